This is an optimization exercise on Yosys and OpenROAD, whose aim is small area, not a production implementation. In this exercise RTL edits were held to simulation tests only and were not proved equivalent to the original. The runs stand in the order in which they began. Some may have run side by side, so a run need not build on the results above it, and the first need not be the original design. Some runs may be left out. An edit can pass the tests and still lose a function that they never use.

==> flow/design.v <==
module pacman 
( 
    input logic won, lost,
    input  logic        Reset, 
    input  logic        frame_clk,
    input  logic        frame_en,    
    input logic [3:0] collide,
    input  logic [7:0]  keycode,
    output logic [9:0]  BallX, 
    output logic [9:0]  BallY, 
    output logic [9:0]  BallS ,
    output logic [9:0] Ball_X_Motion_next_out,
    output logic [9:0] Ball_Y_Motion_next_out 
);
    parameter [9:0] Ball_X_Center=321;   
    parameter [9:0] Ball_Y_Center=307;   
    parameter [9:0] Ball_X_Min=208;        
    parameter [9:0] Ball_X_Max=431;      
    parameter [9:0] Ball_Y_Min=96;        
    parameter [9:0] Ball_Y_Max=383;      
    parameter [9:0] Ball_X_Step=1;       
    parameter [9:0] Ball_Y_Step=1;       
    (* fsm_encoding = "none" *) logic [9:0] Ball_X_Motion;
    logic [9:0] Ball_X_Motion_next;
    (* fsm_encoding = "none" *) logic [9:0] Ball_Y_Motion;
    logic [9:0] Ball_Y_Motion_next;
    (* fsm_encoding = "none" *) logic [3:0] last_key;  
    logic [9:0] Ball_X_next;
    logic [9:0] Ball_Y_next;
    logic[3:0] last_key_next;
    always_comb begin
        Ball_Y_Motion_next = Ball_Y_Motion;  
        Ball_X_Motion_next = Ball_X_Motion;
        last_key_next = last_key;
        if (keycode == 8'h1A) begin
            last_key_next = 4'b1000;end
        if (keycode == 8'h16) begin
            last_key_next = 4'b0100; end
        if (keycode == 8'h04) begin
            last_key_next = 4'b0010; end
        if (keycode == 8'h07) begin
            last_key_next = 4'b0001; end
        if(BallY == 8'h83)
           begin
            if((BallX == 8'hdc) || (BallX == 12'h14c))
            begin
                if(last_key == 4'b0100)
                begin
                    Ball_Y_Motion_next = 10'd1;
                    Ball_X_Motion_next = 10'd0; 
                end
                if(last_key == 4'b0001)
                begin
                    Ball_Y_Motion_next = 10'd0;
                    Ball_X_Motion_next = 10'd1;
                end
                if((last_key == 4'b1000) || (last_key == 4'b0010))
                begin
                    Ball_Y_Motion_next = 10'd0;
                    Ball_X_Motion_next = 10'd0;
                end
            end
            if(((BallX > 8'hdc) && (BallX < 12'h104)) || ((BallX > 12'h104) && (BallX < 12'h134)) || ((BallX > 12'h14c) && (BallX < 12'h17c)) || ((BallX > 12'h17c) && (BallX < 12'h1a4)))
            begin
                if(last_key == 4'b0010)
                begin
                    Ball_Y_Motion_next = 10'd0;
                    Ball_X_Motion_next = -10'd1; 
                end
                if(last_key == 4'b0001)
                begin
                    Ball_Y_Motion_next = 10'd0;
                    Ball_X_Motion_next = 10'd1;
                end
            end
            if((BallX == 12'h104) || (BallX == 12'h17c))
            begin
                if(last_key == 4'b0010)
                begin
                    Ball_Y_Motion_next = 10'd0;
                    Ball_X_Motion_next = -10'd1; 
                end
                if(last_key == 4'b0001)
                begin
                    Ball_Y_Motion_next = 10'd0;
                    Ball_X_Motion_next = 10'd1;
                end
                if(last_key == 4'b0100)
                begin
                    Ball_Y_Motion_next = 10'd1;
                    Ball_X_Motion_next = 10'd0; 
                end
                if((last_key == 4'b1000) && (Ball_Y_Motion_next == -10'd1))
                begin
                    Ball_Y_Motion_next = 10'd0;
                    Ball_X_Motion_next = 10'd0;            
                end
            end
           if((BallX == 12'h134) || (BallX == 12'h1a4))
            begin
                if(last_key == 4'b0010)
                    begin
                    Ball_Y_Motion_next = 10'd0;
                    Ball_X_Motion_next = -10'd1;
                    end
                 if(last_key == 4'b0100)
                    begin
                    Ball_Y_Motion_next = 10'd1;
                    Ball_X_Motion_next = 10'd0;                   
                    end
                  if((last_key == 4'b1000) || (last_key == 4'b0001))
                    begin
                    Ball_Y_Motion_next = 10'd0;
                    Ball_X_Motion_next = 10'd0;
                    end
            end    
            end        
            if((BallY > 8'h83) && (BallY < 8'ha3))
                begin
                    if(last_key == 4'b1000)
                    begin
                      Ball_Y_Motion_next = -10'd1;
                      Ball_X_Motion_next = 10'd0;  
                    end
                    if(last_key == 4'b0100)
                    begin
                      Ball_Y_Motion_next = 10'd1;
                      Ball_X_Motion_next = 10'd0;  
                    end
                end
            if(BallY == 8'ha3)
            begin
                if(((BallX > 8'hdc) && (BallX < 12'h104)) || ((BallX > 12'h104) && (BallX < 12'h11c)) || ((BallX > 12'h11c) && (BallX < 12'h134)) || ((BallX > 12'h134) && (BallX < 12'h14c)) || ((BallX > 12'h14c) && (BallX < 12'h164)) || ((BallX > 12'h164) && (BallX < 12'h17c)) || ((BallX > 12'h17c) && (BallX < 12'h1a4)))
                begin
                    if(last_key == 4'b0010)
                    begin
                        Ball_Y_Motion_next = 10'd0;
                        Ball_X_Motion_next = -10'd1; 
                     end
                    if(last_key == 4'b0001)
                    begin
                        Ball_Y_Motion_next = 10'd0;
                        Ball_X_Motion_next = 10'd1;
                    end                                
                  end
                  if(BallX == 8'hdc)
                  begin
                    if(last_key == 4'b1000)
                    begin
                        Ball_Y_Motion_next = -10'd1;
                        Ball_X_Motion_next = 10'd0; 
                     end
                    if(last_key == 4'b0100)
                    begin
                        Ball_Y_Motion_next = 10'd1;
                        Ball_X_Motion_next = 10'd0; 
                     end
                    if(last_key == 4'b0001)
                    begin
                        Ball_Y_Motion_next = 10'd0;
                        Ball_X_Motion_next = 10'd1;
                    end       
                    if((last_key == 4'b0010) && Ball_X_Motion_next == -10'd1)   
                        begin
                        Ball_Y_Motion_next = 10'd0;
                        Ball_X_Motion_next = 10'd0; 
                        end         
                  end
                  if((BallX == 12'h104) || (BallX == 12'h17c))
                    begin
                    if(last_key == 4'b1000)
                    begin
                        Ball_Y_Motion_next = -10'd1;
                        Ball_X_Motion_next = 10'd0; 
                     end
                    if(last_key == 4'b0100)
                    begin
                        Ball_Y_Motion_next = 10'd1;
                        Ball_X_Motion_next = 10'd0; 
                     end
                    if(last_key == 4'b0001)
                    begin
                        Ball_Y_Motion_next = 10'd0;
                        Ball_X_Motion_next = 10'd1;
                    end       
                    if((last_key == 4'b0010))   
                        begin
                        Ball_Y_Motion_next = 10'd0;
                        Ball_X_Motion_next = -10'd1; 
                        end                      
                    end
                if((BallX == 12'h11c) || (BallX == 12'h164))
                begin
                    if(last_key == 4'b0010)
                    begin
                    Ball_Y_Motion_next = 10'd0;
                    Ball_X_Motion_next = -10'd1; 
                    end
                    if(last_key == 4'b0001)
                    begin
                    Ball_Y_Motion_next = 10'd0;
                    Ball_X_Motion_next = 10'd1;
                    end
                    if(last_key == 4'b0100)
                    begin
                    Ball_Y_Motion_next = 10'd1;
                    Ball_X_Motion_next = 10'd0; 
                    end
                    if((last_key == 4'b1000) && (Ball_Y_Motion_next == -10'd1))
                    begin
                    Ball_Y_Motion_next = 10'd0;
                    Ball_X_Motion_next = 10'd0;            
                    end     
                end
                if((BallX == 12'h134) || (BallX == 12'h14c))
                begin
                    if(last_key == 4'b0010)
                    begin
                    Ball_Y_Motion_next = 10'd0;
                    Ball_X_Motion_next = -10'd1; 
                    end
                    if(last_key == 4'b0001)
                    begin
                    Ball_Y_Motion_next = 10'd0;
                    Ball_X_Motion_next = 10'd1;
                    end
                    if(last_key == 4'b1000)
                    begin
                    Ball_Y_Motion_next = -10'd1;
                    Ball_X_Motion_next = 10'd0; 
                    end
                    if((last_key == 4'b0100) && (Ball_Y_Motion_next == 10'd1))
                    begin
                    Ball_Y_Motion_next = 10'd0;
                    Ball_X_Motion_next = 10'd0;            
                    end
                end
                if(BallX == 12'h1a4)
                begin
                    if(last_key == 4'b0010)
                    begin
                    Ball_Y_Motion_next = 10'd0;
                    Ball_X_Motion_next = -10'd1; 
                    end
                    if(last_key == 4'b0100)
                    begin
                    Ball_Y_Motion_next = 10'd1;
                    Ball_X_Motion_next = 10'd0;
                    end
                    if(last_key == 4'b1000)
                    begin
                    Ball_Y_Motion_next = -10'd1;
                    Ball_X_Motion_next = 10'd0; 
                    end
                    if((last_key == 4'b0001) && (Ball_X_Motion_next == 10'd1))
                    begin
                    Ball_Y_Motion_next = 10'd0;
                    Ball_X_Motion_next = 10'd0;            
                    end                      
                 end       
             end
            if((BallY > 8'ha3) && (BallY < 8'hbb))
              begin
                    if(last_key == 4'b1000)
                    begin
                      Ball_Y_Motion_next = -10'd1;
                      Ball_X_Motion_next = 10'd0;  
                    end
                    if(last_key == 4'b0100)
                    begin
                      Ball_Y_Motion_next = 10'd1;
                      Ball_X_Motion_next = 10'd0;  
                    end
              end
              if(BallY == 8'hbb)
              begin
                if(((BallX > 8'hdc) && (BallX < 12'h104)) || ((BallX > 12'h11c) && (BallX < 12'h134)) || ((BallX > 12'h14c) && (BallX < 12'h164)) || ((BallX > 12'h17c) && (BallX < 12'h1a4)))
                  begin
                    if(last_key == 4'b0010)
                    begin
                        Ball_Y_Motion_next = 10'd0;
                        Ball_X_Motion_next = -10'd1; 
                     end
                    if(last_key == 4'b0001)
                    begin
                        Ball_Y_Motion_next = 10'd0;
                        Ball_X_Motion_next = 10'd1;
                    end               
                   end
                 if((BallX == 8'hdc) || (BallX == 12'h11c))
                    begin
                    if(last_key == 4'b1000)
                        begin
                        Ball_Y_Motion_next = -10'd1;
                        Ball_X_Motion_next = 10'd0; 
                        end
                    if(last_key == 4'b0001)
                        begin
                        Ball_Y_Motion_next = 10'd0;
                        Ball_X_Motion_next = 10'd1;
                        end
                    if(((last_key == 4'b0100)) || ((last_key == 4'b0010)))
                    begin
                    Ball_Y_Motion_next = 10'd0;
                    Ball_X_Motion_next = 10'd0;
                    end
                    end
                  if((BallX == 12'h104))
                   begin
                    if(last_key == 4'b0010)
                    begin
                    Ball_Y_Motion_next = 10'd0;
                    Ball_X_Motion_next = -10'd1; 
                    end
                    if(last_key == 4'b0100)
                    begin
                    Ball_Y_Motion_next = 10'd1;
                    Ball_X_Motion_next = 10'd0;
                    end
                    if(last_key == 4'b1000)
                    begin
                    Ball_Y_Motion_next = -10'd1;
                    Ball_X_Motion_next = 10'd0; 
                    end
                    if((last_key == 4'b0001) && (Ball_X_Motion_next == 10'd1))
                    begin
                    Ball_Y_Motion_next = 10'd0;
                    Ball_X_Motion_next = 10'd0;            
                    end 
                   end
                   if(BallX == 12'h134)
                    begin
                        if(last_key == 4'b0010)
                            begin
                            Ball_Y_Motion_next = 10'd0;
                            Ball_X_Motion_next = -10'd1; 
                            end
                        if(last_key == 4'b0100)
                            begin
                            Ball_Y_Motion_next = 10'd1;
                            Ball_X_Motion_next = 10'd0; 
                            end 
                            if(((last_key == 4'b1000)) || ((last_key == 4'b0001)))
                            begin
                            Ball_Y_Motion_next = 10'd0;
                            Ball_X_Motion_next = 10'd0;
                            end
                    end
                   if(BallX == 12'h14c)
                    begin
                        if(last_key == 4'b0001)
                            begin
                            Ball_Y_Motion_next = 10'd0;
                            Ball_X_Motion_next = 10'd1; 
                            end
                        if(last_key == 4'b0100)
                            begin
                            Ball_Y_Motion_next = 10'd1;
                            Ball_X_Motion_next = 10'd0; 
                            end 
                        if(((last_key == 4'b1000)) || ((last_key == 4'b0010)))
                        begin
                        Ball_Y_Motion_next = 10'd0;
                        Ball_X_Motion_next = 10'd0;
                        end                      
                    end
                   if((BallX == 12'h164) || (BallX == 12'h1a4))
                    begin
                        if(last_key == 4'b0010)
                            begin
                            Ball_Y_Motion_next = 10'd0;
                            Ball_X_Motion_next = -10'd1; 
                            end
                        if(last_key == 4'b1000)
                            begin
                            Ball_Y_Motion_next = -10'd1;
                            Ball_X_Motion_next = 10'd0; 
                            end 
                        if(((last_key == 4'b0100)) || ((last_key == 4'b0001)))
                        begin
                        Ball_Y_Motion_next = 10'd0;
                        Ball_X_Motion_next = 10'd0;
                        end                        
                    end
                    if(BallX == 12'h17c)
                    begin
                        if(last_key == 4'b1000)
                        begin
                        Ball_Y_Motion_next = -10'd1;
                        Ball_X_Motion_next = 10'd0; 
                        end
                        if(last_key == 4'b0100)
                        begin
                        Ball_Y_Motion_next = 10'd1;
                        Ball_X_Motion_next = 10'd0; 
                        end
                        if(last_key == 4'b0001)
                        begin
                        Ball_Y_Motion_next = 10'd0;
                        Ball_X_Motion_next = 10'd1;
                        end       
                        if((last_key == 4'b0010) && Ball_X_Motion_next == -10'd1)   
                        begin
                        Ball_Y_Motion_next = 10'd0;
                        Ball_X_Motion_next = 10'd0; 
                        end                       
                      end        
              end
            if((BallY > 8'hbb) && (BallY < 8'hd3))
              begin
                    if(last_key == 4'b1000)
                    begin
                      Ball_Y_Motion_next = -10'd1;
                      Ball_X_Motion_next = 10'd0;  
                    end
                    if(last_key == 4'b0100)
                    begin
                      Ball_Y_Motion_next = 10'd1;
                      Ball_X_Motion_next = 10'd0;  
                    end
              end
            if(BallY == 8'hd3)
            begin
                if(((BallX > 12'h11c) && (BallX < 12'h134)) || ((BallX > 12'h134) && (BallX < 12'h14c)) || ((BallX > 12'h14c) && (BallX < 12'h164)))
                begin
                    if(last_key == 4'b0010)
                    begin
                        Ball_Y_Motion_next = 10'd0;
                        Ball_X_Motion_next = -10'd1; 
                     end
                    if(last_key == 4'b0001)
                    begin
                        Ball_Y_Motion_next = 10'd0;
                        Ball_X_Motion_next = 10'd1;
                    end              
                  end
                if(BallX == 12'h11c)
                    begin
                        if(last_key == 4'b0100)
                            begin
                            Ball_Y_Motion_next = 10'd1;
                            Ball_X_Motion_next = 10'd0;
                            end
                         if(last_key == 4'b0001)
                            begin
                            Ball_Y_Motion_next = 10'd0;
                            Ball_X_Motion_next = 10'd1;
                            end
                          if(((last_key == 4'b1000)) || ((last_key == 4'b0010)))
                            begin
                            Ball_Y_Motion_next = 10'd0;
                            Ball_X_Motion_next = 10'd0;
                            end
                    end
                 if((BallX == 12'h134) || (BallX == 12'h14c))
                    begin
                    if(last_key == 4'b0010)
                    begin
                    Ball_Y_Motion_next = 10'd0;
                    Ball_X_Motion_next = -10'd1; 
                    end
                    if(last_key == 4'b0001)
                    begin
                    Ball_Y_Motion_next = 10'd0;
                    Ball_X_Motion_next = 10'd1;
                    end
                    if(last_key == 4'b1000)
                    begin
                    Ball_Y_Motion_next = -10'd1;
                    Ball_X_Motion_next = 10'd0; 
                    end
                    if((last_key == 4'b0100) && (Ball_Y_Motion_next == 10'd1))
                    begin
                    Ball_Y_Motion_next = 10'd0;
                    Ball_X_Motion_next = 10'd0;            
                    end                    
                    end
                  if(BallX == 12'h164)
                    begin
                        if(last_key == 4'b0100)
                            begin
                            Ball_Y_Motion_next = 10'd1;
                            Ball_X_Motion_next = 10'd0;
                            end
                         if(last_key == 4'b0010)
                            begin
                            Ball_Y_Motion_next = 10'd0;
                            Ball_X_Motion_next = -10'd1;
                            end
                         if(((last_key == 4'b1000)) || ((last_key == 4'b0001)))
                            begin
                            Ball_Y_Motion_next = 10'd0;
                            Ball_X_Motion_next = 10'd0;
                            end                                                     
                    end
            end
           if((BallY > 8'hd3) && (BallY < 8'heb))
              begin
                    if(last_key == 4'b1000)
                    begin
                      Ball_Y_Motion_next = -10'd1;
                      Ball_X_Motion_next = 10'd0;  
                    end
                    if(last_key == 4'b0100)
                    begin
                      Ball_Y_Motion_next = 10'd1;
                      Ball_X_Motion_next = 10'd0;  
                    end
              end
            if(BallY == 8'heb)
              begin
                  if(((BallX > 12'h104) && (BallX < 12'h11c)) || ((BallX > 12'h164) && (BallX < 12'h17c)))  
                  begin
                    if(last_key == 4'b0010)
                    begin
                        Ball_Y_Motion_next = 10'd0;
                        Ball_X_Motion_next = -10'd1; 
                     end
                    if(last_key == 4'b0001)
                    begin
                        Ball_Y_Motion_next = 10'd0;
                        Ball_X_Motion_next = 10'd1;
                    end    
                  end
                  if((BallX == 12'h104) || (BallX == 12'h164))
                    begin
                    if(last_key == 4'b1000)
                    begin
                        Ball_Y_Motion_next = -10'd1;
                        Ball_X_Motion_next = 10'd0; 
                     end
                    if(last_key == 4'b0100)
                    begin
                        Ball_Y_Motion_next = 10'd1;
                        Ball_X_Motion_next = 10'd0; 
                     end
                    if(last_key == 4'b0001)
                    begin
                        Ball_Y_Motion_next = 10'd0;
                        Ball_X_Motion_next = 10'd1;
                    end       
                    if((last_key == 4'b0010) && Ball_X_Motion_next == -10'd1)   
                        begin
                        Ball_Y_Motion_next = 10'd0;
                        Ball_X_Motion_next = 10'd0; 
                        end                   
                    end
                if((BallX == 12'h11c) || (BallX == 12'h17c))
                    begin
                    if(last_key == 4'b0010)
                    begin
                    Ball_Y_Motion_next = 10'd0;
                    Ball_X_Motion_next = -10'd1; 
                    end
                    if(last_key == 4'b0100)
                    begin
                    Ball_Y_Motion_next = 10'd1;
                    Ball_X_Motion_next = 10'd0;
                    end
                    if(last_key == 4'b1000)
                    begin
                    Ball_Y_Motion_next = -10'd1;
                    Ball_X_Motion_next = 10'd0; 
                    end
                    if((last_key == 4'b0001) && (Ball_X_Motion_next == 10'd1))
                    begin
                    Ball_Y_Motion_next = 10'd0;
                    Ball_X_Motion_next = 10'd0;            
                    end  
                    end
              end
            if((BallY > 8'heb) && (BallY < 12'h103))
              begin
                    if(last_key == 4'b1000)
                    begin
                      Ball_Y_Motion_next = -10'd1;
                      Ball_X_Motion_next = 10'd0;  
                    end
                    if(last_key == 4'b0100)
                    begin
                      Ball_Y_Motion_next = 10'd1;
                      Ball_X_Motion_next = 10'd0;  
                    end
              end      
           if(BallY == 12'h103)
            begin
                if((BallX > 12'h11c) && (BallX < 12'h164))
                begin
                    if(last_key == 4'b0010)
                    begin
                        Ball_Y_Motion_next = 10'd0;
                        Ball_X_Motion_next = -10'd1; 
                     end
                    if(last_key == 4'b0001)
                    begin
                        Ball_Y_Motion_next = 10'd0;
                        Ball_X_Motion_next = 10'd1;
                    end               
                end
                if(BallX == 12'h11c)
                    begin
                    if(last_key == 4'b1000)
                    begin
                        Ball_Y_Motion_next = -10'd1;
                        Ball_X_Motion_next = 10'd0; 
                     end
                    if(last_key == 4'b0100)
                    begin
                        Ball_Y_Motion_next = 10'd1;
                        Ball_X_Motion_next = 10'd0; 
                     end
                    if(last_key == 4'b0001)
                    begin
                        Ball_Y_Motion_next = 10'd0;
                        Ball_X_Motion_next = 10'd1;
                    end       
                    if((last_key == 4'b0010) && Ball_X_Motion_next == -10'd1)   
                        begin
                        Ball_Y_Motion_next = 10'd0;
                        Ball_X_Motion_next = 10'd0; 
                        end                      
                    end
                 if(BallX == 12'h164)
                    begin
                    if(last_key == 4'b0010)
                    begin
                    Ball_Y_Motion_next = 10'd0;
                    Ball_X_Motion_next = -10'd1; 
                    end
                    if(last_key == 4'b0100)
                    begin
                    Ball_Y_Motion_next = 10'd1;
                    Ball_X_Motion_next = 10'd0;
                    end
                    if(last_key == 4'b1000)
                    begin
                    Ball_Y_Motion_next = -10'd1;
                    Ball_X_Motion_next = 10'd0; 
                    end
                    if((last_key == 4'b0001) && (Ball_X_Motion_next == 10'd1))
                    begin
                    Ball_Y_Motion_next = 10'd0;
                    Ball_X_Motion_next = 10'd0;            
                    end                   
                    end
            end
           if((BallY > 12'h103) && (BallY < 12'h11b))
              begin
                    if(last_key == 4'b1000)
                    begin
                      Ball_Y_Motion_next = -10'd1;
                      Ball_X_Motion_next = 10'd0;  
                    end
                    if(last_key == 4'b0100)
                    begin
                      Ball_Y_Motion_next = 10'd1;
                      Ball_X_Motion_next = 10'd0;  
                    end
              end 
            if(BallY == 12'h11b)
                begin
                if(((BallX > 8'hdc) && (BallX < 12'h104)) || ((BallX > 12'h104) && (BallX < 12'h11c)) || ((BallX > 12'h11c) && (BallX < 12'h134)) || ((BallX > 12'h14c) && (BallX < 12'h164)) || ((BallX > 12'h164) && (BallX < 12'h17c)) || ((BallX > 12'h17c) && (BallX < 12'h1a4)))
                begin
                    if(last_key == 4'b0010)
                        begin
                        Ball_Y_Motion_next = 10'd0;
                        Ball_X_Motion_next = -10'd1; 
                        end
                    if(last_key == 4'b0001)
                        begin
                        Ball_Y_Motion_next = 10'd0;
                        Ball_X_Motion_next = 10'd1;
                        end                                
                  end
                  if((BallX == 8'hdc) || (BallX == 12'h14c))
                    begin
                        if(last_key == 4'b0100)
                        begin
                        Ball_Y_Motion_next = 10'd1;
                        Ball_X_Motion_next = 10'd0;
                        end
                        if(last_key == 4'b0001)
                        begin
                        Ball_Y_Motion_next = 10'd0;
                        Ball_X_Motion_next = 10'd1;
                        end
                        if(((last_key == 4'b1000)) || ((last_key == 4'b0010)))
                            begin
                            Ball_Y_Motion_next = 10'd0;
                            Ball_X_Motion_next = 10'd0;
                            end  
                    end
                    if((BallX == 12'h104) || (BallX == 12'h17c))
                        begin
                        if(last_key == 4'b0100)
                        begin
                        Ball_Y_Motion_next = 10'd1;
                        Ball_X_Motion_next = 10'd0;
                        end
                        if(last_key == 4'b0001)
                        begin
                        Ball_Y_Motion_next = 10'd0;
                        Ball_X_Motion_next = 10'd1;
                        end
                        if(last_key == 4'b1000)
                        begin
                        Ball_Y_Motion_next = -10'd1;
                        Ball_X_Motion_next = 10'd0;
                        end
                        if(last_key == 4'b0010)
                        begin
                        Ball_Y_Motion_next = 10'd0;
                        Ball_X_Motion_next = -10'd1;
                        end    
                        end
                      if((BallX == 12'h11c) || (BallX == 12'h164))
                        begin
                            if(last_key == 4'b0010)
                            begin
                            Ball_Y_Motion_next = 10'd0;
                            Ball_X_Motion_next = -10'd1; 
                            end
                            if(last_key == 4'b0001)
                            begin
                            Ball_Y_Motion_next = 10'd0;
                            Ball_X_Motion_next = 10'd1;
                            end
                            if(last_key == 4'b1000)
                            begin
                            Ball_Y_Motion_next = -10'd1;
                            Ball_X_Motion_next = 10'd0; 
                            end
                            if((last_key == 4'b0100) && (Ball_Y_Motion_next == 10'd1))
                            begin
                            Ball_Y_Motion_next = 10'd0;
                            Ball_X_Motion_next = 10'd0;            
                            end
                        end
                       if((BallX == 12'h134) || (BallX == 12'h1a4))
                        begin
                        if(last_key == 4'b0100)
                        begin
                        Ball_Y_Motion_next = 10'd1;
                        Ball_X_Motion_next = 10'd0;
                        end
                        if(last_key == 4'b0010)
                        begin
                        Ball_Y_Motion_next = 10'd0;
                        Ball_X_Motion_next = -10'd1;
                        end
                        if(((last_key == 4'b1000)) || ((last_key == 4'b0001)))
                            begin
                            Ball_Y_Motion_next = 10'd0;
                            Ball_X_Motion_next = 10'd0;
                            end                     
                        end
                end
            if((BallY > 12'h11b) && (BallY < 12'h133))
              begin
                    if(last_key == 4'b1000)
                    begin
                      Ball_Y_Motion_next = -10'd1;
                      Ball_X_Motion_next = 10'd0;  
                    end
                    if(last_key == 4'b0100)
                    begin
                      Ball_Y_Motion_next = 10'd1;
                      Ball_X_Motion_next = 10'd0;  
                    end
              end 
            if(BallY == 12'h133)
                begin
                    if(((BallX > 8'hdc) && (BallX < 8'hec)) || ((BallX > 12'h104) && (BallX < 12'h11c)) || ((BallX > 12'h11c) && (BallX < 12'h134)) || ((BallX > 12'h134) && (BallX < 12'h14c)) || ((BallX > 12'h14c) && (BallX < 12'h164)) || ((BallX > 12'h164) && (BallX < 12'h17c)) || ((BallX > 12'h194) && (BallX < 12'h1a4))) 
                        begin
                        if(last_key == 4'b0010)
                        begin
                        Ball_Y_Motion_next = 10'd0;
                        Ball_X_Motion_next = -10'd1; 
                        end
                        if(last_key == 4'b0001)
                        begin
                        Ball_Y_Motion_next = 10'd0;
                        Ball_X_Motion_next = 10'd1;
                        end                         
                        end
                    if(BallX == 8'hdc)
                        begin
                            if(last_key == 4'b1000)  
                            begin
                            Ball_Y_Motion_next = -10'd1;
                            Ball_X_Motion_next = 10'd0;    
                            end
                            if(last_key == 4'b0001)  
                            begin
                            Ball_Y_Motion_next = 10'd0;
                            Ball_X_Motion_next = 10'd1;
                            end
                            if(((last_key == 4'b0100) ) || ((last_key == 4'b0010)))
                            begin
                            Ball_Y_Motion_next = 10'd0;
                            Ball_X_Motion_next = 10'd0;
                            end
                        end
                       if(BallX == 8'hec)
                        begin
                            if(last_key == 4'b0100)  
                            begin
                            Ball_Y_Motion_next = 10'd1;
                            Ball_X_Motion_next = 10'd0;    
                            end
                            if(last_key == 4'b0010)  
                            begin
                            Ball_Y_Motion_next = 10'd0;
                            Ball_X_Motion_next = -10'd1;
                            end
                            if(((last_key == 4'b1000) ) || ((last_key == 4'b0001)))
                            begin
                            Ball_Y_Motion_next = 10'd0;
                            Ball_X_Motion_next = 10'd0;
                            end
                        end
                        if(BallX == 12'h104)
                            begin
                            if(last_key == 4'b1000)
                            begin
                            Ball_Y_Motion_next = -10'd1;
                            Ball_X_Motion_next = 10'd0; 
                            end
                            if(last_key == 4'b0100)
                            begin
                            Ball_Y_Motion_next = 10'd1;
                            Ball_X_Motion_next = 10'd0; 
                            end
                            if(last_key == 4'b0001)
                            begin
                            Ball_Y_Motion_next = 10'd0;
                            Ball_X_Motion_next = 10'd1;
                            end       
                            if((last_key == 4'b0010) && Ball_X_Motion_next == -10'd1)   
                            begin
                            Ball_Y_Motion_next = 10'd0;
                            Ball_X_Motion_next = 10'd0; 
                            end                            
                            end
                         if((BallX == 12'h11c) || (BallX == 12'h164))
                            begin
                            if(last_key == 4'b0010)
                            begin
                            Ball_Y_Motion_next = 10'd0;
                            Ball_X_Motion_next = -10'd1; 
                            end
                            if(last_key == 4'b0001)
                            begin
                            Ball_Y_Motion_next = 10'd0;
                            Ball_X_Motion_next = 10'd1;
                            end
                            if(last_key == 4'b0100)
                            begin
                            Ball_Y_Motion_next = 10'd1;
                            Ball_X_Motion_next = 10'd0; 
                            end
                            if((last_key == 4'b1000) && (Ball_Y_Motion_next == -10'd1))
                            begin
                            Ball_Y_Motion_next = 10'd0;
                            Ball_X_Motion_next = 10'd0;            
                            end                            
                            end
                         if((BallX == 12'h134) || (BallX == 12'h14c))
                            begin
                            if(last_key == 4'b0010)
                            begin
                            Ball_Y_Motion_next = 10'd0;
                            Ball_X_Motion_next = -10'd1; 
                            end
                            if(last_key == 4'b0001)
                            begin
                            Ball_Y_Motion_next = 10'd0;
                            Ball_X_Motion_next = 10'd1;
                            end
                            if(last_key == 4'b1000)
                            begin
                            Ball_Y_Motion_next = -10'd1;
                            Ball_X_Motion_next = 10'd0; 
                            end
                            if((last_key == 4'b0100) && (Ball_Y_Motion_next == 10'd1))
                            begin
                            Ball_Y_Motion_next = 10'd0;
                            Ball_X_Motion_next = 10'd0;            
                            end                            
                            end
                          if(BallX == 12'h17c)
                            begin
                                if(last_key == 4'b0010)
                                begin
                                Ball_Y_Motion_next = 10'd0;
                                Ball_X_Motion_next = -10'd1; 
                                end
                                if(last_key == 4'b0100)
                                begin
                                Ball_Y_Motion_next = 10'd1;
                                Ball_X_Motion_next = 10'd0;
                                end
                                if(last_key == 4'b1000)
                                begin
                                Ball_Y_Motion_next = -10'd1;
                                Ball_X_Motion_next = 10'd0; 
                                end
                                if((last_key == 4'b0001) && (Ball_X_Motion_next == 10'd1))
                                begin
                                Ball_Y_Motion_next = 10'd0;
                                Ball_X_Motion_next = 10'd0;            
                                end                       
                             end
                          if(BallX == 12'h194)
                            begin
                            if(last_key == 4'b0100)  
                            begin
                            Ball_Y_Motion_next = 10'd1;
                            Ball_X_Motion_next = 10'd0;    
                            end
                            if(last_key == 4'b0001)  
                            begin
                            Ball_Y_Motion_next = 10'd0;
                            Ball_X_Motion_next = 10'd1;
                            end
                            if(((last_key == 4'b1000)) || ((last_key == 4'b0010)))
                            begin
                            Ball_Y_Motion_next = 10'd0;
                            Ball_X_Motion_next = 10'd0;
                            end
                            end
                            if(BallX == 12'h1a4)
                            begin
                            if(last_key == 4'b1000)  
                            begin
                            Ball_Y_Motion_next = -10'd1;
                            Ball_X_Motion_next = 10'd0;    
                            end
                            if(last_key == 4'b0010)  
                            begin
                            Ball_Y_Motion_next = 10'd0;
                            Ball_X_Motion_next = -10'd1;
                            end
                            if(((last_key == 4'b0100) ) || ((last_key == 4'b0001) ))
                            begin
                            Ball_Y_Motion_next = 10'd0;
                            Ball_X_Motion_next = 10'd0;
                            end
                            end     
                end
            if((BallY > 12'h133) && (BallY < 12'h14b))
              begin
                    if(last_key == 4'b1000)
                    begin
                      Ball_Y_Motion_next = -10'd1;
                      Ball_X_Motion_next = 10'd0;  
                    end
                    if(last_key == 4'b0100)
                    begin
                      Ball_Y_Motion_next = 10'd1;
                      Ball_X_Motion_next = 10'd0;  
                    end
              end  
              if(BallY == 12'h14b)
                begin
                    if(((BallX > 8'hdc) && (BallX < 8'hec)) || ((BallX > 8'hec) && (BallX < 12'h104)) || ((BallX > 12'h11c) && (BallX < 12'h134)) || ((BallX > 12'h14c) && (BallX < 12'h164)) || ((BallX > 12'h17c) && (BallX < 12'h194)) || ((BallX > 12'h194) && (BallX < 12'h1a4)))
                        begin
                        if(last_key == 4'b0010)
                        begin
                        Ball_Y_Motion_next = 10'd0;
                        Ball_X_Motion_next = -10'd1; 
                        end
                        if(last_key == 4'b0001)
                        begin
                        Ball_Y_Motion_next = 10'd0;
                        Ball_X_Motion_next = 10'd1;
                        end                     
                        end
                      if((BallX == 8'hdc) || (BallX == 12'h14c))
                      begin
                        if(last_key == 4'b0100)
                        begin
                        Ball_Y_Motion_next = 10'd1;
                        Ball_X_Motion_next = 10'd0;
                        end
                        if(last_key == 4'b0001)
                        begin
                        Ball_Y_Motion_next = 10'd0;
                        Ball_X_Motion_next = 10'd1;
                        end
                        if(((last_key == 4'b1000) ) || ((last_key == 4'b0010) ))
                            begin
                            Ball_Y_Motion_next = 10'd0;
                            Ball_X_Motion_next = 10'd0;
                            end                    
                      end
                      if((BallX == 8'hec) || (BallX == 12'h194))
                      begin
                        if(last_key == 4'b0010)
                        begin
                        Ball_Y_Motion_next = 10'd0;
                        Ball_X_Motion_next = -10'd1; 
                        end
                        if(last_key == 4'b0001)
                        begin
                        Ball_Y_Motion_next = 10'd0;
                        Ball_X_Motion_next = 10'd1;
                        end
                        if(last_key == 4'b1000)
                        begin
                        Ball_Y_Motion_next = -10'd1;
                        Ball_X_Motion_next = 10'd0; 
                        end
                        if((last_key == 4'b0100) && (Ball_Y_Motion_next == 10'd1))
                        begin
                        Ball_Y_Motion_next = 10'd0;
                        Ball_X_Motion_next = 10'd0;            
                        end                     
                        end
                      if((BallX == 12'h104) || (BallX == 12'h164))
                      begin
                        if(last_key == 4'b1000)
                        begin
                        Ball_Y_Motion_next = -10'd1;
                        Ball_X_Motion_next = 10'd0;
                        end
                        if(last_key == 4'b0010)
                        begin
                        Ball_Y_Motion_next = 10'd0;
                        Ball_X_Motion_next = -10'd1;
                        end
                        if(((last_key == 4'b0100)) || ((last_key == 4'b0001)))
                            begin
                            Ball_Y_Motion_next = 10'd0;
                            Ball_X_Motion_next = 10'd0;
                            end                    
                      end
                      if((BallX == 12'h11c) || (BallX == 12'h17c))
                      begin
                        if(last_key == 4'b1000)
                        begin
                        Ball_Y_Motion_next = -10'd1;
                        Ball_X_Motion_next = 10'd0;
                        end
                        if(last_key == 4'b0001)
                        begin
                        Ball_Y_Motion_next = 10'd0;
                        Ball_X_Motion_next = 10'd1;
                        end
                        if(((last_key == 4'b0100)) || ((last_key == 4'b0010) ))
                            begin
                            Ball_Y_Motion_next = 10'd0;
                            Ball_X_Motion_next = 10'd0;
                            end
                      end
                      if((BallX == 12'h134) || (BallX == 12'h1a4))
                      begin
                        if(last_key == 4'b0100)
                        begin
                        Ball_Y_Motion_next = 10'd1;
                        Ball_X_Motion_next = 10'd0;
                        end
                        if(last_key == 4'b0010)
                        begin
                        Ball_Y_Motion_next = 10'd0;
                        Ball_X_Motion_next = -10'd1;
                        end
                        if(((last_key == 4'b1000)) || ((last_key == 4'b0001) ))
                            begin
                            Ball_Y_Motion_next = 10'd0;
                            Ball_X_Motion_next = 10'd0;
                            end                     
                      end                  
                end
  if((BallY > 12'h14b) && (BallY < 12'h163))
              begin
                    if(last_key == 4'b1000)
                    begin
                      Ball_Y_Motion_next = -10'd1;
                      Ball_X_Motion_next = 10'd0;  
                    end
                    if(last_key == 4'b0100)
                    begin
                      Ball_Y_Motion_next = 10'd1;
                      Ball_X_Motion_next = 10'd0;  
                    end
              end  
  if(BallY == 12'h163)
    begin
        if(((BallX > 8'hdc) && (BallX < 12'h134)) || ((BallX > 12'h134) && (BallX < 12'h14c)) || ((BallX > 12'h14c) && (BallX < 12'h1a4)))
            begin
                        if(last_key == 4'b0010)
                        begin
                        Ball_Y_Motion_next = 10'd0;
                        Ball_X_Motion_next = -10'd1; 
                        end
                        if(last_key == 4'b0001)
                        begin
                        Ball_Y_Motion_next = 10'd0;
                        Ball_X_Motion_next = 10'd1;
                        end                
            end
        if(BallX == 8'hdc)
        begin
                        if(last_key == 4'b1000)
                        begin
                        Ball_Y_Motion_next = -10'd1;
                        Ball_X_Motion_next = 10'd0;
                        end
                        if(last_key == 4'b0001)
                        begin
                        Ball_Y_Motion_next = 10'd0;
                        Ball_X_Motion_next = 10'd1;
                        end
                        if(((last_key == 4'b0100) ) || ((last_key == 4'b0010) ))
                            begin
                            Ball_Y_Motion_next = 10'd0;
                            Ball_X_Motion_next = 10'd0;
                            end         
        end
        if((BallX == 12'h134) || (BallX == 12'h14c))
            begin
                    if(last_key == 4'b0010)
                    begin
                    Ball_Y_Motion_next = 10'd0;
                    Ball_X_Motion_next = -10'd1; 
                    end
                    if(last_key == 4'b0001)
                    begin
                    Ball_Y_Motion_next = 10'd0;
                    Ball_X_Motion_next = 10'd1;
                    end
                    if(last_key == 4'b1000)
                    begin
                    Ball_Y_Motion_next = -10'd1;
                    Ball_X_Motion_next = 10'd0; 
                    end
                    if((last_key == 4'b0100) && (Ball_Y_Motion_next == 10'd1))
                    begin
                    Ball_Y_Motion_next = 10'd0;
                    Ball_X_Motion_next = 10'd0;            
                    end            
            end
        if(BallX == 12'h1a4)
        begin
                        if(last_key == 4'b1000)
                        begin
                        Ball_Y_Motion_next = -10'd1;
                        Ball_X_Motion_next = 10'd0;
                        end
                        if(last_key == 4'b0010)
                        begin
                        Ball_Y_Motion_next = 10'd0;
                        Ball_X_Motion_next = -10'd1;
                        end
                        if(((last_key == 4'b0100)) || ((last_key == 4'b0001) ))
                            begin
                            Ball_Y_Motion_next = 10'd0;
                            Ball_X_Motion_next = 10'd0;
                            end       
        end
    end
    end
    assign BallS = 8;   
    assign Ball_X_next = (BallX + Ball_X_Motion_next);
    assign Ball_Y_next = (BallY + Ball_Y_Motion_next);
    assign Ball_X_Motion_next_out = Ball_X_Motion_next;
    assign Ball_Y_Motion_next_out = Ball_Y_Motion_next; 
    always_ff @(posedge frame_clk)  
    begin: Move_Ball
        if (Reset)
        begin 
            Ball_Y_Motion <= 10'd0;  
			Ball_X_Motion <= 10'd0;  
            last_key = 4'b0000;
			BallY <= Ball_Y_Center;
			BallX <= Ball_X_Center;
        end
        else if (!frame_en) begin end  
        else if (won == 1'b1 | lost == 1'b1)
        begin
            Ball_Y_Motion <= 10'd0;  
			Ball_X_Motion <= 10'd0;  
            last_key = 4'b0000;
			BallY <= Ball_Y_Center;
			BallX <= Ball_X_Center;
        end
        else if(collide == 4'b0001)
        begin
            Ball_Y_Motion <= 10'd0;  
			Ball_X_Motion <= 10'd0;  
            last_key = 4'b0000;
			BallY <= Ball_Y_Center;
			BallX <= Ball_X_Center;
        end
        else 
        begin 
			Ball_Y_Motion <= Ball_Y_Motion_next; 
			Ball_X_Motion <= Ball_X_Motion_next; 
            last_key = last_key_next;
            BallY <= Ball_Y_next;   
            BallX <= Ball_X_next;
		end  
    end
endmodule
module clyde(
input logic won, lost,
input  logic        Reset,     
input  logic        frame_clk, 
    input  logic        frame_en,    
input logic [3:0] collide,
input  logic [9:0]  pacX,      
input logic [9:0] pacY,       
input logic eat_time, 
output logic [9:0]  BallX,     
output logic [9:0]  BallY,     
output logic [9:0]  BallS      
    );
    parameter [9:0] Ball_X_Center=336;   
    parameter [9:0] Ball_Y_Center=235;   
    parameter [9:0] Ball_X_Min=208;        
    parameter [9:0] Ball_X_Max=431;      
    parameter [9:0] Ball_Y_Min=96;        
    parameter [9:0] Ball_Y_Max=383;      
    parameter [9:0] Ball_X_Step=1;       
    parameter [9:0] Ball_Y_Step=1;       
    (* fsm_encoding = "none" *) logic [9:0] Ball_X_Motion;                                                                                                                     
    logic [9:0] Ball_X_Motion_next;                                                                                                                
    (* fsm_encoding = "none" *) logic [9:0] Ball_Y_Motion;                                                                                                                     
    logic [9:0] Ball_Y_Motion_next;                                                                                                                
    (* fsm_encoding = "none" *) logic [3:0] last_key;  
    logic [9:0] Ball_X_next;                                                                                                                       
    logic [9:0] Ball_Y_next;                                                                                                                       
    logic [7:0] keycode;                                                                                                                           
    logic[3:0] last_key_next;                                                                                                                      
    always_comb begin                                                                                                                              
        Ball_Y_Motion_next = Ball_Y_Motion;  
        Ball_X_Motion_next = Ball_X_Motion;                                                                                                        
        last_key_next = last_key;                                                                                                                  
        if (pacY < BallY && pacX < BallX)                                                                                                                     
        begin                 
            if(BallY - pacY > BallX - pacX)     
            begin  
            last_key_next = 4'b1000;    
            end         
            else
            begin
             last_key_next = 4'b0010;
            end                                                                                                 
        end   
        else if (pacY > BallY && pacX > BallX)                                                                                                                     
        begin                 
            if(pacY - BallY > pacX - BallX)     
            begin   
             last_key_next = 4'b0100;    
            end         
            else
            begin
             last_key_next = 4'b0001;
            end                                                                                                 
        end   
        else if (pacY > BallY && pacX < BallX)                                                                                                                     
        begin                 
            if(pacY - BallY > BallX - pacX)     
            begin
            last_key_next = 4'b0100;    
            end         
            else
            begin
            last_key_next = 4'b0010;
            end                                                                                                 
        end   
        else if (pacY < BallY && pacX > BallX)                                                                                                                     
        begin                 
            if(BallY - pacY > pacX - BallX)     
            begin     
            last_key_next = 4'b1000;    
            end         
            else
            begin
            last_key_next = 4'b0001;
            end                                                                                                 
        end   
        if(BallY == 8'h83)                                                                                                                         
           begin                                                                                                                                   
            if((BallX == 8'hdc) || (BallX == 12'h14c))                                                                                             
            begin                                                                                                                                  
                if(last_key == 4'b0100)                                                                                                            
                begin                                                                                                                              
                    Ball_Y_Motion_next = 10'd1;                                                                                                    
                    Ball_X_Motion_next = 10'd0;                                                                                                    
                end                                                                                                                                
                if(last_key == 4'b0001)                                                                                                            
                begin                                                                                                                              
                    Ball_Y_Motion_next = 10'd0;                                                                                                    
                    Ball_X_Motion_next = 10'd1;                                                                                                    
                end                                                                                                                                
                if((last_key == 4'b1000) || (last_key == 4'b0010))                                                                                 
                begin                                                                                                                              
                    Ball_Y_Motion_next = 10'd0;                                                                                                    
                    Ball_X_Motion_next = 10'd1;                                                                                                    
                end                                                                                                                                
            end                                                                                                                                    
            if((BallX == 12'h104) || (BallX == 12'h17c))                                                                                           
            begin                                                                                                                                  
                if(last_key == 4'b0010)                                                                                                            
                begin                                                                                                                              
                    Ball_Y_Motion_next = 10'd0;                                                                                                    
                    Ball_X_Motion_next = -10'd1;                                                                                                   
                end                                                                                                                                
                if(last_key == 4'b0001)                                                                                                            
                begin                                                                                                                              
                    Ball_Y_Motion_next = 10'd0;                                                                                                    
                    Ball_X_Motion_next = 10'd1;                                                                                                    
                end                                                                                                                                
                if(last_key == 4'b0100)                                                                                                            
                begin                                                                                                                              
                    Ball_Y_Motion_next = 10'd1;                                                                                                    
                    Ball_X_Motion_next = 10'd0;                                                                                                    
                end                                                                                                                                
                if((last_key == 4'b1000) && (Ball_Y_Motion_next == -10'd1))                                                                        
                begin                                                                                                                              
                    Ball_Y_Motion_next = 10'd0;                                                                                                    
                    Ball_X_Motion_next = -10'd1;                                                                                                    
                end                                                                                                                                
            end                                                                                                                                    
           if((BallX == 12'h134) || (BallX == 12'h1a4))                                                                                            
            begin                                                                                                                                  
                if(last_key == 4'b0010)                                                                                                            
                    begin                                                                                                                          
                    Ball_Y_Motion_next = 10'd0;                                                                                                    
                    Ball_X_Motion_next = -10'd1;                                                                                                   
                    end                                                                                                                            
                 if(last_key == 4'b0100)                                                                                                           
                    begin                                                                                                                          
                    Ball_Y_Motion_next = 10'd1;                                                                                                    
                    Ball_X_Motion_next = 10'd0;                                                                                                    
                    end                                                                                                                            
                  if((last_key == 4'b1000) || (last_key == 4'b0001))                                                                               
                    begin                                                                                                                          
                    Ball_Y_Motion_next = 10'd0;                                                                                                    
                    Ball_X_Motion_next = -10'd1;                                                                                                    
                    end                                                                                                                            
            end                                                                                                                                    
            end                                                                                                                                    
            if(BallY == 8'ha3)                                                                                                                     
            begin                                                                                                                                  
                  if(BallX == 8'hdc)                                                                                                               
                  begin                                                                                                                            
                    if(last_key == 4'b1000)                                                                                                        
                    begin                                                                                                                          
                        Ball_Y_Motion_next = -10'd1;                                                                                               
                        Ball_X_Motion_next = 10'd0;                                                                                                
                     end                                                                                                                           
                    if(last_key == 4'b0100)                                                                                                        
                    begin                                                                                                                          
                        Ball_Y_Motion_next = 10'd1;                                                                                                
                        Ball_X_Motion_next = 10'd0;                                                                                                
                     end                                                                                                                           
                    if(last_key == 4'b0001)                                                                                                        
                    begin                                                                                                                          
                        Ball_Y_Motion_next = 10'd0;                                                                                                
                        Ball_X_Motion_next = 10'd1;                                                                                                
                    end                                                                                                                            
                    if((last_key == 4'b0010) && Ball_X_Motion_next == -10'd1)                                                                      
                        begin                                                                                                                      
                        Ball_Y_Motion_next = 10'd0;                                                                                                
                        Ball_X_Motion_next = 10'd1;                                                                                                
                        end                                                                                                                        
                  end                                                                                                                              
                  if((BallX == 12'h104) || (BallX == 12'h17c))                                                                                     
                    begin                                                                                                                          
                    if(last_key == 4'b1000)                                                                                                        
                    begin                                                                                                                          
                        Ball_Y_Motion_next = -10'd1;                                                                                               
                        Ball_X_Motion_next = 10'd0;                                                                                                
                     end                                                                                                                           
                    if(last_key == 4'b0100)                                                                                                        
                    begin                                                                                                                          
                        Ball_Y_Motion_next = 10'd1;                                                                                                
                        Ball_X_Motion_next = 10'd0;                                                                                                
                     end                                                                                                                           
                    if(last_key == 4'b0001)                                                                                                        
                    begin                                                                                                                          
                        Ball_Y_Motion_next = 10'd0;                                                                                                
                        Ball_X_Motion_next = 10'd1;                                                                                                
                    end                                                                                                                            
                    if((last_key == 4'b0010))                                                                                                      
                        begin                                                                                                                      
                        Ball_Y_Motion_next = 10'd0;                                                                                                
                        Ball_X_Motion_next = -10'd1;                                                                                               
                        end                                                                                                                        
                    end                                                                                                                            
                if((BallX == 12'h11c) || (BallX == 12'h164))                                                                                       
                begin                                                                                                                              
                    if(last_key == 4'b0010)                                                                                                        
                    begin                                                                                                                          
                    Ball_Y_Motion_next = 10'd0;                                                                                                    
                    Ball_X_Motion_next = -10'd1;                                                                                                   
                    end                                                                                                                            
                    if(last_key == 4'b0001)                                                                                                        
                    begin                                                                                                                          
                    Ball_Y_Motion_next = 10'd0;                                                                                                    
                    Ball_X_Motion_next = 10'd1;                                                                                                    
                    end                                                                                                                            
                    if(last_key == 4'b0100)                                                                                                        
                    begin                                                                                                                          
                    Ball_Y_Motion_next = 10'd1;                                                                                                    
                    Ball_X_Motion_next = 10'd0;                                                                                                    
                    end                                                                                                                            
                    if((last_key == 4'b1000) && (Ball_Y_Motion_next == -10'd1))                                                                    
                    begin                                                                                                                          
                    Ball_Y_Motion_next = 10'd0;                                                                                                    
                    Ball_X_Motion_next = 10'd1;                                                                                                    
                    end                                                                                                                            
                end                                                                                                                                
                if((BallX == 12'h134) || (BallX == 12'h14c))                                                                                       
                begin                                                                                                                              
                    if(last_key == 4'b0010)                                                                                                        
                    begin                                                                                                                          
                    Ball_Y_Motion_next = 10'd0;                                                                                                    
                    Ball_X_Motion_next = -10'd1;                                                                                                   
                    end                                                                                                                            
                    if(last_key == 4'b0001)                                                                                                        
                    begin                                                                                                                          
                    Ball_Y_Motion_next = 10'd0;                                                                                                    
                    Ball_X_Motion_next = 10'd1;                                                                                                    
                    end                                                                                                                            
                    if(last_key == 4'b1000)                                                                                                        
                    begin                                                                                                                          
                    Ball_Y_Motion_next = -10'd1;                                                                                                   
                    Ball_X_Motion_next = 10'd0;                                                                                                    
                    end                                                                                                                            
                    if((last_key == 4'b0100) && (Ball_Y_Motion_next == 10'd1))                                                                     
                    begin                                                                                                                          
                    Ball_Y_Motion_next = 10'd0;                                                                                                    
                    Ball_X_Motion_next = 10'd1;                                                                                                    
                    end                                                                                                                            
                end                                                                                                                                
                if(BallX == 12'h1a4)                                                                                                               
                begin                                                                                                                              
                    if(last_key == 4'b0010)                                                                                                        
                    begin                                                                                                                          
                    Ball_Y_Motion_next = 10'd0;                                                                                                    
                    Ball_X_Motion_next = -10'd1;                                                                                                   
                    end                                                                                                                            
                    if(last_key == 4'b0100)                                                                                                        
                    begin                                                                                                                          
                    Ball_Y_Motion_next = 10'd1;                                                                                                    
                    Ball_X_Motion_next = 10'd0;                                                                                                    
                    end                                                                                                                            
                    if(last_key == 4'b1000)                                                                                                        
                    begin                                                                                                                          
                    Ball_Y_Motion_next = -10'd1;                                                                                                   
                    Ball_X_Motion_next = 10'd0;                                                                                                    
                    end                                                                                                                            
                    if((last_key == 4'b0001) && (Ball_X_Motion_next == 10'd1))                                                                     
                    begin                                                                                                                          
                    Ball_Y_Motion_next = 10'd0;                                                                                                    
                    Ball_X_Motion_next = -10'd1;                                                                                                    
                    end                                                                                                                            
                 end                                                                                                                               
             end                                                                                                                                   
              if(BallY == 8'hbb)                                                                                                                   
              begin                                                                                                                                
                 if((BallX == 8'hdc) || (BallX == 12'h11c))                                                                                        
                    begin                                                                                                                          
                    if(last_key == 4'b1000)                                                                                                        
                        begin                                                                                                                      
                        Ball_Y_Motion_next = -10'd1;                                                                                               
                        Ball_X_Motion_next = 10'd0;                                                                                                
                        end                                                                                                                        
                    if(last_key == 4'b0001)                                                                                                        
                        begin                                                                                                                      
                        Ball_Y_Motion_next = 10'd0;                                                                                                
                        Ball_X_Motion_next = 10'd1;                                                                                                
                        end                                                                                                                        
                    if(((last_key == 4'b0100)) || ((last_key == 4'b0010)))                                                                         
                    begin                                                                                                                          
                    Ball_Y_Motion_next = 10'd0;                                                                                                   
                    Ball_X_Motion_next = 10'd1;                                                                                                    
                    end                                                                                                                            
                    end                                                                                                                            
                  if((BallX == 12'h104))                                                                                                           
                   begin                                                                                                                           
                    if(last_key == 4'b0010)                                                                                                        
                    begin                                                                                                                          
                    Ball_Y_Motion_next = 10'd0;                                                                                                    
                    Ball_X_Motion_next = -10'd1;                                                                                                   
                    end                                                                                                                            
                    if(last_key == 4'b0100)                                                                                                        
                    begin                                                                                                                          
                    Ball_Y_Motion_next = 10'd1;                                                                                                    
                    Ball_X_Motion_next = 10'd0;                                                                                                    
                    end                                                                                                                            
                    if(last_key == 4'b1000)                                                                                                        
                    begin                                                                                                                          
                    Ball_Y_Motion_next = -10'd1;                                                                                                   
                    Ball_X_Motion_next = 10'd0;                                                                                                    
                    end                                                                                                                            
                    if((last_key == 4'b0001) && (Ball_X_Motion_next == 10'd1))                                                                     
                    begin                                                                                                                          
                    Ball_Y_Motion_next = 10'd1;                                                                                                    
                    Ball_X_Motion_next = 10'd0;                                                                                                    
                    end                                                                                                                            
                   end                                                                                                                             
                   if(BallX == 12'h134)                                                                                                            
                    begin                                                                                                                          
                        if(last_key == 4'b0010)                                                                                                    
                            begin                                                                                                                  
                            Ball_Y_Motion_next = 10'd0;                                                                                            
                            Ball_X_Motion_next = -10'd1;                                                                                           
                            end                                                                                                                    
                        if(last_key == 4'b0100)                                                                                                    
                            begin                                                                                                                  
                            Ball_Y_Motion_next = 10'd1;                                                                                            
                            Ball_X_Motion_next = 10'd0;                                                                                            
                            end                                                                                                                    
                            if(((last_key == 4'b1000)) || ((last_key == 4'b0001)))                                                                 
                            begin                                                                                                                  
                            Ball_Y_Motion_next = 10'd0;                                                                                            
                            Ball_X_Motion_next = -10'd1;                                                                                            
                            end                                                                                                                    
                    end                                                                                                                            
                   if(BallX == 12'h14c)                                                                                                            
                    begin                                                                                                                          
                        if(last_key == 4'b0001)                                                                                                    
                            begin                                                                                                                  
                            Ball_Y_Motion_next = 10'd0;                                                                                            
                            Ball_X_Motion_next = 10'd1;                                                                                            
                            end                                                                                                                    
                        if(last_key == 4'b0100)                                                                                                    
                            begin                                                                                                                  
                            Ball_Y_Motion_next = 10'd1;                                                                                            
                            Ball_X_Motion_next = 10'd0;                                                                                            
                            end                                                                                                                    
                        if(((last_key == 4'b1000)) || ((last_key == 4'b0010)))                                                                     
                        begin                                                                                                                      
                        Ball_Y_Motion_next = 10'd0;                                                                                                
                        Ball_X_Motion_next = 10'd1;                                                                                                
                        end                                                                                                                        
                    end                                                                                                                            
                   if((BallX == 12'h164) || (BallX == 12'h1a4))                                                                                    
                    begin                                                                                                                          
                        if(last_key == 4'b0010)                                                                                                    
                            begin                                                                                                                  
                            Ball_Y_Motion_next = 10'd0;                                                                                            
                            Ball_X_Motion_next = -10'd1;                                                                                           
                            end                                                                                                                    
                        if(last_key == 4'b1000)                                                                                                    
                            begin                                                                                                                  
                            Ball_Y_Motion_next = -10'd1;                                                                                           
                            Ball_X_Motion_next = 10'd0;                                                                                            
                            end                                                                                                                    
                        if(((last_key == 4'b0100)) || ((last_key == 4'b0001)))                                                                     
                        begin                                                                                                                      
                        Ball_Y_Motion_next = 10'd0;                                                                                               
                        Ball_X_Motion_next = -10'd1;                                                                                                
                        end                                                                                                                        
                    end                                                                                                                            
                    if(BallX == 12'h17c)                                                                                                           
                    begin                                                                                                                          
                        if(last_key == 4'b1000)                                                                                                    
                        begin                                                                                                                      
                        Ball_Y_Motion_next = -10'd1;                                                                                               
                        Ball_X_Motion_next = 10'd0;                                                                                                
                        end                                                                                                                        
                        if(last_key == 4'b0100)                                                                                                    
                        begin                                                                                                                      
                        Ball_Y_Motion_next = 10'd1;                                                                                                
                        Ball_X_Motion_next = 10'd0;                                                                                                
                        end                                                                                                                        
                        if(last_key == 4'b0001)                                                                                                    
                        begin                                                                                                                      
                        Ball_Y_Motion_next = 10'd0;                                                                                                
                        Ball_X_Motion_next = 10'd1;                                                                                                
                        end                                                                                                                        
                        if((last_key == 4'b0010) && Ball_X_Motion_next == -10'd1)                                                                  
                        begin                                                                                                                      
                        Ball_Y_Motion_next = 10'd1;                                                                                                
                        Ball_X_Motion_next = 10'd0;                                                                                                
                        end                                                                                                                        
                      end                                                                                                                          
              end                                                                                                                                  
            if(BallY == 8'hd3)                                                                                                                     
            begin                                                                                                                                  
                if(BallX == 12'h140)         
                 begin                                                                                                                             
                    if((last_key == 4'b0010) || (last_key == 4'b1000))                                                                                                        
                    begin                                                                                                                          
                        Ball_Y_Motion_next = 10'd0;                                                                                                
                        Ball_X_Motion_next = 10'd1;                                                                                               
                     end                                                                                                                           
                    if((last_key == 4'b0001) || (last_key == 4'b0100))                                                                                                        
                    begin                                                                                                                          
                        Ball_Y_Motion_next = 10'd0;                                                                                                
                        Ball_X_Motion_next = -10'd1;                                                                                                
                    end                                                                                                                            
                  end                                                                                                                              
                if(BallX == 12'h11c)                                                                                                               
                    begin                                                                                                                          
                        if(last_key == 4'b0100)                                                                                                    
                            begin                                                                                                                  
                            Ball_Y_Motion_next = 10'd1;                                                                                            
                            Ball_X_Motion_next = 10'd0;                                                                                            
                            end                                                                                                                    
                         if(last_key == 4'b0001)                                                                                                   
                            begin                                                                                                                  
                            Ball_Y_Motion_next = 10'd0;                                                                                            
                            Ball_X_Motion_next = 10'd1;                                                                                            
                            end                                                                                                                    
                          if(((last_key == 4'b1000)) || ((last_key == 4'b0010)))                                                                   
                            begin                                                                                                                  
                            Ball_Y_Motion_next = 10'd0;                                                                                            
                            Ball_X_Motion_next = 10'd1;                                                                                            
                            end                                                                                                                    
                    end                                                                                                                            
                 if((BallX == 12'h134) || (BallX == 12'h14c))                                                                                      
                    begin                                                                                                                          
                    if(last_key == 4'b0010)                                                                                                        
                    begin                                                                                                                          
                    Ball_Y_Motion_next = 10'd0;                                                                                                    
                    Ball_X_Motion_next = -10'd1;                                                                                                   
                    end                                                                                                                            
                    if(last_key == 4'b0001)                                                                                                        
                    begin                                                                                                                          
                    Ball_Y_Motion_next = 10'd0;                                                                                                    
                    Ball_X_Motion_next = 10'd1;                                                                                                    
                    end                                                                                                                            
                    if(last_key == 4'b1000)                                                                                                        
                    begin                                                                                                                          
                    Ball_Y_Motion_next = -10'd1;                                                                                                   
                    Ball_X_Motion_next = 10'd0;                                                                                                    
                    end                                                                                                                            
                    if((last_key == 4'b0100) && (Ball_Y_Motion_next == 10'd1))                                                                     
                    begin      
                    if((BallX == 12'h134))   
                    begin
                    Ball_Y_Motion_next = 10'd0;                                                                                                    
                    Ball_X_Motion_next = -10'd1;
                    end
                    if((BallX == 12'h14c))   
                    begin                                                                                                              
                    Ball_Y_Motion_next = 10'd0;                                                                                                    
                    Ball_X_Motion_next = 10'd1;   
                    end                                                                                                 
                    end                                                                                                                            
                    end                                                                                                                            
                  if(BallX == 12'h164)                                                                                                             
                    begin                                                                                                                          
                        if(last_key == 4'b0100)                                                                                                    
                            begin                                                                                                                  
                            Ball_Y_Motion_next = 10'd1;                                                                                            
                            Ball_X_Motion_next = 10'd0;                                                                                            
                            end                                                                                                                    
                         if(last_key == 4'b0010)                                                                                                   
                            begin                                                                                                                  
                            Ball_Y_Motion_next = 10'd0;                                                                                            
                            Ball_X_Motion_next = -10'd1;                                                                                           
                            end                                                                                                                    
                         if(((last_key == 4'b1000)) || ((last_key == 4'b0001)))                                                                    
                            begin                                                                                                                  
                            Ball_Y_Motion_next = 10'd0;                                                                                            
                            Ball_X_Motion_next = -10'd1;                                                                                            
                            end                                                                                                                    
                    end                                                                                                                            
            end                                                                                                                                    
            if(BallY == 8'heb)                                                                                                                     
              begin                                                                                                                                
                  if(BallX == 12'h150)
                  begin
                    if((pacX != 12'h141) || (pacY != 12'h133))
                    begin
                    if(eat_time)
                    begin 
                    Ball_Y_Motion_next = 10'd0;
                    Ball_X_Motion_next = 10'd0;
                    end 
                    else
                    begin
                    Ball_Y_Motion_next = 10'd0;                                                                                               
                    Ball_X_Motion_next = -10'd1; 
                    end
                    end
                  end
                  if(BallX == 12'h140)
                    begin
                    Ball_Y_Motion_next = -10'd1;
                    Ball_X_Motion_next = 10'd0;
                    end
                  if((BallX == 12'h104) || (BallX == 12'h164))                                                                                     
                    begin                                                                                                                          
                    if(last_key == 4'b1000)                                                                                                        
                    begin                                                                                                                          
                        Ball_Y_Motion_next = -10'd1;                                                                                               
                        Ball_X_Motion_next = 10'd0;                                                                                                
                     end                                                                                                                           
                    if(last_key == 4'b0100)                                                                                                        
                    begin                                                                                                                          
                        Ball_Y_Motion_next = 10'd1;                                                                                                
                        Ball_X_Motion_next = 10'd0;                                                                                                
                     end                                                                                                                           
                    if(last_key == 4'b0001)                                                                                                        
                    begin                                                                                                                          
                        Ball_Y_Motion_next = 10'd0;                                                                                                
                        Ball_X_Motion_next = 10'd1;                                                                                                
                    end                                                                                                                            
                    if((last_key == 4'b0010) && Ball_X_Motion_next == -10'd1)                                                                      
                        begin                                                                                                                      
                        Ball_Y_Motion_next = 10'd1;                                                                                                
                        Ball_X_Motion_next = 10'd0;                                                                                                
                        end                                                                                                                        
                    end                                                                                                                            
                if((BallX == 12'h11c) || (BallX == 12'h17c))                                                                                       
                    begin                                                                                                                          
                    if(last_key == 4'b0010)                                                                                                        
                    begin                                                                                                                          
                    Ball_Y_Motion_next = 10'd0;                                                                                                    
                    Ball_X_Motion_next = -10'd1;                                                                                                   
                    end                                                                                                                            
                    if(last_key == 4'b0100)                                                                                                        
                    begin                                                                                                                          
                    Ball_Y_Motion_next = 10'd1;                                                                                                    
                    Ball_X_Motion_next = 10'd0;                                                                                                    
                    end                                                                                                                            
                    if(last_key == 4'b1000)                                                                                                        
                    begin                                                                                                                          
                    Ball_Y_Motion_next = -10'd1;                                                                                                   
                    Ball_X_Motion_next = 10'd0;                                                                                                    
                    end                                                                                                                            
                    if((last_key == 4'b0001) && (Ball_X_Motion_next == 10'd1))                                                                     
                    begin                                                                                                                          
                    Ball_Y_Motion_next = -10'd1;                                                                                                    
                    Ball_X_Motion_next = 10'd0;                                                                                                    
                    end                                                                                                                            
                    end                                                                                                                            
              end                                                                                                                                  
           if(BallY == 12'h103)                                                                                                                    
            begin                                                                                                                                  
                if(BallX == 12'h11c)                                                                                                               
                    begin                                                                                                                          
                    if(last_key == 4'b1000)                                                                                                        
                    begin                                                                                                                          
                        Ball_Y_Motion_next = -10'd1;                                                                                               
                        Ball_X_Motion_next = 10'd0;                                                                                                
                     end                                                                                                                           
                    if(last_key == 4'b0100)                                                                                                        
                    begin                                                                                                                          
                        Ball_Y_Motion_next = 10'd1;                                                                                                
                        Ball_X_Motion_next = 10'd0;                                                                                                
                     end                                                                                                                           
                    if(last_key == 4'b0001)                                                                                                        
                    begin                                                                                                                          
                        Ball_Y_Motion_next = 10'd0;                                                                                                
                        Ball_X_Motion_next = 10'd1;                                                                                                
                    end                                                                                                                            
                    if((last_key == 4'b0010) && Ball_X_Motion_next == -10'd1)                                                                      
                        begin                                                                                                                      
                        Ball_Y_Motion_next = -10'd1;                                                                                                
                        Ball_X_Motion_next = 10'd0;                                                                                                
                        end                                                                                                                        
                    end                                                                                                                            
                 if(BallX == 12'h164)                                                                                                              
                    begin                                                                                                                          
                    if(last_key == 4'b0010)                                                                                                        
                    begin                                                                                                                          
                    Ball_Y_Motion_next = 10'd0;                                                                                                    
                    Ball_X_Motion_next = -10'd1;                                                                                                   
                    end                                                                                                                            
                    if(last_key == 4'b0100)                                                                                                        
                    begin                                                                                                                          
                    Ball_Y_Motion_next = 10'd1;                                                                                                    
                    Ball_X_Motion_next = 10'd0;                                                                                                    
                    end                                                                                                                            
                    if(last_key == 4'b1000)                                                                                                        
                    begin                                                                                                                          
                    Ball_Y_Motion_next = -10'd1;                                                                                                   
                    Ball_X_Motion_next = 10'd0;                                                                                                    
                    end                                                                                                                            
                    if((last_key == 4'b0001) && (Ball_X_Motion_next == 10'd1))                                                                     
                    begin                                                                                                                          
                    Ball_Y_Motion_next = 10'd1;                                                                                                    
                    Ball_X_Motion_next = 10'd0;                                                                                                    
                    end                                                                                                                            
                    end                                                                                                                            
            end                                                                                                                                    
            if(BallY == 12'h11b)                                                                                                                   
                begin                                                                                                                              
                  if((BallX == 8'hdc) || (BallX == 12'h14c))                                                                                       
                    begin                                                                                                                          
                        if(last_key == 4'b0100)                                                                                                    
                        begin                                                                                                                      
                        Ball_Y_Motion_next = 10'd1;                                                                                                
                        Ball_X_Motion_next = 10'd0;                                                                                                
                        end                                                                                                                        
                        if(last_key == 4'b0001)                                                                                                    
                        begin                                                                                                                      
                        Ball_Y_Motion_next = 10'd0;                                                                                                
                        Ball_X_Motion_next = 10'd1;                                                                                                
                        end                                                                                                                        
                        if(((last_key == 4'b1000)) || ((last_key == 4'b0010)))                                                                     
                            begin                                                                                                                  
                            Ball_Y_Motion_next = 10'd0;                                                                                            
                            Ball_X_Motion_next = 10'd1;                                                                                            
                            end                                                                                                                    
                    end                                                                                                                            
                    if((BallX == 12'h104) || (BallX == 12'h17c))                                                                                   
                        begin                                                                                                                      
                        if(last_key == 4'b0100)                                                                                                    
                        begin                                                                                                                      
                        Ball_Y_Motion_next = 10'd1;                                                                                                
                        Ball_X_Motion_next = 10'd0;                                                                                                
                        end                                                                                                                        
                        if(last_key == 4'b0001)                                                                                                    
                        begin                                                                                                                      
                        Ball_Y_Motion_next = 10'd0;                                                                                                
                        Ball_X_Motion_next = 10'd1;                                                                                                
                        end                                                                                                                        
                        if(last_key == 4'b1000)                                                                                                    
                        begin                                                                                                                      
                        Ball_Y_Motion_next = -10'd1;                                                                                               
                        Ball_X_Motion_next = 10'd0;                                                                                                
                        end                                                                                                                        
                        if(last_key == 4'b0010)                                                                                                    
                        begin                                                                                                                      
                        Ball_Y_Motion_next = 10'd0;                                                                                                
                        Ball_X_Motion_next = -10'd1;                                                                                               
                        end                                                                                                                        
                        end                                                                                                                        
                      if((BallX == 12'h11c) || (BallX == 12'h164))                                                                                 
                        begin                                                                                                                      
                            if(last_key == 4'b0010)                                                                                                
                            begin                                                                                                                  
                            Ball_Y_Motion_next = 10'd0;                                                                                            
                            Ball_X_Motion_next = -10'd1;                                                                                           
                            end                                                                                                                    
                            if(last_key == 4'b0001)                                                                                                
                            begin                                                                                                                  
                            Ball_Y_Motion_next = 10'd0;                                                                                            
                            Ball_X_Motion_next = 10'd1;                                                                                            
                            end                                                                                                                    
                            if(last_key == 4'b1000)                                                                                                
                            begin                                                                                                                  
                            Ball_Y_Motion_next = -10'd1;                                                                                           
                            Ball_X_Motion_next = 10'd0;                                                                                            
                            end                                                                                                                    
                            if((last_key == 4'b0100) && (Ball_Y_Motion_next == 10'd1))                                                             
                            begin                                                                                                                  
                            Ball_Y_Motion_next = 10'd0;                                                                                            
                            Ball_X_Motion_next = 10'd1;                                                                                            
                            end                                                                                                                    
                        end                                                                                                                        
                       if((BallX == 12'h134) || (BallX == 12'h1a4))                                                                                
                        begin                                                                                                                      
                        if(last_key == 4'b0100)                                                                                                    
                        begin                                                                                                                      
                        Ball_Y_Motion_next = 10'd1;                                                                                                
                        Ball_X_Motion_next = 10'd0;                                                                                                
                        end                                                                                                                        
                        if(last_key == 4'b0010)                                                                                                    
                        begin                                                                                                                      
                        Ball_Y_Motion_next = 10'd0;                                                                                                
                        Ball_X_Motion_next = -10'd1;                                                                                               
                        end                                                                                                                        
                        if(((last_key == 4'b1000)) || ((last_key == 4'b0001)))                                                                     
                            begin                                                                                                                  
                            Ball_Y_Motion_next = 10'd0;                                                                                            
                            Ball_X_Motion_next = -10'd1;                                                                                            
                            end                                                                                                                    
                        end                                                                                                                        
                end                                                                                                                                
            if(BallY == 12'h133)                                                                                                                   
                begin                                                                                                                              
                    if(BallX == 8'hdc)                                                                                                             
                        begin                                                                                                                      
                            if(last_key == 4'b1000)                                                                                                
                            begin                                                                                                                  
                            Ball_Y_Motion_next = -10'd1;                                                                                           
                            Ball_X_Motion_next = 10'd0;                                                                                            
                            end                                                                                                                    
                            if(last_key == 4'b0001)                                                                                                
                            begin                                                                                                                  
                            Ball_Y_Motion_next = 10'd0;                                                                                            
                            Ball_X_Motion_next = 10'd1;                                                                                            
                            end                                                                                                                    
                            if(((last_key == 4'b0100) ) || ((last_key == 4'b0010)))                                                                
                            begin                                                                                                                  
                            Ball_Y_Motion_next = 10'd0;                                                                                           
                            Ball_X_Motion_next = 10'd1;                                                                                            
                            end                                                                                                                    
                        end                                                                                                                        
                       if(BallX == 8'hec)                                                                                                          
                        begin                                                                                                                      
                            if(last_key == 4'b0100)                                                                                                
                            begin                                                                                                                  
                            Ball_Y_Motion_next = 10'd1;                                                                                            
                            Ball_X_Motion_next = 10'd0;                                                                                            
                            end                                                                                                                    
                            if(last_key == 4'b0010)                                                                                                
                            begin                                                                                                                  
                            Ball_Y_Motion_next = 10'd0;                                                                                            
                            Ball_X_Motion_next = -10'd1;                                                                                           
                            end                                                                                                                    
                            if(((last_key == 4'b1000) ) || ((last_key == 4'b0001)))                                                                
                            begin                                                                                                                  
                            Ball_Y_Motion_next = 10'd0;                                                                                            
                            Ball_X_Motion_next = -10'd1;                                                                                            
                            end                                                                                                                    
                        end                                                                                                                        
                        if(BallX == 12'h104)                                                                                                       
                            begin                                                                                                                  
                            if(last_key == 4'b1000)                                                                                                
                            begin                                                                                                                  
                            Ball_Y_Motion_next = -10'd1;                                                                                           
                            Ball_X_Motion_next = 10'd0;                                                                                            
                            end                                                                                                                    
                            if(last_key == 4'b0100)                                                                                                
                            begin                                                                                                                  
                            Ball_Y_Motion_next = 10'd1;                                                                                            
                            Ball_X_Motion_next = 10'd0;                                                                                            
                            end                                                                                                                    
                            if(last_key == 4'b0001)                                                                                                
                            begin                                                                                                                  
                            Ball_Y_Motion_next = 10'd0;                                                                                            
                            Ball_X_Motion_next = 10'd1;                                                                                            
                            end                                                                                                                    
                            if((last_key == 4'b0010) && Ball_X_Motion_next == -10'd1)                                                              
                            begin                                                                                                                  
                            Ball_Y_Motion_next = -10'd1;                                                                                            
                            Ball_X_Motion_next = 10'd0;                                                                                            
                            end                                                                                                                    
                            end                                                                                                                    
                         if((BallX == 12'h11c) || (BallX == 12'h164))                                                                              
                            begin                                                                                                                  
                            if(last_key == 4'b0010)                                                                                                
                            begin                                                                                                                  
                            Ball_Y_Motion_next = 10'd0;                                                                                            
                            Ball_X_Motion_next = -10'd1;                                                                                           
                            end                                                                                                                    
                            if(last_key == 4'b0001)                                                                                                
                            begin                                                                                                                  
                            Ball_Y_Motion_next = 10'd0;                                                                                            
                            Ball_X_Motion_next = 10'd1;                                                                                            
                            end                                                                                                                    
                            if(last_key == 4'b0100)                                                                                                
                            begin                                                                                                                  
                            Ball_Y_Motion_next = 10'd1;                                                                                            
                            Ball_X_Motion_next = 10'd0;                                                                                            
                            end                                                                                                                    
                            if((last_key == 4'b1000) && (Ball_Y_Motion_next == -10'd1))                                                            
                            begin                                                                                                                  
                            Ball_Y_Motion_next = 10'd0;                                                                                            
                            Ball_X_Motion_next = -10'd1;                                                                                            
                            end                                                                                                                    
                            end                                                                                                                    
                         if((BallX == 12'h134) || (BallX == 12'h14c))                                                                              
                            begin                                                                                                                  
                            if(last_key == 4'b0010)                                                                                                
                            begin                                                                                                                  
                            Ball_Y_Motion_next = 10'd0;                                                                                            
                            Ball_X_Motion_next = -10'd1;                                                                                           
                            end                                                                                                                    
                            if(last_key == 4'b0001)                                                                                                
                            begin                                                                                                                  
                            Ball_Y_Motion_next = 10'd0;                                                                                            
                            Ball_X_Motion_next = 10'd1;                                                                                            
                            end                                                                                                                    
                            if(last_key == 4'b1000)                                                                                                
                            begin                                                                                                                  
                            Ball_Y_Motion_next = -10'd1;                                                                                           
                            Ball_X_Motion_next = 10'd0;                                                                                            
                            end                                                                                                                    
                            if((last_key == 4'b0100) && (Ball_Y_Motion_next == 10'd1))                                                             
                            begin                                                                                                                  
                            Ball_Y_Motion_next = 10'd0;                                                                                            
                            Ball_X_Motion_next = -10'd1;                                                                                            
                            end                                                                                                                    
                            end                                                                                                                    
                          if(BallX == 12'h17c)                                                                                                     
                            begin                                                                                                                  
                                if(last_key == 4'b0010)                                                                                            
                                begin                                                                                                              
                                Ball_Y_Motion_next = 10'd0;                                                                                        
                                Ball_X_Motion_next = -10'd1;                                                                                       
                                end                                                                                                                
                                if(last_key == 4'b0100)                                                                                            
                                begin                                                                                                              
                                Ball_Y_Motion_next = 10'd1;                                                                                        
                                Ball_X_Motion_next = 10'd0;                                                                                        
                                end                                                                                                                
                                if(last_key == 4'b1000)                                                                                            
                                begin                                                                                                              
                                Ball_Y_Motion_next = -10'd1;                                                                                       
                                Ball_X_Motion_next = 10'd0;                                                                                        
                                end                                                                                                                
                                if((last_key == 4'b0001) && (Ball_X_Motion_next == 10'd1))                                                         
                                begin                                                                                                              
                                Ball_Y_Motion_next = -10'd1;                                                                                        
                                Ball_X_Motion_next = 10'd0;                                                                                        
                                end                                                                                                                
                             end                                                                                                                   
                          if(BallX == 12'h194)                                                                                                     
                            begin                                                                                                                  
                            if(last_key == 4'b0100)                                                                                                
                            begin                                                                                                                  
                            Ball_Y_Motion_next = 10'd1;                                                                                            
                            Ball_X_Motion_next = 10'd0;                                                                                            
                            end                                                                                                                    
                            if(last_key == 4'b0001)                                                                                                
                            begin                                                                                                                  
                            Ball_Y_Motion_next = 10'd0;                                                                                            
                            Ball_X_Motion_next = 10'd1;                                                                                            
                            end                                                                                                                    
                            if(((last_key == 4'b1000)) || ((last_key == 4'b0010)))                                                                 
                            begin                                                                                                                  
                            Ball_Y_Motion_next = 10'd0;                                                                                            
                            Ball_X_Motion_next = 10'd1;                                                                                            
                            end                                                                                                                    
                            end                                                                                                                    
                            if(BallX == 12'h1a4)                                                                                                   
                            begin                                                                                                                  
                            if(last_key == 4'b1000)                                                                                                
                            begin                                                                                                                  
                            Ball_Y_Motion_next = -10'd1;                                                                                           
                            Ball_X_Motion_next = 10'd0;                                                                                            
                            end                                                                                                                    
                            if(last_key == 4'b0010)                                                                                                
                            begin                                                                                                                  
                            Ball_Y_Motion_next = 10'd0;                                                                                            
                            Ball_X_Motion_next = -10'd1;                                                                                           
                            end                                                                                                                    
                            if(((last_key == 4'b0100) ) || ((last_key == 4'b0001) ))                                                               
                            begin                                                                                                                  
                            Ball_Y_Motion_next = 10'd0;                                                                                           
                            Ball_X_Motion_next = -10'd1;                                                                                            
                            end                                                                                                                    
                            end                                                                                                                    
                end                                                                                                                                
              if(BallY == 12'h14b)                                                                                                                 
                begin                                                                                                                              
                      if((BallX == 8'hdc) || (BallX == 12'h14c))                                                                                   
                      begin                                                                                                                        
                        if(last_key == 4'b0100)                                                                                                    
                        begin                                                                                                                      
                        Ball_Y_Motion_next = 10'd1;                                                                                                
                        Ball_X_Motion_next = 10'd0;                                                                                                
                        end                                                                                                                        
                        if(last_key == 4'b0001)                                                                                                    
                        begin                                                                                                                      
                        Ball_Y_Motion_next = 10'd0;                                                                                                
                        Ball_X_Motion_next = 10'd1;                                                                                                
                        end                                                                                                                        
                        if(((last_key == 4'b1000) ) || ((last_key == 4'b0010) ))                                                                   
                            begin                                                                                                                  
                            Ball_Y_Motion_next = 10'd0;                                                                                            
                            Ball_X_Motion_next = 10'd1;                                                                                            
                            end                                                                                                                    
                      end                                                                                                                          
                      if((BallX == 8'hec) || (BallX == 12'h194))                                                                                   
                      begin                                                                                                                        
                        if(last_key == 4'b0010)                                                                                                    
                        begin                                                                                                                      
                        Ball_Y_Motion_next = 10'd0;                                                                                                
                        Ball_X_Motion_next = -10'd1;                                                                                               
                        end                                                                                                                        
                        if(last_key == 4'b0001)                                                                                                    
                        begin                                                                                                                      
                        Ball_Y_Motion_next = 10'd0;                                                                                                
                        Ball_X_Motion_next = 10'd1;                                                                                                
                        end                                                                                                                        
                        if(last_key == 4'b1000)                                                                                                    
                        begin                                                                                                                      
                        Ball_Y_Motion_next = -10'd1;                                                                                               
                        Ball_X_Motion_next = 10'd0;                                                                                                
                        end                                                                                                                        
                        if((last_key == 4'b0100) && (Ball_Y_Motion_next == 10'd1))                                                                 
                        begin                                                                                                                      
                        Ball_Y_Motion_next = 10'd0;                                                                                                
                        Ball_X_Motion_next = -10'd1;                                                                                                
                        end                                                                                                                        
                        end                                                                                                                        
                      if((BallX == 12'h104) || (BallX == 12'h164))                                                                                 
                      begin                                                                                                                        
                        if(last_key == 4'b1000)                                                                                                    
                        begin                                                                                                                      
                        Ball_Y_Motion_next = -10'd1;                                                                                               
                        Ball_X_Motion_next = 10'd0;                                                                                                
                        end                                                                                                                        
                        if(last_key == 4'b0010)                                                                                                    
                        begin                                                                                                                      
                        Ball_Y_Motion_next = 10'd0;                                                                                                
                        Ball_X_Motion_next = -10'd1;                                                                                               
                        end                                                                                                                        
                        if(((last_key == 4'b0100)) || ((last_key == 4'b0001)))                                                                     
                            begin                                                                                                                  
                            Ball_Y_Motion_next = 10'd0;                                                                                           
                            Ball_X_Motion_next = -10'd1;                                                                                            
                            end                                                                                                                    
                      end                                                                                                                          
                      if((BallX == 12'h11c) || (BallX == 12'h17c))                                                                                 
                      begin                                                                                                                        
                        if(last_key == 4'b1000)                                                                                                    
                        begin                                                                                                                      
                        Ball_Y_Motion_next = -10'd1;                                                                                               
                        Ball_X_Motion_next = 10'd0;                                                                                                
                        end                                                                                                                        
                        if(last_key == 4'b0001)                                                                                                    
                        begin                                                                                                                      
                        Ball_Y_Motion_next = 10'd0;                                                                                                
                        Ball_X_Motion_next = 10'd1;                                                                                                
                        end                                                                                                                        
                        if(((last_key == 4'b0100)) || ((last_key == 4'b0010) ))                                                                    
                            begin                                                                                                                  
                            Ball_Y_Motion_next = 10'd0;                                                                                           
                            Ball_X_Motion_next = 10'd1;                                                                                            
                            end                                                                                                                    
                      end                                                                                                                          
                      if((BallX == 12'h134) || (BallX == 12'h1a4))                                                                                 
                      begin                                                                                                                        
                        if(last_key == 4'b0100)                                                                                                    
                        begin                                                                                                                      
                        Ball_Y_Motion_next = 10'd1;                                                                                                
                        Ball_X_Motion_next = 10'd0;                                                                                                
                        end                                                                                                                        
                        if(last_key == 4'b0010)                                                                                                    
                        begin                                                                                                                      
                        Ball_Y_Motion_next = 10'd0;                                                                                                
                        Ball_X_Motion_next = -10'd1;                                                                                               
                        end                                                                                                                        
                        if(((last_key == 4'b1000)) || ((last_key == 4'b0001) ))                                                                    
                            begin                                                                                                                  
                            Ball_Y_Motion_next = 10'd0;                                                                                            
                            Ball_X_Motion_next = -10'd1;                                                                                            
                            end                                                                                                                    
                      end                                                                                                                          
                end                                                                                                                                
  if(BallY == 12'h163)                                                                                                                             
    begin                                                                                                                                          
        if(BallX == 8'hdc)                                                                                                                         
        begin                                                                                                                                      
                        if(last_key == 4'b1000)                                                                                                    
                        begin                                                                                                                      
                        Ball_Y_Motion_next = -10'd1;                                                                                               
                        Ball_X_Motion_next = 10'd0;                                                                                                
                        end                                                                                                                        
                        if(last_key == 4'b0001)                                                                                                    
                        begin                                                                                                                      
                        Ball_Y_Motion_next = 10'd0;                                                                                                
                        Ball_X_Motion_next = 10'd1;                                                                                                
                        end                                                                                                                        
                        if(((last_key == 4'b0100) ) || ((last_key == 4'b0010) ))                                                                   
                            begin                                                                                                                  
                            Ball_Y_Motion_next = 10'd0;                                                                                           
                            Ball_X_Motion_next = 10'd1;                                                                                            
                            end                                                                                                                    
        end                                                                                                                                        
        if((BallX == 12'h134) || (BallX == 12'h14c))                                                                                               
            begin                                                                                                                                  
                    if(last_key == 4'b0010)                                                                                                        
                    begin                                                                                                                          
                    Ball_Y_Motion_next = 10'd0;                                                                                                    
                    Ball_X_Motion_next = -10'd1;                                                                                                   
                    end                                                                                                                            
                    if(last_key == 4'b0001)                                                                                                        
                    begin                                                                                                                          
                    Ball_Y_Motion_next = 10'd0;                                                                                                    
                    Ball_X_Motion_next = 10'd1;                                                                                                    
                    end                                                                                                                            
                    if(last_key == 4'b1000)                                                                                                        
                    begin                                                                                                                          
                    Ball_Y_Motion_next = -10'd1;                                                                                                   
                    Ball_X_Motion_next = 10'd0;                                                                                                    
                    end                                                                                                                            
                    if((last_key == 4'b0100) && (Ball_Y_Motion_next == 10'd1))                                                                     
                    begin                                                                                                                          
                    Ball_Y_Motion_next = 10'd0;                                                                                                    
                    Ball_X_Motion_next = -10'd1;                                                                                                    
                    end                                                                                                                            
            end                                                                                                                                    
        if(BallX == 12'h1a4)                                                                                                                       
        begin                                                                                                                                      
                        if(last_key == 4'b1000)                                                                                                    
                        begin                                                                                                                      
                        Ball_Y_Motion_next = -10'd1;                                                                                               
                        Ball_X_Motion_next = 10'd0;                                                                                                
                        end                                                                                                                        
                        if(last_key == 4'b0010)                                                                                                    
                        begin                                                                                                                      
                        Ball_Y_Motion_next = 10'd0;                                                                                                
                        Ball_X_Motion_next = -10'd1;                                                                                               
                        end                                                                                                                        
                        if(((last_key == 4'b0100)) || ((last_key == 4'b0001) ))                                                                    
                            begin                                                                                                                  
                            Ball_Y_Motion_next = 10'd0;                                                                                           
                            Ball_X_Motion_next = -10'd1;                                                                                            
                            end                                                                                                                    
        end                                                                                                                                        
    end                                                                                                                                            
    end                                                                                                                                            
    assign BallS = 8;   
    assign Ball_X_next = (BallX + Ball_X_Motion_next);                                                                                             
    assign Ball_Y_next = (BallY + Ball_Y_Motion_next);                                                                                             
    int slow;                                                                                                                                               
    always_ff @(posedge frame_clk)  
    begin: Move_Ball                                                                                                                               
        if (Reset)                                                                                                                                 
        begin                                                                                                                                      
            Ball_Y_Motion <= 10'd0;  
			Ball_X_Motion <= 10'd0;  
            last_key = 4'b0000;                                                                                                                    
			BallY <= Ball_Y_Center;                                                                                                                         
			BallX <= Ball_X_Center;   
			slow = 0;                                                                                                                      
        end  
        else if (!frame_en) begin end  
        else if (won == 1'b1 || lost == 1'b1)
        begin                                                                                                                                      
            Ball_Y_Motion <= 10'd0;  
			Ball_X_Motion <= 10'd0;  
            last_key = 4'b0000;                                                                                                                    
			BallY <= Ball_Y_Center;                                                                                                                         
			BallX <= Ball_X_Center;   
			slow = 0;                                                                                                                      
        end  
        else if (collide == 4'b1000 || collide == 4'b0001)  
        begin
            BallY <= Ball_Y_Center;           
			BallX <= Ball_X_Center;
			Ball_Y_Motion <= 10'd0;  
			Ball_X_Motion <= 10'd0;  
            last_key = 4'b0000; 
        end                                                                                                                                      
        else                                                                                                                                       
        begin                                                                                                                                      
            if (slow == 1 || slow == 2)
            begin                                                                                                                                       
			Ball_Y_Motion <= Ball_Y_Motion_next;                                                                                                            
			Ball_X_Motion <= Ball_X_Motion_next;                                                                                                            
            last_key = last_key_next;                                                                                                              
            BallY <= Ball_Y_next;   
            BallX <= Ball_X_next;    
            if (slow == 1) slow++;
            else if (slow == 2) slow = 0;
            end
            else slow++;                                                                                                           
		end                                                                                                                                              
    end   
endmodule                                                                                                                                          
module stinky(
input logic won, lost,
input  logic        Reset,     
input  logic        frame_clk, 
    input  logic        frame_en,    
input logic [3:0] collide,
input  logic [9:0]  pacX,      
input logic [9:0] pacY,     
input logic eat_time,   
output logic [9:0]  BallX,     
output logic [9:0]  BallY,     
output logic [9:0]  BallS      
    );
    parameter [9:0] Ball_X_Center=304;   
    parameter [9:0] Ball_Y_Center=235;   
    parameter [9:0] Ball_X_Min=208;        
    parameter [9:0] Ball_X_Max=431;      
    parameter [9:0] Ball_Y_Min=96;        
    parameter [9:0] Ball_Y_Max=383;      
    parameter [9:0] Ball_X_Step=1;       
    parameter [9:0] Ball_Y_Step=1;       
    (* fsm_encoding = "none" *) logic [9:0] Ball_X_Motion;                                                                                                                     
    logic [9:0] Ball_X_Motion_next;                                                                                                                
    (* fsm_encoding = "none" *) logic [9:0] Ball_Y_Motion;                                                                                                                     
    logic [9:0] Ball_Y_Motion_next;                                                                                                                
    (* fsm_encoding = "none" *) logic [3:0] last_key;  
    logic [9:0] Ball_X_next;                                                                                                                       
    logic [9:0] Ball_Y_next;                                                                                                                       
    logic [7:0] keycode;                                                                                                                           
    logic[3:0] last_key_next;                                                                                                                      
    always_comb begin                                                                                                                              
        Ball_Y_Motion_next = Ball_Y_Motion;  
        Ball_X_Motion_next = Ball_X_Motion;                                                                                                        
        last_key_next = last_key;                                                                                                                  
        if (pacY < BallY)                                                                                                                     
        begin   
            if (eat_time) last_key_next = 4'b0100;                                                                                                                                   
            else last_key_next = 4'b1000;                                                                                                               
        end                                                                                                                                        
        else if (pacY > BallY)                                                                                                                     
        begin    
            if (eat_time) last_key_next = 4'b1000;                                                                                                                                  
            else last_key_next = 4'b0100;                                                                                                               
        end                                                                                             
        else if((pacX > BallX))                                                                                                                         
        begin   
            if (eat_time) last_key_next = 4'b0010;                                                                                                                                   
            else last_key_next = 4'b0001;                                                                                                               
        end                                                                                                                                        
        else if ((pacX < BallX))                                                                                                                   
        begin                                                                                                                                      
            if (eat_time) last_key_next = 4'b0001;
            else last_key_next = 4'b0010;                                                                                                               
        end                                                                                                                                                                                                                                                                           
        if(BallY == 8'h83)                                                                                                                         
           begin                                                                                                                                   
            if((BallX == 8'hdc) || (BallX == 12'h14c))                                                                                             
            begin                                                                                                                                  
                if(last_key == 4'b0100)                                                                                                            
                begin                                                                                                                              
                    Ball_Y_Motion_next = 10'd1;                                                                                                    
                    Ball_X_Motion_next = 10'd0;                                                                                                    
                end                                                                                                                                
                if(last_key == 4'b0001)                                                                                                            
                begin                                                                                                                              
                    Ball_Y_Motion_next = 10'd0;                                                                                                    
                    Ball_X_Motion_next = 10'd1;                                                                                                    
                end                                                                                                                                
                if((last_key == 4'b1000) || (last_key == 4'b0010))                                                                                 
                begin                                                                                                                              
                    Ball_Y_Motion_next = 10'd0;                                                                                                    
                    Ball_X_Motion_next = 10'd1;                                                                                                    
                end                                                                                                                                
            end                                                                                                                                    
            if((BallX == 12'h104) || (BallX == 12'h17c))                                                                                           
            begin                                                                                                                                  
                if(last_key == 4'b0010)                                                                                                            
                begin                                                                                                                              
                    Ball_Y_Motion_next = 10'd0;                                                                                                    
                    Ball_X_Motion_next = -10'd1;                                                                                                   
                end                                                                                                                                
                if(last_key == 4'b0001)                                                                                                            
                begin                                                                                                                              
                    Ball_Y_Motion_next = 10'd0;                                                                                                    
                    Ball_X_Motion_next = 10'd1;                                                                                                    
                end                                                                                                                                
                if(last_key == 4'b0100)                                                                                                            
                begin                                                                                                                              
                    Ball_Y_Motion_next = 10'd1;                                                                                                    
                    Ball_X_Motion_next = 10'd0;                                                                                                    
                end                                                                                                                                
                if((last_key == 4'b1000) && (Ball_Y_Motion_next == -10'd1))                                                                        
                begin                                                                                                                              
                    Ball_Y_Motion_next = 10'd0;                                                                                                    
                    Ball_X_Motion_next = 10'd1;                                                                                                    
                end                                                                                                                                
            end                                                                                                                                    
           if((BallX == 12'h134) || (BallX == 12'h1a4))                                                                                            
            begin                                                                                                                                  
                if(last_key == 4'b0010)                                                                                                            
                    begin                                                                                                                          
                    Ball_Y_Motion_next = 10'd0;                                                                                                    
                    Ball_X_Motion_next = -10'd1;                                                                                                   
                    end                                                                                                                            
                 if(last_key == 4'b0100)                                                                                                           
                    begin                                                                                                                          
                    Ball_Y_Motion_next = 10'd1;                                                                                                    
                    Ball_X_Motion_next = 10'd0;                                                                                                    
                    end                                                                                                                            
                  if((last_key == 4'b1000) || (last_key == 4'b0001))                                                                               
                    begin                                                                                                                          
                    Ball_Y_Motion_next = 10'd0;                                                                                                    
                    Ball_X_Motion_next = -10'd1;                                                                                                    
                    end                                                                                                                            
            end                                                                                                                                    
            end                                                                                                                                    
            if(BallY == 8'ha3)                                                                                                                     
            begin                                                                                                                                  
                  if(BallX == 8'hdc)                                                                                                               
                  begin                                                                                                                            
                    if(last_key == 4'b1000)                                                                                                        
                    begin                                                                                                                          
                        Ball_Y_Motion_next = -10'd1;                                                                                               
                        Ball_X_Motion_next = 10'd0;                                                                                                
                     end                                                                                                                           
                    if(last_key == 4'b0100)                                                                                                        
                    begin                                                                                                                          
                        Ball_Y_Motion_next = 10'd1;                                                                                                
                        Ball_X_Motion_next = 10'd0;                                                                                                
                     end                                                                                                                           
                    if(last_key == 4'b0001)                                                                                                        
                    begin                                                                                                                          
                        Ball_Y_Motion_next = 10'd0;                                                                                                
                        Ball_X_Motion_next = 10'd1;                                                                                                
                    end                                                                                                                            
                    if((last_key == 4'b0010) && Ball_X_Motion_next == -10'd1)                                                                      
                        begin                                                                                                                      
                        Ball_Y_Motion_next = 10'd0;                                                                                                
                        Ball_X_Motion_next = 10'd0;                                                                                                
                        end                                                                                                                        
                  end                                                                                                                              
                  if((BallX == 12'h104) || (BallX == 12'h17c))                                                                                     
                    begin                                                                                                                          
                    if(last_key == 4'b1000)                                                                                                        
                    begin                                                                                                                          
                        Ball_Y_Motion_next = -10'd1;                                                                                               
                        Ball_X_Motion_next = 10'd0;                                                                                                
                     end                                                                                                                           
                    if(last_key == 4'b0100)                                                                                                        
                    begin                                                                                                                          
                        Ball_Y_Motion_next = 10'd1;                                                                                                
                        Ball_X_Motion_next = 10'd0;                                                                                                
                     end                                                                                                                           
                    if(last_key == 4'b0001)                                                                                                        
                    begin                                                                                                                          
                        Ball_Y_Motion_next = 10'd0;                                                                                                
                        Ball_X_Motion_next = 10'd1;                                                                                                
                    end                                                                                                                            
                    if((last_key == 4'b0010))                                                                                                      
                        begin                                                                                                                      
                        Ball_Y_Motion_next = 10'd0;                                                                                                
                        Ball_X_Motion_next = -10'd1;                                                                                               
                        end                                                                                                                        
                    end                                                                                                                            
                if((BallX == 12'h11c) || (BallX == 12'h164))                                                                                       
                begin                                                                                                                              
                    if(last_key == 4'b0010)                                                                                                        
                    begin                                                                                                                          
                    Ball_Y_Motion_next = 10'd0;                                                                                                    
                    Ball_X_Motion_next = -10'd1;                                                                                                   
                    end                                                                                                                            
                    if(last_key == 4'b0001)                                                                                                        
                    begin                                                                                                                          
                    Ball_Y_Motion_next = 10'd0;                                                                                                    
                    Ball_X_Motion_next = 10'd1;                                                                                                    
                    end                                                                                                                            
                    if(last_key == 4'b0100)                                                                                                        
                    begin                                                                                                                          
                    Ball_Y_Motion_next = 10'd1;                                                                                                    
                    Ball_X_Motion_next = 10'd0;                                                                                                    
                    end                                                                                                                            
                    if((last_key == 4'b1000) && (Ball_Y_Motion_next == -10'd1))                                                                    
                    begin                                                                                                                          
                    Ball_Y_Motion_next = 10'd0;                                                                                                    
                    Ball_X_Motion_next = 10'd1;                                                                                                    
                    end                                                                                                                            
                end                                                                                                                                
                if((BallX == 12'h134) || (BallX == 12'h14c))                                                                                       
                begin                                                                                                                              
                    if(last_key == 4'b0010)                                                                                                        
                    begin                                                                                                                          
                    Ball_Y_Motion_next = 10'd0;                                                                                                    
                    Ball_X_Motion_next = -10'd1;                                                                                                   
                    end                                                                                                                            
                    if(last_key == 4'b0001)                                                                                                        
                    begin                                                                                                                          
                    Ball_Y_Motion_next = 10'd0;                                                                                                    
                    Ball_X_Motion_next = 10'd1;                                                                                                    
                    end                                                                                                                            
                    if(last_key == 4'b1000)                                                                                                        
                    begin                                                                                                                          
                    Ball_Y_Motion_next = -10'd1;                                                                                                   
                    Ball_X_Motion_next = 10'd0;                                                                                                    
                    end                                                                                                                            
                    if((last_key == 4'b0100) && (Ball_Y_Motion_next == 10'd1))                                                                     
                    begin                                                                                                                          
                    Ball_Y_Motion_next = 10'd0;                                                                                                    
                    Ball_X_Motion_next = 10'd1;                                                                                                    
                    end                                                                                                                            
                end                                                                                                                                
                if(BallX == 12'h1a4)                                                                                                               
                begin                                                                                                                              
                    if(last_key == 4'b0010)                                                                                                        
                    begin                                                                                                                          
                    Ball_Y_Motion_next = 10'd0;                                                                                                    
                    Ball_X_Motion_next = -10'd1;                                                                                                   
                    end                                                                                                                            
                    if(last_key == 4'b0100)                                                                                                        
                    begin                                                                                                                          
                    Ball_Y_Motion_next = 10'd1;                                                                                                    
                    Ball_X_Motion_next = 10'd0;                                                                                                    
                    end                                                                                                                            
                    if(last_key == 4'b1000)                                                                                                        
                    begin                                                                                                                          
                    Ball_Y_Motion_next = -10'd1;                                                                                                   
                    Ball_X_Motion_next = 10'd0;                                                                                                    
                    end                                                                                                                            
                    if((last_key == 4'b0001) && (Ball_X_Motion_next == 10'd1))                                                                     
                    begin                                                                                                                          
                    Ball_Y_Motion_next = 10'd0;                                                                                                    
                    Ball_X_Motion_next = 10'd0;                                                                                                    
                    end                                                                                                                            
                 end                                                                                                                               
             end                                                                                                                                   
              if(BallY == 8'hbb)                                                                                                                   
              begin                                                                                                                                
                 if((BallX == 8'hdc) || (BallX == 12'h11c))                                                                                        
                    begin                                                                                                                          
                    if(last_key == 4'b1000)                                                                                                        
                        begin                                                                                                                      
                        Ball_Y_Motion_next = -10'd1;                                                                                               
                        Ball_X_Motion_next = 10'd0;                                                                                                
                        end                                                                                                                        
                    if(last_key == 4'b0001)                                                                                                        
                        begin                                                                                                                      
                        Ball_Y_Motion_next = 10'd0;                                                                                                
                        Ball_X_Motion_next = 10'd1;                                                                                                
                        end                                                                                                                        
                    if(((last_key == 4'b0100)) || ((last_key == 4'b0010)))                                                                         
                    begin                                                                                                                          
                    Ball_Y_Motion_next = 10'd0;                                                                                                   
                    Ball_X_Motion_next = 10'd1;                                                                                                    
                    end                                                                                                                            
                    end                                                                                                                            
                  if((BallX == 12'h104))                                                                                                           
                   begin                                                                                                                           
                    if(last_key == 4'b0010)                                                                                                        
                    begin                                                                                                                          
                    Ball_Y_Motion_next = 10'd0;                                                                                                    
                    Ball_X_Motion_next = -10'd1;                                                                                                   
                    end                                                                                                                            
                    if(last_key == 4'b0100)                                                                                                        
                    begin                                                                                                                          
                    Ball_Y_Motion_next = 10'd1;                                                                                                    
                    Ball_X_Motion_next = 10'd0;                                                                                                    
                    end                                                                                                                            
                    if(last_key == 4'b1000)                                                                                                        
                    begin                                                                                                                          
                    Ball_Y_Motion_next = -10'd1;                                                                                                   
                    Ball_X_Motion_next = 10'd0;                                                                                                    
                    end                                                                                                                            
                    if((last_key == 4'b0001) && (Ball_X_Motion_next == 10'd1))                                                                     
                    begin                                                                                                                          
                    Ball_Y_Motion_next = 10'd0;                                                                                                    
                    Ball_X_Motion_next = 10'd0;                                                                                                    
                    end                                                                                                                            
                   end                                                                                                                             
                   if(BallX == 12'h134)                                                                                                            
                    begin                                                                                                                          
                        if(last_key == 4'b0010)                                                                                                    
                            begin                                                                                                                  
                            Ball_Y_Motion_next = 10'd0;                                                                                            
                            Ball_X_Motion_next = -10'd1;                                                                                           
                            end                                                                                                                    
                        if(last_key == 4'b0100)                                                                                                    
                            begin                                                                                                                  
                            Ball_Y_Motion_next = 10'd1;                                                                                            
                            Ball_X_Motion_next = 10'd0;                                                                                            
                            end                                                                                                                    
                            if(((last_key == 4'b1000)) || ((last_key == 4'b0001)))                                                                 
                            begin                                                                                                                  
                            Ball_Y_Motion_next = 10'd0;                                                                                            
                            Ball_X_Motion_next = -10'd1;                                                                                            
                            end                                                                                                                    
                    end                                                                                                                            
                   if(BallX == 12'h14c)                                                                                                            
                    begin                                                                                                                          
                        if(last_key == 4'b0001)                                                                                                    
                            begin                                                                                                                  
                            Ball_Y_Motion_next = 10'd0;                                                                                            
                            Ball_X_Motion_next = 10'd1;                                                                                            
                            end                                                                                                                    
                        if(last_key == 4'b0100)                                                                                                    
                            begin                                                                                                                  
                            Ball_Y_Motion_next = 10'd1;                                                                                            
                            Ball_X_Motion_next = 10'd0;                                                                                            
                            end                                                                                                                    
                        if(((last_key == 4'b1000)) || ((last_key == 4'b0010)))                                                                     
                        begin                                                                                                                      
                        Ball_Y_Motion_next = 10'd0;                                                                                                
                        Ball_X_Motion_next = 10'd1;                                                                                                
                        end                                                                                                                        
                    end                                                                                                                            
                   if((BallX == 12'h164) || (BallX == 12'h1a4))                                                                                    
                    begin                                                                                                                          
                        if(last_key == 4'b0010)                                                                                                    
                            begin                                                                                                                  
                            Ball_Y_Motion_next = 10'd0;                                                                                            
                            Ball_X_Motion_next = -10'd1;                                                                                           
                            end                                                                                                                    
                        if(last_key == 4'b1000)                                                                                                    
                            begin                                                                                                                  
                            Ball_Y_Motion_next = -10'd1;                                                                                           
                            Ball_X_Motion_next = 10'd0;                                                                                            
                            end                                                                                                                    
                        if(((last_key == 4'b0100)) || ((last_key == 4'b0001)))                                                                     
                        begin                                                                                                                      
                        Ball_Y_Motion_next = 10'd0;                                                                                               
                        Ball_X_Motion_next = -10'd1;                                                                                                
                        end                                                                                                                        
                    end                                                                                                                            
                    if(BallX == 12'h17c)                                                                                                           
                    begin                                                                                                                          
                        if(last_key == 4'b1000)                                                                                                    
                        begin                                                                                                                      
                        Ball_Y_Motion_next = -10'd1;                                                                                               
                        Ball_X_Motion_next = 10'd0;                                                                                                
                        end                                                                                                                        
                        if(last_key == 4'b0100)                                                                                                    
                        begin                                                                                                                      
                        Ball_Y_Motion_next = 10'd1;                                                                                                
                        Ball_X_Motion_next = 10'd0;                                                                                                
                        end                                                                                                                        
                        if(last_key == 4'b0001)                                                                                                    
                        begin                                                                                                                      
                        Ball_Y_Motion_next = 10'd0;                                                                                                
                        Ball_X_Motion_next = 10'd1;                                                                                                
                        end                                                                                                                        
                        if((last_key == 4'b0010) && Ball_X_Motion_next == -10'd1)                                                                  
                        begin                                                                                                                      
                        Ball_Y_Motion_next = 10'd0;                                                                                                
                        Ball_X_Motion_next = 10'd0;                                                                                                
                        end                                                                                                                        
                      end                                                                                                                          
              end                                                                                                                                  
            if(BallY == 8'hd3)                                                                                                                     
            begin                                                                                                                                  
                if(BallX == 12'h140)                                                                                                               
                 begin                                                                                                                             
                    if((last_key == 4'b0010) || (last_key == 4'b1000))                                                                                                        
                    begin                                                                                                                          
                        Ball_Y_Motion_next = 10'd0;                                                                                                
                        Ball_X_Motion_next = -10'd1;                                                                                               
                     end                                                                                                                           
                    if((last_key == 4'b0001) || (last_key == 4'b0100))                                                                                                        
                    begin                                                                                                                          
                        Ball_Y_Motion_next = 10'd0;                                                                                                
                        Ball_X_Motion_next = 10'd1;                                                                                                
                    end                                                                                                                            
                  end                                                                                                                              
                if(BallX == 12'h11c)                                                                                                               
                    begin                                                                                                                          
                        if(last_key == 4'b0100)                                                                                                    
                            begin                                                                                                                  
                            Ball_Y_Motion_next = 10'd1;                                                                                            
                            Ball_X_Motion_next = 10'd0;                                                                                            
                            end                                                                                                                    
                         if(last_key == 4'b0001)                                                                                                   
                            begin                                                                                                                  
                            Ball_Y_Motion_next = 10'd0;                                                                                            
                            Ball_X_Motion_next = 10'd1;                                                                                            
                            end                                                                                                                    
                          if(((last_key == 4'b1000)) || ((last_key == 4'b0010)))                                                                   
                            begin                                                                                                                  
                            Ball_Y_Motion_next = 10'd0;                                                                                            
                            Ball_X_Motion_next = 10'd1;                                                                                            
                            end                                                                                                                    
                    end                                                                                                                            
                 if((BallX == 12'h134) || (BallX == 12'h14c))                                                                                      
                    begin                                                                                                                          
                    if(last_key == 4'b0010)                                                                                                        
                    begin                                                                                                                          
                    Ball_Y_Motion_next = 10'd0;                                                                                                    
                    Ball_X_Motion_next = -10'd1;                                                                                                   
                    end                                                                                                                            
                    if(last_key == 4'b0001)                                                                                                        
                    begin                                                                                                                          
                    Ball_Y_Motion_next = 10'd0;                                                                                                    
                    Ball_X_Motion_next = 10'd1;                                                                                                    
                    end                                                                                                                            
                    if(last_key == 4'b1000)                                                                                                        
                    begin                                                                                                                          
                    Ball_Y_Motion_next = -10'd1;                                                                                                   
                    Ball_X_Motion_next = 10'd0;                                                                                                    
                    end                                                                                                                            
                    if((last_key == 4'b0100) && (Ball_Y_Motion_next == 10'd1))                                                                     
                    begin      
                    if((BallX == 12'h134))   
                    begin
                    Ball_Y_Motion_next = 10'd0;                                                                                                    
                    Ball_X_Motion_next = -10'd1;
                    end
                    if((BallX == 12'h14c))   
                    begin                                                                                                              
                    Ball_Y_Motion_next = 10'd0;                                                                                                    
                    Ball_X_Motion_next = 10'd1;   
                    end                                                                                                 
                    end                                                                                                                            
                    end                                                                                                                            
                  if(BallX == 12'h164)                                                                                                             
                    begin                                                                                                                          
                        if(last_key == 4'b0100)                                                                                                    
                            begin                                                                                                                  
                            Ball_Y_Motion_next = 10'd1;                                                                                            
                            Ball_X_Motion_next = 10'd0;                                                                                            
                            end                                                                                                                    
                         if(last_key == 4'b0010)                                                                                                   
                            begin                                                                                                                  
                            Ball_Y_Motion_next = 10'd0;                                                                                            
                            Ball_X_Motion_next = -10'd1;                                                                                           
                            end                                                                                                                    
                         if(((last_key == 4'b1000)) || ((last_key == 4'b0001)))                                                                    
                            begin                                                                                                                  
                            Ball_Y_Motion_next = 10'd0;                                                                                            
                            Ball_X_Motion_next = -10'd1;                                                                                            
                            end                                                                                                                    
                    end                                                                                                                            
            end                                                                                                                                    
            if(BallY == 8'heb)                                                                                                                     
              begin                                                                                                                                
                  if(BallX == 12'h130)
                  begin
                    if((pacX != 12'h141) || (pacY != 12'h133))
                    begin
                    if(eat_time)
                    begin 
                    Ball_Y_Motion_next = 10'd0;
                    Ball_X_Motion_next = 10'd0;
                    end 
                    else
                    begin
                    Ball_Y_Motion_next = 10'd0;                                                                                               
                    Ball_X_Motion_next = 10'd1; 
                    end
                    end
                  end
                  if(BallX == 12'h140)
                    begin
                    Ball_Y_Motion_next = -10'd1;
                    Ball_X_Motion_next = 10'd0;
                    end
                  if((BallX == 12'h104) || (BallX == 12'h164))                                                                                     
                    begin                                                                                                                          
                    if(last_key == 4'b1000)                                                                                                        
                    begin                                                                                                                          
                        Ball_Y_Motion_next = -10'd1;                                                                                               
                        Ball_X_Motion_next = 10'd0;                                                                                                
                     end                                                                                                                           
                    if(last_key == 4'b0100)                                                                                                        
                    begin                                                                                                                          
                        Ball_Y_Motion_next = 10'd1;                                                                                                
                        Ball_X_Motion_next = 10'd0;                                                                                                
                     end                                                                                                                           
                    if(last_key == 4'b0001)                                                                                                        
                    begin                                                                                                                          
                        Ball_Y_Motion_next = 10'd0;                                                                                                
                        Ball_X_Motion_next = 10'd1;                                                                                                
                    end                                                                                                                            
                    if((last_key == 4'b0010) && Ball_X_Motion_next == -10'd1)                                                                      
                        begin                                                                                                                      
                        Ball_Y_Motion_next = 10'd0;                                                                                                
                        Ball_X_Motion_next = 10'd0;                                                                                                
                        end                                                                                                                        
                    end                                                                                                                            
                if((BallX == 12'h11c) || (BallX == 12'h17c))                                                                                       
                    begin                                                                                                                          
                    if(last_key == 4'b0010)                                                                                                        
                    begin                                                                                                                          
                    Ball_Y_Motion_next = 10'd0;                                                                                                    
                    Ball_X_Motion_next = -10'd1;                                                                                                   
                    end                                                                                                                            
                    if(last_key == 4'b0100)                                                                                                        
                    begin                                                                                                                          
                    Ball_Y_Motion_next = 10'd1;                                                                                                    
                    Ball_X_Motion_next = 10'd0;                                                                                                    
                    end                                                                                                                            
                    if(last_key == 4'b1000)                                                                                                        
                    begin                                                                                                                          
                    Ball_Y_Motion_next = -10'd1;                                                                                                   
                    Ball_X_Motion_next = 10'd0;                                                                                                    
                    end                                                                                                                            
                    if((last_key == 4'b0001) && (Ball_X_Motion_next == 10'd1))                                                                     
                    begin                                                                                                                          
                    Ball_Y_Motion_next = 10'd0;                                                                                                    
                    Ball_X_Motion_next = 10'd0;                                                                                                    
                    end                                                                                                                            
                    end                                                                                                                            
              end                                                                                                                                  
           if(BallY == 12'h103)                                                                                                                    
            begin                                                                                                                                  
                if(BallX == 12'h11c)                                                                                                               
                    begin                                                                                                                          
                    if(last_key == 4'b1000)                                                                                                        
                    begin                                                                                                                          
                        Ball_Y_Motion_next = -10'd1;                                                                                               
                        Ball_X_Motion_next = 10'd0;                                                                                                
                     end                                                                                                                           
                    if(last_key == 4'b0100)                                                                                                        
                    begin                                                                                                                          
                        Ball_Y_Motion_next = 10'd1;                                                                                                
                        Ball_X_Motion_next = 10'd0;                                                                                                
                     end                                                                                                                           
                    if(last_key == 4'b0001)                                                                                                        
                    begin                                                                                                                          
                        Ball_Y_Motion_next = 10'd0;                                                                                                
                        Ball_X_Motion_next = 10'd1;                                                                                                
                    end                                                                                                                            
                    if((last_key == 4'b0010) && Ball_X_Motion_next == -10'd1)                                                                      
                        begin                                                                                                                      
                        Ball_Y_Motion_next = 10'd0;                                                                                                
                        Ball_X_Motion_next = 10'd0;                                                                                                
                        end                                                                                                                        
                    end                                                                                                                            
                 if(BallX == 12'h164)                                                                                                              
                    begin                                                                                                                          
                    if(last_key == 4'b0010)                                                                                                        
                    begin                                                                                                                          
                    Ball_Y_Motion_next = 10'd0;                                                                                                    
                    Ball_X_Motion_next = -10'd1;                                                                                                   
                    end                                                                                                                            
                    if(last_key == 4'b0100)                                                                                                        
                    begin                                                                                                                          
                    Ball_Y_Motion_next = 10'd1;                                                                                                    
                    Ball_X_Motion_next = 10'd0;                                                                                                    
                    end                                                                                                                            
                    if(last_key == 4'b1000)                                                                                                        
                    begin                                                                                                                          
                    Ball_Y_Motion_next = -10'd1;                                                                                                   
                    Ball_X_Motion_next = 10'd0;                                                                                                    
                    end                                                                                                                            
                    if((last_key == 4'b0001) && (Ball_X_Motion_next == 10'd1))                                                                     
                    begin                                                                                                                          
                    Ball_Y_Motion_next = 10'd0;                                                                                                    
                    Ball_X_Motion_next = 10'd0;                                                                                                    
                    end                                                                                                                            
                    end                                                                                                                            
            end                                                                                                                                    
            if(BallY == 12'h11b)                                                                                                                   
                begin                                                                                                                              
                  if((BallX == 8'hdc) || (BallX == 12'h14c))                                                                                       
                    begin                                                                                                                          
                        if(last_key == 4'b0100)                                                                                                    
                        begin                                                                                                                      
                        Ball_Y_Motion_next = 10'd1;                                                                                                
                        Ball_X_Motion_next = 10'd0;                                                                                                
                        end                                                                                                                        
                        if(last_key == 4'b0001)                                                                                                    
                        begin                                                                                                                      
                        Ball_Y_Motion_next = 10'd0;                                                                                                
                        Ball_X_Motion_next = 10'd1;                                                                                                
                        end                                                                                                                        
                        if(((last_key == 4'b1000)) || ((last_key == 4'b0010)))                                                                     
                            begin                                                                                                                  
                            Ball_Y_Motion_next = 10'd0;                                                                                            
                            Ball_X_Motion_next = 10'd1;                                                                                            
                            end                                                                                                                    
                    end                                                                                                                            
                    if((BallX == 12'h104) || (BallX == 12'h17c))                                                                                   
                        begin                                                                                                                      
                        if(last_key == 4'b0100)                                                                                                    
                        begin                                                                                                                      
                        Ball_Y_Motion_next = 10'd1;                                                                                                
                        Ball_X_Motion_next = 10'd0;                                                                                                
                        end                                                                                                                        
                        if(last_key == 4'b0001)                                                                                                    
                        begin                                                                                                                      
                        Ball_Y_Motion_next = 10'd0;                                                                                                
                        Ball_X_Motion_next = 10'd1;                                                                                                
                        end                                                                                                                        
                        if(last_key == 4'b1000)                                                                                                    
                        begin                                                                                                                      
                        Ball_Y_Motion_next = -10'd1;                                                                                               
                        Ball_X_Motion_next = 10'd0;                                                                                                
                        end                                                                                                                        
                        if(last_key == 4'b0010)                                                                                                    
                        begin                                                                                                                      
                        Ball_Y_Motion_next = 10'd0;                                                                                                
                        Ball_X_Motion_next = -10'd1;                                                                                               
                        end                                                                                                                        
                        end                                                                                                                        
                      if((BallX == 12'h11c) || (BallX == 12'h164))                                                                                 
                        begin                                                                                                                      
                            if(last_key == 4'b0010)                                                                                                
                            begin                                                                                                                  
                            Ball_Y_Motion_next = 10'd0;                                                                                            
                            Ball_X_Motion_next = -10'd1;                                                                                           
                            end                                                                                                                    
                            if(last_key == 4'b0001)                                                                                                
                            begin                                                                                                                  
                            Ball_Y_Motion_next = 10'd0;                                                                                            
                            Ball_X_Motion_next = 10'd1;                                                                                            
                            end                                                                                                                    
                            if(last_key == 4'b1000)                                                                                                
                            begin                                                                                                                  
                            Ball_Y_Motion_next = -10'd1;                                                                                           
                            Ball_X_Motion_next = 10'd0;                                                                                            
                            end                                                                                                                    
                            if((last_key == 4'b0100) && (Ball_Y_Motion_next == 10'd1))                                                             
                            begin                                                                                                                  
                            Ball_Y_Motion_next = 10'd0;                                                                                            
                            Ball_X_Motion_next = 10'd1;                                                                                            
                            end                                                                                                                    
                        end                                                                                                                        
                       if((BallX == 12'h134) || (BallX == 12'h1a4))                                                                                
                        begin                                                                                                                      
                        if(last_key == 4'b0100)                                                                                                    
                        begin                                                                                                                      
                        Ball_Y_Motion_next = 10'd1;                                                                                                
                        Ball_X_Motion_next = 10'd0;                                                                                                
                        end                                                                                                                        
                        if(last_key == 4'b0010)                                                                                                    
                        begin                                                                                                                      
                        Ball_Y_Motion_next = 10'd0;                                                                                                
                        Ball_X_Motion_next = -10'd1;                                                                                               
                        end                                                                                                                        
                        if(((last_key == 4'b1000)) || ((last_key == 4'b0001)))                                                                     
                            begin                                                                                                                  
                            Ball_Y_Motion_next = 10'd0;                                                                                            
                            Ball_X_Motion_next = -10'd1;                                                                                            
                            end                                                                                                                    
                        end                                                                                                                        
                end                                                                                                                                
            if(BallY == 12'h133)                                                                                                                   
                begin                                                                                                                              
                    if(BallX == 8'hdc)                                                                                                             
                        begin                                                                                                                      
                            if(last_key == 4'b1000)                                                                                                
                            begin                                                                                                                  
                            Ball_Y_Motion_next = -10'd1;                                                                                           
                            Ball_X_Motion_next = 10'd0;                                                                                            
                            end                                                                                                                    
                            if(last_key == 4'b0001)                                                                                                
                            begin                                                                                                                  
                            Ball_Y_Motion_next = 10'd0;                                                                                            
                            Ball_X_Motion_next = 10'd1;                                                                                            
                            end                                                                                                                    
                            if(((last_key == 4'b0100) ) || ((last_key == 4'b0010)))                                                                
                            begin                                                                                                                  
                            Ball_Y_Motion_next = 10'd0;                                                                                           
                            Ball_X_Motion_next = 10'd1;                                                                                            
                            end                                                                                                                    
                        end                                                                                                                        
                       if(BallX == 8'hec)                                                                                                          
                        begin                                                                                                                      
                            if(last_key == 4'b0100)                                                                                                
                            begin                                                                                                                  
                            Ball_Y_Motion_next = 10'd1;                                                                                            
                            Ball_X_Motion_next = 10'd0;                                                                                            
                            end                                                                                                                    
                            if(last_key == 4'b0010)                                                                                                
                            begin                                                                                                                  
                            Ball_Y_Motion_next = 10'd0;                                                                                            
                            Ball_X_Motion_next = -10'd1;                                                                                           
                            end                                                                                                                    
                            if(((last_key == 4'b1000) ) || ((last_key == 4'b0001)))                                                                
                            begin                                                                                                                  
                            Ball_Y_Motion_next = 10'd0;                                                                                            
                            Ball_X_Motion_next = -10'd1;                                                                                            
                            end                                                                                                                    
                        end                                                                                                                        
                        if(BallX == 12'h104)                                                                                                       
                            begin                                                                                                                  
                            if(last_key == 4'b1000)                                                                                                
                            begin                                                                                                                  
                            Ball_Y_Motion_next = -10'd1;                                                                                           
                            Ball_X_Motion_next = 10'd0;                                                                                            
                            end                                                                                                                    
                            if(last_key == 4'b0100)                                                                                                
                            begin                                                                                                                  
                            Ball_Y_Motion_next = 10'd1;                                                                                            
                            Ball_X_Motion_next = 10'd0;                                                                                            
                            end                                                                                                                    
                            if(last_key == 4'b0001)                                                                                                
                            begin                                                                                                                  
                            Ball_Y_Motion_next = 10'd0;                                                                                            
                            Ball_X_Motion_next = 10'd1;                                                                                            
                            end                                                                                                                    
                            if((last_key == 4'b0010) && Ball_X_Motion_next == -10'd1)                                                              
                            begin                                                                                                                  
                            Ball_Y_Motion_next = 10'd0;                                                                                            
                            Ball_X_Motion_next = 10'd0;                                                                                            
                            end                                                                                                                    
                            end                                                                                                                    
                         if((BallX == 12'h11c) || (BallX == 12'h164))                                                                              
                            begin                                                                                                                  
                            if(last_key == 4'b0010)                                                                                                
                            begin                                                                                                                  
                            Ball_Y_Motion_next = 10'd0;                                                                                            
                            Ball_X_Motion_next = -10'd1;                                                                                           
                            end                                                                                                                    
                            if(last_key == 4'b0001)                                                                                                
                            begin                                                                                                                  
                            Ball_Y_Motion_next = 10'd0;                                                                                            
                            Ball_X_Motion_next = 10'd1;                                                                                            
                            end                                                                                                                    
                            if(last_key == 4'b0100)                                                                                                
                            begin                                                                                                                  
                            Ball_Y_Motion_next = 10'd1;                                                                                            
                            Ball_X_Motion_next = 10'd0;                                                                                            
                            end                                                                                                                    
                            if((last_key == 4'b1000) && (Ball_Y_Motion_next == -10'd1))                                                            
                            begin                                                                                                                  
                            Ball_Y_Motion_next = 10'd0;                                                                                            
                            Ball_X_Motion_next = -10'd1;                                                                                            
                            end                                                                                                                    
                            end                                                                                                                    
                         if((BallX == 12'h134) || (BallX == 12'h14c))                                                                              
                            begin                                                                                                                  
                            if(last_key == 4'b0010)                                                                                                
                            begin                                                                                                                  
                            Ball_Y_Motion_next = 10'd0;                                                                                            
                            Ball_X_Motion_next = -10'd1;                                                                                           
                            end                                                                                                                    
                            if(last_key == 4'b0001)                                                                                                
                            begin                                                                                                                  
                            Ball_Y_Motion_next = 10'd0;                                                                                            
                            Ball_X_Motion_next = 10'd1;                                                                                            
                            end                                                                                                                    
                            if(last_key == 4'b1000)                                                                                                
                            begin                                                                                                                  
                            Ball_Y_Motion_next = -10'd1;                                                                                           
                            Ball_X_Motion_next = 10'd0;                                                                                            
                            end                                                                                                                    
                            if((last_key == 4'b0100) && (Ball_Y_Motion_next == 10'd1))                                                             
                            begin                                                                                                                  
                            Ball_Y_Motion_next = 10'd0;                                                                                            
                            Ball_X_Motion_next = -10'd1;                                                                                            
                            end                                                                                                                    
                            end                                                                                                                    
                          if(BallX == 12'h17c)                                                                                                     
                            begin                                                                                                                  
                                if(last_key == 4'b0010)                                                                                            
                                begin                                                                                                              
                                Ball_Y_Motion_next = 10'd0;                                                                                        
                                Ball_X_Motion_next = -10'd1;                                                                                       
                                end                                                                                                                
                                if(last_key == 4'b0100)                                                                                            
                                begin                                                                                                              
                                Ball_Y_Motion_next = 10'd1;                                                                                        
                                Ball_X_Motion_next = 10'd0;                                                                                        
                                end                                                                                                                
                                if(last_key == 4'b1000)                                                                                            
                                begin                                                                                                              
                                Ball_Y_Motion_next = -10'd1;                                                                                       
                                Ball_X_Motion_next = 10'd0;                                                                                        
                                end                                                                                                                
                                if((last_key == 4'b0001) && (Ball_X_Motion_next == 10'd1))                                                         
                                begin                                                                                                              
                                Ball_Y_Motion_next = 10'd0;                                                                                        
                                Ball_X_Motion_next = 10'd0;                                                                                        
                                end                                                                                                                
                             end                                                                                                                   
                          if(BallX == 12'h194)                                                                                                     
                            begin                                                                                                                  
                            if(last_key == 4'b0100)                                                                                                
                            begin                                                                                                                  
                            Ball_Y_Motion_next = 10'd1;                                                                                            
                            Ball_X_Motion_next = 10'd0;                                                                                            
                            end                                                                                                                    
                            if(last_key == 4'b0001)                                                                                                
                            begin                                                                                                                  
                            Ball_Y_Motion_next = 10'd0;                                                                                            
                            Ball_X_Motion_next = 10'd1;                                                                                            
                            end                                                                                                                    
                            if(((last_key == 4'b1000)) || ((last_key == 4'b0010)))                                                                 
                            begin                                                                                                                  
                            Ball_Y_Motion_next = 10'd0;                                                                                            
                            Ball_X_Motion_next = 10'd1;                                                                                            
                            end                                                                                                                    
                            end                                                                                                                    
                            if(BallX == 12'h1a4)                                                                                                   
                            begin                                                                                                                  
                            if(last_key == 4'b1000)                                                                                                
                            begin                                                                                                                  
                            Ball_Y_Motion_next = -10'd1;                                                                                           
                            Ball_X_Motion_next = 10'd0;                                                                                            
                            end                                                                                                                    
                            if(last_key == 4'b0010)                                                                                                
                            begin                                                                                                                  
                            Ball_Y_Motion_next = 10'd0;                                                                                            
                            Ball_X_Motion_next = -10'd1;                                                                                           
                            end                                                                                                                    
                            if(((last_key == 4'b0100) ) || ((last_key == 4'b0001) ))                                                               
                            begin                                                                                                                  
                            Ball_Y_Motion_next = 10'd0;                                                                                           
                            Ball_X_Motion_next = -10'd1;                                                                                            
                            end                                                                                                                    
                            end                                                                                                                    
                end                                                                                                                                
              if(BallY == 12'h14b)                                                                                                                 
                begin                                                                                                                              
                      if((BallX == 8'hdc) || (BallX == 12'h14c))                                                                                   
                      begin                                                                                                                        
                        if(last_key == 4'b0100)                                                                                                    
                        begin                                                                                                                      
                        Ball_Y_Motion_next = 10'd1;                                                                                                
                        Ball_X_Motion_next = 10'd0;                                                                                                
                        end                                                                                                                        
                        if(last_key == 4'b0001)                                                                                                    
                        begin                                                                                                                      
                        Ball_Y_Motion_next = 10'd0;                                                                                                
                        Ball_X_Motion_next = 10'd1;                                                                                                
                        end                                                                                                                        
                        if(((last_key == 4'b1000) ) || ((last_key == 4'b0010) ))                                                                   
                            begin                                                                                                                  
                            Ball_Y_Motion_next = 10'd0;                                                                                            
                            Ball_X_Motion_next = 10'd1;                                                                                            
                            end                                                                                                                    
                      end                                                                                                                          
                      if((BallX == 8'hec) || (BallX == 12'h194))                                                                                   
                      begin                                                                                                                        
                        if(last_key == 4'b0010)                                                                                                    
                        begin                                                                                                                      
                        Ball_Y_Motion_next = 10'd0;                                                                                                
                        Ball_X_Motion_next = -10'd1;                                                                                               
                        end                                                                                                                        
                        if(last_key == 4'b0001)                                                                                                    
                        begin                                                                                                                      
                        Ball_Y_Motion_next = 10'd0;                                                                                                
                        Ball_X_Motion_next = 10'd1;                                                                                                
                        end                                                                                                                        
                        if(last_key == 4'b1000)                                                                                                    
                        begin                                                                                                                      
                        Ball_Y_Motion_next = -10'd1;                                                                                               
                        Ball_X_Motion_next = 10'd0;                                                                                                
                        end                                                                                                                        
                        if((last_key == 4'b0100) && (Ball_Y_Motion_next == 10'd1))                                                                 
                        begin                                                                                                                      
                        Ball_Y_Motion_next = 10'd0;                                                                                                
                        Ball_X_Motion_next = -10'd1;                                                                                                
                        end                                                                                                                        
                        end                                                                                                                        
                      if((BallX == 12'h104) || (BallX == 12'h164))                                                                                 
                      begin                                                                                                                        
                        if(last_key == 4'b1000)                                                                                                    
                        begin                                                                                                                      
                        Ball_Y_Motion_next = -10'd1;                                                                                               
                        Ball_X_Motion_next = 10'd0;                                                                                                
                        end                                                                                                                        
                        if(last_key == 4'b0010)                                                                                                    
                        begin                                                                                                                      
                        Ball_Y_Motion_next = 10'd0;                                                                                                
                        Ball_X_Motion_next = -10'd1;                                                                                               
                        end                                                                                                                        
                        if(((last_key == 4'b0100)) || ((last_key == 4'b0001)))                                                                     
                            begin                                                                                                                  
                            Ball_Y_Motion_next = 10'd0;                                                                                           
                            Ball_X_Motion_next = -10'd1;                                                                                            
                            end                                                                                                                    
                      end                                                                                                                          
                      if((BallX == 12'h11c) || (BallX == 12'h17c))                                                                                 
                      begin                                                                                                                        
                        if(last_key == 4'b1000)                                                                                                    
                        begin                                                                                                                      
                        Ball_Y_Motion_next = -10'd1;                                                                                               
                        Ball_X_Motion_next = 10'd0;                                                                                                
                        end                                                                                                                        
                        if(last_key == 4'b0001)                                                                                                    
                        begin                                                                                                                      
                        Ball_Y_Motion_next = 10'd0;                                                                                                
                        Ball_X_Motion_next = 10'd1;                                                                                                
                        end                                                                                                                        
                        if(((last_key == 4'b0100)) || ((last_key == 4'b0010) ))                                                                    
                            begin                                                                                                                  
                            Ball_Y_Motion_next = 10'd0;                                                                                           
                            Ball_X_Motion_next = 10'd1;                                                                                            
                            end                                                                                                                    
                      end                                                                                                                          
                      if((BallX == 12'h134) || (BallX == 12'h1a4))                                                                                 
                      begin                                                                                                                        
                        if(last_key == 4'b0100)                                                                                                    
                        begin                                                                                                                      
                        Ball_Y_Motion_next = 10'd1;                                                                                                
                        Ball_X_Motion_next = 10'd0;                                                                                                
                        end                                                                                                                        
                        if(last_key == 4'b0010)                                                                                                    
                        begin                                                                                                                      
                        Ball_Y_Motion_next = 10'd0;                                                                                                
                        Ball_X_Motion_next = -10'd1;                                                                                               
                        end                                                                                                                        
                        if(((last_key == 4'b1000)) || ((last_key == 4'b0001) ))                                                                    
                            begin                                                                                                                  
                            Ball_Y_Motion_next = 10'd0;                                                                                            
                            Ball_X_Motion_next = -10'd1;                                                                                            
                            end                                                                                                                    
                      end                                                                                                                          
                end                                                                                                                                
  if(BallY == 12'h163)                                                                                                                             
    begin                                                                                                                                          
        if(BallX == 8'hdc)                                                                                                                         
        begin                                                                                                                                      
                        if(last_key == 4'b1000)                                                                                                    
                        begin                                                                                                                      
                        Ball_Y_Motion_next = -10'd1;                                                                                               
                        Ball_X_Motion_next = 10'd0;                                                                                                
                        end                                                                                                                        
                        if(last_key == 4'b0001)                                                                                                    
                        begin                                                                                                                      
                        Ball_Y_Motion_next = 10'd0;                                                                                                
                        Ball_X_Motion_next = 10'd1;                                                                                                
                        end                                                                                                                        
                        if(((last_key == 4'b0100) ) || ((last_key == 4'b0010) ))                                                                   
                            begin                                                                                                                  
                            Ball_Y_Motion_next = 10'd0;                                                                                           
                            Ball_X_Motion_next = 10'd1;                                                                                            
                            end                                                                                                                    
        end                                                                                                                                        
        if((BallX == 12'h134) || (BallX == 12'h14c))                                                                                               
            begin                                                                                                                                  
                    if(last_key == 4'b0010)                                                                                                        
                    begin                                                                                                                          
                    Ball_Y_Motion_next = 10'd0;                                                                                                    
                    Ball_X_Motion_next = -10'd1;                                                                                                   
                    end                                                                                                                            
                    if(last_key == 4'b0001)                                                                                                        
                    begin                                                                                                                          
                    Ball_Y_Motion_next = 10'd0;                                                                                                    
                    Ball_X_Motion_next = 10'd1;                                                                                                    
                    end                                                                                                                            
                    if(last_key == 4'b1000)                                                                                                        
                    begin                                                                                                                          
                    Ball_Y_Motion_next = -10'd1;                                                                                                   
                    Ball_X_Motion_next = 10'd0;                                                                                                    
                    end                                                                                                                            
                    if((last_key == 4'b0100) && (Ball_Y_Motion_next == 10'd1))                                                                     
                    begin                                                                                                                          
                    Ball_Y_Motion_next = 10'd0;                                                                                                    
                    Ball_X_Motion_next = -10'd1;                                                                                                    
                    end                                                                                                                            
            end                                                                                                                                    
        if(BallX == 12'h1a4)                                                                                                                       
        begin                                                                                                                                      
                        if(last_key == 4'b1000)                                                                                                    
                        begin                                                                                                                      
                        Ball_Y_Motion_next = -10'd1;                                                                                               
                        Ball_X_Motion_next = 10'd0;                                                                                                
                        end                                                                                                                        
                        if(last_key == 4'b0010)                                                                                                    
                        begin                                                                                                                      
                        Ball_Y_Motion_next = 10'd0;                                                                                                
                        Ball_X_Motion_next = -10'd1;                                                                                               
                        end                                                                                                                        
                        if(((last_key == 4'b0100)) || ((last_key == 4'b0001) ))                                                                    
                            begin                                                                                                                  
                            Ball_Y_Motion_next = 10'd0;                                                                                           
                            Ball_X_Motion_next = -10'd1;                                                                                            
                            end                                                                                                                    
        end                                                                                                                                        
    end                                                                                                                                            
    end                                                                                                                                            
    assign BallS = 8;   
    assign Ball_X_next = (BallX + Ball_X_Motion_next);                                                                                             
    assign Ball_Y_next = (BallY + Ball_Y_Motion_next);                                                                                             
    int slow;                                                                                                                                               
    always_ff @(posedge frame_clk)  
    begin: Move_Ball                                                                                                                               
        if (Reset)                                                                                                                                 
        begin                                                                                                                                      
            Ball_Y_Motion <= 10'd0;  
			Ball_X_Motion <= 10'd0;  
            last_key = 4'b0000;                                                                                                                    
			BallY <= Ball_Y_Center;                                                                                                                         
			BallX <= Ball_X_Center;   
			slow = 0;                                                                                                                      
        end   
        else if (!frame_en) begin end  
        else if (won == 1'b1 || lost == 1'b1)
        begin                                                                                                                                      
            Ball_Y_Motion <= 10'd0;  
			Ball_X_Motion <= 10'd0;  
            last_key = 4'b0000;                                                                                                                    
			BallY <= Ball_Y_Center;                                                                                                                         
			BallX <= Ball_X_Center;   
			slow = 0;                                                                                                                      
        end   
        else if (collide == 4'b0100 || collide == 4'b0001) 
        begin
            BallY <= Ball_Y_Center;                                                                                                                         
			BallX <= Ball_X_Center;
			Ball_Y_Motion <= 10'd0;  
			Ball_X_Motion <= 10'd0;  
            last_key = 4'b0000; 
        end                                                                                                                                       
        else                                                                                                                                       
        begin                                                                                                                                      
            if (slow == 1 || slow == 2)
            begin                                                                                                                                       
			Ball_Y_Motion <= Ball_Y_Motion_next;                                                                                                            
			Ball_X_Motion <= Ball_X_Motion_next;                                                                                                            
            last_key = last_key_next;                                                                                                              
            BallY <= Ball_Y_next;   
            BallX <= Ball_X_next;    
            if (slow == 1) slow++;
            else if (slow == 2) slow = 0;
            end
            else slow++;                                                                                                           
		end                                                                                                                                              
    end                                                                                                                                            
endmodule                                                                                                                                          
module tinky 
( 
    input logic won, lost,
    input  logic        Reset, 
    input  logic        frame_clk,
    input  logic        frame_en,    
    input logic [3:0] collide,
    input  logic [9:0]  pacX,
    input logic [9:0] pacY,
    input logic eat_time,
    output logic [9:0]  BallX, 
    output logic [9:0]  BallY, 
    output logic [9:0]  BallS 
);
    parameter [9:0] Ball_X_Center=320;   
    parameter [9:0] Ball_Y_Center=235;   
    parameter [9:0] Ball_X_Min=208;        
    parameter [9:0] Ball_X_Max=431;      
    parameter [9:0] Ball_Y_Min=96;        
    parameter [9:0] Ball_Y_Max=383;      
    parameter [9:0] Ball_X_Step=1;       
    parameter [9:0] Ball_Y_Step=1;       
    (* fsm_encoding = "none" *) logic [9:0] Ball_X_Motion;
    logic [9:0] Ball_X_Motion_next;
    (* fsm_encoding = "none" *) logic [9:0] Ball_Y_Motion;
    logic [9:0] Ball_Y_Motion_next;
    (* fsm_encoding = "none" *) logic [3:0] last_key;  
    logic [9:0] Ball_X_next;
    logic [9:0] Ball_Y_next;
    logic [7:0] keycode;
    logic[3:0] last_key_next;
    always_comb begin
        Ball_Y_Motion_next = Ball_Y_Motion;  
        Ball_X_Motion_next = Ball_X_Motion;
        last_key_next = last_key;
        if((pacX > BallX))
        begin
            if (eat_time) last_key_next = 4'b0010;
            else last_key_next = 4'b0001;
        end
        else if ((pacX < BallX))
        begin
            if (eat_time) last_key_next = 4'b0001;
            else last_key_next = 4'b0010;
        end
        else if (pacY < BallY)
        begin
            if (eat_time) last_key_next = 4'b0100;
            else last_key_next = 4'b1000;
        end
        else if (pacY > BallY)
        begin
            if (eat_time) last_key_next = 4'b1000;
            last_key_next = 4'b0100;
        end
        if(BallY == 8'h83)
           begin
            if((BallX == 8'hdc) || (BallX == 12'h14c))
            begin
                if(last_key == 4'b0100)
                begin
                    Ball_Y_Motion_next = 10'd1;
                    Ball_X_Motion_next = 10'd0; 
                end
                if(last_key == 4'b0001)
                begin
                    Ball_Y_Motion_next = 10'd0;
                    Ball_X_Motion_next = 10'd1;
                end
                if((last_key == 4'b1000) || (last_key == 4'b0010))
                begin
                    Ball_Y_Motion_next = 10'd1;
                    Ball_X_Motion_next = 10'd0;
                end
            end
            if((BallX == 12'h104) || (BallX == 12'h17c))
            begin
                if(last_key == 4'b0010)
                begin
                    Ball_Y_Motion_next = 10'd0;
                    Ball_X_Motion_next = -10'd1; 
                end
                if(last_key == 4'b0001)
                begin
                    Ball_Y_Motion_next = 10'd0;
                    Ball_X_Motion_next = 10'd1;
                end
                if(last_key == 4'b0100)
                begin
                    Ball_Y_Motion_next = 10'd1;
                    Ball_X_Motion_next = 10'd0; 
                end
                if((last_key == 4'b1000) && (Ball_Y_Motion_next == -10'd1))
                begin
                    Ball_Y_Motion_next = 10'd0;
                    Ball_X_Motion_next = 10'd0;            
                end
            end
           if((BallX == 12'h134) || (BallX == 12'h1a4))
            begin
                if(last_key == 4'b0010)
                    begin
                    Ball_Y_Motion_next = 10'd0;
                    Ball_X_Motion_next = -10'd1;
                    end
                 if(last_key == 4'b0100)
                    begin
                    Ball_Y_Motion_next = 10'd1;
                    Ball_X_Motion_next = 10'd0;                   
                    end
                  if((last_key == 4'b1000) || (last_key == 4'b0001))
                    begin
                    Ball_Y_Motion_next = 10'd1;
                    Ball_X_Motion_next = 10'd0;
                    end
            end    
            end        
            if((BallY > 8'h83) && (BallY < 8'ha3))
                begin
                    if(last_key == 4'b1000)
                    begin
                      Ball_Y_Motion_next = -10'd1;
                      Ball_X_Motion_next = 10'd0;  
                    end
                    if(last_key == 4'b0100)
                    begin
                      Ball_Y_Motion_next = 10'd1;
                      Ball_X_Motion_next = 10'd0;  
                    end
                end
            if(BallY == 8'ha3)
            begin
                  if(BallX == 8'hdc)
                  begin
                    if(last_key == 4'b1000)
                    begin
                        Ball_Y_Motion_next = -10'd1;
                        Ball_X_Motion_next = 10'd0; 
                     end
                    if(last_key == 4'b0100)
                    begin
                        Ball_Y_Motion_next = 10'd1;
                        Ball_X_Motion_next = 10'd0; 
                     end
                    if(last_key == 4'b0001)
                    begin
                        Ball_Y_Motion_next = 10'd0;
                        Ball_X_Motion_next = 10'd1;
                    end       
                    if((last_key == 4'b0010) && Ball_X_Motion_next == -10'd1)   
                        begin
                        Ball_Y_Motion_next = 10'd1;
                        Ball_X_Motion_next = 10'd0; 
                        end         
                  end
                  if((BallX == 12'h104) || (BallX == 12'h17c))
                    begin
                    if(last_key == 4'b1000)
                    begin
                        Ball_Y_Motion_next = -10'd1;
                        Ball_X_Motion_next = 10'd0; 
                     end
                    if(last_key == 4'b0100)
                    begin
                        Ball_Y_Motion_next = 10'd1;
                        Ball_X_Motion_next = 10'd0; 
                     end
                    if(last_key == 4'b0001)
                    begin
                        Ball_Y_Motion_next = 10'd0;
                        Ball_X_Motion_next = 10'd1;
                    end       
                    if((last_key == 4'b0010))   
                        begin
                        Ball_Y_Motion_next = 10'd0;
                        Ball_X_Motion_next = -10'd1; 
                        end                      
                    end
                if((BallX == 12'h11c) || (BallX == 12'h164))
                begin
                    if(last_key == 4'b0010)
                    begin
                    Ball_Y_Motion_next = 10'd0;
                    Ball_X_Motion_next = -10'd1; 
                    end
                    if(last_key == 4'b0001)
                    begin
                    Ball_Y_Motion_next = 10'd0;
                    Ball_X_Motion_next = 10'd1;
                    end
                    if(last_key == 4'b0100)
                    begin
                    Ball_Y_Motion_next = 10'd1;
                    Ball_X_Motion_next = 10'd0; 
                    end
                    if((last_key == 4'b1000) && (Ball_Y_Motion_next == -10'd1))
                    begin
                    Ball_Y_Motion_next = 10'd0;
                    Ball_X_Motion_next = 10'd0;            
                    end     
                end
                if((BallX == 12'h134) || (BallX == 12'h14c))
                begin
                    if(last_key == 4'b0010)
                    begin
                    Ball_Y_Motion_next = 10'd0;
                    Ball_X_Motion_next = -10'd1; 
                    end
                    if(last_key == 4'b0001)
                    begin
                    Ball_Y_Motion_next = 10'd0;
                    Ball_X_Motion_next = 10'd1;
                    end
                    if(last_key == 4'b1000)
                    begin
                    Ball_Y_Motion_next = -10'd1;
                    Ball_X_Motion_next = 10'd0; 
                    end
                    if((last_key == 4'b0100) && (Ball_Y_Motion_next == 10'd1))
                    begin
                    Ball_Y_Motion_next = 10'd0;
                    Ball_X_Motion_next = 10'd0;            
                    end
                end
                if(BallX == 12'h1a4)
                begin
                    if(last_key == 4'b0010)
                    begin
                    Ball_Y_Motion_next = 10'd0;
                    Ball_X_Motion_next = -10'd1; 
                    end
                    if(last_key == 4'b0100)
                    begin
                    Ball_Y_Motion_next = 10'd1;
                    Ball_X_Motion_next = 10'd0;
                    end
                    if(last_key == 4'b1000)
                    begin
                    Ball_Y_Motion_next = -10'd1;
                    Ball_X_Motion_next = 10'd0; 
                    end
                    if((last_key == 4'b0001) && (Ball_X_Motion_next == 10'd1))
                    begin
                    Ball_Y_Motion_next = 10'd1;
                    Ball_X_Motion_next = 10'd0;            
                    end                      
                 end       
             end
            if((BallY > 8'ha3) && (BallY < 8'hbb))
              begin
                    if(last_key == 4'b1000)
                    begin
                      Ball_Y_Motion_next = -10'd1;
                      Ball_X_Motion_next = 10'd0;  
                    end
                    if(last_key == 4'b0100)
                    begin
                      Ball_Y_Motion_next = 10'd1;
                      Ball_X_Motion_next = 10'd0;  
                    end
              end
              if(BallY == 8'hbb)
              begin
                 if((BallX == 8'hdc) || (BallX == 12'h11c))
                    begin
                    if(last_key == 4'b1000)
                        begin
                        Ball_Y_Motion_next = -10'd1;
                        Ball_X_Motion_next = 10'd0; 
                        end
                    if(last_key == 4'b0001)
                        begin
                        Ball_Y_Motion_next = 10'd0;
                        Ball_X_Motion_next = 10'd1;
                        end
                    if(((last_key == 4'b0100)) || ((last_key == 4'b0010)))
                    begin
                    Ball_Y_Motion_next = -10'd1;
                    Ball_X_Motion_next = 10'd0;
                    end
                    end
                  if((BallX == 12'h104))
                   begin
                    if(last_key == 4'b0010)
                    begin
                    Ball_Y_Motion_next = 10'd0;
                    Ball_X_Motion_next = -10'd1; 
                    end
                    if(last_key == 4'b0100)
                    begin
                    Ball_Y_Motion_next = 10'd1;
                    Ball_X_Motion_next = 10'd0;
                    end
                    if(last_key == 4'b1000)
                    begin
                    Ball_Y_Motion_next = -10'd1;
                    Ball_X_Motion_next = 10'd0; 
                    end
                    if((last_key == 4'b0001) && (Ball_X_Motion_next == 10'd1))
                    begin
                    Ball_Y_Motion_next = -10'd1;
                    Ball_X_Motion_next = 10'd0;            
                    end 
                   end
                   if(BallX == 12'h134)
                    begin
                        if(last_key == 4'b0010)
                            begin
                            Ball_Y_Motion_next = 10'd0;
                            Ball_X_Motion_next = -10'd1; 
                            end
                        if(last_key == 4'b0100)
                            begin
                            Ball_Y_Motion_next = 10'd1;
                            Ball_X_Motion_next = 10'd0; 
                            end 
                            if(((last_key == 4'b1000)) || ((last_key == 4'b0001)))
                            begin
                            Ball_Y_Motion_next = 10'd1;
                            Ball_X_Motion_next = 10'd0;
                            end
                    end
                   if(BallX == 12'h14c)
                    begin
                        if(last_key == 4'b0001)
                            begin
                            Ball_Y_Motion_next = 10'd0;
                            Ball_X_Motion_next = 10'd1; 
                            end
                        if(last_key == 4'b0100)
                            begin
                            Ball_Y_Motion_next = 10'd1;
                            Ball_X_Motion_next = 10'd0; 
                            end 
                        if(((last_key == 4'b1000)) || ((last_key == 4'b0010)))
                        begin
                        Ball_Y_Motion_next = 10'd1;
                        Ball_X_Motion_next = 10'd0;
                        end                      
                    end
                   if((BallX == 12'h164) || (BallX == 12'h1a4))
                    begin
                        if(last_key == 4'b0010)
                            begin
                            Ball_Y_Motion_next = 10'd0;
                            Ball_X_Motion_next = -10'd1; 
                            end
                        if(last_key == 4'b1000)
                            begin
                            Ball_Y_Motion_next = -10'd1;
                            Ball_X_Motion_next = 10'd0; 
                            end 
                        if(((last_key == 4'b0100)) || ((last_key == 4'b0001)))
                        begin
                        Ball_Y_Motion_next = -10'd1;
                        Ball_X_Motion_next = 10'd0;
                        end                        
                    end
                    if(BallX == 12'h17c)
                    begin
                        if(last_key == 4'b1000)
                        begin
                        Ball_Y_Motion_next = -10'd1;
                        Ball_X_Motion_next = 10'd0; 
                        end
                        if(last_key == 4'b0100)
                        begin
                        Ball_Y_Motion_next = 10'd1;
                        Ball_X_Motion_next = 10'd0; 
                        end
                        if(last_key == 4'b0001)
                        begin
                        Ball_Y_Motion_next = 10'd0;
                        Ball_X_Motion_next = 10'd1;
                        end       
                        if((last_key == 4'b0010) && Ball_X_Motion_next == -10'd1)   
                        begin
                        Ball_Y_Motion_next = 10'd1;
                        Ball_X_Motion_next = 10'd0; 
                        end                       
                      end        
              end
            if((BallY > 8'hbb) && (BallY < 8'hd3))
              begin
                    if(last_key == 4'b1000)
                    begin
                      Ball_Y_Motion_next = -10'd1;
                      Ball_X_Motion_next = 10'd0;  
                    end
                    if(last_key == 4'b0100)
                    begin
                      Ball_Y_Motion_next = 10'd1;
                      Ball_X_Motion_next = 10'd0;  
                    end
              end
            if(BallY == 8'hd3)
            begin
                if(BallX == 12'h140)
                 begin
                    if(last_key == 4'b0010)
                    begin
                        Ball_Y_Motion_next = 10'd0;
                        Ball_X_Motion_next = -10'd1; 
                     end
                    if(last_key == 4'b0001)
                    begin
                        Ball_Y_Motion_next = 10'd0;
                        Ball_X_Motion_next = 10'd1;
                    end              
                  end 
                if(BallX == 12'h11c)
                    begin
                        if(last_key == 4'b0100)
                            begin
                            Ball_Y_Motion_next = 10'd1;
                            Ball_X_Motion_next = 10'd0;
                            end
                         if(last_key == 4'b0001)
                            begin
                            Ball_Y_Motion_next = 10'd0;
                            Ball_X_Motion_next = 10'd1;
                            end
                          if(((last_key == 4'b1000)) || ((last_key == 4'b0010)))
                            begin
                            Ball_Y_Motion_next = 10'd1;
                            Ball_X_Motion_next = 10'd0;
                            end
                    end
                 if((BallX == 12'h134) || (BallX == 12'h14c))
                    begin
                    if(last_key == 4'b0010)
                    begin
                    Ball_Y_Motion_next = 10'd0;
                    Ball_X_Motion_next = -10'd1; 
                    end
                    if(last_key == 4'b0001)
                    begin
                    Ball_Y_Motion_next = 10'd0;
                    Ball_X_Motion_next = 10'd1;
                    end
                    if(last_key == 4'b1000)
                    begin
                    Ball_Y_Motion_next = -10'd1;
                    Ball_X_Motion_next = 10'd0; 
                    end
                    if((last_key == 4'b0100) && (Ball_Y_Motion_next == 10'd1))
                    begin
                    Ball_Y_Motion_next = 10'd0;
                    Ball_X_Motion_next = 10'd0;            
                    end                    
                    end
                  if(BallX == 12'h164)
                    begin
                        if(last_key == 4'b0100)
                            begin
                            Ball_Y_Motion_next = 10'd1;
                            Ball_X_Motion_next = 10'd0;
                            end
                         if(last_key == 4'b0010)
                            begin
                            Ball_Y_Motion_next = 10'd0;
                            Ball_X_Motion_next = -10'd1;
                            end
                         if(((last_key == 4'b1000)) || ((last_key == 4'b0001)))
                            begin
                            Ball_Y_Motion_next = 10'd1;
                            Ball_X_Motion_next = 10'd0;
                            end                                                     
                    end
            end
           if((BallY > 8'hd3) && (BallY < 8'heb))
              begin
                    if(last_key == 4'b1000)
                    begin
                      Ball_Y_Motion_next = -10'd1;
                      Ball_X_Motion_next = 10'd0;  
                    end
                    if(last_key == 4'b0100)
                    begin
                      Ball_Y_Motion_next = 10'd1;
                      Ball_X_Motion_next = 10'd0;  
                    end
              end
            if(BallY == 8'heb)
              begin
                    if(BallX == 12'h140)
                    begin
                    if(pacX != 12'h141 || pacY != 12'h133)
                    begin
                    if(eat_time)
                    begin 
                    Ball_Y_Motion_next = 10'd0;
                    Ball_X_Motion_next = 10'd0;
                    end 
                    else
                    begin
                    Ball_Y_Motion_next = -10'd1;
                    Ball_X_Motion_next = 10'd0;
                    end
                    end
                    end
                  if((BallX == 12'h104) || (BallX == 12'h164))
                    begin
                    if(last_key == 4'b1000)
                    begin
                        Ball_Y_Motion_next = -10'd1;
                        Ball_X_Motion_next = 10'd0; 
                     end
                    if(last_key == 4'b0100)
                    begin
                        Ball_Y_Motion_next = 10'd1;
                        Ball_X_Motion_next = 10'd0; 
                     end
                    if(last_key == 4'b0001)
                    begin
                        Ball_Y_Motion_next = 10'd0;
                        Ball_X_Motion_next = 10'd1;
                    end       
                    if((last_key == 4'b0010) && Ball_X_Motion_next == -10'd1)   
                        begin
                        Ball_Y_Motion_next = 10'd1;
                        Ball_X_Motion_next = 10'd0; 
                        end                   
                    end
                if((BallX == 12'h11c) || (BallX == 12'h17c))
                    begin
                    if(last_key == 4'b0010)
                    begin
                    Ball_Y_Motion_next = 10'd0;
                    Ball_X_Motion_next = -10'd1; 
                    end
                    if(last_key == 4'b0100)
                    begin
                    Ball_Y_Motion_next = 10'd1;
                    Ball_X_Motion_next = 10'd0;
                    end
                    if(last_key == 4'b1000)
                    begin
                    Ball_Y_Motion_next = -10'd1;
                    Ball_X_Motion_next = 10'd0; 
                    end
                    if((last_key == 4'b0001) && (Ball_X_Motion_next == 10'd1))
                    begin
                    Ball_Y_Motion_next = 10'd1;
                    Ball_X_Motion_next = 10'd0;            
                    end  
                    end
              end
            if((BallY > 8'heb) && (BallY < 12'h103))
              begin
                    if(last_key == 4'b1000)
                    begin
                      Ball_Y_Motion_next = -10'd1;
                      Ball_X_Motion_next = 10'd0;  
                    end
                    if(last_key == 4'b0100)
                    begin
                      Ball_Y_Motion_next = 10'd1;
                      Ball_X_Motion_next = 10'd0;  
                    end
              end      
           if(BallY == 12'h103)
            begin
                if(BallX == 12'h11c)
                    begin
                    if(last_key == 4'b1000)
                    begin
                        Ball_Y_Motion_next = -10'd1;
                        Ball_X_Motion_next = 10'd0; 
                     end
                    if(last_key == 4'b0100)
                    begin
                        Ball_Y_Motion_next = 10'd1;
                        Ball_X_Motion_next = 10'd0; 
                     end
                    if(last_key == 4'b0001)
                    begin
                        Ball_Y_Motion_next = 10'd0;
                        Ball_X_Motion_next = 10'd1;
                    end       
                    if((last_key == 4'b0010) && Ball_X_Motion_next == -10'd1)   
                        begin
                        Ball_Y_Motion_next = -10'd1;
                        Ball_X_Motion_next = 10'd0; 
                        end                      
                    end
                 if(BallX == 12'h164)
                    begin
                    if(last_key == 4'b0010)
                    begin
                    Ball_Y_Motion_next = 10'd0;
                    Ball_X_Motion_next = -10'd1; 
                    end
                    if(last_key == 4'b0100)
                    begin
                    Ball_Y_Motion_next = 10'd1;
                    Ball_X_Motion_next = 10'd0;
                    end
                    if(last_key == 4'b1000)
                    begin
                    Ball_Y_Motion_next = -10'd1;
                    Ball_X_Motion_next = 10'd0; 
                    end
                    if((last_key == 4'b0001) && (Ball_X_Motion_next == 10'd1))
                    begin
                    Ball_Y_Motion_next = -10'd1;
                    Ball_X_Motion_next = 10'd0;            
                    end                   
                    end
            end
           if((BallY > 12'h103) && (BallY < 12'h11b))
              begin
                    if(last_key == 4'b1000)
                    begin
                      Ball_Y_Motion_next = -10'd1;
                      Ball_X_Motion_next = 10'd0;  
                    end
                    if(last_key == 4'b0100)
                    begin
                      Ball_Y_Motion_next = 10'd1;
                      Ball_X_Motion_next = 10'd0;  
                    end
              end 
            if(BallY == 12'h11b)
                begin
                  if((BallX == 8'hdc) || (BallX == 12'h14c))
                    begin
                        if(last_key == 4'b0100)
                        begin
                        Ball_Y_Motion_next = 10'd1;
                        Ball_X_Motion_next = 10'd0;
                        end
                        if(last_key == 4'b0001)
                        begin
                        Ball_Y_Motion_next = 10'd0;
                        Ball_X_Motion_next = 10'd1;
                        end
                        if(((last_key == 4'b1000)) || ((last_key == 4'b0010)))
                            begin
                            Ball_Y_Motion_next = 10'd1;
                            Ball_X_Motion_next = 10'd0;
                            end  
                    end
                    if((BallX == 12'h104) || (BallX == 12'h17c))
                        begin
                        if(last_key == 4'b0100)
                        begin
                        Ball_Y_Motion_next = 10'd1;
                        Ball_X_Motion_next = 10'd0;
                        end
                        if(last_key == 4'b0001)
                        begin
                        Ball_Y_Motion_next = 10'd0;
                        Ball_X_Motion_next = 10'd1;
                        end
                        if(last_key == 4'b1000)
                        begin
                        Ball_Y_Motion_next = -10'd1;
                        Ball_X_Motion_next = 10'd0;
                        end
                        if(last_key == 4'b0010)
                        begin
                        Ball_Y_Motion_next = 10'd0;
                        Ball_X_Motion_next = -10'd1;
                        end    
                        end
                      if((BallX == 12'h11c) || (BallX == 12'h164))
                        begin
                            if(last_key == 4'b0010)
                            begin
                            Ball_Y_Motion_next = 10'd0;
                            Ball_X_Motion_next = -10'd1; 
                            end
                            if(last_key == 4'b0001)
                            begin
                            Ball_Y_Motion_next = 10'd0;
                            Ball_X_Motion_next = 10'd1;
                            end
                            if(last_key == 4'b1000)
                            begin
                            Ball_Y_Motion_next = -10'd1;
                            Ball_X_Motion_next = 10'd0; 
                            end
                            if((last_key == 4'b0100) && (Ball_Y_Motion_next == 10'd1))
                            begin
                            Ball_Y_Motion_next = 10'd0;
                            Ball_X_Motion_next = 10'd0;            
                            end
                        end
                       if((BallX == 12'h134) || (BallX == 12'h1a4))
                        begin
                        if(last_key == 4'b0100)
                        begin
                        Ball_Y_Motion_next = 10'd1;
                        Ball_X_Motion_next = 10'd0;
                        end
                        if(last_key == 4'b0010)
                        begin
                        Ball_Y_Motion_next = 10'd0;
                        Ball_X_Motion_next = -10'd1;
                        end
                        if(((last_key == 4'b1000)) || ((last_key == 4'b0001)))
                            begin
                            Ball_Y_Motion_next = 10'd1;
                            Ball_X_Motion_next = 10'd0;
                            end                     
                        end
                end
            if((BallY > 12'h11b) && (BallY < 12'h133))
              begin
                    if(last_key == 4'b1000)
                    begin
                      Ball_Y_Motion_next = -10'd1;
                      Ball_X_Motion_next = 10'd0;  
                    end
                    if(last_key == 4'b0100)
                    begin
                      Ball_Y_Motion_next = 10'd1;
                      Ball_X_Motion_next = 10'd0;  
                    end
              end 
            if(BallY == 12'h133)
                begin
                    if(BallX == 8'hdc)
                        begin
                            if(last_key == 4'b1000)  
                            begin
                            Ball_Y_Motion_next = -10'd1;
                            Ball_X_Motion_next = 10'd0;    
                            end
                            if(last_key == 4'b0001)  
                            begin
                            Ball_Y_Motion_next = 10'd0;
                            Ball_X_Motion_next = 10'd1;
                            end
                            if(((last_key == 4'b0100) ) || ((last_key == 4'b0010)))
                            begin
                            Ball_Y_Motion_next = -10'd1;
                            Ball_X_Motion_next = 10'd0;
                            end
                        end
                       if(BallX == 8'hec)
                        begin
                            if(last_key == 4'b0100)  
                            begin
                            Ball_Y_Motion_next = 10'd1;
                            Ball_X_Motion_next = 10'd0;    
                            end
                            if(last_key == 4'b0010)  
                            begin
                            Ball_Y_Motion_next = 10'd0;
                            Ball_X_Motion_next = -10'd1;
                            end
                            if(((last_key == 4'b1000) ) || ((last_key == 4'b0001)))
                            begin
                            Ball_Y_Motion_next = 10'd1;
                            Ball_X_Motion_next = 10'd0;
                            end
                        end
                        if(BallX == 12'h104)
                            begin
                            if(last_key == 4'b1000)
                            begin
                            Ball_Y_Motion_next = -10'd1;
                            Ball_X_Motion_next = 10'd0; 
                            end
                            if(last_key == 4'b0100)
                            begin
                            Ball_Y_Motion_next = 10'd1;
                            Ball_X_Motion_next = 10'd0; 
                            end
                            if(last_key == 4'b0001)
                            begin
                            Ball_Y_Motion_next = 10'd0;
                            Ball_X_Motion_next = 10'd1;
                            end       
                            if((last_key == 4'b0010) && Ball_X_Motion_next == -10'd1)   
                            begin
                            Ball_Y_Motion_next = -10'd1;
                            Ball_X_Motion_next = 10'd0; 
                            end                            
                            end
                         if((BallX == 12'h11c) || (BallX == 12'h164))
                            begin
                            if(last_key == 4'b0010)
                            begin
                            Ball_Y_Motion_next = 10'd0;
                            Ball_X_Motion_next = -10'd1; 
                            end
                            if(last_key == 4'b0001)
                            begin
                            Ball_Y_Motion_next = 10'd0;
                            Ball_X_Motion_next = 10'd1;
                            end
                            if(last_key == 4'b0100)
                            begin
                            Ball_Y_Motion_next = 10'd1;
                            Ball_X_Motion_next = 10'd0; 
                            end
                            if((last_key == 4'b1000) && (Ball_Y_Motion_next == -10'd1))
                            begin
                            Ball_Y_Motion_next = 10'd0;
                            Ball_X_Motion_next = 10'd0;            
                            end                            
                            end
                         if((BallX == 12'h134) || (BallX == 12'h14c))
                            begin
                            if(last_key == 4'b0010)
                            begin
                            Ball_Y_Motion_next = 10'd0;
                            Ball_X_Motion_next = -10'd1; 
                            end
                            if(last_key == 4'b0001)
                            begin
                            Ball_Y_Motion_next = 10'd0;
                            Ball_X_Motion_next = 10'd1;
                            end
                            if(last_key == 4'b1000)
                            begin
                            Ball_Y_Motion_next = -10'd1;
                            Ball_X_Motion_next = 10'd0; 
                            end
                            if((last_key == 4'b0100) && (Ball_Y_Motion_next == 10'd1))
                            begin
                            Ball_Y_Motion_next = 10'd0;
                            Ball_X_Motion_next = 10'd0;            
                            end                            
                            end
                          if(BallX == 12'h17c)
                            begin
                                if(last_key == 4'b0010)
                                begin
                                Ball_Y_Motion_next = 10'd0;
                                Ball_X_Motion_next = -10'd1; 
                                end
                                if(last_key == 4'b0100)
                                begin
                                Ball_Y_Motion_next = 10'd1;
                                Ball_X_Motion_next = 10'd0;
                                end
                                if(last_key == 4'b1000)
                                begin
                                Ball_Y_Motion_next = -10'd1;
                                Ball_X_Motion_next = 10'd0; 
                                end
                                if((last_key == 4'b0001) && (Ball_X_Motion_next == 10'd1))
                                begin
                                Ball_Y_Motion_next = -10'd1;
                                Ball_X_Motion_next = 10'd0;            
                                end                       
                             end
                          if(BallX == 12'h194)
                            begin
                            if(last_key == 4'b0100)  
                            begin
                            Ball_Y_Motion_next = 10'd1;
                            Ball_X_Motion_next = 10'd0;    
                            end
                            if(last_key == 4'b0001)  
                            begin
                            Ball_Y_Motion_next = 10'd0;
                            Ball_X_Motion_next = 10'd1;
                            end
                            if(((last_key == 4'b1000)) || ((last_key == 4'b0010)))
                            begin
                            Ball_Y_Motion_next = 10'd1;
                            Ball_X_Motion_next = 10'd0;
                            end
                            end
                            if(BallX == 12'h1a4)
                            begin
                            if(last_key == 4'b1000)  
                            begin
                            Ball_Y_Motion_next = -10'd1;
                            Ball_X_Motion_next = 10'd0;    
                            end
                            if(last_key == 4'b0010)  
                            begin
                            Ball_Y_Motion_next = 10'd0;
                            Ball_X_Motion_next = -10'd1;
                            end
                            if(((last_key == 4'b0100) ) || ((last_key == 4'b0001) ))
                            begin
                            Ball_Y_Motion_next = -10'd1;
                            Ball_X_Motion_next = 10'd0;
                            end
                            end     
                end
            if((BallY > 12'h133) && (BallY < 12'h14b))
              begin
                    if(last_key == 4'b1000)
                    begin
                      Ball_Y_Motion_next = -10'd1;
                      Ball_X_Motion_next = 10'd0;  
                    end
                    if(last_key == 4'b0100)
                    begin
                      Ball_Y_Motion_next = 10'd1;
                      Ball_X_Motion_next = 10'd0;  
                    end
              end  
              if(BallY == 12'h14b)
                begin
                      if((BallX == 8'hdc) || (BallX == 12'h14c))
                      begin
                        if(last_key == 4'b0100)
                        begin
                        Ball_Y_Motion_next = 10'd1;
                        Ball_X_Motion_next = 10'd0;
                        end
                        if(last_key == 4'b0001)
                        begin
                        Ball_Y_Motion_next = 10'd0;
                        Ball_X_Motion_next = 10'd1;
                        end
                        if(((last_key == 4'b1000) ) || ((last_key == 4'b0010) ))
                            begin
                            Ball_Y_Motion_next = 10'd1;
                            Ball_X_Motion_next = 10'd0;
                            end                    
                      end
                      if((BallX == 8'hec) || (BallX == 12'h194))
                      begin
                        if(last_key == 4'b0010)
                        begin
                        Ball_Y_Motion_next = 10'd0;
                        Ball_X_Motion_next = -10'd1; 
                        end
                        if(last_key == 4'b0001)
                        begin
                        Ball_Y_Motion_next = 10'd0;
                        Ball_X_Motion_next = 10'd1;
                        end
                        if(last_key == 4'b1000)
                        begin
                        Ball_Y_Motion_next = -10'd1;
                        Ball_X_Motion_next = 10'd0; 
                        end
                        if((last_key == 4'b0100) && (Ball_Y_Motion_next == 10'd1))
                        begin
                        Ball_Y_Motion_next = 10'd0;
                        Ball_X_Motion_next = 10'd0;            
                        end                     
                        end
                      if((BallX == 12'h104) || (BallX == 12'h164))
                      begin
                        if(last_key == 4'b1000)
                        begin
                        Ball_Y_Motion_next = -10'd1;
                        Ball_X_Motion_next = 10'd0;
                        end
                        if(last_key == 4'b0010)
                        begin
                        Ball_Y_Motion_next = 10'd0;
                        Ball_X_Motion_next = -10'd1;
                        end
                        if(((last_key == 4'b0100)) || ((last_key == 4'b0001)))
                            begin
                            Ball_Y_Motion_next = -10'd1;
                            Ball_X_Motion_next = 10'd0;
                            end                    
                      end
                      if((BallX == 12'h11c) || (BallX == 12'h17c))
                      begin
                        if(last_key == 4'b1000)
                        begin
                        Ball_Y_Motion_next = -10'd1;
                        Ball_X_Motion_next = 10'd0;
                        end
                        if(last_key == 4'b0001)
                        begin
                        Ball_Y_Motion_next = 10'd0;
                        Ball_X_Motion_next = 10'd1;
                        end
                        if(((last_key == 4'b0100)) || ((last_key == 4'b0010) ))
                            begin
                            Ball_Y_Motion_next = -10'd1;
                            Ball_X_Motion_next = 10'd0;
                            end
                      end
                      if((BallX == 12'h134) || (BallX == 12'h1a4))
                      begin
                        if(last_key == 4'b0100)
                        begin
                        Ball_Y_Motion_next = 10'd1;
                        Ball_X_Motion_next = 10'd0;
                        end
                        if(last_key == 4'b0010)
                        begin
                        Ball_Y_Motion_next = 10'd0;
                        Ball_X_Motion_next = -10'd1;
                        end
                        if(((last_key == 4'b1000)) || ((last_key == 4'b0001) ))
                            begin
                            Ball_Y_Motion_next = 10'd1;
                            Ball_X_Motion_next = 10'd0;
                            end                     
                      end                  
                end
  if((BallY > 12'h14b) && (BallY < 12'h163))
              begin
                    if(last_key == 4'b1000)
                    begin
                      Ball_Y_Motion_next = -10'd1;
                      Ball_X_Motion_next = 10'd0;  
                    end
                    if(last_key == 4'b0100)
                    begin
                      Ball_Y_Motion_next = 10'd1;
                      Ball_X_Motion_next = 10'd0;  
                    end
              end  
  if(BallY == 12'h163)
    begin
        if(BallX == 8'hdc)
        begin
                        if(last_key == 4'b1000)
                        begin
                        Ball_Y_Motion_next = -10'd1;
                        Ball_X_Motion_next = 10'd0;
                        end
                        if(last_key == 4'b0001)
                        begin
                        Ball_Y_Motion_next = 10'd0;
                        Ball_X_Motion_next = 10'd1;
                        end
                        if(((last_key == 4'b0100) ) || ((last_key == 4'b0010) ))
                            begin
                            Ball_Y_Motion_next = -10'd1;
                            Ball_X_Motion_next = 10'd0;
                            end         
        end
        if((BallX == 12'h134) || (BallX == 12'h14c))
            begin
                    if(last_key == 4'b0010)
                    begin
                    Ball_Y_Motion_next = 10'd0;
                    Ball_X_Motion_next = -10'd1; 
                    end
                    if(last_key == 4'b0001)
                    begin
                    Ball_Y_Motion_next = 10'd0;
                    Ball_X_Motion_next = 10'd1;
                    end
                    if(last_key == 4'b1000)
                    begin
                    Ball_Y_Motion_next = -10'd1;
                    Ball_X_Motion_next = 10'd0; 
                    end
                    if((last_key == 4'b0100) && (Ball_Y_Motion_next == 10'd1))
                    begin
                    Ball_Y_Motion_next = 10'd0;
                    Ball_X_Motion_next = 10'd0;            
                    end            
            end
        if(BallX == 12'h1a4)
        begin
                        if(last_key == 4'b1000)
                        begin
                        Ball_Y_Motion_next = -10'd1;
                        Ball_X_Motion_next = 10'd0;
                        end
                        if(last_key == 4'b0010)
                        begin
                        Ball_Y_Motion_next = 10'd0;
                        Ball_X_Motion_next = -10'd1;
                        end
                        if(((last_key == 4'b0100)) || ((last_key == 4'b0001) ))
                            begin
                            Ball_Y_Motion_next = -10'd1;
                            Ball_X_Motion_next = 10'd0;
                            end       
        end
    end
    end
    assign BallS = 8;   
    assign Ball_X_next = (BallX + Ball_X_Motion_next);                                                                                             
    assign Ball_Y_next = (BallY + Ball_Y_Motion_next);                                                                                             
    int slow;                                                                                                                                               
    always_ff @(posedge frame_clk)  
    begin: Move_Ball                                                                                                                               
        if (Reset)                                                                                                                                 
        begin                                                                                                                                      
            Ball_Y_Motion <= 10'd0;  
			Ball_X_Motion <= 10'd0;  
            last_key = 4'b0000;                                                                                                                    
			BallY <= Ball_Y_Center;                                                                                                                         
			BallX <= Ball_X_Center;   
			slow = 0;                                                                                                                      
        end 
        else if (!frame_en) begin end  
        else if (won == 1'b1 || lost == 1'b1)
        begin                                                                                                                                      
            Ball_Y_Motion <= 10'd0;  
			Ball_X_Motion <= 10'd0;  
            last_key = 4'b0000;                                                                                                                    
			BallY <= Ball_Y_Center;                                                                                                                         
			BallX <= Ball_X_Center;   
			slow = 0;                                                                                                                      
        end  
        else if (collide == 4'b0010 || collide == 4'b0001) 
        begin
            BallY <= Ball_Y_Center;                                                                                                                      
			BallX <= Ball_X_Center;
			Ball_Y_Motion <= 10'd0;  
			Ball_X_Motion <= 10'd0;  
            last_key = 4'b0000; 
        end                                                                                                                                         
        else                                                                                                                                       
        begin                                                                                                                                      
            if (slow == 1 || slow == 2)
            begin                                                                                                                                       
			Ball_Y_Motion <= Ball_Y_Motion_next;                                                                                                            
			Ball_X_Motion <= Ball_X_Motion_next;                                                                                                            
            last_key = last_key_next;                                                                                                              
            BallY <= Ball_Y_next;   
            BallX <= Ball_X_next;    
            if (slow == 1) slow++;
            else if (slow == 2) slow = 0;
            end
            else slow++;                                                                                                           
		end                                                                                                                                              
    end   
endmodule
module collision(
    input logic[12:0] pac,
    input logic[12:0] clyde,
    input logic[12:0] stinky,
    input logic[12:0] tinky,
    input logic eat_time,
    output logic[3:0] collide
    );
    always_comb
    begin
    if(eat_time)
    begin
    if(pac == clyde || pac == stinky || pac == tinky)
    begin
        if(pac == clyde)
        begin
            collide =  4'b1000;
        end
        else if (pac == stinky)
        begin
            collide = 4'b0100;
        end
        else if(pac == tinky)
        begin
            collide = 4'b0010;
        end
        else
            collide = 4'b0000;
    end
    else collide = 4'b0000;
    end
    else
    begin
        if(pac == clyde || pac == stinky || pac == tinky)
        begin
        collide = 4'b0001;
        end
        else collide = 4'b0000;
    end
    end
endmodule
module lives(
    input logic clk,
    input logic reset,
    input logic en,      
    input logic [3:0] collide,
    output logic [3:0] livesout,
    output logic lost
    );
    logic [3:0] lives_local; 
    logic stop;
    always_ff @(posedge clk or posedge reset)
    begin
        if (reset) 
            begin
            lives_local <= 4'b0011;
            lost <= 1'b0;
            stop = 1'b0;
            end
        else if (!en)
            begin
            end
        else if (lives_local == 4'b0000)
            lost <= 1'b1;
        else if (collide == 4'b0001 && ~stop)
            begin
            lives_local <= lives_local - 1'b1;
            stop = 1'b1;
            end
        else
            stop = 1'b0;
    end
    assign livesout = lives_local; 
endmodule
module scorereg (
    input logic clk,
    input logic reset,
    input logic scoreUpdate,
    output logic [11:0] scoreout,
    output logic won
);
    logic [11:0] score; 
    always_ff @(posedge clk or posedge reset)
    begin
        if (reset) 
            begin
            score <= 8'h00;
            won <= 0;
            end
        else if (scoreUpdate) 
            begin
            score <= score + 1'b1;
            if (score == 12'h1de || score == 12'h1df) won <= 1'b1;
            end
    end
    assign scoreout = score; 
endmodule
module Scoretodec(
        input logic [11:0] scorein,
        output logic [3:0] cien,
        output logic [3:0] diez,
        output logic [3:0] uno
    );
always_comb
begin
    uno = scorein %10;
    cien = scorein/100;
    diez = (scorein/10)%10;
end
endmodule
module eat_counter(
    input logic clk,
    input logic reset,
    input logic en,
    output logic eat_time,
    output logic white
);
typedef enum logic [1:0] {
    IDLE,
    RUNNING,
    DONE
} timer_state;
logic [31:0] counter;
timer_state state;
always_ff @(posedge clk or posedge reset) begin
    if (reset) 
    begin
        counter <= 0;
        state <= IDLE;
        eat_time <= 0;
        white <= 0;
    end 
    else begin
        case (state)
            IDLE: 
            begin
                if (en) 
                begin
                    state <= RUNNING;
                    counter <= 0;
                end
            end
            RUNNING: 
            begin
                counter <= counter + 1;
                eat_time <= 1;
                if (counter <= 2_000 && counter >= 1_900)
                    white <= 1'b1;
                else if (counter <= 1_800 && counter >= 1_700)
                    white <= 1'b1;
                else if (counter <= 1_600 && counter >= 1_500)
                    white <= 1'b1;
                else if (counter <= 1_400 && counter >= 1_300)
                    white <= 1'b1;
                else
                    white <= 1'b0;
                if (en) counter <= 0;  
                else if (counter == 2_000) 
                begin  
                    state <= DONE;
                end
            end
            DONE: 
            begin
                if (!en) 
                begin
                    state <= IDLE;
                    eat_time <= 0;
                    white <= 0;
                end
            end
        endcase
    end
end
endmodule
module pacman_fsm(
	input logic clk,
	input logic reset,
	input logic [9:0] motion_x,
	input logic [9:0] motion_y,
	input logic won, 
	output logic [3:0] pac_code
	);
typedef enum logic [3:0] {
CIRCLE,
UP_OPEN,
UP_CLOSE,
DOWN_OPEN,
DOWN_CLOSE,
LEFT_OPEN,
LEFT_CLOSE,
RIGHT_OPEN,
RIGHT_CLOSE
} animation_state;
logic [22:0] counter;
animation_state state;
always_ff @(posedge clk or posedge reset) begin	
	if (reset) begin
	counter <= 0;
	state <= CIRCLE;
	pac_code <= 5'b0;
	end else begin
		case (state)
		CIRCLE : begin
		counter <= counter + 1;
		pac_code <= 4'b0000; 
		if (counter == 20) begin
		counter <= 0;
		if (won == 1'b1)
			state <= CIRCLE;
		else if (motion_x == -10'd1)
			state <= LEFT_OPEN;
		else if (motion_x == 10'd1)
			state <= RIGHT_OPEN;
		else if (motion_y == -10'd1)
			state <= UP_OPEN;
		else if (motion_y == 10'd1)
			state <= DOWN_OPEN;
		else
			state <= CIRCLE;
		end
		end
		UP_OPEN : begin
		counter <= counter + 1;
		pac_code <= 4'b0010; 
		if (counter == 20) begin
		counter <= 0;
		if (won == 1'b1)
			state <= CIRCLE;
		else if (motion_x == -10'd1)
			state <= LEFT_CLOSE;
		else if (motion_x == 10'd1)
			state <= RIGHT_CLOSE;
		else if (motion_y == -10'd1)
			state <= UP_CLOSE;
		else if (motion_y == 10'd1)
			state <= DOWN_CLOSE;
		else
			state <= CIRCLE;
		end
		end
		UP_CLOSE : begin
		counter <= counter + 1;
		pac_code <= 4'b0001; 
		if (counter == 20) begin
		counter <= 0;
		if (won == 1'b1)
			state <= CIRCLE;
		else if (motion_x == -10'd1)
			state <= LEFT_CLOSE;
		else if (motion_x == 10'd1)
			state <= RIGHT_OPEN;
		else if (motion_y == -10'd1)
			state <= UP_OPEN;
		else if (motion_y == 10'd1)
			state <= DOWN_OPEN;
		else
			state <= CIRCLE;
		end
		end
		DOWN_OPEN : begin
		counter <= counter + 1;
		pac_code <= 4'b0110; 
		if (counter == 20) begin
		counter <= 0;
		if (won == 1'b1)
			state <= CIRCLE;
		else if (motion_x == -10'd1)
			state <= LEFT_CLOSE;
		else if (motion_x == 10'd1)
			state <= RIGHT_CLOSE;
		else if (motion_y == -10'd1)
			state <= UP_CLOSE;
		else if (motion_y == 10'd1)
			state <= DOWN_CLOSE;
		else
			state <= CIRCLE;
		end
		end
		DOWN_CLOSE : begin
		counter <= counter + 1;
		pac_code <= 4'b0101; 
		if (counter == 20) begin
		counter <= 0;
		if (won == 1'b1)
			state <= CIRCLE;
		else if (motion_x == -10'd1)
			state <= LEFT_OPEN;
		else if (motion_x == 10'd1)
			state <= RIGHT_OPEN;
		else if (motion_y == -10'd1)
			state <= UP_OPEN;
		else if (motion_y == 10'd1)
			state <= DOWN_OPEN;
		else
			state <= CIRCLE;
		end
		end
		LEFT_OPEN : begin
		counter <= counter + 1;
		pac_code <= 4'b1000; 
		if (counter == 20) begin
		counter <= 0;
		if (won == 1'b1)
			state <= CIRCLE;
		else if (motion_x == -10'd1)
			state <= LEFT_CLOSE;
		else if (motion_x == 10'd1)
			state <= RIGHT_CLOSE;
		else if (motion_y == -10'd1)
			state <= UP_CLOSE;
		else if (motion_y == 10'd1)
			state <= DOWN_CLOSE;
		else
			state <= CIRCLE;
		end
		end
		LEFT_CLOSE : begin
		counter <= counter + 1;
		pac_code <= 4'b0111;
		if (counter == 20) begin
		counter <= 0;
		if (won == 1'b1)
			state <= CIRCLE;
		else if (motion_x == -10'd1)
			state <= LEFT_OPEN;
		else if (motion_x == 10'd1)
			state <= RIGHT_OPEN;
		else if (motion_y == -10'd1)
			state <= UP_OPEN;
		else if (motion_y == 10'd1)
			state <= DOWN_OPEN;
		else
			state <= CIRCLE;
		end
		end
		RIGHT_OPEN : begin
		counter <= counter + 1;
		pac_code <= 4'b0100;
		if (counter == 20) begin
		counter <= 0;
		if (won == 1'b1)
			state <= CIRCLE;
		else if (motion_x == -10'd1)
			state <= LEFT_CLOSE;
		else if (motion_x == 10'd1)
			state <= RIGHT_CLOSE;
		else if (motion_y == -10'd1)
			state <= UP_CLOSE;
		else if (motion_y == 10'd1)
			state <= DOWN_CLOSE;
		else
			state <= CIRCLE;
		end
		end
		RIGHT_CLOSE : begin
		counter <= counter + 1;
		pac_code <= 4'b0011;
		if (counter == 20) begin
		counter <= 0;
		if (won == 1'b1)
			state <= CIRCLE;
		else if (motion_x == -10'd1)
			state <= LEFT_OPEN;
		else if (motion_x == 10'd1)
			state <= RIGHT_OPEN;
		else if (motion_y == -10'd1)
			state <= UP_OPEN;
		else if (motion_y == 10'd1)
			state <= DOWN_OPEN;
		else
			state <= CIRCLE;
		end
		end 
		endcase
	end
end
endmodule
module ghost_fsm(
	input logic clk,
	input logic reset,
	output logic [1:0] ghost_code
	);
typedef enum logic [1:0] {
	FIRST,
	SECOND
} animation_state;
logic [22:0] counter;
animation_state state;
always_ff @(posedge clk or posedge reset) begin
	if (reset) begin
	counter <= 0;
	state <= FIRST;
	ghost_code <= 2'b00;
	end else begin
		case (state)
			FIRST : begin
			 counter <= counter + 1;
			 ghost_code <= 2'b00;
             if (counter == 20) begin 
			 counter <= 0;
             state <= SECOND;
			 end
            end
			SECOND : begin
			 counter <= counter + 1;
			 ghost_code <= 2'b01;
             if (counter == 20) begin 
			 counter <= 0;
             state <= FIRST;
			 end
            end
		endcase
	end
    end
endmodule
module pacman_game (
    input  logic        clk,
    input  logic        reset,
    input  logic        frame_tick,
    input  logic [7:0]  keycode,
    input  logic        pellet,
    input  logic        power_pellet,
    output logic [9:0]  pac_x,
    output logic [9:0]  pac_y,
    output logic [9:0]  clyde_x,
    output logic [9:0]  clyde_y,
    output logic [9:0]  stinky_x,
    output logic [9:0]  stinky_y,
    output logic [9:0]  tinky_x,
    output logic [9:0]  tinky_y,
    output logic [3:0]  collide,
    output logic [3:0]  lives,
    output logic        lost,
    output logic        won,
    output logic [11:0] score,
    output logic [3:0]  score_hundreds,
    output logic [3:0]  score_tens,
    output logic [3:0]  score_ones,
    output logic        eat_time,
    output logic        white,
    output logic [3:0]  pac_code,
    output logic [1:0]  ghost_code
);
    logic [9:0] pac_s, clyde_s, stinky_s, tinky_s;
    logic [9:0] pac_dx, pac_dy;
    logic [12:0] pac_tile, clyde_tile, stinky_tile, tinky_tile;
    function automatic logic [12:0] tile_of(input logic [9:0] x, input logic [9:0] y);
        tile_of = y[9:3] * 13'd80 + {6'd0, x[9:3]};
    endfunction
    assign pac_tile    = tile_of(pac_x, pac_y);
    assign clyde_tile  = tile_of(clyde_x, clyde_y);
    assign stinky_tile = tile_of(stinky_x, stinky_y);
    assign tinky_tile  = tile_of(tinky_x, tinky_y);
    pacman u_pacman (
        .won(won), .lost(lost), .Reset(reset), .frame_clk(clk), .frame_en(frame_tick),
        .collide(collide), .keycode(keycode),
        .BallX(pac_x), .BallY(pac_y), .BallS(pac_s),
        .Ball_X_Motion_next_out(pac_dx), .Ball_Y_Motion_next_out(pac_dy)
    );
    clyde u_clyde (
        .won(won), .lost(lost), .Reset(reset), .frame_clk(clk), .frame_en(frame_tick),
        .collide(collide), .pacX(pac_x), .pacY(pac_y), .eat_time(eat_time),
        .BallX(clyde_x), .BallY(clyde_y), .BallS(clyde_s)
    );
    stinky u_stinky (
        .won(won), .lost(lost), .Reset(reset), .frame_clk(clk), .frame_en(frame_tick),
        .collide(collide), .pacX(pac_x), .pacY(pac_y), .eat_time(eat_time),
        .BallX(stinky_x), .BallY(stinky_y), .BallS(stinky_s)
    );
    tinky u_tinky (
        .won(won), .lost(lost), .Reset(reset), .frame_clk(clk), .frame_en(frame_tick),
        .collide(collide), .pacX(pac_x), .pacY(pac_y), .eat_time(eat_time),
        .BallX(tinky_x), .BallY(tinky_y), .BallS(tinky_s)
    );
    collision u_collision (
        .pac(pac_tile), .clyde(clyde_tile), .stinky(stinky_tile), .tinky(tinky_tile),
        .eat_time(eat_time), .collide(collide)
    );
    lives u_lives (
        .clk(clk), .reset(reset), .en(frame_tick), .collide(collide),
        .livesout(lives), .lost(lost)
    );
    scorereg u_score (
        .clk(clk), .reset(reset), .scoreUpdate(pellet),
        .scoreout(score), .won(won)
    );
    Scoretodec u_dec (
        .scorein(score), .cien(score_hundreds), .diez(score_tens), .uno(score_ones)
    );
    eat_counter u_eat (
        .clk(clk), .reset(reset), .en(power_pellet),
        .eat_time(eat_time), .white(white)
    );
    pacman_fsm u_pac_anim (
        .clk(clk), .reset(reset), .motion_x(pac_dx), .motion_y(pac_dy),
        .won(won), .pac_code(pac_code)
    );
    ghost_fsm u_ghost_anim (
        .clk(clk), .reset(reset), .ghost_code(ghost_code)
    );
endmodule
==> flow/run.sh <==
#!/bin/bash
# synth_recipe.tcl (not shown) runs the flow's synth.tcl, then flattens the netlist and writes it again
# the make line also repeats each setting of config.mk as NAME=value (left out here)
make -C /OpenROAD-flow-scripts/flow DESIGN_CONFIG=/design/flow/config.mk WORK_HOME=/design/flow/orfs CLKGATE_MAP_FILE= SYNTH_SCRIPT=/design/flow/synth_recipe.tcl finish
==> flow/config.mk <==
export PLATFORM = sky130hd
export DESIGN_NAME = pacman_game
export DESIGN_NICKNAME = pacman_game
export VERILOG_FILES = /design/flow/design.v
export SDC_FILE = /design/flow/constraint.sdc
export NUM_CORES = 4
export LEC_CHECK = 0
export CAP_MARGIN = 20
export CORE_MARGIN = 2
export CORE_UTILIZATION = 25
export SLEW_MARGIN = 20
==> flow/constraint.sdc <==
create_clock -name core_clock -period 25.0 [get_ports {clk}]
set_input_delay 5.0000 -clock core_clock [delete_from_list [all_inputs] [get_ports {clk}]]
set_output_delay 5.0000 -clock core_clock [all_outputs]
set_load 0.01 [all_outputs]
==> out/summary.txt, run 1 <==
Hold path cells: 0
Layout cell share with drive strength beyond 1: 6.89%
Clock Skews: 0.0300 ns
Relative slew slack: 13.2%
Worst-path clk slew: 0.06 ns
Setup CP Type: flop to flop
Outcome: no timing/DRC/antenna violations
Die area: 294000 sq um
H-tree depth: 2
Initial antenna violation count: 13
Cell taking the most area after synthesis: a21oi_1
Final Hold Fails: 0
Number of flops mapped to enable cells by yosys: 0
All-Layer GR Usage: 27.5%
Layout Cell Area excl Fill: 80800 sq um
Fin crit period: 18.37 ns
Final core utilization: 28.0%
Ys async rst share: 29.0%
MaxCap Viol Count: 0
GPL Wtd Cong: 1.11
Clock latency on the worst-skew pair: 0.66 ns
Post-synth cell types: 147
Critical path startpoint category: flop
Iteration-0 DRC Markers: 15700
Area share of the largest cell type after synthesis: 8.47%
Placed cell area: 79000 sq um
Die H: 542 um
Core footprint: 288000 sq um
Final #Nets: 11800
Post-cts gate resize count: 0
Routed len/inst: 28.0 um
Fin crit share: 73.5%
Worst Path Arrival: 18.88 ns
Final setup TNS: 0 ns
R2r setup slk: 6.63 ns
Buffer levels on the longest clock path: 3
Worst hold slack: 0.394 ns
F_max: 54.4 MHz
CTS tree: built
Crit Path Max Fanout: 16
Yosys warning count: 12
Worst EP required: 25.52 ns
Mean post-synth cell area: 6.26 sq um
Min-Delay Path Class: flop to flop
I/O pin total: 135
Slowest-stage cell, CP: a2111oi_2
Die width: 542 um
Port Buffer Count: 133
Total routed wirelength: 429000 um
RSZ-0062 raised after global routing: no
CP endpoint kind: flop
FILL cells: 32300
Slew Limit Fails: 0
Row count: 197
Initial Util: 25.2%
Syn Inst Count: 11600
Synth area leaders: a21oi_1, nor2_1, nand2_1, dfxtp_1, o21ai_0
First-pass iteration count of the detailed router: 9
Via count: 99300
Primary FF master, synth: dfxtp_1
Antenna viol nets, final: 0
Largest net degree at the start of global routing: 80
Post-DP HPWL: 332000 um
Layout Area Growth over Synthesis: 11.4%
# hold bufs at CTS: 0
Clk root buf: clkbuf_16
Post-CTS Setup Inserts: 0
Post-route DRC violation count: 0
Sequential area share after synthesis: 11.3%
Clock sink total: 383
Synthesized area: 72500 sq um
Setup Viol. Count Final: 0
FF+latch count, synth: 383
Grt ovf: 0
Clock buffer count from CTS: 49
Slowest Stage Delay on Critical Path: 0.84 ns
Worst slew pin tran: 1.30 ns
R2R cell count: 57
Vias per cell: 6.48
Vias in the first global route: 90100
First-pass GRT wire length: 619000 um
[per-stage QoR]
| stage | setup slack (ns) | cells |
|---|---|---|
| 6_report | 6.63 | 15300 |
| 5_1_grt | 5.73 | 15300 |
| 4_1_cts | 7.22 | 15300 |
| 3_5_place_dp | 7.32 | 15200 |
| 3_3_place_gp | 7.48 | 15200 |
| 2_1_floorplan | 11.03 | 11600 |
[cell usage after synthesis (142+ instances only)]
cell type / instances
dfxtp_1: 272
nor2_1: 1551
inv_1: 239
nor3_1: 328
o211ai_1: 187
nand3_1: 451
clkbuf_1: 514
a31oi_1: 237
xor2_1: 142
o21ai_0: 1061
xnor2_1: 211
a211oi_1: 154
a21o_1: 177
ha_1: 267
a21oi_1: 1226
nand2_1: 1525
nand4_1: 192
[routing by layer]
| metal | vias to the layer above | routed length (um) | GRT usage, % |
|---|---|---|---|
| li1 | 43500 | - | - |
| met1 | 46600 | 167000 | 35.2 |
| met2 | 7409 | 173000 | 40.1 |
| met3 | 1809 | 52400 | 6.93 |
| met4 | 14 | 36400 | 18.8 |
| met5 | - | 88 | 0.0164 |
[cells by family (layout without fill, tap and decap cells)]
family	count (synthesis)	count (layout)	synth area share, %
muxes	26	26	0.366
AOI/OAI and AO/OA	4554	4554	40.6
buffers and inverters	833	792	4.41
adders and majority gates	299	299	5.33
other	1	9	0.00517
DFF	383	383	11.3
xor gates and xnor gates	353	353	4.27
and+or+nand+nor	5132	5132	33.7
[sequential cells by signal, indices dropped and copies added (netlist names), 12 cells and up]
signal	cells
u_eat.counter	32
u_score.score	12
u_stinky.slow	32
u_ghost_anim.counter	23
u_tinky.slow	32
u_clyde.slow	32
u_pac_anim.counter	23
[placed cells by master, fill, tap and decap left out, drive strengths merged, types with 55 or more instances in the layout]
cell type / Yosys / final
or3: 115 / 115
a211oi: 162 / 162
nor4: 132 / 132
a21oi: 1235 / 1235
ha: 267 / 267
a21boi: 65 / 65
buf: 76 / 327
and4: 56 / 56
o21bai: 61 / 61
o31ai: 149 / 149
inv: 241 / 248
nand2: 1528 / 1528
clkbuf: 515 / 65
o22ai: 122 / 122
a221oi: 55 / 55
o21ai: 1171 / 1171
a31oi: 241 / 241
nand3: 452 / 452
o211ai: 190 / 190
and3: 135 / 135
xnor2: 211 / 211
nor2: 1557 / 1557
a31o: 57 / 57
a21o: 177 / 177
dfxtp: 272 / 272
clkdlybuf4s50: 0 / 131
and2: 108 / 108
o21a: 126 / 126
nor2b: 89 / 89
or2: 91 / 91
nor3: 335 / 335
nand2b: 106 / 106
xor2: 142 / 142
a211o: 65 / 65
a22oi: 97 / 97
dfrtp: 109 / 109
nand4: 192 / 192
[final cells by class]
class / instances / area, sq um / area share [%]
multi-input combinational: 10400 / 61400 / 76.0
inverter: 242 / 913 / 1.13
tap: 3781 / 4730 / 5.86
antenna: 8 / 20.0 / 0.0248
sequential: 383 / 8230 / 10.2
clock buffer: 65 / 1390 / 1.72
clock inverter: 27 / 298 / 0.369
timing repair buffer: 458 / 3770 / 4.67
[worst max-delay path: cells and delay by family, from the launching register on]
kind / cells / cell delay, ns
flip-flops: 1 / 0.83
AND/OR/NAND/NOR: 21 / 6.25
adder cells (fa/ha/maj): 1 / 0.27
AO/OA/AOI/OAI: 35 / 10.88
[worst paths after layout]
path                                                         from                              endpoint
worst max-delay path                u_clyde.BallX[8]$_SDFFE_PP1P_         u_clyde.BallX[9]$_SDFFE_PP0P_
max in group asynchronous                                   reset     u_ghost_anim.counter[0]$_DFF_PP0_
worst min-delay path            u_ghost_anim.state[0]$_DFFE_PP0P_  u_ghost_anim.ghost_code[0]$_DFF_PP0_
min in group asynchronous                                   reset              u_lives.lost$_DFFE_PP0P_
worst max register to register      u_clyde.BallX[8]$_SDFFE_PP1P_         u_clyde.BallX[9]$_SDFFE_PP0P_
worst min register to register  u_ghost_anim.state[0]$_DFFE_PP0P_  u_ghost_anim.ghost_code[0]$_DFF_PP0_
Power of run 1 is not shown: the default activity estimate is doubtful for this run.
==> inputs of run 2 (changes only) <==
==> flow/design.v (replaced) <==
module pacman (
    input  logic       clk,
    input  logic       reset,
    input  logic       frame_en,
    input  logic       home,         
    input  logic [7:0] keycode,
    output logic [9:0] x,
    output logic [9:0] y,
    output logic [2:0] mn            
);
    logic [8:0] X, Y;
    logic [2:0] m, l, ln;
    pac_maze u_maze (.X(X), .Y({1'b0, Y}), .m(m), .l(l), .ph(1'b0), .eat(1'b0), .mn(mn));
    always_comb begin
        ln = l;
        case (keycode)
            8'h1A: ln = 3'b111;
            8'h16: ln = 3'b110;
            8'h04: ln = 3'b101;
            8'h07: ln = 3'b100;
            default: ;
        endcase
    end
    always_ff @(posedge clk) begin
        if (reset || (frame_en && home)) begin
            X <= 9'd321;
            Y <= 9'd307;
            m <= 3'b000;
            l <= 3'b000;
        end else if (frame_en) begin
            m <= mn;
            l <= ln;
            if (mn[2] && !mn[1]) X <= mn[0] ? X - 9'd1 : X + 9'd1;
            if (mn[2] &&  mn[1]) Y <= mn[0] ? Y - 9'd1 : Y + 9'd1;
        end
    end
    assign x = {1'b0, X};
    assign y = {1'b0, Y};
endmodule
module pac_maze(input logic [8:0] X, input logic [9:0] Y, input logic [2:0] m, input logic [2:0] l, input logic ph, input logic eat, output logic [2:0] mn);
    logic yr, xc, rh, ch;
    logic [3:0] k;
    assign yr = (Y[2:0] == 3'd3);
    assign xc = (X[2:0] == 3'd4);
    assign rh = (Y == 10'd131) | (Y == 10'd163) | (Y == 10'd187) | (Y == 10'd211) | (Y == 10'd235) | (Y == 10'd259) | (Y == 10'd283) | (Y == 10'd307) | (Y == 10'd331) | (Y == 10'd355);
    assign ch = (X == 9'd220) | (X == 9'd236) | (X == 9'd260) | (X == 9'd284) | (X == 9'd308) | (X == 9'd332) | (X == 9'd356) | (X == 9'd380) | (X == 9'd404) | (X == 9'd420);
    assign k[0] = (~ch) |
        (~rh) |
        (~X[8] & Y[5]) |
        (X[4] & ~X[5] & X[8] & ~Y[3] & ~Y[4]) |
        (X[5] & ~Y[5] & ~Y[6] & Y[7]) |
        (X[5] & ~X[6] & ~Y[5] & ~Y[7]) |
        (X[4] & Y[4] & Y[5] & ~Y[8]) |
        (~X[3] & X[6] & ~Y[3] & Y[5]) |
        (~X[5] & ~X[6] & ~X[7] & Y[5] & ~Y[7]) |
        (~X[3] & Y[3] & ~Y[4] & Y[5]) |
        (X[4] & ~X[7] & Y[3] & ~Y[5] & Y[6]) |
        (~X[4] & ~X[8] & Y[4]) |
        (X[7] & X[8] & Y[4] & ~Y[5]) |
        (~X[3] & X[6] & ~Y[3] & Y[7]) |
        (~X[3] & ~Y[5] & ~Y[6] & ~Y[8]) |
        (X[3] & ~X[5] & ~Y[3] & ~Y[5] & ~Y[7]) |
        (X[5] & X[6] & ~Y[4] & Y[5] & Y[8]);
    assign k[1] = (Y[3] & ~Y[4] & Y[7] & rh & ch) |
        (X[5] & ~X[6] & Y[3] & ~Y[5] & rh & ch) |
        (X[4] & ~X[8] & ~Y[5] & rh & ch) |
        (~X[4] & ~X[5] & X[6] & Y[3] & xc & rh) |
        (X[3] & X[5] & ~Y[3] & ~Y[6] & ~Y[7] & rh & ch) |
        (~X[3] & ~X[5] & ~Y[3] & ~Y[6] & ~Y[7] & rh & ch) |
        (X[2] & X[5] & X[6] & Y[4] & ~Y[5] & ~Y[8] & rh) |
        (X[5] & X[7] & X[8] & ~Y[4] & Y[7] & rh & ch) |
        (~X[3] & ~X[5] & ~X[6] & ~X[7] & Y[4] & Y[7] & xc & rh) |
        (X[4] & X[5] & X[8] & Y[4] & Y[5] & Y[7] & xc & rh) |
        (X[4] & ~X[8] & ~Y[3] & ~Y[8] & rh & ch) |
        (X[3] & ~X[6] & Y[6] & Y[7] & rh & ch) |
        (~X[5] & ~X[6] & ~Y[3] & ~Y[5] & Y[8] & rh & ch) |
        (X[5] & X[6] & ~Y[4] & ~Y[6] & ~Y[7] & rh & ch) |
        (~X[5] & X[6] & ~Y[5] & ~Y[6] & Y[7] & rh & ch) |
        (~X[3] & X[4] & ~X[7] & ~Y[5] & ~Y[6] & ~Y[8] & rh & ch);
    assign k[2] = (~ch) |
        (~rh) |
        (X[5] & ~X[8] & ~Y[6]) |
        (~X[5] & X[6] & ~Y[4] & ~Y[5]) |
        (~X[3] & ~X[5] & X[7] & Y[5]) |
        (X[4] & ~X[5] & ~Y[5] & ~Y[8]) |
        (~X[3] & X[6] & ~Y[5] & Y[7]) |
        (X[7] & Y[3] & Y[4] & Y[8]) |
        (X[5] & ~X[6] & ~Y[4] & ~Y[5]) |
        (~X[4] & ~X[5] & Y[4] & ~Y[5] & ~Y[7]) |
        (~X[5] & ~X[6] & ~Y[4] & Y[5] & ~Y[7]) |
        (X[4] & X[5] & X[6] & ~Y[3] & ~Y[4] & Y[5]) |
        (~X[3] & X[4] & ~X[7] & Y[3]) |
        (~X[4] & X[6] & X[7] & Y[5]) |
        (X[3] & ~X[4] & Y[3] & Y[7]) |
        (~X[3] & X[6] & ~Y[4] & Y[5] & Y[8]) |
        (X[4] & X[5] & Y[4] & ~Y[5] & ~Y[7]) |
        (~X[3] & ~X[5] & ~Y[3] & Y[5] & Y[7]);
    assign k[3] = (X[5] & X[7] & X[8] & ~Y[3] & ~Y[7] & xc & rh) |
        (X[3] & X[4] & X[8] & Y[3] & ~Y[4] & ~Y[7] & rh & ch) |
        (~X[4] & ~X[6] & ~X[7] & ~Y[4] & ~Y[5] & Y[8] & rh & ch) |
        (~X[5] & ~X[8] & Y[5] & Y[6] & yr & ch) |
        (X[4] & ~X[8] & Y[3] & Y[5] & rh & ch) |
        (X[3] & ~X[6] & Y[3] & Y[4] & ~Y[8] & rh & ch) |
        (X[3] & X[5] & X[6] & ~Y[5] & Y[6] & ~Y[8] & rh) |
        (X[4] & X[6] & ~Y[3] & ~Y[5] & Y[8] & rh & ch) |
        (~X[4] & ~X[5] & ~X[6] & ~Y[3] & Y[4] & ~Y[8] & rh) |
        (~X[4] & X[5] & ~X[6] & Y[3] & ~Y[8] & rh & ch) |
        (~X[3] & X[6] & Y[3] & ~Y[6] & ~Y[8] & rh & ch) |
        (~X[3] & X[6] & Y[0] & Y[1] & Y[3] & Y[6] & ~Y[7] & ch) |
        (~X[5] & X[6] & X[7] & Y[4] & Y[5] & ~Y[7] & yr & xc);
    assign mn[0] = (~k[0] & ~k[1] & l[0]) |
        (~k[0] & ~k[2] & ~k[3] & l[0]) |
        (~k[1] & ~k[3] & ~m[1] & l[0] & ~l[1]) |
        (k[1] & k[3] & m[0]) |
        (k[0] & m[0] & m[1] & l[0] & ~l[1]) |
        (k[0] & k[1] & ~k[2] & l[0] & l[1]) |
        (k[0] & k[3] & l[0] & l[1]) |
        (k[0] & k[1] & k[2] & l[0] & ~l[1]) |
        (~k[0] & k[1] & ~k[2] & m[0] & ~l[1]) |
        (~k[0] & ~k[2] & m[0] & ~m[1] & l[1]) |
        (~k[1] & k[2] & m[1] & l[0] & l[1]) |
        (~k[2] & m[0] & ~m[1] & l[0] & l[1]) |
        (k[0] & k[2] & m[0] & ~m[1] & l[1]) |
        (k[0] & ~k[1] & k[2] & m[0] & m[1] & ~l[1]);
    assign mn[1] = (k[1] & ~k[2] & l[1]) |
        (~k[0] & ~k[1] & l[0] & l[1]) |
        (k[0] & ~k[1] & k[2] & m[1]) |
        (~k[0] & k[2] & ~l[0] & l[1]) |
        (k[1] & k[3]) |
        (k[0] & ~k[2] & ~k[3] & ~l[0] & l[1]) |
        (k[3] & l[0] & l[1]) |
        (k[1] & ~l[0] & l[1]) |
        (k[0] & k[1] & ~k[2] & m[1] & l[0]) |
        (~k[0] & k[1] & ~k[2] & m[1] & ~l[0]);
    assign mn[2] = (~k[1] & ~k[3] & ~l[1] & l[2]) |
        (~k[0] & ~k[2] & l[0]) |
        (~k[1] & k[2] & m[2]) |
        (k[1] & ~l[0] & l[1]) |
        (k[0] & ~k[2] & ~k[3] & ~l[0]) |
        (~k[0] & m[0] & ~l[0]) |
        (k[1] & ~k[2] & l[1]) |
        (k[3] & l[0] & l[1]) |
        (k[1] & ~m[0] & m[1]) |
        (k[0] & k[3] & ~l[0] & ~l[1]) |
        (k[0] & k[2] & l[0] & ~l[1]) |
        (~k[1] & ~k[3] & ~m[1] & m[2]) |
        (~k[0] & k[2] & ~l[0]) |
        (~k[2] & ~k[3] & m[1] & ~l[1]);
endmodule
module clyde (
    input  logic       clk,
    input  logic       reset,
    input  logic       frame_en,
    input  logic       over,         
    input  logic       hit,          
    input  logic       eat_time,
    input  logic       pac_home,     
    input  logic [8:0] pacX,
    input  logic [8:0] pacY,
    output logic [9:0] x,
    output logic [9:0] y
);
    logic [8:0] X;
    logic [9:0] Y;
    logic [2:0] m, l, ln, mn;
    logic [1:0] slow;
    clyde_maze u_maze (.X(X), .Y(Y), .m(m), .l(l), .ph(pac_home), .eat(eat_time), .mn(mn));
    logic signed [10:0] dy, dx;
    logic vert;
    assign dy = {1'b0, Y} - {2'b00, pacY};
    assign dx = {2'b00, X} - {2'b00, pacX};
    always_comb begin
        if (!dy[10] && !dx[10])     vert = dy > dx;
        else if (dy[10] && dx[10])  vert = dy < dx;
        else if (dy[10])            vert = (dy + dx) < 0;
        else                        vert = (dy + dx) > 0;
        ln = l;
        if (dy != 0 && dx != 0) begin
            if (vert) ln = {2'b11, !dy[10]};
            else      ln = {2'b10, !dx[10]};
        end
    end
    always_ff @(posedge clk) begin
        if (reset || (frame_en && over)) begin
            X <= 9'd336;
            Y <= 10'd235;
            m <= 3'b000;
            l <= 3'b000;
            slow <= 2'd0;
        end else if (frame_en && hit) begin
            X <= 9'd336;
            Y <= 10'd235;
            m <= 3'b000;
            l <= 3'b000;
        end else if (frame_en) begin
            if (slow == 2'd0) slow <= 2'd1;
            else begin
                slow <= (slow == 2'd1) ? 2'd2 : 2'd0;
                m <= mn;
                l <= ln;
                if (mn[2] && !mn[1]) X <= mn[0] ? X - 1'b1 : X + 1'b1;
                if (mn[2] &&  mn[1]) Y <= mn[0] ? Y - 1'b1 : Y + 1'b1;
            end
        end
    end
    assign x = {1'b0, X};
    assign y = Y;
endmodule
module clyde_maze(input logic [8:0] X, input logic [9:0] Y, input logic [2:0] m, input logic [2:0] l, input logic ph, input logic eat, output logic [2:0] mn);
    logic yr, xc, rh, ch;
    logic [3:0] k;
    assign yr = (Y[2:0] == 3'd3);
    assign xc = (X[2:0] == 3'd4);
    assign rh = (Y == 10'd131) | (Y == 10'd163) | (Y == 10'd187) | (Y == 10'd211) | (Y == 10'd235) | (Y == 10'd259) | (Y == 10'd283) | (Y == 10'd307) | (Y == 10'd331) | (Y == 10'd355);
    assign ch = (X == 9'd220) | (X == 9'd236) | (X == 9'd260) | (X == 9'd284) | (X == 9'd308) | (X == 9'd332) | (X == 9'd356) | (X == 9'd380) | (X == 9'd404) | (X == 9'd420);
    assign k[0] = (X[5] & ~X[6] & Y[5] & ~Y[7] & rh & ch) |
        (X[4] & ~X[8] & ~Y[5] & rh & ch) |
        (~X[4] & X[6] & Y[3] & Y[6] & ~Y[7] & rh & ch) |
        (X[4] & Y[5] & Y[6] & ~Y[8] & rh & ch) |
        (~X[5] & X[6] & X[8] & Y[4] & Y[5] & yr & ch) |
        (~X[3] & ~X[6] & ~Y[3] & Y[4] & ~Y[6] & rh & ch) |
        (~X[0] & ~X[1] & ~X[2] & ~X[3] & ~X[4] & ~X[5] & Y[6] & ~Y[8] & rh) |
        (X[5] & ~X[6] & X[7] & Y[3] & Y[7] & xc & rh) |
        (X[3] & ~X[4] & ~X[5] & Y[3] & ~Y[7] & rh & ch) |
        (~X[5] & X[7] & X[8] & Y[3] & ~Y[4] & yr & ch) |
        (~X[4] & X[5] & ~Y[3] & ~Y[5] & ~Y[7] & rh & ch) |
        (~X[4] & ~X[7] & Y[3] & ~Y[5] & Y[6] & rh & ch) |
        (X[3] & ~X[4] & X[8] & ~Y[5] & ~Y[6] & ~Y[8] & rh & ch) |
        (X[3] & X[5] & ~X[7] & ~Y[3] & Y[4] & Y[5] & rh & ch) |
        (X[4] & ~X[5] & ~Y[3] & ~Y[5] & Y[6] & ~Y[8] & yr & ch) |
        (~X[3] & X[4] & X[5] & ~Y[3] & Y[6] & ~Y[8] & xc & rh) |
        (X[3] & ~X[4] & ~X[5] & X[6] & Y[5] & ~Y[7] & xc & rh) |
        (~X[3] & ~X[5] & ~X[7] & Y[3] & Y[5] & ~Y[6] & rh & ch) |
        (X[3] & ~X[5] & ~X[6] & ~Y[4] & ~Y[6] & ~Y[7] & xc & rh) |
        (~X[3] & X[6] & Y[0] & Y[1] & Y[3] & Y[4] & ~Y[6] & Y[7] & ch);
    assign k[1] = (~rh) |
        (~Y[6] & ~ch) |
        (Y[8] & ~ch) |
        (X[1]) |
        (X[0]) |
        (~X[3] & Y[6] & xc) |
        (X[3] & ~ch) |
        (X[5] & Y[4] & ~Y[8]) |
        (~X[6] & ~Y[4] & ~Y[5]) |
        (~X[4] & Y[5] & Y[8]) |
        (X[5] & ~X[8]) |
        (X[4] & X[8] & ~Y[4] & Y[8]) |
        (X[5] & ~X[6] & Y[8]) |
        (X[4] & Y[3] & Y[4] & Y[7]) |
        (~X[3] & X[4] & ~Y[5]) |
        (X[5] & ~Y[5] & Y[7]) |
        (~X[8] & ~Y[3] & ~Y[7]) |
        (~X[5] & ~X[7] & ~Y[3] & Y[8]) |
        (~X[4] & Y[3] & Y[6] & ~Y[8]) |
        (~X[6] & ~xc) |
        (X[5] & ~ch) |
        (~X[5] & ~X[6] & X[7] & Y[7]);
    assign k[2] = (X[4] & ~X[8] & rh & ch) |
        (X[5] & ~X[6] & X[7] & ~Y[5] & rh & ch) |
        (X[4] & X[5] & ~X[6] & Y[3] & xc & rh) |
        (X[3] & ~X[4] & X[8] & ~Y[6] & Y[7] & rh & ch) |
        (X[5] & Y[3] & ~Y[4] & Y[7] & rh & ch) |
        (~X[5] & X[6] & Y[3] & ~Y[5] & rh & ch) |
        (~X[3] & ~X[5] & Y[5] & ~Y[6] & Y[8] & rh & ch) |
        (~X[4] & X[6] & ~Y[5] & Y[6] & Y[7] & rh & ch) |
        (~X[3] & X[4] & ~X[7] & ~Y[4] & ~Y[8] & rh & ch) |
        (X[3] & ~X[6] & Y[4] & Y[7] & rh & ch) |
        (~X[6] & ~Y[4] & Y[6] & ~Y[8] & rh & ch) |
        (X[3] & ~X[6] & ~Y[5] & Y[8] & rh & ch) |
        (X[4] & X[6] & ~Y[3] & Y[4] & Y[8] & rh & ch) |
        (~X[3] & X[5] & X[7] & ~Y[3] & ~Y[8] & rh & ch) |
        (~X[4] & X[5] & X[8] & Y[4] & ~Y[5] & rh & ch) |
        (X[3] & X[5] & X[7] & ~Y[3] & Y[4] & yr & xc) |
        (X[4] & X[5] & X[8] & ~Y[5] & Y[6] & ~Y[7] & xc & rh) |
        (X[4] & X[5] & X[8] & Y[3] & ~Y[6] & ~Y[8] & xc & rh);
    assign k[3] = (X[4] & ~X[8] & rh & ch) |
        (X[5] & X[7] & X[8] & xc & rh) |
        (~X[7] & Y[3] & ~Y[4] & Y[6] & Y[8] & yr & ch) |
        (~X[4] & X[5] & X[8] & Y[5] & ~Y[6] & rh & ch) |
        (~X[6] & ~X[7] & Y[3] & ~Y[6] & Y[7] & rh & ch) |
        (X[3] & ~X[6] & ~Y[3] & Y[4] & rh & ch) |
        (~X[4] & ~X[5] & ~Y[5] & ~Y[6] & Y[7] & rh & ch) |
        (X[4] & X[5] & ~Y[5] & ~Y[6] & Y[7] & rh & ch) |
        (X[5] & ~X[6] & Y[3] & rh & ch) |
        (~X[8] & ~Y[3] & Y[4] & rh & ch) |
        (~X[3] & X[6] & Y[4] & Y[6] & rh & ch) |
        (~X[4] & ~X[5] & X[6] & Y[3] & ~Y[7] & xc & rh) |
        (~X[3] & X[5] & X[6] & ~Y[3] & ~Y[5] & ~Y[7] & xc & rh) |
        (X[4] & ~X[5] & ~Y[3] & Y[4] & Y[5] & Y[8] & yr & ch) |
        (X[4] & ~X[5] & ~X[7] & ~Y[3] & Y[5] & ~Y[8] & rh & ch) |
        (~X[0] & ~X[1] & ~X[2] & ~X[3] & ~X[4] & Y[5] & Y[6] & ~Y[8] & rh) |
        (X[3] & ~X[4] & X[8] & ~Y[2] & Y[3] & Y[5] & ~Y[6] & ~Y[8] & ch);
    assign mn[0] = (k[0] & k[1] & k[3]) |
        (~k[0] & ~k[1] & ~k[3] & m[2] & l[0]) |
        (~k[0] & k[1] & ~k[2] & ~k[3] & m[0]) |
        (~k[2] & k[3] & l[0] & ~l[1]) |
        (k[0] & ~k[1] & ~k[2] & ~k[3] & ~l[0]) |
        (~k[1] & k[2] & ~k[3] & l[0]) |
        (k[0] & k[1] & ~k[2] & l[0]) |
        (k[1] & m[0] & m[1] & l[0]) |
        (k[2] & k[3] & ~m[0] & ~m[1] & ~l[1]) |
        (k[0] & ~k[2] & k[3] & l[0]) |
        (~k[0] & ~k[1] & k[2] & m[1] & l[0]) |
        (~m[2] & ~ph & ~eat) |
        (k[2] & ~m[0] & l[0] & l[1]) |
        (k[0] & k[1] & ~m[1] & l[0]) |
        (~k[0] & m[0] & ~m[1] & l[0] & l[1]) |
        (k[0] & k[1] & ~k[2] & m[1] & l[1]) |
        (k[0] & k[2] & ~m[0] & ~m[1] & ~l[1]) |
        (k[0] & ~k[2] & k[3] & m[0] & ~l[1]) |
        (k[1] & ~k[2] & ~k[3] & m[0] & l[1]) |
        (k[1] & k[2] & k[3] & m[0] & m[1] & ~l[1]) |
        (k[0] & ~k[1] & ~k[3] & m[0] & ~l[0] & ~l[1]) |
        (~k[0] & ~k[1] & k[2] & ~k[3] & m[0] & l[1]);
    assign mn[1] = (~k[1] & k[3] & ~l[0] & l[1]) |
        (k[1] & k[2] & ~k[3] & l[1]) |
        (k[0] & k[1] & k[3] & m[0]) |
        (~m[0] & m[1] & l[0] & l[1]) |
        (~k[0] & k[1] & ~k[2] & ~k[3] & m[1]) |
        (~k[0] & ~k[1] & ~k[2] & ~k[3] & m[2] & l[1]) |
        (k[1] & k[2] & ~k[3] & l[0]) |
        (k[0] & ~k[1] & k[2] & ~k[3] & ~l[0]) |
        (k[2] & ~k[3] & l[0] & l[1]) |
        (k[0] & k[1] & l[0] & l[1]) |
        (k[0] & ~k[1] & ~k[2] & k[3] & ~l[0]) |
        (~k[0] & ~k[1] & k[2] & k[3] & l[1]) |
        (~k[0] & ~k[2] & k[3] & ~l[0] & l[1]) |
        (k[0] & ~k[2] & k[3] & l[0] & l[1]) |
        (m[1] & ~l[2]) |
        (~k[0] & m[0] & m[1] & ~l[0] & l[1]) |
        (k[1] & k[2] & m[0] & ~m[1] & l[0] & l[1]) |
        (~k[0] & k[3] & ~m[0] & ~m[1] & ~l[0] & l[1]);
    assign mn[2] = (m[2]) |
        (~ph & ~eat);
endmodule
module stinky (
    input  logic       clk,
    input  logic       reset,
    input  logic       frame_en,
    input  logic       over,         
    input  logic       hit,          
    input  logic       eat_time,
    input  logic       pac_home,     
    input  logic [8:0] pacX,
    input  logic [8:0] pacY,
    output logic [9:0] x,
    output logic [9:0] y
);
    logic [8:0] X;
    logic [8:0] Y;
    logic [2:0] m, l, ln, mn;
    logic [1:0] slow;
    stinky_maze u_maze (.X(X), .Y({1'b0, Y}), .m(m), .l(l), .ph(pac_home), .eat(eat_time), .mn(mn));
    always_comb begin
        ln = l;
        if (pacY < Y)       ln = {2'b11, !eat_time};
        else if (pacY > Y)  ln = {2'b11, eat_time};
        else if (pacX > X)  ln = {2'b10, eat_time};
        else if (pacX < X)  ln = {2'b10, !eat_time};
    end
    always_ff @(posedge clk) begin
        if (reset || (frame_en && over)) begin
            X <= 9'd304;
            Y <= 9'd235;
            m <= 3'b000;
            l <= 3'b000;
            slow <= 2'd0;
        end else if (frame_en && hit) begin
            X <= 9'd304;
            Y <= 9'd235;
            m <= 3'b000;
            l <= 3'b000;
        end else if (frame_en) begin
            if (slow == 2'd0) slow <= 2'd1;
            else begin
                slow <= (slow == 2'd1) ? 2'd2 : 2'd0;
                m <= mn;
                l <= ln;
                if (mn[2] && !mn[1]) X <= mn[0] ? X - 1'b1 : X + 1'b1;
                if (mn[2] &&  mn[1]) Y <= mn[0] ? Y - 1'b1 : Y + 1'b1;
            end
        end
    end
    assign x = {1'b0, X};
    assign y = {1'b0, Y};
endmodule
module stinky_maze(input logic [8:0] X, input logic [9:0] Y, input logic [2:0] m, input logic [2:0] l, input logic ph, input logic eat, output logic [2:0] mn);
    logic yr, xc, rh, ch;
    logic [3:0] k;
    assign yr = (Y[2:0] == 3'd3);
    assign xc = (X[2:0] == 3'd4);
    assign rh = (Y == 10'd131) | (Y == 10'd163) | (Y == 10'd187) | (Y == 10'd211) | (Y == 10'd235) | (Y == 10'd259) | (Y == 10'd283) | (Y == 10'd307) | (Y == 10'd331) | (Y == 10'd355);
    assign ch = (X == 9'd220) | (X == 9'd236) | (X == 9'd260) | (X == 9'd284) | (X == 9'd308) | (X == 9'd332) | (X == 9'd356) | (X == 9'd380) | (X == 9'd404) | (X == 9'd420);
    assign k[0] = (X[4] & X[8] & ~Y[5] & Y[6] & ~Y[7] & rh & ch) |
        (X[2] & X[5] & X[7] & X[8] & ~Y[5] & rh) |
        (~X[3] & X[5] & ~X[7] & ~Y[3] & Y[4] & rh & ch) |
        (~X[6] & ~X[7] & Y[4] & Y[5] & Y[7] & rh & ch) |
        (X[3] & X[4] & ~X[7] & Y[3] & ~Y[4] & rh & ch) |
        (~X[0] & ~X[1] & ~X[2] & ~X[3] & ~X[4] & ~X[5] & Y[6] & ~Y[8] & rh) |
        (~X[5] & ~X[8] & ~Y[3] & ~Y[7] & xc & rh) |
        (X[5] & ~X[6] & ~Y[5] & Y[7] & rh & ch) |
        (X[3] & ~Y[3] & Y[4] & ~Y[6] & rh & ch) |
        (X[5] & ~X[8] & Y[3] & Y[6] & rh & ch) |
        (X[4] & X[5] & ~X[6] & Y[3] & ~Y[6] & xc & rh) |
        (~X[0] & ~X[1] & ~X[5] & ~X[8] & Y[4] & ~Y[8] & rh) |
        (~X[4] & X[5] & ~Y[4] & ~Y[6] & ~Y[7] & rh & ch) |
        (X[3] & ~X[4] & X[8] & Y[5] & ~Y[7] & rh & ch) |
        (X[5] & X[7] & X[8] & ~Y[4] & ~Y[6] & xc & rh) |
        (~X[0] & ~X[1] & X[2] & ~X[3] & X[4] & X[5] & ~X[6] & Y[5] & Y[8] & rh);
    assign k[1] = (X[3] & ~X[4] & ~X[7] & Y[3] & rh & ch) |
        (~X[0] & ~X[1] & ~X[5] & ~X[8] & ~Y[5] & rh) |
        (X[4] & ~X[5] & ~X[6] & ~Y[3] & Y[4] & rh & ch) |
        (~X[3] & ~X[4] & X[5] & X[6] & X[8] & Y[5] & ~Y[6] & xc & rh) |
        (~X[3] & X[5] & X[7] & Y[4] & Y[5] & rh & ch) |
        (X[4] & X[6] & X[8] & ~Y[4] & ~Y[6] & Y[7] & rh & ch) |
        (~X[3] & ~X[5] & ~X[7] & ~Y[3] & ~Y[6] & ~Y[8] & rh & ch) |
        (~X[3] & ~X[4] & ~X[5] & ~X[7] & Y[3] & ~Y[7] & xc & rh) |
        (~X[0] & ~X[1] & ~X[2] & ~X[3] & ~X[4] & ~X[5] & Y[6] & ~Y[8] & rh) |
        (X[3] & ~X[6] & ~Y[3] & Y[5] & ~Y[8] & rh & ch) |
        (X[4] & X[6] & Y[3] & ~Y[5] & ~Y[6] & rh & ch) |
        (~X[3] & ~X[4] & X[7] & ~Y[3] & Y[8] & rh & ch) |
        (~X[4] & ~X[5] & X[6] & ~Y[4] & ~Y[5] & ~Y[8] & xc & rh) |
        (~X[4] & X[6] & X[8] & Y[3] & ~Y[4] & ~Y[7] & xc & rh) |
        (~X[0] & ~X[1] & ~X[3] & X[5] & ~X[6] & ~Y[4] & Y[6] & ~Y[8] & ~xc);
    assign k[2] = (~xc & ~rh) |
        (~X[3] & X[4] & ~X[7] & ~Y[3] & Y[5] & rh & ch) |
        (X[3] & ~X[4] & ~X[5] & X[6] & ~Y[3] & Y[5] & xc & rh) |
        (X[3] & ~X[6] & ~Y[3] & Y[5] & ~Y[6] & rh & ch) |
        (~X[4] & X[5] & X[6] & X[8] & Y[4] & ~Y[7] & rh & ch) |
        (~X[5] & X[6] & Y[4] & ~Y[5] & ~Y[8] & rh & ch) |
        (~X[3] & X[4] & ~Y[5] & Y[6] & Y[7] & rh & ch) |
        (~X[3] & X[6] & ~Y[3] & Y[5] & Y[7] & rh & ch) |
        (X[4] & X[6] & X[8] & ~Y[5] & ~Y[6] & ~Y[8] & rh & ch) |
        (X[3] & X[4] & ~X[5] & X[8] & Y[4] & ~Y[7] & rh & ch) |
        (X[3] & ~X[4] & X[5] & X[7] & Y[3] & ~Y[4] & yr & xc) |
        (~X[4] & ~X[6] & ~X[7] & ~Y[5] & ~Y[6] & ~Y[8] & rh & ch) |
        (~X[3] & X[4] & ~X[5] & Y[0] & Y[1] & Y[3] & ~Y[4] & ch);
    assign k[3] = (X[2] & ~rh) |
        (~Y[6] & ~ch) |
        (~Y[7] & ~ch) |
        (X[1] & Y[4]) |
        (~X[5] & ~X[6] & ~ch) |
        (X[5] & X[6] & ~xc) |
        (X[0] & ~Y[3]) |
        (X[7] & Y[4]) |
        (X[4] & ~X[5] & ~Y[5] & ~Y[8]) |
        (~X[4] & X[5] & ~Y[3] & Y[6]) |
        (~X[7] & ~Y[5] & Y[6] & ~Y[7]) |
        (X[3] & ~X[4] & ~Y[5] & ~Y[6]) |
        (X[3] & ~Y[3] & ~ch) |
        (X[6] & xc & ~ch) |
        (X[4] & X[6] & ~Y[3] & Y[6]) |
        (X[5] & ~X[6] & ~Y[5] & ~Y[7]) |
        (~X[5] & X[6] & Y[3] & rh) |
        (~X[3] & X[5] & ~Y[4] & ~Y[5] & Y[7]) |
        (X[4] & ~X[5] & ~Y[3] & Y[6]) |
        (~X[4] & ~X[6] & ~Y[4] & ~Y[7]) |
        (X[4] & ~X[6] & Y[3] & ~Y[6] & ~Y[8]) |
        (~X[6] & ~Y[3] & ~ch) |
        (X[5] & ~X[8] & Y[5]) |
        (~X[4] & ~X[6] & ~Y[5] & Y[6]) |
        (X[4] & X[7] & X[8] & ~Y[3]) |
        (X[3] & X[6] & ~Y[3] & ~Y[5] & ~Y[7]) |
        (~X[3] & X[6] & Y[4] & ~Y[8] & ch);
    assign mn[0] = (~k[1] & k[2] & l[0]) |
        (k[1] & ~k[2] & ~k[3] & m[2] & l[0]) |
        (k[1] & k[3] & ~m[0]) |
        (~k[1] & m[0] & m[1] & l[0]) |
        (k[2] & l[0] & ~l[1]) |
        (k[0] & ~k[1] & ~k[3] & l[0]) |
        (~k[0] & ~k[1] & k[3] & m[0]) |
        (k[0] & m[0] & l[0] & l[1]) |
        (~k[1] & k[2] & m[0] & l[1]) |
        (k[0] & ~k[2] & l[0] & l[1]) |
        (k[0] & ~k[1] & m[0] & m[1] & ~l[1]) |
        (k[0] & k[3] & ~m[0] & ~m[1] & ~l[1]) |
        (~k[3] & m[0] & ~m[1] & l[0] & l[1]) |
        (~k[1] & k[2] & m[0] & m[1]) |
        (~k[1] & ~m[2] & l[0] & l[1]) |
        (k[0] & k[2] & ~m[0] & m[1] & l[1]) |
        (~k[3] & ~m[0] & m[1] & l[0] & l[1]);
    assign mn[1] = (~k[0] & ~k[1] & k[3] & m[1]) |
        (~k[0] & ~k[2] & ~k[3] & m[0] & l[1]) |
        (k[0] & ~k[1] & ~k[2] & ~k[3] & l[1]) |
        (~k[1] & k[2] & l[0] & l[1]) |
        (k[1] & k[2] & ~l[0] & l[1]) |
        (k[0] & k[1] & k[3]) |
        (~m[0] & m[1] & l[0] & l[1]) |
        (~k[1] & k[2] & m[0] & m[1]) |
        (~k[0] & k[1] & ~k[2] & ~k[3] & m[2] & l[1]) |
        (~k[1] & ~m[2] & l[1]) |
        (~k[0] & ~k[1] & ~k[2] & m[1] & l[0]) |
        (~k[0] & k[1] & m[0] & ~l[0] & l[1]) |
        (k[0] & ~k[1] & ~k[2] & ~k[3] & m[1] & ~l[0]) |
        (k[1] & k[3] & ~m[0] & l[0] & l[1]) |
        (~k[0] & ~k[1] & ~k[2] & m[1] & l[1]) |
        (~k[1] & m[0] & m[1] & ~l[0] & l[1]) |
        (k[0] & k[3] & m[0] & ~m[1] & l[0] & l[1]) |
        (k[0] & k[3] & ~m[0] & ~m[1] & ~l[0] & l[1]);
    assign mn[2] = (m[1]) |
        (k[1] & m[2]) |
        (~k[1] & l[1]) |
        (k[2]) |
        (k[3]) |
        (~k[0] & ~k[1] & ~l[0]) |
        (k[0] & l[0]) |
        (k[1] & ~ph & ~eat) |
        (~m[0] & m[2] & l[0]);
endmodule
module tinky (
    input  logic       clk,
    input  logic       reset,
    input  logic       frame_en,
    input  logic       over,         
    input  logic       hit,          
    input  logic       eat_time,
    input  logic       pac_home,     
    input  logic [8:0] pacX,
    input  logic [8:0] pacY,
    output logic [9:0] x,
    output logic [9:0] y
);
    logic [8:0] X;
    logic [9:0] Y;
    logic [2:0] m, l, ln, mn;
    logic [1:0] slow;
    tinky_maze u_maze (.X(X), .Y(Y), .m(m), .l(l), .ph(pac_home), .eat(eat_time), .mn(mn));
    always_comb begin
        ln = l;
        if (pacX > X)       ln = {2'b10, eat_time};
        else if (pacX < X)  ln = {2'b10, !eat_time};
        else if (pacY < Y)  ln = {2'b11, !eat_time};
        else if (pacY > Y)  ln = 3'b110;
    end
    always_ff @(posedge clk) begin
        if (reset || (frame_en && over)) begin
            X <= 9'd320;
            Y <= 10'd235;
            m <= 3'b000;
            l <= 3'b000;
            slow <= 2'd0;
        end else if (frame_en && hit) begin
            X <= 9'd320;
            Y <= 10'd235;
            m <= 3'b000;
            l <= 3'b000;
        end else if (frame_en) begin
            if (slow == 2'd0) slow <= 2'd1;
            else begin
                slow <= (slow == 2'd1) ? 2'd2 : 2'd0;
                m <= mn;
                l <= ln;
                if (mn[2] && !mn[1]) X <= mn[0] ? X - 1'b1 : X + 1'b1;
                if (mn[2] &&  mn[1]) Y <= mn[0] ? Y - 1'b1 : Y + 1'b1;
            end
        end
    end
    assign x = {1'b0, X};
    assign y = Y;
endmodule
module tinky_maze(input logic [8:0] X, input logic [9:0] Y, input logic [2:0] m, input logic [2:0] l, input logic ph, input logic eat, output logic [2:0] mn);
    logic yr, xc, rh, ch;
    logic [3:0] k;
    assign yr = (Y[2:0] == 3'd3);
    assign xc = (X[2:0] == 3'd4);
    assign rh = (Y == 10'd131) | (Y == 10'd163) | (Y == 10'd187) | (Y == 10'd211) | (Y == 10'd235) | (Y == 10'd259) | (Y == 10'd283) | (Y == 10'd307) | (Y == 10'd331) | (Y == 10'd355);
    assign ch = (X == 9'd220) | (X == 9'd236) | (X == 9'd260) | (X == 9'd284) | (X == 9'd308) | (X == 9'd332) | (X == 9'd356) | (X == 9'd380) | (X == 9'd404) | (X == 9'd420);
    assign k[0] = (X[4] & ~X[7] & Y[3] & Y[6] & rh & ch) |
        (~X[3] & ~X[6] & ~X[7] & Y[3] & ~Y[6] & rh & ch) |
        (~X[4] & ~X[6] & ~Y[3] & ~Y[4] & ~Y[8] & rh & ch) |
        (X[3] & X[4] & Y[5] & ~Y[6] & ~Y[7] & rh & ch) |
        (X[2] & X[5] & X[7] & X[8] & ~Y[5] & rh) |
        (~X[3] & X[6] & ~Y[3] & Y[4] & rh & ch) |
        (X[4] & X[5] & ~Y[5] & ~Y[6] & Y[7] & rh & ch) |
        (X[5] & X[6] & X[8] & ~Y[3] & Y[5] & Y[7] & rh & ch) |
        (~X[0] & ~X[1] & ~X[2] & ~X[3] & ~X[4] & ~X[5] & Y[6] & ~Y[8] & rh) |
        (~X[5] & ~X[8] & ~Y[3] & ~Y[7] & xc & rh) |
        (X[3] & ~X[6] & Y[4] & Y[5] & rh & ch) |
        (~X[5] & ~X[8] & Y[3] & Y[5] & rh & ch) |
        (X[4] & X[5] & Y[3] & ~Y[7] & rh & ch) |
        (X[5] & ~X[8] & ~Y[3] & Y[4] & yr & ch) |
        (~X[4] & X[5] & ~Y[4] & ~Y[6] & ~Y[7] & rh & ch) |
        (~X[5] & ~X[6] & ~X[7] & ~Y[3] & Y[5] & Y[7] & rh & ch);
    assign k[1] = (~X[7] & Y[3] & ~Y[5] & rh & ch) |
        (~X[5] & ~X[8] & xc & rh) |
        (~X[5] & X[6] & Y[7] & rh & ch) |
        (~X[4] & Y[3] & ~Y[4] & rh & ch) |
        (X[5] & ~X[6] & Y[5] & ~Y[7] & rh & ch) |
        (X[5] & ~X[6] & ~Y[5] & Y[7] & rh & ch) |
        (X[3] & ~X[4] & ~X[7] & Y[5] & rh & ch) |
        (~X[4] & ~X[6] & X[7] & Y[3] & rh & ch) |
        (X[6] & ~X[7] & Y[3] & ~Y[6] & rh & ch) |
        (X[4] & X[5] & ~X[6] & Y[5] & rh & ch) |
        (X[3] & ~X[5] & Y[4] & Y[7] & rh & ch) |
        (~X[0] & ~X[1] & ~X[2] & ~X[3] & ~X[4] & ~X[5] & Y[6] & ~Y[8] & rh) |
        (X[7] & Y[0] & Y[1] & ~Y[2] & ~Y[3] & Y[4] & Y[5] & ~Y[7] & ch) |
        (~X[3] & X[6] & Y[4] & Y[6] & rh & ch) |
        (~X[4] & ~X[5] & ~Y[3] & Y[5] & ~Y[8] & rh & ch) |
        (~X[5] & X[7] & X[8] & Y[3] & ~Y[4] & yr & ch) |
        (X[3] & X[5] & X[8] & ~Y[3] & Y[5] & Y[7] & rh & ch);
    assign k[2] = (Y[2] & Y[7] & ~Y[8] & ~Y[9]) |
        (~Y[5] & ~Y[7] & Y[8] & ~Y[9] & ~rh) |
        (~Y[6] & ~Y[7] & Y[8] & ~Y[9] & ~rh) |
        (Y[4] & Y[7] & ~Y[8] & ~Y[9] & ~rh) |
        (Y[6] & Y[7] & ~Y[8] & ~Y[9] & ~rh) |
        (Y[3] & Y[7] & ~Y[8] & ~Y[9] & ~rh) |
        (~X[4] & ~X[5] & Y[3] & Y[8] & ch) |
        (~X[4] & X[8] & Y[4] & ~Y[6] & ~Y[8] & ch) |
        (X[5] & X[6] & X[8] & ~Y[3] & Y[5] & ~Y[6] & ch) |
        (X[4] & ~X[8] & ~Y[5] & ch) |
        (Y[5] & Y[7] & ~Y[8] & ~Y[9] & ~yr) |
        (~Y[2] & ~Y[3] & ~Y[4] & ~Y[7] & Y[8] & ~Y[9] & ~rh) |
        (~X[3] & X[7] & ~Y[3] & Y[4] & ch) |
        (~X[4] & ~X[5] & ~X[6] & ~Y[6] & ~Y[8] & ch) |
        (X[3] & X[4] & X[8] & ~Y[3] & Y[5] & ~Y[6] & ch) |
        (X[3] & X[6] & X[8] & ~Y[5] & ~Y[6] & Y[7] & ch) |
        (~X[4] & X[5] & X[6] & X[8] & ~Y[4] & ~Y[5] & ~Y[7] & ch) |
        (X[4] & ~X[5] & ~Y[3] & Y[4] & ~Y[5] & ch) |
        (~X[5] & X[6] & Y[3] & Y[5] & Y[6] & rh) |
        (~X[4] & X[7] & X[8] & ~Y[3] & ~Y[7] & ch) |
        (X[4] & X[6] & Y[3] & Y[4] & ~Y[5] & ch);
    assign k[3] = (Y[2] & Y[7] & ~Y[8] & ~Y[9]) |
        (~Y[5] & ~Y[7] & Y[8] & ~Y[9] & ~rh) |
        (~Y[6] & ~Y[7] & Y[8] & ~Y[9] & ~rh) |
        (Y[6] & Y[7] & ~Y[8] & ~Y[9] & ~rh) |
        (Y[3] & Y[7] & ~Y[8] & ~Y[9] & ~rh) |
        (~Y[3] & Y[4] & ~Y[6] & Y[7] & ~Y[8] & ~Y[9]) |
        (X[4] & ~X[8] & ch) |
        (X[5] & ~X[6] & Y[3] & ch) |
        (~X[7] & Y[3] & Y[6] & Y[8] & ch) |
        (X[7] & ~Y[3] & Y[4] & ch) |
        (Y[5] & Y[7] & ~Y[8] & ~Y[9] & ~yr) |
        (~X[4] & X[5] & ~X[7] & Y[5] & ~Y[8] & ch) |
        (X[3] & X[4] & ~X[5] & Y[5] & ~Y[6] & ch) |
        (~Y[2] & ~Y[3] & ~Y[4] & ~Y[7] & Y[8] & ~Y[9] & ~yr) |
        (~X[5] & X[6] & Y[3] & ch) |
        (~X[4] & ~X[6] & ~Y[5] & ~Y[6] & Y[7] & ch) |
        (~X[3] & ~X[4] & Y[4] & Y[5] & ~Y[7] & ch) |
        (X[3] & X[6] & ~X[7] & ~Y[4] & ~Y[5] & ~Y[8] & ch) |
        (~X[0] & ~X[1] & ~X[3] & ~X[4] & Y[3] & Y[6] & Y[7] & rh) |
        (~X[4] & X[7] & X[8] & ~Y[7] & ch) |
        (~X[3] & X[6] & Y[4] & Y[7] & ch) |
        (X[3] & ~X[6] & Y[4] & ~Y[8] & ch) |
        (X[5] & ~X[6] & ~Y[4] & ~Y[5] & ~Y[8] & ch) |
        (X[3] & ~X[6] & ~Y[3] & ~Y[6] & Y[8] & ch) |
        (X[4] & X[5] & Y[3] & Y[4] & Y[5] & ch);
    assign mn[0] = (k[2] & ~k[3] & l[0]) |
        (~k[0] & k[1] & k[2] & ~m[0]) |
        (k[0] & ~k[2] & l[0] & ~l[1]) |
        (~k[0] & k[1] & ~k[3] & l[0]) |
        (~k[0] & ~k[1] & m[0] & l[0]) |
        (~k[0] & ~k[1] & ~k[3] & m[0]) |
        (k[0] & ~k[1] & l[0] & ~l[1]) |
        (~k[0] & ~k[2] & k[3] & l[0] & l[1]) |
        (k[0] & k[1] & k[2] & k[3] & ~ph & ~eat) |
        (k[0] & ~k[2] & m[0] & ~m[1] & l[1]) |
        (k[0] & ~k[1] & ~k[2] & l[0]) |
        (~k[1] & ~k[3] & m[0] & ~l[1]) |
        (k[1] & ~k[2] & ~k[3] & m[0] & l[1]) |
        (k[0] & ~k[2] & k[3] & ~m[0] & m[1] & l[1]) |
        (k[0] & k[1] & k[2] & k[3] & m[0] & ph) |
        (~k[1] & m[0] & ~m[1] & l[0]) |
        (~k[1] & k[2] & ~k[3] & ~m[1] & ~l[1]) |
        (~k[0] & ~k[1] & k[2] & m[0] & ~l[1]) |
        (~k[0] & k[3] & ~m[0] & l[0] & l[1]) |
        (~k[0] & ~k[2] & m[0] & m[1] & l[0]);
    assign mn[1] = (~k[0] & k[3] & l[1]) |
        (k[0] & ~k[3] & m[1] & l[1]) |
        (~k[2] & k[3] & l[1]) |
        (~k[1] & ~k[3] & m[1] & ~l[0]) |
        (~k[0] & ~k[1] & m[1] & l[0]) |
        (k[2] & ~k[3] & l[1]) |
        (~k[0] & k[3] & m[0] & l[0]) |
        (k[0] & ~k[1] & ~l[0] & l[1]) |
        (~k[0] & k[1] & l[0] & l[1]) |
        (k[0] & k[1] & k[2] & k[3] & m[2] & ph) |
        (k[0] & k[1] & k[2] & k[3] & ~ph & ~eat) |
        (~k[0] & k[2] & ~m[0] & ~l[0]) |
        (k[0] & ~k[1] & ~k[3] & ~l[0]) |
        (~k[2] & k[3] & ~m[0] & m[1] & l[0]) |
        (~k[0] & ~k[1] & k[2]) |
        (k[0] & ~k[1] & ~k[2] & l[1]) |
        (k[1] & k[3] & m[0] & ~m[1] & l[0]) |
        (~k[2] & k[3] & ~m[0] & ~m[1] & ~l[0]) |
        (k[0] & ~k[2] & k[3] & m[0] & m[1] & ~l[0]);
    assign mn[2] = (~m[1] & m[2]) |
        (~k[0] & k[3]) |
        (k[0] & ~k[3]) |
        (~k[2] & l[0]) |
        (~k[1] & ~l[0]) |
        (k[0] & k[1] & m[2] & ph) |
        (~k[1] & ~l[1]) |
        (~k[3] & ~l[1]) |
        (k[1] & k[2] & ~ph & ~eat) |
        (k[0] & ~k[2]);
endmodule
module collision (
    input  logic [8:0] pac_x,
    input  logic [8:0] pac_y,
    input  logic [8:0] clyde_x,
    input  logic [9:0] clyde_y,
    input  logic [8:0] stinky_x,
    input  logic [8:0] stinky_y,
    input  logic [8:0] tinky_x,
    input  logic [9:0] tinky_y,
    input  logic       eat_time,
    output logic [3:0] collide
);
    logic hc, hs, ht;
    assign hc = (pac_x[8:3] == clyde_x[8:3])  && ({1'b0, pac_y[8:3]} == clyde_y[9:3]);
    assign hs = (pac_x[8:3] == stinky_x[8:3]) && (pac_y[8:3] == stinky_y[8:3]);
    assign ht = (pac_x[8:3] == tinky_x[8:3])  && ({1'b0, pac_y[8:3]} == tinky_y[9:3]);
    always_comb begin
        if (eat_time) collide = hc ? 4'b1000 : hs ? 4'b0100 : ht ? 4'b0010 : 4'b0000;
        else          collide = {3'b000, hc | hs | ht};
    end
endmodule
module lives (
    input  logic       clk,
    input  logic       reset,
    input  logic       en,
    input  logic       touch,        
    output logic [3:0] livesout,
    output logic       lost
);
    logic [1:0] n;
    logic stop;
    always_ff @(posedge clk) begin
        if (reset) begin
            n <= 2'd3;
            lost <= 1'b0;
            stop <= 1'b0;
        end else if (en) begin
            if (n == 2'd0) lost <= 1'b1;
            else if (touch && !stop) begin
                n <= n - 2'd1;
                stop <= 1'b1;
            end else stop <= 1'b0;
        end
    end
    assign livesout = {2'b00, n};
endmodule
module scorereg (
    input  logic        clk,
    input  logic        reset,
    input  logic        scoreUpdate,
    output logic [11:0] scoreout,
    output logic [3:0]  cien,
    output logic [3:0]  diez,
    output logic [3:0]  uno,
    output logic        won
);
    always_ff @(posedge clk) begin
        if (reset) begin
            scoreout <= 12'd0;
            cien <= 4'd0;
            diez <= 4'd0;
            uno <= 4'd0;
            won <= 1'b0;
        end else if (scoreUpdate) begin
            scoreout <= scoreout + 12'd1;
            if (scoreout == 12'h1de || scoreout == 12'h1df) won <= 1'b1;
            if (scoreout == 12'hfff) begin
                cien <= 4'd0;
                diez <= 4'd0;
                uno <= 4'd0;
            end else if (uno != 4'd9) uno <= uno + 4'd1;
            else begin
                uno <= 4'd0;
                if (diez != 4'd9) diez <= diez + 4'd1;
                else begin
                    diez <= 4'd0;
                    cien <= cien + 4'd1;
                end
            end
        end
    end
endmodule
module eat_counter (
    input  logic clk,
    input  logic reset,
    input  logic en,
    output logic eat_time,
    output logic white
);
    localparam logic [1:0] IDLE = 2'd0, RUNNING = 2'd1, DONE = 2'd2;
    logic [1:0]  state;
    logic [10:0] counter;
    always_ff @(posedge clk) begin
        if (reset) begin
            state <= IDLE;
            counter <= 11'd0;
            eat_time <= 1'b0;
            white <= 1'b0;
        end else begin
            case (state)
                IDLE: if (en) begin
                    state <= RUNNING;
                    counter <= 11'd0;
                end
                RUNNING: begin
                    eat_time <= 1'b1;
                    white <= (counter >= 11'd1300 && counter <= 11'd1400) ||
                             (counter >= 11'd1500 && counter <= 11'd1600) ||
                             (counter >= 11'd1700 && counter <= 11'd1800) ||
                             (counter >= 11'd1900 && counter <= 11'd2000);
                    if (en) counter <= 11'd0;
                    else begin
                        counter <= counter + 11'd1;
                        if (counter == 11'd2000) state <= DONE;
                    end
                end
                default: if (!en) begin
                    state <= IDLE;
                    eat_time <= 1'b0;
                    white <= 1'b0;
                end
            endcase
        end
    end
endmodule
module pacman_fsm (
    input  logic       clk,
    input  logic       reset,
    input  logic [2:0] mn,           
    input  logic       won,
    output logic       tick,
    output logic [3:0] pac_code
);
    localparam logic [3:0] CIRCLE = 4'd0, UP_CLOSE = 4'd1, UP_OPEN = 4'd2,
        RIGHT_CLOSE = 4'd3, RIGHT_OPEN = 4'd4, DOWN_CLOSE = 4'd5, DOWN_OPEN = 4'd6,
        LEFT_CLOSE = 4'd7, LEFT_OPEN = 4'd8;
    logic [4:0] counter;
    logic [3:0] state, nxt;
    logic opened;
    assign tick = (counter == 5'd20);
    assign opened = (state == UP_OPEN) || (state == DOWN_OPEN) ||
                    (state == LEFT_OPEN) || (state == RIGHT_OPEN);
    always_comb begin
        if (won || !mn[2]) nxt = CIRCLE;
        else if (!mn[1] && mn[0])
            nxt = (opened || state == UP_CLOSE) ? LEFT_CLOSE : LEFT_OPEN;
        else if (!mn[1]) nxt = opened ? RIGHT_CLOSE : RIGHT_OPEN;
        else if (mn[0])  nxt = opened ? UP_CLOSE : UP_OPEN;
        else             nxt = opened ? DOWN_CLOSE : DOWN_OPEN;
    end
    always_ff @(posedge clk) begin
        if (reset) begin
            counter <= 5'd0;
            state <= CIRCLE;
            pac_code <= 4'd0;
        end else begin
            counter <= tick ? 5'd0 : counter + 5'd1;
            if (tick) state <= nxt;
            pac_code <= state;
        end
    end
endmodule
module ghost_fsm (
    input  logic       clk,
    input  logic       reset,
    input  logic       tick,
    output logic [1:0] ghost_code
);
    logic second, g0;
    always_ff @(posedge clk) begin
        if (reset) begin
            second <= 1'b0;
            g0 <= 1'b0;
        end else begin
            if (tick) second <= !second;
            g0 <= second;
        end
    end
    assign ghost_code = {1'b0, g0};
endmodule
module pacman_game (
    input  logic        clk,
    input  logic        reset,
    input  logic        frame_tick,
    input  logic [7:0]  keycode,
    input  logic        pellet,
    input  logic        power_pellet,
    output logic [9:0]  pac_x,
    output logic [9:0]  pac_y,
    output logic [9:0]  clyde_x,
    output logic [9:0]  clyde_y,
    output logic [9:0]  stinky_x,
    output logic [9:0]  stinky_y,
    output logic [9:0]  tinky_x,
    output logic [9:0]  tinky_y,
    output logic [3:0]  collide,
    output logic [3:0]  lives,
    output logic        lost,
    output logic        won,
    output logic [11:0] score,
    output logic [3:0]  score_hundreds,
    output logic [3:0]  score_tens,
    output logic [3:0]  score_ones,
    output logic        eat_time,
    output logic        white,
    output logic [3:0]  pac_code,
    output logic [1:0]  ghost_code
);
    logic [2:0] pac_mn;
    logic over, touch, tick, pac_home;
    assign pac_home = (pac_x == 10'd321) && (pac_y == 10'd307);
    assign over  = won | lost;
    assign touch = (collide == 4'b0001);
    pacman u_pacman (
        .clk(clk), .reset(reset), .frame_en(frame_tick), .home(over | touch),
        .keycode(keycode), .x(pac_x), .y(pac_y), .mn(pac_mn)
    );
    clyde u_clyde (
        .clk(clk), .reset(reset), .frame_en(frame_tick), .over(over),
        .hit(touch | collide[3]), .eat_time(eat_time), .pac_home(pac_home),
        .pacX(pac_x[8:0]), .pacY(pac_y[8:0]), .x(clyde_x), .y(clyde_y)
    );
    stinky u_stinky (
        .clk(clk), .reset(reset), .frame_en(frame_tick), .over(over),
        .hit(touch | collide[2]), .eat_time(eat_time), .pac_home(pac_home),
        .pacX(pac_x[8:0]), .pacY(pac_y[8:0]), .x(stinky_x), .y(stinky_y)
    );
    tinky u_tinky (
        .clk(clk), .reset(reset), .frame_en(frame_tick), .over(over),
        .hit(touch | collide[1]), .eat_time(eat_time), .pac_home(pac_home),
        .pacX(pac_x[8:0]), .pacY(pac_y[8:0]), .x(tinky_x), .y(tinky_y)
    );
    collision u_collision (
        .pac_x(pac_x[8:0]), .pac_y(pac_y[8:0]),
        .clyde_x(clyde_x[8:0]), .clyde_y(clyde_y),
        .stinky_x(stinky_x[8:0]), .stinky_y(stinky_y[8:0]),
        .tinky_x(tinky_x[8:0]), .tinky_y(tinky_y),
        .eat_time(eat_time), .collide(collide)
    );
    lives u_lives (
        .clk(clk), .reset(reset), .en(frame_tick), .touch(touch),
        .livesout(lives), .lost(lost)
    );
    scorereg u_score (
        .clk(clk), .reset(reset), .scoreUpdate(pellet), .scoreout(score),
        .cien(score_hundreds), .diez(score_tens), .uno(score_ones), .won(won)
    );
    eat_counter u_eat (
        .clk(clk), .reset(reset), .en(power_pellet),
        .eat_time(eat_time), .white(white)
    );
    pacman_fsm u_pac_anim (
        .clk(clk), .reset(reset), .mn(pac_mn), .won(won),
        .tick(tick), .pac_code(pac_code)
    );
    ghost_fsm u_ghost_anim (
        .clk(clk), .reset(reset), .tick(tick), .ghost_code(ghost_code)
    );
endmodule
==> run 2 against run 1 <==
  * Still clean
  * Sequential share of layout area rose by 5.8 points
  * Global-route usage fell by 11 points
  * Wire length fell by 86%
  * Highest routed layer unchanged
==> out/summary.txt, run 2 <==
Outcome: no timing/DRC/antenna violations (unchanged)
Final Hold Fails: 0 (unchanged)
Clock sink total: 161 (was 383)
H-tree depth: 4 (was 2)
Clk root buf: clkbuf_16 (unchanged)
Vias in the first global route: 16200 (was 90100)
Area share of the largest cell type after synthesis: 18.4% (was 8.47%)
Row count: 97 (was 197)
Clock latency on the worst-skew pair: 0.49 ns (was 0.66 ns)
Initial Util: 25.2% (about the same)
Synthesized area: 17600 sq um (was 72500 sq um)
CP cell instances: inv_1, ha_1, nand4_1, nor4_1, nor2_1, a21oi_1, clkdlybuf4s50_1
FF+latch count, synth: 161 (was 383)
All-Layer GR Usage: 16.1% (was 27.5%)
Largest regs: u_score.scoreout (12), u_eat.counter (11)
Slowest-stage cell, CP: dfxtp_1 (was a2111oi_2)
Fin crit period: 8.80 ns (was 18.37 ns)
Delay-heaviest family, CP: buffers and inverters (was compound AO/OA/AOI/OAI gates)
Slew Limit Fails: 0 (unchanged)
CTS tree: built (unchanged)
Critical path startpoint category: flop (unchanged)
I/O pin total: 135 (unchanged)
Worst EP required: 20.00 ns (was 25.52 ns)
Post-route DRC violation count: 0 (unchanged)
Finished Layout Cells: 3344 (was 15300)
Crit Path Max Fanout: 27 (was 16)
Worst slew pin tran: 1.01 ns (was 1.30 ns)
Relative slew slack: 32.6% (was 13.2%)
Most common cell after layout, fill and taps aside: nor2_1 (unchanged)
Layout cell share with drive strength beyond 1: 5.28% (was 6.89%)
Cell taking the most area after synthesis: dfxtp_1 (was a21oi_1)
Worst-path clk slew: 0.07 ns (was 0.06 ns)
Number of flip-flops in the largest register: 12
Grt ovf: 0 (unchanged)
Core footprint: 69800 sq um (was 288000 sq um)
Setup Viol. Count Final: 0 (unchanged)
Final #Nets: 2562 (was 11800)
Min-Delay Path Class: flop to flop (unchanged)
Top reg by flops: u_score.scoreout
F_max: 114 MHz (was 54.4 MHz)
# hold bufs at CTS: 0 (unchanged)
Number of flops mapped to enable cells by yosys: 0 (unchanged)
Top cells by count, synth: nor2_1, nand2_1, a21oi_1 (unchanged)
MaxCap Viol Count: 0 (unchanged)
Yosys warning count: 10 (was 12)
Post-CTS Setup Inserts: 0 (unchanged)
RSZ-0062 raised after global routing: no (unchanged)
Clock Skews: 0.0124 ns (was 0.0300 ns)
Layout Area Growth over Synthesis: 14.7% (was 11.4%)
Initial antenna violation count: 1 (was 13)
Vias per cell: 5.36 (was 6.48)
Antenna viol nets, final: 0 (unchanged)
Slowest Stage Delay on Critical Path: 0.88 ns (was 0.84 ns)
Most numerous cell in the Yosys netlist: nor2_1 (unchanged)
Commonest non-fill, non-tap cells in the layout: nor2_1, nand2_1, a21oi_1, dfxtp_1, ha_1 (was nor2_1, nand2_1, a21oi_1)
Port Buffer Count: 125 (was 133)
Ys async rst share: 0% (was 29.0%)
Clock buffer count from CTS: 17 (was 49)
Critical path buffers and inverters: 2 (was 0)
CP endpoint kind: output port (was flop)
Die H: 269 um (was 542 um)
Final setup TNS: 0 ns (unchanged)
Post-cts gate resize count: 0 (unchanged)
Post-synth cell types: 104 (was 147)
Setup CP Type: flop to output port (was flop to flop)
Die width: 269 um (was 542 um)
Synth area leaders: dfxtp_1, ha_1, a21oi_1, nor2_1, nand2_1 (was a21oi_1, nor2_1, nand2_1, dfxtp_1, o21ai_0)
Fin crit share: 35.2% (was 73.5%)
Die area: 72400 sq um (was 294000 sq um)
# diodes: 0 (was 8)
Routed len/inst: 17.6 um (was 28.0 um)
GPL Wtd Cong: 0.923 (was 1.11)
Largest net degree at the start of global routing: 51 (was 80)
Total routed wirelength: 58900 um (was 429000 um)
Placed cell count: 3312 (was 15200)
First-pass iteration count of the detailed router: 6 (was 9)
Iteration-0 DRC Markers: 1618 (was 15700)
First-pass GRT wire length: 92900 um (was 619000 um)
Buffer levels on the longest clock path: 2 (was 3)
Primary FF master, synth: dfxtp_1 (unchanged)
FILL cells: 7561 (was 32300)
Sequential area share after synthesis: 18.4% (was 11.3%)
Via count: 17900 (was 99300)
Mean post-synth cell area: 7.44 sq um (was 6.26 sq um)
Syn Inst Count: 2359 (was 11600)
Post-DP HPWL: 42700 um (was 332000 um)
Worst Path Arrival: 3.80 ns (was 18.88 ns)
[run 2: cell count changes in the layout (fill, tap and decap cells not counted), sizes merged, moves of 201 or more]
cell   change
nand2   -1363
nor2    -1358
a21oi   -1072
o21ai   -1050
nand3    -391
buf      -286
nor3     -279
a31oi    -201
[run 2: area by class of cell]
cell class / instances / area [sq um] / share of cell area [%]
flip-flops and latches: 161 / 3220 / 16.0
multi-input cells: 1898 / 13000 / 64.8
clock buffers: 17 / 425 / 2.11
well taps: 940 / 1180 / 5.84
repair buffers: 165 / 1550 / 7.68
inverters: 148 / 556 / 2.76
clock inverters: 15 / 164 / 0.814
[run 2: final timing paths]
| kind | startpoint | cells past startpoint | slack (ns) | end |
|---|---|---|---|---|
| max | u_stinky.X[5]$_SDFFE_PP1P_ | 7 | 16.20 | collide[0] |
| min | u_lives.stop$_SDFFE_PP0P_ | 2 | 0.45 | u_lives.stop$_SDFFE_PP0P_ |
| max reg2reg | u_clyde.X[3]$_SDFFE_PP0P_ | 24 | 18.27 | u_clyde.Y[9]$_SDFFE_PP0P_ |
| min reg2reg | u_lives.stop$_SDFFE_PP0P_ | 2 | 0.45 | u_lives.stop$_SDFFE_PP0P_ |
[run 2: per-stage QoR]
| stage | setup WS (ns) | util (%) | instance area [sq um] | hold WS (ns) |
|---|---|---|---|---|
| after floorplan | 17.55 | - | 17600 | 0.430 |
| after global routing | 15.89 | 28.9 | 20100 | 0.480 |
| after detailed placement | 16.72 | 28.0 | 19500 | 0.451 |
| after CTS | 16.16 | 28.9 | 20100 | 0.460 |
| after global placement | 16.75 | 28.0 | 19500 | 0.447 |
| final | 16.20 | 28.9 | 20100 | 0.453 |
[run 2: worst reg2reg max path: stages (launching register included)]
cell,delay [ns]
dfxtp_1,0.80
inv_1,0.30
and3_1,0.23
o2111ai_1,0.33
and2_1,0.26
o22ai_1,0.16
nor2_1,0.53
nand2_1,0.16
a31o_2,0.27
a2111oi_2,0.49
and2_1,0.34
inv_1,0.37
ha_1,0.41
a21o_1,0.17
a21oi_1,0.21
o21bai_1,0.11
a21oi_1,0.23
nor2b_1,0.07
o21a_1,0.17
o21ai_0,0.20
nand2b_1,0.09
a21o_1,0.23
and3_1,0.20
o21ai_1,0.15
mux2i_1,0.19
[run 2: kinds of logic (layout without fill, tap and decap cells)]
group	count (synthesis)	after routing	synth area share [%]
AOI/OAI and AO/OA	704	704	27.4
xor gates and xnor gates	110	110	5.49
adders and majority gates	158	158	11.7
buffers and inverters	308	345	7.55
DFF	161	161	18.4
muxes	38	38	2.20
other	1	9	0.0214
and+or+nand+nor	879	879	27.3
[run 2: routing by layer]
metal  GRT usage (%)  up-vias  share of wire (%)
li1                -     8751                  -
met1            22.1     8410                 46
met2            24.6      653                 44
met3            4.31       93                8.1
met4            4.52        2                2.0
met5               0        -              0.034
Power of run 2 is not shown: the default activity estimate is doubtful for this run.
==> inputs of run 3 (changes only) <==
--- a/flow/design.v
+++ b/flow/design.v
@@ -1,2 +1,43 @@
+module stepper #(parameter int W = 9) (
+    input  logic [W-1:0] v,
+    input  logic         en,
+    input  logic         dn,
+    output logic [W-1:0] q
+);
+    logic [W:0] c;
+    assign c[0] = en;
+    for (genvar i = 0; i < W; i++) begin : g_bit
+        assign q[i] = v[i] ^ c[i];
+        assign c[i+1] = c[i] & (v[i] ^ dn);
+    end
+endmodule
+module cmp #(parameter int W = 9) (
+    input  logic [W-1:0] a,
+    input  logic [W-1:0] b,
+    output logic         lt,
+    output logic         gt
+);
+    logic [W:0] l, g;
+    assign l[0] = 1'b0;
+    assign g[0] = 1'b0;
+    for (genvar i = 0; i < W; i++) begin : g_bit
+        assign l[i+1] = (a[i] ^ b[i]) ? b[i] : l[i];
+        assign g[i+1] = (a[i] ^ b[i]) ? a[i] : g[i];
+    end
+    assign lt = l[W];
+    assign gt = g[W];
+endmodule
+module sub #(parameter int W = 10) (
+    input  logic [W-1:0] a,
+    input  logic [W-1:0] b,
+    output logic [W-1:0] d
+);
+    logic [W:0] c;
+    assign c[0] = 1'b1;
+    for (genvar i = 0; i < W; i++) begin : g_bit
+        assign d[i] = a[i] ^ ~b[i] ^ c[i];
+        assign c[i+1] = (a[i] & ~b[i]) | (a[i] & c[i]) | (~b[i] & c[i]);
+    end
+endmodule
 module pacman (
     input  logic       clk,
@@ -22,4 +63,7 @@
         endcase
     end
+    logic [8:0] Xs, Ys;
+    stepper #(9) u_sx (.v(X), .en(frame_en & mn[2] & !mn[1]), .dn(mn[0]), .q(Xs));
+    stepper #(9) u_sy (.v(Y), .en(frame_en & mn[2] &  mn[1]), .dn(mn[0]), .q(Ys));
     always_ff @(posedge clk) begin
         if (reset || (frame_en && home)) begin
@@ -28,9 +72,11 @@
             m <= 3'b000;
             l <= 3'b000;
-        end else if (frame_en) begin
-            m <= mn;
-            l <= ln;
-            if (mn[2] && !mn[1]) X <= mn[0] ? X - 9'd1 : X + 9'd1;
-            if (mn[2] &&  mn[1]) Y <= mn[0] ? Y - 9'd1 : Y + 9'd1;
+        end else begin
+            X <= Xs;
+            Y <= Ys;
+            if (frame_en) begin
+                m <= mn;
+                l <= ln;
+            end
         end
     end
@@ -166,19 +212,33 @@
     logic [1:0] slow;
     clyde_maze u_maze (.X(X), .Y(Y), .m(m), .l(l), .ph(pac_home), .eat(eat_time), .mn(mn));
-    logic signed [10:0] dy, dx;
-    logic vert;
-    assign dy = {1'b0, Y} - {2'b00, pacY};
-    assign dx = {2'b00, X} - {2'b00, pacX};
+    logic [10:0] dy;             
+    logic [9:0]  dx, ndx;        
+    logic sy, sx, zy, zx, vert;
+    logic gt1, lt1, gt2, lt2;
+    sub #(11) u_dy (.a({1'b0, Y}), .b({2'b00, pacY}), .d(dy));
+    sub #(10) u_dx (.a({1'b0, X}), .b({1'b0, pacX}), .d(dx));
+    sub #(10) u_nx (.a({1'b0, pacX}), .b({1'b0, X}), .d(ndx));
+    assign sy = dy[10];
+    assign sx = dx[9];
+    assign zy = (dy == 11'd0);
+    assign zx = (dx == 10'd0);
+    cmp #(11) u_c1 (.a({~dy[10], dy[9:0]}), .b({~dx[9], dx[9], dx[8:0]}), .lt(lt1), .gt(gt1));
+    cmp #(11) u_c2 (.a({~dy[10], dy[9:0]}), .b({~ndx[9], ndx[9], ndx[8:0]}), .lt(lt2), .gt(gt2));
     always_comb begin
-        if (!dy[10] && !dx[10])     vert = dy > dx;
-        else if (dy[10] && dx[10])  vert = dy < dx;
-        else if (dy[10])            vert = (dy + dx) < 0;
-        else                        vert = (dy + dx) > 0;
+        case ({sy, sx})
+            2'b00:   vert = gt1;     
+            2'b11:   vert = lt1;     
+            2'b10:   vert = lt2;     
+            default: vert = gt2;     
+        endcase
         ln = l;
-        if (dy != 0 && dx != 0) begin
-            if (vert) ln = {2'b11, !dy[10]};
-            else      ln = {2'b10, !dx[10]};
-        end
+        if (!zy && !zx) ln = vert ? {2'b11, !sy} : {2'b10, !sx};
     end
+    logic step;
+    logic [8:0] Xs;
+    logic [9:0] Ys;
+    assign step = frame_en & (slow != 2'd0) & mn[2];
+    stepper #(9) u_sx (.v(X), .en(step & !mn[1]), .dn(mn[0]), .q(Xs));
+    stepper #(10) u_sy (.v(Y), .en(step &  mn[1]), .dn(mn[0]), .q(Ys));
     always_ff @(posedge clk) begin
         if (reset || (frame_en && over)) begin
@@ -193,12 +253,14 @@
             m <= 3'b000;
             l <= 3'b000;
-        end else if (frame_en) begin
-            if (slow == 2'd0) slow <= 2'd1;
-            else begin
-                slow <= (slow == 2'd1) ? 2'd2 : 2'd0;
-                m <= mn;
-                l <= ln;
-                if (mn[2] && !mn[1]) X <= mn[0] ? X - 1'b1 : X + 1'b1;
-                if (mn[2] &&  mn[1]) Y <= mn[0] ? Y - 1'b1 : Y + 1'b1;
+        end else begin
+            X <= Xs;
+            Y <= Ys;
+            if (frame_en) begin
+                if (slow == 2'd0) slow <= 2'd1;
+                else begin
+                    slow <= (slow == 2'd1) ? 2'd2 : 2'd0;
+                    m <= mn;
+                    l <= ln;
+                end
             end
         end
@@ -352,11 +414,20 @@
     logic [1:0] slow;
     stinky_maze u_maze (.X(X), .Y({1'b0, Y}), .m(m), .l(l), .ph(pac_home), .eat(eat_time), .mn(mn));
+    logic ylt, ygt, xlt, xgt;    
+    cmp #(9) u_cy (.a(pacY), .b(Y), .lt(ylt), .gt(ygt));
+    cmp #(9) u_cx (.a(pacX), .b(X), .lt(xlt), .gt(xgt));
     always_comb begin
         ln = l;
-        if (pacY < Y)       ln = {2'b11, !eat_time};
-        else if (pacY > Y)  ln = {2'b11, eat_time};
-        else if (pacX > X)  ln = {2'b10, eat_time};
-        else if (pacX < X)  ln = {2'b10, !eat_time};
-    end
+        if (ylt)       ln = {2'b11, !eat_time};
+        else if (ygt)  ln = {2'b11, eat_time};
+        else if (xgt)  ln = {2'b10, eat_time};
+        else if (xlt)  ln = {2'b10, !eat_time};
+    end
+    logic step;
+    logic [8:0] Xs;
+    logic [8:0] Ys;
+    assign step = frame_en & (slow != 2'd0) & mn[2];
+    stepper #(9) u_sx (.v(X), .en(step & !mn[1]), .dn(mn[0]), .q(Xs));
+    stepper #(9) u_sy (.v(Y), .en(step &  mn[1]), .dn(mn[0]), .q(Ys));
     always_ff @(posedge clk) begin
         if (reset || (frame_en && over)) begin
@@ -371,12 +442,14 @@
             m <= 3'b000;
             l <= 3'b000;
-        end else if (frame_en) begin
-            if (slow == 2'd0) slow <= 2'd1;
-            else begin
-                slow <= (slow == 2'd1) ? 2'd2 : 2'd0;
-                m <= mn;
-                l <= ln;
-                if (mn[2] && !mn[1]) X <= mn[0] ? X - 1'b1 : X + 1'b1;
-                if (mn[2] &&  mn[1]) Y <= mn[0] ? Y - 1'b1 : Y + 1'b1;
+        end else begin
+            X <= Xs;
+            Y <= Ys;
+            if (frame_en) begin
+                if (slow == 2'd0) slow <= 2'd1;
+                else begin
+                    slow <= (slow == 2'd1) ? 2'd2 : 2'd0;
+                    m <= mn;
+                    l <= ln;
+                end
             end
         end
@@ -526,11 +599,20 @@
     logic [1:0] slow;
     tinky_maze u_maze (.X(X), .Y(Y), .m(m), .l(l), .ph(pac_home), .eat(eat_time), .mn(mn));
+    logic ylt, ygt, xlt, xgt;    
+    cmp #(10) u_cy (.a({1'b0, pacY}), .b(Y), .lt(ylt), .gt(ygt));
+    cmp #(9) u_cx (.a(pacX), .b(X), .lt(xlt), .gt(xgt));
     always_comb begin
         ln = l;
-        if (pacX > X)       ln = {2'b10, eat_time};
-        else if (pacX < X)  ln = {2'b10, !eat_time};
-        else if (pacY < Y)  ln = {2'b11, !eat_time};
-        else if (pacY > Y)  ln = 3'b110;
-    end
+        if (xgt)       ln = {2'b10, eat_time};
+        else if (xlt)  ln = {2'b10, !eat_time};
+        else if (ylt)  ln = {2'b11, !eat_time};
+        else if (ygt)  ln = 3'b110;
+    end
+    logic step;
+    logic [8:0] Xs;
+    logic [9:0] Ys;
+    assign step = frame_en & (slow != 2'd0) & mn[2];
+    stepper #(9) u_sx (.v(X), .en(step & !mn[1]), .dn(mn[0]), .q(Xs));
+    stepper #(10) u_sy (.v(Y), .en(step &  mn[1]), .dn(mn[0]), .q(Ys));
     always_ff @(posedge clk) begin
         if (reset || (frame_en && over)) begin
@@ -545,12 +627,14 @@
             m <= 3'b000;
             l <= 3'b000;
-        end else if (frame_en) begin
-            if (slow == 2'd0) slow <= 2'd1;
-            else begin
-                slow <= (slow == 2'd1) ? 2'd2 : 2'd0;
-                m <= mn;
-                l <= ln;
-                if (mn[2] && !mn[1]) X <= mn[0] ? X - 1'b1 : X + 1'b1;
-                if (mn[2] &&  mn[1]) Y <= mn[0] ? Y - 1'b1 : Y + 1'b1;
+        end else begin
+            X <= Xs;
+            Y <= Ys;
+            if (frame_en) begin
+                if (slow == 2'd0) slow <= 2'd1;
+                else begin
+                    slow <= (slow == 2'd1) ? 2'd2 : 2'd0;
+                    m <= mn;
+                    l <= ln;
+                end
             end
         end
@@ -751,27 +835,23 @@
     output logic        won
 );
+    logic [11:0] nxt;
+    logic wrap, c1, c2;
+    assign {wrap, nxt} = {1'b0, scoreout} + {12'd0, scoreUpdate};
+    assign c1 = scoreUpdate & uno[3] & uno[0];
+    assign c2 = c1 & diez[3] & diez[0];
     always_ff @(posedge clk) begin
+        if (reset || wrap) begin
+            uno <= 4'd0; diez <= 4'd0; cien <= 4'd0;
+        end else begin
+            uno <= c1 ? 4'd0 : uno + {3'd0, scoreUpdate};
+            diez <= c2 ? 4'd0 : diez + {3'd0, c1};
+            cien <= cien + {3'd0, c2};
+        end
         if (reset) begin
             scoreout <= 12'd0;
-            cien <= 4'd0;
-            diez <= 4'd0;
-            uno <= 4'd0;
             won <= 1'b0;
-        end else if (scoreUpdate) begin
-            scoreout <= scoreout + 12'd1;
-            if (scoreout == 12'h1de || scoreout == 12'h1df) won <= 1'b1;
-            if (scoreout == 12'hfff) begin
-                cien <= 4'd0;
-                diez <= 4'd0;
-                uno <= 4'd0;
-            end else if (uno != 4'd9) uno <= uno + 4'd1;
-            else begin
-                uno <= 4'd0;
-                if (diez != 4'd9) diez <= diez + 4'd1;
-                else begin
-                    diez <= 4'd0;
-                    cien <= cien + 4'd1;
-                end
-            end
+        end else begin
+            scoreout <= nxt;
+            if (scoreUpdate && scoreout[11:1] == 11'h0ef) won <= 1'b1;
         end
     end
@@ -787,16 +867,18 @@
     logic [1:0]  state;
     logic [10:0] counter;
+    logic run;
+    assign run = (state == RUNNING);
+    always_ff @(posedge clk) begin
+        if (reset) counter <= 11'd0;
+        else counter <= en ? 11'd0 : counter + {10'd0, run};
+    end
     always_ff @(posedge clk) begin
         if (reset) begin
             state <= IDLE;
-            counter <= 11'd0;
             eat_time <= 1'b0;
             white <= 1'b0;
         end else begin
             case (state)
-                IDLE: if (en) begin
-                    state <= RUNNING;
-                    counter <= 11'd0;
-                end
+                IDLE: if (en) state <= RUNNING;
                 RUNNING: begin
                     eat_time <= 1'b1;
@@ -805,9 +887,5 @@
                              (counter >= 11'd1700 && counter <= 11'd1800) ||
                              (counter >= 11'd1900 && counter <= 11'd2000);
-                    if (en) counter <= 11'd0;
-                    else begin
-                        counter <= counter + 11'd1;
-                        if (counter == 11'd2000) state <= DONE;
-                    end
+                    if (!en && counter == 11'd2000) state <= DONE;
                 end
                 default: if (!en) begin
==> run 3 against run 2 <==
  * Sequential cell count unchanged
  * Setup slack worse by 0.12 ns
  * Design area shrank 6.0%
  * Critical path depth rose by 1
  * Cell count fell by 5.4%
==> out/summary.txt, run 3 <==
Setup CP Type: flop to output port (unchanged)
H-tree depth: 4 (unchanged)
Clock sink total: 161 (unchanged)
Multi-input logic area: 11900 sq um (was 13000 sq um)
CP endpoint kind: output port (unchanged)
Core footprint: 64600 sq um (was 69800 sq um)
Most common cell after layout, fill and taps aside: nor2_1 (unchanged)
CTS tree: built (unchanged)
Slew Limit Fails: 0 (unchanged)
First-pass iteration count of the detailed router: 6 (unchanged)
Register Area: 3220 sq um (unchanged)
Die H: 260 um (was 269 um)
Number of flops mapped to enable cells by yosys: 0 (unchanged)
Final setup TNS: 0 ns (unchanged)
Post-DP HPWL: 40100 um (was 42700 um)
Post-synth cell types: 102 (was 104)
Post-route DRC violation count: 0 (unchanged)
Yosys warning count: 10 (unchanged)
Post-CTS Setup Inserts: 0 (unchanged)
Die width: 260 um (was 269 um)
Most numerous cell in the Yosys netlist: nor2_1 (unchanged)
Top cells by count, synth: nor2_1, nand2_1, dfxtp_1 (was nor2_1, nand2_1, a21oi_1)
Post-cts gate resize count: 0 (unchanged)
Cell taking the most area after synthesis: dfxtp_1 (unchanged)
F_max: 112 MHz (was 114 MHz)
Clock latency on the worst-skew pair: 0.47 ns (was 0.49 ns)
FF+latch count, synth: 161 (unchanged)
Row count: 93 (was 97)
Clk root buf: clkbuf_16 (unchanged)
Vias per cell: 5.54 (was 5.36)
Worst Path Arrival: 3.93 ns (was 3.80 ns)
Initial Util: 25.3% (was 25.2%)
Die area: 67500 sq um (was 72400 sq um)
Ys async rst share: 0% (unchanged)
Dpl ws: 16.60 ns (was 16.72 ns)
First-pass GRT wire length: 89600 um (was 92900 um)
Fin crit period: 8.93 ns (was 8.80 ns)
Area share of the largest cell type after synthesis: 19.7% (was 18.4%)
Largest regs: u_score.scoreout (12), u_eat.counter (11) (unchanged)
RSZ-0062 raised after global routing: no (unchanged)
Synthesized area: 16400 sq um (was 17600 sq um)
Outcome: no timing/DRC/antenna violations (unchanged)
Routed len/inst: 17.8 um (was 17.6 um)
FILL cells: 6955 (was 7561)
Layout Area Growth over Synthesis: 15.6% (was 14.7%)
Top reg by flops: u_score.scoreout (unchanged)
Relative slew slack: 31.3% (was 32.6%)
Syn Inst Count: 2280 (was 2359)
Initial antenna violation count: 0 (was 1)
Port Buffer Count: 125 (unchanged)
Primary FF master, synth: dfxtp_1 (unchanged)
Iteration-0 DRC Markers: 2153 (was 1618)
Worst EP required: 20.00 ns (about the same)
Buffer levels on the longest clock path: 2 (unchanged)
# diodes: 0 (unchanged)
Mean post-synth cell area: 7.18 sq um (was 7.44 sq um)
Crit Path Max Fanout: 19 (was 27)
Largest net degree at the start of global routing: 35 (was 51)
Fin crit share: 35.7% (was 35.2%)
Final WS setup: 16.07 ns (was 16.20 ns)
Worst slew pin tran: 1.03 ns (was 1.01 ns)
GPL Wtd Cong: 0.918 (was 0.923)
Number of flip-flops in the largest register: 12 (unchanged)
Clock buffer count from CTS: 17 (unchanged)
Synth area leaders: dfxtp_1, nor2_1, a21oi_1, o21ai_0, nand2_1 (was dfxtp_1, ha_1, a21oi_1, nor2_1, nand2_1)
Critical path startpoint category: flop (unchanged)
Via count: 17500 (was 17900)
Commonest non-fill, non-tap cells in the layout: nor2_1, nand2_1, dfxtp_1 (was nor2_1, nand2_1, a21oi_1, dfxtp_1, ha_1)
Min-Delay Path Class: flop to flop (unchanged)
Sequential area share after synthesis: 19.7% (was 18.4%)
Antenna viol nets, final: 0 (unchanged)
I/O pin total: 135 (unchanged)
Final #Nets: 2367 (was 2562)
Layout cell share with drive strength beyond 1: 6.49% (was 5.28%)
Vias in the first global route: 15600 (was 16200)
Worst-path clk slew: 0.08 ns (was 0.07 ns)
All-Layer GR Usage: 16.2% (was 16.1%)
Total routed wirelength: 56400 um (was 58900 um)
Grt ovf: 0 (unchanged)
Final Hold Fails: 0 (unchanged)
# hold bufs at CTS: 0 (unchanged)
Clock Skews: 0.0150 ns (was 0.0124 ns)
Setup Viol. Count Final: 0 (unchanged)
MaxCap Viol Count: 0 (unchanged)
-- run 3: path summary, 6_finish.rpt --
kind / from / slack [ns] / depth (start not counted) / end
max: u_pacman.Y[8]$_SDFF_PP1_ / 16.07 / 8 / collide[0]
min: u_pac_anim.counter[0]$_SDFF_PP0_ / 0.47 / 1 / u_pac_anim.counter[0]$_SDFF_PP0_
max reg2reg: u_pacman.Y[1]$_SDFF_PP1_ / 18.42 / 20 / u_clyde.l[0]$_SDFFE_PP0P_
min reg2reg: u_pac_anim.counter[0]$_SDFF_PP0_ / 0.47 / 1 / u_pac_anim.counter[0]$_SDFF_PP0_
-- run 3: kinds of logic after synthesis --
| group | share of synthesized area (%) |
|---|---|
| compound gates | 27.3 |
| xor+xnor | 5.67 |
| fa+ha+maj | 7.78 |
| buf+inv | 7.64 |
| flops | 19.7 |
| mux | 1.57 |
| other cells | 0.0229 |
| simple gates | 30.4 |
-- run 3: layout make-up --
class | count | share of cell area, %
Tap cell | 855 | 5.65
Multi-Input combinational cell | 1832 | 63.0
Clock inverter | 15 | 1.18
Inverter | 107 | 2.12
Clock buffer | 17 | 2.25
Sequential cell | 161 | 17.0
Timing Repair Buffer | 178 | 8.72
-- run 3: worst max-delay path, stage by stage (launching register included) --
cell,delay (ns)
dfxtp_1,0.75
clkinv_1,0.52
ha_1,0.44
nand2_1,0.04
or4_1,0.65
nand3_1,0.16
nand2_1,0.12
inv_1,0.15
clkdlybuf4s50_1,0.64
-- run 3: routing by layer --
layer,up-vias,part of all wire [%],global-route usage [%]
met5,-,0,0
li1,8422,-,-
met1,8298,45,22.2
met4,0,3.3,5.95
met2,716,44,25.1
met3,90,7.7,3.20
-- run 3: through the flow --
| stage | area (sq um) | utilization (%) | instances | hold WS, ns |
|---|---|---|---|---|
| 6_report | 18900 | 29.3 | 3165 | 0.473 |
| 4_1_cts | 18900 | 29.3 | 3165 | 0.479 |
| 3_3_place_gp | 18300 | 28.3 | 3133 | 0.451 |
| 5_1_grt | 18900 | 29.3 | 3165 | 0.505 |
| 2_1_floorplan | 16400 | - | 2288 | 0.430 |
| 3_5_place_dp | 18300 | 28.3 | 3133 | 0.460 |
Power of run 3 is not shown: the default activity estimate is doubtful for this run.
==> inputs of run 4 (changes only) <==
==> flow/flow/run.sh (new file) <==
#!/bin/bash
# Standard ORFS layout, with two changes:
#  1. after the standard synthesis, its combinational cells are re-mapped for area by
#     abc (flip-flops untouched: same instances, names and cell types);
#  2. ports are buffered with the smallest buffer (every port still gets one).
set -euo pipefail
F=$(cd "$(dirname "$0")" && pwd)
R=$PWD/orfs/results/$FLOW_PLATFORM/pacman_game/base
L=$PWD/orfs/logs/$FLOW_PLATFORM/pacman_game/base
LIB=$(ls $FLOW_HOME/platforms/$FLOW_PLATFORM/lib/sky130_fd_sc_hd__tt_025C_1v80.lib)
bash standard.sh synth > std_synth.log 2>&1
cp $R/1_2_yosys.v std_1_2_yosys.v
grep -o -- "-dont_use [A-Za-z0-9_]*" $L/1_2_yosys.log | sort -u > dont_use_args.txt
bash $F/resynth.ys.sh std_1_2_yosys.v resynth.v $F/abc_area.script dont_use_args.txt $LIB > resynth.log 2>&1
cp resynth.v $R/1_2_yosys.v
touch $R/1_2_yosys.v
bash standard.sh "BUFFER_PORTS_ARGS=-buffer_cell sky130_fd_sc_hd__buf_1" finish > std_layout.log 2>&1
==> flow/flow/abc_area.script (new file) <==
strash
&get -n
&deepsyn -T 60
&put
dch -f
amap
topo
==> flow/flow/resynth.ys.sh (new file) <==
#!/bin/bash
# Re-maps the combinational cells of the standard synthesis netlist for area with abc.
# The flip-flop instances (names, cell types, connections) are left exactly as they are;
# the steps after abc are those of ORFS's synth.tcl (splitnets, tie cells, pass-through buffers).
# usage: resynth.ys.sh IN.v OUT.v ABCSCRIPT DONTUSE_ARGS_FILE LIB
IN=$1; OUT=$2; S=$3; DU=$4; LIB=$5
seq=$(grep -oE "sky130_fd_sc_hd__(df|edf|sdf|dl|sedf)[a-z0-9_]*" "$IN" | sort -u | tr '\n' ' ')
du=$(tr '\n' ' ' < "$DU")
yosys -p "read_liberty -ignore_miss_func $LIB; read_verilog $IN; blackbox $seq; hierarchy -top $FLOW_TOP; flatten; rename -hide w:_*_.*; opt_clean -purge; delete $seq; read_liberty -lib $LIB; hierarchy -top $FLOW_TOP; abc -script $S -liberty $LIB $du; setundef -zero; splitnets; opt_clean -purge; hilomap -singleton -hicell sky130_fd_sc_hd__conb_1 HI -locell sky130_fd_sc_hd__conb_1 LO; insbuf -buf sky130_fd_sc_hd__buf_4 A X; hierarchy -top $FLOW_TOP; check -assert -mapped; stat -liberty $LIB; write_verilog -noattr -nohex -nodec $OUT"
==> flow/standard.sh (new file) <==
#!/bin/bash
# synth_recipe.tcl (not shown) runs the flow's synth.tcl, then flattens the netlist and writes it again
# the make line also repeats each setting of config.mk as NAME=value (left out here)
make -C /OpenROAD-flow-scripts/flow DESIGN_CONFIG=/design/flow/config.mk WORK_HOME=/design/flow/orfs CLKGATE_MAP_FILE= SYNTH_SCRIPT=/design/flow/synth_recipe.tcl "${@:-finish}"
removed: flow/run.sh
==> run 4 against run 3 <==
  * Still clean
  * Fmax grew 2.0%
  * Wire length fell by 12%
  * Register-to-register slack worse by 1.4 ns
  * Cell count decreased by 13%
  * First-iteration DRC count up 7.2%
==> out/summary.txt, run 4 <==
Worst-path clk slew: 0.07 ns (was 0.08 ns)
Final #Nets: 2081 (was 2367)
Critical path startpoint category: flop (unchanged)
Relative slew slack: 27.1% (was 31.3%)
Post-CTS Setup Inserts: 0 (unchanged)
Clock buffer count from CTS: 17 (unchanged)
Total routed wirelength: 49700 um (was 56400 um)
Layout cell share with drive strength beyond 1: 2.40% (was 6.49%)
Die area: 52600 sq um (was 67500 sq um)
Die width: 229 um (was 260 um)
Die H: 229 um (was 260 um)
CTS tree: built (unchanged)
Initial antenna violation count: 0 (unchanged)
Row count: 82 (was 93)
Most common cell after layout, fill and taps aside: nor2_1 (unchanged)
Worst setup path startpoint: u_pacman.X[5]$_SDFF_PP0_ (was u_pacman.Y[8]$_SDFF_PP1_)
Worst EP required: 20.00 ns (about the same)
Post-route DRC violation count: 0 (unchanged)
Worst r2r src: u_pacman.X[5]$_SDFF_PP0_ (was u_pacman.Y[1]$_SDFF_PP1_)
Slew Limit Fails: 0 (unchanged)
Synthesized area: 12700 sq um (was 16400 sq um)
Iteration-0 DRC Markers: 2309 (was 2153)
H-tree depth: 4 (unchanged)
Delay-heaviest family, CP: buffers and inverters (unchanged)
Routed len/inst: 18.1 um (was 17.8 um)
Antenna viol nets, final: 0 (unchanged)
I/O pin total: 135 (unchanged)
Fin crit period: 8.75 ns (was 8.93 ns)
Layout Area Growth over Synthesis: 11.8% (was 15.6%)
Post-cts gate resize count: 0 (unchanged)
Setup CP Type: flop to output port (unchanged)
Grt ovf: 0 (unchanged)
Crit Path Max Fanout: 18 (was 19)
Fin crit share: 35.0% (was 35.7%)
Mean post-synth cell area: 6.44 sq um (was 7.18 sq um)
Commonest non-fill, non-tap cells in the layout: nor2_1, clkinv_1, dfxtp_1 (was nor2_1, nand2_1, dfxtp_1)
Clock latency on the worst-skew pair: 0.45 ns (was 0.47 ns)
Final setup TNS: 0 ns (unchanged)
Clock sink total: 161 (unchanged)
Largest regs: u_score.scoreout (12), u_eat.counter (11) (unchanged)
Top reg by flops: u_score.scoreout (unchanged)
Outcome: no timing/DRC/antenna violations (unchanged)
Clock Skews: 0.0160 ns (was 0.0150 ns)
Final Hold Fails: 0 (unchanged)
Core footprint: 50200 sq um (was 64600 sq um)
Syn Inst Count: 1972 (was 2280)
Port Buffer Count: 125 (unchanged)
Worst slew pin tran: 1.08 ns (was 1.03 ns)
First-pass iteration count of the detailed router: 8 (was 6)
Slowest-stage cell, CP: nor4b_1 (was dfxtp_1)
Clk root buf: clkbuf_16 (unchanged)
Hold wc startpoint: u_ghost_anim.second$_SDFFE_PP0P_ (was u_pac_anim.counter[0]$_SDFF_PP0_)
# diodes: 0 (unchanged)
Via count: 15600 (was 17500)
Cell repeated most along the worst path: clkinv_1 (was nand2_1)
# hold bufs at CTS: 0 (unchanged)
RSZ-0062 raised after global routing: no (unchanged)
Final core utilization: 28.3% (was 29.3%)
Setup Viol. Count Final: 0 (unchanged)
GPL Wtd Cong: 0.970 (was 0.918)
Post-DP HPWL: 37200 um (was 40100 um)
Vias in the first global route: 13700 (was 15600)
Yosys warning count: 10 (unchanged)
All-Layer GR Usage: 18.2% (was 16.2%)
Vias per cell: 5.67 (was 5.54)
Slowest Stage Delay on Critical Path: 0.71 ns (was 0.75 ns)
Min-Delay Path Class: flop to flop (unchanged)
F_max: 114 MHz (was 112 MHz)
Critical path buffers and inverters: 3 (unchanged)
Number of flip-flops in the largest register: 12 (unchanged)
First-pass GRT wire length: 77500 um (was 89600 um)
Largest net degree at the start of global routing: 24 (was 35)
CP endpoint kind: output port (unchanged)
MaxCap Viol Count: 0 (unchanged)
Worst Path Arrival: 3.75 ns (was 3.93 ns)
CP cell instances: clkinv_1, o22ai_1, clkinv_1, nand4_1, nor4b_2, nor4b_1, buf_1 (was clkinv_1, ha_1, nand2_1, or4_1, nand3_1, nand2_1, inv_1, clkdlybuf4s50_1)
Initial Util: 25.3% (about the same)
Buffer levels on the longest clock path: 2 (unchanged)
## run 4: area by class of cell
| class | count | area [sq um] |
|---|---|---|
| multi-input combinational | 1474 | 7940 |
| sequential | 161 | 3220 |
| inverter | 271 | 1020 |
| clock inverter | 12 | 121 |
| fill | 5574 | 36000 |
| clock buffer | 19 | 453 |
| timing repair buffer | 143 | 604 |
| tap | 672 | 841 |
## run 4: through the flow
step           worst slack (ns)  hold WS, ns  instance area, sq um  std cells
5_1_grt                   15.93        0.431                 14200       2752
4_1_cts                   16.13        0.428                 14200       2752
6_report                  16.25        0.425                 14200       2752
3_5_place_dp              16.54        0.413                 13600       2721
2_1_floorplan             17.59        0.398                 12700       1980
3_3_place_gp              16.68        0.407                 13600       2721
## run 4: path summary, 6_finish.rpt
| kind | to | slack, ns | cells after the start |
|---|---|---|---|
| setup / recovery | collide[1] | 16.25 | 7 |
| setup reg to reg | u_pacman.Y[8]$_SDFF_PP1_ | 17.02 | 26 |
| hold reg to reg | u_ghost_anim.second$_SDFFE_PP0P_ | 0.42 | 1 |
| hold / removal | u_ghost_anim.second$_SDFFE_PP0P_ | 0.42 | 1 |
## run 4: metal layers
metal,part of all wire (%),vias up,GRT usage (%)
met5,0,-,0
met4,4.1,0,8.34
met3,9.0,171,3.44
met2,43,917,27.4
met1,44,7104,25.0
li1,-,7411,-
Power of run 4 is not shown: the default activity estimate is doubtful for this run.
==> inputs of run 5 (changes only) <==
--- a/flow/design.v
+++ b/flow/design.v
@@ -40,4 +40,17 @@
     end
 endmodule
+module cmpc #(parameter int W = 10) (
+    input  logic [W-1:0] a,
+    input  logic [W-1:0] b,
+    input  logic         cin,
+    output logic         gt
+);
+    logic [W:0] g;
+    assign g[0] = cin;
+    for (genvar i = 0; i < W; i++) begin : g_bit
+        assign g[i+1] = (a[i] ^ b[i]) ? a[i] : g[i];
+    end
+    assign gt = g[W];
+endmodule
 module pacman (
     input  logic       clk,
@@ -94,65 +107,59 @@
         (~rh) |
         (~X[8] & Y[5]) |
-        (X[4] & ~X[5] & X[8] & ~Y[3] & ~Y[4]) |
-        (X[5] & ~Y[5] & ~Y[6] & Y[7]) |
+        (X[4] & ~X[5] & ~X[6] & ~Y[3] & ~Y[4]) |
+        (X[5] & ~Y[4] & ~Y[5] & ~Y[8]) |
         (X[5] & ~X[6] & ~Y[5] & ~Y[7]) |
-        (X[4] & Y[4] & Y[5] & ~Y[8]) |
-        (~X[3] & X[6] & ~Y[3] & Y[5]) |
-        (~X[5] & ~X[6] & ~X[7] & Y[5] & ~Y[7]) |
-        (~X[3] & Y[3] & ~Y[4] & Y[5]) |
-        (X[4] & ~X[7] & Y[3] & ~Y[5] & Y[6]) |
+        (X[4] & Y[3] & Y[4] & ~Y[8]) |
+        (~X[3] & ~X[4] & ~X[7] & Y[5] & ~Y[7]) |
+        (X[3] & X[4] & X[8] & Y[6] & ~Y[7]) |
+        (~X[3] & X[6] & ~Y[4] & Y[7]) |
         (~X[4] & ~X[8] & Y[4]) |
-        (X[7] & X[8] & Y[4] & ~Y[5]) |
-        (~X[3] & X[6] & ~Y[3] & Y[7]) |
-        (~X[3] & ~Y[5] & ~Y[6] & ~Y[8]) |
-        (X[3] & ~X[5] & ~Y[3] & ~Y[5] & ~Y[7]) |
-        (X[5] & X[6] & ~Y[4] & Y[5] & Y[8]);
-    assign k[1] = (Y[3] & ~Y[4] & Y[7] & rh & ch) |
-        (X[5] & ~X[6] & Y[3] & ~Y[5] & rh & ch) |
-        (X[4] & ~X[8] & ~Y[5] & rh & ch) |
-        (~X[4] & ~X[5] & X[6] & Y[3] & xc & rh) |
-        (X[3] & X[5] & ~Y[3] & ~Y[6] & ~Y[7] & rh & ch) |
-        (~X[3] & ~X[5] & ~Y[3] & ~Y[6] & ~Y[7] & rh & ch) |
-        (X[2] & X[5] & X[6] & Y[4] & ~Y[5] & ~Y[8] & rh) |
-        (X[5] & X[7] & X[8] & ~Y[4] & Y[7] & rh & ch) |
-        (~X[3] & ~X[5] & ~X[6] & ~X[7] & Y[4] & Y[7] & xc & rh) |
-        (X[4] & X[5] & X[8] & Y[4] & Y[5] & Y[7] & xc & rh) |
-        (X[4] & ~X[8] & ~Y[3] & ~Y[8] & rh & ch) |
-        (X[3] & ~X[6] & Y[6] & Y[7] & rh & ch) |
+        (X[3] & ~X[6] & ~Y[3] & ~Y[6]) |
+        (~X[6] & ~Y[5] & ~Y[6] & ~Y[8]) |
+        (~X[3] & X[6] & Y[4] & Y[6]) |
+        (~X[3] & Y[3] & ~Y[4] & Y[5]) |
+        (~X[6] & X[7] & Y[4] & ~Y[5]) |
+        (X[3] & ~X[4] & ~Y[4] & ~Y[6] & Y[8]);
+    assign k[1] = (X[5] & ~X[6] & Y[3] & ~Y[5] & rh & ch) |
+        (~X[5] & X[6] & Y[3] & ~Y[7] & rh & ch) |
+        (X[3] & X[5] & ~Y[3] & Y[4] & rh & ch) |
+        (~X[3] & ~X[5] & ~Y[3] & Y[4] & rh & ch) |
+        (~X[5] & ~X[8] & ~Y[4] & Y[7] & rh & ch) |
+        (X[4] & X[5] & Y[3] & Y[5] & rh & ch) |
+        (~X[4] & ~X[5] & Y[3] & ~Y[8] & rh & ch) |
         (~X[5] & ~X[6] & ~Y[3] & ~Y[5] & Y[8] & rh & ch) |
-        (X[5] & X[6] & ~Y[4] & ~Y[6] & ~Y[7] & rh & ch) |
+        (~X[4] & ~X[6] & X[7] & ~Y[3] & Y[7] & rh & ch) |
+        (X[2] & X[5] & X[6] & ~Y[4] & ~Y[6] & ~Y[7] & rh) |
+        (~X[5] & ~X[6] & Y[6] & Y[7] & rh & ch) |
+        (~X[4] & X[5] & Y[6] & ~Y[8] & rh & ch) |
         (~X[5] & X[6] & ~Y[5] & ~Y[6] & Y[7] & rh & ch) |
-        (~X[3] & X[4] & ~X[7] & ~Y[5] & ~Y[6] & ~Y[8] & rh & ch);
+        (X[5] & ~X[6] & ~Y[5] & ~Y[6] & Y[7] & rh & ch);
     assign k[2] = (~ch) |
         (~rh) |
-        (X[5] & ~X[8] & ~Y[6]) |
+        (X[7] & ~Y[5] & ~Y[6]) |
+        (~X[4] & ~X[8] & Y[5]) |
         (~X[5] & X[6] & ~Y[4] & ~Y[5]) |
-        (~X[3] & ~X[5] & X[7] & Y[5]) |
-        (X[4] & ~X[5] & ~Y[5] & ~Y[8]) |
-        (~X[3] & X[6] & ~Y[5] & Y[7]) |
-        (X[7] & Y[3] & Y[4] & Y[8]) |
-        (X[5] & ~X[6] & ~Y[4] & ~Y[5]) |
+        (~X[3] & X[4] & X[7] & Y[5]) |
+        (X[5] & ~X[6] & ~Y[5] & ~Y[7]) |
+        (~X[5] & X[6] & ~X[7] & Y[3]) |
+        (X[3] & ~X[6] & ~Y[3] & Y[6]) |
+        (~X[4] & X[5] & ~Y[5] & Y[7]) |
+        (~X[3] & ~X[5] & ~Y[3] & ~Y[4] & Y[5]) |
+        (X[4] & ~X[6] & ~Y[5] & ~Y[6] & ~Y[8]) |
+        (X[5] & X[6] & ~Y[3] & ~Y[4] & Y[6]) |
+        (~X[3] & X[4] & Y[3] & Y[7]) |
         (~X[4] & ~X[5] & Y[4] & ~Y[5] & ~Y[7]) |
-        (~X[5] & ~X[6] & ~Y[4] & Y[5] & ~Y[7]) |
-        (X[4] & X[5] & X[6] & ~Y[3] & ~Y[4] & Y[5]) |
-        (~X[3] & X[4] & ~X[7] & Y[3]) |
-        (~X[4] & X[6] & X[7] & Y[5]) |
-        (X[3] & ~X[4] & Y[3] & Y[7]) |
-        (~X[3] & X[6] & ~Y[4] & Y[5] & Y[8]) |
-        (X[4] & X[5] & Y[4] & ~Y[5] & ~Y[7]) |
-        (~X[3] & ~X[5] & ~Y[3] & Y[5] & Y[7]);
-    assign k[3] = (X[5] & X[7] & X[8] & ~Y[3] & ~Y[7] & xc & rh) |
-        (X[3] & X[4] & X[8] & Y[3] & ~Y[4] & ~Y[7] & rh & ch) |
-        (~X[4] & ~X[6] & ~X[7] & ~Y[4] & ~Y[5] & Y[8] & rh & ch) |
-        (~X[5] & ~X[8] & Y[5] & Y[6] & yr & ch) |
-        (X[4] & ~X[8] & Y[3] & Y[5] & rh & ch) |
-        (X[3] & ~X[6] & Y[3] & Y[4] & ~Y[8] & rh & ch) |
-        (X[3] & X[5] & X[6] & ~Y[5] & Y[6] & ~Y[8] & rh) |
-        (X[4] & X[6] & ~Y[3] & ~Y[5] & Y[8] & rh & ch) |
-        (~X[4] & ~X[5] & ~X[6] & ~Y[3] & Y[4] & ~Y[8] & rh) |
-        (~X[4] & X[5] & ~X[6] & Y[3] & ~Y[8] & rh & ch) |
-        (~X[3] & X[6] & Y[3] & ~Y[6] & ~Y[8] & rh & ch) |
-        (~X[3] & X[6] & Y[0] & Y[1] & Y[3] & Y[6] & ~Y[7] & ch) |
-        (~X[5] & X[6] & X[7] & Y[4] & Y[5] & ~Y[7] & yr & xc);
+        (X[4] & X[6] & Y[4] & ~Y[5] & ~Y[7]) |
+        (X[3] & X[5] & ~Y[3] & Y[5] & ~Y[8]);
+    assign k[3] = (~X[5] & ~X[8] & Y[5] & Y[8] & xc & rh) |
+        (X[4] & X[6] & ~X[7] & ~Y[5] & Y[6] & rh & ch) |
+        (~X[4] & X[7] & X[8] & ~Y[3] & ~Y[7] & rh & ch) |
+        (~X[5] & ~X[6] & ~X[7] & Y[3] & Y[6] & ~Y[7] & xc & rh) |
+        (X[3] & X[4] & ~X[5] & Y[3] & ~Y[6] & Y[7] & rh & ch) |
+        (~X[4] & X[5] & X[8] & Y[3] & Y[5] & ~Y[6] & rh & ch) |
+        (~X[4] & ~X[6] & Y[4] & Y[6] & rh & ch) |
+        (~X[4] & ~X[5] & ~X[6] & ~Y[3] & ~Y[5] & Y[8] & rh) |
+        (X[4] & X[5] & X[6] & ~Y[4] & ~Y[6] & Y[8] & rh) |
+        (~X[3] & X[6] & Y[3] & Y[6] & ~Y[7] & yr & ch);
     assign mn[0] = (~k[0] & ~k[1] & l[0]) |
         (~k[0] & ~k[2] & ~k[3] & l[0]) |
@@ -161,10 +168,11 @@
         (k[0] & m[0] & m[1] & l[0] & ~l[1]) |
         (k[0] & k[1] & ~k[2] & l[0] & l[1]) |
-        (k[0] & k[3] & l[0] & l[1]) |
+        (~k[1] & k[3] & l[0] & l[1]) |
+        (~k[1] & k[2] & m[0] & l[0]) |
         (k[0] & k[1] & k[2] & l[0] & ~l[1]) |
         (~k[0] & k[1] & ~k[2] & m[0] & ~l[1]) |
         (~k[0] & ~k[2] & m[0] & ~m[1] & l[1]) |
-        (~k[1] & k[2] & m[1] & l[0] & l[1]) |
-        (~k[2] & m[0] & ~m[1] & l[0] & l[1]) |
+        (~k[1] & ~m[0] & m[1] & l[0] & l[1]) |
+        (~k[1] & m[0] & ~m[1] & l[0] & l[1]) |
         (k[0] & k[2] & m[0] & ~m[1] & l[1]) |
         (k[0] & ~k[1] & k[2] & m[0] & m[1] & ~l[1]);
@@ -180,17 +188,15 @@
         (~k[0] & k[1] & ~k[2] & m[1] & ~l[0]);
     assign mn[2] = (~k[1] & ~k[3] & ~l[1] & l[2]) |
-        (~k[0] & ~k[2] & l[0]) |
+        (k[1] & ~k[2] & m[1]) |
         (~k[1] & k[2] & m[2]) |
+        (~k[0] & ~k[2] & l[0]) |
         (k[1] & ~l[0] & l[1]) |
-        (k[0] & ~k[2] & ~k[3] & ~l[0]) |
-        (~k[0] & m[0] & ~l[0]) |
-        (k[1] & ~k[2] & l[1]) |
+        (~k[2] & ~k[3] & ~m[1] & m[2] & l[1]) |
+        (k[0] & ~k[2] & ~l[0] & ~l[1]) |
+        (~k[0] & k[2] & ~l[0]) |
         (k[3] & l[0] & l[1]) |
-        (k[1] & ~m[0] & m[1]) |
-        (k[0] & k[3] & ~l[0] & ~l[1]) |
         (k[0] & k[2] & l[0] & ~l[1]) |
-        (~k[1] & ~k[3] & ~m[1] & m[2]) |
-        (~k[0] & k[2] & ~l[0]) |
-        (~k[2] & ~k[3] & m[1] & ~l[1]);
+        (k[0] & ~k[2] & ~k[3] & ~l[0]) |
+        (k[1] & ~k[2] & l[1]);
 endmodule
 module clyde (
@@ -213,23 +219,18 @@
     clyde_maze u_maze (.X(X), .Y(Y), .m(m), .l(l), .ph(pac_home), .eat(eat_time), .mn(mn));
     logic [10:0] dy;             
-    logic [9:0]  dx, ndx;        
+    logic [8:0]  dx;             
     logic sy, sx, zy, zx, vert;
-    logic gt1, lt1, gt2, lt2;
+    logic [9:0]  ay;             
+    logic [7:0]  ax;             
     sub #(11) u_dy (.a({1'b0, Y}), .b({2'b00, pacY}), .d(dy));
-    sub #(10) u_dx (.a({1'b0, X}), .b({1'b0, pacX}), .d(dx));
-    sub #(10) u_nx (.a({1'b0, pacX}), .b({1'b0, X}), .d(ndx));
+    sub #(9)  u_dx (.a(X), .b(pacX), .d(dx));
     assign sy = dy[10];
-    assign sx = dx[9];
+    assign sx = dx[8];
     assign zy = (dy == 11'd0);
-    assign zx = (dx == 10'd0);
-    cmp #(11) u_c1 (.a({~dy[10], dy[9:0]}), .b({~dx[9], dx[9], dx[8:0]}), .lt(lt1), .gt(gt1));
-    cmp #(11) u_c2 (.a({~dy[10], dy[9:0]}), .b({~ndx[9], ndx[9], ndx[8:0]}), .lt(lt2), .gt(gt2));
+    assign zx = (dx == 9'd0);
+    assign ay = dy[9:0] ^ {10{sy}};
+    stepper #(8) u_ax (.v(dx[7:0] ^ {8{sx}}), .en(sx), .dn(1'b0), .q(ax));
+    cmpc #(10) u_cv (.a(ay), .b({2'b00, ax}), .cin(sy), .gt(vert));
     always_comb begin
-        case ({sy, sx})
-            2'b00:   vert = gt1;     
-            2'b11:   vert = lt1;     
-            2'b10:   vert = lt2;     
-            default: vert = gt2;     
-        endcase
         ln = l;
         if (!zy && !zx) ln = vert ? {2'b11, !sy} : {2'b10, !sx};
@@ -277,120 +278,108 @@
     assign ch = (X == 9'd220) | (X == 9'd236) | (X == 9'd260) | (X == 9'd284) | (X == 9'd308) | (X == 9'd332) | (X == 9'd356) | (X == 9'd380) | (X == 9'd404) | (X == 9'd420);
     assign k[0] = (X[5] & ~X[6] & Y[5] & ~Y[7] & rh & ch) |
+        (~X[4] & X[8] & Y[3] & ~Y[6] & Y[7] & rh & ch) |
         (X[4] & ~X[8] & ~Y[5] & rh & ch) |
+        (X[4] & ~X[6] & Y[6] & ~Y[8] & rh & ch) |
         (~X[4] & X[6] & Y[3] & Y[6] & ~Y[7] & rh & ch) |
-        (X[4] & Y[5] & Y[6] & ~Y[8] & rh & ch) |
-        (~X[5] & X[6] & X[8] & Y[4] & Y[5] & yr & ch) |
-        (~X[3] & ~X[6] & ~Y[3] & Y[4] & ~Y[6] & rh & ch) |
+        (X[3] & ~X[4] & ~X[7] & Y[4] & ~Y[6] & rh & ch) |
+        (~X[3] & ~X[6] & Y[4] & Y[5] & ~Y[7] & rh & ch) |
+        (~X[3] & ~X[5] & Y[3] & Y[6] & ~Y[7] & rh & ch) |
         (~X[0] & ~X[1] & ~X[2] & ~X[3] & ~X[4] & ~X[5] & Y[6] & ~Y[8] & rh) |
-        (X[5] & ~X[6] & X[7] & Y[3] & Y[7] & xc & rh) |
-        (X[3] & ~X[4] & ~X[5] & Y[3] & ~Y[7] & rh & ch) |
-        (~X[5] & X[7] & X[8] & Y[3] & ~Y[4] & yr & ch) |
-        (~X[4] & X[5] & ~Y[3] & ~Y[5] & ~Y[7] & rh & ch) |
-        (~X[4] & ~X[7] & Y[3] & ~Y[5] & Y[6] & rh & ch) |
-        (X[3] & ~X[4] & X[8] & ~Y[5] & ~Y[6] & ~Y[8] & rh & ch) |
-        (X[3] & X[5] & ~X[7] & ~Y[3] & Y[4] & Y[5] & rh & ch) |
-        (X[4] & ~X[5] & ~Y[3] & ~Y[5] & Y[6] & ~Y[8] & yr & ch) |
-        (~X[3] & X[4] & X[5] & ~Y[3] & Y[6] & ~Y[8] & xc & rh) |
-        (X[3] & ~X[4] & ~X[5] & X[6] & Y[5] & ~Y[7] & xc & rh) |
-        (~X[3] & ~X[5] & ~X[7] & Y[3] & Y[5] & ~Y[6] & rh & ch) |
-        (X[3] & ~X[5] & ~X[6] & ~Y[4] & ~Y[6] & ~Y[7] & xc & rh) |
-        (~X[3] & X[6] & Y[0] & Y[1] & Y[3] & Y[4] & ~Y[6] & Y[7] & ch);
+        (X[4] & ~Y[4] & Y[6] & ~Y[8] & rh & ch) |
+        (X[4] & X[5] & Y[5] & ~Y[6] & Y[8] & rh & ch) |
+        (~X[4] & X[5] & ~Y[4] & ~Y[6] & ~Y[7] & rh & ch) |
+        (X[3] & ~X[6] & ~Y[3] & ~Y[5] & Y[8] & rh & ch) |
+        (~X[5] & X[6] & ~Y[5] & ~Y[6] & Y[7] & rh & ch) |
+        (X[3] & ~X[4] & X[8] & Y[6] & ~Y[7] & rh & ch);
     assign k[1] = (~rh) |
         (~Y[6] & ~ch) |
-        (Y[8] & ~ch) |
+        (~Y[7] & ~ch) |
         (X[1]) |
         (X[0]) |
-        (~X[3] & Y[6] & xc) |
+        (X[2] & ~X[3] & Y[6]) |
         (X[3] & ~ch) |
         (X[5] & Y[4] & ~Y[8]) |
         (~X[6] & ~Y[4] & ~Y[5]) |
         (~X[4] & Y[5] & Y[8]) |
-        (X[5] & ~X[8]) |
-        (X[4] & X[8] & ~Y[4] & Y[8]) |
+        (X[3] & ~X[5] & ~Y[3] & Y[8]) |
+        (~X[4] & ~X[8]) |
+        (~X[3] & X[4] & ~X[6] & Y[3]) |
+        (X[4] & X[8] & ~Y[4] & ~Y[7]) |
+        (X[5] & ~Y[5] & ~Y[8]) |
         (X[5] & ~X[6] & Y[8]) |
-        (X[4] & Y[3] & Y[4] & Y[7]) |
-        (~X[3] & X[4] & ~Y[5]) |
-        (X[5] & ~Y[5] & Y[7]) |
-        (~X[8] & ~Y[3] & ~Y[7]) |
-        (~X[5] & ~X[7] & ~Y[3] & Y[8]) |
-        (~X[4] & Y[3] & Y[6] & ~Y[8]) |
-        (~X[6] & ~xc) |
-        (X[5] & ~ch) |
-        (~X[5] & ~X[6] & X[7] & Y[7]);
-    assign k[2] = (X[4] & ~X[8] & rh & ch) |
-        (X[5] & ~X[6] & X[7] & ~Y[5] & rh & ch) |
-        (X[4] & X[5] & ~X[6] & Y[3] & xc & rh) |
-        (X[3] & ~X[4] & X[8] & ~Y[6] & Y[7] & rh & ch) |
+        (~X[4] & Y[5] & Y[6]) |
+        (X[4] & X[6] & Y[4] & Y[7]) |
+        (X[5] & ~xc) |
+        (X[4] & Y[3] & ~Y[6] & Y[7]) |
+        (~X[5] & ~X[6] & X[7] & ~Y[4]);
+    assign k[2] = (~X[5] & ~X[8] & xc & rh) |
+        (X[4] & ~X[6] & ~X[7] & Y[3] & rh & ch) |
+        (X[5] & ~X[6] & ~Y[4] & Y[7] & rh & ch) |
+        (~X[4] & X[6] & X[8] & Y[4] & ~Y[5] & rh & ch) |
+        (~X[5] & X[6] & ~Y[6] & Y[7] & rh & ch) |
         (X[5] & Y[3] & ~Y[4] & Y[7] & rh & ch) |
-        (~X[5] & X[6] & Y[3] & ~Y[5] & rh & ch) |
-        (~X[3] & ~X[5] & Y[5] & ~Y[6] & Y[8] & rh & ch) |
-        (~X[4] & X[6] & ~Y[5] & Y[6] & Y[7] & rh & ch) |
-        (~X[3] & X[4] & ~X[7] & ~Y[4] & ~Y[8] & rh & ch) |
-        (X[3] & ~X[6] & Y[4] & Y[7] & rh & ch) |
-        (~X[6] & ~Y[4] & Y[6] & ~Y[8] & rh & ch) |
-        (X[3] & ~X[6] & ~Y[5] & Y[8] & rh & ch) |
-        (X[4] & X[6] & ~Y[3] & Y[4] & Y[8] & rh & ch) |
-        (~X[3] & X[5] & X[7] & ~Y[3] & ~Y[8] & rh & ch) |
-        (~X[4] & X[5] & X[8] & Y[4] & ~Y[5] & rh & ch) |
-        (X[3] & X[5] & X[7] & ~Y[3] & Y[4] & yr & xc) |
-        (X[4] & X[5] & X[8] & ~Y[5] & Y[6] & ~Y[7] & xc & rh) |
-        (X[4] & X[5] & X[8] & Y[3] & ~Y[6] & ~Y[8] & xc & rh);
-    assign k[3] = (X[4] & ~X[8] & rh & ch) |
+        (X[5] & ~X[6] & Y[3] & ~Y[5] & rh & ch) |
+        (X[4] & X[6] & Y[4] & Y[5] & rh & ch) |
+        (~X[3] & ~X[5] & ~Y[3] & Y[4] & ~Y[6] & rh & ch) |
+        (X[3] & X[8] & ~Y[4] & ~Y[5] & Y[6] & rh & ch) |
+        (~X[8] & ~Y[3] & ~Y[6] & Y[8] & rh & ch) |
+        (X[3] & ~X[6] & Y[4] & ~Y[5] & rh & ch) |
+        (X[3] & ~X[6] & ~Y[5] & ~Y[7] & rh & ch) |
+        (~X[6] & Y[3] & Y[5] & Y[6] & rh & ch);
+    assign k[3] = (~X[5] & ~X[8] & rh & ch) |
         (X[5] & X[7] & X[8] & xc & rh) |
-        (~X[7] & Y[3] & ~Y[4] & Y[6] & Y[8] & yr & ch) |
-        (~X[4] & X[5] & X[8] & Y[5] & ~Y[6] & rh & ch) |
-        (~X[6] & ~X[7] & Y[3] & ~Y[6] & Y[7] & rh & ch) |
-        (X[3] & ~X[6] & ~Y[3] & Y[4] & rh & ch) |
-        (~X[4] & ~X[5] & ~Y[5] & ~Y[6] & Y[7] & rh & ch) |
-        (X[4] & X[5] & ~Y[5] & ~Y[6] & Y[7] & rh & ch) |
+        (~X[7] & ~Y[5] & Y[6] & ~Y[7] & rh & ch) |
+        (~X[3] & X[6] & Y[5] & ~Y[6] & rh & ch) |
+        (X[4] & ~X[5] & ~Y[3] & Y[4] & rh & ch) |
+        (~X[6] & ~X[7] & Y[3] & Y[5] & ~Y[6] & rh & ch) |
+        (~X[4] & X[5] & ~Y[3] & Y[4] & rh & ch) |
+        (~X[5] & X[6] & Y[3] & ~Y[6] & rh & ch) |
+        (~X[4] & ~X[5] & ~Y[5] & ~Y[6] & ~Y[8] & rh & ch) |
+        (X[4] & X[5] & ~Y[4] & ~Y[5] & ~Y[8] & rh & ch) |
         (X[5] & ~X[6] & Y[3] & rh & ch) |
-        (~X[8] & ~Y[3] & Y[4] & rh & ch) |
-        (~X[3] & X[6] & Y[4] & Y[6] & rh & ch) |
-        (~X[4] & ~X[5] & X[6] & Y[3] & ~Y[7] & xc & rh) |
-        (~X[3] & X[5] & X[6] & ~Y[3] & ~Y[5] & ~Y[7] & xc & rh) |
-        (X[4] & ~X[5] & ~Y[3] & Y[4] & Y[5] & Y[8] & yr & ch) |
-        (X[4] & ~X[5] & ~X[7] & ~Y[3] & Y[5] & ~Y[8] & rh & ch) |
-        (~X[0] & ~X[1] & ~X[2] & ~X[3] & ~X[4] & Y[5] & Y[6] & ~Y[8] & rh) |
-        (X[3] & ~X[4] & X[8] & ~Y[2] & Y[3] & Y[5] & ~Y[6] & ~Y[8] & ch);
+        (X[3] & ~X[6] & Y[5] & ~Y[6] & rh & ch) |
+        (~X[3] & X[6] & ~Y[3] & ~Y[6] & Y[8] & rh & ch) |
+        (~X[0] & ~X[1] & ~X[2] & ~X[3] & ~X[4] & Y[5] & Y[6] & ~Y[8] & rh);
     assign mn[0] = (k[0] & k[1] & k[3]) |
+        (~k[0] & k[2] & l[0] & l[1]) |
         (~k[0] & ~k[1] & ~k[3] & m[2] & l[0]) |
-        (~k[0] & k[1] & ~k[2] & ~k[3] & m[0]) |
         (~k[2] & k[3] & l[0] & ~l[1]) |
         (k[0] & ~k[1] & ~k[2] & ~k[3] & ~l[0]) |
         (~k[1] & k[2] & ~k[3] & l[0]) |
-        (k[0] & k[1] & ~k[2] & l[0]) |
-        (k[1] & m[0] & m[1] & l[0]) |
+        (~k[0] & k[1] & ~k[2] & ~k[3] & m[0]) |
+        (k[0] & k[1] & l[0] & l[1]) |
         (k[2] & k[3] & ~m[0] & ~m[1] & ~l[1]) |
+        (k[1] & m[0] & m[1] & l[0]) |
         (k[0] & ~k[2] & k[3] & l[0]) |
+        (k[0] & k[1] & ~k[2] & l[0]) |
         (~k[0] & ~k[1] & k[2] & m[1] & l[0]) |
         (~m[2] & ~ph & ~eat) |
-        (k[2] & ~m[0] & l[0] & l[1]) |
-        (k[0] & k[1] & ~m[1] & l[0]) |
+        (k[0] & k[1] & m[0] & l[0]) |
         (~k[0] & m[0] & ~m[1] & l[0] & l[1]) |
         (k[0] & k[1] & ~k[2] & m[1] & l[1]) |
         (k[0] & k[2] & ~m[0] & ~m[1] & ~l[1]) |
+        (k[0] & k[1] & ~k[2] & m[0] & l[1]) |
         (k[0] & ~k[2] & k[3] & m[0] & ~l[1]) |
-        (k[1] & ~k[2] & ~k[3] & m[0] & l[1]) |
         (k[1] & k[2] & k[3] & m[0] & m[1] & ~l[1]) |
-        (k[0] & ~k[1] & ~k[3] & m[0] & ~l[0] & ~l[1]) |
-        (~k[0] & ~k[1] & k[2] & ~k[3] & m[0] & l[1]);
-    assign mn[1] = (~k[1] & k[3] & ~l[0] & l[1]) |
-        (k[1] & k[2] & ~k[3] & l[1]) |
+        (~k[1] & k[2] & ~k[3] & m[0] & m[1] & ~l[1]) |
+        (~k[1] & k[2] & ~k[3] & m[0] & ~m[1] & l[1]);
+    assign mn[1] = (k[0] & k[2] & ~k[3] & l[1]) |
+        (~k[1] & k[3] & ~l[0] & l[1]) |
         (k[0] & k[1] & k[3] & m[0]) |
         (~m[0] & m[1] & l[0] & l[1]) |
+        (k[1] & k[2] & ~k[3] & l[0]) |
         (~k[0] & k[1] & ~k[2] & ~k[3] & m[1]) |
         (~k[0] & ~k[1] & ~k[2] & ~k[3] & m[2] & l[1]) |
-        (k[1] & k[2] & ~k[3] & l[0]) |
-        (k[0] & ~k[1] & k[2] & ~k[3] & ~l[0]) |
-        (k[2] & ~k[3] & l[0] & l[1]) |
+        (~k[0] & ~k[1] & k[2] & l[0] & l[1]) |
         (k[0] & k[1] & l[0] & l[1]) |
+        (k[1] & k[2] & ~k[3] & l[1]) |
+        (k[0] & ~k[1] & k[2] & ~k[3] & ~l[0]) |
         (k[0] & ~k[1] & ~k[2] & k[3] & ~l[0]) |
-        (~k[0] & ~k[1] & k[2] & k[3] & l[1]) |
         (~k[0] & ~k[2] & k[3] & ~l[0] & l[1]) |
         (k[0] & ~k[2] & k[3] & l[0] & l[1]) |
         (m[1] & ~l[2]) |
-        (~k[0] & m[0] & m[1] & ~l[0] & l[1]) |
-        (k[1] & k[2] & m[0] & ~m[1] & l[0] & l[1]) |
-        (~k[0] & k[3] & ~m[0] & ~m[1] & ~l[0] & l[1]);
+        (k[1] & m[0] & m[1] & ~l[0] & l[1]) |
+        (k[2] & k[3] & ~m[0] & ~m[1] & ~l[0] & l[1]) |
+        (k[1] & k[2] & m[0] & ~m[1] & l[0] & l[1]);
     assign mn[2] = (m[2]) |
         (~ph & ~eat);
@@ -465,75 +454,69 @@
     assign rh = (Y == 10'd131) | (Y == 10'd163) | (Y == 10'd187) | (Y == 10'd211) | (Y == 10'd235) | (Y == 10'd259) | (Y == 10'd283) | (Y == 10'd307) | (Y == 10'd331) | (Y == 10'd355);
     assign ch = (X == 9'd220) | (X == 9'd236) | (X == 9'd260) | (X == 9'd284) | (X == 9'd308) | (X == 9'd332) | (X == 9'd356) | (X == 9'd380) | (X == 9'd404) | (X == 9'd420);
-    assign k[0] = (X[4] & X[8] & ~Y[5] & Y[6] & ~Y[7] & rh & ch) |
-        (X[2] & X[5] & X[7] & X[8] & ~Y[5] & rh) |
-        (~X[3] & X[5] & ~X[7] & ~Y[3] & Y[4] & rh & ch) |
-        (~X[6] & ~X[7] & Y[4] & Y[5] & Y[7] & rh & ch) |
-        (X[3] & X[4] & ~X[7] & Y[3] & ~Y[4] & rh & ch) |
-        (~X[0] & ~X[1] & ~X[2] & ~X[3] & ~X[4] & ~X[5] & Y[6] & ~Y[8] & rh) |
-        (~X[5] & ~X[8] & ~Y[3] & ~Y[7] & xc & rh) |
+    assign k[0] = (X[6] & Y[5] & ~Y[6] & ~Y[7] & rh & ch) |
+        (X[5] & ~X[6] & Y[3] & ~Y[7] & rh & ch) |
+        (X[3] & X[4] & X[8] & Y[3] & ~Y[4] & rh & ch) |
         (X[5] & ~X[6] & ~Y[5] & Y[7] & rh & ch) |
-        (X[3] & ~Y[3] & Y[4] & ~Y[6] & rh & ch) |
+        (~X[6] & ~X[7] & Y[4] & ~Y[6] & Y[7] & rh & ch) |
+        (~X[5] & X[6] & Y[5] & ~Y[7] & rh & ch) |
+        (~X[3] & X[4] & X[5] & Y[5] & Y[8] & rh & ch) |
+        (X[3] & X[4] & ~X[5] & Y[4] & Y[5] & rh & ch) |
+        (~X[0] & ~X[1] & ~X[2] & ~X[3] & ~X[4] & ~X[5] & Y[6] & ~Y[8] & rh) |
         (X[5] & ~X[8] & Y[3] & Y[6] & rh & ch) |
-        (X[4] & X[5] & ~X[6] & Y[3] & ~Y[6] & xc & rh) |
-        (~X[0] & ~X[1] & ~X[5] & ~X[8] & Y[4] & ~Y[8] & rh) |
-        (~X[4] & X[5] & ~Y[4] & ~Y[6] & ~Y[7] & rh & ch) |
-        (X[3] & ~X[4] & X[8] & Y[5] & ~Y[7] & rh & ch) |
-        (X[5] & X[7] & X[8] & ~Y[4] & ~Y[6] & xc & rh) |
-        (~X[0] & ~X[1] & X[2] & ~X[3] & X[4] & X[5] & ~X[6] & Y[5] & Y[8] & rh);
-    assign k[1] = (X[3] & ~X[4] & ~X[7] & Y[3] & rh & ch) |
-        (~X[0] & ~X[1] & ~X[5] & ~X[8] & ~Y[5] & rh) |
+        (~X[3] & X[6] & ~Y[3] & Y[4] & rh & ch) |
+        (~X[3] & X[6] & ~Y[3] & ~Y[5] & Y[8] & rh & ch) |
+        (X[5] & X[7] & X[8] & ~Y[3] & Y[7] & rh & ch) |
+        (X[4] & ~X[6] & Y[3] & ~Y[4] & ~Y[7] & rh & ch);
+    assign k[1] = (~X[4] & ~X[5] & Y[3] & Y[8] & rh & ch) |
+        (~X[4] & X[5] & X[8] & Y[4] & Y[5] & rh & ch) |
+        (X[4] & ~X[8] & ~Y[5] & rh & ch) |
         (X[4] & ~X[5] & ~X[6] & ~Y[3] & Y[4] & rh & ch) |
-        (~X[3] & ~X[4] & X[5] & X[6] & X[8] & Y[5] & ~Y[6] & xc & rh) |
-        (~X[3] & X[5] & X[7] & Y[4] & Y[5] & rh & ch) |
-        (X[4] & X[6] & X[8] & ~Y[4] & ~Y[6] & Y[7] & rh & ch) |
-        (~X[3] & ~X[5] & ~X[7] & ~Y[3] & ~Y[6] & ~Y[8] & rh & ch) |
-        (~X[3] & ~X[4] & ~X[5] & ~X[7] & Y[3] & ~Y[7] & xc & rh) |
+        (~X[4] & ~X[5] & ~Y[4] & ~Y[5] & Y[7] & rh & ch) |
+        (X[4] & X[6] & ~X[7] & ~Y[4] & ~Y[6] & ~Y[8] & rh & ch) |
+        (~X[3] & ~X[4] & ~X[7] & ~Y[3] & Y[5] & ~Y[8] & rh & ch) |
         (~X[0] & ~X[1] & ~X[2] & ~X[3] & ~X[4] & ~X[5] & Y[6] & ~Y[8] & rh) |
-        (X[3] & ~X[6] & ~Y[3] & Y[5] & ~Y[8] & rh & ch) |
-        (X[4] & X[6] & Y[3] & ~Y[5] & ~Y[6] & rh & ch) |
-        (~X[3] & ~X[4] & X[7] & ~Y[3] & Y[8] & rh & ch) |
-        (~X[4] & ~X[5] & X[6] & ~Y[4] & ~Y[5] & ~Y[8] & xc & rh) |
-        (~X[4] & X[6] & X[8] & Y[3] & ~Y[4] & ~Y[7] & xc & rh) |
-        (~X[0] & ~X[1] & ~X[3] & X[5] & ~X[6] & ~Y[4] & Y[6] & ~Y[8] & ~xc);
-    assign k[2] = (~xc & ~rh) |
-        (~X[3] & X[4] & ~X[7] & ~Y[3] & Y[5] & rh & ch) |
-        (X[3] & ~X[4] & ~X[5] & X[6] & ~Y[3] & Y[5] & xc & rh) |
+        (~X[5] & X[6] & X[8] & Y[3] & rh & ch) |
+        (X[4] & X[6] & Y[4] & ~Y[5] & ~Y[6] & rh & ch) |
+        (X[5] & X[7] & X[8] & ~Y[3] & Y[6] & rh & ch) |
+        (~X[4] & ~X[7] & Y[3] & Y[6] & ~Y[7] & rh & ch) |
         (X[3] & ~X[6] & ~Y[3] & Y[5] & ~Y[6] & rh & ch) |
-        (~X[4] & X[5] & X[6] & X[8] & Y[4] & ~Y[7] & rh & ch) |
-        (~X[5] & X[6] & Y[4] & ~Y[5] & ~Y[8] & rh & ch) |
-        (~X[3] & X[4] & ~Y[5] & Y[6] & Y[7] & rh & ch) |
-        (~X[3] & X[6] & ~Y[3] & Y[5] & Y[7] & rh & ch) |
-        (X[4] & X[6] & X[8] & ~Y[5] & ~Y[6] & ~Y[8] & rh & ch) |
-        (X[3] & X[4] & ~X[5] & X[8] & Y[4] & ~Y[7] & rh & ch) |
-        (X[3] & ~X[4] & X[5] & X[7] & Y[3] & ~Y[4] & yr & xc) |
-        (~X[4] & ~X[6] & ~X[7] & ~Y[5] & ~Y[6] & ~Y[8] & rh & ch) |
-        (~X[3] & X[4] & ~X[5] & Y[0] & Y[1] & Y[3] & ~Y[4] & ch);
-    assign k[3] = (X[2] & ~rh) |
+        (~X[0] & ~X[1] & ~X[3] & X[5] & ~X[6] & ~Y[4] & Y[6] & Y[7] & ~ch);
+    assign k[2] = (~xc & ~rh) |
+        (~X[4] & X[6] & ~X[7] & ~Y[3] & Y[5] & ~Y[6] & rh & ch) |
+        (X[4] & ~X[6] & ~X[7] & ~Y[3] & Y[5] & ~Y[6] & rh & ch) |
+        (X[3] & ~X[4] & ~X[5] & ~Y[3] & Y[6] & rh & ch) |
+        (X[4] & X[5] & ~X[6] & ~Y[3] & Y[6] & rh & ch) |
+        (X[3] & ~X[6] & Y[4] & ~Y[7] & rh & ch) |
+        (~X[4] & ~X[8] & Y[3] & Y[6] & rh & ch) |
+        (~X[3] & X[4] & ~X[5] & Y[3] & ~Y[4] & rh & ch) |
+        (~X[4] & X[5] & ~X[7] & Y[4] & Y[8] & rh & ch) |
+        (X[3] & X[5] & X[8] & ~Y[5] & ~Y[6] & ~Y[8] & rh & ch) |
+        (~X[4] & ~X[6] & ~X[7] & ~Y[5] & ~Y[6] & ~Y[8] & rh & ch);
+    assign k[3] = (xc & ~rh) |
         (~Y[6] & ~ch) |
         (~Y[7] & ~ch) |
-        (X[1] & Y[4]) |
+        (X[0] & Y[4]) |
+        (X[5] & X[6] & ~ch) |
         (~X[5] & ~X[6] & ~ch) |
-        (X[5] & X[6] & ~xc) |
-        (X[0] & ~Y[3]) |
+        (X[1] & Y[4]) |
         (X[7] & Y[4]) |
-        (X[4] & ~X[5] & ~Y[5] & ~Y[8]) |
         (~X[4] & X[5] & ~Y[3] & Y[6]) |
-        (~X[7] & ~Y[5] & Y[6] & ~Y[7]) |
+        (X[4] & ~X[5] & ~Y[5] & ~Y[8]) |
+        (X[5] & ~X[6] & ~Y[4] & ~Y[5]) |
         (X[3] & ~X[4] & ~Y[5] & ~Y[6]) |
-        (X[3] & ~Y[3] & ~ch) |
-        (X[6] & xc & ~ch) |
+        (~X[5] & ~X[6] & ~Y[3] & Y[6]) |
+        (~X[7] & Y[3] & ~Y[4] & Y[8]) |
+        (~X[3] & X[4] & Y[3] & Y[4]) |
         (X[4] & X[6] & ~Y[3] & Y[6]) |
-        (X[5] & ~X[6] & ~Y[5] & ~Y[7]) |
         (~X[5] & X[6] & Y[3] & rh) |
-        (~X[3] & X[5] & ~Y[4] & ~Y[5] & Y[7]) |
-        (X[4] & ~X[5] & ~Y[3] & Y[6]) |
+        (~X[3] & X[6] & ~Y[5] & Y[7] & xc) |
+        (X[3] & ~Y[5] & ~xc) |
+        (~X[6] & Y[4] & ~xc) |
+        (X[5] & ~X[8] & ~Y[3]) |
+        (~X[3] & X[4] & ~X[5] & ~Y[8]) |
+        (~X[4] & X[5] & Y[4] & Y[7]) |
+        (X[3] & ~X[6] & Y[4] & Y[7]) |
         (~X[4] & ~X[6] & ~Y[4] & ~Y[7]) |
-        (X[4] & ~X[6] & Y[3] & ~Y[6] & ~Y[8]) |
-        (~X[6] & ~Y[3] & ~ch) |
-        (X[5] & ~X[8] & Y[5]) |
-        (~X[4] & ~X[6] & ~Y[5] & Y[6]) |
-        (X[4] & X[7] & X[8] & ~Y[3]) |
-        (X[3] & X[6] & ~Y[3] & ~Y[5] & ~Y[7]) |
-        (~X[3] & X[6] & Y[4] & ~Y[8] & ch);
+        (X[3] & X[6] & ~Y[3] & ~Y[5] & ~Y[7]);
     assign mn[0] = (~k[1] & k[2] & l[0]) |
         (k[1] & ~k[2] & ~k[3] & m[2] & l[0]) |
@@ -545,5 +528,5 @@
         (k[0] & m[0] & l[0] & l[1]) |
         (~k[1] & k[2] & m[0] & l[1]) |
-        (k[0] & ~k[2] & l[0] & l[1]) |
+        (k[0] & k[3] & l[0] & l[1]) |
         (k[0] & ~k[1] & m[0] & m[1] & ~l[1]) |
         (k[0] & k[3] & ~m[0] & ~m[1] & ~l[1]) |
@@ -564,16 +547,16 @@
         (~k[1] & ~m[2] & l[1]) |
         (~k[0] & ~k[1] & ~k[2] & m[1] & l[0]) |
-        (~k[0] & k[1] & m[0] & ~l[0] & l[1]) |
+        (k[3] & m[0] & m[1] & ~l[0] & l[1]) |
         (k[0] & ~k[1] & ~k[2] & ~k[3] & m[1] & ~l[0]) |
+        (~k[1] & ~k[2] & ~k[3] & m[1] & l[1]) |
         (k[1] & k[3] & ~m[0] & l[0] & l[1]) |
-        (~k[0] & ~k[1] & ~k[2] & m[1] & l[1]) |
-        (~k[1] & m[0] & m[1] & ~l[0] & l[1]) |
+        (~k[0] & k[1] & m[0] & ~l[0] & l[1]) |
         (k[0] & k[3] & m[0] & ~m[1] & l[0] & l[1]) |
         (k[0] & k[3] & ~m[0] & ~m[1] & ~l[0] & l[1]);
     assign mn[2] = (m[1]) |
         (k[1] & m[2]) |
-        (~k[1] & l[1]) |
-        (k[2]) |
         (k[3]) |
+        (k[2]) |
+        (~k[1] & l[1]) |
         (~k[0] & ~k[1] & ~l[0]) |
         (k[0] & l[0]) |
@@ -650,132 +633,116 @@
     assign rh = (Y == 10'd131) | (Y == 10'd163) | (Y == 10'd187) | (Y == 10'd211) | (Y == 10'd235) | (Y == 10'd259) | (Y == 10'd283) | (Y == 10'd307) | (Y == 10'd331) | (Y == 10'd355);
     assign ch = (X == 9'd220) | (X == 9'd236) | (X == 9'd260) | (X == 9'd284) | (X == 9'd308) | (X == 9'd332) | (X == 9'd356) | (X == 9'd380) | (X == 9'd404) | (X == 9'd420);
-    assign k[0] = (X[4] & ~X[7] & Y[3] & Y[6] & rh & ch) |
-        (~X[3] & ~X[6] & ~X[7] & Y[3] & ~Y[6] & rh & ch) |
-        (~X[4] & ~X[6] & ~Y[3] & ~Y[4] & ~Y[8] & rh & ch) |
-        (X[3] & X[4] & Y[5] & ~Y[6] & ~Y[7] & rh & ch) |
-        (X[2] & X[5] & X[7] & X[8] & ~Y[5] & rh) |
-        (~X[3] & X[6] & ~Y[3] & Y[4] & rh & ch) |
-        (X[4] & X[5] & ~Y[5] & ~Y[6] & Y[7] & rh & ch) |
-        (X[5] & X[6] & X[8] & ~Y[3] & Y[5] & Y[7] & rh & ch) |
-        (~X[0] & ~X[1] & ~X[2] & ~X[3] & ~X[4] & ~X[5] & Y[6] & ~Y[8] & rh) |
-        (~X[5] & ~X[8] & ~Y[3] & ~Y[7] & xc & rh) |
-        (X[3] & ~X[6] & Y[4] & Y[5] & rh & ch) |
-        (~X[5] & ~X[8] & Y[3] & Y[5] & rh & ch) |
-        (X[4] & X[5] & Y[3] & ~Y[7] & rh & ch) |
-        (X[5] & ~X[8] & ~Y[3] & Y[4] & yr & ch) |
-        (~X[4] & X[5] & ~Y[4] & ~Y[6] & ~Y[7] & rh & ch) |
-        (~X[5] & ~X[6] & ~X[7] & ~Y[3] & Y[5] & Y[7] & rh & ch);
-    assign k[1] = (~X[7] & Y[3] & ~Y[5] & rh & ch) |
-        (~X[5] & ~X[8] & xc & rh) |
-        (~X[5] & X[6] & Y[7] & rh & ch) |
-        (~X[4] & Y[3] & ~Y[4] & rh & ch) |
-        (X[5] & ~X[6] & Y[5] & ~Y[7] & rh & ch) |
-        (X[5] & ~X[6] & ~Y[5] & Y[7] & rh & ch) |
-        (X[3] & ~X[4] & ~X[7] & Y[5] & rh & ch) |
-        (~X[4] & ~X[6] & X[7] & Y[3] & rh & ch) |
-        (X[6] & ~X[7] & Y[3] & ~Y[6] & rh & ch) |
-        (X[4] & X[5] & ~X[6] & Y[5] & rh & ch) |
-        (X[3] & ~X[5] & Y[4] & Y[7] & rh & ch) |
+    assign k[0] = (~X[4] & X[8] & Y[3] & Y[7] & rh & ch) |
+        (~X[5] & X[6] & Y[3] & ~Y[5] & rh & ch) |
+        (~X[4] & X[5] & ~X[6] & Y[5] & rh & ch) |
+        (X[5] & X[6] & X[8] & Y[4] & Y[5] & rh & ch) |
+        (X[4] & ~X[5] & ~X[6] & ~Y[3] & Y[4] & rh & ch) |
+        (X[3] & X[4] & ~X[5] & ~Y[4] & Y[5] & ~Y[8] & rh & ch) |
+        (~X[4] & ~X[7] & Y[3] & ~Y[4] & rh & ch) |
+        (~X[4] & ~X[5] & ~Y[4] & ~Y[5] & Y[7] & rh & ch) |
+        (X[4] & X[6] & ~Y[5] & ~Y[6] & Y[7] & rh & ch) |
         (~X[0] & ~X[1] & ~X[2] & ~X[3] & ~X[4] & ~X[5] & Y[6] & ~Y[8] & rh) |
-        (X[7] & Y[0] & Y[1] & ~Y[2] & ~Y[3] & Y[4] & Y[5] & ~Y[7] & ch) |
-        (~X[3] & X[6] & Y[4] & Y[6] & rh & ch) |
-        (~X[4] & ~X[5] & ~Y[3] & Y[5] & ~Y[8] & rh & ch) |
-        (~X[5] & X[7] & X[8] & Y[3] & ~Y[4] & yr & ch) |
-        (X[3] & X[5] & X[8] & ~Y[3] & Y[5] & Y[7] & rh & ch);
+        (Y[3] & ~Y[4] & ~Y[8] & rh & ch) |
+        (~X[3] & X[6] & Y[5] & ~Y[6] & rh & ch) |
+        (~X[4] & X[5] & ~Y[3] & ~Y[5] & ~Y[7] & rh & ch);
+    assign k[1] = (Y[3] & Y[5] & Y[6] & rh & ch) |
+        (X[4] & X[6] & X[8] & Y[4] & ~Y[6] & rh & ch) |
+        (~X[3] & ~X[5] & ~X[7] & Y[5] & ~Y[6] & rh & ch) |
+        (X[4] & X[6] & ~Y[3] & Y[5] & ~Y[8] & rh & ch) |
+        (~X[5] & X[6] & Y[5] & Y[6] & ~Y[8] & rh) |
+        (~X[4] & ~X[6] & ~X[7] & Y[4] & Y[8] & rh & ch) |
+        (~X[4] & ~X[6] & ~Y[4] & Y[5] & ~Y[6] & rh & ch) |
+        (~X[3] & X[6] & ~Y[3] & ~Y[5] & ~Y[7] & rh & ch) |
+        (X[3] & ~X[6] & ~Y[3] & ~Y[5] & Y[8] & rh & ch);
     assign k[2] = (Y[2] & Y[7] & ~Y[8] & ~Y[9]) |
-        (~Y[5] & ~Y[7] & Y[8] & ~Y[9] & ~rh) |
         (~Y[6] & ~Y[7] & Y[8] & ~Y[9] & ~rh) |
-        (Y[4] & Y[7] & ~Y[8] & ~Y[9] & ~rh) |
-        (Y[6] & Y[7] & ~Y[8] & ~Y[9] & ~rh) |
-        (Y[3] & Y[7] & ~Y[8] & ~Y[9] & ~rh) |
-        (~X[4] & ~X[5] & Y[3] & Y[8] & ch) |
-        (~X[4] & X[8] & Y[4] & ~Y[6] & ~Y[8] & ch) |
-        (X[5] & X[6] & X[8] & ~Y[3] & Y[5] & ~Y[6] & ch) |
-        (X[4] & ~X[8] & ~Y[5] & ch) |
-        (Y[5] & Y[7] & ~Y[8] & ~Y[9] & ~yr) |
-        (~Y[2] & ~Y[3] & ~Y[4] & ~Y[7] & Y[8] & ~Y[9] & ~rh) |
-        (~X[3] & X[7] & ~Y[3] & Y[4] & ch) |
-        (~X[4] & ~X[5] & ~X[6] & ~Y[6] & ~Y[8] & ch) |
-        (X[3] & X[4] & X[8] & ~Y[3] & Y[5] & ~Y[6] & ch) |
-        (X[3] & X[6] & X[8] & ~Y[5] & ~Y[6] & Y[7] & ch) |
-        (~X[4] & X[5] & X[6] & X[8] & ~Y[4] & ~Y[5] & ~Y[7] & ch) |
-        (X[4] & ~X[5] & ~Y[3] & Y[4] & ~Y[5] & ch) |
-        (~X[5] & X[6] & Y[3] & Y[5] & Y[6] & rh) |
-        (~X[4] & X[7] & X[8] & ~Y[3] & ~Y[7] & ch) |
-        (X[4] & X[6] & Y[3] & Y[4] & ~Y[5] & ch);
-    assign k[3] = (Y[2] & Y[7] & ~Y[8] & ~Y[9]) |
         (~Y[5] & ~Y[7] & Y[8] & ~Y[9] & ~rh) |
-        (~Y[6] & ~Y[7] & Y[8] & ~Y[9] & ~rh) |
         (Y[6] & Y[7] & ~Y[8] & ~Y[9] & ~rh) |
+        (Y[4] & Y[7] & ~Y[8] & ~Y[9] & ~rh) |
+        (X[3] & X[4] & Y[5] & Y[7] & ch) |
         (Y[3] & Y[7] & ~Y[8] & ~Y[9] & ~rh) |
-        (~Y[3] & Y[4] & ~Y[6] & Y[7] & ~Y[8] & ~Y[9]) |
-        (X[4] & ~X[8] & ch) |
-        (X[5] & ~X[6] & Y[3] & ch) |
-        (~X[7] & Y[3] & Y[6] & Y[8] & ch) |
-        (X[7] & ~Y[3] & Y[4] & ch) |
-        (Y[5] & Y[7] & ~Y[8] & ~Y[9] & ~yr) |
-        (~X[4] & X[5] & ~X[7] & Y[5] & ~Y[8] & ch) |
-        (X[3] & X[4] & ~X[5] & Y[5] & ~Y[6] & ch) |
+        (X[4] & X[5] & Y[3] & ch) |
+        (~X[4] & ~X[6] & ~Y[4] & ~Y[8] & ch) |
+        (Y[5] & Y[7] & ~Y[8] & ~Y[9] & ~rh) |
         (~Y[2] & ~Y[3] & ~Y[4] & ~Y[7] & Y[8] & ~Y[9] & ~yr) |
-        (~X[5] & X[6] & Y[3] & ch) |
-        (~X[4] & ~X[6] & ~Y[5] & ~Y[6] & Y[7] & ch) |
-        (~X[3] & ~X[4] & Y[4] & Y[5] & ~Y[7] & ch) |
-        (X[3] & X[6] & ~X[7] & ~Y[4] & ~Y[5] & ~Y[8] & ch) |
-        (~X[0] & ~X[1] & ~X[3] & ~X[4] & Y[3] & Y[6] & Y[7] & rh) |
-        (~X[4] & X[7] & X[8] & ~Y[7] & ch) |
-        (~X[3] & X[6] & Y[4] & Y[7] & ch) |
-        (X[3] & ~X[6] & Y[4] & ~Y[8] & ch) |
-        (X[5] & ~X[6] & ~Y[4] & ~Y[5] & ~Y[8] & ch) |
-        (X[3] & ~X[6] & ~Y[3] & ~Y[6] & Y[8] & ch) |
-        (X[4] & X[5] & Y[3] & Y[4] & Y[5] & ch);
-    assign mn[0] = (k[2] & ~k[3] & l[0]) |
-        (~k[0] & k[1] & k[2] & ~m[0]) |
-        (k[0] & ~k[2] & l[0] & ~l[1]) |
-        (~k[0] & k[1] & ~k[3] & l[0]) |
-        (~k[0] & ~k[1] & m[0] & l[0]) |
-        (~k[0] & ~k[1] & ~k[3] & m[0]) |
-        (k[0] & ~k[1] & l[0] & ~l[1]) |
-        (~k[0] & ~k[2] & k[3] & l[0] & l[1]) |
-        (k[0] & k[1] & k[2] & k[3] & ~ph & ~eat) |
-        (k[0] & ~k[2] & m[0] & ~m[1] & l[1]) |
-        (k[0] & ~k[1] & ~k[2] & l[0]) |
-        (~k[1] & ~k[3] & m[0] & ~l[1]) |
-        (k[1] & ~k[2] & ~k[3] & m[0] & l[1]) |
-        (k[0] & ~k[2] & k[3] & ~m[0] & m[1] & l[1]) |
-        (k[0] & k[1] & k[2] & k[3] & m[0] & ph) |
-        (~k[1] & m[0] & ~m[1] & l[0]) |
-        (~k[1] & k[2] & ~k[3] & ~m[1] & ~l[1]) |
-        (~k[0] & ~k[1] & k[2] & m[0] & ~l[1]) |
-        (~k[0] & k[3] & ~m[0] & l[0] & l[1]) |
-        (~k[0] & ~k[2] & m[0] & m[1] & l[0]);
-    assign mn[1] = (~k[0] & k[3] & l[1]) |
-        (k[0] & ~k[3] & m[1] & l[1]) |
-        (~k[2] & k[3] & l[1]) |
-        (~k[1] & ~k[3] & m[1] & ~l[0]) |
-        (~k[0] & ~k[1] & m[1] & l[0]) |
-        (k[2] & ~k[3] & l[1]) |
-        (~k[0] & k[3] & m[0] & l[0]) |
-        (k[0] & ~k[1] & ~l[0] & l[1]) |
-        (~k[0] & k[1] & l[0] & l[1]) |
-        (k[0] & k[1] & k[2] & k[3] & m[2] & ph) |
-        (k[0] & k[1] & k[2] & k[3] & ~ph & ~eat) |
-        (~k[0] & k[2] & ~m[0] & ~l[0]) |
-        (k[0] & ~k[1] & ~k[3] & ~l[0]) |
-        (~k[2] & k[3] & ~m[0] & m[1] & l[0]) |
-        (~k[0] & ~k[1] & k[2]) |
+        (X[4] & ~X[8] & Y[5] & ch) |
+        (X[5] & ~X[6] & Y[3] & ~Y[5] & ch) |
+        (~X[3] & X[6] & Y[6] & ~Y[8] & ch) |
+        (X[4] & X[5] & ~Y[4] & ~Y[5] & Y[7] & ch) |
+        (~X[4] & X[5] & X[6] & Y[4] & Y[5] & ~Y[7] & ch) |
+        (X[3] & ~X[6] & Y[3] & ~Y[4] & ch) |
+        (X[3] & ~X[6] & Y[4] & Y[5] & ch) |
+        (~X[3] & ~X[4] & ~Y[4] & Y[5] & Y[7] & ch) |
+        (~X[4] & ~X[6] & Y[4] & ~Y[5] & ~Y[6] & ch) |
+        (~X[0] & ~X[1] & ~X[3] & ~X[4] & ~X[5] & Y[4] & Y[6] & ~xc & rh);
+    assign k[3] = (~X[3] & X[5] & Y[4] & ~Y[5] & rh & ch) |
+        (~X[5] & ~X[8] & Y[5] & rh & ch) |
+        (X[4] & X[5] & Y[4] & Y[5] & rh & ch) |
+        (X[4] & X[8] & Y[3] & ~Y[4] & Y[6] & Y[8] & yr & ch) |
+        (X[3] & ~X[4] & X[8] & ~Y[3] & Y[5] & rh & ch) |
+        (~X[4] & Y[5] & Y[6] & Y[7] & rh & ch) |
+        (X[3] & ~X[6] & Y[3] & Y[4] & rh & ch) |
+        (X[2] & X[5] & ~X[6] & X[7] & ~Y[5] & rh) |
+        (~X[3] & X[4] & X[5] & Y[7] & rh & ch) |
+        (~X[3] & ~X[4] & ~X[5] & Y[4] & Y[5] & rh & ch) |
+        (~X[8] & ~Y[3] & Y[4] & rh & ch) |
+        (X[5] & ~X[8] & Y[3] & Y[6] & yr & ch) |
+        (X[3] & ~X[6] & ~Y[5] & ~Y[7] & rh & ch) |
+        (~X[3] & X[4] & X[5] & Y[6] & rh & ch) |
+        (~X[5] & X[6] & ~Y[3] & Y[6] & rh & ch) |
+        (~X[3] & X[6] & ~Y[5] & ~Y[6] & Y[8] & rh & ch) |
+        (~X[0] & ~X[1] & ~X[2] & ~X[3] & ~X[4] & ~X[5] & Y[4] & Y[6] & rh);
+    assign mn[0] = (k[1] & k[2] & ~k[3] & l[0]) |
+        (~k[1] & k[3] & l[0] & ~l[1]) |
+        (~k[2] & k[3] & l[0] & l[1]) |
+        (k[0] & ~k[1] & ~k[2] & ~m[0]) |
+        (~k[0] & ~k[2] & ~k[3] & m[0]) |
+        (~k[1] & k[3] & m[0] & ~m[1] & l[1]) |
+        (k[1] & k[3] & m[0] & m[1] & l[0]) |
+        (k[0] & k[2] & ~k[3] & l[0] & ~l[1]) |
+        (k[1] & ~k[2] & ~k[3] & ~ph & ~eat) |
+        (~k[2] & k[3] & ~m[1] & l[0]) |
+        (k[1] & k[2] & l[0] & l[1]) |
+        (k[0] & ~k[1] & k[3] & m[0] & l[1]) |
+        (k[1] & ~k[2] & ~k[3] & m[0] & ph) |
+        (~k[0] & k[2] & k[3] & ~m[0] & m[1] & l[1]) |
+        (k[0] & ~k[2] & k[3] & l[0]) |
+        (~k[0] & k[2] & ~k[3] & l[0] & l[1]) |
+        (k[1] & k[3] & ~m[0] & ~m[1] & ~l[1]) |
+        (~k[0] & ~k[1] & ~k[3] & m[0] & ~l[1]) |
+        (k[2] & m[0] & ~m[1] & l[0] & l[1]) |
+        (k[0] & ~k[2] & k[3] & m[0] & ~l[1]) |
+        (k[0] & k[1] & k[2] & ~k[3] & m[0] & ~l[1]);
+    assign mn[1] = (k[1] & k[2] & l[1]) |
+        (~k[0] & ~k[1] & ~k[3] & m[1]) |
+        (k[1] & k[3] & l[1]) |
+        (~k[0] & k[2] & l[1]) |
         (k[0] & ~k[1] & ~k[2] & l[1]) |
-        (k[1] & k[3] & m[0] & ~m[1] & l[0]) |
-        (~k[2] & k[3] & ~m[0] & ~m[1] & ~l[0]) |
-        (k[0] & ~k[2] & k[3] & m[0] & m[1] & ~l[0]);
+        (k[2] & k[3] & m[1] & l[1]) |
+        (~k[0] & k[3] & l[0] & l[1]) |
+        (k[2] & ~k[3] & ~l[0] & l[1]) |
+        (k[1] & ~k[2] & ~k[3] & m[1] & ph) |
+        (k[1] & ~k[2] & ~k[3] & ~ph & ~eat) |
+        (k[0] & ~k[2] & k[3] & ~l[0]) |
+        (~k[0] & k[1] & ~k[2] & l[0]) |
+        (k[1] & k[2] & k[3] & l[0]) |
+        (k[0] & k[1] & k[2] & ~k[3] & ~l[0]) |
+        (k[0] & ~k[1] & ~k[2] & m[0] & l[0]) |
+        (k[0] & ~k[1] & ~k[2] & ~m[0] & ~l[0]) |
+        (~k[0] & ~k[1] & m[0] & m[1] & ~l[0]) |
+        (~k[0] & ~k[1] & k[2] & ~m[0] & m[1] & l[0]) |
+        (~k[0] & k[2] & k[3] & ~m[0] & ~m[1] & ~l[0]) |
+        (~k[0] & ~k[1] & k[2] & m[0] & ~m[1] & l[0]);
     assign mn[2] = (~m[1] & m[2]) |
-        (~k[0] & k[3]) |
-        (k[0] & ~k[3]) |
-        (~k[2] & l[0]) |
-        (~k[1] & ~l[0]) |
-        (k[0] & k[1] & m[2] & ph) |
-        (~k[1] & ~l[1]) |
-        (~k[3] & ~l[1]) |
-        (k[1] & k[2] & ~ph & ~eat) |
-        (k[0] & ~k[2]);
+        (k[2] & ~l[1]) |
+        (k[1] & k[3]) |
+        (~k[0] & ~k[3]) |
+        (k[3] & l[0]) |
+        (k[2] & ~l[0]) |
+        (k[0] & ~k[1] & ~k[2]) |
+        (k[1] & m[2] & ph) |
+        (k[1] & ~ph & ~eat) |
+        (k[3] & ~l[1]) |
+        (k[1] & k[2]);
 endmodule
 module collision (
--- a/flow/config.mk
+++ b/flow/config.mk
@@ -8,4 +8,7 @@
 export CAP_MARGIN = 20
 export CORE_MARGIN = 2
-export CORE_UTILIZATION = 25
+export CORE_UTILIZATION = 50
+export CTS_CLUSTER_DIAMETER = 150
+export CTS_CLUSTER_SIZE = 40
+export GPL_TIMING_DRIVEN = 0
 export SLEW_MARGIN = 20
==> run 5 against run 4 <==
  * Die area shrank 51%
  * Synthesized cell count shrank 2.8%
  * Critical endpoint is now collide[2]
  * Clock-buffer cell count shrank 2
==> out/summary.txt, run 5 <==
Outcome: no timing/DRC/antenna violations (unchanged)
Slowest-stage cell, CP: dfxtp_1 (was nor4b_1)
Post-route DRC violation count: 0 (unchanged)
Hold path cells: 1 (unchanged)
Worst setup path startpoint: u_pacman.X[5]$_SDFF_PP0_ (unchanged)
# diodes: 0 (unchanged)
Placed cell area: 13200 sq um (was 13600 sq um)
Largest net degree at the start of global routing: 21 (was 24)
Post-DP HPWL: 31500 um (was 37200 um)
Layout Cell Area excl Fill: 13900 sq um (was 14200 sq um)
Total routed wirelength: 43400 um (was 49700 um)
Number of flip-flops in the largest register: 12 (unchanged)
Final Hold Fails: 0 (unchanged)
Via count: 15000 (was 15600)
Buffer levels on the longest clock path: 2 (unchanged)
H-tree depth: 4 (unchanged)
Mean post-synth cell area: 6.41 sq um (was 6.44 sq um)
Die area: 25800 sq um (was 52600 sq um)
GPL Wtd Cong: 0.982 (was 0.970)
Fin crit period: 8.96 ns (was 8.75 ns)
Initial Util: 50.6% (was 25.3%)
Synthesized area: 12300 sq um (was 12700 sq um)
Clock latency on the worst-skew pair: 0.44 ns (was 0.45 ns)
Port Buffer Count: 125 (unchanged)
Antenna viol nets, final: 0 (unchanged)
Worst Path Arrival: 3.96 ns (was 3.75 ns)
Slew Limit Fails: 0 (unchanged)
Final core utilization: 57.1% (was 28.3%)
Routed len/inst: 18.0 um (was 18.1 um)
I/O pin total: 135 (unchanged)
Clock buffer count from CTS: 17 (unchanged)
Critical path startpoint category: flop (unchanged)
Yosys warning count: 10 (unchanged)
Layout cell share with drive strength beyond 1: 5.28% (was 2.40%)
Fin crit share: 35.8% (was 35.0%)
Post-CTS Setup Inserts: 0 (unchanged)
Layout Area Growth over Synthesis: 12.8% (was 11.8%)
Core footprint: 24200 sq um (was 50200 sq um)
Row count: 57 (was 82)
CP cell instances: clkinv_1, nor2_1, nor3_1, a221oi_1, nor2_1, a221oi_1, o21ai_0, nor4_1, clkinv_1, nor3_1, buf_1 (was clkinv_1, o22ai_1, clkinv_1, nand4_1, nor4b_2, nor4b_1, buf_1)
Clk root buf: clkbuf_16 (unchanged)
First-pass iteration count of the detailed router: 8 (unchanged)
Vias in the first global route: 13500 (was 13700)
RSZ-0062 raised after global routing: no (unchanged)
Syn Inst Count: 1917 (was 1972)
Final setup TNS: 0 ns (unchanged)
Slowest Stage Delay on Critical Path: 0.72 ns (was 0.71 ns)
Worst-path clk slew: 0.08 ns (was 0.07 ns)
# hold bufs at CTS: 0 (unchanged)
Delay-heaviest family, CP: simple AND/OR/NAND/NOR gates (was buffers and inverters)
Largest regs: u_score.scoreout (12), u_eat.counter (11) (unchanged)
Final #Nets: 2084 (was 2081)
Worst slew pin tran: 1.24 ns (was 1.08 ns)
Most common cell after layout, fill and taps aside: nor2_1 (unchanged)
MaxCap Viol Count: 0 (unchanged)
Relative slew slack: 15.2% (was 27.1%)
Post-cts gate resize count: 0 (unchanged)
WP depth: 11 (was 7)
Vias per cell: 6.21 (was 5.67)
Worst EP required: 20.00 ns (about the same)
Hold wc startpoint: u_ghost_anim.second$_SDFFE_PP0P_ (unchanged)
CTS tree: built (unchanged)
Critical path buffers and inverters: 3 (unchanged)
Grt ovf: 0 (unchanged)
Worst hold slack: 0.431 ns (was 0.425 ns)
R2R cell count: 26 (unchanged)
Die width: 161 um (was 229 um)
Iteration-0 DRC Markers: 1807 (was 2309)
Setup Viol. Count Final: 0 (unchanged)
F_max: 112 MHz (was 114 MHz)
Clock Skews: 0.0103 ns (was 0.0160 ns)
CP endpoint kind: output port (unchanged)
Min-Delay Path Class: flop to flop (unchanged)
Crit Path Max Fanout: 13 (was 18)
Initial antenna violation count: 0 (unchanged)
Top reg by flops: u_score.scoreout (unchanged)
Die H: 161 um (was 229 um)
Clock sink total: 161 (unchanged)
First-pass GRT wire length: 69000 um (was 77500 um)
Worst r2r src: u_clyde.Y[7]$_SDFF_PP1_ (was u_pacman.X[5]$_SDFF_PP0_)
Setup CP Type: flop to output port (unchanged)
Commonest non-fill, non-tap cells in the layout: nor2_1, clkinv_1, dfxtp_1 (unchanged)
All-Layer GR Usage: 32.3% (was 18.2%)
-- run 5: path summary, 6_finish.rpt --
check | endpoint | slack (ns)
max | collide[2] | 16.04
min | u_ghost_anim.second$_SDFFE_PP0P_ | 0.43
max reg2reg | u_clyde.Y[9]$_SDFF_PP0_ | 16.94
min reg2reg | u_ghost_anim.second$_SDFFE_PP0P_ | 0.43
-- run 5: final cells by class --
cell class	instances	area, sq um
plain buffers	71	533
clock buffers	17	425
clock inverters	15	206
fillers	2428	10400
inverters	274	1030
multi-input cells	1419	7540
flip-flops and latches	161	3220
well taps	324	405
repair buffers	127	492
-- run 5: through the flow --
stage               cells  setup WS (ns)
finish               2408          16.04
global route         2408          15.80
CTS                  2408          16.12
detailed placement   2376          15.66
global placement     2374          14.64
floorplan            1925          17.41
-- run 5: per-layer routing --
metal	vias to the layer above	global-route usage [%]	share of wire, %
met4	0	11.5	3.0
met3	132	6.53	9.4
li1	7247	-	-
met2	820	53.3	45
met5	-	0	0
met1	6756	42.1	42
Power of run 5 is not shown: the default activity estimate is doubtful for this run.
==> inputs of run 6 (changes only) <==
--- a/flow/config.mk
+++ b/flow/config.mk
@@ -9,6 +9,6 @@
 export CORE_MARGIN = 2
 export CORE_UTILIZATION = 50
-export CTS_CLUSTER_DIAMETER = 150
-export CTS_CLUSTER_SIZE = 40
+export CTS_BUF_LIST = sky130_fd_sc_hd__clkbuf_8 sky130_fd_sc_hd__clkbuf_16
+export CTS_CLUSTER_SIZE = 20
 export GPL_TIMING_DRIVEN = 0
 export SLEW_MARGIN = 20
==> run 6 against run 5 <==
  * Cell count is the same
  * Largest cell class unchanged
  * Highest routed layer unchanged
  * Register-to-register slack is essentially flat
  * Design area stayed put
  * Core utilization unchanged
  * Via count did not move
  * Die area stayed put
  * Non-clock buffer count did not move
  * Setup slack unchanged
  * Area after synthesis unchanged
==> out/summary.txt, run 6 <==
F_max: 112 MHz (unchanged)
Critical path startpoint category: flop (unchanged)
Vias per cell: 6.21 (unchanged)
All-Layer GR Usage: 32.3% (unchanged)
Layout Area Growth over Synthesis: 12.8% (unchanged)
Initial antenna violation count: 0 (unchanged)
Setup Viol. Count Final: 0 (unchanged)
Final setup TNS: 0 ns (unchanged)
Post-cts gate resize count: 0 (unchanged)
Slowest-stage cell, CP: dfxtp_1 (unchanged)
Met3 WL post-DR: 4090 um (unchanged)
H-tree depth: 4 (unchanged)
CP cell instances: clkinv_1, nor2_1, nor3_1, a221oi_1, nor2_1, a221oi_1, o21ai_0, nor4_1, clkinv_1, nor3_1, buf_1 (unchanged)
Clock latency on the worst-skew pair: 0.44 ns (about the same)
Worst-path clk slew: 0.08 ns (about the same)
Core footprint: 24200 sq um (unchanged)
Top reg by flops: u_score.scoreout (unchanged)
Row count: 57 (unchanged)
GPL Wtd Cong: 0.982 (unchanged)
Routed len/inst: 18.0 um (unchanged)
Antenna viol nets, final: 0 (unchanged)
# hold bufs at CTS: 0 (unchanged)
Layout cell share with drive strength beyond 1: 5.28% (unchanged)
Grt ovf: 0 (unchanged)
CTS tree: built (unchanged)
Hold wc startpoint: u_ghost_anim.second$_SDFFE_PP0P_ (unchanged)
CP endpoint kind: output port (unchanged)
Worst slew pin tran: 1.24 ns (unchanged)
Die H: 161 um (unchanged)
Multi-input logic area: 7540 sq um (unchanged)
FILL cells: 2428 (unchanged)
Yosys warning count: 10 (unchanged)
Clk root buf: clkbuf_16 (unchanged)
Fin crit share: 35.8% (unchanged)
Delay-heaviest family, CP: simple AND/OR/NAND/NOR gates (unchanged)
Synthesized area: 12300 sq um (unchanged)
Final #Nets: 2084 (unchanged)
Port Buffer Count: 125 (unchanged)
Detail Route met2 WL: 19600 um (unchanged)
Total routed wirelength: 43400 um (unchanged)
Number of flip-flops in the largest register: 12 (unchanged)
Commonest non-fill, non-tap cells in the layout: nor2_1, clkinv_1, dfxtp_1 (unchanged)
Clock Skews: 0.0103 ns (unchanged)
Worst r2r src: u_clyde.Y[7]$_SDFF_PP1_ (unchanged)
Post-CTS Setup Inserts: 0 (unchanged)
Most common cell after layout, fill and taps aside: nor2_1 (unchanged)
Initial Util: 50.6% (unchanged)
Largest regs: u_score.scoreout (12), u_eat.counter (11) (unchanged)
Die width: 161 um (unchanged)
Syn Inst Count: 1917 (unchanged)
First-pass GRT wire length: 69000 um (unchanged)
R2r setup slk: 16.94 ns (about the same)
Post-DP HPWL: 31500 um (unchanged)
Worst Path Arrival: 3.96 ns (about the same)
# diodes: 0 (unchanged)
Final Hold Fails: 0 (unchanged)
Register Area: 3220 sq um (unchanged)
Largest net degree at the start of global routing: 21 (unchanged)
Post-route DRC violation count: 0 (unchanged)
Via count: 15000 (unchanged)
Clock sink total: 161 (unchanged)
Slowest Stage Delay on Critical Path: 0.72 ns (about the same)
Buffer levels on the longest clock path: 2 (unchanged)
I/O pin total: 135 (unchanged)
Vias in the first global route: 13500 (unchanged)
Min-Delay Path Class: flop to flop (unchanged)
Crit Path Max Fanout: 13 (unchanged)
Worst EP required: 20.00 ns (about the same)
Clock buffer count from CTS: 17 (unchanged)
Iteration-0 DRC Markers: 1807 (unchanged)
Worst setup path startpoint: u_pacman.X[5]$_SDFF_PP0_ (unchanged)
Mean post-synth cell area: 6.41 sq um (unchanged)
Met1 WL: 18400 um (unchanged)
Die area: 25800 sq um (unchanged)
Relative slew slack: 15.2% (unchanged)
Slew Limit Fails: 0 (unchanged)
Outcome: no timing/DRC/antenna violations (unchanged)
Critical path buffers and inverters: 3 (unchanged)
MaxCap Viol Count: 0 (unchanged)
First-pass iteration count of the detailed router: 8 (unchanged)
Setup CP Type: flop to output port (unchanged)
Fin crit period: 8.96 ns (unchanged)
Highest routed layer: met4 (unchanged)
RSZ-0062 raised after global routing: no (unchanged)
-- run 6: cell counts in the layout (fill, tap and decap cells not counted) --
Identical to the previous run, type by type.
-- run 6: worst register-to-register path: stages, from the launching register on --
cell,delay (ns)
dfxtp_1,0.67
clkinv_1,0.37
nor2_1,0.28
o22ai_1,0.13
nor2_1,0.13
a221oi_1,0.06
a2111oi_0,0.98
clkinv_1,0.44
nor2_1,0.35
clkinv_1,0.14
nor2_1,0.19
nand2_1,0.08
a21oi_1,0.15
nor3_1,0.06
o21ai_1,0.70
clkinv_1,0.56
nor4_1,0.37
o21ai_0,0.18
clkinv_1,0.13
o221ai_1,0.19
o32ai_1,0.44
clkinv_1,0.15
a211oi_1,0.36
o21ai_0,0.28
a221oi_1,0.33
nor2_1,0.07
a211oi_1,0.17
-- run 6: worst paths after layout --
| kind | cells past startpoint | endpoint |
|---|---|---|
| worst min-delay path | 1 | u_ghost_anim.second$_SDFFE_PP0P_ |
| worst min register to register | 1 | u_ghost_anim.second$_SDFFE_PP0P_ |
| worst max-delay path | 11 | collide[2] |
| worst max register to register | 26 | u_clyde.Y[9]$_SDFF_PP0_ |
-- run 6: area by class of cell --
class                      instances  share of cell area (%)
buffer                            71                    3.85
clock buffer                      17                    3.07
clock inverter                    15                    1.49
inverter                         274                    7.42
multi-input combinational       1419                    54.4
sequential                       161                    23.3
tap                              324                    2.93
timing repair buffer             127                    3.55
-- run 6: stage by stage --
step | hold WS (ns) | cell area (sq um) | std cells | utilization, % | setup slack [ns]
2_1_floorplan | 0.398 | 12300 | 1925 | - | 17.41
3_3_place_gp | 0.406 | 13200 | 2374 | 54.4 | 14.64
3_5_place_dp | 0.423 | 13200 | 2376 | 54.5 | 15.66
4_1_cts | 0.434 | 13900 | 2408 | 57.1 | 16.12
5_1_grt | 0.459 | 13900 | 2408 | 57.1 | 15.80
6_report | 0.431 | 13900 | 2408 | 57.1 | 16.04
-- run 6: metal layers --
metal  track usage (%)  up-vias
li1                  -     7247
met1              42.1     6756
met2              53.3      820
met3              6.53      132
met4              11.5        0
met5                 0        -
Power of run 6 is not shown: the default activity estimate is doubtful for this run.
==> inputs of run 7 (changes only) <==
--- a/flow/flow/run.sh
+++ b/flow/flow/run.sh
@@ -1,7 +1,8 @@
 #!/bin/bash
-# Standard ORFS layout, with two changes:
+# Standard ORFS layout, with three changes:
 #  1. after the standard synthesis, its combinational cells are re-mapped for area by
 #     abc (flip-flops untouched: same instances, names and cell types);
-#  2. ports are buffered with the smallest buffer (every port still gets one).
+#  2. ports are buffered with the smallest buffer (every port still gets one);
+#  3. buffers left by synthesis are removed at floorplan (REMOVE_ABC_BUFFERS).
 set -euo pipefail
 F=$(cd "$(dirname "$0")" && pwd)
@@ -15,3 +16,3 @@
 cp resynth.v $R/1_2_yosys.v
 touch $R/1_2_yosys.v
-bash standard.sh "BUFFER_PORTS_ARGS=-buffer_cell sky130_fd_sc_hd__buf_1" finish > std_layout.log 2>&1
+bash standard.sh REMOVE_ABC_BUFFERS=1 "BUFFER_PORTS_ARGS=-buffer_cell sky130_fd_sc_hd__buf_1" finish > std_layout.log 2>&1
==> flow/flow/abc_area.script (replaced) <==
strash
&get -n
&deepsyn -T 300
&put
dch -f
amap
topo
--- a/flow/config.mk
+++ b/flow/config.mk
@@ -9,6 +9,4 @@
 export CORE_MARGIN = 2
 export CORE_UTILIZATION = 50
-export CTS_BUF_LIST = sky130_fd_sc_hd__clkbuf_8 sky130_fd_sc_hd__clkbuf_16
-export CTS_CLUSTER_SIZE = 20
 export GPL_TIMING_DRIVEN = 0
 export SLEW_MARGIN = 20
==> run 7 against run 6 <==
  * Via count decreased by 8.2%
  * Area after synthesis decreased by 4.7%
  * Fmax decreased by 4.0%
  * Synthesized cell count decreased by 6.8%
  * Clock skew increased by 0.0052 ns
  * Sequential cell count unchanged
  * Global-route usage decreased by 0.28 points
  * Register-to-register slack improved by 0.39 ns
  * Wire length decreased by 8.0%
  * First-iteration DRC count decreased by 15%
==> out/summary.txt, run 7 <==
Outcome: no timing/DRC/antenna violations (unchanged)
Worst EP required: 20.00 ns (about the same)
Commonest non-fill, non-tap cells in the layout: nor2_1, clkinv_1, dfxtp_1 (unchanged)
Final WS setup: 15.66 ns (was 16.04 ns)
Row count: 55 (was 57)
Via count: 13700 (was 15000)
F_max: 107 MHz (was 112 MHz)
Post-route DRC violation count: 0 (unchanged)
Clock sink total: 161 (unchanged)
Relative slew slack: 36.3% (was 15.2%)
Vias in the first global route: 12300 (was 13500)
Fin crit share: 37.3% (was 35.8%)
Post-CTS Setup Inserts: 0 (unchanged)
Post-DP HPWL: 29300 um (was 31500 um)
Most common cell after layout, fill and taps aside: nor2_1 (unchanged)
Vias per cell: 6.25 (was 6.21)
Hold path cells: 2 (was 1)
Setup CP Type: flop to output port (unchanged)
Clock latency on the worst-skew pair: 0.44 ns (about the same)
# hold bufs at CTS: 0 (unchanged)
Yosys warning count: 10 (unchanged)
Routed len/inst: 18.2 um (was 18.0 um)
H-tree depth: 4 (unchanged)
R2R cell count: 28 (was 26)
Worst hold slack: 0.446 ns (was 0.431 ns)
Largest regs: u_score.scoreout (12), u_eat.counter (11) (unchanged)
Initial antenna violation count: 0 (unchanged)
Antenna viol nets, final: 0 (unchanged)
Worst slew pin tran: 0.953 ns (was 1.24 ns)
Clock Skews: 0.0155 ns (was 0.0103 ns)
Largest net degree at the start of global routing: 26 (was 21)
# diodes: 0 (unchanged)
Min-Delay Path Class: flop to flop (unchanged)
Fin crit period: 9.34 ns (was 8.96 ns)
CP cell instances: clkinv_1, nor2_1, nor3_1, a221oi_1, nor2_1, a221oi_1, o21ai_0, nor4_1, clkinv_1, and3_1, nor2_1, buf_1 (was clkinv_1, nor2_1, nor3_1, a221oi_1, nor2_1, a221oi_1, o21ai_0, nor4_1, clkinv_1, nor3_1, buf_1)
Crit Path Max Fanout: 11 (was 13)
CTS tree: built (unchanged)
Buffer levels on the longest clock path: 2 (unchanged)
Clock buffer count from CTS: 17 (unchanged)
Setup Viol. Count Final: 0 (unchanged)
FF-to-FF End: u_clyde.Y[9]$_SDFF_PP0_ (unchanged)
Critical path buffers and inverters: 3 (unchanged)
Die H: 157 um (was 161 um)
Delay-heaviest family, CP: simple AND/OR/NAND/NOR gates (unchanged)
Initial Util: 51.4% (was 50.6%)
WHS Endpoint: u_ghost_anim.g0$_SDFF_PP0_ (was u_ghost_anim.second$_SDFFE_PP0P_)
Slew Limit Fails: 0 (unchanged)
Layout Area Growth over Synthesis: 8.83% (was 12.8%)
Slowest Stage Delay on Critical Path: 0.71 ns (was 0.72 ns)
Final #Nets: 1882 (was 2084)
Final setup TNS: 0 ns (unchanged)
R2r setup slk: 17.33 ns (was 16.94 ns)
First-pass iteration count of the detailed router: 6 (was 8)
WP depth: 12 (was 11)
Slowest-stage cell, CP: nor4_1 (was dfxtp_1)
Synthesized area: 11700 sq um (was 12300 sq um)
Mean post-synth cell area: 6.55 sq um (was 6.41 sq um)
Hold wc startpoint: u_ghost_anim.second$_SDFFE_PP0P_ (unchanged)
Core footprint: 22800 sq um (was 24200 sq um)
Port Buffer Count: 125 (unchanged)
CP endpoint kind: output port (unchanged)
Critical path startpoint category: flop (unchanged)
First-pass GRT wire length: 63900 um (was 69000 um)
Cell repeated most along the worst path: nor2_1
MaxCap Viol Count: 0 (unchanged)
Die width: 157 um (was 161 um)
Worst setup path startpoint: u_pacman.X[5]$_SDFF_PP0_ (unchanged)
Worst Path Arrival: 4.34 ns (was 3.96 ns)
Worst r2r src: u_clyde.X[4]$_SDFF_PP1_ (was u_clyde.Y[7]$_SDFF_PP1_)
GPL Wtd Cong: 0.939 (was 0.982)
I/O pin total: 135 (unchanged)
Number of flip-flops in the largest register: 12 (unchanged)
Syn Inst Count: 1787 (was 1917)
Dpl ws: 15.70 ns (was 15.66 ns)
RSZ-0062 raised after global routing: no (unchanged)
Final Hold Fails: 0 (unchanged)
All-Layer GR Usage: 32.0% (was 32.3%)
Layout cell share with drive strength beyond 1: 2.07% (was 5.28%)
Top reg by flops: u_score.scoreout (unchanged)
Post-cts gate resize count: 0 (unchanged)
Worst-path clk slew: 0.08 ns (about the same)
Clk root buf: clkbuf_16 (unchanged)
Total routed wirelength: 39900 um (was 43400 um)
Iteration-0 DRC Markers: 1543 (was 1807)
Grt ovf: 0 (unchanged)
Die area: 24600 sq um (was 25800 sq um)
==> run 7: per-stage QoR <==
step / std cells / instance area, sq um / utilization, %
after global placement: 2162 / 12100 / 52.9
after global routing: 2195 / 12700 / 55.9
final: 2195 / 12700 / 55.9
after floorplan: 1724 / 11200 / -
after detailed placement: 2163 / 12100 / 53.1
after CTS: 2195 / 12700 / 55.9
==> run 7: how the worst max path moves through the flow <==
stage | to | slack [ns]
after floorplan | collide[0] | 17.54
after global placement | u_stinky.m[1]$_SDFFE_PP0P_ | 14.49
after detailed placement | u_stinky.m[1]$_SDFFE_PP0P_ | 15.70
after CTS | collide[0] | 15.85
after global routing | collide[0] | 15.28
final | collide[0] | 15.66
==> run 7: metal layers <==
layer	up-vias	track usage (%)	wire [um]	part of all wire, %
met5	-	0	0	0
li1	6656	-	-	-
met1	6300	44.1	17500	44
met4	0	9.04	695	1.7
met3	73	5.75	3850	9.6
met2	696	51.4	17800	45
==> run 7: area by class of cell <==
type                    instances  area [sq um]
fillers                      2286         10000
multi-input cells            1310          7040
flip-flops and latches        161          3220
inverters                     253           950
repair buffers                126           482
clock buffers                  17           425
well taps                     313           392
clock inverters                15           219
==> run 7: tightest hold or removal path, stage by stage, from the launching register on <==
cell      delay [ns]
dfxtp_1         0.31
clkinv_1        0.05
nor2_1          0.04
Power of run 7 is not shown: the default activity estimate is doubtful for this run.
==> inputs of run 8 (changes only) <==
--- a/flow/config.mk
+++ b/flow/config.mk
@@ -9,4 +9,7 @@
 export CORE_MARGIN = 2
 export CORE_UTILIZATION = 50
+export CTS_BUF_LIST = sky130_fd_sc_hd__clkbuf_8
+export CTS_CLUSTER_DIAMETER = 50
+export CTS_CLUSTER_SIZE = 10
 export GPL_TIMING_DRIVEN = 0
 export SLEW_MARGIN = 20
==> run 8 against run 7 <==
  * Register-to-register slack worse by 0.07 ns
  * Via count grew 0.52%
  * Sequential cell count stayed put
  * Cell count stayed put
  * Non-clock buffer count unchanged
  * Global-route usage shrank 0.053 points
  * Area after synthesis unchanged
  * Die area is the same
  * Core utilization decreased by 0.84 points
  * Highest routed layer unchanged
==> out/summary.txt, run 8 <==
Outcome: no timing/DRC/antenna violations (unchanged)
Initial Util: 51.4% (unchanged)
Largest regs: u_score.scoreout (12), u_eat.counter (11) (unchanged)
Final Hold Fails: 0 (unchanged)
GPL Wtd Cong: 0.939 (unchanged)
Crit Path Max Fanout: 11 (unchanged)
Iteration-0 DRC Markers: 1543 (unchanged)
CP endpoint kind: output port (unchanged)
Vias per cell: 6.29 (was 6.25)
Final #Nets: 1882 (unchanged)
Hold path cells: 2 (unchanged)
Dpl ws: 15.70 ns (unchanged)
Top reg by flops: u_score.scoreout (unchanged)
Post-DP HPWL: 29300 um (unchanged)
Fin crit period: 9.27 ns (was 9.34 ns)
FILL cells: 2305 (was 2286)
FF-to-FF End: u_clyde.Y[9]$_SDFF_PP0_ (unchanged)
Via count: 13800 (was 13700)
Largest net degree at the start of global routing: 26 (unchanged)
Clock buffer count from CTS: 17 (unchanged)
Die width: 157 um (unchanged)
Post-cts gate resize count: 0 (unchanged)
First-pass GRT wire length: 63700 um (was 63900 um)
Yosys warning count: 10 (unchanged)
Core footprint: 22800 sq um (unchanged)
MaxCap Viol Count: 0 (unchanged)
CTS tree: built (unchanged)
Multi-input logic area: 7040 sq um (unchanged)
Clock sink total: 161 (unchanged)
I/O pin total: 135 (unchanged)
Buffer levels on the longest clock path: 2 (unchanged)
Synthesized area: 11700 sq um (unchanged)
Critical path startpoint category: flop (unchanged)
Final setup TNS: 0 ns (unchanged)
First-pass iteration count of the detailed router: 6 (unchanged)
Min-Delay Path Class: flop to flop (unchanged)
H-tree depth: 4 (unchanged)
Clock Skews: 0.0259 ns (was 0.0155 ns)
Hold wc startpoint: u_ghost_anim.second$_SDFFE_PP0P_ (unchanged)
All-Layer GR Usage: 32.0% (about the same)
Die area: 24600 sq um (unchanged)
Number of flip-flops in the largest register: 12 (unchanged)
Initial antenna violation count: 0 (unchanged)
Row count: 55 (unchanged)
Worst-path clk slew: 0.11 ns (was 0.08 ns)
F_max: 108 MHz (was 107 MHz)
Clk root buf: clkbuf_8 (was clkbuf_16)
Die H: 157 um (unchanged)
Routed len/inst: 18.1 um (was 18.2 um)
Layout Area Growth over Synthesis: 7.20% (was 8.83%)
Final WS setup: 15.73 ns (was 15.66 ns)
RSZ-0062 raised after global routing: no (unchanged)
Commonest non-fill, non-tap cells in the layout: nor2_1, clkinv_1, dfxtp_1 (unchanged)
Mean post-synth cell area: 6.55 sq um (unchanged)
Worst Path Arrival: 4.27 ns (was 4.34 ns)
Setup CP Type: flop to output port (unchanged)
Layout cell share with drive strength beyond 1: 2.07% (unchanged)
Grt ovf: 0 (unchanged)
R2r setup slk: 17.26 ns (was 17.33 ns)
Worst hold slack: 0.452 ns (was 0.446 ns)
Vias in the first global route: 12300 (about the same)
Setup Viol. Count Final: 0 (unchanged)
WHS Endpoint: u_ghost_anim.g0$_SDFF_PP0_ (unchanged)
Relative slew slack: 33.3% (was 36.3%)
Most common cell after layout, fill and taps aside: nor2_1 (unchanged)
Fin crit share: 37.1% (was 37.3%)
Worst r2r src: u_clyde.X[4]$_SDFF_PP1_ (unchanged)
# diodes: 0 (unchanged)
Port Buffer Count: 125 (unchanged)
Post-CTS Setup Inserts: 0 (unchanged)
R2R cell count: 28 (unchanged)
Syn Inst Count: 1787 (unchanged)
Worst EP required: 20.00 ns (about the same)
Post-route DRC violation count: 0 (unchanged)
Clock latency on the worst-skew pair: 0.50 ns (was 0.44 ns)
Worst slew pin tran: 0.998 ns (was 0.953 ns)
Register Area: 3220 sq um (unchanged)
Total routed wirelength: 39700 um (was 39900 um)
Slew Limit Fails: 0 (unchanged)
Antenna viol nets, final: 0 (unchanged)
# hold bufs at CTS: 0 (unchanged)
[run 8: cell types whose count changed in the layout (fill, tap and decap cells not counted)]
cell | previous run | this run
clkbuf_8 | 0 | 17
clkbuf_16 | 17 | 0
[run 8: area by class of cell]
class                      count  area share, %
sequential                   161           25.7
tap                          313           3.12
clock buffer                  17           1.87
clock inverter                15           1.75
timing repair buffer         126           3.84
inverter                     253           7.57
multi-input combinational   1310           56.2
[run 8: metal layers]
metal  routed length, um  GRT usage, %
met5                   0             0
met4                 884          10.2
met1               17600          43.8
met2               17500          50.8
met3                3680          5.97
[run 8: how the worst max path moves through the flow]
stage | start | endpoint | depth (start not counted)
3_5_place_dp | reset | u_stinky.m[1]$_SDFFE_PP0P_ | 12
5_1_grt | u_pacman.X[5]$_SDFF_PP0_ | collide[0] | 12
4_1_cts | u_pacman.X[5]$_SDFF_PP0_ | collide[0] | 12
2_1_floorplan | u_pacman.X[5]$_SDFF_PP0_ | collide[0] | 11
6_report | u_pacman.X[5]$_SDFF_PP0_ | collide[0] | 12
3_3_place_gp | reset | u_stinky.m[1]$_SDFFE_PP0P_ | 12
[run 8: worst max-delay path, cell delays in order (launching register included)]
cell and delay, ns:
dfxtp_1 0.65, clkinv_1 0.53, nor2_1 0.27, nor3_1 0.06, a221oi_1 0.23, nor2_1 0.07, a221oi_1 0.29, o21ai_0 0.25
nor4_1 0.61, clkinv_1 0.19, and3_1 0.25, nor2_1 0.16, buf_1 0.22
[run 8: metrics by stage]
step                area [sq um]  utilization [%]  std cells
floorplan                  11200                -       1724
global placement           12100             52.9       2162
detailed placement         12100             53.1       2163
CTS                        12500             55.1       2195
global route               12500             55.1       2195
finish                     12500             55.1       2195
Power of run 8 is not shown: the default activity estimate is doubtful for this run.
==> inputs of run 9 (changes only) <==
==> flow/flow/abc_area.script (replaced) <==
strash
&get -n
&deepsyn -T 600
&put
dch -f
amap
mfs2 -a
strash
dch -f
amap
topo
--- a/flow/config.mk
+++ b/flow/config.mk
@@ -8,5 +8,5 @@
 export CAP_MARGIN = 20
 export CORE_MARGIN = 2
-export CORE_UTILIZATION = 50
+export CORE_UTILIZATION = 55
 export CTS_BUF_LIST = sky130_fd_sc_hd__clkbuf_8
 export CTS_CLUSTER_DIAMETER = 50
==> run 9 against run 8 <==
  * Wire length decreased by 2.6%
  * Cell count down 3.5%
  * Critical path type unchanged
  * Global-route usage up 2.2 points
  * Still clean
  * Largest cell class unchanged
==> out/summary.txt, run 9 <==
Die width: 149 um (was 157 um)
Crit Path Max Fanout: 16 (was 11)
Met3 WL post-DR: 3620 um (was 3680 um)
Syn Inst Count: 1748 (was 1787)
Slowest Stage Delay on Critical Path: 0.79 ns (was 0.65 ns)
Clk root buf: clkbuf_8 (unchanged)
Mean post-synth cell area: 6.62 sq um (was 6.55 sq um)
Final Hold Fails: 0 (unchanged)
Synthesized area: 11600 sq um (was 11700 sq um)
Initial Util: 55.6% (was 51.4%)
Core footprint: 20800 sq um (was 22800 sq um)
Clock latency on the worst-skew pair: 0.47 ns (was 0.50 ns)
Worst EP required: 20.00 ns (about the same)
# hold bufs at CTS: 0 (unchanged)
Multi-input logic area: 6970 sq um (was 7040 sq um)
Register Area: 3220 sq um (unchanged)
CTS tree: built (unchanged)
Fin crit share: 36.3% (was 37.1%)
CP cell instances: clkinv_1, a22oi_1, nand4_1, nor4_1, clkinv_1, and3_1, buf_1 (was clkinv_1, nor2_1, nor3_1, a221oi_1, nor2_1, a221oi_1, o21ai_0, nor4_1, clkinv_1, and3_1, nor2_1, buf_1)
RSZ-0062 raised after global routing: no (unchanged)
Met1 WL: 16500 um (was 17600 um)
Layout Area Growth over Synthesis: 6.59% (was 7.20%)
Critical path buffers and inverters: 3 (unchanged)
Yosys warning count: 10 (unchanged)
Most common cell after layout, fill and taps aside: nor2_1 (unchanged)
Top reg by flops: u_score.scoreout (unchanged)
Post-cts gate resize count: 0 (unchanged)
Grt ovf: 0 (unchanged)
Outcome: no timing/DRC/antenna violations (unchanged)
Worst-path clk slew: 0.11 ns (about the same)
Die area: 22200 sq um (was 24600 sq um)
Row count: 53 (was 55)
Clock buffer count from CTS: 17 (unchanged)
H-tree depth: 4 (unchanged)
Worst Path Arrival: 4.06 ns (was 4.27 ns)
Final setup TNS: 0 ns (unchanged)
MaxCap Viol Count: 0 (unchanged)
CP endpoint kind: output port (unchanged)
Setup Viol. Count Final: 0 (unchanged)
Clock sink total: 161 (unchanged)
Post-route DRC violation count: 0 (unchanged)
Post-CTS Setup Inserts: 0 (unchanged)
Buffer levels on the longest clock path: 2 (unchanged)
Worst slew pin tran: 1.06 ns (was 0.998 ns)
Port Buffer Count: 125 (unchanged)
Cell repeated most along the worst path: clkinv_1 (was nor2_1)
Layout cell share with drive strength beyond 1: 1.95% (was 2.07%)
Initial antenna violation count: 0 (unchanged)
Largest net degree at the start of global routing: 27 (was 26)
Commonest non-fill, non-tap cells in the layout: nor2_1, clkinv_1, dfxtp_1 (unchanged)
Fin crit period: 9.06 ns (was 9.27 ns)
Delay-heaviest family, CP: simple AND/OR/NAND/NOR gates (unchanged)
Vias in the first global route: 12100 (was 12300)
Critical path startpoint category: flop (unchanged)
Slowest-stage cell, CP: nor4_1 (was dfxtp_1)
Slew Limit Fails: 0 (unchanged)
Dpl ws: 16.04 ns (was 15.70 ns)
Number of flip-flops in the largest register: 12 (unchanged)
Relative slew slack: 27.7% (was 33.3%)
FILL cells: 2077 (was 2305)
Die H: 149 um (was 157 um)
Antenna viol nets, final: 0 (unchanged)
GPL Wtd Cong: 1.01 (was 0.939)
First-pass iteration count of the detailed router: 8 (was 6)
Final #Nets: 1844 (was 1882)
Iteration-0 DRC Markers: 1402 (was 1543)
F_max: 110 MHz (was 108 MHz)
# diodes: 0 (unchanged)
Total routed wirelength: 38700 um (was 39700 um)
Highest routed layer: met4 (unchanged)
Via count: 13600 (was 13800)
I/O pin total: 135 (unchanged)
Min-Delay Path Class: flop to flop (unchanged)
Final WS setup: 15.94 ns (was 15.73 ns)
All-Layer GR Usage: 34.2% (was 32.0%)
Clock Skews: 0.0210 ns (was 0.0259 ns)
Setup CP Type: flop to output port (unchanged)
Detail Route met2 WL: 17300 um (was 17500 um)
Routed len/inst: 18.3 um (was 18.1 um)
Post-DP HPWL: 28500 um (was 29300 um)
Largest regs: u_score.scoreout (12), u_eat.counter (11) (unchanged)
First-pass GRT wire length: 61900 um (was 63700 um)
Vias per cell: 6.43 (was 6.29)
==> run 9: worst paths after layout <==
| check | from | endpoint | slack, ns | cells past startpoint |
|---|---|---|---|---|
| worst min register to register | u_pac_anim.counter[0]$_SDFF_PP0_ | u_pac_anim.counter[0]$_SDFF_PP0_ | 0.44 | 1 |
| worst max register to register | u_pacman.Y[3]$_SDFF_PP0_ | u_pacman.X[7]$_SDFF_PP0_ | 17.20 | 24 |
| worst min-delay path | u_pac_anim.counter[0]$_SDFF_PP0_ | u_pac_anim.counter[0]$_SDFF_PP0_ | 0.44 | 1 |
| worst max-delay path | u_pacman.Y[3]$_SDFF_PP0_ | collide[2] | 15.94 | 7 |
==> run 9: final cells by class <==
class | count | area share [%]
clock buffer | 17 | 1.90
clock inverter | 15 | 1.55
inverter | 236 | 7.18
multi-input combinational | 1288 | 56.5
sequential | 161 | 26.1
tap | 275 | 2.79
timing repair buffer | 127 | 4.00
==> run 9: per-layer routing <==
metal	GRT usage [%]	vias to the layer above
li1	-	6539
met1	46.0	6223
met2	54.0	736
met3	6.33	126
met4	14.0	0
met5	0	-
==> run 9: through the flow <==
stage / std cells / hold slack (ns) / util (%) / area, sq um
floorplan: 1685 / 0.409 / - / 11100
CTS: 2119 / 0.439 / 59.3 / 12300
detailed placement: 2087 / 0.423 / 57.2 / 11900
finish: 2119 / 0.436 / 59.3 / 12300
global route: 2119 / 0.458 / 59.3 / 12300
global placement: 2085 / 0.420 / 57.1 / 11900
==> run 9: worst register-to-register path: stages (launching register included) <==
cell	delay [ns]
dfxtp_1	0.78
clkinv_1	0.73
o21a_1	0.39
o41a_1	0.39
or3_1	0.41
or2_0	0.28
nor2b_1	0.29
clkinv_1	0.21
o21ai_0	0.35
o21ai_0	0.20
a221oi_1	0.26
a21oi_1	0.11
o21ai_0	0.14
nor4_1	0.08
a2111oi_1	0.89
clkinv_1	0.23
nor2_1	0.29
o221ai_1	0.26
nor2_1	0.31
o221ai_1	0.26
nor2_1	0.21
clkinv_1	0.10
nor2_1	0.24
a21oi_1	0.11
a311oi_1	0.20
Power of run 9 is not shown: the default activity estimate is doubtful for this run.
==> inputs of run 10 (changes only) <==
--- a/flow/config.mk
+++ b/flow/config.mk
@@ -8,5 +8,5 @@
 export CAP_MARGIN = 20
 export CORE_MARGIN = 2
-export CORE_UTILIZATION = 55
+export CORE_UTILIZATION = 62
 export CTS_BUF_LIST = sky130_fd_sc_hd__clkbuf_8
 export CTS_CLUSTER_DIAMETER = 50
==> run 10 against run 9 <==
  * Still clean on timing, DRC and antenna
  * Global-route usage rose by 2.9 points
  * Cell count fell by 2.2%
  * Setup slack improved by 0.032 ns
  * Critical endpoint is now collide[1]
==> out/summary.txt, run 10 <==
Final #Nets: 1843 (was 1844)
# diodes: 0 (unchanged)
Initial Util: 63.8% (was 55.6%)
Row count: 49 (was 53)
F_max: 111 MHz (was 110 MHz)
Total routed wirelength: 37500 um (was 38700 um)
# hold bufs at CTS: 0 (unchanged)
Layout Area Growth over Synthesis: 6.36% (was 6.59%)
I/O pin total: 135 (unchanged)
Final setup TNS: 0 ns (unchanged)
Largest net degree at the start of global routing: 27 (unchanged)
Slew Limit Fails: 0 (unchanged)
Buffer levels on the longest clock path: 2 (unchanged)
Commonest non-fill, non-tap cells in the layout: nor2_1, clkinv_1, dfxtp_1 (unchanged)
Post-cts gate resize count: 0 (unchanged)
Worst slew pin tran: 1.10 ns (was 1.06 ns)
Post-CTS Setup Inserts: 0 (unchanged)
Setup Viol. Count Final: 0 (unchanged)
Iteration-0 DRC Markers: 1711 (was 1402)
GPL Wtd Cong: 0.993 (was 1.01)
Worst-path clk slew: 0.11 ns (about the same)
Most common cell after layout, fill and taps aside: nor2_1 (unchanged)
Post-DP HPWL: 27700 um (was 28500 um)
Clock latency on the worst-skew pair: 0.50 ns (was 0.47 ns)
H-tree depth: 4 (unchanged)
All-Layer GR Usage: 37.1% (was 34.2%)
CP endpoint kind: output port (unchanged)
Critical path startpoint category: flop (unchanged)
Vias in the first global route: 12200 (was 12100)
MaxCap Viol Count: 0 (unchanged)
Yosys warning count: 10 (unchanged)
Busiest grt layer: met2 (unchanged)
Hold path cells: 2 (was 1)
First-pass iteration count of the detailed router: 6 (was 8)
Syn Inst Count: 1748 (unchanged)
M3 GR Usage: 7.71% (was 6.33%)
Final Hold Fails: 0 (unchanged)
Number of flip-flops in the largest register: 12 (unchanged)
Fin crit period: 9.03 ns (was 9.06 ns)
Relative slew slack: 25.6% (was 27.7%)
Setup CP Type: flop to output port (unchanged)
Met2 usage: 60.3% (was 54.0%)
Via count: 13700 (was 13600)
Clock Skews: 0.0173 ns (was 0.0210 ns)
Dpl ws: 15.28 ns (was 16.04 ns)
Core footprint: 18100 sq um (was 20800 sq um)
Min-Delay Path Class: flop to flop (unchanged)
Port Buffer Count: 125 (unchanged)
Grt ovf: 0 (unchanged)
Met1 Use GR: 48.3% (was 46.0%)
Clk root buf: clkbuf_8 (unchanged)
Clock sink total: 161 (unchanged)
Vias per cell: 6.60 (was 6.43)
RSZ-0062 raised after global routing: no (unchanged)
Fin crit share: 36.1% (was 36.3%)
Die width: 141 um (was 149 um)
Top reg by flops: u_score.scoreout (unchanged)
Largest regs: u_score.scoreout (12), u_eat.counter (11) (unchanged)
Worst Path Arrival: 4.03 ns (was 4.06 ns)
Clock buffer count from CTS: 17 (unchanged)
Antenna viol nets, final: 0 (unchanged)
Outcome: no timing/DRC/antenna violations (unchanged)
Post-route DRC violation count: 0 (unchanged)
Final WS setup: 15.97 ns (was 15.94 ns)
Synthesized area: 11600 sq um (unchanged)
Die H: 141 um (was 149 um)
First-pass GRT wire length: 60700 um (was 61900 um)
Routed len/inst: 18.1 um (was 18.3 um)
CTS tree: built (unchanged)
Initial antenna violation count: 0 (unchanged)
Worst EP required: 20.00 ns (about the same)
Layout cell share with drive strength beyond 1: 1.95% (about the same)
R2R cell count: 28 (was 24)
Crit Path Max Fanout: 11 (was 16)
Die area: 19800 sq um (was 22200 sq um)
Mean post-synth cell area: 6.62 sq um (unchanged)
-- run 10: layout make-up --
| class | instances | area, sq um |
|---|---|---|
| inverter | 236 | 886 |
| tap | 229 | 287 |
| fill | 1648 | 5840 |
| sequential | 161 | 3220 |
| multi-input combinational | 1288 | 6970 |
| clock buffer | 17 | 234 |
| clock inverter | 15 | 225 |
| timing repair buffer | 126 | 485 |
-- run 10: worst max-delay path, cell delays in order, from the launching register on --
cell and delay [ns]:
dfxtp_1 0.71, clkinv_1 0.58, nor2_1 0.27, nor2_1 0.06, a221oi_1 0.43, nand3_1 0.19
nor3_1 0.49, nor4b_1 0.60, buf_1 0.22
-- run 10: per-stage QoR --
step	hold WS, ns	instances	instance area, sq um	util, %
after floorplan	0.409	1685	11100	-
after global placement	0.422	2039	11800	65.2
after detailed placement	0.430	2040	11800	65.3
after CTS	0.445	2072	12300	67.8
after global routing	0.455	2072	12300	67.8
final	0.442	2072	12300	67.8
-- run 10: path summary, 6_finish.rpt --
kind,to,slack [ns],start
worst max-delay path,collide[1],15.97,u_pacman.Y[8]$_SDFF_PP1_
worst min register to register,u_ghost_anim.g0$_SDFF_PP0_,0.44,u_ghost_anim.second$_SDFFE_PP0P_
worst max register to register,u_clyde.Y[9]$_SDFF_PP0_,17.36,u_clyde.X[5]$_SDFF_PP0_
worst min-delay path,u_ghost_anim.g0$_SDFF_PP0_,0.44,u_ghost_anim.second$_SDFFE_PP0P_
-- run 10: layer usage --
layer,routed length (um),vias up,share of wire (%)
li1,-,6543,-
met1,15300,6137,41
met2,17100,855,45
met3,3970,137,11
met4,1240,0,3.3
met5,0,-,0
Power of run 10 is not shown: the default activity estimate is doubtful for this run.

## afterwards: timing with drivers on the ports
In the flow no input, the clock included, has a driving cell. The finished layouts below were timed again as built, in two steps. Step 1, drivers: a clkbuf_16 drives clk and a buf_2 each remaining input, both assumed. Step 2 adds t to the input delays and takes it off the output delays; t is the mean of the earliest and latest rising clock arrival at the registers after step 1. Input paths then give back, and output paths get back, about the clock's delay inside the block. a / b / c = ideal / step 1 / step 2; a / b = the first two.
| run | t, ns | slack for setup (ns) | worst setup path after step 2 | worst data-port slew with drivers (ns) |
|---|---|---|---|---|
| run 1 | 0.734 | 6.631 / 6.631 / 6.631 | register to register | 0.04 |
| run 2 | 0.542 | 16.195 / 16.141 / 16.684 | register to output | 0.03 |
| run 3 | 0.512 | 16.074 / 16.022 / 16.534 | register to output | 0.04 |
| run 4 | 0.497 | 16.253 / 16.200 / 16.452 | input to register | 0.03 |
| run 5 | 0.489 | 16.038 / 15.988 / 15.678 | input to register | 0.03 |
| run 6 | 0.489 | 16.038 / 15.988 / 15.678 | input to register | 0.03 |
| run 7 | 0.488 | 15.663 / 15.612 / 15.831 | input to register | 0.05 |
| run 8 | 0.534 | 15.729 / 15.683 / 15.891 | input to register | 0.05 |
| run 9 | 0.512 | 15.936 / 15.887 / 16.005 | input to register | 0.03 |
| run 10 | 0.532 | 15.968 / 15.925 / 15.974 | input to register | 0.05 |
After both steps setup and hold are still met in every run listed.
